Background: an optimization exercise with open tools, aiming at small area and a short achievable clock period. Do not read the settings as production practice. RTL that was checked went through simulation tests only; none was proved equivalent to the original. Order is by start time. A run may have started before the one above it ended, and the first run may already hold edits. Some runs may be left out. An edit can pass the tests and still lose a function that they never use. Only the layout flow was run in runs 3 to 10, 12 to 22, 25, 26, 28, 31 and 34; the RTL was not checked for function there.

--- design/flow/run.sh ---
#!/bin/bash
# synth_recipe.tcl (not shown) runs the flow's synth.tcl, then flattens the netlist and writes it again
# the make line also repeats each setting of config.mk as NAME=value (left out here)
make -C /OpenROAD-flow-scripts/flow DESIGN_CONFIG=/design/flow/config.mk WORK_HOME=/design/flow/orfs CLKGATE_MAP_FILE= SYNTH_SCRIPT=/design/flow/synth_recipe.tcl finish
--- design/flow/config.mk ---
export PLATFORM = sky130hd
export DESIGN_NAME = maxpool_new
export DESIGN_NICKNAME = maxpool_new
export VERILOG_FILES = /design/flow/design.v
export SDC_FILE = /design/flow/constraint.sdc
export NUM_CORES = 4
export LEC_CHECK = 0
export CAP_MARGIN = 20
export CORE_MARGIN = 2
export CORE_UTILIZATION = 40
export SLEW_MARGIN = 20
--- design/flow/constraint.sdc ---
create_clock -name core_clock -period 25.0 [get_ports {clk}]
set_input_delay 5.0000 -clock core_clock [delete_from_list [all_inputs] [get_ports {clk}]]
set_output_delay 5.0000 -clock core_clock [all_outputs]
set_load 0.01 [all_outputs]
--- design/flow/design.v ---
`timescale 1ns / 1ps
module maxpool_new(
	input [4:0] stride,
	input  maxpool_enable, 
	output reg [18:0] address1 , write_address,
	output reg maxpool_done, patch_end,
	input clk ,
	input reset,
	input [9:0]  w1 ,h1,
	input [4:0] w2,h2,
	output reg [9:0] width, height
    );
reg [9:0] H1_index_outer , V1_index_outer ;
reg [5:0]	v1_index_inner , h1_index_inner ;
reg patch_begin ;
always @ (posedge clk) begin	 
		if (reset) begin
			H1_index_outer = 0;
			V1_index_outer = 0;
			v1_index_inner = 0;
			h1_index_inner = 0;
			address1 = 0;
			write_address = 0;
			patch_begin = 1;
			patch_end = 0;
			maxpool_done = 0;
			width = 0;
			height = 0;
		end
		else if (maxpool_enable) begin
				if (patch_begin) begin
						v1_index_inner = 0;
						h1_index_inner = 0;
						patch_end = 0;
						patch_begin = 0;
				end	
				if (!maxpool_done) begin
					address1 = address1 + 2'b01;
					h1_index_inner = h1_index_inner + 2'b01 ;
					if (h1_index_inner == w2) begin			 
						v1_index_inner = v1_index_inner + 1;
						h1_index_inner = 6'b0;								
						address1 = (v1_index_inner + V1_index_outer )* w1 + H1_index_outer;
					end	
					if (v1_index_inner == h2) begin			 
						H1_index_outer = H1_index_outer + stride;
						address1 = V1_index_outer * w1 + H1_index_outer ;
						patch_end = 1;
						patch_begin =1;
						v1_index_inner = 6'b0;
					end
					if ((H1_index_outer + w2) > w1	) begin		 
						width = H1_index_outer/w2;
						patch_begin = 1;
						V1_index_outer = V1_index_outer + stride;
						H1_index_outer = 10'b0000000000;
						address1 = V1_index_outer * w1;
					end
					if (address1 == h1*w1 ) 		maxpool_done = 1;		 
					if (maxpool_done)   height = V1_index_outer/h2 ;
					if (patch_begin)	write_address	= write_address + 1;
				end
		end
    end
endmodule 
==> results of run 1 <==
==> timing repair <==
item,in CTS,in global routing
setup buffers,0,5
gates resized for setup,3,38
endpoints found under the setup margin,1,3
pin swaps,0,8
endpoints found under the hold margin,0,0
==> per-layer routing <==
| metal | vias to the layer above | GRT usage | part of all wire |
|---|---|---|---|
| met5 | - | 0 | 0 |
| met4 | 0 | 0.0525 | 0.020 |
| met3 | 57 | 0.0260 | 0.054 |
| met2 | 561 | 0.352 | 0.44 |
| met1 | 10100 | 0.335 | 0.49 |
| li1 | 10100 | - | - |
==> stage by stage <==
stage	hold slack (ps)	area, um^2
after CTS	479	26700
final	473	26900
after detailed placement	464	26400
after global placement	456	26400
after global routing	519	26900
after floorplan	458	24300
==> cells in the final DEF (no fill, tap or decap), types with 39 or more instances in the layout <==
| cell | synthesis | routed |
|---|---|---|
| dfxtp_1 | 93 | 93 |
| mux2i_1 | 42 | 39 |
| xor2_1 | 62 | 62 |
| buf_4 | 0 | 90 |
| nor3_1 | 78 | 76 |
| nand2_1 | 345 | 345 |
| o21a_1 | 57 | 57 |
| a21oi_1 | 141 | 136 |
| ha_1 | 329 | 328 |
| clkdlybuf4s50_1 | 0 | 94 |
| nor2b_1 | 44 | 43 |
| fa_1 | 276 | 276 |
| inv_1 | 392 | 392 |
| and2_1 | 213 | 212 |
| xnor2_1 | 120 | 117 |
| o21ai_0 | 101 | 91 |
| nor2_1 | 217 | 216 |
| nand2b_1 | 46 | 46 |
==> registers in the layout (all words and copies together) (netlist names), 6 cells and up <==
signal          flops
h1_index_inner      6
height             10
H1_index_outer     10
width              10
V1_index_outer     10
v1_index_inner      6
write_address      19
address1           19
==> critical path, delay by kind of cell <==
kind	cells	cell delay (ps)
simple gates	20	4920
compound gates	45	7350
mux	6	1680
xor+xnor	3	430
fa+ha+maj	12	3420
buf+inv	7	1220
==> area by class of cell <==
class / count / area [um^2] / share of cell area
diodes: 1 / 2.50 / 0.0000930
flip-flops and latches: 93 / 1860 / 0.0692
multi-input cells: 2429 / 20600 / 0.766
clock inverters: 7 / 83.8 / 0.00312
clock buffers: 9 / 225 / 0.00837
inverters: 397 / 1500 / 0.0556
repair buffers: 187 / 1640 / 0.0609
well taps: 782 / 978 / 0.0364
==> path summary, 6_finish.rpt <==
kind              cells past startpoint  slack (ps)   startpoint        end
setup reg to reg                     96        5060  patch_begin  height[0]
hold reg to reg                       2         470     width[6]   width[6]
setup / recovery                     93        1230        w2[2]  height[0]
hold / removal                        2         470     width[6]   width[6]
==> cell families (layout without fill, tap and decap cells) <==
| group | count (synthesis) | in the layout |
|---|---|---|
| xor gates and xnor gates | 184 | 184 |
| DFF | 93 | 93 |
| adders and majority gates | 605 | 605 |
| muxes | 73 | 73 |
| AOI/OAI and AO/OA | 477 | 477 |
| and+or+nand+nor | 1090 | 1090 |
| other | 0 | 1 |
| buffers and inverters | 515 | 600 |
==> impl_metrics.yaml, run 1 <==
sta:
  slew_headroom: 0.272
  worst_slack_ps: 1230
  tightest_slew_ps: 1090
  rsz0062_at_grt: "true"
  hold_violations: 0
  setup_viol: 0
  drv_slew: 0
  layout_min_cycle_time_ps: 23770
  clock.fmax_mhz: 42.1
  skew_ps: 19.4
  timing.final.crit_share: 0.951
  fin_tns_setup_ps: 0
yosys:
  yosys-top-cells-count: "inv_1 (392), nand2_1 (345), ha_1 (329)"
  synth_compound_area_frac: 0.126
  synth.area.mux_share: 0.0319
  synth_area_mm2: 0.0243
  async_flop_share: 0
  synthCells: 3037
  synth.distinct_cells: 81
  yosysTopAreaCell: "fa_1"
  synthTopCellsByArea: "fa_1 (23%), ha_1 (17%), dfxtp_1 (7.7%)"
  yosysWarningCount: 1
  synth_fa_ha_area_frac: 0.397
  seq_area_frac_synth: 0.0767
  synth_area_per_cell_um2: 7.99
  synthXorXnorAreaFrac: 0.0677
  ys_seq_elements: 93
  synth_top_family_by_area: "adder cells"
  synth_edf_count: 0
  synthSimpleGateAreaFrac: 0.220
  synth_top_area_frac: 0.228
  ys.flop_type: "dfxtp_1"
  synth_most_common_cell: "inv_1"
drt:
  drt-initial-drc-count: 1647
  wl_um: 70100
  drt-vias-per-instance: 5.34
  final_antenna_net_count: 0
  drt_pass1_iterations: 5
  wl_per_cell_um: 18.0
  drcViolationCount: 0
  vias: 20800
floorplanning:
  die_y_um: 250
  core_mm2: 0.0601
  rows: 90
  io_pins: 98
  start_util: 0.404
  fp.dieW_um: 250
  dieArea_mm2: 0.0627
critical_path:
  end_kind: "register"
  cp_data_required_time_ps: 25290
  critical_path_class: "input port to register"
  max_stage_delay_ps: 570
  path_max_fanout: 14
  cp_slowest_cell: "or4_4"
  crit_path_frequent_cell: "o21a_1"
  crit_arrival_ps: 24060
  start_kind: "input port"
placed_design:
  port-buffer-count: 97
  pre_cts_ws_ps: -491
  dpl.cell_count: 3883
  gp_congestion: 0.904
  hpwl_um: 55100
cts:
  postCtsHoldBufs: 0
  clock_sinks: 93
  cts_max_level: 3
  clk_pin_slew_ps: 90
  clock_latency_ps: 400
  cts-root-buf: "clkbuf_16"
  clock_tree.buffer_depth: 2
  cts_buffers: 9
  cts_tree: "yes"
finish:
  nFillCells: 6085
  final_core_util: 0.447
  nets: 3760
  post_route_cells_drive_above_1_share: 0.0612
  fin_cells: 3905
  area_growth_pct: 10.8
flow_run:
  maxCapViolations: 0
global_route:
  grt_max_degree: 64
  gr-usage-all-layers: 0.226
  grt_pass1_vias: 20000
  antenna_found_initial: 1
  grt.overflow.total: 0
  grt_first_pass_wirelength_um: 113000
outcome:
  outcome: "timing/DRC/antenna clean"
worst_hold_path:
  hp-class: "register to register"
Power of run 1 is not shown: the default activity estimate is doubtful for this run.
==> run 2, diff against run 1 <==
==> design/flow/design.v (replaced) <==
module maxpool_new(
	input [4:0] stride,
	input  maxpool_enable,
	output reg [18:0] address1 , write_address,
	output reg maxpool_done, patch_end,
	input clk ,
	input reset,
	input [9:0]  w1 ,h1,
	input [4:0] w2,h2,
	output [9:0] width, height
    );
reg [9:0] w1r;
reg [4:0] w2r, h2r, sr;
reg [4:0]  hi, vi;       
reg [9:0]  H;            
reg [18:0] R;            
reg [14:0] M;            
reg [9:0]  Vrem;         
reg [9:0]  qw;           
reg [4:0]  rw;           
reg        wvalid;       
reg [9:0]  qh;           
reg [4:0]  rh;           
assign width  = wvalid ? qw : 10'd0;
assign height = maxpool_done ? qh : 10'd0;
wire [9:0]  C     = w1r - {5'd0, w2r};           
wire [9:0]  D1    = C + 10'd1;                   
wire        wrap  = (hi == w2r - 5'd1);
wire        vlast = (vi == h2r - 5'd1);
wire        pend  = wrap & vlast;
wire [9:0]  Hs    = H + {5'd0, sr};
wire        lastwin = (Hs > C);
wire        rowend  = pend & lastwin;
wire [4:0]  vi1   = vi + 5'd1;
wire [18:0] a_step = address1 + (wrap ? {9'd0, D1} : 19'd1);
wire [18:0] r_sum  = R + (lastwin ? {4'd0, M} : {9'd0, Hs});
wire [5:0]  rw_t  = {1'b0, rw} + {1'b0, sr};
wire        rw_ge = (rw_t >= {1'b0, w2r});
wire [5:0]  rh_t  = {1'b0, rh} + {1'b0, sr};
wire        rh_ge = (rh_t >= {1'b0, h2r});
wire        mcap  = wrap & (vi1 == sr) & (write_address == 19'd0);
wire [18:0] r_new = mcap ? a_step : r_sum;
wire done_n = rowend ? (Vrem == {5'd0, sr})
                     : (wrap & ~vlast & (H == 10'd0) & ({5'd0, vi1} == Vrem));
always @(posedge clk) begin
	w1r <= w1;
	w2r <= w2;
	h2r <= h2;
	sr  <= stride;
end
always @(posedge clk) begin
	if (reset) begin
		address1 <= 19'd0;
		write_address <= 19'd0;
		maxpool_done <= 1'b0;
		patch_end <= 1'b0;
		hi <= 5'd0;
		vi <= 5'd0;
		H <= 10'd0;
		R <= 19'd0;
		M <= 15'd0;
		Vrem <= h1;
		qw <= 10'd0;
		rw <= 5'd0;
		wvalid <= 1'b0;
		qh <= 10'd0;
		rh <= 5'd0;
	end else if (maxpool_enable) begin
		patch_end <= 1'b0;
		if (!maxpool_done) begin
			hi <= wrap ? 5'd0 : hi + 5'd1;
			if (wrap) vi <= vlast ? 5'd0 : vi1;
			if (mcap)
				M <= a_step[14:0];
			if (pend) begin
				patch_end <= 1'b1;
				write_address <= write_address + 19'd1;
				if (!wvalid) begin
					qw <= qw + {9'd0, rw_ge};
					rw <= rw_ge ? rw_t[4:0] - w2r : rw_t[4:0];
				end
			end
			if (rowend) begin
				address1 <= r_new;
				R <= r_new;
				H <= 10'd0;
				wvalid <= 1'b1;
				Vrem <= Vrem - {5'd0, sr};
				qh <= qh + {9'd0, rh_ge};
				rh <= rh_ge ? rh_t[4:0] - h2r : rh_t[4:0];
			end else if (pend) begin
				address1 <= r_sum;
				H <= Hs;
			end else begin
				address1 <= a_step;
			end
			maxpool_done <= done_n;
		end
	end
end
endmodule
==> run 2 against run 1 <==
Register-to-register slack improved by 13000 ps. Synthesized area fell by 58%. Routed wire length fell by 62%. Worst hold slack got worse by 21 ps. Via count fell by 58%. Utilization rose by 3.2 points. Sequential cell count rose by 67. Critical path type unchanged. Critical endpoint is now qh[9]. Largest cell class unchanged.
==> impl_metrics.yaml, run 2 <==
yosys:
  synth_area_per_cell_um2: 8.46
  yosysTopAreaCell: "dfxtp_1"
  synth_most_common_cell: "dfxtp_1"
  synthCells: 1219
  synth_edf_count: 10
  ys_seq_elements: 160
  yosysWarningCount: 1
  synthTopCellsByArea: "dfxtp_1 (29%), ha_1 (9.7%), xnor2_1 (5.9%)"
  synth_top_area_frac: 0.291
  ys.flop_type: "dfxtp_1"
  synth.distinct_cells: 79
  seq_area_frac_synth: 0.320
  yosys-top-cells-count: "dfxtp_1 (150), nor2_1 (134), nand2_1 (118)"
  synth_area_mm2: 0.0103
  async_flop_share: 0
global_route:
  grt.overflow.total: 0
  grt_max_degree: 79
  gr-usage-all-layers: 0.202
  grt_first_pass_wirelength_um: 43200
  grt_pass1_vias: 8319
  antenna_found_initial: 0
sta:
  drv_slew: 0
  hold_violations: 0
  clock.fmax_mhz: 136
  rsz0062_at_grt: "false"
  fin_tns_setup_ps: 0
  hold_ws_ps: 451
  setup_viol: 0
  tightest_slew_ps: 962
  slew_headroom: 0.356
  skew_ps: 9.16
  layout_min_cycle_time_ps: 7340
  timing.final.crit_share: 0.294
finish:
  design_area_mm2: 0.0121
  area_growth_pct: 17.4
  final_common_cell: "dfxtp_1"
  nets: 1422
  post_route_cells_drive_above_1_share: 0.0674
  final_cell_mix: "dfxtp_1 (150), nor2_1 (134), nand2_1 (118), clkdlybuf4s50_1 (96), a21oi_1 (83)"
  num_antenna_cells: 0
  nFillCells: 2495
drt:
  wl_met1_um: 12700
  wl_um: 26800
  drcViolationCount: 0
  dr_wl_met2_um: 12500
  vias: 8726
  wl_met3_um: 1160
  drt-initial-drc-count: 525
  drt-vias-per-instance: 5.33
  top_layer: "met4"
  wl_per_cell_um: 16.4
  drt_pass1_iterations: 5
  final_antenna_net_count: 0
critical_path:
  path_max_fanout: 27
  start_kind: "input port"
  r2r_setup_slack_ps: 18010
  cp_data_required_time_ps: 25290
  crit_arrival_ps: 7630
  end_kind: "register"
  critical_path_class: "input port to register"
cts:
  clock_sinks: 160
  postCtsHoldBufs: 0
  post_cts_resized: 0
  cts_tree: "yes"
  postCtsSetupBuffers: 0
  clk_pin_slew_ps: 60
  clock_tree.buffer_depth: 2
  clock_latency_ps: 430
  cts-root-buf: "clkbuf_16"
  cts_buffers: 17
  cts_max_level: 4
placed_design:
  place_area_mm2: 0.0115
  gp_congestion: 0.840
  hpwl_um: 19500
  port-buffer-count: 97
floorplanning:
  fp.dieW_um: 165
  start_util: 0.408
  dieArea_mm2: 0.0271
  rows: 58
  core_mm2: 0.0253
  die_y_um: 165
  io_pins: 98
outcome:
  outcome: "timing/DRC/antenna clean"
worst_hold_path:
  hp-class: "register to register"
flow_run:
  maxCapViolations: 0
[run 2: worst paths after layout]
check / from / to / cells after the start
worst max-delay path: maxpool_enable / qh[9] / 9
worst min-delay path: M[9] / M[9] / 2
worst max register to register: sr[1] / address1[8] / 26
worst min register to register: M[9] / M[9] / 2
[run 2: cells by family (layout without fill, tap and decap cells)]
| group | after synthesis | count (layout) | synth area share |
|---|---|---|---|
| DFF | 160 | 160 | 0.320 |
| buffers and inverters | 95 | 182 | 0.0380 |
| muxes | 28 | 28 | 0.0283 |
| and+or+nand+nor | 463 | 463 | 0.222 |
| xor gates and xnor gates | 134 | 134 | 0.117 |
| adders and majority gates | 90 | 90 | 0.116 |
| AOI/OAI and AO/OA | 249 | 249 | 0.159 |
[run 2: metal layers]
layer	up-vias	global-route usage
li1	4434	-
met1	4083	0.271
met2	177	0.333
met3	32	0.0319
met4	0	0.0632
met5	-	0
[run 2: stage by stage]
stage                      util  worst slack, ps  cells
final                     0.479            17660   1636
after global routing      0.479            17420   1636
after CTS                 0.479            17680   1636
after detailed placement  0.457            17210   1606
after global placement    0.457            17250   1606
after floorplan               -            18340   1219
[run 2: worst max-delay path, stage by stage]
cell and delay, ps:
clkdlybuf4s50_1 520, nor2b_2 150, buf_4 350, nand2_2 200, nor2_4 380, nand2b_4 260, or4_4 570, xor2_1 140
nor2_1 50
[run 2: cell type report]
class                           instances  area [um^2]  area share
Clock buffer                           21          460      0.0380
Clock inverter                          9          109     0.00899
Inverter                               48          180      0.0149
Multi-Input combinational cell        964         6620       0.547
Sequential cell                       160         3300       0.273
Tap cell                              330          413      0.0341
Timing Repair Buffer                  104         1020      0.0843
Power of run 2 is not shown: the default activity estimate is doubtful for this run.
==> run 3, diff against run 2 <==
==> design/flow/design.v (replaced) <==
module maxpool_new(
	input [4:0] stride,
	input  maxpool_enable,
	output reg [18:0] address1 , write_address,
	output reg maxpool_done, patch_end,
	input clk ,
	input reset,
	input [9:0]  w1 ,h1,
	input [4:0] w2,h2,
	output [9:0] width, height
    );
reg [9:0] w1r;
reg [4:0] w2m1, h2m1, sr;
reg [4:0]  hi, vi;       
reg [9:0]  Hn;           
reg [18:0] R;            
reg [18:0] N;            
reg [9:0]  Vrem;         
reg [9:0]  qw;           
reg [4:0]  rw;           
reg        wvalid;       
reg [9:0]  qh;           
reg [4:0]  rh;           
assign width  = wvalid ? qw : 10'd0;
assign height = maxpool_done ? qh : 10'd0;
wire [18:0] a_n, R_n, N_n, wa_n;
wire [4:0]  hi_n, vi_n, rw_n, rh_n;
wire [9:0]  Hn_n, Vrem_n, qw_n, qh_n;
wire        done_n, pe_n;
wire        u_run, u_vi, u_pend, u_rowend, u_ncap, u_w;
maxpool_next nx (
	.w1r(w1r), .w2m1(w2m1), .h2m1(h2m1), .sr(sr),
	.address1(address1), .write_address(write_address), .maxpool_done(maxpool_done),
	.hi(hi), .vi(vi), .Hn(Hn), .R(R), .N(N), .Vrem(Vrem),
	.qw(qw), .rw(rw), .wvalid(wvalid), .qh(qh), .rh(rh),
	.a_n(a_n), .R_n(R_n), .N_n(N_n), .wa_n(wa_n), .hi_n(hi_n), .vi_n(vi_n), .rw_n(rw_n), .rh_n(rh_n),
	.Hn_n(Hn_n), .Vrem_n(Vrem_n), .qw_n(qw_n), .qh_n(qh_n), .done_n(done_n), .pe_n(pe_n),
	.u_run(u_run), .u_vi(u_vi), .u_pend(u_pend), .u_rowend(u_rowend), .u_ncap(u_ncap), .u_w(u_w)
);
always @(posedge clk) begin
	w1r  <= w1;
	w2m1 <= w2 - 5'd1;
	h2m1 <= h2 - 5'd1;
	sr   <= stride;
end
always @(posedge clk) begin
	if (reset) begin
		address1 <= 19'd0;
		write_address <= 19'd0;
		maxpool_done <= 1'b0;
		patch_end <= 1'b0;
		hi <= 5'd0;
		vi <= 5'd0;
		Hn <= {5'd0, stride};
		R <= 19'd0;
		Vrem <= h1;
		qw <= 10'd0;
		rw <= 5'd0;
		wvalid <= 1'b0;
		qh <= 10'd0;
		rh <= 5'd0;
	end else if (maxpool_enable) begin
		patch_end <= pe_n;
		if (u_run) begin
			address1 <= a_n;
			hi <= hi_n;
			maxpool_done <= done_n;
		end
		if (u_vi) vi <= vi_n;
		if (u_pend) begin
			write_address <= wa_n;
			Hn <= Hn_n;
		end
		if (u_w) begin
			qw <= qw_n;
			rw <= rw_n;
		end
		if (u_rowend) begin
			R <= R_n;
			Vrem <= Vrem_n;
			qh <= qh_n;
			rh <= rh_n;
			wvalid <= 1'b1;
		end
	end
end
always @(posedge clk) begin
	if (maxpool_enable & u_ncap) N <= N_n;
end
endmodule
module maxpool_next(
	input [9:0]  w1r,
	input [4:0]  w2m1, h2m1, sr,
	input [18:0] address1, write_address,
	input        maxpool_done,
	input [4:0]  hi, vi,
	input [9:0]  Hn,
	input [18:0] R, N,
	input [9:0]  Vrem,
	input [9:0]  qw,
	input [4:0]  rw,
	input        wvalid,
	input [9:0]  qh,
	input [4:0]  rh,
	output [18:0] a_n, R_n, N_n, wa_n,
	output [4:0]  hi_n, vi_n, rw_n, rh_n,
	output [9:0]  Hn_n, Vrem_n, qw_n, qh_n,
	output        done_n, pe_n,
	output        u_run, u_vi, u_pend, u_rowend, u_ncap, u_w
);
wire [9:0]  D1      = w1r - {5'd0, w2m1};          
wire        wrap    = (hi == w2m1);
wire        vlast   = (vi == h2m1);
wire        pend    = wrap & vlast;
wire        lastwin = (Hn >= D1);                  
wire        rowend  = pend & lastwin;
wire [4:0]  vi1     = vi + 5'd1;
wire        firstw  = (Hn == {5'd0, sr});          
wire [18:0] a_step  = address1 + (wrap ? {9'd0, D1} : 19'd1);
wire [18:0] r_sum   = R + {9'd0, Hn};
wire        ncap    = wrap & (vi1 == sr) & firstw;
assign u_run    = ~maxpool_done;
assign u_vi     = u_run & wrap;
assign u_pend   = u_run & pend;
assign u_rowend = u_run & rowend;
assign u_ncap   = u_run & ncap;
assign u_w      = u_pend & ~wvalid;
assign N_n  = a_step;
assign R_n  = ncap ? a_step : N;
assign a_n  = rowend ? R_n : pend ? r_sum : a_step;
assign hi_n = wrap ? 5'd0 : hi + 5'd1;
assign vi_n = vlast ? 5'd0 : vi1;
assign wa_n = write_address + 19'd1;
assign Hn_n = lastwin ? {5'd0, sr} : Hn + {5'd0, sr};
assign Vrem_n = Vrem - {5'd0, sr};
wire [5:0]  rw_t  = {1'b0, rw} + {1'b0, sr};
wire        rw_ge = (rw_t > {1'b0, w2m1});
assign rw_n = rw_ge ? rw_t[4:0] - w2m1 - 5'd1 : rw_t[4:0];
assign qw_n = qw + {9'd0, rw_ge};
wire [5:0]  rh_t  = {1'b0, rh} + {1'b0, sr};
wire        rh_ge = (rh_t > {1'b0, h2m1});
assign rh_n = rh_ge ? rh_t[4:0] - h2m1 - 5'd1 : rh_t[4:0];
assign qh_n = qh + {9'd0, rh_ge};
assign done_n = rowend ? (Vrem == {5'd0, sr})
                       : (wrap & ~vlast & firstw & ({5'd0, vi1} == Vrem));
assign pe_n = u_pend;
endmodule
==> run 3 against run 2 <==
Still clean on timing, DRC and antenna. Critical endpoint is now address1[18]. Worst hold slack better by 14 ps. Global-route usage down 0.22 points. Final area down 0.99%. Sequential share of layout area up 2.9 points. Worst setup slack worse by 440 ps.
==> impl_metrics.yaml, run 3 <==
critical_path:
  cp_data_required_time_ps: 25350
  r2r-start: "w2m1[1]"
  crit_arrival_ps: 8140
  start_kind: "input port"
  critical_path_class: "input port to register"
  crit_path_frequent_cell: "buf_4"
  ff2ff_path_depth: 18
  max_stage_delay_ps: 660
  r2r_setup_slack_ps: 19480
  crit_path_cell_trace: "clkdlybuf4s50_1, nand2b_1, buf_4, or4_4, a211oi_4, buf_4, and2_1, a22o_1, a21oi_1, o2bb2ai_1"
  timing.rr.end: "address1[13]"
  path_max_fanout: 27
  end_kind: "register"
  cp_slowest_cell: "a211oi_4"
flow_run:
  maxCapViolations: 0
yosys:
  synth_area_mm2: 0.0101
  yosysTopAreaCell: "dfxtp_1"
  synth_fa_ha_area_frac: 0.112
  yosysWarningCount: 1
  synth_most_common_cell: "dfxtp_1"
  synth_area_per_cell_um2: 8.51
  synth_compound_area_frac: 0.167
  ys_seq_elements: 164
  ys.flop_type: "dfxtp_1"
  synth_edf_count: 34
  synthCells: 1188
  synthTopCellsByArea: "dfxtp_1 (26%), edfxtp_1 (10%), ha_1 (9.4%)"
  synthXorXnorAreaFrac: 0.103
  synth.area.mux_share: 0.0179
  synth.distinct_cells: 66
  synth_top_family_by_area: "simple AND/OR/NAND/NOR gates"
  yosys-top-cells-count: "dfxtp_1 (130), nand2_1 (122), nor2_1 (106)"
  synthSimpleGateAreaFrac: 0.196
  seq_area_frac_synth: 0.359
  synth_top_area_frac: 0.257
  async_flop_share: 0
finish:
  num_antenna_cells: 0
  final_core_util: 0.480
  nFillCells: 2462
  final_common_cell: "dfxtp_1"
  area_growth_pct: 18.6
  final_cell_mix: "dfxtp_1 (130), nand2_1 (122), nor2_1 (106), a21oi_1 (100), clkdlybuf4s50_1 (96)"
  post_route_cells_drive_above_1_share: 0.0485
  design_area_mm2: 0.0120
  nets: 1388
cts:
  cts_max_level: 4
  clk_pin_slew_ps: 70
  clock_sinks: 164
  postCtsSetupBuffers: 0
  post_cts_resized: 0
  cts_buffers: 17
  postCtsHoldBufs: 0
  cts-root-buf: "clkbuf_16"
  clock_latency_ps: 440
  clock_tree.buffer_depth: 2
  cts_tree: "yes"
sta:
  hold_violations: 0
  drv_slew: 0
  clock.fmax_mhz: 128
  timing.final.crit_share: 0.311
  skew_ps: 10.2
  setup_viol: 0
  layout_min_cycle_time_ps: 7780
  tightest_slew_ps: 1100
  fin_tns_setup_ps: 0
  slew_headroom: 0.264
  rsz0062_at_grt: "false"
drt:
  wl_per_cell_um: 16.4
  drcViolationCount: 0
  drt-initial-drc-count: 512
  drt_pass1_iterations: 5
  wl_met3_um: 1110
  dr_wl_met2_um: 12200
  top_layer: "met4"
  final_antenna_net_count: 0
  vias: 8517
  wl_met1_um: 12500
  drt-vias-per-instance: 5.30
  wl_um: 26300
outcome:
  outcome: "timing/DRC/antenna clean"
global_route:
  grt_pass1_vias: 7989
  antenna_found_initial: 0
  gr-usage-all-layers: 0.200
  grt.overflow.total: 0
  grt_max_degree: 88
  grt_first_pass_wirelength_um: 41800
floorplanning:
  rows: 58
  die_y_um: 163
  dieArea_mm2: 0.0266
  io_pins: 98
  fp.dieW_um: 163
  start_util: 0.405
  core_mm2: 0.0250
placed_design:
  gp_congestion: 0.837
  place_area_mm2: 0.0114
  port-buffer-count: 97
  hpwl_um: 19400
worst_hold_path:
  hold_end: "R[2]"
  hp-class: "register to register"
  hold_depth: 2
  min_from: "R[2]"
==> run 3: final cells by class <==
type	instances	area, um^2	share of cell area
inverters	75	282	0.0235
well taps	330	413	0.0345
multi-input cells	904	6040	0.504
clock buffers	20	468	0.0390
clock inverters	12	143	0.0119
repair buffers	103	1010	0.0846
flip-flops and latches	164	3620	0.302
==> run 3: worst max-delay path by stage <==
stage,start,cells past startpoint,slack [ps],to
2_1_floorplan,maxpool_enable,6,17930,Vrem[0]
3_3_place_gp,maxpool_enable,10,16880,address1[18]
3_5_place_dp,maxpool_enable,10,16790,address1[18]
4_1_cts,maxpool_enable,10,17250,address1[18]
5_1_grt,maxpool_enable,10,17060,address1[18]
6_report,maxpool_enable,10,17220,address1[18]
==> run 3: logic make-up (layout without fill, tap and decap cells) <==
logic type,after synthesis,in the layout
adders and majority gates,85,85
muxes,17,17
DFF,164,164
buffers and inverters,120,210
xor gates and xnor gates,118,118
AOI/OAI and AO/OA,279,279
and+or+nand+nor,405,405
==> run 3: layer usage <==
| metal | vias to the layer above | track usage |
|---|---|---|
| li1 | 4290 | - |
| met2 | 192 | 0.326 |
| met4 | 0 | 0.0644 |
| met5 | - | 0 |
| met1 | 4002 | 0.268 |
| met3 | 33 | 0.0346 |
==> run 3: per-stage QoR <==
| stage | hold WS (ps) | setup slack, ps | instances |
|---|---|---|---|
| finish | 466 | 17220 | 1608 |
| global route | 491 | 17060 | 1608 |
| CTS | 467 | 17250 | 1608 |
| detailed placement | 458 | 16790 | 1576 |
| global placement | 451 | 16880 | 1576 |
| floorplan | 441 | 17930 | 1188 |
==> run 3: critical path, delay by kind of cell <==
| family | cells | cell delay (ps) |
|---|---|---|
| AO/OA/AOI/OAI | 4 | 1030 |
| buffers and inverters | 3 | 1150 |
| AND/OR/NAND/NOR | 3 | 930 |
Power of run 3 is not shown: the default activity estimate is doubtful for this run.
==> run 4, diff against run 3 <==
--- a/design/flow/config.mk
+++ b/design/flow/config.mk
@@ -11 +11,2 @@
 export SLEW_MARGIN = 20
+export SYNTH_HIERARCHICAL = 1
==> run 4 against run 3 <==
Still clean. Synthesized cell count increased by 11%. Routed wire length rose by 6.3%. Worst setup slack improved by 900 ps.
==> impl_metrics.yaml, run 4 <==
yosys:
  yosys-top-cells-count: "nand3_1 (141), a21oi_1 (137), dfxtp_1 (130)"
  yosysTopAreaCell: "dfxtp_1"
  synth_area_mm2: 0.0115
  ys_seq_elements: 164
  synth_top_area_frac: 0.226
  synth_area_per_cell_um2: 8.77
  seq_area_frac_synth: 0.315
  synthTopCellsByArea: "dfxtp_1 (23%), edfxtp_1 (8.9%), a21bo_2 (8.6%)"
  yosysWarningCount: 7
  synthXorXnorAreaFrac: 0.0957
  ys.flop_type: "dfxtp_1"
  synthSimpleGateAreaFrac: 0.163
  synth_most_common_cell: "nand3_1"
  synth_compound_area_frac: 0.236
  synth_edf_count: 34
  synthCells: 1314
  synth.distinct_cells: 72
  synth_top_family_by_area: "compound AO/OA/AOI/OAI gates"
  synth_fa_ha_area_frac: 0.0982
  synth.area.mux_share: 0.0300
  async_flop_share: 0
sta:
  hold_ws_ps: 550
  timing.final.crit_share: 0.275
  rsz0062_at_grt: "false"
  fin_tns_setup_ps: 0
  slew_headroom: 0.292
  tightest_slew_ps: 1060
  layout_min_cycle_time_ps: 6890
  skew_ps: 12.1
  setup_viol: 0
  drv_slew: 0
  hold_violations: 0
  clock.fmax_mhz: 145
cts:
  cts_buffers: 17
  clk_pin_slew_ps: 70
  cts-root-buf: "clkbuf_16"
  cts_max_level: 4
  clock_latency_ps: 430
  postCtsHoldBufs: 0
  postCtsSetupBuffers: 0
  cts_tree: "yes"
  post_cts_resized: 0
  clock_tree.buffer_depth: 2
  clock_sinks: 164
global_route:
  grt_first_pass_wirelength_um: 46000
  grt_pass1_vias: 9023
  grt_max_degree: 120
  gr-usage-all-layers: 0.186
  grt.overflow.total: 0
  antenna_found_initial: 0
flow_run:
  maxCapViolations: 0
floorplanning:
  fp.dieW_um: 174
  rows: 62
  die_y_um: 174
  core_mm2: 0.0285
  start_util: 0.403
  io_pins: 98
  dieArea_mm2: 0.0302
finish:
  final_core_util: 0.461
  final_cell_mix: "nand3_1 (141), a21oi_1 (137), dfxtp_1 (130), a21bo_2 (99), clkdlybuf4s50_1 (95)"
  num_antenna_cells: 0
  nets: 1481
  post_route_cells_drive_above_1_share: 0.125
  final_common_cell: "nand3_1"
  area_growth_pct: 14.3
critical_path:
  cp_data_required_time_ps: 25080
  crit_arrival_ps: 6970
  end_kind: "register"
  critical_path_class: "input port to register"
  start_kind: "input port"
  path_max_fanout: 119
placed_design:
  hpwl_um: 20000
  gp_congestion: 0.856
  port-buffer-count: 97
drt:
  drt_pass1_iterations: 5
  final_antenna_net_count: 0
  drt-vias-per-instance: 5.37
  drt-initial-drc-count: 503
  drcViolationCount: 0
  vias: 9428
  wl_per_cell_um: 15.9
  wl_um: 28000
worst_hold_path:
  hp-class: "register to register"
outcome:
  outcome: "timing/DRC/antenna clean"
[run 4: worst max-delay path: stages]
cell and delay [ps]:
buf_6 600, buf_4 830, a21o_1 450
[run 4: modules after synthesis, one instance, submodules excluded]
| module | flops+latches | copies in the design |
|---|---|---|
| maxpool_new | 164 | 1 |
| maxpool_next | 0 | 1 |
[run 4: cell type report]
| cell class | count | area (um^2) |
|---|---|---|
| multi-input cells | 995 | 7190 |
| fillers | 2880 | 15400 |
| clock buffers | 21 | 460 |
| flip-flops and latches | 164 | 3620 |
| clock inverters | 11 | 101 |
| repair buffers | 105 | 1030 |
| well taps | 384 | 480 |
| inverters | 75 | 282 |
[run 4: cells by family after synthesis]
family          after synthesis
compound gates              382
fa+ha+maj                    85
xor+xnor                    125
simple gates                372
flops                       164
buf+inv                     155
mux                          31
[run 4: worst paths after layout]
kind             startpoint        end  slack [ps]  depth (start not counted)
max          maxpool_enable    Vrem[6]       18110                          3
min               patch_end  patch_end         550                          2
max reg2reg         w2m1[0]      R[18]       20140                         17
min reg2reg       patch_end  patch_end         550                          2
[run 4: metal layers]
metal,GRT usage,up-vias,part of all wire
met3,0.0316,31,0.029
li1,-,4755,-
met5,0,-,0
met1,0.237,4480,0.46
met4,0.0529,0,0.019
met2,0.325,162,0.49
[run 4: per-stage QoR]
stage	setup slack (ps)	area, um^2	std cells
2_1_floorplan	18760	11500	1314
3_3_place_gp	17720	12600	1723
3_5_place_dp	17640	12600	1723
4_1_cts	18110	13200	1755
5_1_grt	17910	13200	1755
6_report	18110	13200	1755
Power of run 4 is not shown: the default activity estimate is doubtful for this run.
==> run 5, diff against run 4 <==
==> design/flow/design.v (replaced) <==
module maxpool_new(
	input [4:0] stride,
	input  maxpool_enable,
	output reg [18:0] address1 , write_address,
	output reg maxpool_done, patch_end,
	input clk ,
	input reset,
	input [9:0]  w1 ,h1,
	input [4:0] w2,h2,
	output [9:0] width, height
    );
reg [9:0] w1r;
reg [4:0] w2m1, h2m1, sr;
reg [4:0]  hi, vi;       
reg [9:0]  Hn;           
reg [18:0] R;            
reg [18:0] N;            
reg [9:0]  Vrem;         
reg [9:0]  qw;           
reg [4:0]  rw;           
reg        wvalid;       
reg [9:0]  qh;           
reg [4:0]  rh;           
assign width  = wvalid ? qw : 10'd0;
assign height = maxpool_done ? qh : 10'd0;
wire [18:0] a_d, wa_d, R_d, N_d;
wire [4:0]  hi_d, vi_d, rw_d, rh_d;
wire [9:0]  Hn_d, Vrem_d, qw_d, qh_d;
wire        done_d, pe_d, wv_d;
wire        ce_run, ce_pe, ce_vi, ce_pend, ce_w, ce_row, ce_ncap;
maxpool_next nx (
	.reset(reset), .en(maxpool_enable), .stride(stride), .h1(h1),
	.w1r(w1r), .w2m1(w2m1), .h2m1(h2m1), .sr(sr),
	.address1(address1), .write_address(write_address), .maxpool_done(maxpool_done),
	.hi(hi), .vi(vi), .Hn(Hn), .R(R), .N(N), .Vrem(Vrem),
	.qw(qw), .rw(rw), .wvalid(wvalid), .qh(qh), .rh(rh),
	.a_d(a_d), .wa_d(wa_d), .R_d(R_d), .N_d(N_d),
	.hi_d(hi_d), .vi_d(vi_d), .rw_d(rw_d), .rh_d(rh_d),
	.Hn_d(Hn_d), .Vrem_d(Vrem_d), .qw_d(qw_d), .qh_d(qh_d),
	.done_d(done_d), .pe_d(pe_d), .wv_d(wv_d),
	.ce_run(ce_run), .ce_pe(ce_pe), .ce_vi(ce_vi), .ce_pend(ce_pend),
	.ce_w(ce_w), .ce_row(ce_row), .ce_ncap(ce_ncap)
);
always @(posedge clk) begin
	w1r  <= w1;
	w2m1 <= w2 - 5'd1;
	h2m1 <= h2 - 5'd1;
	sr   <= stride;
end
always @(posedge clk) begin
	if (ce_run) begin
		address1 <= a_d;
		hi <= hi_d;
		maxpool_done <= done_d;
	end
	if (ce_pe) patch_end <= pe_d;
	if (ce_vi) vi <= vi_d;
	if (ce_pend) begin
		write_address <= wa_d;
		Hn <= Hn_d;
	end
	if (ce_w) begin
		qw <= qw_d;
		rw <= rw_d;
	end
	if (ce_row) begin
		R <= R_d;
		Vrem <= Vrem_d;
		qh <= qh_d;
		rh <= rh_d;
		wvalid <= wv_d;
	end
	if (ce_ncap) N <= N_d;
end
endmodule
module maxpool_next(
	input        reset, en,
	input [4:0]  stride,
	input [9:0]  h1,
	input [9:0]  w1r,
	input [4:0]  w2m1, h2m1, sr,
	input [18:0] address1, write_address,
	input        maxpool_done,
	input [4:0]  hi, vi,
	input [9:0]  Hn,
	input [18:0] R, N,
	input [9:0]  Vrem,
	input [9:0]  qw,
	input [4:0]  rw,
	input        wvalid,
	input [9:0]  qh,
	input [4:0]  rh,
	output [18:0] a_d, wa_d, R_d, N_d,
	output [4:0]  hi_d, vi_d, rw_d, rh_d,
	output [9:0]  Hn_d, Vrem_d, qw_d, qh_d,
	output        done_d, pe_d, wv_d,
	output        ce_run, ce_pe, ce_vi, ce_pend, ce_w, ce_row, ce_ncap
);
wire [9:0]  D1      = w1r - {5'd0, w2m1};          
wire        wrap    = (hi == w2m1);
wire        vlast   = (vi == h2m1);
wire        pend    = wrap & vlast;
wire        lastwin = (Hn >= D1);                  
wire        rowend  = pend & lastwin;
wire [4:0]  vi1     = vi + 5'd1;
wire        firstw  = (Hn == {5'd0, sr});          
wire [18:0] a_step  = address1 + (wrap ? {9'd0, D1} : 19'd1);
wire [18:0] r_sum   = R + {9'd0, Hn};
wire        ncap    = wrap & (vi1 == sr) & firstw;
wire run = en & ~maxpool_done;
assign ce_run  = reset | run;
assign ce_pe   = reset | en;
assign ce_vi   = reset | run & wrap;
assign ce_pend = reset | run & pend;
assign ce_w    = reset | run & pend & ~wvalid;
assign ce_row  = reset | run & rowend;
assign ce_ncap = run & ncap;
wire [18:0] Rn  = ncap ? a_step : N;
wire [18:0] a_n = rowend ? Rn : pend ? r_sum : a_step;
wire [5:0]  rw_t  = {1'b0, rw} + {1'b0, sr};
wire        rw_ge = (rw_t > {1'b0, w2m1});
wire [5:0]  rh_t  = {1'b0, rh} + {1'b0, sr};
wire        rh_ge = (rh_t > {1'b0, h2m1});
wire done_n = rowend ? (Vrem == {5'd0, sr})
                     : (wrap & ~vlast & firstw & ({5'd0, vi1} == Vrem));
assign N_d    = a_step;
assign a_d    = reset ? 19'd0 : a_n;
assign R_d    = reset ? 19'd0 : Rn;
assign wa_d   = reset ? 19'd0 : write_address + 19'd1;
assign hi_d   = reset ? 5'd0 : wrap ? 5'd0 : hi + 5'd1;
assign vi_d   = reset ? 5'd0 : vlast ? 5'd0 : vi1;
assign Hn_d   = reset ? {5'd0, stride} : lastwin ? {5'd0, sr} : Hn + {5'd0, sr};
assign Vrem_d = reset ? h1 : Vrem - {5'd0, sr};
assign rw_d   = reset ? 5'd0 : rw_ge ? rw_t[4:0] - w2m1 - 5'd1 : rw_t[4:0];
assign qw_d   = reset ? 10'd0 : qw + {9'd0, rw_ge};
assign rh_d   = reset ? 5'd0 : rh_ge ? rh_t[4:0] - h2m1 - 5'd1 : rh_t[4:0];
assign qh_d   = reset ? 10'd0 : qh + {9'd0, rh_ge};
assign done_d = ~reset & done_n;
assign pe_d   = ~reset & ~maxpool_done & pend;
assign wv_d   = ~reset;
endmodule
==> run 5 against run 4 <==
Non-clock buffer count is 3 lower. Worst setup slack worse by 710 ps. Maximum frequency is 9.4% lower. Clock-buffer cell count is 4 lower. Worst hold slack better by 53 ps. Global-route usage is 0.19 points higher. Final area is 7.1% lower. Die area is 9.6% lower. Routed wire length is 12% lower. Cell count is 17% lower. Sequential share of layout area is 11 points higher. Critical path type unchanged.
==> impl_metrics.yaml, run 5 <==
critical_path:
  cp_slowest_cell: "buf_4"
  r2r-start: "w2m1[1]"
  r2r_setup_slack_ps: 20610
  crit_path_cell_trace: "buf_4, buf_4, a21oi_1, a21oi_1, nand2_1, nor2b_4, buf_4"
  critPathBufInv: 3
  critical_path_class: "input port to register"
  ff2ff_path_depth: 17
  max_stage_delay_ps: 720
  timing.rr.end: "address1[10]"
  crit_arrival_ps: 7670
  start_kind: "input port"
  crit_family: "buffers and inverters"
  cp_data_required_time_ps: 25070
  path_max_fanout: 73
  end_kind: "register"
  crit_path_frequent_cell: "buf_4"
drt:
  wl_per_cell_um: 17.0
  vias: 7719
  final_antenna_net_count: 0
  drt-initial-drc-count: 608
  drcViolationCount: 0
  drt_pass1_iterations: 5
  drt-vias-per-instance: 5.32
  wl_um: 24700
sta:
  timing.final.crit_share: 0.304
  tightest_slew_ps: 1140
  hold_violations: 0
  slew_headroom: 0.243
  skew_ps: 12.7
  clock.fmax_mhz: 132
  setup_viol: 0
  drv_slew: 0
  rsz0062_at_grt: "false"
  layout_min_cycle_time_ps: 7600
  fin_tns_setup_ps: 0
floorplanning:
  start_util: 0.410
  io_pins: 98
  rows: 58
  dieArea_mm2: 0.0273
  core_mm2: 0.0253
  fp.dieW_um: 165
  die_y_um: 165
cts:
  clock_tree.buffer_depth: 2
  cts_buffers: 17
  clk_pin_slew_ps: 70
  cts_max_level: 4
  post_cts_resized: 0
  postCtsSetupBuffers: 0
  cts-root-buf: "clkbuf_16"
  clock_sinks: 164
  cts_tree: "yes"
  postCtsHoldBufs: 0
  clock_latency_ps: 440
global_route:
  grt_pass1_vias: 7631
  met3_usage: 0.0265
  grt_first_pass_wirelength_um: 39800
  antenna_found_initial: 0
  grt_max_degree: 74
  met2_usage: 0.320
  gr-usage-all-layers: 0.188
  busiest_layer: "met2"
  use_met1: 0.251
  grt.overflow.total: 0
yosys:
  synth_edf_count: 139
  synth_area_per_cell_um2: 10.2
  synth_top_area_frac: 0.402
  seq_area_frac_synth: 0.450
  synth_area_mm2: 0.0104
  yosysTopAreaCell: "edfxtp_1"
  ys_seq_elements: 164
  synthCells: 1017
  yosysWarningCount: 7
  yosys-top-cells-count: "edfxtp_1 (139), nor2_1 (97), nand2_1 (86)"
  synth.distinct_cells: 74
  synthTopCellsByArea: "edfxtp_1 (40%), ha_1 (9.2%), xor2_1 (5.0%)"
  async_flop_share: 0
  synth_most_common_cell: "edfxtp_1"
  ys.flop_type: "edfxtp_1"
placed_design:
  gp_congestion: 0.824
  port-buffer-count: 97
  hpwl_um: 17800
flow_run:
  maxCapViolations: 0
finish:
  final_cell_mix: "edfxtp_1 (139), nor2_1 (97), clkdlybuf4s50_1 (96), nand2_1 (86), ha_1 (76)"
  post_route_cells_drive_above_1_share: 0.0579
  nets: 1232
  area_growth_pct: 17.8
  final_common_cell: "edfxtp_1"
  num_antenna_cells: 0
worst_hold_path:
  min_from: "N[1]"
  hold_end: "R[1]"
  hp-class: "register to register"
  hold_depth: 2
outcome:
  outcome: "timing/DRC/antenna clean"
-- run 5: cell count changes after synthesis, sizes merged, moves of 11 or more --
cell / delta
dfxtp: -105
edfxtp: +105
nand3: -104
a21bo: -103
a21oi: -69
buf: -40
nor2: +40
mux2: -26
nand2: +22
xnor2: -12
clkbuf: -11
-- run 5: worst max-delay path by stage --
stage / from / end / cells past startpoint
2_1_floorplan: reset / R[0] / 4
4_1_cts: reset / R[9] / 6
5_1_grt: reset / R[9] / 7
6_report: reset / Vrem[5] / 7
3_3_place_gp: reset / write_address[16] / 6
3_5_place_dp: reset / R[14] / 7
-- run 5: logic make-up after synthesis --
family / after synthesis / share of synthesized area
fa+ha+maj: 85 / 0.109
mux: 12 / 0.0118
flops: 164 / 0.450
compound gates: 195 / 0.123
xor+xnor: 121 / 0.105
simple gates: 344 / 0.163
buf+inv: 96 / 0.0372
-- run 5: worst reg2reg max path, cell delays in order, from the launching register on --
cell      delay, ps
dfxtp_1         320
inv_1           180
ha_1            260
nor2b_1         120
o21ai_0         200
a21boi_0        130
o21ai_0         290
nor2b_1         200
xnor2_1         190
ha_1            320
nand3_1          90
nand2_1          50
a41oi_1         220
a21oi_2          90
buf_4           250
nor2_1          840
o311a_1         310
nor3_1           50
-- run 5: per-layer routing --
metal,share of wire,wire length (um)
met1,0.47,11500
met5,0,0
met3,0.041,1010
met4,0.016,387
met2,0.48,11800
-- run 5: area by class of cell --
cell class | count | area (um^2)
inverters | 67 | 251
flip-flops and latches | 164 | 4670
clock inverters | 15 | 123
fillers | 2375 | 13100
repair buffers | 102 | 1010
well taps | 330 | 413
clock buffers | 17 | 425
multi-input cells | 757 | 5330
-- run 5: per-stage QoR --
step | utilization | instance area, um^2 | instances | hold WS, ps | setup slack, ps
2_1_floorplan | - | 10400 | 1017 | 554 | 16810
3_3_place_gp | 0.461 | 11700 | 1420 | 574 | 16710
3_5_place_dp | 0.461 | 11700 | 1420 | 584 | 16930
4_1_cts | 0.483 | 12200 | 1452 | 599 | 17390
5_1_grt | 0.483 | 12200 | 1452 | 660 | 17160
6_report | 0.483 | 12200 | 1452 | 603 | 17400
-- run 5: Yosys stat by module (local to each module, per instance) --
module        flip-flops and latches  cell area (um^2)  cells inside  times used
maxpool_new                      164              4940           202           1
maxpool_next                       0              5440           815           1
Power of run 5 is not shown: the default activity estimate is doubtful for this run.
==> run 6, diff against run 5 <==
--- a/design/flow/config.mk
+++ b/design/flow/config.mk
@@ -7,6 +7,6 @@
 export LEC_CHECK = 0
-export CAP_MARGIN = 20
+export CAP_MARGIN = 50
 export CORE_MARGIN = 2
 export CORE_UTILIZATION = 40
-export SLEW_MARGIN = 20
+export SLEW_MARGIN = 70
 export SYNTH_HIERARCHICAL = 1
==> run 6 against run 5 <==
Highest routed layer unchanged. Largest cell class unchanged. Global-route usage is 0.25 points higher. Cell count is 0.21% higher. Sequential cell count stayed put. Sequential share of layout area is 0.53 points lower. Routed wire length is 0.43% higher. Die area stayed put. Utilization is 0.69 points higher. First-iteration DRC count is 3.5% lower.
==> impl_metrics.yaml, run 6 <==
outcome:
  outcome: "timing/DRC/antenna clean"
critical_path:
  crit_arrival_ps: 6840
  cp_slowest_cell: "a21oi_2"
  critical_path_class: "input port to register"
  crit_path_cell_trace: "buf_6, clkinv_2, a21oi_2, nand2_1, nor2b_4, buf_8"
  path_max_fanout: 45
  start_kind: "input port"
  cp_data_required_time_ps: 25090
  end_kind: "register"
  critPathBufInv: 3
  max_stage_delay_ps: 410
  crit_family: "buffers and inverters"
floorplanning:
  dieArea_mm2: 0.0273
  die_y_um: 165
  io_pins: 98
  fp.dieW_um: 165
  start_util: 0.410
  core_mm2: 0.0253
  rows: 58
drt:
  vias: 7702
  drt_pass1_iterations: 5
  drcViolationCount: 0
  final_antenna_net_count: 0
  wl_um: 24800
  drt-initial-drc-count: 587
  drt-vias-per-instance: 5.29
  wl_per_cell_um: 17.1
yosys:
  async_flop_share: 0
  seq_area_frac_synth: 0.450
  yosysTopAreaCell: "edfxtp_1"
  yosys-top-cells-count: "edfxtp_1 (139), nor2_1 (97), nand2_1 (86)"
  synth.distinct_cells: 74
  ys_seq_elements: 164
  synth_area_mm2: 0.0104
  synthCells: 1017
  synth_top_area_frac: 0.402
  yosysWarningCount: 7
  synthTopCellsByArea: "edfxtp_1 (40%), ha_1 (9.2%), xor2_1 (5.0%)"
  synth_most_common_cell: "edfxtp_1"
  ys.flop_type: "edfxtp_1"
  synth_edf_count: 139
  synth_area_per_cell_um2: 10.2
sta:
  tightest_slew_ps: 421
  rsz0062_at_grt: "false"
  drv_slew: 0
  timing.final.crit_share: 0.270
  skew_ps: 15.3
  clock.fmax_mhz: 148
  layout_min_cycle_time_ps: 6750
  slew_headroom: 0.719
  fin_tns_setup_ps: 0
  hold_violations: 0
  setup_viol: 0
cts:
  cts_tree: "yes"
  clock_tree.buffer_depth: 2
  clock_latency_ps: 430
  cts_buffers: 17
  post_cts_resized: 0
  cts_max_level: 4
  postCtsSetupBuffers: 0
  clk_pin_slew_ps: 60
  postCtsHoldBufs: 0
  cts-root-buf: "clkbuf_16"
  clock_sinks: 164
global_route:
  antenna_found_initial: 0
  grt_max_degree: 46
  grt_first_pass_wirelength_um: 40200
  gr-usage-all-layers: 0.191
  grt.overflow.total: 0
  grt_pass1_vias: 7626
finish:
  area_growth_pct: 19.4
  final_common_cell: "edfxtp_1"
  nFillCells: 2360
  multi_input_area_mm2: 0.00542
  num_antenna_cells: 0
  final_cell_mix: "edfxtp_1 (139), clkdlybuf4s50_1 (96), nor2_1 (94), nand2_1 (85), ha_1 (76)"
  seq_area_mm2: 0.00468
  post_route_cells_drive_above_1_share: 0.0756
  nets: 1235
placed_design:
  hpwl_um: 18000
  port-buffer-count: 97
  gp_congestion: 0.824
flow_run:
  maxCapViolations: 0
worst_hold_path:
  hp-class: "register to register"
==> run 6: cell types whose count changed in the layout (fill, tap and decap cells not counted), sizes merged <==
cell / previous run / this run
clkdlybuf4s15: 0 / 1
inv: 73 / 72
clkinv: 9 / 8
bufinv: 0 / 1
buf: 6 / 7
clkbuf: 17 / 18
clkinvlp: 0 / 1
==> run 6: modules after synthesis, one instance, submodules excluded <==
module | cell area (um^2) | copies in the design | flip-flops and latches | cells inside
maxpool_new | 4940 | 1 | 164 | 202
maxpool_next | 5440 | 1 | 0 | 815
==> run 6: path summary, 6_finish.rpt <==
path / start / slack (ps) / depth (start not counted) / endpoint
hold / removal: N[1] / 610 / 2 / R[1]
setup reg to reg: w2m1[1] / 20590 / 18 / address1[15]
setup / recovery: reset / 18250 / 6 / R[18]
hold reg to reg: N[1] / 610 / 2 / R[1]
==> run 6: routing by layer <==
metal,routed length (um),vias to the layer above,GRT usage
met2,11900,191,0.327
met1,11600,3665,0.256
li1,-,3830,-
met3,1150,16,0.0307
met5,0,-,0
met4,194,0,0.0387
==> run 6: through the flow <==
step	hold slack [ps]	cell area, um^2	std cells	worst slack [ps]	util
after floorplan	554	10400	1017	16810	-
after global placement	574	11700	1420	16710	0.461
after detailed placement	590	11800	1422	17630	0.466
after CTS	604	12400	1454	18090	0.488
after global routing	639	12400	1455	18100	0.490
final	607	12400	1455	18250	0.490
==> run 6: tightest hold or removal path, stage by stage (launching register included) <==
cell and delay [ps]:
edfxtp_1 350, a21oi_1 60, nor2_1 80
==> run 6: final cells by class <==
| class | instances | area share |
|---|---|---|
| inverters | 67 | 0.0206 |
| flip-flops and latches | 164 | 0.377 |
| well taps | 330 | 0.0333 |
| repair buffers | 105 | 0.0861 |
| clock inverters | 15 | 0.0119 |
| multi-input cells | 757 | 0.437 |
| clock buffers | 17 | 0.0343 |
==> run 6: cell families (layout without fill, tap and decap cells) <==
group	after synthesis	in the layout	share of synthesized area
compound gates	195	195	0.123
xor+xnor	121	121	0.105
fa+ha+maj	85	85	0.109
buf+inv	96	204	0.0372
flops	164	164	0.450
mux	12	12	0.0118
simple gates	344	344	0.163
Power of run 6 is not shown: the default activity estimate is doubtful for this run.
==> run 7, diff against run 6 <==
==> design/flow/design.v (replaced) <==
module maxpool_new(
	input [4:0] stride,
	input  maxpool_enable,
	output reg [18:0] address1 , write_address,
	output reg maxpool_done, patch_end,
	input clk ,
	input reset,
	input [9:0]  w1 ,h1,
	input [4:0] w2,h2,
	output [9:0] width, height
    );
reg [9:0] w1r;
reg [4:0] w2m1, h2m1, sr;
reg [4:0]  hi, vi;       
reg [9:0]  Hn;           
reg        fw;           
reg [18:0] R;            
reg [18:0] N;            
reg [9:0]  Vrem;         
reg [9:0]  qw;           
reg [4:0]  rw;           
reg        wvalid;       
reg [9:0]  qh;           
reg [4:0]  rh;           
assign width  = wvalid ? qw : 10'd0;
assign height = maxpool_done ? qh : 10'd0;
wire [18:0] a_n, wa_n, R_n, N_n;
wire [4:0]  hi_n, vi_n, rw_n, rh_n;
wire [9:0]  Hn_n, Vrem_n, qw_n, qh_n;
wire        done_n, pe_n, fw_n;
wire        c_run, c_vi, c_pend, c_w, c_row, c_ncap;
maxpool_step st (
	.w1r(w1r), .w2m1(w2m1), .h2m1(h2m1), .sr(sr),
	.address1(address1), .write_address(write_address), .maxpool_done(maxpool_done),
	.hi(hi), .vi(vi), .Hn(Hn), .fw(fw), .R(R), .N(N), .Vrem(Vrem),
	.qw(qw), .rw(rw), .wvalid(wvalid), .qh(qh), .rh(rh),
	.a_n(a_n), .wa_n(wa_n), .R_n(R_n), .N_n(N_n),
	.hi_n(hi_n), .vi_n(vi_n), .rw_n(rw_n), .rh_n(rh_n),
	.Hn_n(Hn_n), .Vrem_n(Vrem_n), .qw_n(qw_n), .qh_n(qh_n),
	.done_n(done_n), .pe_n(pe_n), .fw_n(fw_n),
	.c_run(c_run), .c_vi(c_vi), .c_pend(c_pend), .c_w(c_w), .c_row(c_row), .c_ncap(c_ncap)
);
wire [18:0] a_d, wa_d, R_d, N_d;
wire [4:0]  hi_d, vi_d, rw_d, rh_d;
wire [9:0]  Hn_d, Vrem_d, qw_d, qh_d;
wire        done_d, pe_d, fw_d, wv_d;
wire        ce_run, ce_pe, ce_vi, ce_pend, ce_w, ce_row, ce_ncap;
maxpool_gate gt (
	.reset(reset), .en(maxpool_enable), .stride(stride), .h1(h1),
	.a_n(a_n), .wa_n(wa_n), .R_n(R_n), .N_n(N_n),
	.hi_n(hi_n), .vi_n(vi_n), .rw_n(rw_n), .rh_n(rh_n),
	.Hn_n(Hn_n), .Vrem_n(Vrem_n), .qw_n(qw_n), .qh_n(qh_n),
	.done_n(done_n), .pe_n(pe_n), .fw_n(fw_n),
	.c_run(c_run), .c_vi(c_vi), .c_pend(c_pend), .c_w(c_w), .c_row(c_row), .c_ncap(c_ncap),
	.a_d(a_d), .wa_d(wa_d), .R_d(R_d), .N_d(N_d),
	.hi_d(hi_d), .vi_d(vi_d), .rw_d(rw_d), .rh_d(rh_d),
	.Hn_d(Hn_d), .Vrem_d(Vrem_d), .qw_d(qw_d), .qh_d(qh_d),
	.done_d(done_d), .pe_d(pe_d), .fw_d(fw_d), .wv_d(wv_d),
	.ce_run(ce_run), .ce_pe(ce_pe), .ce_vi(ce_vi), .ce_pend(ce_pend),
	.ce_w(ce_w), .ce_row(ce_row), .ce_ncap(ce_ncap)
);
always @(posedge clk) begin
	w1r  <= w1;
	w2m1 <= w2 - 5'd1;
	h2m1 <= h2 - 5'd1;
	sr   <= stride;
end
always @(posedge clk) begin
	if (ce_run) begin
		address1 <= a_d;
		hi <= hi_d;
		maxpool_done <= done_d;
	end
	if (ce_pe) patch_end <= pe_d;
	if (ce_vi) vi <= vi_d;
	if (ce_pend) begin
		write_address <= wa_d;
		Hn <= Hn_d;
		fw <= fw_d;
	end
	if (ce_w) begin
		qw <= qw_d;
		rw <= rw_d;
	end
	if (ce_row) begin
		R <= R_d;
		Vrem <= Vrem_d;
		qh <= qh_d;
		rh <= rh_d;
		wvalid <= wv_d;
	end
	if (ce_ncap) N <= N_d;
end
endmodule
module maxpool_step(
	input [9:0]  w1r,
	input [4:0]  w2m1, h2m1, sr,
	input [18:0] address1, write_address,
	input        maxpool_done,
	input [4:0]  hi, vi,
	input [9:0]  Hn,
	input        fw,
	input [18:0] R, N,
	input [9:0]  Vrem,
	input [9:0]  qw,
	input [4:0]  rw,
	input        wvalid,
	input [9:0]  qh,
	input [4:0]  rh,
	output [18:0] a_n, wa_n, R_n, N_n,
	output [4:0]  hi_n, vi_n, rw_n, rh_n,
	output [9:0]  Hn_n, Vrem_n, qw_n, qh_n,
	output        done_n, pe_n, fw_n,
	output        c_run, c_vi, c_pend, c_w, c_row, c_ncap
);
wire [9:0]  D1      = w1r - {5'd0, w2m1};          
wire        wrap    = (hi == w2m1);
wire        vlast   = (vi == h2m1);
wire        pend    = wrap & vlast;
wire        lastwin = (Hn >= D1);                  
wire        rowend  = pend & lastwin;
wire [4:0]  vi1     = vi + 5'd1;
wire [18:0] a_step  = address1 + (wrap ? {9'd0, D1} : 19'd1);
wire [18:0] r_sum   = R + {9'd0, Hn};
wire        ncap    = wrap & (vi1 == sr) & fw;
assign c_run  = ~maxpool_done;
assign c_vi   = c_run & wrap;
assign c_pend = c_run & pend;
assign c_w    = c_pend & ~wvalid;
assign c_row  = c_run & rowend;
assign c_ncap = c_run & ncap;
wire [5:0]  rw_t  = {1'b0, rw} + {1'b0, sr};
wire        rw_ge = (rw_t > {1'b0, w2m1});
wire [5:0]  rh_t  = {1'b0, rh} + {1'b0, sr};
wire        rh_ge = (rh_t > {1'b0, h2m1});
assign N_n    = a_step;
assign R_n    = ncap ? a_step : N;
assign a_n    = rowend ? R_n : pend ? r_sum : a_step;
assign wa_n   = write_address + 19'd1;
assign hi_n   = wrap ? 5'd0 : hi + 5'd1;
assign vi_n   = vlast ? 5'd0 : vi1;
assign Hn_n   = lastwin ? {5'd0, sr} : Hn + {5'd0, sr};
assign fw_n   = lastwin;
assign Vrem_n = Vrem - {5'd0, sr};
assign rw_n   = rw_ge ? rw_t[4:0] - w2m1 - 5'd1 : rw_t[4:0];
assign qw_n   = qw + {9'd0, rw_ge};
assign rh_n   = rh_ge ? rh_t[4:0] - h2m1 - 5'd1 : rh_t[4:0];
assign qh_n   = qh + {9'd0, rh_ge};
assign done_n = rowend ? (Vrem == {5'd0, sr})
                       : (wrap & ~vlast & fw & ({5'd0, vi1} == Vrem));
assign pe_n   = c_pend;
endmodule
module maxpool_gate(
	input        reset, en,
	input [4:0]  stride,
	input [9:0]  h1,
	input [18:0] a_n, wa_n, R_n, N_n,
	input [4:0]  hi_n, vi_n, rw_n, rh_n,
	input [9:0]  Hn_n, Vrem_n, qw_n, qh_n,
	input        done_n, pe_n, fw_n,
	input        c_run, c_vi, c_pend, c_w, c_row, c_ncap,
	output [18:0] a_d, wa_d, R_d, N_d,
	output [4:0]  hi_d, vi_d, rw_d, rh_d,
	output [9:0]  Hn_d, Vrem_d, qw_d, qh_d,
	output        done_d, pe_d, fw_d, wv_d,
	output        ce_run, ce_pe, ce_vi, ce_pend, ce_w, ce_row, ce_ncap
);
assign ce_run  = reset | en & c_run;
assign ce_pe   = reset | en;
assign ce_vi   = reset | en & c_vi;
assign ce_pend = reset | en & c_pend;
assign ce_w    = reset | en & c_w;
assign ce_row  = reset | en & c_row;
assign ce_ncap = en & c_ncap;
assign a_d    = reset ? 19'd0 : a_n;
assign wa_d   = reset ? 19'd0 : wa_n;
assign R_d    = reset ? 19'd0 : R_n;
assign N_d    = N_n;
assign hi_d   = reset ? 5'd0 : hi_n;
assign vi_d   = reset ? 5'd0 : vi_n;
assign rw_d   = reset ? 5'd0 : rw_n;
assign rh_d   = reset ? 5'd0 : rh_n;
assign Hn_d   = reset ? {5'd0, stride} : Hn_n;
assign Vrem_d = reset ? h1 : Vrem_n;
assign qw_d   = reset ? 10'd0 : qw_n;
assign qh_d   = reset ? 10'd0 : qh_n;
assign done_d = ~reset & done_n;
assign pe_d   = ~reset & pe_n;
assign fw_d   = reset | fw_n;
assign wv_d   = ~reset;
endmodule
==> run 7 against run 6 <==
Synthesized area rose by 10%. Critical path depth fell by 4. Clock-buffer cell count did not move. Register-to-register slack got worse by 440 ps. Worst setup slack improved by 16 ps. Sequential share of layout area fell by 2.4 points. Still clean. Global-route usage fell by 0.78 points. Critical endpoint is now height[3]. Non-clock buffer count rose by 1. Utilization fell by 1.4 points. Maximum frequency rose by 0.24%. Sequential cell count rose by 1. Die area rose by 10%.
==> impl_metrics.yaml, run 7 <==
critical_path:
  r2r-start: "w2m1[1]"
  crit_family: "flip-flops"
  crit_arrival_ps: 1740
  cp_data_required_time_ps: 20000
  critical_path_class: "register to output pin"
  path_max_fanout: 13
  crit_path_cell_trace: "and2_1, clkdlybuf4s50_1"
  cp_slowest_cell: "edfxtp_1"
  end_kind: "output pin"
  critPathBufInv: 1
  ff2ff_path_depth: 18
  max_stage_delay_ps: 580
  r2r_setup_slack_ps: 20150
  timing.rr.end: "address1[16]"
  start_kind: "register"
finish:
  seq_area_mm2: 0.00471
  final_common_cell: "edfxtp_1"
  num_antenna_cells: 0
  area_growth_pct: 16.4
  final_cell_mix: "edfxtp_1 (140), clkdlybuf4s50_1 (96), inv_1 (92), xnor2_1 (79), ha_1 (76)"
  multi_input_area_mm2: 0.00615
  nets: 1317
  post_route_cells_drive_above_1_share: 0.0920
  nFillCells: 2648
drt:
  final_antenna_net_count: 0
  drt-initial-drc-count: 511
  drcViolationCount: 0
  wl_um: 27100
  drt_pass1_iterations: 5
  vias: 8171
  wl_per_cell_um: 17.1
  drt-vias-per-instance: 5.16
yosys:
  synth_area_mm2: 0.0114
  synthCells: 1121
  synth_compound_area_frac: 0.110
  ys.flop_type: "edfxtp_1"
  synth.area.mux_share: 0.0273
  synth_fa_ha_area_frac: 0.0988
  synth_edf_count: 140
  yosysTopAreaCell: "edfxtp_1"
  synthTopCellsByArea: "edfxtp_1 (37%), ha_1 (8.3%), xnor2_1 (6.0%)"
  yosysWarningCount: 7
  seq_area_frac_synth: 0.411
  yosys-top-cells-count: "edfxtp_1 (140), inv_1 (92), xnor2_1 (79)"
  synth_top_area_frac: 0.367
  synthSimpleGateAreaFrac: 0.197
  ys_seq_elements: 165
  synth_top_family_by_area: "simple AND/OR/NAND/NOR gates"
  synth_most_common_cell: "edfxtp_1"
  synth.distinct_cells: 86
  synth_area_per_cell_um2: 10.2
  synthXorXnorAreaFrac: 0.0956
  async_flop_share: 0
cts:
  cts-root-buf: "clkbuf_16"
  clock_latency_ps: 440
  postCtsSetupBuffers: 0
  clock_sinks: 165
  clk_pin_slew_ps: 70
  clock_tree.buffer_depth: 2
  cts_max_level: 4
  cts_buffers: 17
  post_cts_resized: 0
  cts_tree: "yes"
  postCtsHoldBufs: 0
sta:
  timing.final.crit_share: 0.270
  clock.fmax_mhz: 148
  layout_min_cycle_time_ps: 6740
  worst_slack_ps: 18260
  rsz0062_at_grt: "false"
  hold_ws_ps: 627
  tightest_slew_ps: 423
  hold_violations: 0
  drv_slew: 0
  skew_ps: 12.8
  fin_tns_setup_ps: 0
  slew_headroom: 0.718
  setup_viol: 0
placed_design:
  port-buffer-count: 97
  gp_congestion: 0.843
  hpwl_um: 19600
  pre_cts_ws_ps: 18170
floorplanning:
  core_mm2: 0.0280
  die_y_um: 173
  dieArea_mm2: 0.0300
  io_pins: 98
  start_util: 0.409
  rows: 61
  fp.dieW_um: 173
worst_hold_path:
  min_from: "address1[18]"
  hp-class: "register to register"
  hold_depth: 2
  hold_end: "N[18]"
global_route:
  grt.overflow.total: 0
  gr-usage-all-layers: 0.183
  antenna_found_initial: 0
  grt_pass1_vias: 8028
  grt_max_degree: 66
  grt_first_pass_wirelength_um: 43700
outcome:
  outcome: "timing/DRC/antenna clean"
flow_run:
  maxCapViolations: 0
[run 7: changes by cell type in the layout (fill, tap and decap cells not counted), moves of 8 or more]
| cell | delta |
|---|---|
| nand2_1 | -14 |
| a21oi_1 | -19 |
| and2b_1 | +40 |
| mux2_2 | +21 |
| nor2b_1 | +57 |
| inv_1 | +27 |
| xor2_1 | -20 |
| xnor2_1 | +22 |
| mux2i_1 | -8 |
| nor2_1 | -46 |
[run 7: how the worst max path moves through the flow]
stage                   startpoint        end  slack [ps]  cells past startpoint
floorplan                    reset       R[0]       18290                      4
global placement    maxpool_enable       N[6]       17980                      2
detailed placement  maxpool_enable      R[12]       18170                      3
CTS                   maxpool_done  height[0]       18240                      2
global route          maxpool_done  height[9]       18180                      2
finish                maxpool_done  height[3]       18260                      2
[run 7: layout make-up]
cell class                      count  share of cell area
Multi-Input combinational cell    811               0.462
Sequential cell                   165               0.353
Tap cell                          378              0.0355
Inverter                           93              0.0262
Timing Repair Buffer              106              0.0813
Clock inverter                     15              0.0104
Clock buffer                       17              0.0319
[run 7: worst register-to-register path, delay by kind of cell (launching register included)]
kind | cells | cell delay, ps
fa+ha+maj | 2 | 570
simple gates | 7 | 1510
compound gates | 6 | 1440
flops | 1 | 430
buf+inv | 3 | 770
[run 7: stage by stage]
stage | util | cells | cell area [um^2]
floorplan | - | 1121 | 11400
global placement | 0.449 | 1548 | 12600
detailed placement | 0.453 | 1549 | 12700
CTS | 0.473 | 1581 | 13300
global route | 0.476 | 1585 | 13300
finish | 0.476 | 1585 | 13300
[run 7: modules after synthesis (local to each module, per instance)]
| module | cells inside | flip-flops and latches | area (um^2) |
|---|---|---|---|
| maxpool_gate | 161 | 0 | 1160 |
| maxpool_new | 203 | 165 | 4970 |
| maxpool_step | 757 | 0 | 5320 |
[run 7: metal layers]
layer,up-vias,wire [um],track usage
met1,3846,13100,0.260
met2,209,12100,0.284
met3,32,1330,0.0341
li1,4084,-,-
met5,-,0,0
met4,0,479,0.0519
[run 7: cell families (layout without fill, tap and decap cells)]
| group | Yosys count | in the layout |
|---|---|---|
| XOR/XNOR | 121 | 121 |
| adder cells (fa/ha/maj) | 85 | 85 |
| multiplexers | 28 | 28 |
| flip-flops | 165 | 165 |
| buffers and inverters | 145 | 231 |
| AO/OA/AOI/OAI | 185 | 185 |
| AND/OR/NAND/NOR | 392 | 392 |
Power of run 7 is not shown: the default activity estimate is doubtful for this run.
==> run 8, diff against run 7 <==
--- a/design/flow/config.mk
+++ b/design/flow/config.mk
@@ -7,2 +7,3 @@
 export LEC_CHECK = 0
+export ABC_AREA = 1
 export CAP_MARGIN = 50
==> run 8 against run 7 <==
Maximum frequency is 0.63% lower. Sequential cell count did not move. Global-route usage is 0.27 points higher. Die area grew 4.8%. Register-to-register slack improved by 600 ps. Clock skew barely moved. Worst hold slack improved by 38 ps. Cell count grew 30%. Utilization is 0.84 points lower. Critical path type unchanged. Highest routed layer unchanged.
==> impl_metrics.yaml, run 8 <==
outcome:
  outcome: "timing/DRC/antenna clean"
floorplanning:
  core_mm2: 0.0296
  rows: 63
  start_util: 0.406
  dieArea_mm2: 0.0314
  die_y_um: 177
  io_pins: 98
  fp.dieW_um: 177
yosys:
  yosysTopAreaCell: "edfxtp_1"
  ys.flop_type: "edfxtp_1"
  synth_top_area_frac: 0.350
  synth_compound_area_frac: 0.0385
  synth_area_mm2: 0.0120
  async_flop_share: 0
  synth_area_per_cell_um2: 7.59
  synth.distinct_cells: 42
  synthTopCellsByArea: "edfxtp_1 (35%), nand2_1 (14%), inv_1 (9.2%)"
  yosysWarningCount: 7
  synth.area.mux_share: 0
  yosys-top-cells-count: "nand2_1 (432), inv_1 (295), nor2_1 (189)"
  seq_area_frac_synth: 0.392
  synth_most_common_cell: "nand2_1"
  synthCells: 1581
  synthSimpleGateAreaFrac: 0.280
  synth_edf_count: 140
  synthXorXnorAreaFrac: 0.0691
  synth_top_family_by_area: "simple AND/OR/NAND/NOR gates"
  synth_fa_ha_area_frac: 0.0942
  ys_seq_elements: 165
critical_path:
  r2r_setup_slack_ps: 20750
  start_kind: "register"
  ff2ff_path_depth: 22
  r2r-start: "sr[0]"
  crit_arrival_ps: 1780
  timing.rr.end: "qh[8]"
  end_kind: "output pin"
  path_max_fanout: 7
  cp_data_required_time_ps: 20000
  critical_path_class: "register to output pin"
drt:
  wl_per_cell_um: 13.5
  drcViolationCount: 0
  drt-vias-per-instance: 4.71
  final_antenna_net_count: 0
  drt_pass1_iterations: 5
  wl_um: 27900
  drt-initial-drc-count: 566
  vias: 9703
global_route:
  grt_first_pass_wirelength_um: 46200
  antenna_found_initial: 0
  grt_pass1_vias: 9251
  grt_max_degree: 46
  gr-usage-all-layers: 0.186
  grt.overflow.total: 0
finish:
  nets: 1779
  final_common_cell: "nand2_1"
  final_cell_mix: "nand2_1 (427), inv_1 (292), nor2_1 (188), edfxtp_1 (140), nand3_1 (97)"
  post_route_cells_drive_above_1_share: 0.0557
  design_area_mm2: 0.0138
  area_growth_pct: 15.1
  nFillCells: 2909
  num_antenna_cells: 0
sta:
  clock.fmax_mhz: 147
  layout_min_cycle_time_ps: 6780
  hold_violations: 0
  setup_viol: 0
  rsz0062_at_grt: "false"
  drv_slew: 0
  slew_headroom: 0.718
  fin_tns_setup_ps: 0
  skew_ps: 12.6
  timing.final.crit_share: 0.271
  tightest_slew_ps: 422
cts:
  cts_max_level: 4
  cts-root-buf: "clkbuf_16"
  cts_tree: "yes"
  clock_sinks: 165
  cts_buffers: 17
  postCtsSetupBuffers: 0
  clk_pin_slew_ps: 70
  clock_latency_ps: 440
  postCtsHoldBufs: 0
  post_cts_resized: 0
  clock_tree.buffer_depth: 2
worst_hold_path:
  hold_depth: 4
  hold_end: "R[2]"
  min_from: "N[2]"
  hp-class: "register to register"
placed_design:
  gp_congestion: 0.888
  port-buffer-count: 97
  place_area_mm2: 0.0132
  hpwl_um: 21100
flow_run:
  maxCapViolations: 0
[run 8: changes by cell type after synthesis, moves of 40 or more]
cell | previous run | this run
nor2b_1 | 74 | 0
nand2_1 | 72 | 432
nor2_1 | 49 | 189
inv_1 | 92 | 295
and2b_1 | 40 | 0
nand3_1 | 37 | 98
xnor2_1 | 79 | 33
[run 8: layer usage]
layer  GRT usage  up-vias  share of wire
li1            -     5067              -
met1       0.250     4404           0.48
met4      0.0534        0          0.016
met3      0.0232       29          0.039
met2       0.313      203           0.46
met5           0        -              0
[run 8: logic make-up after synthesis]
kind of cell | count (synthesis)
simple gates | 802
fa+ha+maj | 85
buf+inv | 349
xor+xnor | 93
compound gates | 87
flops | 165
[run 8: final cells by class]
| cell class | instances | area [um^2] | share of cell area |
|---|---|---|---|
| multi-input combinational | 1067 | 5860 | 0.424 |
| sequential | 165 | 4710 | 0.341 |
| inverter | 296 | 1120 | 0.0812 |
| timing repair buffer | 109 | 1070 | 0.0776 |
| tap | 390 | 488 | 0.0353 |
| clock buffer | 17 | 425 | 0.0308 |
| clock inverter | 15 | 138 | 0.00996 |
[run 8: worst max-delay path by stage]
stage,start,endpoint,slack (ps),depth (start not counted)
3_5_place_dp,maxpool_enable,address1[18],18260,4
2_1_floorplan,reset,R[0],18290,4
3_3_place_gp,reset,rh[3],17810,3
5_1_grt,maxpool_done,height[9],18100,4
4_1_cts,maxpool_done,height[5],18190,4
6_report,maxpool_done,height[1],18220,4
[run 8: metrics by stage]
| stage | hold slack (ps) | worst slack, ps | std cells | utilization |
|---|---|---|---|---|
| after detailed placement | 648 | 18260 | 2025 | 0.448 |
| after global routing | 698 | 18100 | 2059 | 0.467 |
| after CTS | 669 | 18190 | 2057 | 0.467 |
| final | 665 | 18220 | 2059 | 0.467 |
| after global placement | 635 | 17810 | 2019 | 0.443 |
| after floorplan | 611 | 18290 | 1581 | - |
[run 8: worst max-delay path, cell delays in order (launching register included)]
cell             delay (ps)
edfxtp_1                460
buf_2                   230
nand2_1                  70
inv_1                    60
clkdlybuf4s50_1         530
[run 8: per-module statistics from Yosys (local to each module, per instance)]
module        copies in the design  flops+latches  area [um^2]  cells inside
maxpool_step                     1              0         5650          1037
maxpool_new                      1            165         5020           241
maxpool_gate                     1              0         1330           303
Power of run 8 is not shown: the default activity estimate is doubtful for this run.
==> run 9, diff against run 8 <==
==> design/flow/flow/run.sh (new file) <==
#!/bin/bash
# Standard layout, with the port buffers made from buf_2 cells and timing
# repair asked to leave more setup slack than the clock period needs.
cp standard.sh standard_copy.txt
export BUFFER_PORTS_ARGS="-buffer_cell sky130_fd_sc_hd__buf_2"
export SETUP_SLACK_MARGIN=18
bash standard.sh > standard.log 2>&1
==> design/flow/standard.sh (new file) <==
#!/bin/bash
# synth_recipe.tcl (not shown) runs the flow's synth.tcl, then flattens the netlist and writes it again
# the make line also repeats each setting of config.mk as NAME=value (left out here)
make -C /OpenROAD-flow-scripts/flow DESIGN_CONFIG=/design/flow/config.mk WORK_HOME=/design/flow/orfs CLKGATE_MAP_FILE= SYNTH_SCRIPT=/design/flow/synth_recipe.tcl "${@:-finish}"
--- a/design/flow/config.mk
+++ b/design/flow/config.mk
@@ -7,3 +7,2 @@
 export LEC_CHECK = 0
-export ABC_AREA = 1
 export CAP_MARGIN = 50
removed: design/flow/run.sh
==> run 9 against run 8 <==
Worst hold slack got worse by 14 ps. Clock skew shrank 4.4 ps. Final area shrank 6.9%. Synthesized area down 4.6%. Worst setup slack improved by 410 ps. Still clean on timing, DRC and antenna.
==> impl_metrics.yaml, run 9 <==
critical_path:
  max_stage_delay_ps: 430
  crit_path_cell_trace: "clkbuf_4, and2_1, buf_2"
  cp_data_required_time_ps: 20000
  cp_slowest_cell: "edfxtp_1"
  crit_arrival_ps: 1370
  path_max_fanout: 11
  critical_path_class: "register to output pin"
  start_kind: "register"
  end_kind: "output pin"
sta:
  layout_min_cycle_time_ps: 6370
  slew_headroom: 0.709
  skew_ps: 8.23
  setup_viol: 0
  timing.final.crit_share: 0.255
  clock.fmax_mhz: 157
  drv_slew: 0
  hold_violations: 0
  worst_slack_ps: 18630
  fin_tns_setup_ps: 0
  rsz0062_at_grt: "false"
  tightest_slew_ps: 430
finish:
  area_growth_pct: 12.4
  post_route_cells_drive_above_1_share: 0.171
  final_cell_mix: "edfxtp_1 (140), buf_2 (96), inv_1 (92), xnor2_1 (79), ha_1 (76)"
  nets: 1317
  fin_cells: 1585
  final_common_cell: "edfxtp_1"
  num_antenna_cells: 0
drt:
  final_antenna_net_count: 0
  vias: 8114
  drt-initial-drc-count: 529
  wl_um: 26800
  wl_per_cell_um: 16.9
  drcViolationCount: 0
  drt-vias-per-instance: 5.12
  drt_pass1_iterations: 5
yosys:
  synth_area_per_cell_um2: 10.2
  ys.flop_type: "edfxtp_1"
  seq_area_frac_synth: 0.411
  ys_seq_elements: 165
  synthTopCellsByArea: "edfxtp_1 (37%), ha_1 (8.3%), xnor2_1 (6.0%)"
  synth_area_mm2: 0.0114
  synth_edf_count: 140
  yosys-top-cells-count: "edfxtp_1 (140), inv_1 (92), xnor2_1 (79)"
  synth_most_common_cell: "edfxtp_1"
  synthCells: 1121
  yosysWarningCount: 7
  synth.distinct_cells: 86
  synth_top_area_frac: 0.367
  yosysTopAreaCell: "edfxtp_1"
  async_flop_share: 0
cts:
  post_cts_resized: 0
  clk_pin_slew_ps: 70
  cts_max_level: 4
  clock_latency_ps: 440
  clock_tree.buffer_depth: 2
  clock_sinks: 165
  cts_tree: "yes"
  cts-root-buf: "clkbuf_16"
  postCtsHoldBufs: 0
  cts_buffers: 17
  postCtsSetupBuffers: 0
global_route:
  grt_first_pass_wirelength_um: 42500
  grt.overflow.total: 0
  antenna_found_initial: 2
  grt_max_degree: 76
  grt_pass1_vias: 7758
  gr-usage-all-layers: 0.180
placed_design:
  port-buffer-count: 97
  dpl.cell_count: 1549
  pre_cts_ws_ps: 18450
  hpwl_um: 19500
  gp_congestion: 0.884
floorplanning:
  core_mm2: 0.0280
  rows: 61
  io_pins: 98
  die_y_um: 173
  dieArea_mm2: 0.0300
  fp.dieW_um: 173
  start_util: 0.409
outcome:
  outcome: "timing/DRC/antenna clean"
flow_run:
  maxCapViolations: 0
worst_hold_path:
  hp-class: "register to register"
==> run 9: changes by cell type after synthesis, moves of 26 or more <==
cell     delta
inv_1     -203
nor2b_1    +74
nand2_1   -360
and2b_1    +40
xnor2_1    +46
and2_1     +26
nand3_1    -61
nor2_1    -140
==> run 9: kinds of logic after synthesis <==
family / after synthesis / share of synthesized area
AOI/OAI and AO/OA: 185 / 0.110
xor gates and xnor gates: 121 / 0.0956
adders and majority gates: 85 / 0.0988
buffers and inverters: 145 / 0.0598
DFF: 165 / 0.411
muxes: 28 / 0.0273
and+or+nand+nor: 392 / 0.197
==> run 9: area by class of cell <==
type | count | area (um^2)
inverters | 93 | 349
multi-input cells | 811 | 6150
fillers | 2708 | 15100
repair buffers | 106 | 592
clock buffers | 17 | 425
well taps | 378 | 473
flip-flops and latches | 165 | 4710
clock inverters | 15 | 168
==> run 9: through the flow <==
stage          hold WS [ps]  utilization  cell area (um^2)
2_1_floorplan           612            -             11400
3_3_place_gp            601        0.432             12100
3_5_place_dp            618        0.436             12200
4_1_cts                 640        0.457             12800
5_1_grt                 665        0.459             12900
6_report                651        0.459             12900
==> run 9: final timing paths <==
| check | from | endpoint | slack, ps | cells after the start |
|---|---|---|---|---|
| setup reg to reg | w2m1[1] | address1[16] | 20230 | 18 |
| hold reg to reg | address1[18] | N[18] | 650 | 2 |
| setup / recovery | maxpool_done | height[9] | 18630 | 3 |
| hold / removal | address1[18] | N[18] | 650 | 2 |
==> run 9: worst max-delay path, delay by kind of cell, from the launching register on <==
| kind | cells | cell delay, ps |
|---|---|---|
| flip-flops | 1 | 430 |
| buffers and inverters | 2 | 350 |
| AND/OR/NAND/NOR | 1 | 160 |
==> run 9: per-module statistics from Yosys (local to each module, per instance) <==
module | copies in the design | flip-flops and latches | area [um^2] | cells inside
maxpool_step | 1 | 0 | 5320 | 757
maxpool_new | 1 | 165 | 4970 | 203
maxpool_gate | 1 | 0 | 1160 | 161
==> run 9: layer usage <==
metal / vias up / GRT usage / routed length, um
met3: 18 / 0.0405 / 1460
met2: 197 / 0.284 / 12200
met5: - / 0 / 13
met4: 2 / 0.0311 / 206
li1: 4077 / - / -
met1: 3820 / 0.255 / 12900
Power of run 9 is not shown: the default activity estimate is doubtful for this run.
==> run 10, diff against run 9 <==
==> design/flow/design.v (replaced) <==
module maxpool_new(
	input [4:0] stride,
	input  maxpool_enable,
	output reg [18:0] address1 , write_address,
	output reg maxpool_done, patch_end,
	input clk ,
	input reset,
	input [9:0]  w1 ,h1,
	input [4:0] w2,h2,
	output reg [9:0] width,
	output [9:0] height
    );
reg [9:0] w1r;
reg [4:0] w2m1, h2m1, sr;
reg [4:0]  hi, vi;       
reg [9:0]  Hn;           
reg        fw;           
reg [18:0] R;            
reg [18:0] N;            
reg [9:0]  Vrem;         
reg [9:0]  q;            
reg [4:0]  r;            
reg        wvalid;       
assign height = maxpool_done ? q : 10'd0;
wire [18:0] a_n, wa_n, R_n, N_n;
wire [4:0]  hi_n, vi_n, r_n;
wire [9:0]  Hn_n, Vrem_n, q_n, width_n;
wire        done_n, pe_n, fw_n;
wire        c_run, c_vi, c_pend, c_qr, c_row, c_width, c_ncap;
maxpool_step st (
	.w1r(w1r), .w2m1(w2m1), .h2m1(h2m1), .sr(sr),
	.address1(address1), .write_address(write_address), .maxpool_done(maxpool_done),
	.hi(hi), .vi(vi), .Hn(Hn), .fw(fw), .R(R), .N(N), .Vrem(Vrem),
	.q(q), .r(r), .wvalid(wvalid),
	.a_n(a_n), .wa_n(wa_n), .R_n(R_n), .N_n(N_n),
	.hi_n(hi_n), .vi_n(vi_n), .r_n(r_n),
	.Hn_n(Hn_n), .Vrem_n(Vrem_n), .q_n(q_n), .width_n(width_n),
	.done_n(done_n), .pe_n(pe_n), .fw_n(fw_n),
	.c_run(c_run), .c_vi(c_vi), .c_pend(c_pend), .c_qr(c_qr), .c_row(c_row),
	.c_width(c_width), .c_ncap(c_ncap)
);
wire [18:0] a_d, wa_d, R_d, N_d;
wire [4:0]  hi_d, vi_d, r_d;
wire [9:0]  Hn_d, Vrem_d, q_d, width_d;
wire        done_d, pe_d, fw_d, wv_d;
maxpool_gate gt (
	.reset(reset), .en(maxpool_enable), .stride(stride), .h1(h1),
	.address1(address1), .write_address(write_address), .maxpool_done(maxpool_done),
	.patch_end(patch_end), .hi(hi), .vi(vi), .Hn(Hn), .fw(fw), .R(R), .N(N),
	.Vrem(Vrem), .q(q), .r(r), .wvalid(wvalid), .width(width),
	.a_n(a_n), .wa_n(wa_n), .R_n(R_n), .N_n(N_n),
	.hi_n(hi_n), .vi_n(vi_n), .r_n(r_n),
	.Hn_n(Hn_n), .Vrem_n(Vrem_n), .q_n(q_n), .width_n(width_n),
	.done_n(done_n), .pe_n(pe_n), .fw_n(fw_n),
	.c_run(c_run), .c_vi(c_vi), .c_pend(c_pend), .c_qr(c_qr), .c_row(c_row),
	.c_width(c_width), .c_ncap(c_ncap),
	.a_d(a_d), .wa_d(wa_d), .R_d(R_d), .N_d(N_d),
	.hi_d(hi_d), .vi_d(vi_d), .r_d(r_d),
	.Hn_d(Hn_d), .Vrem_d(Vrem_d), .q_d(q_d), .width_d(width_d),
	.done_d(done_d), .pe_d(pe_d), .fw_d(fw_d), .wv_d(wv_d)
);
always @(posedge clk) begin
	w1r  <= w1;
	w2m1 <= w2 - 5'd1;
	h2m1 <= h2 - 5'd1;
	sr   <= stride;
	address1      <= a_d;
	write_address <= wa_d;
	maxpool_done  <= done_d;
	patch_end     <= pe_d;
	hi     <= hi_d;
	vi     <= vi_d;
	Hn     <= Hn_d;
	fw     <= fw_d;
	R      <= R_d;
	N      <= N_d;
	Vrem   <= Vrem_d;
	q      <= q_d;
	r      <= r_d;
	wvalid <= wv_d;
	width  <= width_d;
end
endmodule
module maxpool_step(
	input [9:0]  w1r,
	input [4:0]  w2m1, h2m1, sr,
	input [18:0] address1, write_address,
	input        maxpool_done,
	input [4:0]  hi, vi,
	input [9:0]  Hn,
	input        fw,
	input [18:0] R, N,
	input [9:0]  Vrem,
	input [9:0]  q,
	input [4:0]  r,
	input        wvalid,
	output [18:0] a_n, wa_n, R_n, N_n,
	output [4:0]  hi_n, vi_n, r_n,
	output [9:0]  Hn_n, Vrem_n, q_n, width_n,
	output        done_n, pe_n, fw_n,
	output        c_run, c_vi, c_pend, c_qr, c_row, c_width, c_ncap
);
function [19:0] radd;
	input [18:0] x, y;
	input        ci;
	integer i;
	reg c;
	begin
		c = ci;
		for (i = 0; i < 19; i = i + 1) begin
			radd[i] = x[i] ^ y[i] ^ c;
			c = (x[i] & y[i]) | (c & (x[i] ^ y[i]));
		end
		radd[19] = c;
	end
endfunction
function [18:0] fadd;
	input [18:0] x;
	input [9:0]  y;
	reg [5:0] lo, m0, m1;
	reg [18:0] hi0, hi1;
	reg c10;
	begin
		lo  = radd({14'd0, x[4:0]}, {14'd0, y[4:0]}, 1'b0);
		m0  = radd({14'd0, x[9:5]}, {14'd0, y[9:5]}, 1'b0);
		m1  = radd({14'd0, x[9:5]}, {14'd0, y[9:5]}, 1'b1);
		hi0 = {10'd0, x[18:10]};
		hi1 = radd({10'd0, x[18:10]}, 19'd0, 1'b1);
		c10 = lo[5] ? m1[5] : m0[5];
		fadd = {c10 ? hi1[8:0] : hi0[8:0], lo[5] ? m1[4:0] : m0[4:0], lo[4:0]};
	end
endfunction
wire [9:0]  D1      = w1r - {5'd0, w2m1};          
wire        wrap    = (hi == w2m1);
wire        vlast   = (vi == h2m1);
wire        pend    = wrap & vlast;
wire [19:0] hd      = radd({9'd0, Hn}, {9'd0, ~D1}, 1'b1);
wire        lastwin = hd[10];                      
wire        rowend  = pend & lastwin;
wire [19:0] vi1w    = radd({14'd0, vi}, 19'd0, 1'b1);
wire [4:0]  vi1     = vi1w[4:0];
wire [18:0] a_step  = fadd(address1, wrap ? D1 : 10'd1);
wire [18:0] r_sum   = fadd(R, Hn);
wire        ncap    = wrap & (vi1 == sr) & fw;
assign c_run   = ~maxpool_done;
assign c_vi    = c_run & wrap;
assign c_pend  = c_run & pend;
assign c_qr    = c_pend & (~wvalid | lastwin);
assign c_row   = c_run & rowend;
assign c_width = c_row & ~wvalid;
assign c_ncap  = c_run & ncap;
wire [4:0]  dm1   = wvalid ? h2m1 : w2m1;
wire [19:0] rt    = radd({14'd0, r}, {14'd0, sr}, 1'b0);              
wire [19:0] rs    = radd({13'd0, rt[5:0]}, {13'd1, ~dm1}, 1'b0);      
wire        ge    = rs[6];
wire [19:0] qi    = radd({9'd0, q}, 19'd0, ge);
wire        s_h2  = (sr == h2m1 + 5'd1);                              
wire        first = rowend & ~wvalid;
wire [19:0] wa1   = radd(write_address, 19'd0, 1'b1);
wire [19:0] hi1   = radd({14'd0, hi}, 19'd0, 1'b1);
wire [19:0] hs    = radd({9'd0, Hn}, {14'd0, sr}, 1'b0);
wire [19:0] vs    = radd({9'd0, Vrem}, {9'd0, 5'h1f, ~sr}, 1'b1);
assign N_n    = a_step;
assign R_n    = ncap ? a_step : N;
assign a_n    = rowend ? R_n : pend ? r_sum : a_step;
assign wa_n   = wa1[18:0];
assign hi_n   = wrap ? 5'd0 : hi1[4:0];
assign vi_n   = vlast ? 5'd0 : vi1;
assign Hn_n   = lastwin ? {5'd0, sr} : hs[9:0];
assign fw_n   = lastwin;
assign Vrem_n = vs[9:0];
assign width_n = qi[9:0];
assign q_n    = first ? {9'd0, s_h2} : qi[9:0];
assign r_n    = first ? (s_h2 ? 5'd0 : sr) : ge ? rs[4:0] : rt[4:0];
assign done_n = rowend ? (Vrem == {5'd0, sr})
                       : (wrap & ~vlast & fw & ({5'd0, vi1} == Vrem));
assign pe_n   = c_pend;
endmodule
module maxpool_gate(
	input        reset, en,
	input [4:0]  stride,
	input [9:0]  h1,
	input [18:0] address1, write_address,
	input        maxpool_done, patch_end,
	input [4:0]  hi, vi,
	input [9:0]  Hn,
	input        fw,
	input [18:0] R, N,
	input [9:0]  Vrem, q,
	input [4:0]  r,
	input        wvalid,
	input [9:0]  width,
	input [18:0] a_n, wa_n, R_n, N_n,
	input [4:0]  hi_n, vi_n, r_n,
	input [9:0]  Hn_n, Vrem_n, q_n, width_n,
	input        done_n, pe_n, fw_n,
	input        c_run, c_vi, c_pend, c_qr, c_row, c_width, c_ncap,
	output [18:0] a_d, wa_d, R_d, N_d,
	output [4:0]  hi_d, vi_d, r_d,
	output [9:0]  Hn_d, Vrem_d, q_d, width_d,
	output        done_d, pe_d, fw_d, wv_d
);
wire e_run   = en & c_run;
wire e_vi    = en & c_vi;
wire e_pend  = en & c_pend;
wire e_qr    = en & c_qr;
wire e_row   = en & c_row;
wire e_width = en & c_width;
wire e_ncap  = en & c_ncap;
assign a_d     = reset ? 19'd0 : e_run ? a_n : address1;
assign done_d  = reset ? 1'b0 : e_run ? done_n : maxpool_done;
assign hi_d    = reset ? 5'd0 : e_run ? hi_n : hi;
assign pe_d    = reset ? 1'b0 : en ? pe_n : patch_end;
assign vi_d    = reset ? 5'd0 : e_vi ? vi_n : vi;
assign wa_d    = reset ? 19'd0 : e_pend ? wa_n : write_address;
assign Hn_d    = reset ? {5'd0, stride} : e_pend ? Hn_n : Hn;
assign fw_d    = reset ? 1'b1 : e_pend ? fw_n : fw;
assign q_d     = reset ? 10'd0 : e_qr ? q_n : q;
assign r_d     = reset ? 5'd0 : e_qr ? r_n : r;
assign R_d     = reset ? 19'd0 : e_row ? R_n : R;
assign Vrem_d  = reset ? h1 : e_row ? Vrem_n : Vrem;
assign wv_d    = reset ? 1'b0 : e_row ? 1'b1 : wvalid;
assign width_d = reset ? 10'd0 : e_width ? width_n : width;
assign N_d     = e_ncap ? N_n : N;
endmodule
--- a/design/flow/flow/run.sh
+++ b/design/flow/flow/run.sh
@@ -3,3 +3,2 @@
 # repair asked to leave more setup slack than the clock period needs.
-cp standard.sh standard_copy.txt
 export BUFFER_PORTS_ARGS="-buffer_cell sky130_fd_sc_hd__buf_2"
==> run 10 against run 9 <==
Non-clock buffer count grew 14. Still clean. Synthesized area shrank 8.8%. Register-to-register slack lost 1000 ps. Critical endpoint is now Vrem[3]. First-iteration DRC count down 13%. Routed wire length shrank 6.4%. Largest cell class unchanged.
==> impl_metrics.yaml, run 10 <==
outcome:
  outcome: "timing/DRC/antenna clean"
cts:
  cts_buffers: 17
  clock_latency_ps: 440
  clock_sinks: 160
  cts_max_level: 4
  postCtsSetupBuffers: 0
  clock_tree.buffer_depth: 2
  post_cts_resized: 0
  cts_tree: "yes"
  cts-root-buf: "clkbuf_16"
  clk_pin_slew_ps: 70
  postCtsHoldBufs: 0
sta:
  tightest_slew_ps: 420
  drv_slew: 0
  slew_headroom: 0.720
  layout_min_cycle_time_ps: 6350
  hold_violations: 0
  skew_ps: 12.6
  timing.final.crit_share: 0.254
  rsz0062_at_grt: "false"
  fin_tns_setup_ps: 0
  worst_slack_ps: 18650
  clock.fmax_mhz: 158
  setup_viol: 0
  hold_ws_ps: 488
worst_hold_path:
  hp-class: "register to register"
  min_from: "N[18]"
  hold_end: "N[18]"
  hold_depth: 1
drt:
  drcViolationCount: 0
  drt-initial-drc-count: 462
  vias: 8139
  wl_per_cell_um: 16.3
  drt-vias-per-instance: 5.29
  wl_um: 25100
  drt_pass1_iterations: 4
  final_antenna_net_count: 0
floorplanning:
  fp.dieW_um: 166
  dieArea_mm2: 0.0274
  die_y_um: 166
  core_mm2: 0.0258
  rows: 59
  io_pins: 98
  start_util: 0.404
finish:
  nets: 1348
  nFillCells: 2531
  multi_input_area_mm2: 0.00642
  num_antenna_cells: 0
  final_cell_mix: "dfxtp_1 (156), nand3_1 (118), a21oi_1 (110), inv_1 (102), buf_2 (96)"
  fin_cells: 1540
  post_route_cells_drive_above_1_share: 0.211
  area_growth_pct: 13.0
  seq_area_mm2: 0.00321
  final_common_cell: "dfxtp_1"
yosys:
  yosys-top-cells-count: "dfxtp_1 (160), nand3_1 (118), a21oi_1 (111)"
  ys.flop_type: "dfxtp_1"
  synth_area_mm2: 0.0104
  synth_area_per_cell_um2: 9.19
  synthTopCellsByArea: "dfxtp_1 (31%), ha_1 (10%), fa_1 (6.3%)"
  seq_area_frac_synth: 0.307
  synth.distinct_cells: 62
  yosysWarningCount: 8
  yosysTopAreaCell: "dfxtp_1"
  synthCells: 1136
  synth_edf_count: 0
  ys_seq_elements: 160
  synth_top_area_frac: 0.307
  synth_most_common_cell: "dfxtp_1"
  async_flop_share: 0
placed_design:
  dpl.cell_count: 1505
  pre_cts_ws_ps: 18290
  hpwl_um: 17400
  gp_congestion: 0.820
  port-buffer-count: 97
critical_path:
  ff2ff_path_depth: 23
  crit_path_cell_trace: "buf_8, buf_12, buf_12, buf_8, and2_1, clkbuf_2, o311ai_1"
  cp_data_required_time_ps: 25310
  max_stage_delay_ps: 390
  critical_path_class: "input port to register"
  r2r_setup_slack_ps: 19230
  end_kind: "register"
  timing.rr.end: "address1[18]"
  cp_slowest_cell: "buf_8"
  r2r-start: "w2m1[0]"
  crit_arrival_ps: 6650
  start_kind: "input port"
  path_max_fanout: 70
flow_run:
  maxCapViolations: 0
global_route:
  antenna_found_initial: 0
  grt_max_degree: 71
  grt.overflow.total: 0
  gr-usage-all-layers: 0.190
  grt_first_pass_wirelength_um: 41200
  grt_pass1_vias: 7868
==> run 10: cell types whose count changed after synthesis, sizes merged, moves of 49 or more <==
| cell | previous run | this run |
|---|---|---|
| edfxtp | 140 | 0 |
| dfxtp | 25 | 160 |
| a21bo | 0 | 98 |
| nand3 | 39 | 118 |
| a21oi | 46 | 111 |
| nor2b | 74 | 11 |
| xnor2 | 80 | 31 |
==> run 10: critical path: cells and delay by family <==
family                 cells  cell delay [ps]
AOI/OAI and AO/OA          1               90
and+or+nand+nor            1              340
buffers and inverters      5             1150
==> run 10: cell type report <==
| class | instances | area share |
|---|---|---|
| clock buffers | 17 | 0.0361 |
| clock inverters | 15 | 0.0125 |
| inverters | 103 | 0.0328 |
| multi-input cells | 790 | 0.544 |
| flip-flops and latches | 160 | 0.272 |
| well taps | 335 | 0.0355 |
| repair buffers | 120 | 0.0668 |
==> run 10: logic make-up after synthesis <==
family | Yosys count | share of synthesized area
and+or+nand+nor | 278 | 0.143
AOI/OAI and AO/OA | 302 | 0.212
xor gates and xnor gates | 48 | 0.0416
DFF | 160 | 0.307
buffers and inverters | 186 | 0.0823
adders and majority gates | 118 | 0.165
muxes | 44 | 0.0487
==> run 10: worst max path at each step <==
stage	depth (start not counted)	slack [ps]	from	end
finish	7	18650	maxpool_enable	Vrem[3]
global placement	4	17600	maxpool_enable	Vrem[7]
CTS	2	18590	maxpool_done	height[1]
global route	7	18540	maxpool_enable	Vrem[3]
floorplan	4	19170	maxpool_enable	N[10]
detailed placement	6	18290	maxpool_enable	Vrem[5]
==> run 10: metal layers <==
metal | vias up | part of all wire | GRT usage
met4 | 0 | 0.019 | 0.0584
li1 | 4080 | - | -
met1 | 3905 | 0.47 | 0.255
met3 | 30 | 0.033 | 0.0295
met5 | - | 0 | 0
met2 | 124 | 0.48 | 0.316
==> run 10: modules after synthesis (local to each module, per instance) <==
module / area [um^2] / cells / times used
maxpool_gate: 3020 / 447 / 1
maxpool_step: 4010 / 501 / 1
maxpool_new: 3410 / 188 / 1
==> run 10: metrics by stage <==
stage | utilization | area [um^2]
floorplan | - | 10400
global placement | 0.424 | 11000
detailed placement | 0.432 | 11200
CTS | 0.454 | 11700
global route | 0.457 | 11800
finish | 0.457 | 11800
Power of run 10 is not shown: the default activity estimate is doubtful for this run.
==> run 11, diff against run 10 <==
--- a/design/flow/design.v
+++ b/design/flow/design.v
@@ -202,24 +202,39 @@
 );
-wire e_run   = en & c_run;
-wire e_vi    = en & c_vi;
-wire e_pend  = en & c_pend;
-wire e_qr    = en & c_qr;
-wire e_row   = en & c_row;
-wire e_width = en & c_width;
-wire e_ncap  = en & c_ncap;
-assign a_d     = reset ? 19'd0 : e_run ? a_n : address1;
-assign done_d  = reset ? 1'b0 : e_run ? done_n : maxpool_done;
-assign hi_d    = reset ? 5'd0 : e_run ? hi_n : hi;
-assign pe_d    = reset ? 1'b0 : en ? pe_n : patch_end;
-assign vi_d    = reset ? 5'd0 : e_vi ? vi_n : vi;
-assign wa_d    = reset ? 19'd0 : e_pend ? wa_n : write_address;
-assign Hn_d    = reset ? {5'd0, stride} : e_pend ? Hn_n : Hn;
-assign fw_d    = reset ? 1'b1 : e_pend ? fw_n : fw;
-assign q_d     = reset ? 10'd0 : e_qr ? q_n : q;
-assign r_d     = reset ? 5'd0 : e_qr ? r_n : r;
-assign R_d     = reset ? 19'd0 : e_row ? R_n : R;
-assign Vrem_d  = reset ? h1 : e_row ? Vrem_n : Vrem;
-assign wv_d    = reset ? 1'b0 : e_row ? 1'b1 : wvalid;
-assign width_d = reset ? 10'd0 : e_width ? width_n : width;
-assign N_d     = e_ncap ? N_n : N;
-endmodule
+wire nr = ~reset;
+wire l_run   = nr & en & c_run,   k_run   = nr & ~(en & c_run);
+wire l_pe    = nr & en,           k_pe    = nr & ~en;
+wire l_vi    = nr & en & c_vi,    k_vi    = nr & ~(en & c_vi);
+wire l_pend  = nr & en & c_pend,  k_pend  = nr & ~(en & c_pend);
+wire l_qr    = nr & en & c_qr,    k_qr    = nr & ~(en & c_qr);
+wire l_row   = nr & en & c_row,   k_row   = nr & ~(en & c_row);
+wire l_width = nr & en & c_width, k_width = nr & ~(en & c_width);
+wire l_ncap  = en & c_ncap,       k_ncap  = ~(en & c_ncap);
+mp_sel #(19) s_a_d (.l(l_run), .k(k_run), .n(a_n), .q(address1), .d(a_d));
+mp_sel #(1) s_done_d (.l(l_run), .k(k_run), .n(done_n), .q(maxpool_done), .d(done_d));
+mp_sel #(5) s_hi_d (.l(l_run), .k(k_run), .n(hi_n), .q(hi), .d(hi_d));
+mp_sel #(1) s_pe_d (.l(l_pe), .k(k_pe), .n(pe_n), .q(patch_end), .d(pe_d));
+mp_sel #(5) s_vi_d (.l(l_vi), .k(k_vi), .n(vi_n), .q(vi), .d(vi_d));
+mp_sel #(19) s_wa_d (.l(l_pend), .k(k_pend), .n(wa_n), .q(write_address), .d(wa_d));
+wire [9:0] Hn_d_s;
+mp_sel #(10) s_Hn_d (.l(l_pend), .k(k_pend), .n(Hn_n), .q(Hn), .d(Hn_d_s));
+assign Hn_d = Hn_d_s | {10{reset}} & {5'd0, stride};
+wire fw_d_s;
+mp_sel #(1) s_fw_d (.l(l_pend), .k(k_pend), .n(fw_n), .q(fw), .d(fw_d_s));
+assign fw_d = fw_d_s | reset;
+mp_sel #(10) s_q_d (.l(l_qr), .k(k_qr), .n(q_n), .q(q), .d(q_d));
+mp_sel #(5) s_r_d (.l(l_qr), .k(k_qr), .n(r_n), .q(r), .d(r_d));
+mp_sel #(19) s_R_d (.l(l_row), .k(k_row), .n(R_n), .q(R), .d(R_d));
+wire [9:0] Vrem_d_s;
+mp_sel #(10) s_Vrem_d (.l(l_row), .k(k_row), .n(Vrem_n), .q(Vrem), .d(Vrem_d_s));
+assign Vrem_d = Vrem_d_s | {10{reset}} & h1;
+assign wv_d    = l_row | k_row & wvalid;
+mp_sel #(10) s_width_d (.l(l_width), .k(k_width), .n(width_n), .q(width), .d(width_d));
+mp_sel #(19) s_N_d (.l(l_ncap), .k(k_ncap), .n(N_n), .q(N), .d(N_d));
+endmodule
+module mp_sel #(parameter W = 1) (
+	input          l, k,
+	input  [W-1:0] n, q,
+	output [W-1:0] d
+);
+assign d = {W{l}} & n | {W{k}} & q;
+endmodule
==> run 11 against run 10 <==
Worst setup slack gained 140 ps. Still clean. Final area shrank 12%. Clock skew shrank 2.5 ps. Via count shrank 18%. Synthesized area shrank 13%. Critical endpoint is now height[8]. Worst hold slack lost 17 ps. Routed wire length shrank 13%. Synthesized cell count shrank 22%. Maximum frequency grew 2.2%. Critical path type is now register to output pin. Clock-buffer cell count grew 1.
==> impl_metrics.yaml, run 11 <==
yosys:
  yosys-top-cells-count: "dfxtp_1 (160), a22o_1 (134), ha_1 (85)"
  yosysWarningCount: 8
  synth_most_common_cell: "dfxtp_1"
  async_flop_share: 0
  synthCells: 890
  synth_area_per_cell_um2: 10.2
  synth_edf_count: 0
  synth.distinct_cells: 54
  ys.flop_type: "dfxtp_1"
  seq_area_frac_synth: 0.352
  synthTopCellsByArea: "dfxtp_1 (35%), a22o_1 (13%), ha_1 (12%)"
  yosysTopAreaCell: "dfxtp_1"
  ys_seq_elements: 160
  synth_area_mm2: 0.00911
  synth_top_area_frac: 0.352
global_route:
  grt_first_pass_wirelength_um: 35400
  grt_max_degree: 41
  met2_usage: 0.302
  busiest_layer: "met2"
  antenna_found_initial: 0
  use_met1: 0.258
  gr-usage-all-layers: 0.186
  grt_pass1_vias: 6607
  grt.overflow.total: 0
  met3_usage: 0.0304
sta:
  tightest_slew_ps: 436
  clock.fmax_mhz: 161
  rsz0062_at_grt: "false"
  skew_ps: 10.1
  fin_tns_setup_ps: 0
  drv_slew: 0
  hold_violations: 0
  worst_slack_ps: 18790
  setup_viol: 0
  slew_headroom: 0.708
  timing.final.crit_share: 0.248
  layout_min_cycle_time_ps: 6210
placed_design:
  dpl.cell_count: 1239
  place_area_mm2: 0.00972
  port-buffer-count: 97
  pre_cts_ws_ps: 18530
  gp_congestion: 0.844
  hpwl_um: 15900
critical_path:
  critical_path_class: "register to output pin"
  end_kind: "output pin"
  start_kind: "register"
  timing.rr.end: "R[18]"
  crit_end: "height[8]"
  cp_data_required_time_ps: 20000
  path_max_fanout: 15
  r2r_setup_slack_ps: 19330
  ff2ff_path_depth: 19
  r2r-start: "hi[0]"
  crit_start: "maxpool_done"
  crit_arrival_ps: 1210
finish:
  design_area_mm2: 0.0104
  nets: 1130
  seq_area_mm2: 0.00321
  multi_input_area_mm2: 0.00528
  nFillCells: 2153
  final_cell_mix: "dfxtp_1 (155), a22o_1 (134), buf_2 (98), ha_1 (85), inv_1 (82)"
  area_growth_pct: 14.0
  num_antenna_cells: 0
  fin_cells: 1271
  post_route_cells_drive_above_1_share: 0.192
  final_common_cell: "dfxtp_1"
cts:
  cts_buffers: 17
  postCtsSetupBuffers: 0
  clock_tree.buffer_depth: 2
  post_cts_resized: 0
  cts_max_level: 4
  postCtsHoldBufs: 0
  clk_pin_slew_ps: 60
  cts_tree: "yes"
  clock_sinks: 160
  clock_latency_ps: 430
  cts-root-buf: "clkbuf_16"
worst_hold_path:
  hp-class: "register to register"
  min_from: "patch_end"
floorplanning:
  dieArea_mm2: 0.0240
  core_mm2: 0.0225
  fp.dieW_um: 155
  rows: 55
  die_y_um: 155
  start_util: 0.405
  io_pins: 98
drt:
  drt_pass1_iterations: 5
  drt-initial-drc-count: 456
  wl_um: 21800
  drcViolationCount: 0
  final_antenna_net_count: 0
  vias: 6693
  drt-vias-per-instance: 5.27
  wl_per_cell_um: 17.2
flow_run:
  maxCapViolations: 0
outcome:
  outcome: "timing/DRC/antenna clean"
[run 11: changes by cell type after synthesis, moves of 22 or more]
cell      delta
a21oi_1     -94
nand3_1     -95
clkbuf_1    -22
a22o_1     +134
a21bo_2     -43
buf_2       -26
a21bo_1     -55
[run 11: per-module statistics from Yosys, one instance, submodules excluded, a selection]
module | cells | area, um^2 | times used | flops+latches
maxpool_gate | 38 | 262 | 1 | 0
maxpool_new | 188 | 3410 | 1 | 160
maxpool_step | 506 | 4000 | 1 | 0
[run 11: cells by family (layout without fill, tap and decap cells)]
logic type	count (synthesis)	count (layout)	share of synthesized area
AND/OR/NAND/NOR	168	168	0.0967
flip-flops	160	160	0.352
adder cells (fa/ha/maj)	118	118	0.189
multiplexers	24	24	0.0272
buffers and inverters	129	225	0.0789
XOR/XNOR	53	53	0.0525
AO/OA/AOI/OAI	238	238	0.204
[run 11: metrics by stage]
step,hold slack (ps),utilization
floorplan,439,-
global placement,451,0.427
detailed placement,453,0.432
CTS,469,0.460
global route,491,0.461
finish,471,0.461
[run 11: layout make-up]
| cell class | instances | share of cell area |
|---|---|---|
| well taps | 285 | 0.0343 |
| flip-flops and latches | 160 | 0.309 |
| multi-input cells | 601 | 0.508 |
| inverters | 84 | 0.0304 |
| repair buffers | 110 | 0.0582 |
| clock inverters | 13 | 0.0178 |
| clock buffers | 18 | 0.0423 |
[run 11: metal layers]
metal | wire length, um | part of all wire
met5 | 0 | 0
met4 | 313 | 0.014
met3 | 736 | 0.034
met2 | 10100 | 0.46
met1 | 10700 | 0.49
[run 11: critical path, stage by stage (launching register included)]
cell	delay, ps
dfxtp_2	470
and2_1	190
buf_2	130
[run 11: how the worst min path moves through the flow]
stage               cells past startpoint        end  slack, ps
floorplan                               1       N[5]        440
CTS                                     1   width[6]        470
detailed placement                      1   width[6]        450
finish                                  1  patch_end        470
global placement                        1   width[9]        450
global route                            1   width[3]        490
Power of run 11 is not shown: the default activity estimate is doubtful for this run.
==> run 12, diff against run 11 <==
==> design/flow/design.v (replaced) <==
module maxpool_new(
	input [4:0] stride,
	input  maxpool_enable,
	output reg [18:0] address1 , write_address,
	output reg maxpool_done, patch_end,
	input clk ,
	input reset,
	input [9:0]  w1 ,h1,
	input [4:0] w2,h2,
	output reg [9:0] width,
	output [9:0] height
    );
reg [9:0] w1r;
reg [4:0] w2m1, h2m1, sr;
reg [4:0]  hi, vi;       
reg [9:0]  Hn;           
reg        fw;           
reg [18:0] W;            
reg [18:0] N;            
reg [9:0]  Vrem;         
reg [9:0]  q;            
reg [4:0]  r;            
reg        wvalid;       
assign height = maxpool_done ? q : 10'd0;
wire [18:0] a_step, w_sum, wa_n;
wire [4:0]  hi_n, vi_n, r_n;
wire [9:0]  Hn_n, Vrem_n, q_n, width_n;
wire        done_n, pe_n, fw_n;
wire        c_run, c_a_step, c_a_w, c_a_N, c_vi, c_pend, c_w_step, c_w_N, c_w_w;
wire        c_qr, c_row, c_width, c_ncap;
maxpool_step st (
	.w1r(w1r), .w2m1(w2m1), .h2m1(h2m1), .sr(sr),
	.address1(address1), .write_address(write_address), .maxpool_done(maxpool_done),
	.hi(hi), .vi(vi), .Hn(Hn), .fw(fw), .W(W), .Vrem(Vrem),
	.q(q), .r(r), .wvalid(wvalid),
	.a_step(a_step), .w_sum(w_sum), .wa_n(wa_n),
	.hi_n(hi_n), .vi_n(vi_n), .r_n(r_n),
	.Hn_n(Hn_n), .Vrem_n(Vrem_n), .q_n(q_n), .width_n(width_n),
	.done_n(done_n), .pe_n(pe_n), .fw_n(fw_n),
	.c_run(c_run), .c_a_step(c_a_step), .c_a_w(c_a_w), .c_a_N(c_a_N),
	.c_vi(c_vi), .c_pend(c_pend), .c_w_step(c_w_step), .c_w_N(c_w_N), .c_w_w(c_w_w),
	.c_qr(c_qr), .c_row(c_row), .c_width(c_width), .c_ncap(c_ncap)
);
wire [18:0] a_d, wa_d, W_d, N_d;
wire [4:0]  hi_d, vi_d, r_d;
wire [9:0]  Hn_d, Vrem_d, q_d, width_d;
wire        done_d, pe_d, fw_d, wv_d;
maxpool_gate gt (
	.reset(reset), .en(maxpool_enable), .stride(stride), .h1(h1),
	.address1(address1), .write_address(write_address), .maxpool_done(maxpool_done),
	.patch_end(patch_end), .hi(hi), .vi(vi), .Hn(Hn), .fw(fw), .W(W), .N(N),
	.Vrem(Vrem), .q(q), .r(r), .wvalid(wvalid), .width(width),
	.a_step(a_step), .w_sum(w_sum), .wa_n(wa_n),
	.hi_n(hi_n), .vi_n(vi_n), .r_n(r_n),
	.Hn_n(Hn_n), .Vrem_n(Vrem_n), .q_n(q_n), .width_n(width_n),
	.done_n(done_n), .pe_n(pe_n), .fw_n(fw_n),
	.c_run(c_run), .c_a_step(c_a_step), .c_a_w(c_a_w), .c_a_N(c_a_N),
	.c_vi(c_vi), .c_pend(c_pend), .c_w_step(c_w_step), .c_w_N(c_w_N), .c_w_w(c_w_w),
	.c_qr(c_qr), .c_row(c_row), .c_width(c_width), .c_ncap(c_ncap),
	.a_d(a_d), .wa_d(wa_d), .W_d(W_d), .N_d(N_d),
	.hi_d(hi_d), .vi_d(vi_d), .r_d(r_d),
	.Hn_d(Hn_d), .Vrem_d(Vrem_d), .q_d(q_d), .width_d(width_d),
	.done_d(done_d), .pe_d(pe_d), .fw_d(fw_d), .wv_d(wv_d)
);
always @(posedge clk) begin
	w1r  <= w1;
	w2m1 <= w2 - 5'd1;
	h2m1 <= h2 - 5'd1;
	sr   <= stride;
	address1      <= a_d;
	write_address <= wa_d;
	maxpool_done  <= done_d;
	patch_end     <= pe_d;
	hi     <= hi_d;
	vi     <= vi_d;
	Hn     <= Hn_d;
	fw     <= fw_d;
	W      <= W_d;
	N      <= N_d;
	Vrem   <= Vrem_d;
	q      <= q_d;
	r      <= r_d;
	wvalid <= wv_d;
	width  <= width_d;
end
endmodule
module maxpool_step(
	input [9:0]  w1r,
	input [4:0]  w2m1, h2m1, sr,
	input [18:0] address1, write_address,
	input        maxpool_done,
	input [4:0]  hi, vi,
	input [9:0]  Hn,
	input        fw,
	input [18:0] W,
	input [9:0]  Vrem,
	input [9:0]  q,
	input [4:0]  r,
	input        wvalid,
	output [18:0] a_step, w_sum, wa_n,
	output [4:0]  hi_n, vi_n, r_n,
	output [9:0]  Hn_n, Vrem_n, q_n, width_n,
	output        done_n, pe_n, fw_n,
	output        c_run, c_a_step, c_a_w, c_a_N, c_vi, c_pend, c_w_step, c_w_N, c_w_w,
	output        c_qr, c_row, c_width, c_ncap
);
function [19:0] radd;
	input [18:0] x, y;
	input        ci;
	integer i;
	reg c;
	begin
		c = ci;
		for (i = 0; i < 19; i = i + 1) begin
			radd[i] = x[i] ^ y[i] ^ c;
			c = (x[i] & y[i]) | (c & (x[i] ^ y[i]));
		end
		radd[19] = c;
	end
endfunction
function [18:0] fadd;
	input [18:0] x;
	input [9:0]  y;
	reg [5:0] lo, m0, m1;
	reg [18:0] hi0, hi1;
	reg c10;
	begin
		lo  = radd({14'd0, x[4:0]}, {14'd0, y[4:0]}, 1'b0);
		m0  = radd({14'd0, x[9:5]}, {14'd0, y[9:5]}, 1'b0);
		m1  = radd({14'd0, x[9:5]}, {14'd0, y[9:5]}, 1'b1);
		hi0 = {10'd0, x[18:10]};
		hi1 = radd({10'd0, x[18:10]}, 19'd0, 1'b1);
		c10 = lo[5] ? m1[5] : m0[5];
		fadd = {c10 ? hi1[8:0] : hi0[8:0], lo[5] ? m1[4:0] : m0[4:0], lo[4:0]};
	end
endfunction
wire [9:0]  D1      = w1r - {5'd0, w2m1};          
wire        wrap    = (hi == w2m1);
wire        vlast   = (vi == h2m1);
wire        pend    = wrap & vlast;
wire [19:0] hd      = radd({9'd0, Hn}, {9'd0, ~D1}, 1'b1);
wire        lastwin = hd[10];                      
wire        rowend  = pend & lastwin;
wire [19:0] vi1w    = radd({14'd0, vi}, 19'd0, 1'b1);
wire [4:0]  vi1     = vi1w[4:0];
wire        ncap    = wrap & (vi1 == sr) & fw;
assign a_step = fadd(address1, wrap ? D1 : 10'd1);
wire [19:0] ws = radd(W, {14'd0, sr}, 1'b0);
assign w_sum  = ws[18:0];
assign c_run    = ~maxpool_done;
assign c_a_step = c_run & (~pend | rowend & ncap);
assign c_a_w    = c_run & pend & ~rowend;
assign c_a_N    = c_run & rowend & ~ncap;
assign c_vi     = c_run & wrap;
assign c_pend   = c_run & pend;
assign c_w_step = c_pend & rowend & ncap;
assign c_w_N    = c_pend & rowend & ~ncap;
assign c_w_w    = c_pend & ~rowend;
assign c_qr     = c_pend & (~wvalid | lastwin);
assign c_row    = c_run & rowend;
assign c_width  = c_row & ~wvalid;
assign c_ncap   = c_run & ncap;
wire [4:0]  dm1   = wvalid ? h2m1 : w2m1;
wire [19:0] rt    = radd({14'd0, r}, {14'd0, sr}, 1'b0);              
wire [19:0] rs    = radd({13'd0, rt[5:0]}, {13'd1, ~dm1}, 1'b0);      
wire        ge    = rs[6];
wire [19:0] qi    = radd({9'd0, q}, 19'd0, ge);
wire        s_h2  = (sr == h2m1 + 5'd1);                              
wire        first = rowend & ~wvalid;
wire [19:0] wa1   = radd(write_address, 19'd0, 1'b1);
wire [19:0] hi1   = radd({14'd0, hi}, 19'd0, 1'b1);
wire [19:0] hs    = radd({9'd0, Hn}, {14'd0, sr}, 1'b0);
wire [19:0] vs    = radd({9'd0, Vrem}, {9'd0, 5'h1f, ~sr}, 1'b1);
assign wa_n    = wa1[18:0];
assign hi_n    = wrap ? 5'd0 : hi1[4:0];
assign vi_n    = vlast ? 5'd0 : vi1;
assign Hn_n    = lastwin ? {5'd0, sr} : hs[9:0];
assign fw_n    = lastwin;
assign Vrem_n  = vs[9:0];
assign width_n = qi[9:0];
assign q_n     = first ? {9'd0, s_h2} : qi[9:0];
assign r_n     = first ? (s_h2 ? 5'd0 : sr) : ge ? rs[4:0] : rt[4:0];
assign done_n  = rowend ? (Vrem == {5'd0, sr})
                        : (wrap & ~vlast & fw & ({5'd0, vi1} == Vrem));
assign pe_n    = c_pend;
endmodule
module maxpool_gate(
	input        reset, en,
	input [4:0]  stride,
	input [9:0]  h1,
	input [18:0] address1, write_address,
	input        maxpool_done, patch_end,
	input [4:0]  hi, vi,
	input [9:0]  Hn,
	input        fw,
	input [18:0] W, N,
	input [9:0]  Vrem, q,
	input [4:0]  r,
	input        wvalid,
	input [9:0]  width,
	input [18:0] a_step, w_sum, wa_n,
	input [4:0]  hi_n, vi_n, r_n,
	input [9:0]  Hn_n, Vrem_n, q_n, width_n,
	input        done_n, pe_n, fw_n,
	input        c_run, c_a_step, c_a_w, c_a_N, c_vi, c_pend, c_w_step, c_w_N, c_w_w,
	input        c_qr, c_row, c_width, c_ncap,
	output [18:0] a_d, wa_d, W_d, N_d,
	output [4:0]  hi_d, vi_d, r_d,
	output [9:0]  Hn_d, Vrem_d, q_d, width_d,
	output        done_d, pe_d, fw_d, wv_d
);
wire ne = ~reset & en;
wire nr = ~reset;
wire l_run    = ne & c_run,    k_run   = nr & ~(en & c_run);
wire l_a_step = ne & c_a_step;
wire l_a_w    = ne & c_a_w;
wire l_a_N    = ne & c_a_N;
wire l_pe     = ne,            k_pe    = nr & ~en;
wire l_vi     = ne & c_vi,     k_vi    = nr & ~(en & c_vi);
wire l_pend   = ne & c_pend,   k_pend  = nr & ~(en & c_pend);
wire l_w_step = ne & c_w_step;
wire l_w_N    = ne & c_w_N;
wire l_w_w    = ne & c_w_w;
wire l_qr     = ne & c_qr,     k_qr    = nr & ~(en & c_qr);
wire l_row    = ne & c_row,    k_row   = nr & ~(en & c_row);
wire l_width  = ne & c_width,  k_width = nr & ~(en & c_width);
wire l_ncap   = en & c_ncap,   k_ncap  = ~(en & c_ncap);
mp_sel3 #(19) s_a (.l0(l_a_step), .l1(l_a_w), .l2(l_a_N), .k(k_run),
	.n0(a_step), .n1(w_sum), .n2(N), .q(address1), .d(a_d));
mp_sel3 #(19) s_W (.l0(l_w_step), .l1(l_w_w), .l2(l_w_N), .k(k_pend),
	.n0(a_step), .n1(w_sum), .n2(N), .q(W), .d(W_d));
mp_sel #(19) s_N  (.l(l_ncap), .k(k_ncap), .n(a_step), .q(N), .d(N_d));
mp_sel #(19) s_wa (.l(l_pend), .k(k_pend), .n(wa_n), .q(write_address), .d(wa_d));
mp_sel #(1)  s_dn (.l(l_run), .k(k_run), .n(done_n), .q(maxpool_done), .d(done_d));
mp_sel #(5)  s_hi (.l(l_run), .k(k_run), .n(hi_n), .q(hi), .d(hi_d));
mp_sel #(1)  s_pe (.l(l_pe), .k(k_pe), .n(pe_n), .q(patch_end), .d(pe_d));
mp_sel #(5)  s_vi (.l(l_vi), .k(k_vi), .n(vi_n), .q(vi), .d(vi_d));
mp_sel #(10) s_q  (.l(l_qr), .k(k_qr), .n(q_n), .q(q), .d(q_d));
mp_sel #(5)  s_r  (.l(l_qr), .k(k_qr), .n(r_n), .q(r), .d(r_d));
mp_sel #(10) s_wd (.l(l_width), .k(k_width), .n(width_n), .q(width), .d(width_d));
mp_sel #(1)  s_wv (.l(l_row), .k(k_row), .n(1'b1), .q(wvalid), .d(wv_d));
mp_sel2 #(10) s_Hn (.l0(l_pend), .l1(reset), .k(k_pend),
	.n0(Hn_n), .n1({5'd0, stride}), .q(Hn), .d(Hn_d));
mp_sel2 #(10) s_V  (.l0(l_row), .l1(reset), .k(k_row),
	.n0(Vrem_n), .n1(h1), .q(Vrem), .d(Vrem_d));
assign fw_d = reset | l_pend & fw_n | k_pend & fw;
endmodule
module mp_sel #(parameter W = 1) (
	input          l, k,
	input  [W-1:0] n, q,
	output [W-1:0] d
);
assign d = {W{l}} & n | {W{k}} & q;
endmodule
module mp_sel2 #(parameter W = 1) (
	input          l0, l1, k,
	input  [W-1:0] n0, n1, q,
	output [W-1:0] d
);
assign d = {W{l0}} & n0 | {W{l1}} & n1 | {W{k}} & q;
endmodule
module mp_sel3 #(parameter W = 1) (
	input          l0, l1, l2, k,
	input  [W-1:0] n0, n1, n2, q,
	output [W-1:0] d
);
assign d = {W{l0}} & n0 | {W{l1}} & n1 | {W{l2}} & n2 | {W{k}} & q;
endmodule
==> run 12 against run 11 <==
Cell count down 2.8%. Routed wire length is 4.4% lower. Worst setup slack worse by 48 ps. Final area fell by 2.4%. Synthesized cell count is 2.6% lower. Worst hold slack worse by 8.4 ps. Utilization about the same. Via count decreased by 1.7%. First-iteration DRC count fell by 8.8%. Die area is 0.93% lower. Sequential cell count is the same. Global-route usage down 0.20 points. Highest routed layer unchanged.
==> impl_metrics.yaml, run 12 <==
outcome:
  outcome: "timing/DRC/antenna clean"
critical_path:
  crit_end: "height[5]"
  cp.depth: 2
  start_kind: "register"
  r2r-start: "w2m1[0]"
  max_stage_delay_ps: 490
  ff2ff_path_depth: 21
  cp_data_required_time_ps: 20000
  crit_arrival_ps: 1260
  crit_start: "maxpool_done"
  critical_path_class: "register to output pin"
  end_kind: "output pin"
  crit_family: "flip-flops"
  timing.rr.end: "W[14]"
  r2r_setup_slack_ps: 19800
  critPathBufInv: 1
  crit_path_cell_trace: "and2_1, buf_2"
  cp_slowest_cell: "dfxtp_2"
  path_max_fanout: 17
cts:
  cts_max_level: 4
  clock_tree.buffer_depth: 2
  clk_pin_slew_ps: 70
  cts-root-buf: "clkbuf_16"
  clock_sinks: 160
  clock_latency_ps: 440
  cts_buffers: 17
  cts_tree: "yes"
  postCtsHoldBufs: 0
  post_cts_resized: 0
  postCtsSetupBuffers: 0
global_route:
  antenna_found_initial: 0
  grt_max_degree: 49
  grt_pass1_vias: 6650
  grt_first_pass_wirelength_um: 34800
  gr-usage-all-layers: 0.184
  grt.overflow.total: 0
yosys:
  synthTopCellsByArea: "dfxtp_1 (36%), ha_1 (12%), a22o_1 (7.4%)"
  synth_most_common_cell: "dfxtp_1"
  synth_top_area_frac: 0.355
  synth_edf_count: 0
  synth.distinct_cells: 53
  async_flop_share: 0
  ys_seq_elements: 160
  yosysTopAreaCell: "dfxtp_1"
  synth_area_mm2: 0.00902
  ys.flop_type: "dfxtp_1"
  synthCells: 867
  yosys-top-cells-count: "dfxtp_1 (160), ha_1 (89), inv_1 (89)"
  yosysWarningCount: 8
  synth_area_per_cell_um2: 10.4
  seq_area_frac_synth: 0.355
finish:
  final_cell_mix: "dfxtp_1 (154), buf_2 (96), ha_1 (89), inv_1 (88), a22o_1 (76)"
  post_route_cells_drive_above_1_share: 0.210
  num_antenna_cells: 0
  final_common_cell: "dfxtp_1"
  nets: 1099
  multi_input_area_mm2: 0.00512
  seq_area_mm2: 0.00321
  area_growth_pct: 12.4
  nFillCells: 2102
drt:
  drt_pass1_iterations: 10
  drt-initial-drc-count: 416
  wl_per_cell_um: 16.9
  final_antenna_net_count: 0
  vias: 6580
  wl_um: 20900
  drt-vias-per-instance: 5.32
  drcViolationCount: 0
sta:
  skew_ps: 7.33
  rsz0062_at_grt: "false"
  drv_slew: 0
  hold_violations: 0
  layout_min_cycle_time_ps: 6260
  clock.fmax_mhz: 160
  setup_viol: 0
  fin_tns_setup_ps: 0
  timing.final.crit_share: 0.250
  hold_ws_ps: 463
floorplanning:
  rows: 54
  dieArea_mm2: 0.0238
  die_y_um: 154
  start_util: 0.411
  core_mm2: 0.0220
  fp.dieW_um: 154
  io_pins: 98
flow_run:
  maxCapViolations: 0
worst_hold_path:
  hp-class: "register to register"
  hold_depth: 1
placed_design:
  gp_congestion: 0.823
  port-buffer-count: 97
  hpwl_um: 14700
run 12: cell types whose count changed in the layout (fill, tap and decap cells not counted), sizes merged, moves of 9 or more:
cell	change
buf	-9
xnor2	-12
inv	+9
a21o	-17
o221ai	-9
a222oi	+20
mux2i	-15
a22o	-58
o21ai	-22
nand3	-18
a22oi	+75
run 12: how the worst min path moves through the flow:
stage / start / to / slack, ps
3_5_place_dp: width[3] / width[3] / 450
3_3_place_gp: width[2] / width[2] / 450
4_1_cts: patch_end / patch_end / 470
2_1_floorplan: r[4] / r[4] / 440
5_1_grt: patch_end / patch_end / 480
6_report: patch_end / patch_end / 460
run 12: per-module statistics from Yosys, one instance, submodules excluded, excerpt:
module / cells inside / flip-flops and latches
maxpool_step: 386 / 0
maxpool_gate: 29 / 0
maxpool_new: 188 / 160
run 12: layout make-up:
cell class / instances / share of cell area
Multi-Input combinational cell: 573 / 0.505
Clock inverter: 14 / 0.0152
Clock buffer: 18 / 0.0423
Sequential cell: 160 / 0.317
Timing Repair Buffer: 102 / 0.0528
Inverter: 89 / 0.0330
Tap cell: 280 / 0.0346
run 12: cell families (layout without fill, tap and decap cells):
kind of cell,count (synthesis),in the layout,share of synthesized area
compound gates,233,233,0.214
flops,160,160,0.355
simple gates,157,157,0.0913
buf+inv,138,223,0.0885
fa+ha+maj,118,118,0.188
xor+xnor,47,47,0.0472
mux,12,12,0.0150
other cells,2,6,0.000832
run 12: routing by layer:
metal	up-vias	GRT usage	part of all wire
met2	183	0.286	0.46
met1	3119	0.250	0.47
met5	-	0	0
met3	26	0.0451	0.050
li1	3252	-	-
met4	0	0.0619	0.016
run 12: per-stage QoR:
stage | utilization | area [um^2] | cells | worst slack (ps)
after floorplan | - | 9040 | 871 | 18920
after global placement | 0.431 | 9470 | 1204 | 18070
after detailed placement | 0.435 | 9540 | 1204 | 18520
after CTS | 0.461 | 10100 | 1236 | 18740
after global routing | 0.462 | 10100 | 1236 | 18660
final | 0.462 | 10100 | 1236 | 18740
run 12: worst reg2reg max path, cell delays in order (launching register included):
cell and delay, ps:
dfxtp_1 400, ha_1 190, inv_1 50, fa_1 510, nand2_1 100, fa_1 420, fa_1 370, inv_1 80
fa_1 150, inv_1 50, fa_1 410, nand2_1 70, o21ai_0 100, fa_1 390, fa_1 400, inv_1 90
fa_1 170, inv_1 50, fa_2 450, mux2_2 350, a22oi_1 210, nand2_1 70
Power of run 12 is not shown: the default activity estimate is doubtful for this run.
==> run 13, diff against run 12 <==
==> design/flow/flow/run.sh (replaced) <==
#!/bin/bash
# Standard layout, with the port buffers made from buf_2 cells and timing
# repair asked to leave more setup slack than the clock period needs.
export BUFFER_PORTS_ARGS="-buffer_cell sky130_fd_sc_hd__buf_1"
export SETUP_SLACK_MARGIN=18
bash standard.sh > standard.log 2>&1
==> run 13 against run 12 <==
Global-route usage decreased by 0.39 points. Sequential share of layout area grew 0.36 points. Final area fell by 1.2%. Synthesized area did not move. Routed wire length fell by 2.0%. Clock skew grew 2.2 ps. Non-clock buffer count up 1. Critical endpoint is now height[0].
==> impl_metrics.yaml, run 13 <==
sta:
  skew_ps: 9.57
  timing.final.crit_share: 0.250
  clock.fmax_mhz: 160
  fin_tns_setup_ps: 0
  rsz0062_at_grt: "false"
  setup_viol: 0
  hold_violations: 0
  drv_slew: 0
  layout_min_cycle_time_ps: 6260
finish:
  nets: 1100
  area_growth_pct: 11.1
  seq_area_mm2: 0.00321
  num_antenna_cells: 0
  multi_input_area_mm2: 0.00512
  final_cell_mix: "dfxtp_1 (155), buf_1 (96), ha_1 (89), inv_1 (88), a22o_1 (76)"
  final_common_cell: "dfxtp_1"
  post_route_cells_drive_above_1_share: 0.109
  nFillCells: 2126
yosys:
  yosys-top-cells-count: "dfxtp_1 (160), ha_1 (89), inv_1 (89)"
  synth_edf_count: 0
  synth_top_area_frac: 0.355
  synth.distinct_cells: 53
  yosysWarningCount: 8
  async_flop_share: 0
  synth_area_per_cell_um2: 10.4
  yosysTopAreaCell: "dfxtp_1"
  seq_area_frac_synth: 0.355
  synthTopCellsByArea: "dfxtp_1 (36%), ha_1 (12%), a22o_1 (7.4%)"
  synthCells: 867
  synth_most_common_cell: "dfxtp_1"
  ys.flop_type: "dfxtp_1"
  ys_seq_elements: 160
  synth_area_mm2: 0.00902
global_route:
  grt.overflow.total: 0
  grt_max_degree: 49
  grt_pass1_vias: 6585
  gr-usage-all-layers: 0.180
  grt_first_pass_wirelength_um: 34100
  antenna_found_initial: 0
floorplanning:
  io_pins: 98
  dieArea_mm2: 0.0238
  fp.dieW_um: 154
  core_mm2: 0.0220
  die_y_um: 154
  start_util: 0.411
  rows: 54
cts:
  post_cts_resized: 0
  cts-root-buf: "clkbuf_16"
  cts_max_level: 4
  cts_tree: "yes"
  clock_latency_ps: 430
  cts_buffers: 17
  clock_tree.buffer_depth: 2
  postCtsSetupBuffers: 0
  clock_sinks: 160
  postCtsHoldBufs: 0
  clk_pin_slew_ps: 60
drt:
  drcViolationCount: 0
  drt-vias-per-instance: 5.27
  drt_pass1_iterations: 5
  wl_um: 20500
  drt-initial-drc-count: 416
  wl_per_cell_um: 16.5
  vias: 6516
  final_antenna_net_count: 0
critical_path:
  cp_data_required_time_ps: 20000
  critical_path_class: "register to output pin"
  path_max_fanout: 17
  r2r_setup_slack_ps: 19780
  timing.rr.end: "W[13]"
  end_kind: "output pin"
  crit_arrival_ps: 1260
  start_kind: "register"
  ff2ff_path_depth: 21
  r2r-start: "w2m1[3]"
worst_hold_path:
  hold_end: "width[2]"
  min_from: "width[2]"
  hp-class: "register to register"
  hold_depth: 1
outcome:
  outcome: "timing/DRC/antenna clean"
placed_design:
  gp_congestion: 0.831
  port-buffer-count: 97
  hpwl_um: 14600
flow_run:
  maxCapViolations: 0
## run 13: cell counts after synthesis
Identical to the previous run, type by type.
## run 13: how the worst max path moves through the flow
| stage | start | end | slack (ps) | depth (start not counted) |
|---|---|---|---|---|
| final | maxpool_done | height[0] | 18740 | 2 |
| after global routing | maxpool_done | height[4] | 18650 | 2 |
| after CTS | maxpool_done | height[0] | 18710 | 2 |
| after detailed placement | reset | Hn[6] | 18540 | 6 |
| after global placement | maxpool_enable | Hn[8] | 17870 | 5 |
| after floorplan | reset | Hn[8] | 18920 | 7 |
## run 13: stage by stage
step / hold slack (ps) / std cells / setup WS [ps] / utilization / area (um^2)
floorplan: 439 / 871 / 18920 / - / 9040
global placement: 456 / 1205 / 17870 / 0.426 / 9350
detailed placement: 455 / 1205 / 18540 / 0.429 / 9420
CTS: 474 / 1237 / 18710 / 0.455 / 10000
global route: 499 / 1237 / 18650 / 0.456 / 10000
finish: 471 / 1237 / 18740 / 0.456 / 10000
## run 13: worst max-delay path, stage by stage (launching register included)
cell and delay (ps):
dfxtp_2 500, and2_1 190, buf_1 150
## run 13: Yosys stat by module, one instance, submodules excluded, excerpt
module,flops+latches,area (um^2)
maxpool_gate,0,189
maxpool_step,0,3290
maxpool_new,160,3410
## run 13: cell families (layout without fill, tap and decap cells)
group / Yosys count / count (layout) / share of synthesized area
AOI/OAI and AO/OA: 233 / 233 / 0.214
xor gates and xnor gates: 47 / 47 / 0.0472
adders and majority gates: 118 / 118 / 0.188
buffers and inverters: 138 / 224 / 0.0885
DFF: 160 / 160 / 0.355
muxes: 12 / 12 / 0.0150
other: 2 / 6 / 0.000832
and+or+nand+nor: 157 / 157 / 0.0913
## run 13: metal layers
layer | global-route usage | up-vias | share of wire
met5 | 0 | - | 0
met4 | 0.0490 | 0 | 0.010
met3 | 0.0403 | 18 | 0.047
met2 | 0.293 | 148 | 0.46
met1 | 0.242 | 3096 | 0.48
li1 | - | 3254 | -
## run 13: area by class of cell
class | instances | area share
multi-input cells | 573 | 0.511
well taps | 280 | 0.0350
inverters | 89 | 0.0333
clock inverters | 12 | 0.0134
flip-flops and latches | 160 | 0.320
clock buffers | 20 | 0.0446
repair buffers | 103 | 0.0420
Power of run 13 is not shown: the default activity estimate is doubtful for this run.
==> run 14, diff against run 13 <==
==> design/flow/flow/run.sh (replaced) <==
#!/bin/bash
# Standard layout, with the port buffers made from buf_2 cells and timing
# repair asked to leave more setup slack than the clock period needs.
export BUFFER_PORTS_ARGS="-buffer_cell sky130_fd_sc_hd__buf_2"
export SETUP_SLACK_MARGIN=18
bash standard.sh > standard.log 2>&1
--- a/design/flow/config.mk
+++ b/design/flow/config.mk
@@ -10,2 +10,3 @@
 export CORE_UTILIZATION = 40
+export CTS_BUF_LIST = sky130_fd_sc_hd__clkbuf_8
 export SLEW_MARGIN = 70
==> run 14 against run 13 <==
Final area decreased by 0.74%. Critical path depth did not move. Register-to-register slack is essentially flat. Utilization down 0.34 points. First-iteration DRC count shrank 2.2%. Largest cell class unchanged. Sequential cell count unchanged. Highest routed layer unchanged. Die area stayed put.
==> impl_metrics.yaml, run 14 <==
yosys:
  synth_area_mm2: 0.00902
  synthTopCellsByArea: "dfxtp_1 (36%), ha_1 (12%), a22o_1 (7.4%)"
  synthCells: 867
  ys_seq_elements: 160
  synth.distinct_cells: 53
  ys.flop_type: "dfxtp_1"
  synth_edf_count: 0
  synth_top_area_frac: 0.355
  yosys-top-cells-count: "dfxtp_1 (160), ha_1 (89), inv_1 (89)"
  async_flop_share: 0
  yosysTopAreaCell: "dfxtp_1"
  seq_area_frac_synth: 0.355
  synth_most_common_cell: "dfxtp_1"
  yosysWarningCount: 8
  synth_area_per_cell_um2: 10.4
worst_hold_path:
  hp-class: "register to register"
  hold_end: "patch_end"
  hold_depth: 1
  min_from: "patch_end"
cts:
  clock_tree.buffer_depth: 2
  postCtsHoldBufs: 0
  cts_tree: "yes"
  post_cts_resized: 0
  clock_sinks: 160
  clk_pin_slew_ps: 90
  cts_max_level: 4
  cts_buffers: 17
  clock_latency_ps: 460
  cts-root-buf: "clkbuf_8"
  postCtsSetupBuffers: 0
sta:
  setup_viol: 0
  layout_min_cycle_time_ps: 6270
  hold_violations: 0
  drv_slew: 0
  fin_tns_setup_ps: 0
  rsz0062_at_grt: "false"
  timing.final.crit_share: 0.251
  hold_ws_ps: 468
  clock.fmax_mhz: 160
  skew_ps: 16.6
drt:
  final_antenna_net_count: 0
  drt_pass1_iterations: 6
  drt-vias-per-instance: 5.30
  vias: 6548
  wl_um: 20700
  drcViolationCount: 0
  wl_per_cell_um: 16.8
  drt-initial-drc-count: 407
floorplanning:
  io_pins: 98
  rows: 54
  start_util: 0.411
  die_y_um: 154
  dieArea_mm2: 0.0238
  core_mm2: 0.0220
  fp.dieW_um: 154
critical_path:
  critical_path_class: "register to output pin"
  end_kind: "output pin"
  cp_data_required_time_ps: 20000
  timing.rr.end: "W[18]"
  r2r_setup_slack_ps: 19790
  ff2ff_path_depth: 21
  r2r-start: "sr[0]"
  start_kind: "register"
  crit_arrival_ps: 1270
  path_max_fanout: 17
finish:
  nets: 1099
  final_cell_mix: "dfxtp_1 (155), buf_2 (96), inv_1 (89), ha_1 (89), a22o_1 (76)"
  final_common_cell: "dfxtp_1"
  num_antenna_cells: 0
  post_route_cells_drive_above_1_share: 0.209
  fin_cells: 1236
  area_growth_pct: 10.2
global_route:
  antenna_found_initial: 0
  grt_max_degree: 49
  grt.overflow.total: 0
  grt_first_pass_wirelength_um: 34700
  gr-usage-all-layers: 0.182
  grt_pass1_vias: 6685
placed_design:
  port-buffer-count: 97
  gp_congestion: 0.823
  dpl.cell_count: 1204
  hpwl_um: 14700
flow_run:
  maxCapViolations: 0
outcome:
  outcome: "timing/DRC/antenna clean"
[run 14: cell counts after synthesis]
No cell type changed its count.
[run 14: cell families (layout without fill, tap and decap cells)]
logic type | count (synthesis) | after routing | synth area share
AO/OA/AOI/OAI | 233 | 233 | 0.214
flip-flops | 160 | 160 | 0.355
AND/OR/NAND/NOR | 157 | 157 | 0.0913
buffers and inverters | 138 | 223 | 0.0885
adder cells (fa/ha/maj) | 118 | 118 | 0.188
XOR/XNOR | 47 | 47 | 0.0472
multiplexers | 12 | 12 | 0.0150
other | 2 | 6 | 0.000832
[run 14: worst max-delay path by stage]
| stage | endpoint | slack, ps | from | depth (start not counted) |
|---|---|---|---|---|
| 4_1_cts | height[5] | 18710 | maxpool_done | 2 |
| 5_1_grt | height[5] | 18630 | maxpool_done | 2 |
| 3_3_place_gp | Hn[8] | 18070 | reset | 5 |
| 2_1_floorplan | Hn[8] | 18920 | reset | 7 |
| 6_report | height[5] | 18730 | maxpool_done | 2 |
| 3_5_place_dp | W[15] | 18520 | maxpool_enable | 5 |
[run 14: per-stage QoR]
stage,area (um^2),worst slack (ps),util
finish,9950,18730,0.453
global route,9950,18630,0.453
CTS,9930,18710,0.452
detailed placement,9540,18520,0.435
global placement,9470,18070,0.431
floorplan,9040,18920,-
[run 14: critical path, stage by stage, from the launching register on]
cell and delay [ps]:
dfxtp_2 490, and2_1 190, buf_2 130
[run 14: layout make-up]
cell class / count / area [um^2]
fillers: 2133 / 12000
multi-input cells: 573 / 5120
flip-flops and latches: 160 / 3210
repair buffers: 102 / 536
well taps: 280 / 350
inverters: 89 / 334
clock buffers: 17 / 234
clock inverters: 15 / 158
[run 14: per-module statistics from Yosys (local to each module, per instance), excerpt]
| module | flops+latches | area (um^2) |
|---|---|---|
| maxpool_new | 160 | 3410 |
| maxpool_gate | 0 | 189 |
| maxpool_step | 0 | 3290 |
[run 14: per-layer routing]
layer	GRT usage	routed length (um)
met5	0	0
met4	0.0534	312
met3	0.0415	933
met2	0.290	9660
met1	0.247	9830
Power of run 14 is not shown: the default activity estimate is doubtful for this run.
==> run 15, diff against run 14 <==
--- a/design/flow/design.v
+++ b/design/flow/design.v
@@ -9,4 +9,3 @@
 	input [4:0] w2,h2,
-	output reg [9:0] width,
-	output [9:0] height
+	output reg [9:0] width, height
     );
@@ -14,2 +13,3 @@
 reg [4:0] w2m1, h2m1, sr;
+reg       s_h2;          
 reg [4:0]  hi, vi;       
@@ -23,6 +23,5 @@
 reg        wvalid;       
-assign height = maxpool_done ? q : 10'd0;
 wire [18:0] a_step, w_sum, wa_n;
 wire [4:0]  hi_n, vi_n, r_n;
-wire [9:0]  Hn_n, Vrem_n, q_n, width_n;
+wire [9:0]  Hn_n, Vrem_n, q_n, width_n, height_n;
 wire        done_n, pe_n, fw_n;
@@ -31,3 +30,3 @@
 maxpool_step st (
-	.w1r(w1r), .w2m1(w2m1), .h2m1(h2m1), .sr(sr),
+	.w1r(w1r), .w2m1(w2m1), .h2m1(h2m1), .sr(sr), .s_h2(s_h2),
 	.address1(address1), .write_address(write_address), .maxpool_done(maxpool_done),
@@ -37,3 +36,3 @@
 	.hi_n(hi_n), .vi_n(vi_n), .r_n(r_n),
-	.Hn_n(Hn_n), .Vrem_n(Vrem_n), .q_n(q_n), .width_n(width_n),
+	.Hn_n(Hn_n), .Vrem_n(Vrem_n), .q_n(q_n), .width_n(width_n), .height_n(height_n),
 	.done_n(done_n), .pe_n(pe_n), .fw_n(fw_n),
@@ -45,3 +44,3 @@
 wire [4:0]  hi_d, vi_d, r_d;
-wire [9:0]  Hn_d, Vrem_d, q_d, width_d;
+wire [9:0]  Hn_d, Vrem_d, q_d, width_d, height_d;
 wire        done_d, pe_d, fw_d, wv_d;
@@ -51,6 +50,6 @@
 	.patch_end(patch_end), .hi(hi), .vi(vi), .Hn(Hn), .fw(fw), .W(W), .N(N),
-	.Vrem(Vrem), .q(q), .r(r), .wvalid(wvalid), .width(width),
+	.Vrem(Vrem), .q(q), .r(r), .wvalid(wvalid), .width(width), .height(height),
 	.a_step(a_step), .w_sum(w_sum), .wa_n(wa_n),
 	.hi_n(hi_n), .vi_n(vi_n), .r_n(r_n),
-	.Hn_n(Hn_n), .Vrem_n(Vrem_n), .q_n(q_n), .width_n(width_n),
+	.Hn_n(Hn_n), .Vrem_n(Vrem_n), .q_n(q_n), .width_n(width_n), .height_n(height_n),
 	.done_n(done_n), .pe_n(pe_n), .fw_n(fw_n),
@@ -61,3 +60,3 @@
 	.hi_d(hi_d), .vi_d(vi_d), .r_d(r_d),
-	.Hn_d(Hn_d), .Vrem_d(Vrem_d), .q_d(q_d), .width_d(width_d),
+	.Hn_d(Hn_d), .Vrem_d(Vrem_d), .q_d(q_d), .width_d(width_d), .height_d(height_d),
 	.done_d(done_d), .pe_d(pe_d), .fw_d(fw_d), .wv_d(wv_d)
@@ -69,2 +68,3 @@
 	sr   <= stride;
+	s_h2 <= (stride == h2);
 	address1      <= a_d;
@@ -84,2 +84,3 @@
 	width  <= width_d;
+	height <= height_d;
 end
@@ -89,2 +90,3 @@
 	input [4:0]  w2m1, h2m1, sr,
+	input        s_h2,
 	input [18:0] address1, write_address,
@@ -101,3 +103,3 @@
 	output [4:0]  hi_n, vi_n, r_n,
-	output [9:0]  Hn_n, Vrem_n, q_n, width_n,
+	output [9:0]  Hn_n, Vrem_n, q_n, width_n, height_n,
 	output        done_n, pe_n, fw_n,
@@ -167,3 +169,2 @@
 wire [19:0] qi    = radd({9'd0, q}, 19'd0, ge);
-wire        s_h2  = (sr == h2m1 + 5'd1);                              
 wire        first = rowend & ~wvalid;
@@ -181,2 +182,3 @@
 assign q_n     = first ? {9'd0, s_h2} : qi[9:0];
+assign height_n = rowend ? q_n : q;
 assign r_n     = first ? (s_h2 ? 5'd0 : sr) : ge ? rs[4:0] : rt[4:0];
@@ -199,6 +201,6 @@
 	input        wvalid,
-	input [9:0]  width,
+	input [9:0]  width, height,
 	input [18:0] a_step, w_sum, wa_n,
 	input [4:0]  hi_n, vi_n, r_n,
-	input [9:0]  Hn_n, Vrem_n, q_n, width_n,
+	input [9:0]  Hn_n, Vrem_n, q_n, width_n, height_n,
 	input        done_n, pe_n, fw_n,
@@ -208,3 +210,3 @@
 	output [4:0]  hi_d, vi_d, r_d,
-	output [9:0]  Hn_d, Vrem_d, q_d, width_d,
+	output [9:0]  Hn_d, Vrem_d, q_d, width_d, height_d,
 	output        done_d, pe_d, fw_d, wv_d
@@ -239,2 +241,5 @@
 mp_sel #(5)  s_r  (.l(l_qr), .k(k_qr), .n(r_n), .q(r), .d(r_d));
+wire l_ht = l_run & done_n;
+wire k_ht = nr & ~l_ht;
+mp_sel #(10) s_ht (.l(l_ht), .k(k_ht), .n(height_n), .q(height), .d(height_d));
 mp_sel #(10) s_wd (.l(l_width), .k(k_width), .n(width_n), .q(width), .d(width_d));
==> design/flow/flow/run.sh (replaced) <==
#!/bin/bash
# Standard layout, with the port buffers made from buf_1 cells and timing
# repair asked to leave more setup slack than the clock period needs.
export BUFFER_PORTS_ARGS="-buffer_cell sky130_fd_sc_hd__buf_1"
export SETUP_SLACK_MARGIN=18
bash standard.sh > standard.log 2>&1
==> run 15 against run 14 <==
Register-to-register slack lost 120 ps. Synthesized area grew 4.3%. Sequential share of layout area grew 1.1 points. Global-route usage shrank 0.50 points. Routed wire length grew 2.6%. Largest cell class unchanged. Critical path depth shrank 1. Sequential cell count grew 11. Worst setup slack gained 110 ps. Die area grew 4.2%. Critical endpoint is now maxpool_done.
==> impl_metrics.yaml, run 15 <==
floorplanning:
  start_util: 0.404
  fp.dieW_um: 157
  io_pins: 98
  dieArea_mm2: 0.0248
  die_y_um: 157
  rows: 56
  core_mm2: 0.0233
global_route:
  grt_first_pass_wirelength_um: 34600
  antenna_found_initial: 0
  grt_max_degree: 30
  grt_pass1_vias: 6628
  grt.overflow.total: 0
  gr-usage-all-layers: 0.177
placed_design:
  port-buffer-count: 97
  hpwl_um: 15300
  gp_congestion: 0.832
worst_hold_path:
  min_from: "height[0]"
  hp-class: "register to register"
yosys:
  synth_edf_count: 0
  yosysWarningCount: 8
  yosysTopAreaCell: "dfxtp_1"
  synth_top_area_frac: 0.364
  ys.flop_type: "dfxtp_1"
  ys_seq_elements: 171
  yosys-top-cells-count: "dfxtp_1 (171), ha_1 (88), inv_1 (88)"
  synth_most_common_cell: "dfxtp_1"
  synth_area_mm2: 0.00941
  synthTopCellsByArea: "dfxtp_1 (36%), ha_1 (12%), a22o_1 (8.1%)"
  synth.distinct_cells: 56
  async_flop_share: 0
  synthCells: 909
  seq_area_frac_synth: 0.364
  synth_area_per_cell_um2: 10.3
drt:
  vias: 6808
  drt-initial-drc-count: 447
  final_antenna_net_count: 0
  drcViolationCount: 0
  wl_um: 21300
  wl_per_cell_um: 16.1
  drt_pass1_iterations: 7
  drt-vias-per-instance: 5.15
finish:
  seq_area_mm2: 0.00343
  multi_input_area_mm2: 0.00526
  post_route_cells_drive_above_1_share: 0.112
  nets: 1145
  final_cell_mix: "dfxtp_1 (167), buf_1 (96), inv_1 (91), ha_1 (88), a22o_1 (87)"
  final_common_cell: "dfxtp_1"
  nFillCells: 2334
  area_growth_pct: 9.22
  num_antenna_cells: 0
cts:
  postCtsSetupBuffers: 0
  clock_tree.buffer_depth: 2
  postCtsHoldBufs: 0
  cts_tree: "yes"
  clock_sinks: 171
  cts-root-buf: "clkbuf_8"
  post_cts_resized: 0
  cts_buffers: 17
  clock_latency_ps: 460
  cts_max_level: 4
  clk_pin_slew_ps: 90
flow_run:
  maxCapViolations: 0
sta:
  setup_viol: 0
  hold_violations: 0
  skew_ps: 10.3
  timing.final.crit_share: 0.246
  fin_tns_setup_ps: 0
  clock.fmax_mhz: 162
  layout_min_cycle_time_ps: 6160
  drv_slew: 0
  rsz0062_at_grt: "false"
critical_path:
  r2r-start: "sr[0]"
  end_kind: "output pin"
  cp_data_required_time_ps: 20000
  start_kind: "register"
  critPathBufInv: 1
  max_stage_delay_ps: 510
  crit_start: "maxpool_done"
  crit_arrival_ps: 1160
  path_max_fanout: 7
  cp_slowest_cell: "dfxtp_1"
  crit_family: "flip-flops"
  critical_path_class: "register to output pin"
  crit_path_cell_trace: "buf_1"
outcome:
  outcome: "timing/DRC/antenna clean"
## run 15: kinds of logic after synthesis
| family | synth area share |
|---|---|
| compound gates | 0.208 |
| simple gates | 0.0988 |
| flops | 0.364 |
| buf+inv | 0.0859 |
| fa+ha+maj | 0.179 |
| xor+xnor | 0.0438 |
| mux | 0.0197 |
| other cells | 0.000798 |
## run 15: cell type report
type	instances	area share
clock buffers	20	0.0268
clock inverters	12	0.00986
inverters	89	0.0325
multi-input cells	602	0.512
flip-flops and latches	171	0.334
well taps	319	0.0388
repair buffers	109	0.0458
## run 15: final timing paths
check                                    end  slack (ps)  cells after the start
worst min-delay path               height[0]         480                      1
worst max register to register     height[9]       19670                     21
worst min register to register     height[0]         480                      1
worst max-delay path            maxpool_done       18840                      1
## run 15: per-layer routing
layer / GRT usage / routed length (um)
met5: 0 / 0
met4: 0.0615 / 432
met3: 0.0328 / 785
met2: 0.283 / 9860
met1: 0.239 / 10200
## run 15: per-module statistics from Yosys, one instance, submodules excluded, excerpt
module / times used / cells / area, um^2 / flip-flops and latches
maxpool_step: 1 / 406 / 3340 / 0
maxpool_new: 1 / 196 / 3620 / 171
maxpool_gate: 1 / 31 / 213 / 0
## run 15: metrics by stage
step	area, um^2	worst slack, ps	cells	util	hold WS (ps)
after floorplan	9420	18920	913	-	439
after global placement	9760	17990	1283	0.420	455
after detailed placement	9890	18440	1289	0.425	458
after CTS	10300	18820	1321	0.441	483
after global routing	10300	18770	1322	0.442	492
final	10300	18840	1322	0.442	480
Power of run 15 is not shown: the default activity estimate is doubtful for this run.
==> run 16, diff against run 15 <==
--- a/design/flow/design.v
+++ b/design/flow/design.v
@@ -23,2 +23,3 @@
 reg        wvalid;       
+reg        done_i;       
 wire [18:0] a_step, w_sum, wa_n;
@@ -31,3 +32,3 @@
 	.w1r(w1r), .w2m1(w2m1), .h2m1(h2m1), .sr(sr), .s_h2(s_h2),
-	.address1(address1), .write_address(write_address), .maxpool_done(maxpool_done),
+	.address1(address1), .write_address(write_address), .maxpool_done(done_i),
 	.hi(hi), .vi(vi), .Hn(Hn), .fw(fw), .W(W), .Vrem(Vrem),
@@ -45,3 +46,3 @@
 wire [9:0]  Hn_d, Vrem_d, q_d, width_d, height_d;
-wire        done_d, pe_d, fw_d, wv_d;
+wire        done_d, done_i_d, pe_d, fw_d, wv_d;
 maxpool_gate gt (
@@ -49,3 +50,3 @@
 	.address1(address1), .write_address(write_address), .maxpool_done(maxpool_done),
-	.patch_end(patch_end), .hi(hi), .vi(vi), .Hn(Hn), .fw(fw), .W(W), .N(N),
+	.done_i(done_i), .patch_end(patch_end), .hi(hi), .vi(vi), .Hn(Hn), .fw(fw), .W(W), .N(N),
 	.Vrem(Vrem), .q(q), .r(r), .wvalid(wvalid), .width(width), .height(height),
@@ -61,3 +62,3 @@
 	.Hn_d(Hn_d), .Vrem_d(Vrem_d), .q_d(q_d), .width_d(width_d), .height_d(height_d),
-	.done_d(done_d), .pe_d(pe_d), .fw_d(fw_d), .wv_d(wv_d)
+	.done_d(done_d), .done_i_d(done_i_d), .pe_d(pe_d), .fw_d(fw_d), .wv_d(wv_d)
 );
@@ -72,2 +73,3 @@
 	maxpool_done  <= done_d;
+	done_i        <= done_i_d;
 	patch_end     <= pe_d;
@@ -193,3 +195,3 @@
 	input [18:0] address1, write_address,
-	input        maxpool_done, patch_end,
+	input        maxpool_done, done_i, patch_end,
 	input [4:0]  hi, vi,
@@ -211,3 +213,3 @@
 	output [9:0]  Hn_d, Vrem_d, q_d, width_d, height_d,
-	output        done_d, pe_d, fw_d, wv_d
+	output        done_d, done_i_d, pe_d, fw_d, wv_d
 );
@@ -236,2 +238,3 @@
 mp_sel #(1)  s_dn (.l(l_run), .k(k_run), .n(done_n), .q(maxpool_done), .d(done_d));
+mp_sel #(1)  s_di (.l(l_run), .k(k_run), .n(done_n), .q(done_i), .d(done_i_d));
 mp_sel #(5)  s_hi (.l(l_run), .k(k_run), .n(hi_n), .q(hi), .d(hi_d));
--- a/design/flow/config.mk
+++ b/design/flow/config.mk
@@ -10,3 +10,3 @@
 export CORE_UTILIZATION = 40
-export CTS_BUF_LIST = sky130_fd_sc_hd__clkbuf_8
+export CTS_BUF_LIST = sky130_fd_sc_hd__clkbuf_4 sky130_fd_sc_hd__clkbuf_8
 export SLEW_MARGIN = 70
==> run 16 against run 15 <==
Final area up 1.3%. Synthesized area up 0.56%. Clock-buffer cell count unchanged. Critical path type unchanged. Maximum frequency up 1.4%. Highest routed layer unchanged. Largest cell class unchanged. Non-clock buffer count unchanged.
==> impl_metrics.yaml, run 16 <==
cts:
  cts_buffers: 17
  post_cts_resized: 0
  clock_latency_ps: 460
  postCtsSetupBuffers: 0
  clk_pin_slew_ps: 90
  cts_max_level: 4
  cts-root-buf: "clkbuf_8"
  clock_sinks: 172
  clock_tree.buffer_depth: 2
  postCtsHoldBufs: 0
  cts_tree: "yes"
finish:
  multi_input_area_mm2: 0.00528
  post_route_cells_drive_above_1_share: 0.119
  seq_area_mm2: 0.00345
  final_common_cell: "dfxtp_1"
  nFillCells: 2310
  area_growth_pct: 9.97
  final_cell_mix: "dfxtp_1 (168), inv_1 (98), buf_1 (96), ha_1 (88), a22o_1 (87)"
  num_antenna_cells: 0
  nets: 1150
critical_path:
  crit_family: "flip-flops"
  crit_arrival_ps: 1070
  crit_path_cell_trace: "buf_1"
  max_stage_delay_ps: 440
  cp_slowest_cell: "dfxtp_1"
  critical_path_class: "register to output pin"
  start_kind: "register"
  end_kind: "output pin"
  path_max_fanout: 3
  cp_data_required_time_ps: 20000
  critPathBufInv: 1
placed_design:
  hpwl_um: 15200
  port-buffer-count: 97
  gp_congestion: 0.794
global_route:
  grt_pass1_vias: 6735
  grt.overflow.total: 0
  busiest_layer: "met2"
  grt_max_degree: 49
  grt_first_pass_wirelength_um: 34700
  met3_usage: 0.0287
  met2_usage: 0.294
  use_met1: 0.234
  gr-usage-all-layers: 0.176
  antenna_found_initial: 0
floorplanning:
  dieArea_mm2: 0.0249
  start_util: 0.405
  core_mm2: 0.0233
  fp.dieW_um: 158
  io_pins: 98
  rows: 56
  die_y_um: 158
yosys:
  synth_area_mm2: 0.00946
  async_flop_share: 0
  synth.distinct_cells: 55
  synth_top_area_frac: 0.364
  synthCells: 913
  synth_most_common_cell: "dfxtp_1"
  synth_edf_count: 0
  ys.flop_type: "dfxtp_1"
  yosysTopAreaCell: "dfxtp_1"
  synth_area_per_cell_um2: 10.4
  yosysWarningCount: 8
  ys_seq_elements: 172
  synthTopCellsByArea: "dfxtp_1 (36%), ha_1 (12%), a22o_1 (8.1%)"
  yosys-top-cells-count: "dfxtp_1 (172), inv_1 (99), ha_1 (88)"
  seq_area_frac_synth: 0.364
drt:
  drcViolationCount: 0
  drt-vias-per-instance: 5.17
  wl_um: 21300
  vias: 6859
  drt_pass1_iterations: 6
  drt-initial-drc-count: 445
  wl_per_cell_um: 16.0
  final_antenna_net_count: 0
sta:
  skew_ps: 10.3
  clock.fmax_mhz: 165
  fin_tns_setup_ps: 0
  setup_viol: 0
  rsz0062_at_grt: "false"
  layout_min_cycle_time_ps: 6070
  hold_violations: 0
  drv_slew: 0
  timing.final.crit_share: 0.243
worst_hold_path:
  hp-class: "register to register"
outcome:
  outcome: "timing/DRC/antenna clean"
flow_run:
  maxCapViolations: 0
## run 16: area by class of cell
type	instances	area share
clock inverters	12	0.0177
inverters	99	0.0357
well taps	319	0.0384
flip-flops and latches	172	0.331
repair buffers	109	0.0434
clock buffers	20	0.0259
multi-input cells	596	0.508
## run 16: Yosys stat by module, one instance, submodules excluded, a selection
module        cells inside  area (um^2)  copies in the design  flip-flops and latches
maxpool_gate            31          213                     1                       0
maxpool_new            197         3640                     1                     172
maxpool_step           408         3370                     1                       0
## run 16: worst paths after layout
| kind | end | depth (start not counted) | startpoint | slack, ps |
|---|---|---|---|---|
| hold / removal | height[5] | 1 | height[5] | 470 |
| hold reg to reg | height[5] | 1 | height[5] | 470 |
| setup / recovery | address1[3] | 1 | address1[3] | 18930 |
| setup reg to reg | W[16] | 20 | w2m1[0] | 19660 |
## run 16: metal layers
metal	wire length [um]	vias up	part of all wire
met2	9840	154	0.46
met4	295	0	0.014
li1	-	3414	-
met3	929	17	0.044
met5	0	-	0
met1	10200	3274	0.48
## run 16: stage by stage
step / cell area (um^2) / hold WS, ps / util / std cells / setup WS, ps
detailed placement: 9930 / 455 / 0.426 / 1295 / 18470
global placement: 9830 / 454 / 0.421 / 1289 / 18020
global route: 10400 / 501 / 0.446 / 1327 / 18850
CTS: 10400 / 480 / 0.445 / 1327 / 18890
floorplan: 9480 / 437 / - / 917 / 18920
finish: 10400 / 474 / 0.446 / 1327 / 18930
## run 16: cells by family (layout without fill, tap and decap cells)
| kind of cell | Yosys count | count (layout) | share of synthesized area |
|---|---|---|---|
| xor+xnor | 46 | 46 | 0.0426 |
| fa+ha+maj | 117 | 117 | 0.178 |
| flops | 172 | 172 | 0.364 |
| buf+inv | 149 | 240 | 0.0885 |
| other cells | 2 | 6 | 0.000794 |
| compound gates | 238 | 238 | 0.207 |
| simple gates | 172 | 172 | 0.0999 |
| mux | 17 | 17 | 0.0192 |
Power of run 16 is not shown: the default activity estimate is doubtful for this run.
==> run 17, diff against run 16 <==
--- a/design/flow/config.mk
+++ b/design/flow/config.mk
@@ -10,3 +10,3 @@
 export CORE_UTILIZATION = 40
-export CTS_BUF_LIST = sky130_fd_sc_hd__clkbuf_4 sky130_fd_sc_hd__clkbuf_8
+export CTS_BUF_LIST = sky130_fd_sc_hd__clkbuf_8
 export SLEW_MARGIN = 70
==> run 17 against run 16 <==
Clock-buffer cell count fell by 1. Sequential share of layout area barely moved. Synthesized area did not move. First-iteration DRC count did not move. Global-route usage did not move. Synthesized cell count did not move. Worst setup slack did not move. Maximum frequency did not move. Utilization barely moved. Highest routed layer unchanged.
==> impl_metrics.yaml, run 17 <==
outcome:
  outcome: "timing/DRC/antenna clean"
yosys:
  synthTopCellsByArea: "dfxtp_1 (36%), ha_1 (12%), a22o_1 (8.1%)"
  synth_area_per_cell_um2: 10.4
  async_flop_share: 0
  seq_area_frac_synth: 0.364
  synth_most_common_cell: "dfxtp_1"
  yosysTopAreaCell: "dfxtp_1"
  synth.distinct_cells: 55
  yosys-top-cells-count: "dfxtp_1 (172), inv_1 (99), ha_1 (88)"
  ys_seq_elements: 172
  yosysWarningCount: 8
  synth_edf_count: 0
  synth_top_area_frac: 0.364
  synthCells: 913
  ys.flop_type: "dfxtp_1"
  synth_area_mm2: 0.00946
drt:
  wl_um: 21300
  drt-initial-drc-count: 445
  drcViolationCount: 0
  drt_pass1_iterations: 6
  drt-vias-per-instance: 5.17
  vias: 6854
  wl_per_cell_um: 16.0
  final_antenna_net_count: 0
floorplanning:
  io_pins: 98
  fp.dieW_um: 158
  start_util: 0.405
  dieArea_mm2: 0.0249
  rows: 56
  core_mm2: 0.0233
  die_y_um: 158
cts:
  post_cts_resized: 0
  clock_latency_ps: 460
  clk_pin_slew_ps: 90
  cts_buffers: 17
  cts_tree: "yes"
  cts-root-buf: "clkbuf_8"
  clock_tree.buffer_depth: 2
  cts_max_level: 4
  clock_sinks: 172
  postCtsSetupBuffers: 0
  postCtsHoldBufs: 0
finish:
  post_route_cells_drive_above_1_share: 0.118
  num_antenna_cells: 0
  area_growth_pct: 9.93
  nets: 1150
  final_common_cell: "dfxtp_1"
  seq_area_mm2: 0.00345
  final_cell_mix: "dfxtp_1 (168), inv_1 (99), buf_1 (96), ha_1 (88), a22o_1 (87)"
  nFillCells: 2310
  multi_input_area_mm2: 0.00528
critical_path:
  crit_path_cell_trace: "buf_1"
  cp_data_required_time_ps: 20000
  end_kind: "output pin"
  crit_arrival_ps: 1070
  max_stage_delay_ps: 440
  critPathBufInv: 1
  cp_slowest_cell: "dfxtp_1"
  crit_family: "flip-flops"
  critical_path_class: "register to output pin"
  start_kind: "register"
  path_max_fanout: 3
global_route:
  antenna_found_initial: 0
  grt_max_degree: 49
  grt_first_pass_wirelength_um: 34700
  grt.overflow.total: 0
  grt_pass1_vias: 6735
  gr-usage-all-layers: 0.176
placed_design:
  port-buffer-count: 97
  gp_congestion: 0.794
  hpwl_um: 15200
sta:
  layout_min_cycle_time_ps: 6070
  skew_ps: 10.3
  fin_tns_setup_ps: 0
  rsz0062_at_grt: "false"
  timing.final.crit_share: 0.243
  setup_viol: 0
  clock.fmax_mhz: 165
  drv_slew: 0
  hold_violations: 0
worst_hold_path:
  hp-class: "register to register"
flow_run:
  maxCapViolations: 0
[run 17: cell counts after synthesis]
Identical to the previous run, type by type.
[run 17: kinds of logic (layout without fill, tap and decap cells)]
group,count (synthesis),in the layout,synth area share
XOR/XNOR,46,46,0.0426
AO/OA/AOI/OAI,238,238,0.207
AND/OR/NAND/NOR,172,172,0.0999
multiplexers,17,17,0.0192
buffers and inverters,149,240,0.0885
flip-flops,172,172,0.364
other,2,6,0.000794
adder cells (fa/ha/maj),117,117,0.178
[run 17: metrics by stage]
step | hold WS [ps] | util | cell area, um^2 | std cells | setup slack [ps]
floorplan | 437 | - | 9480 | 917 | 18920
detailed placement | 455 | 0.426 | 9930 | 1295 | 18470
finish | 474 | 0.446 | 10400 | 1327 | 18930
global route | 501 | 0.446 | 10400 | 1327 | 18850
CTS | 480 | 0.445 | 10400 | 1327 | 18890
global placement | 454 | 0.421 | 9830 | 1289 | 18020
[run 17: metal layers]
metal / global-route usage / vias up / wire, um
met5: 0 / - / 0
met2: 0.294 / 152 / 9840
met3: 0.0287 / 17 / 917
met4: 0.0541 / 0 / 295
met1: 0.234 / 3271 / 10200
li1: - / 3414 / -
[run 17: area by class of cell]
class,instances,share of cell area
Multi-Input combinational cell,596,0.508
Sequential cell,172,0.332
Timing Repair Buffer,109,0.0434
Tap cell,319,0.0384
Inverter,99,0.0357
Clock buffer,19,0.0251
Clock inverter,13,0.0180
[run 17: path summary, 6_finish.rpt]
check	slack (ps)	from	cells past startpoint	end
hold / removal	470	height[5]	1	height[5]
hold reg to reg	470	height[5]	1	height[5]
setup reg to reg	19660	w2m1[0]	20	W[16]
setup / recovery	18930	address1[3]	1	address1[3]
[run 17: Yosys stat by module (local to each module, per instance), a selection]
module / area, um^2 / flops+latches / cells
maxpool_gate: 213 / 0 / 31
maxpool_step: 3370 / 0 / 408
maxpool_new: 3640 / 172 / 197
Power of run 17 is not shown: the default activity estimate is doubtful for this run.
==> run 18, diff against run 17 <==
--- a/design/flow/config.mk
+++ b/design/flow/config.mk
@@ -11,2 +11,4 @@
 export CTS_BUF_LIST = sky130_fd_sc_hd__clkbuf_8
+export CTS_CLUSTER_DIAMETER = 150
+export CTS_CLUSTER_SIZE = 40
 export SLEW_MARGIN = 70
==> run 18 against run 17 <==
Via count is the same. Worst setup slack is the same. Critical path depth is the same. Critical path type unchanged. Highest routed layer unchanged.
==> impl_metrics.yaml, run 18 <==
global_route:
  grt_max_degree: 49
  grt_first_pass_wirelength_um: 34700
  gr-usage-all-layers: 0.176
  antenna_found_initial: 0
  grt.overflow.total: 0
  grt_pass1_vias: 6735
yosys:
  async_flop_share: 0
  synth_area_per_cell_um2: 10.4
  ys.flop_type: "dfxtp_1"
  synth_area_mm2: 0.00946
  ys_seq_elements: 172
  seq_area_frac_synth: 0.364
  yosys-top-cells-count: "dfxtp_1 (172), inv_1 (99), ha_1 (88)"
  synthTopCellsByArea: "dfxtp_1 (36%), ha_1 (12%), a22o_1 (8.1%)"
  synth_most_common_cell: "dfxtp_1"
  synth_edf_count: 0
  synthCells: 913
  synth.distinct_cells: 55
  synth_top_area_frac: 0.364
  yosysTopAreaCell: "dfxtp_1"
  yosysWarningCount: 8
floorplanning:
  fp.dieW_um: 158
  dieArea_mm2: 0.0249
  io_pins: 98
  core_mm2: 0.0233
  start_util: 0.405
  die_y_um: 158
  rows: 56
drt:
  final_antenna_net_count: 0
  wl_per_cell_um: 16.0
  wl_um: 21300
  drt-vias-per-instance: 5.17
  drt-initial-drc-count: 445
  vias: 6854
  drt_pass1_iterations: 6
  drcViolationCount: 0
sta:
  layout_min_cycle_time_ps: 6070
  drv_slew: 0
  setup_viol: 0
  skew_ps: 10.3
  hold_violations: 0
  rsz0062_at_grt: "false"
  clock.fmax_mhz: 165
  fin_tns_setup_ps: 0
  hold_ws_ps: 474
  timing.final.crit_share: 0.243
cts:
  cts_buffers: 17
  cts-root-buf: "clkbuf_8"
  postCtsSetupBuffers: 0
  clk_pin_slew_ps: 90
  cts_max_level: 4
  post_cts_resized: 0
  cts_tree: "yes"
  clock_sinks: 172
  clock_tree.buffer_depth: 2
  clock_latency_ps: 460
  postCtsHoldBufs: 0
critical_path:
  crit_arrival_ps: 1070
  critical_path_class: "register to output pin"
  end_kind: "output pin"
  crit_family: "flip-flops"
  path_max_fanout: 3
  cp_data_required_time_ps: 20000
  start_kind: "register"
  cp.depth: 1
  critPathBufInv: 1
  max_stage_delay_ps: 440
  cp_slowest_cell: "dfxtp_1"
  ff2ff_path_depth: 20
  crit_path_cell_trace: "buf_1"
finish:
  num_antenna_cells: 0
  nets: 1150
  final_common_cell: "dfxtp_1"
  area_growth_pct: 9.93
  nFillCells: 2310
  final_cell_mix: "dfxtp_1 (168), inv_1 (99), buf_1 (96), ha_1 (88), a22o_1 (87)"
  post_route_cells_drive_above_1_share: 0.118
  fin_cells: 1327
  design_area_mm2: 0.0104
placed_design:
  gp_congestion: 0.794
  port-buffer-count: 97
  place_area_mm2: 0.00993
  hpwl_um: 15200
  dpl.cell_count: 1295
worst_hold_path:
  hp-class: "register to register"
  hold_depth: 1
outcome:
  outcome: "timing/DRC/antenna clean"
flow_run:
  maxCapViolations: 0
## run 18: per-layer routing
metal  part of all wire  wire length (um)  track usage  vias up
met5                  0                 0            0        -
met4              0.014               295       0.0541        0
met3              0.043               917       0.0287       17
met2               0.46              9840        0.294      152
met1               0.48             10200        0.234     3271
li1                   -                 -            -     3414
## run 18: stage by stage
step                      utilization  setup WS, ps
after global placement          0.421         18020
after detailed placement        0.426         18470
after CTS                       0.445         18890
after global routing            0.446         18850
after floorplan                     -         18920
final                           0.446         18930
## run 18: final cells by class
class                           count  area (um^2)  area share
Multi-Input combinational cell    596         5280       0.508
Inverter                           99          372      0.0357
Sequential cell                   172         3450       0.332
Clock inverter                     13          188      0.0180
Timing Repair Buffer              109          452      0.0434
Clock buffer                       19          262      0.0251
Tap cell                          319          399      0.0384
## run 18: modules after synthesis, one instance, submodules excluded, a selection
module | copies in the design | cells inside
maxpool_new | 1 | 197
maxpool_step | 1 | 408
maxpool_gate | 1 | 31
## run 18: path summary, 6_finish.rpt
| path | startpoint | to | slack, ps |
|---|---|---|---|
| max | address1[3] | address1[3] | 18930 |
| min | height[5] | height[5] | 470 |
| max reg2reg | w2m1[0] | W[16] | 19660 |
| min reg2reg | height[5] | height[5] | 470 |
## run 18: kinds of logic after synthesis
group / count (synthesis) / share of synthesized area
AOI/OAI and AO/OA: 238 / 0.207
xor gates and xnor gates: 46 / 0.0426
adders and majority gates: 117 / 0.178
buffers and inverters: 149 / 0.0885
DFF: 172 / 0.364
muxes: 17 / 0.0192
other: 2 / 0.000794
and+or+nand+nor: 172 / 0.0999
Power of run 18 is not shown: the default activity estimate is doubtful for this run.
==> run 19, diff against run 18 <==
--- a/design/flow/config.mk
+++ b/design/flow/config.mk
@@ -7,3 +7,3 @@
 export LEC_CHECK = 0
-export CAP_MARGIN = 50
+export CAP_MARGIN = 20
 export CORE_MARGIN = 2
@@ -11,5 +11,3 @@
 export CTS_BUF_LIST = sky130_fd_sc_hd__clkbuf_8
-export CTS_CLUSTER_DIAMETER = 150
-export CTS_CLUSTER_SIZE = 40
-export SLEW_MARGIN = 70
+export SLEW_MARGIN = 20
 export SYNTH_HIERARCHICAL = 1
==> run 19 against run 18 <==
Register-to-register slack lost 170 ps. Cell count shrank 0.38%. Critical path type is now input port to register. Via count shrank 0.96%.
==> impl_metrics.yaml, run 19 <==
yosys:
  synth_compound_area_frac: 0.207
  synth_most_common_cell: "dfxtp_1"
  yosys-top-cells-count: "dfxtp_1 (172), inv_1 (99), ha_1 (88)"
  ys.flop_type: "dfxtp_1"
  synth_top_area_frac: 0.364
  synth_fa_ha_area_frac: 0.178
  async_flop_share: 0
  yosysWarningCount: 8
  synth_area_per_cell_um2: 10.4
  synthTopCellsByArea: "dfxtp_1 (36%), ha_1 (12%), a22o_1 (8.1%)"
  synth.distinct_cells: 55
  ys_seq_elements: 172
  synth.area.mux_share: 0.0192
  seq_area_frac_synth: 0.364
  yosysTopAreaCell: "dfxtp_1"
  synthCells: 913
  synth_area_mm2: 0.00946
  synthSimpleGateAreaFrac: 0.0999
  synthXorXnorAreaFrac: 0.0426
  synth_top_family_by_area: "compound AO/OA/AOI/OAI gates"
  synth_edf_count: 0
sta:
  fin_tns_setup_ps: 0
  hold_ws_ps: 473
  layout_min_cycle_time_ps: 6650
  drv_slew: 0
  clock.fmax_mhz: 150
  slew_headroom: 0.312
  rsz0062_at_grt: "false"
  timing.final.crit_share: 0.266
  hold_violations: 0
  setup_viol: 0
  tightest_slew_ps: 1020
  skew_ps: 17.3
finish:
  final_common_cell: "dfxtp_1"
  area_growth_pct: 8.74
  nets: 1145
  post_route_cells_drive_above_1_share: 0.101
  final_cell_mix: "dfxtp_1 (172), inv_1 (99), buf_1 (97), ha_1 (88), a22o_1 (87)"
  num_antenna_cells: 0
drt:
  drt_pass1_iterations: 5
  vias: 6788
  wl_um: 21300
  wl_per_cell_um: 16.1
  drt-initial-drc-count: 378
  drcViolationCount: 0
  drt-vias-per-instance: 5.13
  final_antenna_net_count: 0
worst_hold_path:
  hold_end: "height[5]"
  min_from: "height[5]"
  hp-class: "register to register"
  hold_depth: 1
global_route:
  gr-usage-all-layers: 0.177
  grt_pass1_vias: 6690
  grt_first_pass_wirelength_um: 34600
  antenna_found_initial: 0
  grt.overflow.total: 0
  grt_max_degree: 49
critical_path:
  max_stage_delay_ps: 710
  r2r_setup_slack_ps: 19490
  critPathBufInv: 2
  crit_arrival_ps: 7050
  path_max_fanout: 20
  cp_slowest_cell: "inv_1"
  r2r-start: "w2m1[2]"
  crit_family: "buffers and inverters"
  timing.rr.end: "W[16]"
  crit_path_cell_trace: "buf_1, nand2_1, inv_1, a22o_1"
  cp_data_required_time_ps: 25400
  critical_path_class: "input port to register"
  cp.depth: 4
  ff2ff_path_depth: 20
  start_kind: "input port"
  end_kind: "register"
cts:
  clock_latency_ps: 470
  post_cts_resized: 0
  postCtsHoldBufs: 0
  cts_tree: "yes"
  cts-root-buf: "clkbuf_8"
  clk_pin_slew_ps: 90
  postCtsSetupBuffers: 0
  cts_max_level: 4
  cts_buffers: 17
  clock_sinks: 172
  clock_tree.buffer_depth: 2
floorplanning:
  io_pins: 98
  die_y_um: 158
  fp.dieW_um: 158
  core_mm2: 0.0233
  rows: 56
  dieArea_mm2: 0.0249
  start_util: 0.405
flow_run:
  maxCapViolations: 0
placed_design:
  gp_congestion: 0.794
  hpwl_um: 15100
  port-buffer-count: 97
outcome:
  outcome: "timing/DRC/antenna clean"
==> run 19: cell counts after synthesis <==
Identical to the previous run, type by type.
==> run 19: kinds of logic (layout without fill, tap and decap cells) <==
logic type               Yosys count  in the layout
buffers and inverters            149            235
AO/OA/AOI/OAI                    238            238
adder cells (fa/ha/maj)          117            117
flip-flops                       172            172
XOR/XNOR                          46             46
other                              2              6
multiplexers                      17             17
AND/OR/NAND/NOR                  172            172
==> run 19: worst max path at each step <==
stage | end | from
detailed placement | N[6] | maxpool_enable
finish | N[15] | maxpool_enable
global placement | N[13] | maxpool_enable
floorplan | Hn[8] | reset
CTS | N[15] | maxpool_enable
global route | N[5] | maxpool_enable
==> run 19: cell type report <==
cell class	count	area [um^2]
clock buffers	21	289
clock inverters	11	158
fillers	2301	13000
inverters	99	372
multi-input cells	596	5210
flip-flops and latches	172	3440
well taps	319	399
repair buffers	104	417
==> run 19: through the flow <==
step	worst slack, ps	area, um^2	utilization	std cells
after global routing	18180	10300	0.441	1322
final	18350	10300	0.441	1322
after detailed placement	17840	9830	0.421	1289
after global placement	18020	9830	0.421	1289
after CTS	18350	10300	0.441	1321
after floorplan	18920	9480	-	917
==> run 19: worst register-to-register path, cell delays in order (launching register included) <==
cell and delay (ps):
dfxtp_1 370, xnor2_1 310, and4_1 480, nand2_1 190, fa_1 440, fa_1 360, inv_1 80, fa_1 160
inv_1 50, fa_1 410, nand2_1 90, o21ai_0 100, fa_1 420, fa_1 390, inv_1 80, fa_1 170
inv_1 50, fa_1 570, mux2_2 390, a22oi_1 220, nand2_1 70
==> run 19: metal layers <==
| metal | vias up | global-route usage | share of wire |
|---|---|---|---|
| li1 | 3401 | - | - |
| met3 | 17 | 0.0383 | 0.047 |
| met5 | - | 0 | 0 |
| met4 | 0 | 0.0519 | 0.015 |
| met1 | 3210 | 0.234 | 0.48 |
| met2 | 160 | 0.289 | 0.46 |
==> run 19: Yosys stat by module (local to each module, per instance), a selection <==
module        times used  cells  flops+latches
maxpool_new            1    197            172
maxpool_step           1    408              0
maxpool_gate           1     31              0
Power of run 19 is not shown: the default activity estimate is doubtful for this run.
==> run 20, diff against run 19 <==
--- a/design/flow/flow/run.sh
+++ b/design/flow/flow/run.sh
@@ -4,3 +4,3 @@
 export BUFFER_PORTS_ARGS="-buffer_cell sky130_fd_sc_hd__buf_1"
-export SETUP_SLACK_MARGIN=18
+export SETUP_SLACK_MARGIN=19.3
 bash standard.sh > standard.log 2>&1
--- a/design/flow/config.mk
+++ b/design/flow/config.mk
@@ -7,3 +7,3 @@
 export LEC_CHECK = 0
-export CAP_MARGIN = 20
+export CAP_MARGIN = 50
 export CORE_MARGIN = 2
@@ -11,3 +11,3 @@
 export CTS_BUF_LIST = sky130_fd_sc_hd__clkbuf_8
-export SLEW_MARGIN = 20
+export SLEW_MARGIN = 70
 export SYNTH_HIERARCHICAL = 1
==> run 20 against run 19 <==
Synthesized area unchanged. First-iteration DRC count is 29% higher. Largest cell class unchanged. Maximum frequency increased by 12%. Utilization up 6.6 points. Critical path depth down 3. Sequential cell count did not move. Routed wire length up 10%.
==> impl_metrics.yaml, run 20 <==
yosys:
  async_flop_share: 0
  synth_edf_count: 0
  synth_area_per_cell_um2: 10.4
  ys_seq_elements: 172
  yosysWarningCount: 8
  synth.distinct_cells: 55
  yosysTopAreaCell: "dfxtp_1"
  ys.flop_type: "dfxtp_1"
  synth_area_mm2: 0.00946
  synthCells: 913
  seq_area_frac_synth: 0.364
  synth_top_area_frac: 0.364
  synthTopCellsByArea: "dfxtp_1 (36%), ha_1 (12%), a22o_1 (8.1%)"
  yosys-top-cells-count: "dfxtp_1 (172), inv_1 (99), ha_1 (88)"
  synth_most_common_cell: "dfxtp_1"
global_route:
  antenna_found_initial: 0
  grt.overflow.total: 0
  grt_first_pass_wirelength_um: 37300
  grt_pass1_vias: 7297
  gr-usage-all-layers: 0.191
  grt_max_degree: 49
flow_run:
  maxCapViolations: 0
floorplanning:
  core_mm2: 0.0233
  start_util: 0.405
  io_pins: 98
  die_y_um: 158
  fp.dieW_um: 158
  rows: 56
  dieArea_mm2: 0.0249
critical_path:
  path_max_fanout: 2
  max_stage_delay_ps: 380
  cp_slowest_cell: "dfxtp_4"
  crit_family: "flip-flops"
  start_kind: "register"
  critPathBufInv: 1
  end_kind: "output pin"
  crit_arrival_ps: 960
  crit_path_cell_trace: "buf_6"
  cp_data_required_time_ps: 20000
  critical_path_class: "register to output pin"
placed_design:
  gp_congestion: 0.778
  port-buffer-count: 97
  dpl.cell_count: 1295
  hpwl_um: 15400
  place_area_mm2: 0.0101
sta:
  timing.final.crit_share: 0.238
  layout_min_cycle_time_ps: 5960
  setup_viol: 0
  skew_ps: 15.8
  clock.fmax_mhz: 168
  hold_violations: 0
  drv_slew: 0
  fin_tns_setup_ps: 0
  rsz0062_at_grt: "true"
cts:
  clock_latency_ps: 470
  cts_buffers: 17
  clk_pin_slew_ps: 90
  cts_tree: "yes"
  clock_tree.buffer_depth: 2
  cts-root-buf: "clkbuf_8"
  postCtsHoldBufs: 0
  clock_sinks: 172
  cts_max_level: 4
worst_hold_path:
  hp-class: "register to register"
drt:
  final_antenna_net_count: 0
  wl_um: 23400
  drt-vias-per-instance: 5.19
  drt_pass1_iterations: 7
  drt-initial-drc-count: 486
  vias: 7286
  wl_per_cell_um: 16.7
  drcViolationCount: 0
finish:
  num_antenna_cells: 0
  fin_cells: 1403
  nets: 1226
  area_growth_pct: 25.0
  design_area_mm2: 0.0118
  final_common_cell: "dfxtp_1"
  post_route_cells_drive_above_1_share: 0.311
  final_cell_mix: "dfxtp_1 (107), inv_1 (98), ha_1 (88), a22o_1 (87), nand2_1 (64)"
outcome:
  outcome: "timing/DRC/antenna clean"
==> run 20: cell counts after synthesis <==
Identical to the previous run, type by type.
==> run 20: metal layers <==
layer,track usage,share of wire,vias up
met2,0.323,0.47,206
met5,0,0,-
li1,-,-,3567
met3,0.0337,0.051,25
met1,0.249,0.46,3488
met4,0.0550,0.016,0
==> run 20: cell type report <==
type	count	area, um^2
Inverter	99	372
Multi-Input combinational cell	600	5440
Timing Repair Buffer	181	1630
Tap cell	319	399
Fill cell	2094	11500
Clock inverter	14	205
Sequential cell	172	3540
Clock buffer	18	248
==> run 20: logic make-up (layout without fill, tap and decap cells) <==
logic type,count (synthesis),after routing,share of synthesized area
AND/OR/NAND/NOR,172,176,0.0999
AO/OA/AOI/OAI,238,238,0.207
adder cells (fa/ha/maj),117,117,0.178
flip-flops,172,172,0.364
buffers and inverters,149,312,0.0885
other,2,6,0.000794
XOR/XNOR,46,46,0.0426
multiplexers,17,17,0.0192
==> run 20: modules after synthesis, one instance, submodules excluded, excerpt <==
module	flip-flops and latches	cells inside
maxpool_gate	0	31
maxpool_new	172	197
maxpool_step	0	408
==> run 20: path summary, 6_finish.rpt <==
path	start	endpoint	slack (ps)	depth (start not counted)
min	width[6]	width[6]	480	1
min reg2reg	width[6]	width[6]	480	1
max reg2reg	sr[0]	height[9]	19730	22
max	address1[0]	address1[0]	19040	1
==> run 20: what timing repair did <==
item | in CTS | in global routing
gates resized for setup | 194 | 2
gates cloned | 3 | 2
pin swaps | 2 | 8
endpoints found under the setup margin | 199 | 119
setup buffers | 55 | 16
==> run 20: metrics by stage <==
step	utilization	hold slack [ps]	setup slack (ps)
final	0.507	479	19040
after global routing	0.507	484	19000
after CTS	0.496	480	19020
after detailed placement	0.431	455	18540
after global placement	0.426	454	18260
after floorplan	-	437	18980
Power of run 20 is not shown: the default activity estimate is doubtful for this run.
==> run 21, diff against run 20 <==
--- a/design/flow/flow/run.sh
+++ b/design/flow/flow/run.sh
@@ -4,3 +4,3 @@
 export BUFFER_PORTS_ARGS="-buffer_cell sky130_fd_sc_hd__buf_1"
-export SETUP_SLACK_MARGIN=19.3
+export SETUP_SLACK_MARGIN=18
 bash standard.sh > standard.log 2>&1
--- a/design/flow/config.mk
+++ b/design/flow/config.mk
@@ -7,3 +7,3 @@
 export LEC_CHECK = 0
-export CAP_MARGIN = 50
+export CAP_MARGIN = 70
 export CORE_MARGIN = 2
@@ -11,3 +11,3 @@
 export CTS_BUF_LIST = sky130_fd_sc_hd__clkbuf_8
-export SLEW_MARGIN = 70
+export SLEW_MARGIN = 85
 export SYNTH_HIERARCHICAL = 1
==> run 21 against run 20 <==
Worst hold slack got worse by 6.3 ps. Utilization fell by 2.5 points. Global-route usage fell by 1.2 points. Synthesized area did not move. Critical path depth rose by 10. Register-to-register slack got worse by 330 ps. Final area fell by 5.0%. Synthesized cell count did not move. Highest routed layer unchanged.
==> impl_metrics.yaml, run 21 <==
flow_run:
  maxCapViolations: 0
sta:
  worst_slack_ps: 18660
  skew_ps: 15.3
  setup_viol: 0
  hold_violations: 0
  layout_min_cycle_time_ps: 6340
  timing.final.crit_share: 0.254
  fin_tns_setup_ps: 0
  clock.fmax_mhz: 158
  drv_slew: 0
  hold_ws_ps: 473
  rsz0062_at_grt: "false"
critical_path:
  cp_data_required_time_ps: 25410
  end_kind: "register"
  crit_arrival_ps: 6750
  max_stage_delay_ps: 250
  crit_family: "buffers and inverters"
  crit_start: "reset"
  critical_path_class: "input port to register"
  r2r-start: "sr[0]"
  crit_path_cell_trace: "buf_1, buf_8, buf_8, buf_16, nor2b_4, buf_2, buf_2, and2_4, buf_6, buf_6, a22o_1"
  critPathBufInv: 8
  path_max_fanout: 13
  start_kind: "input port"
  cp_slowest_cell: "and2_4"
finish:
  final_cell_mix: "dfxtp_1 (149), buf_1 (105), inv_1 (93), ha_1 (88), a22o_1 (87)"
  seq_area_mm2: 0.00348
  nets: 1196
  num_antenna_cells: 0
  post_route_cells_drive_above_1_share: 0.201
  nFillCells: 2180
  final_common_cell: "dfxtp_1"
  multi_input_area_mm2: 0.00563
  area_growth_pct: 18.8
cts:
  post_cts_resized: 0
  cts_tree: "yes"
  cts_max_level: 4
  cts_buffers: 17
  postCtsHoldBufs: 0
  cts-root-buf: "clkbuf_8"
  clock_sinks: 172
  clock_latency_ps: 470
  clock_tree.buffer_depth: 2
  postCtsSetupBuffers: 0
  clk_pin_slew_ps: 90
drt:
  drt-vias-per-instance: 5.16
  drt-initial-drc-count: 458
  final_antenna_net_count: 0
  drt_pass1_iterations: 5
  wl_um: 22000
  wl_per_cell_um: 16.1
  vias: 7079
  drcViolationCount: 0
yosys:
  synth.distinct_cells: 55
  ys_seq_elements: 172
  synth_area_per_cell_um2: 10.4
  synthCells: 913
  synth_top_area_frac: 0.364
  async_flop_share: 0
  yosysTopAreaCell: "dfxtp_1"
  synth_most_common_cell: "dfxtp_1"
  synth_edf_count: 0
  synthTopCellsByArea: "dfxtp_1 (36%), ha_1 (12%), a22o_1 (8.1%)"
  ys.flop_type: "dfxtp_1"
  synth_area_mm2: 0.00946
  yosysWarningCount: 8
  seq_area_frac_synth: 0.364
  yosys-top-cells-count: "dfxtp_1 (172), inv_1 (99), ha_1 (88)"
floorplanning:
  die_y_um: 158
  rows: 56
  core_mm2: 0.0233
  dieArea_mm2: 0.0249
  fp.dieW_um: 158
  io_pins: 98
  start_util: 0.405
outcome:
  outcome: "timing/DRC/antenna clean"
global_route:
  gr-usage-all-layers: 0.179
  grt_max_degree: 20
  grt.overflow.total: 0
  antenna_found_initial: 0
  grt_first_pass_wirelength_um: 35300
  grt_pass1_vias: 6964
placed_design:
  hpwl_um: 16700
  port-buffer-count: 97
  pre_cts_ws_ps: 18190
  gp_congestion: 0.794
worst_hold_path:
  hp-class: "register to register"
  min_from: "height[5]"
==> run 21: changes by cell type in the layout (fill, tap and decap cells not counted), sizes merged, moves of 3 or more <==
cell | before | now
inv | 104 | 101
clkdlybuf4s50 | 0 | 5
clkbuf | 18 | 27
buf | 179 | 139
clkinvlp | 1 | 4
clkdlybuf4s15 | 0 | 3
==> run 21: path summary, 6_finish.rpt <==
kind | endpoint | slack, ps | cells after the start
hold reg to reg | height[5] | 470 | 1
setup / recovery | write_address[5] | 18660 | 11
setup reg to reg | height[9] | 19400 | 23
hold / removal | height[5] | 470 | 1
==> run 21: layer usage <==
layer | routed length, um | GRT usage | part of all wire | up-vias
li1 | - | - | - | 3503
met1 | 10300 | 0.238 | 0.47 | 3369
met2 | 10300 | 0.292 | 0.47 | 180
met3 | 1040 | 0.0337 | 0.047 | 27
met4 | 393 | 0.0584 | 0.018 | 0
met5 | 0 | 0 | 0 | -
==> run 21: modules after synthesis, one instance, submodules excluded, a selection <==
module | flops+latches | cells inside
maxpool_gate | 0 | 31
maxpool_new | 172 | 197
maxpool_step | 0 | 408
==> run 21: layout make-up <==
type                            count  share of cell area
Multi-Input combinational cell    596               0.501
Sequential cell                   172               0.310
Timing Repair Buffer              155              0.0791
Tap cell                          319              0.0355
Inverter                           99              0.0337
Clock buffer                       19              0.0233
Clock inverter                     13              0.0168
==> run 21: cell families after synthesis <==
logic type      share of synthesized area
compound gates                      0.207
simple gates                       0.0999
other cells                      0.000794
flops                               0.364
xor+xnor                           0.0426
fa+ha+maj                           0.178
buf+inv                            0.0885
mux                                0.0192
==> run 21: through the flow <==
step           instances   util  area (um^2)
3_3_place_gp        1289  0.421         9830
6_report            1373  0.482        11200
5_1_grt             1373  0.482        11200
3_5_place_dp        1338  0.455        10600
4_1_cts             1370  0.474        11100
2_1_floorplan        917      -         9480
Power of run 21 is not shown: the default activity estimate is doubtful for this run.
==> run 22, diff against run 21 <==
--- a/design/flow/design.v
+++ b/design/flow/design.v
@@ -26,5 +26,5 @@
 wire [4:0]  hi_n, vi_n, r_n;
-wire [9:0]  Hn_n, Vrem_n, q_n, width_n, height_n;
+wire [9:0]  Hn_n, Vrem_n, q_n, width_n;
 wire        done_n, pe_n, fw_n;
-wire        c_run, c_a_step, c_a_w, c_a_N, c_vi, c_pend, c_w_step, c_w_N, c_w_w;
+wire        c_run, c_a_step, c_a_w, c_a_N, c_vi, c_pend;
 wire        c_qr, c_row, c_width, c_ncap;
@@ -37,6 +37,6 @@
 	.hi_n(hi_n), .vi_n(vi_n), .r_n(r_n),
-	.Hn_n(Hn_n), .Vrem_n(Vrem_n), .q_n(q_n), .width_n(width_n), .height_n(height_n),
+	.Hn_n(Hn_n), .Vrem_n(Vrem_n), .q_n(q_n), .width_n(width_n),
 	.done_n(done_n), .pe_n(pe_n), .fw_n(fw_n),
 	.c_run(c_run), .c_a_step(c_a_step), .c_a_w(c_a_w), .c_a_N(c_a_N),
-	.c_vi(c_vi), .c_pend(c_pend), .c_w_step(c_w_step), .c_w_N(c_w_N), .c_w_w(c_w_w),
+	.c_vi(c_vi), .c_pend(c_pend),
 	.c_qr(c_qr), .c_row(c_row), .c_width(c_width), .c_ncap(c_ncap)
@@ -54,6 +54,6 @@
 	.hi_n(hi_n), .vi_n(vi_n), .r_n(r_n),
-	.Hn_n(Hn_n), .Vrem_n(Vrem_n), .q_n(q_n), .width_n(width_n), .height_n(height_n),
+	.Hn_n(Hn_n), .Vrem_n(Vrem_n), .q_n(q_n), .width_n(width_n),
 	.done_n(done_n), .pe_n(pe_n), .fw_n(fw_n),
 	.c_run(c_run), .c_a_step(c_a_step), .c_a_w(c_a_w), .c_a_N(c_a_N),
-	.c_vi(c_vi), .c_pend(c_pend), .c_w_step(c_w_step), .c_w_N(c_w_N), .c_w_w(c_w_w),
+	.c_vi(c_vi), .c_pend(c_pend),
 	.c_qr(c_qr), .c_row(c_row), .c_width(c_width), .c_ncap(c_ncap),
@@ -105,5 +105,5 @@
 	output [4:0]  hi_n, vi_n, r_n,
-	output [9:0]  Hn_n, Vrem_n, q_n, width_n, height_n,
+	output [9:0]  Hn_n, Vrem_n, q_n, width_n,
 	output        done_n, pe_n, fw_n,
-	output        c_run, c_a_step, c_a_w, c_a_N, c_vi, c_pend, c_w_step, c_w_N, c_w_w,
+	output        c_run, c_a_step, c_a_w, c_a_N, c_vi, c_pend,
 	output        c_qr, c_row, c_width, c_ncap
@@ -159,5 +159,2 @@
 assign c_pend   = c_run & pend;
-assign c_w_step = c_pend & rowend & ncap;
-assign c_w_N    = c_pend & rowend & ~ncap;
-assign c_w_w    = c_pend & ~rowend;
 assign c_qr     = c_pend & (~wvalid | lastwin);
@@ -184,3 +181,2 @@
 assign q_n     = first ? {9'd0, s_h2} : qi[9:0];
-assign height_n = rowend ? q_n : q;
 assign r_n     = first ? (s_h2 ? 5'd0 : sr) : ge ? rs[4:0] : rt[4:0];
@@ -206,5 +202,5 @@
 	input [4:0]  hi_n, vi_n, r_n,
-	input [9:0]  Hn_n, Vrem_n, q_n, width_n, height_n,
+	input [9:0]  Hn_n, Vrem_n, q_n, width_n,
 	input        done_n, pe_n, fw_n,
-	input        c_run, c_a_step, c_a_w, c_a_N, c_vi, c_pend, c_w_step, c_w_N, c_w_w,
+	input        c_run, c_a_step, c_a_w, c_a_N, c_vi, c_pend,
 	input        c_qr, c_row, c_width, c_ncap,
@@ -224,5 +220,2 @@
 wire l_pend   = ne & c_pend,   k_pend  = nr & ~(en & c_pend);
-wire l_w_step = ne & c_w_step;
-wire l_w_N    = ne & c_w_N;
-wire l_w_w    = ne & c_w_w;
 wire l_qr     = ne & c_qr,     k_qr    = nr & ~(en & c_qr);
@@ -233,4 +226,4 @@
 	.n0(a_step), .n1(w_sum), .n2(N), .q(address1), .d(a_d));
-mp_sel3 #(19) s_W (.l0(l_w_step), .l1(l_w_w), .l2(l_w_N), .k(k_pend),
-	.n0(a_step), .n1(w_sum), .n2(N), .q(W), .d(W_d));
+wire l_W = reset | l_pend;
+mp_sel #(19) s_W (.l(l_W), .k(k_pend), .n(a_d), .q(W), .d(W_d));
 mp_sel #(19) s_N  (.l(l_ncap), .k(k_ncap), .n(a_step), .q(N), .d(N_d));
@@ -246,3 +239,3 @@
 wire k_ht = nr & ~l_ht;
-mp_sel #(10) s_ht (.l(l_ht), .k(k_ht), .n(height_n), .q(height), .d(height_d));
+mp_sel #(10) s_ht (.l(l_ht), .k(k_ht), .n(q_d), .q(height), .d(height_d));
 mp_sel #(10) s_wd (.l(l_width), .k(k_width), .n(width_n), .q(width), .d(width_d));
--- a/design/flow/config.mk
+++ b/design/flow/config.mk
@@ -7,3 +7,3 @@
 export LEC_CHECK = 0
-export CAP_MARGIN = 70
+export CAP_MARGIN = 50
 export CORE_MARGIN = 2
@@ -11,3 +11,3 @@
 export CTS_BUF_LIST = sky130_fd_sc_hd__clkbuf_8
-export SLEW_MARGIN = 85
+export SLEW_MARGIN = 70
 export SYNTH_HIERARCHICAL = 1
==> run 22 against run 21 <==
Cell count down 12%. Utilization down 3.4 points. Die area down 5.3%. Maximum frequency up 0.56%. Synthesized area down 5.4%. Critical endpoint is now W[14]. Clock skew up 2.4 ps. Sequential share of layout area up 4.2 points. Global-route usage down 0.78 points. Register-to-register slack better by 140 ps. Critical path depth down 5. Clock-buffer cell count unchanged. Worst setup slack better by 36 ps.
==> impl_metrics.yaml, run 22 <==
global_route:
  gr-usage-all-layers: 0.171
  grt_max_degree: 31
  grt.overflow.total: 0
  grt_first_pass_wirelength_um: 32600
  grt_pass1_vias: 6191
  antenna_found_initial: 0
cts:
  cts_buffers: 17
  clock_tree.buffer_depth: 2
  cts_max_level: 4
  clock_sinks: 172
  cts-root-buf: "clkbuf_8"
  post_cts_resized: 0
  clk_pin_slew_ps: 90
  postCtsSetupBuffers: 0
  cts_tree: "yes"
  postCtsHoldBufs: 0
  clock_latency_ps: 470
floorplanning:
  start_util: 0.409
  dieArea_mm2: 0.0236
  fp.dieW_um: 154
  die_y_um: 154
  io_pins: 98
  core_mm2: 0.0219
  rows: 54
worst_hold_path:
  hold_depth: 1
  hp-class: "register to register"
drt:
  wl_um: 19800
  wl_met1_um: 9620
  wl_per_cell_um: 16.4
  dr_wl_met2_um: 8940
  drcViolationCount: 0
  drt-vias-per-instance: 5.25
  drt_pass1_iterations: 7
  drt-initial-drc-count: 378
  vias: 6328
  wl_met3_um: 901
  final_antenna_net_count: 0
  top_layer: "met4"
finish:
  num_antenna_cells: 0
  area_growth_pct: 9.38
  post_route_cells_drive_above_1_share: 0.107
  nFillCells: 2146
  nets: 1068
  final_cell_mix: "dfxtp_1 (167), a22o_1 (106), buf_1 (97), inv_1 (90), ha_1 (88)"
  final_common_cell: "dfxtp_1"
sta:
  layout_min_cycle_time_ps: 6300
  hold_violations: 0
  skew_ps: 17.7
  clock.fmax_mhz: 159
  rsz0062_at_grt: "false"
  fin_tns_setup_ps: 0
  timing.final.crit_share: 0.252
  setup_viol: 0
  drv_slew: 0
critical_path:
  ff2ff_path_depth: 21
  cp_data_required_time_ps: 25360
  crit_arrival_ps: 6670
  end_kind: "register"
  path_max_fanout: 30
  critical_path_class: "input port to register"
  start_kind: "input port"
yosys:
  synth_top_area_frac: 0.385
  seq_area_frac_synth: 0.385
  ys.flop_type: "dfxtp_1"
  synth.distinct_cells: 55
  yosys-top-cells-count: "dfxtp_1 (172), a22o_1 (106), inv_1 (91)"
  ys_seq_elements: 172
  yosysWarningCount: 8
  async_flop_share: 0
  yosysTopAreaCell: "dfxtp_1"
  synth_most_common_cell: "dfxtp_1"
  synthTopCellsByArea: "dfxtp_1 (38%), ha_1 (12%), a22o_1 (10%)"
  synth_area_per_cell_um2: 10.8
  synth_edf_count: 0
  synthCells: 827
  synth_area_mm2: 0.00895
outcome:
  outcome: "timing/DRC/antenna clean"
placed_design:
  hpwl_um: 14300
  port-buffer-count: 97
  gp_congestion: 0.815
flow_run:
  maxCapViolations: 0
-- run 22: Yosys stat by module, one instance, submodules excluded, a selection --
module | area [um^2] | cells
maxpool_new | 3640 | 197
maxpool_step | 3160 | 366
maxpool_gate | 196 | 29
-- run 22: cell families (layout without fill, tap and decap cells) --
logic type	after synthesis	after routing	share of synthesized area
buf+inv	134	229	0.0843
other cells	2	6	0.000839
fa+ha+maj	117	117	0.188
compound gates	209	209	0.193
flops	172	172	0.385
mux	19	19	0.0226
simple gates	128	128	0.0798
xor+xnor	46	46	0.0465
-- run 22: per-layer routing --
metal,up-vias,track usage
li1,3117,-
met2,157,0.269
met3,19,0.0299
met4,0,0.0507
met5,-,0
met1,3035,0.241
-- run 22: final cells by class --
| cell class | count | area (um^2) | share of cell area |
|---|---|---|---|
| Clock buffer | 19 | 262 | 0.0267 |
| Clock inverter | 13 | 105 | 0.0107 |
| Inverter | 91 | 343 | 0.0350 |
| Multi-Input combinational cell | 525 | 4850 | 0.495 |
| Sequential cell | 172 | 3450 | 0.352 |
| Tap cell | 280 | 350 | 0.0358 |
| Timing Repair Buffer | 106 | 432 | 0.0441 |
-- run 22: worst paths after layout --
path,startpoint,to,slack (ps)
worst max register to register,w2m1[0],W[15],19540
worst min register to register,r[4],r[4],480
worst max-delay path,reset,W[14],18700
worst min-delay path,r[4],r[4],480
-- run 22: through the flow --
| step | std cells | instance area, um^2 | hold WS, ps | util | setup slack, ps |
|---|---|---|---|---|---|
| after detailed placement | 1174 | 9400 | 455 | 0.429 | 18100 |
| after floorplan | 831 | 8970 | 439 | - | 18740 |
| after global routing | 1206 | 9790 | 498 | 0.447 | 18630 |
| after global placement | 1170 | 9310 | 454 | 0.425 | 17940 |
| after CTS | 1206 | 9770 | 483 | 0.446 | 18600 |
| final | 1206 | 9790 | 477 | 0.447 | 18700 |
-- run 22: critical path, cell delays in order --
cell      delay, ps
buf_1            90
buf_6           290
a21o_4          300
clkinv_2        370
buf_4           370
a22o_1          230
Power of run 22 is not shown: the default activity estimate is doubtful for this run.
==> run 23, diff against run 22 <==
--- a/design/flow/design.v
+++ b/design/flow/design.v
@@ -25,6 +25,7 @@
 wire [18:0] a_step, w_sum, wa_n;
-wire [4:0]  hi_n, vi_n, r_n;
-wire [9:0]  Hn_n, Vrem_n, q_n, width_n;
+wire [4:0]  hi_n, vi_n, rs_n, rt_n;
+wire [9:0]  hs_n, Vrem_n, q_n;
 wire        done_n, pe_n, fw_n;
 wire        c_run, c_a_step, c_a_w, c_a_N, c_vi, c_pend;
+wire        c_hi, c_vi1, c_hs, c_qi, c_q0, c_rs, c_rt, c_rsr;
 wire        c_qr, c_row, c_width, c_ncap;
@@ -36,4 +37,4 @@
 	.a_step(a_step), .w_sum(w_sum), .wa_n(wa_n),
-	.hi_n(hi_n), .vi_n(vi_n), .r_n(r_n),
-	.Hn_n(Hn_n), .Vrem_n(Vrem_n), .q_n(q_n), .width_n(width_n),
+	.hi_n(hi_n), .vi_n(vi_n), .rs_n(rs_n), .rt_n(rt_n),
+	.hs_n(hs_n), .Vrem_n(Vrem_n), .q_n(q_n),
 	.done_n(done_n), .pe_n(pe_n), .fw_n(fw_n),
@@ -41,3 +42,5 @@
 	.c_vi(c_vi), .c_pend(c_pend),
-	.c_qr(c_qr), .c_row(c_row), .c_width(c_width), .c_ncap(c_ncap)
+	.c_qr(c_qr), .c_row(c_row), .c_width(c_width), .c_ncap(c_ncap),
+	.c_hi(c_hi), .c_vi1(c_vi1), .c_hs(c_hs), .c_qi(c_qi), .c_q0(c_q0),
+	.c_rs(c_rs), .c_rt(c_rt), .c_rsr(c_rsr)
 );
@@ -48,3 +51,3 @@
 maxpool_gate gt (
-	.reset(reset), .en(maxpool_enable), .stride(stride), .h1(h1),
+	.reset(reset), .en(maxpool_enable), .stride(stride), .sr(sr), .h1(h1),
 	.address1(address1), .write_address(write_address), .maxpool_done(maxpool_done),
@@ -53,4 +56,4 @@
 	.a_step(a_step), .w_sum(w_sum), .wa_n(wa_n),
-	.hi_n(hi_n), .vi_n(vi_n), .r_n(r_n),
-	.Hn_n(Hn_n), .Vrem_n(Vrem_n), .q_n(q_n), .width_n(width_n),
+	.hi_n(hi_n), .vi_n(vi_n), .rs_n(rs_n), .rt_n(rt_n),
+	.hs_n(hs_n), .Vrem_n(Vrem_n), .q_n(q_n),
 	.done_n(done_n), .pe_n(pe_n), .fw_n(fw_n),
@@ -59,2 +62,4 @@
 	.c_qr(c_qr), .c_row(c_row), .c_width(c_width), .c_ncap(c_ncap),
+	.c_hi(c_hi), .c_vi1(c_vi1), .c_hs(c_hs), .c_qi(c_qi), .c_q0(c_q0),
+	.c_rs(c_rs), .c_rt(c_rt), .c_rsr(c_rsr),
 	.a_d(a_d), .wa_d(wa_d), .W_d(W_d), .N_d(N_d),
@@ -104,7 +109,8 @@
 	output [18:0] a_step, w_sum, wa_n,
-	output [4:0]  hi_n, vi_n, r_n,
-	output [9:0]  Hn_n, Vrem_n, q_n, width_n,
+	output [4:0]  hi_n, vi_n, rs_n, rt_n,
+	output [9:0]  hs_n, Vrem_n, q_n,
 	output        done_n, pe_n, fw_n,
 	output        c_run, c_a_step, c_a_w, c_a_N, c_vi, c_pend,
-	output        c_qr, c_row, c_width, c_ncap
+	output        c_qr, c_row, c_width, c_ncap,
+	output        c_hi, c_vi1, c_hs, c_qi, c_q0, c_rs, c_rt, c_rsr
 );
@@ -173,11 +179,19 @@
 wire [19:0] vs    = radd({9'd0, Vrem}, {9'd0, 5'h1f, ~sr}, 1'b1);
+assign c_hi    = c_run & ~wrap;
+assign c_vi1   = c_vi & ~vlast;
+assign c_hs    = c_pend & ~lastwin;
+assign c_qi    = c_qr & ~first;
+assign c_q0    = c_qr & first & s_h2;
+assign c_rs    = c_qi & ge;
+assign c_rt    = c_qi & ~ge;
+assign c_rsr   = c_qr & first & ~s_h2;
 assign wa_n    = wa1[18:0];
-assign hi_n    = wrap ? 5'd0 : hi1[4:0];
-assign vi_n    = vlast ? 5'd0 : vi1;
-assign Hn_n    = lastwin ? {5'd0, sr} : hs[9:0];
+assign hi_n    = hi1[4:0];
+assign vi_n    = vi1;
+assign hs_n    = hs[9:0];
 assign fw_n    = lastwin;
 assign Vrem_n  = vs[9:0];
-assign width_n = qi[9:0];
-assign q_n     = first ? {9'd0, s_h2} : qi[9:0];
-assign r_n     = first ? (s_h2 ? 5'd0 : sr) : ge ? rs[4:0] : rt[4:0];
+assign q_n     = qi[9:0];
+assign rs_n    = rs[4:0];
+assign rt_n    = rt[4:0];
 assign done_n  = rowend ? (Vrem == {5'd0, sr})
@@ -188,3 +202,3 @@
 	input        reset, en,
-	input [4:0]  stride,
+	input [4:0]  stride, sr,
 	input [9:0]  h1,
@@ -201,4 +215,4 @@
 	input [18:0] a_step, w_sum, wa_n,
-	input [4:0]  hi_n, vi_n, r_n,
-	input [9:0]  Hn_n, Vrem_n, q_n, width_n,
+	input [4:0]  hi_n, vi_n, rs_n, rt_n,
+	input [9:0]  hs_n, Vrem_n, q_n,
 	input        done_n, pe_n, fw_n,
@@ -206,2 +220,3 @@
 	input        c_qr, c_row, c_width, c_ncap,
+	input        c_hi, c_vi1, c_hs, c_qi, c_q0, c_rs, c_rt, c_rsr,
 	output [18:0] a_d, wa_d, W_d, N_d,
@@ -232,7 +247,10 @@
 mp_sel #(1)  s_di (.l(l_run), .k(k_run), .n(done_n), .q(done_i), .d(done_i_d));
-mp_sel #(5)  s_hi (.l(l_run), .k(k_run), .n(hi_n), .q(hi), .d(hi_d));
+mp_sel #(5)  s_hi (.l(ne & c_hi), .k(k_run), .n(hi_n), .q(hi), .d(hi_d));
 mp_sel #(1)  s_pe (.l(l_pe), .k(k_pe), .n(pe_n), .q(patch_end), .d(pe_d));
-mp_sel #(5)  s_vi (.l(l_vi), .k(k_vi), .n(vi_n), .q(vi), .d(vi_d));
-mp_sel #(10) s_q  (.l(l_qr), .k(k_qr), .n(q_n), .q(q), .d(q_d));
-mp_sel #(5)  s_r  (.l(l_qr), .k(k_qr), .n(r_n), .q(r), .d(r_d));
+mp_sel #(5)  s_vi (.l(ne & c_vi1), .k(k_vi), .n(vi_n), .q(vi), .d(vi_d));
+wire l_qi = ne & c_qi;
+mp_sel #(9)  s_q  (.l(l_qi), .k(k_qr), .n(q_n[9:1]), .q(q[9:1]), .d(q_d[9:1]));
+mp_sel2 #(1) s_q0 (.l0(l_qi), .l1(ne & c_q0), .k(k_qr), .n0(q_n[0]), .n1(1'b1), .q(q[0]), .d(q_d[0]));
+mp_sel3 #(5) s_r  (.l0(ne & c_rs), .l1(ne & c_rt), .l2(ne & c_rsr), .k(k_qr),
+	.n0(rs_n), .n1(rt_n), .n2(sr), .q(r), .d(r_d));
 wire l_ht = l_run & done_n;
@@ -240,6 +258,6 @@
 mp_sel #(10) s_ht (.l(l_ht), .k(k_ht), .n(q_d), .q(height), .d(height_d));
-mp_sel #(10) s_wd (.l(l_width), .k(k_width), .n(width_n), .q(width), .d(width_d));
+mp_sel #(10) s_wd (.l(l_width), .k(k_width), .n(q_n), .q(width), .d(width_d));
 mp_sel #(1)  s_wv (.l(l_row), .k(k_row), .n(1'b1), .q(wvalid), .d(wv_d));
-mp_sel2 #(10) s_Hn (.l0(l_pend), .l1(reset), .k(k_pend),
-	.n0(Hn_n), .n1({5'd0, stride}), .q(Hn), .d(Hn_d));
+mp_sel2 #(10) s_Hn (.l0(ne & c_hs), .l1(reset | l_row), .k(k_pend),
+	.n0(hs_n), .n1({5'd0, stride}), .q(Hn), .d(Hn_d));
 mp_sel2 #(10) s_V  (.l0(l_row), .l1(reset), .k(k_row),
==> run 23 against run 22 <==
Still clean on timing, DRC and antenna. Non-clock buffer count down 2. Worst setup slack better by 150 ps. Utilization is 0.31 points lower. Sequential cell count unchanged. Clock-buffer cell count fell by 2. Cell count down 1.9%. Maximum frequency up 2.4%. Highest routed layer unchanged.
==> impl_metrics.yaml, run 23 <==
outcome:
  outcome: "timing/DRC/antenna clean"
floorplanning:
  rows: 54
  dieArea_mm2: 0.0231
  io_pins: 98
  fp.dieW_um: 152
  start_util: 0.404
  core_mm2: 0.0217
  die_y_um: 152
drt:
  drcViolationCount: 0
  vias: 5987
  wl_um: 18600
  drt_pass1_iterations: 5
  drt-initial-drc-count: 340
  drt-vias-per-instance: 5.06
  final_antenna_net_count: 0
  wl_per_cell_um: 15.7
yosys:
  synthTopCellsByArea: "dfxtp_1 (39%), ha_1 (13%), a22o_1 (10%)"
  synth_area_mm2: 0.00877
  synth_top_area_frac: 0.393
  yosysTopAreaCell: "dfxtp_1"
  async_flop_share: 0
  synth_area_per_cell_um2: 10.9
  seq_area_frac_synth: 0.393
  ys_seq_elements: 172
  synth_edf_count: 0
  ys.flop_type: "dfxtp_1"
  synth.distinct_cells: 55
  synthCells: 801
  synth_most_common_cell: "dfxtp_1"
  yosys-top-cells-count: "dfxtp_1 (172), a22o_1 (100), inv_1 (99)"
  yosysWarningCount: 8
finish:
  fin_cells: 1183
  nets: 1045
  final_common_cell: "dfxtp_1"
  num_antenna_cells: 0
  area_growth_pct: 9.89
  post_route_cells_drive_above_1_share: 0.111
  multi_input_area_mm2: 0.00468
  final_cell_mix: "dfxtp_1 (168), a22o_1 (100), inv_1 (98), buf_1 (97), ha_1 (88)"
  final_core_util: 0.444
  seq_area_mm2: 0.00345
  nFillCells: 2101
placed_design:
  gp_congestion: 0.834
  hpwl_um: 13700
  dpl.cell_count: 1151
  port-buffer-count: 97
sta:
  drv_slew: 0
  setup_viol: 0
  rsz0062_at_grt: "false"
  clock.fmax_mhz: 162
  layout_min_cycle_time_ps: 6160
  fin_tns_setup_ps: 0
  hold_violations: 0
  skew_ps: 20.0
  hold_ws_ps: 475
  timing.final.crit_share: 0.246
critical_path:
  end_kind: "register"
  critical_path_class: "input port to register"
  max_stage_delay_ps: 360
  cp_slowest_cell: "a222oi_1"
  crit_path_cell_trace: "buf_1, buf_4, nor2b_4, and2_2, a222oi_1, inv_1, a22o_1"
  start_kind: "input port"
  path_max_fanout: 20
  cp_data_required_time_ps: 25350
  crit_arrival_ps: 6500
flow_run:
  maxCapViolations: 0
cts:
  post_cts_resized: 0
  clock_sinks: 172
  cts-root-buf: "clkbuf_8"
  cts_buffers: 17
  postCtsHoldBufs: 0
  clk_pin_slew_ps: 90
  cts_tree: "yes"
  clock_tree.buffer_depth: 2
  cts_max_level: 4
  clock_latency_ps: 460
  postCtsSetupBuffers: 0
global_route:
  grt_max_degree: 42
  grt_pass1_vias: 6035
  antenna_found_initial: 0
  gr-usage-all-layers: 0.164
  grt_first_pass_wirelength_um: 31200
  grt.overflow.total: 0
worst_hold_path:
  hp-class: "register to register"
run 23: kinds of logic after synthesis:
group,Yosys count,share of synthesized area
AOI/OAI and AO/OA,207,0.201
DFF,172,0.393
buffers and inverters,138,0.0865
adders and majority gates,117,0.192
and+or+nand+nor,109,0.0678
xor gates and xnor gates,47,0.0478
muxes,9,0.0113
other,2,0.000857
run 23: worst max-delay path: cells and delay by family:
family	cells	cell delay, ps
AO/OA/AOI/OAI	2	600
buffers and inverters	3	460
AND/OR/NAND/NOR	2	440
run 23: routing by layer:
| metal | GRT usage | routed length [um] |
|---|---|---|
| met1 | 0.229 | 9200 |
| met2 | 0.262 | 8550 |
| met4 | 0.0441 | 219 |
| met3 | 0.0308 | 607 |
| met5 | 0 | 0 |
run 23: path summary, 6_finish.rpt:
path	startpoint	endpoint	slack, ps	cells after the start
setup / recovery	reset	height[0]	18840	7
hold / removal	width[0]	width[0]	470	1
setup reg to reg	w2m1[0]	W[13]	19650	21
hold reg to reg	width[0]	width[0]	470	1
run 23: stage by stage:
| step | worst slack [ps] | instance area, um^2 |
|---|---|---|
| CTS | 18660 | 9600 |
| detailed placement | 18160 | 9230 |
| global placement | 18030 | 9150 |
| global route | 18700 | 9630 |
| finish | 18840 | 9630 |
| floorplan | 18730 | 8780 |
run 23: area by class of cell:
type | instances | share of cell area
Inverter | 99 | 0.0386
Multi-Input combinational cell | 496 | 0.486
Timing Repair Buffer | 104 | 0.0429
Clock buffer | 17 | 0.0243
Sequential cell | 172 | 0.358
Tap cell | 280 | 0.0364
Clock inverter | 15 | 0.0143
run 23: per-module statistics from Yosys (local to each module, per instance), a selection:
module	cells	area [um^2]
maxpool_step	322	2880
maxpool_new	197	3630
maxpool_gate	36	250
Power of run 23 is not shown: the default activity estimate is doubtful for this run.
==> run 24, diff against run 23 <==
==> design/flow/flow/run.sh (replaced) <==
#!/bin/bash
# Standard layout, with the port buffers made from buf_1 cells and timing
# repair (gate upsizing and pin swaps only) asked to leave more setup slack
# than the clock period needs.
export BUFFER_PORTS_ARGS="-buffer_cell sky130_fd_sc_hd__buf_1"
export SETUP_SLACK_MARGIN=19.0
export SETUP_MOVE_SEQUENCE="sizeup,swap"
export SKIP_GATE_CLONING=1
bash standard.sh > standard.log 2>&1
==> run 24 against run 23 <==
Register-to-register slack got worse by 30 ps. Worst hold slack worse by 9.2 ps. Still clean on timing, DRC and antenna. Synthesized cell count is the same. Final area increased by 5.7%. Cell count did not move. Routed wire length grew 1.1%. Via count increased by 0.92%. Maximum frequency grew 2.3%. Global-route usage is 0.22 points higher.
==> impl_metrics.yaml, run 24 <==
outcome:
  outcome: "timing/DRC/antenna clean"
sta:
  clock.fmax_mhz: 166
  fin_tns_setup_ps: 0
  setup_viol: 0
  timing.final.crit_share: 0.241
  drv_slew: 0
  rsz0062_at_grt: "true"
  hold_violations: 0
  skew_ps: 16.5
  layout_min_cycle_time_ps: 6020
yosys:
  synth_top_area_frac: 0.393
  yosys-top-cells-count: "dfxtp_1 (172), a22o_1 (100), inv_1 (99)"
  synth_edf_count: 0
  synthTopCellsByArea: "dfxtp_1 (39%), ha_1 (13%), a22o_1 (10%)"
  ys_seq_elements: 172
  synth.distinct_cells: 55
  synth_area_per_cell_um2: 10.9
  yosysTopAreaCell: "dfxtp_1"
  synthCells: 801
  ys.flop_type: "dfxtp_1"
  synth_most_common_cell: "dfxtp_1"
  synth_area_mm2: 0.00877
  async_flop_share: 0
  seq_area_frac_synth: 0.393
  yosysWarningCount: 8
cts:
  clock_tree.buffer_depth: 2
  clock_latency_ps: 470
  cts_max_level: 4
  clk_pin_slew_ps: 110
  postCtsHoldBufs: 0
  cts_tree: "yes"
  postCtsSetupBuffers: 0
  cts-root-buf: "clkbuf_8"
  cts_buffers: 17
  clock_sinks: 172
finish:
  area_growth_pct: 16.1
  multi_input_area_mm2: 0.00475
  nFillCells: 1996
  final_cell_mix: "dfxtp_1 (111), a22o_1 (100), inv_1 (97), ha_1 (88), dfxtp_2 (45)"
  final_common_cell: "dfxtp_1"
  post_route_cells_drive_above_1_share: 0.259
  nets: 1045
  num_antenna_cells: 0
  design_area_mm2: 0.0102
  seq_area_mm2: 0.00356
floorplanning:
  rows: 54
  core_mm2: 0.0217
  fp.dieW_um: 152
  die_y_um: 152
  io_pins: 98
  dieArea_mm2: 0.0231
  start_util: 0.404
critical_path:
  start_kind: "input port"
  critical_path_class: "input port to register"
  cp_data_required_time_ps: 25420
  end_kind: "register"
  path_max_fanout: 20
  crit_arrival_ps: 6440
drt:
  drt-initial-drc-count: 301
  drt-vias-per-instance: 5.11
  drcViolationCount: 0
  vias: 6042
  wl_per_cell_um: 15.9
  drt_pass1_iterations: 6
  final_antenna_net_count: 0
  wl_um: 18800
flow_run:
  maxCapViolations: 0
global_route:
  grt_first_pass_wirelength_um: 31400
  gr-usage-all-layers: 0.167
  antenna_found_initial: 0
  grt_max_degree: 32
  grt.overflow.total: 0
  grt_pass1_vias: 6015
placed_design:
  hpwl_um: 13700
  gp_congestion: 0.821
  port-buffer-count: 97
  place_area_mm2: 0.00929
worst_hold_path:
  hp-class: "register to register"
run 24: path summary, 6_finish.rpt:
path / cells after the start / slack (ps) / end / start
max: 7 / 18980 / W[3] / reset
min: 1 / 470 / patch_end / patch_end
max reg2reg: 21 / 19620 / W[14] / w2m1[0]
min reg2reg: 1 / 470 / patch_end / patch_end
run 24: repair_timing:
item / CTS / global route
gates resized for setup: 123 / 63
endpoints found under the setup margin: 105 / 77
pin swaps: 1 / 12
cloned: 0 / 0
run 24: critical path, cell delays in order:
cell	delay, ps
buf_6	100
buf_12	150
nor2b_4	330
and2_4	450
a22oi_1	150
nand2_1	110
a22o_1	140
run 24: layout make-up:
cell class	count	share of cell area
timing repair buffer	104	0.0713
sequential	172	0.350
clock inverter	15	0.0178
tap	280	0.0344
inverter	99	0.0368
clock buffer	17	0.0230
multi-input combinational	496	0.467
run 24: per-module statistics from Yosys (local to each module, per instance), a selection:
module / area, um^2 / times used / flip-flops and latches
maxpool_new: 3630 / 1 / 172
maxpool_step: 2880 / 1 / 0
maxpool_gate: 250 / 1 / 0
run 24: per-layer routing:
| metal | track usage | wire length (um) | vias to the layer above |
|---|---|---|---|
| met5 | 0 | 0 | - |
| met1 | 0.232 | 9220 | 2871 |
| met2 | 0.267 | 8650 | 122 |
| met3 | 0.0331 | 712 | 14 |
| li1 | - | - | 3035 |
| met4 | 0.0396 | 201 | 0 |
run 24: stage by stage:
step / instances / worst slack [ps] / util / hold WS [ps]
after global placement: 1147 / 17990 / 0.424 / 456
final: 1183 / 18980 / 0.469 / 466
after CTS: 1183 / 18990 / 0.459 / 483
after global routing: 1183 / 18890 / 0.469 / 480
after detailed placement: 1151 / 18140 / 0.428 / 453
after floorplan: 806 / 18790 / - / 440
run 24: logic make-up (layout without fill, tap and decap cells):
logic type / count (synthesis) / after routing / share of synthesized area
mux: 9 / 9 / 0.0113
buf+inv: 138 / 235 / 0.0865
xor+xnor: 47 / 47 / 0.0478
compound gates: 207 / 207 / 0.201
flops: 172 / 172 / 0.393
simple gates: 109 / 109 / 0.0678
other cells: 2 / 7 / 0.000857
fa+ha+maj: 117 / 117 / 0.192
Power of run 24 is not shown: the default activity estimate is doubtful for this run.
==> run 25, diff against run 24 <==
--- a/design/flow/design.v
+++ b/design/flow/design.v
@@ -9,3 +9,4 @@
 	input [4:0] w2,h2,
-	output reg [9:0] width, height
+	output reg [9:0] width,
+	output [9:0] height
     );
@@ -23,3 +24,3 @@
 reg        wvalid;       
-reg        done_i;       
+assign height = maxpool_done ? q : 10'd0;
 wire [18:0] a_step, w_sum, wa_n;
@@ -33,3 +34,3 @@
 	.w1r(w1r), .w2m1(w2m1), .h2m1(h2m1), .sr(sr), .s_h2(s_h2),
-	.address1(address1), .write_address(write_address), .maxpool_done(done_i),
+	.address1(address1), .write_address(write_address), .maxpool_done(maxpool_done),
 	.hi(hi), .vi(vi), .Hn(Hn), .fw(fw), .W(W), .Vrem(Vrem),
@@ -48,4 +49,4 @@
 wire [4:0]  hi_d, vi_d, r_d;
-wire [9:0]  Hn_d, Vrem_d, q_d, width_d, height_d;
-wire        done_d, done_i_d, pe_d, fw_d, wv_d;
+wire [9:0]  Hn_d, Vrem_d, q_d, width_d;
+wire        done_d, pe_d, fw_d, wv_d;
 maxpool_gate gt (
@@ -53,4 +54,4 @@
 	.address1(address1), .write_address(write_address), .maxpool_done(maxpool_done),
-	.done_i(done_i), .patch_end(patch_end), .hi(hi), .vi(vi), .Hn(Hn), .fw(fw), .W(W), .N(N),
-	.Vrem(Vrem), .q(q), .r(r), .wvalid(wvalid), .width(width), .height(height),
+	.patch_end(patch_end), .hi(hi), .vi(vi), .Hn(Hn), .fw(fw), .W(W), .N(N),
+	.Vrem(Vrem), .q(q), .r(r), .wvalid(wvalid), .width(width),
 	.a_step(a_step), .w_sum(w_sum), .wa_n(wa_n),
@@ -66,4 +67,4 @@
 	.hi_d(hi_d), .vi_d(vi_d), .r_d(r_d),
-	.Hn_d(Hn_d), .Vrem_d(Vrem_d), .q_d(q_d), .width_d(width_d), .height_d(height_d),
-	.done_d(done_d), .done_i_d(done_i_d), .pe_d(pe_d), .fw_d(fw_d), .wv_d(wv_d)
+	.Hn_d(Hn_d), .Vrem_d(Vrem_d), .q_d(q_d), .width_d(width_d),
+	.done_d(done_d), .pe_d(pe_d), .fw_d(fw_d), .wv_d(wv_d)
 );
@@ -78,3 +79,2 @@
 	maxpool_done  <= done_d;
-	done_i        <= done_i_d;
 	patch_end     <= pe_d;
@@ -91,3 +91,2 @@
 	width  <= width_d;
-	height <= height_d;
 end
@@ -205,3 +204,3 @@
 	input [18:0] address1, write_address,
-	input        maxpool_done, done_i, patch_end,
+	input        maxpool_done, patch_end,
 	input [4:0]  hi, vi,
@@ -213,3 +212,3 @@
 	input        wvalid,
-	input [9:0]  width, height,
+	input [9:0]  width,
 	input [18:0] a_step, w_sum, wa_n,
@@ -223,4 +222,4 @@
 	output [4:0]  hi_d, vi_d, r_d,
-	output [9:0]  Hn_d, Vrem_d, q_d, width_d, height_d,
-	output        done_d, done_i_d, pe_d, fw_d, wv_d
+	output [9:0]  Hn_d, Vrem_d, q_d, width_d,
+	output        done_d, pe_d, fw_d, wv_d
 );
@@ -246,3 +245,2 @@
 mp_sel #(1)  s_dn (.l(l_run), .k(k_run), .n(done_n), .q(maxpool_done), .d(done_d));
-mp_sel #(1)  s_di (.l(l_run), .k(k_run), .n(done_n), .q(done_i), .d(done_i_d));
 mp_sel #(5)  s_hi (.l(ne & c_hi), .k(k_run), .n(hi_n), .q(hi), .d(hi_d));
@@ -255,5 +253,2 @@
 	.n0(rs_n), .n1(rt_n), .n2(sr), .q(r), .d(r_d));
-wire l_ht = l_run & done_n;
-wire k_ht = nr & ~l_ht;
-mp_sel #(10) s_ht (.l(l_ht), .k(k_ht), .n(q_d), .q(height), .d(height_d));
 mp_sel #(10) s_wd (.l(l_width), .k(k_width), .n(q_n), .q(width), .d(width_d));
==> design/flow/flow/run.sh (replaced) <==
#!/bin/bash
# Standard layout, with the port buffers made from buf_1 cells and timing
# repair asked to leave more setup slack than the clock period needs.
export BUFFER_PORTS_ARGS="-buffer_cell sky130_fd_sc_hd__buf_1"
export SETUP_SLACK_MARGIN=18
bash standard.sh > standard.log 2>&1
==> run 25 against run 24 <==
Cell count shrank 1.9%. Routed wire length shrank 2.9%. First-iteration DRC count grew 46%. Sequential cell count shrank 11. Worst hold slack gained 13 ps. Synthesized area shrank 3.5%. Largest cell class unchanged.
==> impl_metrics.yaml, run 25 <==
outcome:
  outcome: "timing/DRC/antenna clean"
placed_design:
  hpwl_um: 13300
  port-buffer-count: 97
  place_area_mm2: 0.00891
  gp_congestion: 0.763
yosys:
  synthCells: 785
  synth_top_area_frac: 0.381
  seq_area_frac_synth: 0.381
  async_flop_share: 0
  synth_edf_count: 0
  synth_area_mm2: 0.00846
  ys_seq_elements: 161
  yosysTopAreaCell: "dfxtp_1"
  synthTopCellsByArea: "dfxtp_1 (38%), ha_1 (13%), a22o_1 (9.2%)"
  synth.distinct_cells: 53
  yosys-top-cells-count: "dfxtp_1 (161), inv_1 (98), a22o_1 (89)"
  synth_area_per_cell_um2: 10.8
  yosysWarningCount: 8
  synth_most_common_cell: "dfxtp_1"
  ys.flop_type: "dfxtp_1"
global_route:
  grt_pass1_vias: 5620
  gr-usage-all-layers: 0.169
  antenna_found_initial: 0
  grt.overflow.total: 0
  grt_max_degree: 42
  grt_first_pass_wirelength_um: 29600
floorplanning:
  core_mm2: 0.0209
  rows: 53
  dieArea_mm2: 0.0223
  start_util: 0.405
  die_y_um: 149
  io_pins: 98
  fp.dieW_um: 149
sta:
  skew_ps: 17.2
  rsz0062_at_grt: "false"
  fin_tns_setup_ps: 0
  drv_slew: 0
  clock.fmax_mhz: 157
  setup_viol: 0
  timing.final.crit_share: 0.255
  layout_min_cycle_time_ps: 6370
  hold_violations: 0
cts:
  postCtsHoldBufs: 0
  clock_tree.buffer_depth: 2
  clk_pin_slew_ps: 90
  clock_latency_ps: 460
  cts-root-buf: "clkbuf_8"
  post_cts_resized: 0
  clock_sinks: 161
  cts_buffers: 17
  cts_max_level: 4
  cts_tree: "yes"
  postCtsSetupBuffers: 0
worst_hold_path:
  min_from: "N[5]"
  hp-class: "register to register"
critical_path:
  crit_arrival_ps: 1370
  critical_path_class: "register to output pin"
  start_kind: "register"
  r2r-start: "w2m1[0]"
  path_max_fanout: 19
  cp_data_required_time_ps: 20000
  end_kind: "output pin"
  crit_start: "maxpool_done"
finish:
  post_route_cells_drive_above_1_share: 0.0993
  final_cell_mix: "dfxtp_1 (156), inv_1 (98), buf_1 (95), a22o_1 (89), ha_1 (88)"
  area_growth_pct: 10.7
  design_area_mm2: 0.00937
  nFillCells: 2012
  nets: 1029
  final_common_cell: "dfxtp_1"
  num_antenna_cells: 0
drt:
  drt-vias-per-instance: 5.06
  drt-initial-drc-count: 439
  drcViolationCount: 0
  final_antenna_net_count: 0
  wl_um: 18200
  vias: 5874
  drt_pass1_iterations: 6
  wl_per_cell_um: 15.7
flow_run:
  maxCapViolations: 0
## run 25: changes by cell type after synthesis, moves of 2 or more
cell	previous run	this run
and2_1	3	28
and2_2	15	0
a22o_1	100	89
dfxtp_1	172	161
buf_2	6	4
## run 25: stage by stage
stage	worst slack (ps)	std cells	hold slack, ps	utilization
finish	18630	1161	479	0.448
global route	18540	1161	499	0.448
global placement	17790	1128	456	0.423
detailed placement	18130	1130	455	0.427
floorplan	18760	790	440	-
CTS	18590	1161	480	0.447
## run 25: final timing paths
path | endpoint | slack [ps] | cells after the start
setup / recovery | height[0] | 18630 | 2
hold reg to reg | N[5] | 480 | 1
setup reg to reg | W[11] | 19560 | 22
hold / removal | N[5] | 480 | 1
## run 25: layer usage
layer	routed length, um	part of all wire	track usage
met4	335	0.018	0.0619
met3	680	0.037	0.0287
met1	9150	0.50	0.241
met5	0	0	0
met2	8070	0.44	0.256
## run 25: Yosys stat by module (local to each module, per instance), a selection
module	flops+latches	copies in the design	cell area [um^2]
maxpool_new	161	1	3470
maxpool_step	0	1	2870
maxpool_gate	0	1	226
## run 25: final cells by class
class	count	area [um^2]	share of cell area
clock inverter	11	151	0.0162
tap	275	344	0.0367
clock buffer	20	275	0.0294
timing repair buffer	102	405	0.0433
inverter	98	370	0.0395
multi-input combinational	494	4590	0.490
sequential	161	3230	0.345
## run 25: logic make-up (layout without fill, tap and decap cells)
kind of cell / after synthesis / in the layout / synth area share
compound gates: 196 / 196 / 0.196
xor+xnor: 47 / 47 / 0.0495
fa+ha+maj: 117 / 117 / 0.199
buf+inv: 135 / 231 / 0.0880
flops: 161 / 161 / 0.381
mux: 8 / 8 / 0.0105
other cells: 2 / 7 / 0.000888
simple gates: 119 / 119 / 0.0750
## run 25: worst max-delay path, cell delays in order, from the launching register on
cell and delay (ps):
dfxtp_2 540, and2_1 180, buf_1 200
Power of run 25 is not shown: the default activity estimate is doubtful for this run.
==> run 26, diff against run 25 <==
--- a/design/flow/design.v
+++ b/design/flow/design.v
@@ -24,2 +24,3 @@
 reg        wvalid;       
+reg        done_i;       
 assign height = maxpool_done ? q : 10'd0;
@@ -34,3 +35,3 @@
 	.w1r(w1r), .w2m1(w2m1), .h2m1(h2m1), .sr(sr), .s_h2(s_h2),
-	.address1(address1), .write_address(write_address), .maxpool_done(maxpool_done),
+	.address1(address1), .write_address(write_address), .maxpool_done(done_i),
 	.hi(hi), .vi(vi), .Hn(Hn), .fw(fw), .W(W), .Vrem(Vrem),
@@ -50,3 +51,3 @@
 wire [9:0]  Hn_d, Vrem_d, q_d, width_d;
-wire        done_d, pe_d, fw_d, wv_d;
+wire        done_d, done_i_d, pe_d, fw_d, wv_d;
 maxpool_gate gt (
@@ -54,3 +55,3 @@
 	.address1(address1), .write_address(write_address), .maxpool_done(maxpool_done),
-	.patch_end(patch_end), .hi(hi), .vi(vi), .Hn(Hn), .fw(fw), .W(W), .N(N),
+	.done_i(done_i), .patch_end(patch_end), .hi(hi), .vi(vi), .Hn(Hn), .fw(fw), .W(W), .N(N),
 	.Vrem(Vrem), .q(q), .r(r), .wvalid(wvalid), .width(width),
@@ -68,3 +69,3 @@
 	.Hn_d(Hn_d), .Vrem_d(Vrem_d), .q_d(q_d), .width_d(width_d),
-	.done_d(done_d), .pe_d(pe_d), .fw_d(fw_d), .wv_d(wv_d)
+	.done_d(done_d), .done_i_d(done_i_d), .pe_d(pe_d), .fw_d(fw_d), .wv_d(wv_d)
 );
@@ -79,2 +80,3 @@
 	maxpool_done  <= done_d;
+	done_i        <= done_i_d;
 	patch_end     <= pe_d;
@@ -204,3 +206,3 @@
 	input [18:0] address1, write_address,
-	input        maxpool_done, patch_end,
+	input        maxpool_done, done_i, patch_end,
 	input [4:0]  hi, vi,
@@ -223,39 +225,94 @@
 	output [9:0]  Hn_d, Vrem_d, q_d, width_d,
-	output        done_d, pe_d, fw_d, wv_d
+	output        done_d, done_i_d, pe_d, fw_d, wv_d
 );
-wire ne = ~reset & en;
-wire nr = ~reset;
-wire l_run    = ne & c_run,    k_run   = nr & ~(en & c_run);
-wire l_a_step = ne & c_a_step;
-wire l_a_w    = ne & c_a_w;
-wire l_a_N    = ne & c_a_N;
-wire l_pe     = ne,            k_pe    = nr & ~en;
-wire l_vi     = ne & c_vi,     k_vi    = nr & ~(en & c_vi);
-wire l_pend   = ne & c_pend,   k_pend  = nr & ~(en & c_pend);
-wire l_qr     = ne & c_qr,     k_qr    = nr & ~(en & c_qr);
-wire l_row    = ne & c_row,    k_row   = nr & ~(en & c_row);
-wire l_width  = ne & c_width,  k_width = nr & ~(en & c_width);
-wire l_ncap   = en & c_ncap,   k_ncap  = ~(en & c_ncap);
-mp_sel3 #(19) s_a (.l0(l_a_step), .l1(l_a_w), .l2(l_a_N), .k(k_run),
+wire la0;
+mp_l u_la0 (.reset(reset), .en(en), .c(c_a_step), .l(la0));
+wire la1;
+mp_l u_la1 (.reset(reset), .en(en), .c(c_a_w), .l(la1));
+wire la2;
+mp_l u_la2 (.reset(reset), .en(en), .c(c_a_N), .l(la2));
+wire ka;
+mp_k u_ka (.reset(reset), .en(en), .c(c_run), .k(ka));
+mp_sel3 #(19) s_a (.l0(la0), .l1(la1), .l2(la2), .k(ka),
 	.n0(a_step), .n1(w_sum), .n2(N), .q(address1), .d(a_d));
-wire l_W = reset | l_pend;
-mp_sel #(19) s_W (.l(l_W), .k(k_pend), .n(a_d), .q(W), .d(W_d));
-mp_sel #(19) s_N  (.l(l_ncap), .k(k_ncap), .n(a_step), .q(N), .d(N_d));
-mp_sel #(19) s_wa (.l(l_pend), .k(k_pend), .n(wa_n), .q(write_address), .d(wa_d));
-mp_sel #(1)  s_dn (.l(l_run), .k(k_run), .n(done_n), .q(maxpool_done), .d(done_d));
-mp_sel #(5)  s_hi (.l(ne & c_hi), .k(k_run), .n(hi_n), .q(hi), .d(hi_d));
-mp_sel #(1)  s_pe (.l(l_pe), .k(k_pe), .n(pe_n), .q(patch_end), .d(pe_d));
-mp_sel #(5)  s_vi (.l(ne & c_vi1), .k(k_vi), .n(vi_n), .q(vi), .d(vi_d));
-wire l_qi = ne & c_qi;
-mp_sel #(9)  s_q  (.l(l_qi), .k(k_qr), .n(q_n[9:1]), .q(q[9:1]), .d(q_d[9:1]));
-mp_sel2 #(1) s_q0 (.l0(l_qi), .l1(ne & c_q0), .k(k_qr), .n0(q_n[0]), .n1(1'b1), .q(q[0]), .d(q_d[0]));
-mp_sel3 #(5) s_r  (.l0(ne & c_rs), .l1(ne & c_rt), .l2(ne & c_rsr), .k(k_qr),
+wire lW;
+mp_lr u_lW (.reset(reset), .en(en), .c(c_pend), .l(lW));
+wire kW;
+mp_k u_kW (.reset(reset), .en(en), .c(c_pend), .k(kW));
+mp_sel #(19) s_W (.l(lW), .k(kW), .n(a_d), .q(W), .d(W_d));
+wire lN = en & c_ncap, kN = ~(en & c_ncap);
+mp_sel #(19) s_N  (.l(lN), .k(kN), .n(a_step), .q(N), .d(N_d));
+wire lwa;
+mp_l u_lwa (.reset(reset), .en(en), .c(c_pend), .l(lwa));
+wire kwa;
+mp_k u_kwa (.reset(reset), .en(en), .c(c_pend), .k(kwa));
+mp_sel #(19) s_wa (.l(lwa), .k(kwa), .n(wa_n), .q(write_address), .d(wa_d));
+wire ldn;
+mp_l u_ldn (.reset(reset), .en(en), .c(c_run), .l(ldn));
+wire kdn;
+mp_k u_kdn (.reset(reset), .en(en), .c(c_run), .k(kdn));
+mp_sel #(1)  s_dn (.l(ldn), .k(kdn), .n(done_n), .q(maxpool_done), .d(done_d));
+mp_sel #(1)  s_di (.l(ldn), .k(kdn), .n(done_n), .q(done_i), .d(done_i_d));
+wire lhi;
+mp_l u_lhi (.reset(reset), .en(en), .c(c_hi), .l(lhi));
+wire khi;
+mp_k u_khi (.reset(reset), .en(en), .c(c_run), .k(khi));
+mp_sel #(5)  s_hi (.l(lhi), .k(khi), .n(hi_n), .q(hi), .d(hi_d));
+wire lpe;
+mp_l u_lpe (.reset(reset), .en(en), .c(1'b1), .l(lpe));
+wire kpe;
+mp_k u_kpe (.reset(reset), .en(en), .c(1'b1), .k(kpe));
+mp_sel #(1)  s_pe (.l(lpe), .k(kpe), .n(pe_n), .q(patch_end), .d(pe_d));
+wire lvi;
+mp_l u_lvi (.reset(reset), .en(en), .c(c_vi1), .l(lvi));
+wire kvi;
+mp_k u_kvi (.reset(reset), .en(en), .c(c_vi), .k(kvi));
+mp_sel #(5)  s_vi (.l(lvi), .k(kvi), .n(vi_n), .q(vi), .d(vi_d));
+wire lqi;
+mp_l u_lqi (.reset(reset), .en(en), .c(c_qi), .l(lqi));
+wire lq0;
+mp_l u_lq0 (.reset(reset), .en(en), .c(c_q0), .l(lq0));
+wire kq;
+mp_k u_kq (.reset(reset), .en(en), .c(c_qr), .k(kq));
+mp_sel #(9)  s_q  (.l(lqi), .k(kq), .n(q_n[9:1]), .q(q[9:1]), .d(q_d[9:1]));
+mp_sel2 #(1) s_q0 (.l0(lqi), .l1(lq0), .k(kq), .n0(q_n[0]), .n1(1'b1), .q(q[0]), .d(q_d[0]));
+wire lr0;
+mp_l u_lr0 (.reset(reset), .en(en), .c(c_rs), .l(lr0));
+wire lr1;
+mp_l u_lr1 (.reset(reset), .en(en), .c(c_rt), .l(lr1));
+wire lr2;
+mp_l u_lr2 (.reset(reset), .en(en), .c(c_rsr), .l(lr2));
+wire kr;
+mp_k u_kr (.reset(reset), .en(en), .c(c_qr), .k(kr));
+mp_sel3 #(5) s_r  (.l0(lr0), .l1(lr1), .l2(lr2), .k(kr),
 	.n0(rs_n), .n1(rt_n), .n2(sr), .q(r), .d(r_d));
-mp_sel #(10) s_wd (.l(l_width), .k(k_width), .n(q_n), .q(width), .d(width_d));
-mp_sel #(1)  s_wv (.l(l_row), .k(k_row), .n(1'b1), .q(wvalid), .d(wv_d));
-mp_sel2 #(10) s_Hn (.l0(ne & c_hs), .l1(reset | l_row), .k(k_pend),
+wire lwd;
+mp_l u_lwd (.reset(reset), .en(en), .c(c_width), .l(lwd));
+wire kwd;
+mp_k u_kwd (.reset(reset), .en(en), .c(c_width), .k(kwd));
+mp_sel #(10) s_wd (.l(lwd), .k(kwd), .n(q_n), .q(width), .d(width_d));
+wire lwv;
+mp_l u_lwv (.reset(reset), .en(en), .c(c_row), .l(lwv));
+wire kwv;
+mp_k u_kwv (.reset(reset), .en(en), .c(c_row), .k(kwv));
+mp_sel #(1)  s_wv (.l(lwv), .k(kwv), .n(1'b1), .q(wvalid), .d(wv_d));
+wire lHn0;
+mp_l u_lHn0 (.reset(reset), .en(en), .c(c_hs), .l(lHn0));
+wire lHn1;
+mp_lr u_lHn1 (.reset(reset), .en(en), .c(c_row), .l(lHn1));
+wire kHn;
+mp_k u_kHn (.reset(reset), .en(en), .c(c_pend), .k(kHn));
+mp_sel2 #(10) s_Hn (.l0(lHn0), .l1(lHn1), .k(kHn),
 	.n0(hs_n), .n1({5'd0, stride}), .q(Hn), .d(Hn_d));
-mp_sel2 #(10) s_V  (.l0(l_row), .l1(reset), .k(k_row),
+wire lV;
+mp_l u_lV (.reset(reset), .en(en), .c(c_row), .l(lV));
+wire kV;
+mp_k u_kV (.reset(reset), .en(en), .c(c_row), .k(kV));
+mp_sel2 #(10) s_V  (.l0(lV), .l1(reset), .k(kV),
 	.n0(Vrem_n), .n1(h1), .q(Vrem), .d(Vrem_d));
-assign fw_d = reset | l_pend & fw_n | k_pend & fw;
+wire lfw;
+mp_l u_lfw (.reset(reset), .en(en), .c(c_pend), .l(lfw));
+wire kfw;
+mp_k u_kfw (.reset(reset), .en(en), .c(c_pend), .k(kfw));
+assign fw_d = reset | lfw & fw_n | kfw & fw;
 endmodule
@@ -282 +339,10 @@
 endmodule
+module mp_l (input reset, en, c, output l);
+assign l = ~reset & en & c;
+endmodule
+module mp_k (input reset, en, c, output k);
+assign k = ~reset & ~(en & c);
+endmodule
+module mp_lr (input reset, en, c, output l);
+assign l = reset | en & c;
+endmodule
==> run 26 against run 25 <==
Final area is 1.6% higher. Critical path depth stayed put. Maximum frequency is 0.29% higher. Synthesized cell count is 0.64% higher. Worst setup slack better by 18 ps. Sequential cell count is 1 higher. Non-clock buffer count is 2 higher. Clock skew is 1.3 ps higher. Critical endpoint unchanged.
==> impl_metrics.yaml, run 26 <==
cts:
  clk_pin_slew_ps: 80
  cts_max_level: 4
  clock_tree.buffer_depth: 2
  clock_latency_ps: 470
  postCtsHoldBufs: 0
  cts_tree: "yes"
  postCtsSetupBuffers: 0
  clock_sinks: 162
  cts_buffers: 17
  cts-root-buf: "clkbuf_8"
  post_cts_resized: 0
critical_path:
  critical_path_class: "register to output pin"
  ff2ff_path_depth: 21
  crit_arrival_ps: 1350
  cp_slowest_cell: "dfxtp_1"
  timing.rr.end: "W[13]"
  cp_data_required_time_ps: 20000
  end_kind: "output pin"
  r2r-start: "w2m1[0]"
  crit_path_cell_trace: "and2_1, buf_1"
  crit_start: "maxpool_done"
  max_stage_delay_ps: 540
  start_kind: "register"
  r2r_setup_slack_ps: 19590
  path_max_fanout: 12
global_route:
  gr-usage-all-layers: 0.171
  grt_first_pass_wirelength_um: 30300
  grt_pass1_vias: 5844
  grt_max_degree: 46
  grt.overflow.total: 0
  antenna_found_initial: 0
worst_hold_path:
  hp-class: "register to register"
  hold_depth: 1
  min_from: "width[6]"
  hold_end: "width[6]"
sta:
  drv_slew: 0
  skew_ps: 18.6
  clock.fmax_mhz: 157
  setup_viol: 0
  rsz0062_at_grt: "false"
  fin_tns_setup_ps: 0
  layout_min_cycle_time_ps: 6350
  timing.final.crit_share: 0.254
  hold_violations: 0
yosys:
  yosys-top-cells-count: "dfxtp_1 (162), inv_1 (95), a22o_1 (91)"
  synthTopCellsByArea: "dfxtp_1 (38%), ha_1 (13%), a22o_1 (9.3%)"
  async_flop_share: 0
  seq_area_frac_synth: 0.378
  ys.flop_type: "dfxtp_1"
  synth.distinct_cells: 52
  synth_most_common_cell: "dfxtp_1"
  synth_area_per_cell_um2: 10.9
  synth_edf_count: 0
  yosysWarningCount: 8
  yosysTopAreaCell: "dfxtp_1"
  synthCells: 790
  synth_area_mm2: 0.00859
  synth_top_area_frac: 0.378
  ys_seq_elements: 162
drt:
  drt-vias-per-instance: 5.17
  wl_per_cell_um: 15.9
  vias: 6063
  drt_pass1_iterations: 6
  wl_um: 18600
  final_antenna_net_count: 0
  drt-initial-drc-count: 480
  drcViolationCount: 0
placed_design:
  gp_congestion: 0.794
  port-buffer-count: 97
  hpwl_um: 13600
finish:
  post_route_cells_drive_above_1_share: 0.110
  num_antenna_cells: 0
  nFillCells: 2029
  area_growth_pct: 10.8
  final_common_cell: "dfxtp_1"
  final_cell_mix: "dfxtp_1 (158), buf_1 (95), inv_1 (94), a22o_1 (91), ha_1 (88)"
  nets: 1040
floorplanning:
  die_y_um: 151
  dieArea_mm2: 0.0227
  io_pins: 98
  start_util: 0.408
  rows: 53
  core_mm2: 0.0210
  fp.dieW_um: 151
outcome:
  outcome: "timing/DRC/antenna clean"
flow_run:
  maxCapViolations: 0
## run 26: changes by cell type after synthesis, moves of 4 or more
cell and change:
a21o_1 +4, a21oi_1 -4, a21oi_2 +14, and2_1 -14, and3b_1 +17
## run 26: layer usage
metal  share of wire  track usage  vias up  wire [um]
met5               0            0        -          0
met4           0.012       0.0509        0        227
met3           0.055       0.0339       16       1030
met2            0.46        0.273      171       8540
met1            0.47        0.234     2855       8830
li1                -            -     3021          -
## run 26: through the flow
stage,worst slack (ps),util,hold WS [ps],area [um^2],std cells
6_report,18650,0.453,475,9520,1173
5_1_grt,18540,0.453,488,9520,1173
4_1_cts,18580,0.452,481,9510,1173
3_5_place_dp,18460,0.434,453,9130,1141
3_3_place_gp,17900,0.428,457,8990,1136
2_1_floorplan,19020,-,437,8610,797
## run 26: worst max-delay path: cells and delay by family (launching register included)
| family | cells | cell delay [ps] |
|---|---|---|
| DFF | 1 | 540 |
| buffers and inverters | 1 | 160 |
| and+or+nand+nor | 1 | 200 |
## run 26: kinds of logic (layout without fill, tap and decap cells)
logic type	Yosys count	after routing	synth area share
mux	9	9	0.0115
buf+inv	131	232	0.0825
fa+ha+maj	117	117	0.196
simple gates	115	115	0.0771
xor+xnor	47	47	0.0488
compound gates	207	207	0.206
flops	162	162	0.378
other cells	2	9	0.000875
## run 26: layout make-up
type / count / area [um^2] / share of cell area
multi-input cells: 504 / 4760 / 0.500
repair buffers: 104 / 429 / 0.0451
well taps: 275 / 344 / 0.0362
flip-flops and latches: 162 / 3250 / 0.341
clock buffers: 17 / 234 / 0.0246
inverters: 96 / 360 / 0.0379
clock inverters: 15 / 144 / 0.0151
## run 26: worst max-delay path by stage
stage | to | slack [ps] | depth (start not counted)
after global placement | W[18] | 17900 | 5
after floorplan | W[10] | 19020 | 6
after CTS | height[0] | 18580 | 2
final | height[0] | 18650 | 2
after detailed placement | W[6] | 18460 | 6
after global routing | height[1] | 18540 | 2
## run 26: per-module statistics from Yosys, one instance, submodules excluded, a selection
module,cells,copies in the design,area (um^2),flip-flops and latches
mp_k,1,14,8.76,0
mp_l,1,18,8.76,0
maxpool_gate,5,1,27.5,0
maxpool_step,320,1,2870,0
mp_lr,1,2,7.51,0
maxpool_new,197,1,3490,162
Power of run 26 is not shown: the default activity estimate is doubtful for this run.
==> run 27, diff against run 26 <==
--- a/design/flow/design.v
+++ b/design/flow/design.v
@@ -227,92 +227,38 @@
 );
-wire la0;
-mp_l u_la0 (.reset(reset), .en(en), .c(c_a_step), .l(la0));
-wire la1;
-mp_l u_la1 (.reset(reset), .en(en), .c(c_a_w), .l(la1));
-wire la2;
-mp_l u_la2 (.reset(reset), .en(en), .c(c_a_N), .l(la2));
-wire ka;
-mp_k u_ka (.reset(reset), .en(en), .c(c_run), .k(ka));
-mp_sel3 #(19) s_a (.l0(la0), .l1(la1), .l2(la2), .k(ka),
+wire ne = ~reset & en;
+wire nr = ~reset;
+wire l_run    = ne & c_run,    k_run   = nr & ~(en & c_run);
+wire l_a_step = ne & c_a_step;
+wire l_a_w    = ne & c_a_w;
+wire l_a_N    = ne & c_a_N;
+wire l_pe     = ne,            k_pe    = nr & ~en;
+wire l_vi     = ne & c_vi,     k_vi    = nr & ~(en & c_vi);
+wire l_pend   = ne & c_pend,   k_pend  = nr & ~(en & c_pend);
+wire l_qr     = ne & c_qr,     k_qr    = nr & ~(en & c_qr);
+wire l_row    = ne & c_row,    k_row   = nr & ~(en & c_row);
+wire l_width  = ne & c_width,  k_width = nr & ~(en & c_width);
+wire l_ncap   = en & c_ncap,   k_ncap  = ~(en & c_ncap);
+mp_sel3 #(19) s_a (.l0(l_a_step), .l1(l_a_w), .l2(l_a_N), .k(k_run),
 	.n0(a_step), .n1(w_sum), .n2(N), .q(address1), .d(a_d));
-wire lW;
-mp_lr u_lW (.reset(reset), .en(en), .c(c_pend), .l(lW));
-wire kW;
-mp_k u_kW (.reset(reset), .en(en), .c(c_pend), .k(kW));
-mp_sel #(19) s_W (.l(lW), .k(kW), .n(a_d), .q(W), .d(W_d));
-wire lN = en & c_ncap, kN = ~(en & c_ncap);
-mp_sel #(19) s_N  (.l(lN), .k(kN), .n(a_step), .q(N), .d(N_d));
-wire lwa;
-mp_l u_lwa (.reset(reset), .en(en), .c(c_pend), .l(lwa));
-wire kwa;
-mp_k u_kwa (.reset(reset), .en(en), .c(c_pend), .k(kwa));
-mp_sel #(19) s_wa (.l(lwa), .k(kwa), .n(wa_n), .q(write_address), .d(wa_d));
-wire ldn;
-mp_l u_ldn (.reset(reset), .en(en), .c(c_run), .l(ldn));
-wire kdn;
-mp_k u_kdn (.reset(reset), .en(en), .c(c_run), .k(kdn));
-mp_sel #(1)  s_dn (.l(ldn), .k(kdn), .n(done_n), .q(maxpool_done), .d(done_d));
-mp_sel #(1)  s_di (.l(ldn), .k(kdn), .n(done_n), .q(done_i), .d(done_i_d));
-wire lhi;
-mp_l u_lhi (.reset(reset), .en(en), .c(c_hi), .l(lhi));
-wire khi;
-mp_k u_khi (.reset(reset), .en(en), .c(c_run), .k(khi));
-mp_sel #(5)  s_hi (.l(lhi), .k(khi), .n(hi_n), .q(hi), .d(hi_d));
-wire lpe;
-mp_l u_lpe (.reset(reset), .en(en), .c(1'b1), .l(lpe));
-wire kpe;
-mp_k u_kpe (.reset(reset), .en(en), .c(1'b1), .k(kpe));
-mp_sel #(1)  s_pe (.l(lpe), .k(kpe), .n(pe_n), .q(patch_end), .d(pe_d));
-wire lvi;
-mp_l u_lvi (.reset(reset), .en(en), .c(c_vi1), .l(lvi));
-wire kvi;
-mp_k u_kvi (.reset(reset), .en(en), .c(c_vi), .k(kvi));
-mp_sel #(5)  s_vi (.l(lvi), .k(kvi), .n(vi_n), .q(vi), .d(vi_d));
-wire lqi;
-mp_l u_lqi (.reset(reset), .en(en), .c(c_qi), .l(lqi));
-wire lq0;
-mp_l u_lq0 (.reset(reset), .en(en), .c(c_q0), .l(lq0));
-wire kq;
-mp_k u_kq (.reset(reset), .en(en), .c(c_qr), .k(kq));
-mp_sel #(9)  s_q  (.l(lqi), .k(kq), .n(q_n[9:1]), .q(q[9:1]), .d(q_d[9:1]));
-mp_sel2 #(1) s_q0 (.l0(lqi), .l1(lq0), .k(kq), .n0(q_n[0]), .n1(1'b1), .q(q[0]), .d(q_d[0]));
-wire lr0;
-mp_l u_lr0 (.reset(reset), .en(en), .c(c_rs), .l(lr0));
-wire lr1;
-mp_l u_lr1 (.reset(reset), .en(en), .c(c_rt), .l(lr1));
-wire lr2;
-mp_l u_lr2 (.reset(reset), .en(en), .c(c_rsr), .l(lr2));
-wire kr;
-mp_k u_kr (.reset(reset), .en(en), .c(c_qr), .k(kr));
-mp_sel3 #(5) s_r  (.l0(lr0), .l1(lr1), .l2(lr2), .k(kr),
+wire l_W = reset | l_pend;
+mp_sel #(19) s_W (.l(l_W), .k(k_pend), .n(a_d), .q(W), .d(W_d));
+mp_sel #(19) s_N  (.l(l_ncap), .k(k_ncap), .n(a_step), .q(N), .d(N_d));
+mp_sel #(19) s_wa (.l(l_pend), .k(k_pend), .n(wa_n), .q(write_address), .d(wa_d));
+mp_sel #(1)  s_dn (.l(l_run), .k(k_run), .n(done_n), .q(maxpool_done), .d(done_d));
+mp_sel #(1)  s_di (.l(l_run), .k(k_run), .n(done_n), .q(done_i), .d(done_i_d));
+mp_sel #(5)  s_hi (.l(ne & c_hi), .k(k_run), .n(hi_n), .q(hi), .d(hi_d));
+mp_sel #(1)  s_pe (.l(l_pe), .k(k_pe), .n(pe_n), .q(patch_end), .d(pe_d));
+mp_sel #(5)  s_vi (.l(ne & c_vi1), .k(k_vi), .n(vi_n), .q(vi), .d(vi_d));
+wire l_qi = ne & c_qi;
+mp_sel #(9)  s_q  (.l(l_qi), .k(k_qr), .n(q_n[9:1]), .q(q[9:1]), .d(q_d[9:1]));
+mp_sel2 #(1) s_q0 (.l0(l_qi), .l1(ne & c_q0), .k(k_qr), .n0(q_n[0]), .n1(1'b1), .q(q[0]), .d(q_d[0]));
+mp_sel3 #(5) s_r  (.l0(ne & c_rs), .l1(ne & c_rt), .l2(ne & c_rsr), .k(k_qr),
 	.n0(rs_n), .n1(rt_n), .n2(sr), .q(r), .d(r_d));
-wire lwd;
-mp_l u_lwd (.reset(reset), .en(en), .c(c_width), .l(lwd));
-wire kwd;
-mp_k u_kwd (.reset(reset), .en(en), .c(c_width), .k(kwd));
-mp_sel #(10) s_wd (.l(lwd), .k(kwd), .n(q_n), .q(width), .d(width_d));
-wire lwv;
-mp_l u_lwv (.reset(reset), .en(en), .c(c_row), .l(lwv));
-wire kwv;
-mp_k u_kwv (.reset(reset), .en(en), .c(c_row), .k(kwv));
-mp_sel #(1)  s_wv (.l(lwv), .k(kwv), .n(1'b1), .q(wvalid), .d(wv_d));
-wire lHn0;
-mp_l u_lHn0 (.reset(reset), .en(en), .c(c_hs), .l(lHn0));
-wire lHn1;
-mp_lr u_lHn1 (.reset(reset), .en(en), .c(c_row), .l(lHn1));
-wire kHn;
-mp_k u_kHn (.reset(reset), .en(en), .c(c_pend), .k(kHn));
-mp_sel2 #(10) s_Hn (.l0(lHn0), .l1(lHn1), .k(kHn),
+mp_sel #(10) s_wd (.l(l_width), .k(k_width), .n(q_n), .q(width), .d(width_d));
+mp_sel #(1)  s_wv (.l(l_row), .k(k_row), .n(1'b1), .q(wvalid), .d(wv_d));
+mp_sel2 #(10) s_Hn (.l0(ne & c_hs), .l1(reset | l_row), .k(k_pend),
 	.n0(hs_n), .n1({5'd0, stride}), .q(Hn), .d(Hn_d));
-wire lV;
-mp_l u_lV (.reset(reset), .en(en), .c(c_row), .l(lV));
-wire kV;
-mp_k u_kV (.reset(reset), .en(en), .c(c_row), .k(kV));
-mp_sel2 #(10) s_V  (.l0(lV), .l1(reset), .k(kV),
+mp_sel2 #(10) s_V  (.l0(l_row), .l1(reset), .k(k_row),
 	.n0(Vrem_n), .n1(h1), .q(Vrem), .d(Vrem_d));
-wire lfw;
-mp_l u_lfw (.reset(reset), .en(en), .c(c_pend), .l(lfw));
-wire kfw;
-mp_k u_kfw (.reset(reset), .en(en), .c(c_pend), .k(kfw));
-assign fw_d = reset | lfw & fw_n | kfw & fw;
+assign fw_d = reset | l_pend & fw_n | k_pend & fw;
 endmodule
@@ -339,10 +285 @@
 endmodule
-module mp_l (input reset, en, c, output l);
-assign l = ~reset & en & c;
-endmodule
-module mp_k (input reset, en, c, output k);
-assign k = ~reset & ~(en & c);
-endmodule
-module mp_lr (input reset, en, c, output l);
-assign l = reset | en & c;
-endmodule
==> run 27 against run 26 <==
Cell count is 0.68% lower. Critical path depth unchanged. Clock-buffer cell count unchanged. Sequential cell count unchanged. Utilization shrank 0.67 points. Routed wire length decreased by 2.1%. Final area fell by 1.8%. Maximum frequency rose by 1.7%.
==> impl_metrics.yaml, run 27 <==
outcome:
  outcome: "timing/DRC/antenna clean"
critical_path:
  crit_path_cell_trace: "and2_1, buf_1"
  path_max_fanout: 12
  max_stage_delay_ps: 450
  critical_path_class: "register to output pin"
  crit_start: "maxpool_done"
  crit_family: "flip-flops"
  end_kind: "output pin"
  cp_slowest_cell: "dfxtp_2"
  cp_data_required_time_ps: 20000
  r2r-start: "w2m1[0]"
  start_kind: "register"
  crit_arrival_ps: 1250
  critPathBufInv: 1
sta:
  clock.fmax_mhz: 160
  skew_ps: 18.0
  setup_viol: 0
  drv_slew: 0
  timing.final.crit_share: 0.250
  hold_ws_ps: 478
  rsz0062_at_grt: "false"
  fin_tns_setup_ps: 0
  layout_min_cycle_time_ps: 6250
  hold_violations: 0
cts:
  cts_tree: "yes"
  post_cts_resized: 0
  clk_pin_slew_ps: 90
  postCtsSetupBuffers: 0
  postCtsHoldBufs: 0
  cts_max_level: 4
  clock_sinks: 162
  clock_tree.buffer_depth: 2
  cts-root-buf: "clkbuf_8"
  cts_buffers: 17
  clock_latency_ps: 450
yosys:
  ys_seq_elements: 162
  yosysTopAreaCell: "dfxtp_1"
  synth_area_per_cell_um2: 10.8
  synth.distinct_cells: 53
  yosysWarningCount: 8
  synthTopCellsByArea: "dfxtp_1 (38%), ha_1 (13%), a22o_1 (9.3%)"
  async_flop_share: 0
  seq_area_frac_synth: 0.382
  synth_most_common_cell: "dfxtp_1"
  ys.flop_type: "dfxtp_1"
  synth_area_mm2: 0.00850
  synth_edf_count: 0
  synth_top_area_frac: 0.382
  yosys-top-cells-count: "dfxtp_1 (162), inv_1 (98), a22o_1 (90)"
  synthCells: 787
global_route:
  gr-usage-all-layers: 0.170
  antenna_found_initial: 0
  grt.overflow.total: 0
  grt_max_degree: 27
  grt_pass1_vias: 5742
  grt_first_pass_wirelength_um: 29900
worst_hold_path:
  hp-class: "register to register"
  min_from: "width[0]"
finish:
  nets: 1032
  num_antenna_cells: 0
  area_growth_pct: 10.0
  final_core_util: 0.446
  nFillCells: 2102
  final_cell_mix: "dfxtp_1 (157), inv_1 (97), buf_1 (96), a22o_1 (90), ha_1 (88)"
  final_common_cell: "dfxtp_1"
  post_route_cells_drive_above_1_share: 0.101
floorplanning:
  io_pins: 98
  fp.dieW_um: 150
  start_util: 0.405
  core_mm2: 0.0210
  rows: 53
  die_y_um: 150
  dieArea_mm2: 0.0224
drt:
  wl_per_cell_um: 15.7
  drcViolationCount: 0
  wl_um: 18200
  drt_pass1_iterations: 6
  vias: 5926
  drt-vias-per-instance: 5.09
  drt-initial-drc-count: 353
  final_antenna_net_count: 0
placed_design:
  gp_congestion: 0.777
  hpwl_um: 13500
  port-buffer-count: 97
flow_run:
  maxCapViolations: 0
run 27: cell count changes after synthesis, moves of 4 or more:
cell / change
and3b_1: -17
a21oi_2: -14
and2_1: +14
a21o_1: -4
a21oi_1: +4
run 27: worst register-to-register path, delay by kind of cell, from the launching register on:
| kind | cells | cell delay (ps) |
|---|---|---|
| compound gates | 3 | 520 |
| simple gates | 3 | 270 |
| flops | 1 | 400 |
| buf+inv | 5 | 310 |
| fa+ha+maj | 10 | 3450 |
| mux | 1 | 320 |
run 27: worst paths after layout:
| kind | end | slack, ps | cells past startpoint |
|---|---|---|---|
| setup / recovery | height[0] | 18750 | 2 |
| hold / removal | width[0] | 480 | 1 |
| setup reg to reg | W[12] | 19650 | 22 |
| hold reg to reg | width[0] | 480 | 1 |
run 27: Yosys stat by module (local to each module, per instance), excerpt:
module / cell area [um^2] / copies in the design / flops+latches
maxpool_gate: 226 / 1 / 0
maxpool_new: 3490 / 1 / 162
maxpool_step: 2870 / 1 / 0
run 27: layout make-up:
type | count | area, um^2 | share of cell area
Inverter | 98 | 370 | 0.0396
Sequential cell | 162 | 3250 | 0.348
Clock inverter | 15 | 133 | 0.0142
Timing Repair Buffer | 103 | 405 | 0.0434
Tap cell | 275 | 344 | 0.0368
Clock buffer | 17 | 234 | 0.0250
Multi-Input combinational cell | 495 | 4610 | 0.493
run 27: cells by family (layout without fill, tap and decap cells):
group / Yosys count / in the layout / synth area share
other: 2 / 7 / 0.000884
flip-flops: 162 / 162 / 0.382
XOR/XNOR: 47 / 47 / 0.0493
multiplexers: 8 / 8 / 0.0105
buffers and inverters: 135 / 233 / 0.0876
AO/OA/AOI/OAI: 197 / 197 / 0.197
adder cells (fa/ha/maj): 117 / 117 / 0.198
AND/OR/NAND/NOR: 119 / 119 / 0.0747
run 27: routing by layer:
metal | vias up | track usage | share of wire
met5 | - | 0 | 0
met4 | 0 | 0.0594 | 0.020
met3 | 25 | 0.0311 | 0.041
met2 | 120 | 0.261 | 0.46
met1 | 2805 | 0.239 | 0.48
li1 | 2976 | - | -
run 27: through the flow:
| stage | worst slack [ps] | cells | cell area, um^2 |
|---|---|---|---|
| global placement | 17730 | 1131 | 8880 |
| finish | 18750 | 1165 | 9350 |
| CTS | 18560 | 1165 | 9320 |
| detailed placement | 18390 | 1133 | 8960 |
| global route | 18630 | 1165 | 9350 |
| floorplan | 18760 | 792 | 8510 |
Power of run 27 is not shown: the default activity estimate is doubtful for this run.
==> run 28, diff against run 27 <==
--- a/design/flow/design.v
+++ b/design/flow/design.v
@@ -25,3 +25,4 @@
 reg        done_i;       
-assign height = maxpool_done ? q : 10'd0;
+reg        done_h;       
+assign height = done_h ? q : 10'd0;
 wire [18:0] a_step, w_sum, wa_n;
@@ -51,3 +52,3 @@
 wire [9:0]  Hn_d, Vrem_d, q_d, width_d;
-wire        done_d, done_i_d, pe_d, fw_d, wv_d;
+wire        done_d, done_i_d, done_h_d, pe_d, fw_d, wv_d;
 maxpool_gate gt (
@@ -55,3 +56,3 @@
 	.address1(address1), .write_address(write_address), .maxpool_done(maxpool_done),
-	.done_i(done_i), .patch_end(patch_end), .hi(hi), .vi(vi), .Hn(Hn), .fw(fw), .W(W), .N(N),
+	.done_i(done_i), .done_h(done_h), .patch_end(patch_end), .hi(hi), .vi(vi), .Hn(Hn), .fw(fw), .W(W), .N(N),
 	.Vrem(Vrem), .q(q), .r(r), .wvalid(wvalid), .width(width),
@@ -69,3 +70,3 @@
 	.Hn_d(Hn_d), .Vrem_d(Vrem_d), .q_d(q_d), .width_d(width_d),
-	.done_d(done_d), .done_i_d(done_i_d), .pe_d(pe_d), .fw_d(fw_d), .wv_d(wv_d)
+	.done_d(done_d), .done_i_d(done_i_d), .done_h_d(done_h_d), .pe_d(pe_d), .fw_d(fw_d), .wv_d(wv_d)
 );
@@ -81,2 +82,3 @@
 	done_i        <= done_i_d;
+	done_h        <= done_h_d;
 	patch_end     <= pe_d;
@@ -206,3 +208,3 @@
 	input [18:0] address1, write_address,
-	input        maxpool_done, done_i, patch_end,
+	input        maxpool_done, done_i, done_h, patch_end,
 	input [4:0]  hi, vi,
@@ -225,40 +227,95 @@
 	output [9:0]  Hn_d, Vrem_d, q_d, width_d,
-	output        done_d, done_i_d, pe_d, fw_d, wv_d
+	output        done_d, done_i_d, done_h_d, pe_d, fw_d, wv_d
 );
-wire ne = ~reset & en;
-wire nr = ~reset;
-wire l_run    = ne & c_run,    k_run   = nr & ~(en & c_run);
-wire l_a_step = ne & c_a_step;
-wire l_a_w    = ne & c_a_w;
-wire l_a_N    = ne & c_a_N;
-wire l_pe     = ne,            k_pe    = nr & ~en;
-wire l_vi     = ne & c_vi,     k_vi    = nr & ~(en & c_vi);
-wire l_pend   = ne & c_pend,   k_pend  = nr & ~(en & c_pend);
-wire l_qr     = ne & c_qr,     k_qr    = nr & ~(en & c_qr);
-wire l_row    = ne & c_row,    k_row   = nr & ~(en & c_row);
-wire l_width  = ne & c_width,  k_width = nr & ~(en & c_width);
-wire l_ncap   = en & c_ncap,   k_ncap  = ~(en & c_ncap);
-mp_sel3 #(19) s_a (.l0(l_a_step), .l1(l_a_w), .l2(l_a_N), .k(k_run),
+wire la0;
+mp_l u_la0 (.reset(reset), .en(en), .c(c_a_step), .l(la0));
+wire la1;
+mp_l u_la1 (.reset(reset), .en(en), .c(c_a_w), .l(la1));
+wire la2;
+mp_l u_la2 (.reset(reset), .en(en), .c(c_a_N), .l(la2));
+wire ka;
+mp_k u_ka (.reset(reset), .en(en), .c(c_run), .k(ka));
+mp_sel3 #(19) s_a (.l0(la0), .l1(la1), .l2(la2), .k(ka),
 	.n0(a_step), .n1(w_sum), .n2(N), .q(address1), .d(a_d));
-wire l_W = reset | l_pend;
-mp_sel #(19) s_W (.l(l_W), .k(k_pend), .n(a_d), .q(W), .d(W_d));
-mp_sel #(19) s_N  (.l(l_ncap), .k(k_ncap), .n(a_step), .q(N), .d(N_d));
-mp_sel #(19) s_wa (.l(l_pend), .k(k_pend), .n(wa_n), .q(write_address), .d(wa_d));
-mp_sel #(1)  s_dn (.l(l_run), .k(k_run), .n(done_n), .q(maxpool_done), .d(done_d));
-mp_sel #(1)  s_di (.l(l_run), .k(k_run), .n(done_n), .q(done_i), .d(done_i_d));
-mp_sel #(5)  s_hi (.l(ne & c_hi), .k(k_run), .n(hi_n), .q(hi), .d(hi_d));
-mp_sel #(1)  s_pe (.l(l_pe), .k(k_pe), .n(pe_n), .q(patch_end), .d(pe_d));
-mp_sel #(5)  s_vi (.l(ne & c_vi1), .k(k_vi), .n(vi_n), .q(vi), .d(vi_d));
-wire l_qi = ne & c_qi;
-mp_sel #(9)  s_q  (.l(l_qi), .k(k_qr), .n(q_n[9:1]), .q(q[9:1]), .d(q_d[9:1]));
-mp_sel2 #(1) s_q0 (.l0(l_qi), .l1(ne & c_q0), .k(k_qr), .n0(q_n[0]), .n1(1'b1), .q(q[0]), .d(q_d[0]));
-mp_sel3 #(5) s_r  (.l0(ne & c_rs), .l1(ne & c_rt), .l2(ne & c_rsr), .k(k_qr),
+wire lW;
+mp_lr u_lW (.reset(reset), .en(en), .c(c_pend), .l(lW));
+wire kW;
+mp_k u_kW (.reset(reset), .en(en), .c(c_pend), .k(kW));
+mp_sel #(19) s_W (.l(lW), .k(kW), .n(a_d), .q(W), .d(W_d));
+wire lN = en & c_ncap, kN = ~(en & c_ncap);
+mp_sel #(19) s_N  (.l(lN), .k(kN), .n(a_step), .q(N), .d(N_d));
+wire lwa;
+mp_l u_lwa (.reset(reset), .en(en), .c(c_pend), .l(lwa));
+wire kwa;
+mp_k u_kwa (.reset(reset), .en(en), .c(c_pend), .k(kwa));
+mp_sel #(19) s_wa (.l(lwa), .k(kwa), .n(wa_n), .q(write_address), .d(wa_d));
+wire ldn;
+mp_l u_ldn (.reset(reset), .en(en), .c(c_run), .l(ldn));
+wire kdn;
+mp_k u_kdn (.reset(reset), .en(en), .c(c_run), .k(kdn));
+mp_sel #(1)  s_dn (.l(ldn), .k(kdn), .n(done_n), .q(maxpool_done), .d(done_d));
+mp_sel #(1)  s_di (.l(ldn), .k(kdn), .n(done_n), .q(done_i), .d(done_i_d));
+mp_sel #(1)  s_dh (.l(ldn), .k(kdn), .n(done_n), .q(done_h), .d(done_h_d));
+wire lhi;
+mp_l u_lhi (.reset(reset), .en(en), .c(c_hi), .l(lhi));
+wire khi;
+mp_k u_khi (.reset(reset), .en(en), .c(c_run), .k(khi));
+mp_sel #(5)  s_hi (.l(lhi), .k(khi), .n(hi_n), .q(hi), .d(hi_d));
+wire lpe;
+mp_l u_lpe (.reset(reset), .en(en), .c(1'b1), .l(lpe));
+wire kpe;
+mp_k u_kpe (.reset(reset), .en(en), .c(1'b1), .k(kpe));
+mp_sel #(1)  s_pe (.l(lpe), .k(kpe), .n(pe_n), .q(patch_end), .d(pe_d));
+wire lvi;
+mp_l u_lvi (.reset(reset), .en(en), .c(c_vi1), .l(lvi));
+wire kvi;
+mp_k u_kvi (.reset(reset), .en(en), .c(c_vi), .k(kvi));
+mp_sel #(5)  s_vi (.l(lvi), .k(kvi), .n(vi_n), .q(vi), .d(vi_d));
+wire lqi;
+mp_l u_lqi (.reset(reset), .en(en), .c(c_qi), .l(lqi));
+wire lq0;
+mp_l u_lq0 (.reset(reset), .en(en), .c(c_q0), .l(lq0));
+wire kq;
+mp_k u_kq (.reset(reset), .en(en), .c(c_qr), .k(kq));
+mp_sel #(9)  s_q  (.l(lqi), .k(kq), .n(q_n[9:1]), .q(q[9:1]), .d(q_d[9:1]));
+mp_sel2 #(1) s_q0 (.l0(lqi), .l1(lq0), .k(kq), .n0(q_n[0]), .n1(1'b1), .q(q[0]), .d(q_d[0]));
+wire lr0;
+mp_l u_lr0 (.reset(reset), .en(en), .c(c_rs), .l(lr0));
+wire lr1;
+mp_l u_lr1 (.reset(reset), .en(en), .c(c_rt), .l(lr1));
+wire lr2;
+mp_l u_lr2 (.reset(reset), .en(en), .c(c_rsr), .l(lr2));
+wire kr;
+mp_k u_kr (.reset(reset), .en(en), .c(c_qr), .k(kr));
+mp_sel3 #(5) s_r  (.l0(lr0), .l1(lr1), .l2(lr2), .k(kr),
 	.n0(rs_n), .n1(rt_n), .n2(sr), .q(r), .d(r_d));
-mp_sel #(10) s_wd (.l(l_width), .k(k_width), .n(q_n), .q(width), .d(width_d));
-mp_sel #(1)  s_wv (.l(l_row), .k(k_row), .n(1'b1), .q(wvalid), .d(wv_d));
-mp_sel2 #(10) s_Hn (.l0(ne & c_hs), .l1(reset | l_row), .k(k_pend),
+wire lwd;
+mp_l u_lwd (.reset(reset), .en(en), .c(c_width), .l(lwd));
+wire kwd;
+mp_k u_kwd (.reset(reset), .en(en), .c(c_width), .k(kwd));
+mp_sel #(10) s_wd (.l(lwd), .k(kwd), .n(q_n), .q(width), .d(width_d));
+wire lwv;
+mp_l u_lwv (.reset(reset), .en(en), .c(c_row), .l(lwv));
+wire kwv;
+mp_k u_kwv (.reset(reset), .en(en), .c(c_row), .k(kwv));
+mp_sel #(1)  s_wv (.l(lwv), .k(kwv), .n(1'b1), .q(wvalid), .d(wv_d));
+wire lHn0;
+mp_l u_lHn0 (.reset(reset), .en(en), .c(c_hs), .l(lHn0));
+wire lHn1;
+mp_lr u_lHn1 (.reset(reset), .en(en), .c(c_row), .l(lHn1));
+wire kHn;
+mp_k u_kHn (.reset(reset), .en(en), .c(c_pend), .k(kHn));
+mp_sel2 #(10) s_Hn (.l0(lHn0), .l1(lHn1), .k(kHn),
 	.n0(hs_n), .n1({5'd0, stride}), .q(Hn), .d(Hn_d));
-mp_sel2 #(10) s_V  (.l0(l_row), .l1(reset), .k(k_row),
+wire lV;
+mp_l u_lV (.reset(reset), .en(en), .c(c_row), .l(lV));
+wire kV;
+mp_k u_kV (.reset(reset), .en(en), .c(c_row), .k(kV));
+mp_sel2 #(10) s_V  (.l0(lV), .l1(reset), .k(kV),
 	.n0(Vrem_n), .n1(h1), .q(Vrem), .d(Vrem_d));
-assign fw_d = reset | l_pend & fw_n | k_pend & fw;
+wire lfw;
+mp_l u_lfw (.reset(reset), .en(en), .c(c_pend), .l(lfw));
+wire kfw;
+mp_k u_kfw (.reset(reset), .en(en), .c(c_pend), .k(kfw));
+assign fw_d = reset | lfw & fw_n | kfw & fw;
 endmodule
@@ -285 +342,10 @@
 endmodule
+module mp_l (input reset, en, c, output l);
+assign l = ~reset & en & c;
+endmodule
+module mp_k (input reset, en, c, output k);
+assign k = ~reset & ~(en & c);
+endmodule
+module mp_lr (input reset, en, c, output l);
+assign l = reset | en & c;
+endmodule
==> run 28 against run 27 <==
Still clean on timing, DRC and antenna. Global-route usage grew 0.19 points. Sequential share of layout area shrank 0.73 points. Worst setup slack lost 95 ps. Critical endpoint unchanged. Synthesized area grew 1.3%. Utilization grew 0.93 points. Sequential cell count grew 1. Maximum frequency shrank 1.5%. Register-to-register slack lost 50 ps. Via count grew 1.6%.
==> impl_metrics.yaml, run 28 <==
yosys:
  seq_area_frac_synth: 0.379
  synth_edf_count: 0
  synth_most_common_cell: "dfxtp_1"
  synth_compound_area_frac: 0.205
  ys_seq_elements: 163
  yosysTopAreaCell: "dfxtp_1"
  yosysWarningCount: 8
  yosys-top-cells-count: "dfxtp_1 (163), inv_1 (95), a22o_1 (91)"
  synth.distinct_cells: 54
  synth_top_area_frac: 0.379
  synthCells: 792
  synthXorXnorAreaFrac: 0.0487
  synth_fa_ha_area_frac: 0.195
  async_flop_share: 0
  synthTopCellsByArea: "dfxtp_1 (38%), ha_1 (13%), a22o_1 (9.3%)"
  ys.flop_type: "dfxtp_1"
  synth_top_family_by_area: "compound AO/OA/AOI/OAI gates"
  synth.area.mux_share: 0.0115
  synth_area_per_cell_um2: 10.9
  synth_area_mm2: 0.00861
  synthSimpleGateAreaFrac: 0.0769
floorplanning:
  start_util: 0.408
  rows: 53
  die_y_um: 151
  core_mm2: 0.0211
  io_pins: 98
  dieArea_mm2: 0.0227
  fp.dieW_um: 151
cts:
  cts_max_level: 4
  cts_tree: "yes"
  postCtsSetupBuffers: 0
  cts_buffers: 17
  postCtsHoldBufs: 0
  clock_sinks: 163
  clock_tree.buffer_depth: 2
  clk_pin_slew_ps: 90
  clock_latency_ps: 470
  post_cts_resized: 0
  cts-root-buf: "clkbuf_8"
finish:
  fin_cells: 1176
  final_cell_mix: "dfxtp_1 (159), buf_1 (95), inv_1 (94), a22o_1 (91), ha_1 (88)"
  final_core_util: 0.455
  post_route_cells_drive_above_1_share: 0.111
  area_growth_pct: 11.5
  nets: 1043
  num_antenna_cells: 0
  final_common_cell: "dfxtp_1"
drt:
  drt-initial-drc-count: 364
  drcViolationCount: 0
  wl_um: 18800
  vias: 6018
  drt_pass1_iterations: 5
  wl_per_cell_um: 15.9
  drt-vias-per-instance: 5.12
  final_antenna_net_count: 0
global_route:
  grt.overflow.total: 0
  grt_first_pass_wirelength_um: 30600
  gr-usage-all-layers: 0.171
  antenna_found_initial: 0
  grt_max_degree: 46
  grt_pass1_vias: 6000
critical_path:
  critPathBufInv: 1
  cp_data_required_time_ps: 20000
  r2r-start: "w2m1[0]"
  critical_path_class: "register to output pin"
  crit_arrival_ps: 1340
  timing.rr.end: "W[13]"
  cp_slowest_cell: "dfxtp_1"
  ff2ff_path_depth: 21
  r2r_setup_slack_ps: 19600
  max_stage_delay_ps: 500
  crit_path_cell_trace: "and2_1, buf_1"
  start_kind: "register"
  crit_family: "flip-flops"
  path_max_fanout: 11
  end_kind: "output pin"
sta:
  rsz0062_at_grt: "false"
  setup_viol: 0
  timing.final.crit_share: 0.254
  clock.fmax_mhz: 158
  layout_min_cycle_time_ps: 6340
  hold_violations: 0
  fin_tns_setup_ps: 0
  skew_ps: 14.1
  drv_slew: 0
placed_design:
  port-buffer-count: 97
  dpl.cell_count: 1144
  hpwl_um: 13600
  gp_congestion: 0.789
outcome:
  outcome: "timing/DRC/antenna clean"
worst_hold_path:
  hold_end: "N[0]"
  hp-class: "register to register"
  hold_depth: 1
  min_from: "N[0]"
flow_run:
  maxCapViolations: 0
-- run 28: cell types whose count changed in the layout (fill, tap and decap cells not counted), moves of 4 or more --
cell / before / now
a21oi_4: 1 / 6
and3b_1: 1 / 13
nor2_1: 16 / 11
and2_1: 21 / 12
a21oi_2: 5 / 9
and2_2: 4 / 0
-- run 28: area by class of cell --
cell class	instances	area, um^2
fillers	2067	11500
multi-input cells	505	4790
flip-flops and latches	163	3270
repair buffers	105	437
inverters	96	360
well taps	275	344
clock buffers	17	234
clock inverters	15	171
-- run 28: worst max-delay path by stage --
stage | startpoint | end | cells after the start
2_1_floorplan | reset | W[10] | 6
3_3_place_gp | maxpool_enable | W[5] | 5
3_5_place_dp | reset | W[9] | 6
4_1_cts | done_h | height[0] | 2
5_1_grt | done_h | height[0] | 2
6_report | done_h | height[0] | 2
-- run 28: through the flow --
stage	setup WS (ps)	instance area [um^2]	hold slack (ps)
after floorplan	19020	8640	440
after global placement	17910	9010	457
after detailed placement	18440	9170	456
after CTS	18550	9580	483
after global routing	18500	9600	493
final	18660	9600	482
-- run 28: kinds of logic (layout without fill, tap and decap cells) --
kind of cell | Yosys count | count (layout)
simple gates | 116 | 116
flops | 163 | 163
mux | 9 | 9
buf+inv | 131 | 233
fa+ha+maj | 117 | 117
xor+xnor | 47 | 47
other cells | 2 | 9
compound gates | 207 | 207
-- run 28: per-layer routing --
metal,vias up,track usage,wire (um)
met5,-,0,0
met4,0,0.0607,346
met3,24,0.0321,713
met2,117,0.274,8340
met1,2840,0.232,9360
li1,3037,-,-
-- run 28: Yosys stat by module, one instance, submodules excluded, excerpt --
module        cell area (um^2)  cells inside  flip-flops and latches  copies in the design
maxpool_new               3510           198                     163                     1
mp_k                      8.76             1                       0                    14
mp_lr                     7.51             1                       0                     2
mp_l                      8.76             1                       0                    18
maxpool_step              2860           320                       0                     1
maxpool_gate              27.5             5                       0                     1
-- run 28: worst reg2reg max path, cell delays in order, from the launching register on --
cell	delay, ps
dfxtp_1	420
ha_1	190
inv_1	60
fa_1	520
nand2_1	90
fa_1	420
fa_1	360
inv_1	70
fa_1	150
inv_1	50
fa_1	420
mux2i_1	160
fa_1	400
fa_1	370
inv_1	100
fa_1	170
inv_1	50
fa_2	460
mux2_2	340
a22oi_1	200
nand2_1	90
a22o_1	230
Power of run 28 is not shown: the default activity estimate is doubtful for this run.
==> run 29, diff against run 28 <==
==> design/flow/design.v: back to that of run 27 <==
--- a/design/flow/config.mk
+++ b/design/flow/config.mk
@@ -9,4 +9,5 @@
 export CORE_MARGIN = 2
-export CORE_UTILIZATION = 40
+export CORE_UTILIZATION = 60
 export CTS_BUF_LIST = sky130_fd_sc_hd__clkbuf_8
+export PLACE_DENSITY = 0.8
 export SLEW_MARGIN = 70
==> run 29 against run 28 <==
Worst setup slack gained 21 ps. Synthesized cell count shrank 0.63%. Via count grew 1.0%. Die area shrank 33%. Global-route usage grew 6.6 points. Utilization grew 21 points. Sequential cell count shrank 1. Largest cell class unchanged.
==> impl_metrics.yaml, run 29 <==
cts:
  post_cts_resized: 0
  clock_tree.buffer_depth: 2
  cts-root-buf: "clkbuf_8"
  clock_latency_ps: 450
  cts_max_level: 4
  postCtsSetupBuffers: 0
  clk_pin_slew_ps: 80
  postCtsHoldBufs: 0
  cts_buffers: 17
  clock_sinks: 162
  cts_tree: "yes"
floorplanning:
  dieArea_mm2: 0.0151
  die_y_um: 123
  io_pins: 98
  rows: 43
  start_util: 0.612
  core_mm2: 0.0139
  fp.dieW_um: 123
finish:
  final_common_cell: "dfxtp_1"
  fin_cells: 1069
  nFillCells: 1072
  post_route_cells_drive_above_1_share: 0.0945
  final_cell_mix: "dfxtp_1 (158), inv_1 (97), buf_1 (96), a22o_1 (90), ha_1 (88)"
  num_antenna_cells: 0
  seq_area_mm2: 0.00325
  multi_input_area_mm2: 0.00459
  final_core_util: 0.668
  area_growth_pct: 9.09
  nets: 1031
yosys:
  async_flop_share: 0
  synth_top_area_frac: 0.382
  ys_seq_elements: 162
  ys.flop_type: "dfxtp_1"
  yosys-top-cells-count: "dfxtp_1 (162), inv_1 (98), a22o_1 (90)"
  yosysWarningCount: 8
  seq_area_frac_synth: 0.382
  synth.distinct_cells: 53
  synth_most_common_cell: "dfxtp_1"
  synth_edf_count: 0
  synth_area_mm2: 0.00850
  synthTopCellsByArea: "dfxtp_1 (38%), ha_1 (13%), a22o_1 (9.3%)"
  synth_area_per_cell_um2: 10.8
  synthCells: 787
  yosysTopAreaCell: "dfxtp_1"
drt:
  wl_um: 17300
  wl_per_cell_um: 16.2
  drt_pass1_iterations: 5
  drt-initial-drc-count: 492
  final_antenna_net_count: 0
  vias: 6078
  drcViolationCount: 0
  drt-vias-per-instance: 5.69
placed_design:
  port-buffer-count: 97
  pre_cts_ws_ps: 18000
  gp_congestion: 0.845
  hpwl_um: 12400
  dpl.cell_count: 1037
worst_hold_path:
  min_from: "N[2]"
  hold_depth: 1
  hold_end: "N[2]"
  hp-class: "register to register"
sta:
  clock.fmax_mhz: 158
  timing.final.crit_share: 0.253
  worst_slack_ps: 18680
  hold_violations: 0
  setup_viol: 0
  fin_tns_setup_ps: 0
  drv_slew: 0
  layout_min_cycle_time_ps: 6320
  skew_ps: 12.6
  rsz0062_at_grt: "false"
critical_path:
  critical_path_class: "register to output pin"
  cp_data_required_time_ps: 20000
  cp_slowest_cell: "dfxtp_1"
  ff2ff_path_depth: 22
  timing.rr.end: "W[16]"
  path_max_fanout: 12
  critPathBufInv: 1
  crit_family: "flip-flops"
  crit_path_cell_trace: "and2_1, buf_1"
  end_kind: "output pin"
  r2r_setup_slack_ps: 19550
  crit_arrival_ps: 1320
  r2r-start: "w2m1[0]"
  start_kind: "register"
  max_stage_delay_ps: 520
global_route:
  antenna_found_initial: 0
  grt_first_pass_wirelength_um: 28100
  gr-usage-all-layers: 0.238
  grt_max_degree: 39
  grt.overflow.total: 0
  grt_pass1_vias: 5825
flow_run:
  maxCapViolations: 0
outcome:
  outcome: "timing/DRC/antenna clean"
[run 29: modules after synthesis, one instance, submodules excluded, a selection]
module,cells inside,flip-flops and latches,copies in the design
maxpool_new,197,162,1
maxpool_step,322,0,1
maxpool_gate,34,0,1
[run 29: cell type report]
cell class / instances / area share
tap: 180 / 0.0243
clock buffer: 22 / 0.0327
clock inverter: 10 / 0.0132
inverter: 98 / 0.0397
multi-input combinational: 495 / 0.496
sequential: 162 / 0.350
timing repair buffer: 102 / 0.0439
[run 29: cells by family (layout without fill, tap and decap cells)]
group           count (synthesis)  in the layout  share of synthesized area
compound gates                197            197                      0.197
flops                         162            162                      0.382
buf+inv                       135            232                     0.0876
simple gates                  119            119                     0.0747
fa+ha+maj                     117            117                      0.198
xor+xnor                       47             47                     0.0493
mux                             8              8                     0.0105
other cells                     2              7                   0.000884
[run 29: metrics by stage]
| step | cell area (um^2) | hold slack [ps] |
|---|---|---|
| global route | 9270 | 494 |
| global placement | 8750 | 454 |
| floorplan | 8510 | 440 |
| finish | 9270 | 476 |
| detailed placement | 8810 | 454 |
| CTS | 9240 | 480 |
[run 29: layer usage]
layer | up-vias | share of wire | GRT usage
met1 | 2927 | 0.47 | 0.324
met5 | - | 0 | 0
met4 | 0 | 0.015 | 0.0902
met2 | 160 | 0.47 | 0.376
li1 | 2974 | - | -
met3 | 17 | 0.050 | 0.0466
[run 29: worst max path at each step]
stage / startpoint / endpoint / slack, ps / cells past startpoint
final: maxpool_done / height[0] / 18680 / 2
after global routing: maxpool_done / height[9] / 18580 / 2
after CTS: reset / Hn[8] / 18500 / 6
after detailed placement: reset / Hn[8] / 18000 / 6
after global placement: reset / Hn[8] / 17760 / 6
after floorplan: reset / W[10] / 18760 / 9
Power of run 29 is not shown: the default activity estimate is doubtful for this run.
==> run 30, diff against run 29 <==
--- a/design/flow/config.mk
+++ b/design/flow/config.mk
@@ -11,3 +11,2 @@
 export CTS_BUF_LIST = sky130_fd_sc_hd__clkbuf_8
-export PLACE_DENSITY = 0.8
 export SLEW_MARGIN = 70
==> run 30 against run 29 <==
First-iteration DRC count down 7.5%. Sequential share of layout area is essentially flat. Die area unchanged. Critical path type unchanged.
==> impl_metrics.yaml, run 30 <==
outcome:
  outcome: "timing/DRC/antenna clean"
finish:
  final_common_cell: "dfxtp_1"
  nets: 1030
  design_area_mm2: 0.00925
  nFillCells: 1147
  area_growth_pct: 8.90
  post_route_cells_drive_above_1_share: 0.0957
  num_antenna_cells: 0
  final_cell_mix: "dfxtp_1 (159), inv_1 (96), buf_1 (95), a22o_1 (90), ha_1 (88)"
critical_path:
  r2r_setup_slack_ps: 19490
  r2r-start: "w2m1[0]"
  end_kind: "output pin"
  ff2ff_path_depth: 22
  critical_path_class: "register to output pin"
  crit_arrival_ps: 1340
  timing.rr.end: "W[14]"
  path_max_fanout: 12
  start_kind: "register"
  cp_data_required_time_ps: 20000
worst_hold_path:
  hp-class: "register to register"
  hold_end: "N[18]"
  hold_depth: 1
  min_from: "N[18]"
yosys:
  synth_compound_area_frac: 0.197
  synth.distinct_cells: 53
  synthTopCellsByArea: "dfxtp_1 (38%), ha_1 (13%), a22o_1 (9.3%)"
  synth_top_family_by_area: "adder cells"
  ys_seq_elements: 162
  synthXorXnorAreaFrac: 0.0493
  synth_most_common_cell: "dfxtp_1"
  synthCells: 787
  seq_area_frac_synth: 0.382
  synth.area.mux_share: 0.0105
  synth_area_mm2: 0.00850
  synth_area_per_cell_um2: 10.8
  yosysWarningCount: 8
  async_flop_share: 0
  ys.flop_type: "dfxtp_1"
  yosys-top-cells-count: "dfxtp_1 (162), inv_1 (98), a22o_1 (90)"
  synth_edf_count: 0
  synthSimpleGateAreaFrac: 0.0747
  yosysTopAreaCell: "dfxtp_1"
  synth_top_area_frac: 0.382
  synth_fa_ha_area_frac: 0.198
cts:
  clock_sinks: 162
  clock_latency_ps: 450
  postCtsSetupBuffers: 0
  post_cts_resized: 0
  cts_max_level: 4
  clock_tree.buffer_depth: 2
  cts_buffers: 17
  postCtsHoldBufs: 0
  clk_pin_slew_ps: 80
  cts-root-buf: "clkbuf_8"
  cts_tree: "yes"
drt:
  wl_um: 18100
  drt_pass1_iterations: 7
  drt-initial-drc-count: 455
  drt-vias-per-instance: 5.73
  final_antenna_net_count: 0
  drcViolationCount: 0
  vias: 6116
  wl_per_cell_um: 16.9
floorplanning:
  io_pins: 98
  rows: 43
  die_y_um: 123
  fp.dieW_um: 123
  core_mm2: 0.0139
  dieArea_mm2: 0.0151
  start_util: 0.612
global_route:
  gr-usage-all-layers: 0.247
  grt_max_degree: 37
  grt_first_pass_wirelength_um: 29200
  grt_pass1_vias: 5947
  antenna_found_initial: 0
  grt.overflow.total: 0
sta:
  hold_ws_ps: 480
  fin_tns_setup_ps: 0
  rsz0062_at_grt: "false"
  hold_violations: 0
  drv_slew: 0
  skew_ps: 7.30
  clock.fmax_mhz: 158
  timing.final.crit_share: 0.254
  setup_viol: 0
  layout_min_cycle_time_ps: 6340
placed_design:
  gp_congestion: 0.846
  place_area_mm2: 0.00882
  port-buffer-count: 97
  hpwl_um: 13100
flow_run:
  maxCapViolations: 0
## run 30: worst max-delay path by stage
stage / start / endpoint / slack [ps] / depth (start not counted)
after floorplan: reset / W[10] / 18760 / 9
after global placement: reset / W[2] / 17820 / 6
after detailed placement: reset / write_address[16] / 18110 / 5
after CTS: reset / write_address[16] / 18590 / 5
after global routing: maxpool_done / height[8] / 18570 / 2
final: maxpool_done / height[9] / 18660 / 2
## run 30: per-layer routing
metal	vias up	GRT usage	wire, um
li1	2964	-	-
met1	2967	0.318	8230
met2	165	0.411	8650
met3	20	0.0586	885
met4	0	0.0803	303
met5	-	0	0
## run 30: critical path: stages (launching register included)
cell	delay (ps)
dfxtp_1	540
and2_1	200
buf_1	150
## run 30: kinds of logic (layout without fill, tap and decap cells)
family	after synthesis	in the layout
flip-flops	162	162
AND/OR/NAND/NOR	119	119
adder cells (fa/ha/maj)	117	117
AO/OA/AOI/OAI	197	197
multiplexers	8	8
XOR/XNOR	47	47
other	2	7
buffers and inverters	135	231
## run 30: layout make-up
cell class	instances	area, um^2	share of cell area
flip-flops and latches	162	3250	0.351
well taps	180	225	0.0243
multi-input cells	495	4600	0.497
inverters	98	368	0.0398
clock buffers	21	289	0.0312
clock inverters	11	125	0.0135
repair buffers	101	400	0.0433
## run 30: through the flow
step                      worst slack [ps]  std cells  utilization
after floorplan                      18760        792            -
after global placement               17820       1034        0.630
after detailed placement             18110       1036        0.635
after CTS                            18590       1068        0.665
after global routing                 18570       1068        0.666
final                                18660       1068        0.666
## run 30: modules after synthesis, one instance, submodules excluded, a selection
module / area [um^2] / cells inside / flops+latches
maxpool_new: 3490 / 197 / 162
maxpool_gate: 226 / 34 / 0
maxpool_step: 2870 / 322 / 0
Power of run 30 is not shown: the default activity estimate is doubtful for this run.
==> run 31, diff against run 30 <==
--- a/design/flow/design.v
+++ b/design/flow/design.v
@@ -25,3 +25,4 @@
 reg        done_i;       
-assign height = maxpool_done ? q : 10'd0;
+reg        done_h;       
+assign height = done_h ? q : 10'd0;
 wire [18:0] a_step, w_sum, wa_n;
@@ -51,3 +52,3 @@
 wire [9:0]  Hn_d, Vrem_d, q_d, width_d;
-wire        done_d, done_i_d, pe_d, fw_d, wv_d;
+wire        done_d, done_i_d, done_h_d, pe_d, fw_d, wv_d;
 maxpool_gate gt (
@@ -55,3 +56,3 @@
 	.address1(address1), .write_address(write_address), .maxpool_done(maxpool_done),
-	.done_i(done_i), .patch_end(patch_end), .hi(hi), .vi(vi), .Hn(Hn), .fw(fw), .W(W), .N(N),
+	.done_i(done_i), .done_h(done_h), .patch_end(patch_end), .hi(hi), .vi(vi), .Hn(Hn), .fw(fw), .W(W), .N(N),
 	.Vrem(Vrem), .q(q), .r(r), .wvalid(wvalid), .width(width),
@@ -69,3 +70,3 @@
 	.Hn_d(Hn_d), .Vrem_d(Vrem_d), .q_d(q_d), .width_d(width_d),
-	.done_d(done_d), .done_i_d(done_i_d), .pe_d(pe_d), .fw_d(fw_d), .wv_d(wv_d)
+	.done_d(done_d), .done_i_d(done_i_d), .done_h_d(done_h_d), .pe_d(pe_d), .fw_d(fw_d), .wv_d(wv_d)
 );
@@ -81,2 +82,3 @@
 	done_i        <= done_i_d;
+	done_h        <= done_h_d;
 	patch_end     <= pe_d;
@@ -206,3 +208,3 @@
 	input [18:0] address1, write_address,
-	input        maxpool_done, done_i, patch_end,
+	input        maxpool_done, done_i, done_h, patch_end,
 	input [4:0]  hi, vi,
@@ -225,3 +227,3 @@
 	output [9:0]  Hn_d, Vrem_d, q_d, width_d,
-	output        done_d, done_i_d, pe_d, fw_d, wv_d
+	output        done_d, done_i_d, done_h_d, pe_d, fw_d, wv_d
 );
@@ -243,7 +245,12 @@
 wire l_W = reset | l_pend;
-mp_sel #(19) s_W (.l(l_W), .k(k_pend), .n(a_d), .q(W), .d(W_d));
+wire k_W, k_wa, k_Hn;    
+mp_k u_kW  (.reset(reset), .en(en), .c(c_pend), .k(k_W));
+mp_k u_kwa (.reset(reset), .en(en), .c(c_pend), .k(k_wa));
+mp_k u_kHn (.reset(reset), .en(en), .c(c_pend), .k(k_Hn));
+mp_sel #(19) s_W (.l(l_W), .k(k_W), .n(a_d), .q(W), .d(W_d));
 mp_sel #(19) s_N  (.l(l_ncap), .k(k_ncap), .n(a_step), .q(N), .d(N_d));
-mp_sel #(19) s_wa (.l(l_pend), .k(k_pend), .n(wa_n), .q(write_address), .d(wa_d));
+mp_sel #(19) s_wa (.l(l_pend), .k(k_wa), .n(wa_n), .q(write_address), .d(wa_d));
 mp_sel #(1)  s_dn (.l(l_run), .k(k_run), .n(done_n), .q(maxpool_done), .d(done_d));
 mp_sel #(1)  s_di (.l(l_run), .k(k_run), .n(done_n), .q(done_i), .d(done_i_d));
+mp_sel #(1)  s_dh (.l(l_run), .k(k_run), .n(done_n), .q(done_h), .d(done_h_d));
 mp_sel #(5)  s_hi (.l(ne & c_hi), .k(k_run), .n(hi_n), .q(hi), .d(hi_d));
@@ -258,3 +265,3 @@
 mp_sel #(1)  s_wv (.l(l_row), .k(k_row), .n(1'b1), .q(wvalid), .d(wv_d));
-mp_sel2 #(10) s_Hn (.l0(ne & c_hs), .l1(reset | l_row), .k(k_pend),
+mp_sel2 #(10) s_Hn (.l0(ne & c_hs), .l1(reset | l_row), .k(k_Hn),
 	.n0(hs_n), .n1({5'd0, stride}), .q(Hn), .d(Hn_d));
@@ -262,3 +269,3 @@
 	.n0(Vrem_n), .n1(h1), .q(Vrem), .d(Vrem_d));
-assign fw_d = reset | l_pend & fw_n | k_pend & fw;
+assign fw_d = reset | l_pend & fw_n | k_Hn & fw;
 endmodule
@@ -285 +292,4 @@
 endmodule
+module mp_k (input reset, en, c, output k);
+assign k = ~reset & ~(en & c);
+endmodule
--- a/design/flow/config.mk
+++ b/design/flow/config.mk
@@ -9,3 +9,3 @@
 export CORE_MARGIN = 2
-export CORE_UTILIZATION = 60
+export CORE_UTILIZATION = 40
 export CTS_BUF_LIST = sky130_fd_sc_hd__clkbuf_8
==> run 31 against run 30 <==
Via count down 2.3%. First-iteration DRC count down 25%. Final area up 2.1%. Non-clock buffer count up 4. Maximum frequency about the same. Global-route usage down 8.0 points. Register-to-register slack better by 140 ps. Critical path depth unchanged. Worst hold slack worse by 2.0 ps. Clock-buffer cell count down 4. Clock skew up 6.1 ps. Largest cell class unchanged.
==> impl_metrics.yaml, run 31 <==
sta:
  timing.final.crit_share: 0.254
  clock.fmax_mhz: 158
  layout_min_cycle_time_ps: 6340
  setup_viol: 0
  fin_tns_setup_ps: 0
  skew_ps: 13.4
  hold_violations: 0
  rsz0062_at_grt: "false"
  drv_slew: 0
placed_design:
  place_area_mm2: 0.00904
  port-buffer-count: 97
  hpwl_um: 13400
  dpl.cell_count: 1141
  gp_congestion: 0.828
drt:
  wl_um: 18200
  drt_pass1_iterations: 5
  wl_per_cell_um: 15.5
  drt-initial-drc-count: 341
  drt-vias-per-instance: 5.09
  vias: 5973
  final_antenna_net_count: 0
  drcViolationCount: 0
yosys:
  synthTopCellsByArea: "dfxtp_1 (38%), ha_1 (13%), a22o_1 (9.3%)"
  synth_area_mm2: 0.00855
  async_flop_share: 0
  yosys-top-cells-count: "dfxtp_1 (163), inv_1 (98), a22o_1 (91)"
  ys_seq_elements: 163
  yosysTopAreaCell: "dfxtp_1"
  synth_area_per_cell_um2: 10.8
  synth_edf_count: 0
  synth.distinct_cells: 52
  seq_area_frac_synth: 0.381
  synth_most_common_cell: "dfxtp_1"
  synthCells: 793
  synth_top_area_frac: 0.381
  ys.flop_type: "dfxtp_1"
  yosysWarningCount: 8
outcome:
  outcome: "timing/DRC/antenna clean"
critical_path:
  path_max_fanout: 11
  start_kind: "register"
  critical_path_class: "register to output pin"
  r2r_setup_slack_ps: 19630
  ff2ff_path_depth: 21
  crit_arrival_ps: 1340
  cp_data_required_time_ps: 20000
  end_kind: "output pin"
  timing.rr.end: "W[13]"
  r2r-start: "w2m1[0]"
cts:
  clock_latency_ps: 470
  cts_buffers: 17
  cts-root-buf: "clkbuf_8"
  postCtsSetupBuffers: 0
  clock_sinks: 163
  clock_tree.buffer_depth: 2
  post_cts_resized: 0
  postCtsHoldBufs: 0
  clk_pin_slew_ps: 90
  cts_max_level: 4
  cts_tree: "yes"
finish:
  area_growth_pct: 10.4
  nFillCells: 2014
  fin_cells: 1173
  final_common_cell: "dfxtp_1"
  final_cell_mix: "dfxtp_1 (159), inv_1 (97), buf_1 (96), a22o_1 (91), ha_1 (88)"
  post_route_cells_drive_above_1_share: 0.110
  seq_area_mm2: 0.00327
  nets: 1040
  num_antenna_cells: 0
  multi_input_area_mm2: 0.00467
  design_area_mm2: 0.00945
worst_hold_path:
  min_from: "width[2]"
  hold_depth: 1
  hold_end: "width[2]"
  hp-class: "register to register"
floorplanning:
  die_y_um: 150
  io_pins: 98
  fp.dieW_um: 150
  start_util: 0.407
  core_mm2: 0.0210
  dieArea_mm2: 0.0226
  rows: 53
flow_run:
  maxCapViolations: 0
global_route:
  grt_pass1_vias: 5757
  grt_first_pass_wirelength_um: 29800
  grt_max_degree: 25
  gr-usage-all-layers: 0.167
  antenna_found_initial: 0
  grt.overflow.total: 0
[run 31: changes by cell type after synthesis, sizes merged, moves of 2 or more]
cell   before  now
xor2       26   24
xnor2      21   23
a21oi      12   16
nand3       6    8
[run 31: area by class of cell]
| cell class | instances | share of cell area |
|---|---|---|
| clock inverter | 15 | 0.0150 |
| tap | 275 | 0.0364 |
| timing repair buffer | 105 | 0.0448 |
| multi-input combinational | 500 | 0.494 |
| clock buffer | 17 | 0.0248 |
| sequential | 163 | 0.346 |
| inverter | 98 | 0.0389 |
[run 31: worst max path at each step]
stage | cells past startpoint | end | slack, ps | from
2_1_floorplan | 9 | W[10] | 18640 | maxpool_enable
3_3_place_gp | 4 | N[6] | 18050 | maxpool_enable
3_5_place_dp | 6 | W[10] | 18320 | maxpool_enable
4_1_cts | 2 | height[0] | 18590 | done_h
5_1_grt | 2 | height[0] | 18540 | done_h
6_report | 2 | height[0] | 18660 | done_h
[run 31: stage by stage]
step	setup slack, ps	utilization	hold slack, ps
final	18660	0.449	478
after global routing	18540	0.449	496
after CTS	18590	0.448	479
after detailed placement	18320	0.430	453
after global placement	18050	0.425	456
after floorplan	18640	-	440
[run 31: cell families after synthesis]
| logic type | share of synthesized area |
|---|---|
| buf+inv | 0.0867 |
| simple gates | 0.0769 |
| fa+ha+maj | 0.197 |
| compound gates | 0.197 |
| other cells | 0.000878 |
| mux | 0.0116 |
| flops | 0.381 |
| xor+xnor | 0.0490 |
[run 31: critical path, stage by stage, from the launching register on]
cell and delay (ps):
dfxtp_1 510, and2_1 200, buf_1 160
[run 31: per-layer routing]
metal,wire [um],global-route usage,up-vias
li1,-,-,3000
met1,8870,0.232,2814
met2,8210,0.260,140
met3,867,0.0348,19
met4,265,0.0561,0
met5,0,0,-
[run 31: modules after synthesis (local to each module, per instance), a selection]
module | cells | flops+latches | copies in the design
maxpool_gate | 34 | 0 | 1
maxpool_new | 198 | 163 | 1
mp_k | 1 | 0 | 3
maxpool_step | 323 | 0 | 1
Power of run 31 is not shown: the default activity estimate is doubtful for this run.
==> run 32, diff against run 31 <==
--- a/design/flow/design.v
+++ b/design/flow/design.v
@@ -25,4 +25,3 @@
 reg        done_i;       
-reg        done_h;       
-assign height = done_h ? q : 10'd0;
+assign height = maxpool_done ? q : 10'd0;
 wire [18:0] a_step, w_sum, wa_n;
@@ -52,3 +51,3 @@
 wire [9:0]  Hn_d, Vrem_d, q_d, width_d;
-wire        done_d, done_i_d, done_h_d, pe_d, fw_d, wv_d;
+wire        done_d, done_i_d, pe_d, fw_d, wv_d;
 maxpool_gate gt (
@@ -56,3 +55,3 @@
 	.address1(address1), .write_address(write_address), .maxpool_done(maxpool_done),
-	.done_i(done_i), .done_h(done_h), .patch_end(patch_end), .hi(hi), .vi(vi), .Hn(Hn), .fw(fw), .W(W), .N(N),
+	.done_i(done_i), .patch_end(patch_end), .hi(hi), .vi(vi), .Hn(Hn), .fw(fw), .W(W), .N(N),
 	.Vrem(Vrem), .q(q), .r(r), .wvalid(wvalid), .width(width),
@@ -70,3 +69,3 @@
 	.Hn_d(Hn_d), .Vrem_d(Vrem_d), .q_d(q_d), .width_d(width_d),
-	.done_d(done_d), .done_i_d(done_i_d), .done_h_d(done_h_d), .pe_d(pe_d), .fw_d(fw_d), .wv_d(wv_d)
+	.done_d(done_d), .done_i_d(done_i_d), .pe_d(pe_d), .fw_d(fw_d), .wv_d(wv_d)
 );
@@ -82,3 +81,2 @@
 	done_i        <= done_i_d;
-	done_h        <= done_h_d;
 	patch_end     <= pe_d;
@@ -199,3 +197,3 @@
 assign rt_n    = rt[4:0];
-assign done_n  = rowend ? (Vrem == {5'd0, sr})
+assign done_n  = rowend ? (vs[9:0] == 10'd0)                     
                         : (wrap & ~vlast & fw & ({5'd0, vi1} == Vrem));
@@ -208,3 +206,3 @@
 	input [18:0] address1, write_address,
-	input        maxpool_done, done_i, done_h, patch_end,
+	input        maxpool_done, done_i, patch_end,
 	input [4:0]  hi, vi,
@@ -227,3 +225,3 @@
 	output [9:0]  Hn_d, Vrem_d, q_d, width_d,
-	output        done_d, done_i_d, done_h_d, pe_d, fw_d, wv_d
+	output        done_d, done_i_d, pe_d, fw_d, wv_d
 );
@@ -245,12 +243,7 @@
 wire l_W = reset | l_pend;
-wire k_W, k_wa, k_Hn;    
-mp_k u_kW  (.reset(reset), .en(en), .c(c_pend), .k(k_W));
-mp_k u_kwa (.reset(reset), .en(en), .c(c_pend), .k(k_wa));
-mp_k u_kHn (.reset(reset), .en(en), .c(c_pend), .k(k_Hn));
-mp_sel #(19) s_W (.l(l_W), .k(k_W), .n(a_d), .q(W), .d(W_d));
+mp_sel #(19) s_W (.l(l_W), .k(k_pend), .n(a_d), .q(W), .d(W_d));
 mp_sel #(19) s_N  (.l(l_ncap), .k(k_ncap), .n(a_step), .q(N), .d(N_d));
-mp_sel #(19) s_wa (.l(l_pend), .k(k_wa), .n(wa_n), .q(write_address), .d(wa_d));
+mp_sel #(19) s_wa (.l(l_pend), .k(k_pend), .n(wa_n), .q(write_address), .d(wa_d));
 mp_sel #(1)  s_dn (.l(l_run), .k(k_run), .n(done_n), .q(maxpool_done), .d(done_d));
 mp_sel #(1)  s_di (.l(l_run), .k(k_run), .n(done_n), .q(done_i), .d(done_i_d));
-mp_sel #(1)  s_dh (.l(l_run), .k(k_run), .n(done_n), .q(done_h), .d(done_h_d));
 mp_sel #(5)  s_hi (.l(ne & c_hi), .k(k_run), .n(hi_n), .q(hi), .d(hi_d));
@@ -260,3 +253,3 @@
 mp_sel #(9)  s_q  (.l(l_qi), .k(k_qr), .n(q_n[9:1]), .q(q[9:1]), .d(q_d[9:1]));
-mp_sel2 #(1) s_q0 (.l0(l_qi), .l1(ne & c_q0), .k(k_qr), .n0(q_n[0]), .n1(1'b1), .q(q[0]), .d(q_d[0]));
+assign q_d[0] = l_qi & q_n[0] | ne & c_q0 | k_qr & q[0];
 mp_sel3 #(5) s_r  (.l0(ne & c_rs), .l1(ne & c_rt), .l2(ne & c_rsr), .k(k_qr),
@@ -264,8 +257,9 @@
 mp_sel #(10) s_wd (.l(l_width), .k(k_width), .n(q_n), .q(width), .d(width_d));
-mp_sel #(1)  s_wv (.l(l_row), .k(k_row), .n(1'b1), .q(wvalid), .d(wv_d));
-mp_sel2 #(10) s_Hn (.l0(ne & c_hs), .l1(reset | l_row), .k(k_Hn),
-	.n0(hs_n), .n1({5'd0, stride}), .q(Hn), .d(Hn_d));
+assign wv_d = l_row | k_row & wvalid;
+mp_sel2 #(5) s_Hn (.l0(ne & c_hs), .l1(reset | l_row), .k(k_pend),
+	.n0(hs_n[4:0]), .n1(stride), .q(Hn[4:0]), .d(Hn_d[4:0]));
+mp_sel #(5)  s_Hh (.l(ne & c_hs), .k(k_pend), .n(hs_n[9:5]), .q(Hn[9:5]), .d(Hn_d[9:5]));
 mp_sel2 #(10) s_V  (.l0(l_row), .l1(reset), .k(k_row),
 	.n0(Vrem_n), .n1(h1), .q(Vrem), .d(Vrem_d));
-assign fw_d = reset | l_pend & fw_n | k_Hn & fw;
+assign fw_d = reset | l_pend & fw_n | k_pend & fw;
 endmodule
@@ -292,4 +286 @@
 endmodule
-module mp_k (input reset, en, c, output k);
-assign k = ~reset & ~(en & c);
-endmodule
==> run 32 against run 31 <==
Worst setup slack better by 100 ps. Synthesized cell count is 2.1% lower. Die area down 2.0%. Global-route usage is 0.24 points higher. Via count down 1.9%. Critical path type unchanged. Highest routed layer unchanged.
==> impl_metrics.yaml, run 32 <==
sta:
  timing.final.crit_share: 0.250
  tightest_slew_ps: 403
  slew_headroom: 0.731
  clock.fmax_mhz: 160
  drv_slew: 0
  worst_slack_ps: 18760
  rsz0062_at_grt: "false"
  fin_tns_setup_ps: 0
  setup_viol: 0
  hold_violations: 0
  layout_min_cycle_time_ps: 6240
  skew_ps: 15.7
yosys:
  synth_area_mm2: 0.00838
  async_flop_share: 0
  ys_seq_elements: 162
  synth_edf_count: 0
  yosys-top-cells-count: "dfxtp_1 (162), a22o_1 (95), inv_1 (91)"
  synth_top_area_frac: 0.387
  yosysWarningCount: 8
  synth.distinct_cells: 51
  synth_area_per_cell_um2: 10.8
  synthCells: 776
  synthTopCellsByArea: "dfxtp_1 (39%), ha_1 (13%), a22o_1 (9.9%)"
  synth_most_common_cell: "dfxtp_1"
  yosysTopAreaCell: "dfxtp_1"
  ys.flop_type: "dfxtp_1"
  seq_area_frac_synth: 0.387
critical_path:
  end_kind: "output pin"
  timing.rr.end: "W[15]"
  cp_data_required_time_ps: 20000
  ff2ff_path_depth: 21
  r2r-start: "w2m1[0]"
  path_max_fanout: 12
  critical_path_class: "register to output pin"
  r2r_setup_slack_ps: 19600
  start_kind: "register"
  crit_arrival_ps: 1240
drt:
  wl_um: 18100
  drt-vias-per-instance: 5.11
  drcViolationCount: 0
  wl_per_cell_um: 15.8
  vias: 5860
  drt_pass1_iterations: 6
  drt-initial-drc-count: 387
  final_antenna_net_count: 0
worst_hold_path:
  hold_end: "Vrem[6]"
  hold_depth: 2
  hp-class: "register to register"
  min_from: "Vrem[6]"
placed_design:
  gp_congestion: 0.786
  pre_cts_ws_ps: 18260
  port-buffer-count: 97
  hpwl_um: 13200
cts:
  cts-root-buf: "clkbuf_8"
  clk_pin_slew_ps: 90
  cts_tree: "yes"
  cts_buffers: 17
  clock_tree.buffer_depth: 2
  clock_sinks: 162
  clock_latency_ps: 470
  postCtsSetupBuffers: 0
  postCtsHoldBufs: 0
  post_cts_resized: 0
  cts_max_level: 4
finish:
  nets: 1015
  area_growth_pct: 10.9
  num_antenna_cells: 0
  nFillCells: 2006
  final_common_cell: "dfxtp_1"
  final_cell_mix: "dfxtp_1 (157), buf_1 (96), a22o_1 (95), inv_1 (89), ha_1 (84)"
  post_route_cells_drive_above_1_share: 0.0982
global_route:
  grt_pass1_vias: 5867
  grt.overflow.total: 0
  gr-usage-all-layers: 0.170
  grt_first_pass_wirelength_um: 29800
  antenna_found_initial: 0
  grt_max_degree: 27
floorplanning:
  rows: 52
  dieArea_mm2: 0.0221
  io_pins: 98
  core_mm2: 0.0204
  die_y_um: 149
  fp.dieW_um: 149
  start_util: 0.410
outcome:
  outcome: "timing/DRC/antenna clean"
flow_run:
  maxCapViolations: 0
## run 32: changes by cell type after synthesis, moves of 6 or more
cell and change:
a21o_1 +6, and2_2 -15, and2_1 +13, inv_1 -7, a222oi_1 -6
## run 32: layout make-up
class	count	area [um^2]	share of cell area
multi-input combinational	489	4540	0.488
sequential	162	3250	0.350
timing repair buffer	103	405	0.0436
inverter	91	345	0.0372
tap	270	338	0.0363
clock buffer	18	248	0.0267
clock inverter	13	174	0.0187
## run 32: how the worst max path moves through the flow
stage | startpoint | cells past startpoint | to | slack, ps
2_1_floorplan | reset | 9 | W[10] | 18750
3_3_place_gp | maxpool_enable | 5 | W[7] | 17660
3_5_place_dp | reset | 6 | W[11] | 18260
4_1_cts | maxpool_done | 2 | height[0] | 18560
5_1_grt | maxpool_done | 2 | height[7] | 18640
6_report | maxpool_done | 2 | height[7] | 18760
## run 32: critical path: stages, from the launching register on
cell and delay, ps:
dfxtp_2 460, and2_1 170, buf_1 150
## run 32: metal layers
layer | part of all wire | track usage | routed length, um | vias up
met4 | 0.016 | 0.0552 | 297 | 0
met2 | 0.44 | 0.262 | 7970 | 117
met1 | 0.50 | 0.239 | 8980 | 2773
met5 | 0 | 0 | 0 | -
li1 | - | - | - | 2950
met3 | 0.045 | 0.0349 | 804 | 20
## run 32: kinds of logic after synthesis
family,synth area share
buffers and inverters,0.0819
and+or+nand+nor,0.0749
muxes,0.0118
adders and majority gates,0.195
DFF,0.387
AOI/OAI and AO/OA,0.201
xor gates and xnor gates,0.0491
## run 32: per-stage QoR
stage          instance area, um^2  instances  utilization  hold WS [ps]
3_3_place_gp                  8770       1112        0.429           455
2_1_floorplan                 8380        776            -           433
5_1_grt                       9300       1146        0.455           499
3_5_place_dp                  8840       1115        0.433           452
6_report                      9300       1146        0.455           475
4_1_cts                       9270       1146        0.454           478
## run 32: per-module statistics from Yosys (local to each module, per instance), excerpt
| module | flops+latches | cells |
|---|---|---|
| maxpool_step | 0 | 321 |
| maxpool_gate | 0 | 35 |
| maxpool_new | 162 | 197 |
Power of run 32 is not shown: the default activity estimate is doubtful for this run.
==> run 33, diff against run 32 <==
==> design/flow/flow/run.sh (replaced) <==
#!/bin/bash
# Standard layout, with the port buffers made from buf_1 cells and timing
# repair (gate upsizing and pin swaps only) asked to leave more setup slack
# than the clock period needs.
export BUFFER_PORTS_ARGS="-buffer_cell sky130_fd_sc_hd__buf_1"
export SETUP_SLACK_MARGIN=18.9
export SETUP_MOVE_SEQUENCE="sizeup,swap"
export SKIP_GATE_CLONING=1
bash standard.sh > standard.log 2>&1
==> run 33 against run 32 <==
Critical path depth unchanged. Highest routed layer unchanged. Still clean. Maximum frequency is 1.6% higher. Routed wire length hardly changed. Utilization rose by 0.70 points. Register-to-register slack worse by 70 ps. Die area stayed put. Non-clock buffer count shrank 1. Synthesized cell count stayed put. Critical path type unchanged.
==> impl_metrics.yaml, run 33 <==
outcome:
  outcome: "timing/DRC/antenna clean"
worst_hold_path:
  hold_end: "Vrem[6]"
  min_from: "Vrem[6]"
  hp-class: "register to register"
  hold_depth: 2
critical_path:
  cp_data_required_time_ps: 20000
  timing.rr.end: "W[11]"
  cp_slowest_cell: "dfxtp_4"
  path_max_fanout: 12
  r2r_setup_slack_ps: 19530
  crit_arrival_ps: 1140
  start_kind: "register"
  critPathBufInv: 1
  critical_path_class: "register to output pin"
  r2r-start: "w2m1[0]"
  ff2ff_path_depth: 21
  crit_family: "flip-flops"
  crit_path_cell_trace: "and2_4, buf_6"
  max_stage_delay_ps: 430
  end_kind: "output pin"
drt:
  final_antenna_net_count: 0
  drt-vias-per-instance: 5.15
  drt-initial-drc-count: 345
  wl_um: 18100
  drcViolationCount: 0
  vias: 5894
  wl_per_cell_um: 15.8
  drt_pass1_iterations: 7
cts:
  postCtsHoldBufs: 0
  cts_tree: "yes"
  clock_tree.buffer_depth: 2
  postCtsSetupBuffers: 0
  cts_max_level: 4
  clk_pin_slew_ps: 80
  cts_buffers: 17
  clock_latency_ps: 450
  cts-root-buf: "clkbuf_8"
  clock_sinks: 162
yosys:
  ys.flop_type: "dfxtp_1"
  ys_seq_elements: 162
  seq_area_frac_synth: 0.387
  synthCells: 776
  synthTopCellsByArea: "dfxtp_1 (39%), ha_1 (13%), a22o_1 (9.9%)"
  synth_area_per_cell_um2: 10.8
  yosysTopAreaCell: "dfxtp_1"
  synth.distinct_cells: 51
  synth_area_mm2: 0.00838
  yosysWarningCount: 8
  synth_most_common_cell: "dfxtp_1"
  synth_top_area_frac: 0.387
  async_flop_share: 0
  synth_edf_count: 0
  yosys-top-cells-count: "dfxtp_1 (162), a22o_1 (95), inv_1 (91)"
global_route:
  antenna_found_initial: 0
  met2_usage: 0.269
  grt_pass1_vias: 5781
  grt_first_pass_wirelength_um: 29800
  grt_max_degree: 30
  use_met1: 0.234
  grt.overflow.total: 0
  busiest_layer: "met2"
  gr-usage-all-layers: 0.169
  met3_usage: 0.0303
finish:
  area_growth_pct: 12.6
  final_cell_mix: "dfxtp_1 (149), a22o_1 (95), inv_1 (89), ha_1 (84), buf_1 (84)"
  num_antenna_cells: 0
  post_route_cells_drive_above_1_share: 0.141
  final_common_cell: "dfxtp_1"
  seq_area_mm2: 0.00326
  nets: 1014
  multi_input_area_mm2: 0.00460
  nFillCells: 1932
placed_design:
  port-buffer-count: 97
  pre_cts_ws_ps: 18330
  gp_congestion: 0.766
  hpwl_um: 13400
floorplanning:
  die_y_um: 149
  fp.dieW_um: 149
  io_pins: 98
  rows: 52
  dieArea_mm2: 0.0221
  core_mm2: 0.0204
  start_util: 0.410
sta:
  skew_ps: 14.4
  rsz0062_at_grt: "true"
  layout_min_cycle_time_ps: 6140
  setup_viol: 0
  clock.fmax_mhz: 163
  worst_slack_ps: 18860
  slew_headroom: 0.716
  timing.final.crit_share: 0.246
  tightest_slew_ps: 426
  hold_violations: 0
  fin_tns_setup_ps: 0
  drv_slew: 0
flow_run:
  maxCapViolations: 0
==> run 33: cell counts after synthesis <==
Identical to the previous run, type by type.
==> run 33: timing repair <==
action,CTS,global route
gates resized for setup,23,23
setup endpoints to repair,41,57
pin swaps,4,8
==> run 33: Yosys stat by module (local to each module, per instance), a selection <==
module / copies in the design / flops+latches / cells inside / area (um^2)
maxpool_new: 1 / 162 / 197 / 3490
maxpool_step: 1 / 0 / 321 / 2830
maxpool_gate: 1 / 0 / 35 / 231
==> run 33: area by class of cell <==
type / instances / share of cell area
Timing Repair Buffer: 102 / 0.0500
Multi-Input combinational cell: 489 / 0.487
Clock buffer: 18 / 0.0262
Tap cell: 270 / 0.0358
Clock inverter: 13 / 0.0186
Sequential cell: 162 / 0.346
Inverter: 91 / 0.0365
==> run 33: stage by stage <==
| step | instance area, um^2 | util | hold slack [ps] | cells |
|---|---|---|---|---|
| global placement | 8820 | 0.432 | 452 | 1112 |
| detailed placement | 8890 | 0.435 | 457 | 1114 |
| global route | 9440 | 0.462 | 492 | 1145 |
| CTS | 9380 | 0.459 | 480 | 1145 |
| finish | 9440 | 0.462 | 480 | 1145 |
| floorplan | 8460 | - | 433 | 776 |
==> run 33: how the worst max path moves through the flow <==
stage,start,end,slack [ps],cells after the start
after global routing,maxpool_done,height[5],18790,2
after global placement,maxpool_enable,write_address[11],17760,5
after floorplan,reset,W[10],18790,9
after CTS,maxpool_done,height[9],18820,2
after detailed placement,reset,write_address[12],18330,6
final,maxpool_done,height[0],18860,2
==> run 33: logic make-up after synthesis <==
group | Yosys count | share of synthesized area
AOI/OAI and AO/OA | 202 | 0.201
adders and majority gates | 113 | 0.195
buffers and inverters | 125 | 0.0819
and+or+nand+nor | 118 | 0.0749
DFF | 162 | 0.387
xor gates and xnor gates | 47 | 0.0491
muxes | 9 | 0.0118
==> run 33: worst min-delay path, cell delays in order (launching register included) <==
cell and delay (ps):
dfxtp_1 340, a222oi_1 60, inv_1 50
==> run 33: per-layer routing <==
layer | wire, um | up-vias | part of all wire
met5 | 0 | - | 0
met4 | 245 | 0 | 0.014
met3 | 716 | 19 | 0.040
met2 | 8360 | 120 | 0.46
met1 | 8750 | 2799 | 0.48
li1 | - | 2956 | -
Power of run 33 is not shown: the default activity estimate is doubtful for this run.
==> run 34, diff against run 33 <==
--- a/design/flow/design.v
+++ b/design/flow/design.v
@@ -25,3 +25,4 @@
 reg        done_i;       
-assign height = maxpool_done ? q : 10'd0;
+reg        done_h;       
+assign height = {done_h ? q[9:5] : 5'd0, maxpool_done ? q[4:0] : 5'd0};
 wire [18:0] a_step, w_sum, wa_n;
@@ -51,3 +52,3 @@
 wire [9:0]  Hn_d, Vrem_d, q_d, width_d;
-wire        done_d, done_i_d, pe_d, fw_d, wv_d;
+wire        done_d, done_i_d, done_h_d, pe_d, fw_d, wv_d;
 maxpool_gate gt (
@@ -55,3 +56,3 @@
 	.address1(address1), .write_address(write_address), .maxpool_done(maxpool_done),
-	.done_i(done_i), .patch_end(patch_end), .hi(hi), .vi(vi), .Hn(Hn), .fw(fw), .W(W), .N(N),
+	.done_i(done_i), .done_h(done_h), .patch_end(patch_end), .hi(hi), .vi(vi), .Hn(Hn), .fw(fw), .W(W), .N(N),
 	.Vrem(Vrem), .q(q), .r(r), .wvalid(wvalid), .width(width),
@@ -69,3 +70,3 @@
 	.Hn_d(Hn_d), .Vrem_d(Vrem_d), .q_d(q_d), .width_d(width_d),
-	.done_d(done_d), .done_i_d(done_i_d), .pe_d(pe_d), .fw_d(fw_d), .wv_d(wv_d)
+	.done_d(done_d), .done_i_d(done_i_d), .done_h_d(done_h_d), .pe_d(pe_d), .fw_d(fw_d), .wv_d(wv_d)
 );
@@ -81,2 +82,3 @@
 	done_i        <= done_i_d;
+	done_h        <= done_h_d;
 	patch_end     <= pe_d;
@@ -206,3 +208,3 @@
 	input [18:0] address1, write_address,
-	input        maxpool_done, done_i, patch_end,
+	input        maxpool_done, done_i, done_h, patch_end,
 	input [4:0]  hi, vi,
@@ -225,3 +227,3 @@
 	output [9:0]  Hn_d, Vrem_d, q_d, width_d,
-	output        done_d, done_i_d, pe_d, fw_d, wv_d
+	output        done_d, done_i_d, done_h_d, pe_d, fw_d, wv_d
 );
@@ -248,2 +250,3 @@
 mp_sel #(1)  s_di (.l(l_run), .k(k_run), .n(done_n), .q(done_i), .d(done_i_d));
+mp_sel #(1)  s_dh (.l(l_run), .k(k_run), .n(done_n), .q(done_h), .d(done_h_d));
 mp_sel #(5)  s_hi (.l(ne & c_hi), .k(k_run), .n(hi_n), .q(hi), .d(hi_d));
==> run 34 against run 33 <==
Synthesized area up 0.57%. Critical path depth grew 5. Global-route usage up 0.41 points. Cell count increased by 0.35%. Sequential share of layout area decreased by 0.19 points. First-iteration DRC count up 27%. Utilization decreased by 0.28 points. Maximum frequency increased by 0.53%. Routed wire length up 1.9%. Clock-buffer cell count is 1 higher. Clock skew decreased by 3.6 ps.
==> impl_metrics.yaml, run 34 <==
outcome:
  outcome: "timing/DRC/antenna clean"
global_route:
  grt_first_pass_wirelength_um: 30300
  grt_max_degree: 38
  grt.overflow.total: 0
  gr-usage-all-layers: 0.173
  grt_pass1_vias: 5869
  antenna_found_initial: 0
yosys:
  synth_area_mm2: 0.00843
  ys.flop_type: "dfxtp_1"
  seq_area_frac_synth: 0.387
  yosys-top-cells-count: "dfxtp_1 (163), a22o_1 (96), inv_1 (89)"
  synthTopCellsByArea: "dfxtp_1 (39%), ha_1 (12%), a22o_1 (10%)"
  synth_area_per_cell_um2: 10.9
  ys_seq_elements: 163
  async_flop_share: 0
  synthCells: 775
  synth_edf_count: 0
  synth_top_area_frac: 0.387
  yosysWarningCount: 8
  synth.distinct_cells: 56
  yosysTopAreaCell: "dfxtp_1"
  synth_most_common_cell: "dfxtp_1"
cts:
  clk_pin_slew_ps: 90
  clock_latency_ps: 460
  postCtsHoldBufs: 0
  cts_tree: "yes"
  clock_sinks: 163
  cts_max_level: 4
  clock_tree.buffer_depth: 2
  cts-root-buf: "clkbuf_8"
  cts_buffers: 17
placed_design:
  pre_cts_ws_ps: 18050
  gp_congestion: 0.781
  dpl.cell_count: 1117
  hpwl_um: 13700
  port-buffer-count: 97
sta:
  drv_slew: 0
  slew_headroom: 0.727
  timing.final.crit_share: 0.244
  fin_tns_setup_ps: 0
  worst_slack_ps: 18890
  hold_violations: 0
  skew_ps: 10.8
  tightest_slew_ps: 409
  hold_ws_ps: 480
  clock.fmax_mhz: 164
  setup_viol: 0
  rsz0062_at_grt: "true"
  layout_min_cycle_time_ps: 6110
finish:
  num_antenna_cells: 0
  final_cell_mix: "dfxtp_1 (149), a22o_1 (96), inv_1 (88), ha_1 (84), buf_1 (83)"
  seq_area_mm2: 0.00329
  nFillCells: 2021
  multi_input_area_mm2: 0.00463
  area_growth_pct: 13.4
  fin_cells: 1149
  nets: 1012
  final_common_cell: "dfxtp_1"
  post_route_cells_drive_above_1_share: 0.149
drt:
  wl_per_cell_um: 16.0
  drt_pass1_iterations: 5
  wl_um: 18400
  drt-initial-drc-count: 438
  drcViolationCount: 0
  final_antenna_net_count: 0
  drt-vias-per-instance: 5.15
  vias: 5923
floorplanning:
  die_y_um: 149
  start_util: 0.405
  dieArea_mm2: 0.0223
  io_pins: 98
  core_mm2: 0.0208
  rows: 53
  fp.dieW_um: 149
worst_hold_path:
  hp-class: "register to register"
critical_path:
  end_kind: "register"
  cp_data_required_time_ps: 25350
  path_max_fanout: 37
  r2r_setup_slack_ps: 19500
  start_kind: "input port"
  critical_path_class: "input port to register"
  crit_arrival_ps: 6460
flow_run:
  maxCapViolations: 0
## run 34: changes by cell type in the layout (fill, tap and decap cells not counted), moves of 2 or more
| cell | change |
|---|---|
| buf_4 | -3 |
| buf_6 | +3 |
| clkinv_2 | +2 |
| and2_4 | +3 |
| and2_1 | -2 |
| buf_12 | +2 |
| buf_2 | -4 |
| o21ai_1 | +2 |
| inv_8 | -2 |
| nand2_1 | -2 |
## run 34: worst paths after layout
| check | from | to | cells after the start |
|---|---|---|---|
| max | reset | Hn[3] | 7 |
| min | N[4] | N[4] | 1 |
| max reg2reg | w2m1[0] | W[16] | 21 |
| min reg2reg | N[4] | N[4] | 1 |
## run 34: timing repair
action | CTS | global route
pin swaps | 3 | 3
cloned | 0 | 0
resized for setup | 35 | 23
setup endpoints to repair | 49 | 46
setup buffers | 0 | 0
## run 34: logic make-up (layout without fill, tap and decap cells)
group           count (synthesis)  after routing  synth area share
xor+xnor                       47             47            0.0505
simple gates                  120            120            0.0787
fa+ha+maj                     113            113             0.194
mux                             9              9            0.0117
buf+inv                       124            223            0.0810
flops                         163            163             0.387
compound gates                199            199             0.198
## run 34: per-stage QoR
step | area, um^2 | util
after floorplan | 8510 | -
after global placement | 8880 | 0.426
after detailed placement | 8940 | 0.429
after CTS | 9490 | 0.456
after global routing | 9560 | 0.459
final | 9560 | 0.459
## run 34: area by class of cell
cell class,count,share of cell area
multi-input combinational,488,0.484
clock buffer,19,0.0273
clock inverter,13,0.0190
tap,275,0.0360
timing repair buffer,101,0.0543
inverter,90,0.0357
sequential,163,0.344
## run 34: routing by layer
| layer | track usage | vias to the layer above | wire length, um |
|---|---|---|---|
| met5 | 0 | - | 0 |
| met4 | 0.0476 | 0 | 216 |
| met3 | 0.0367 | 16 | 653 |
| met2 | 0.276 | 114 | 8710 |
| met1 | 0.237 | 2838 | 8840 |
| li1 | - | 2955 | - |
## run 34: critical path, cell delays in order
cell and delay (ps):
buf_8 70, buf_12 150, a21o_4 270, clkinvlp_4 300, buf_12 260, a222oi_1 310, inv_1 70
## run 34: Yosys stat by module (local to each module, per instance), excerpt
module / cells inside / flip-flops and latches / area, um^2 / times used
maxpool_new: 198 / 163 / 3510 / 1
maxpool_step: 318 / 0 / 2840 / 1
maxpool_gate: 35 / 0 / 231 / 1
Power of run 34 is not shown: the default activity estimate is doubtful for this run.
==> run 35, diff against run 34 <==
--- a/design/flow/design.v
+++ b/design/flow/design.v
@@ -25,4 +25,3 @@
 reg        done_i;       
-reg        done_h;       
-assign height = {done_h ? q[9:5] : 5'd0, maxpool_done ? q[4:0] : 5'd0};
+assign height = maxpool_done ? q : 10'd0;
 wire [18:0] a_step, w_sum, wa_n;
@@ -52,3 +51,3 @@
 wire [9:0]  Hn_d, Vrem_d, q_d, width_d;
-wire        done_d, done_i_d, done_h_d, pe_d, fw_d, wv_d;
+wire        done_d, done_i_d, pe_d, fw_d, wv_d;
 maxpool_gate gt (
@@ -56,3 +55,3 @@
 	.address1(address1), .write_address(write_address), .maxpool_done(maxpool_done),
-	.done_i(done_i), .done_h(done_h), .patch_end(patch_end), .hi(hi), .vi(vi), .Hn(Hn), .fw(fw), .W(W), .N(N),
+	.done_i(done_i), .patch_end(patch_end), .hi(hi), .vi(vi), .Hn(Hn), .fw(fw), .W(W), .N(N),
 	.Vrem(Vrem), .q(q), .r(r), .wvalid(wvalid), .width(width),
@@ -70,3 +69,3 @@
 	.Hn_d(Hn_d), .Vrem_d(Vrem_d), .q_d(q_d), .width_d(width_d),
-	.done_d(done_d), .done_i_d(done_i_d), .done_h_d(done_h_d), .pe_d(pe_d), .fw_d(fw_d), .wv_d(wv_d)
+	.done_d(done_d), .done_i_d(done_i_d), .pe_d(pe_d), .fw_d(fw_d), .wv_d(wv_d)
 );
@@ -82,3 +81,2 @@
 	done_i        <= done_i_d;
-	done_h        <= done_h_d;
 	patch_end     <= pe_d;
@@ -208,3 +206,3 @@
 	input [18:0] address1, write_address,
-	input        maxpool_done, done_i, done_h, patch_end,
+	input        maxpool_done, done_i, patch_end,
 	input [4:0]  hi, vi,
@@ -227,3 +225,3 @@
 	output [9:0]  Hn_d, Vrem_d, q_d, width_d,
-	output        done_d, done_i_d, done_h_d, pe_d, fw_d, wv_d
+	output        done_d, done_i_d, pe_d, fw_d, wv_d
 );
@@ -250,3 +248,2 @@
 mp_sel #(1)  s_di (.l(l_run), .k(k_run), .n(done_n), .q(done_i), .d(done_i_d));
-mp_sel #(1)  s_dh (.l(l_run), .k(k_run), .n(done_n), .q(done_h), .d(done_h_d));
 mp_sel #(5)  s_hi (.l(ne & c_hi), .k(k_run), .n(hi_n), .q(hi), .d(hi_d));
--- a/design/flow/flow/run.sh
+++ b/design/flow/flow/run.sh
@@ -5,3 +5,3 @@
 export BUFFER_PORTS_ARGS="-buffer_cell sky130_fd_sc_hd__buf_1"
-export SETUP_SLACK_MARGIN=18.9
+export SETUP_SLACK_MARGIN=18.95
 export SETUP_MOVE_SEQUENCE="sizeup,swap"
==> run 35 against run 34 <==
Sequential cell count decreased by 1. Cell count decreased by 0.17%. Register-to-register slack improved by 60 ps.
==> impl_metrics.yaml, run 35 <==
critical_path:
  cp_slowest_cell: "dfxtp_4"
  cp_data_required_time_ps: 20000
  end_kind: "output pin"
  timing.rr.end: "W[12]"
  ff2ff_path_depth: 21
  crit_arrival_ps: 1150
  max_stage_delay_ps: 430
  r2r-start: "w2m1[0]"
  r2r_setup_slack_ps: 19560
  critical_path_class: "register to output pin"
  crit_path_cell_trace: "and2_4, buf_6"
  critPathBufInv: 1
  crit_family: "flip-flops"
  path_max_fanout: 12
  start_kind: "register"
cts:
  postCtsSetupBuffers: 0
  postCtsHoldBufs: 0
  clk_pin_slew_ps: 90
  cts_max_level: 4
  clock_tree.buffer_depth: 2
  clock_latency_ps: 470
  cts_tree: "yes"
  cts_buffers: 17
  cts-root-buf: "clkbuf_8"
  clock_sinks: 162
yosys:
  synthCells: 776
  synth_top_area_frac: 0.387
  yosys-top-cells-count: "dfxtp_1 (162), a22o_1 (95), inv_1 (91)"
  synth_area_per_cell_um2: 10.8
  seq_area_frac_synth: 0.387
  yosysWarningCount: 8
  synthTopCellsByArea: "dfxtp_1 (39%), ha_1 (13%), a22o_1 (9.9%)"
  synth_area_mm2: 0.00838
  synth.distinct_cells: 51
  ys.flop_type: "dfxtp_1"
  async_flop_share: 0
  ys_seq_elements: 162
  synth_most_common_cell: "dfxtp_1"
  yosysTopAreaCell: "dfxtp_1"
  synth_edf_count: 0
floorplanning:
  die_y_um: 149
  fp.dieW_um: 149
  dieArea_mm2: 0.0221
  io_pins: 98
  core_mm2: 0.0204
  rows: 52
  start_util: 0.410
sta:
  skew_ps: 18.0
  tightest_slew_ps: 395
  slew_headroom: 0.736
  setup_viol: 0
  clock.fmax_mhz: 163
  fin_tns_setup_ps: 0
  rsz0062_at_grt: "true"
  timing.final.crit_share: 0.246
  hold_violations: 0
  drv_slew: 0
  layout_min_cycle_time_ps: 6150
finish:
  area_growth_pct: 12.9
  post_route_cells_drive_above_1_share: 0.204
  final_common_cell: "dfxtp_1"
  num_antenna_cells: 0
  nets: 1015
  final_core_util: 0.463
  nFillCells: 2026
  final_cell_mix: "dfxtp_1 (130), a22o_1 (95), inv_1 (91), ha_1 (84), buf_1 (45)"
drt:
  wl_um: 18000
  drcViolationCount: 0
  drt_pass1_iterations: 6
  drt-vias-per-instance: 5.13
  vias: 5887
  wl_per_cell_um: 15.7
  final_antenna_net_count: 0
  drt-initial-drc-count: 400
worst_hold_path:
  min_from: "N[1]"
  hp-class: "register to register"
  hold_depth: 1
  hold_end: "N[1]"
placed_design:
  hpwl_um: 13300
  port-buffer-count: 97
  gp_congestion: 0.763
global_route:
  antenna_found_initial: 0
  gr-usage-all-layers: 0.170
  grt_first_pass_wirelength_um: 29900
  grt_pass1_vias: 5802
  grt.overflow.total: 0
  busiest_layer: "met2"
  use_met1: 0.233
  grt_max_degree: 49
  met3_usage: 0.0382
  met2_usage: 0.272
flow_run:
  maxCapViolations: 0
outcome:
  outcome: "timing/DRC/antenna clean"
## run 35: changes by cell type after synthesis, moves of 2 or more
cell     before  now
inv_1        89   91
nand2_1      34   36
nor3_1        6    8
o21ai_0      10    8
## run 35: worst max-delay path by stage
stage | from | to | cells after the start
2_1_floorplan | reset | W[10] | 9
3_3_place_gp | maxpool_enable | N[13] | 4
3_5_place_dp | reset | Hn[3] | 7
4_1_cts | maxpool_done | height[0] | 2
5_1_grt | maxpool_done | height[8] | 2
6_report | maxpool_done | height[0] | 2
## run 35: repair_timing
| action | 4_1_cts | 5_1_grt |
|---|---|---|
| pin swaps | 4 | 5 |
| resized for setup | 53 | 45 |
| endpoints found under the setup margin | 39 | 64 |
## run 35: area by class of cell
type	instances	area (um^2)	share of cell area
Inverter	91	342	0.0361
Timing Repair Buffer	103	520	0.0550
Tap cell	270	338	0.0357
Clock buffer	18	248	0.0262
Multi-Input combinational cell	489	4600	0.486
Clock inverter	14	126	0.0134
Sequential cell	162	3290	0.348
## run 35: stage by stage
| stage | instances | area, um^2 | setup WS [ps] | hold slack [ps] |
|---|---|---|---|---|
| 2_1_floorplan | 776 | 8460 | 18790 | 433 |
| 3_3_place_gp | 1112 | 8820 | 18020 | 451 |
| 3_5_place_dp | 1115 | 8900 | 18360 | 451 |
| 4_1_cts | 1147 | 9370 | 18800 | 480 |
| 5_1_grt | 1147 | 9460 | 18780 | 501 |
| 6_report | 1147 | 9460 | 18850 | 475 |
## run 35: per-module statistics from Yosys (local to each module, per instance), excerpt
module        area [um^2]  cells
maxpool_step         2830    321
maxpool_new          3490    197
maxpool_gate          231     35
## run 35: routing by layer
layer  vias up  wire, um
met5         -         0
met4         0       199
met3        14       809
met2       130      8250
met1      2784      8760
li1       2959         -
## run 35: cells by family after synthesis
kind of cell,synth area share
mux,0.0118
buf+inv,0.0819
fa+ha+maj,0.195
xor+xnor,0.0491
flops,0.387
simple gates,0.0749
compound gates,0.201
Power of run 35 is not shown: the default activity estimate is doubtful for this run.

[separate check: timing with driven ports]
In the flow no input, the clock included, has a driving cell. The finished layouts below were timed again as built, in two steps. Step 1: set_driving_cell puts a clkbuf_16 on clk and a buf_2 on each other input, an assumption about the parent block. Step 2 also shifts input and output timing later by t, the mid clock arrival at the registers, as if the neighbouring blocks saw the same clock. Slacks: ideal / step 1 / step 2; pairs: ideal / step 1.
run | t, ns | setup slack, ns | clock arrival spread, ns | worst register clock-pin slew, ns | pins driven straight from the clock port
run 1 | 0.445 | 1.233 / 1.253 / 0.808 | 0.019 / 0.020 | 0.09 / 0.09 | 1
run 2 | 0.475 | 17.657 / 17.667 / 17.192 | 0.009 / 0.009 | 0.07 / 0.07 | 1
run 3 | 0.482 | 17.216 / 17.232 / 16.750 | 0.010 / 0.010 | 0.07 / 0.07 | 1
run 4 | 0.473 | 18.114 / 18.122 / 17.649 | 0.012 / 0.012 | 0.07 / 0.07 | 1
run 5 | 0.475 | 17.401 / 17.420 / 16.945 | 0.013 / 0.013 | 0.07 / 0.07 | 1
run 6 | 0.474 | 18.246 / 18.237 / 17.783 | 0.015 / 0.015 | 0.07 / 0.07 | 1
run 7 | 0.482 | 18.262 / 18.214 / 18.185 | 0.013 / 0.012 | 0.08 / 0.08 | 1
run 8 | 0.479 | 18.219 / 18.172 / 18.299 | 0.012 / 0.013 | 0.07 / 0.07 | 1
run 9 | 0.480 | 18.632 / 18.582 / 18.407 | 0.009 / 0.009 | 0.07 / 0.07 | 1
run 10 | 0.477 | 18.652 / 18.620 / 18.169 | 0.012 / 0.013 | 0.08 / 0.08 | 1
run 11 | 0.467 | 18.789 / 18.743 / 18.481 | 0.010 / 0.010 | 0.07 / 0.07 | 1
run 12 | 0.479 | 18.741 / 18.695 / 18.536 | 0.007 / 0.007 | 0.07 / 0.07 | 1
run 13 | 0.470 | 18.741 / 18.693 / 18.500 | 0.010 / 0.010 | 0.07 / 0.07 | 1
run 14 | 0.495 | 18.731 / 18.687 / 18.561 | 0.016 / 0.017 | 0.10 / 0.10 | 1
run 15 | 0.502 | 18.842 / 18.797 / 18.524 | 0.011 / 0.011 | 0.09 / 0.09 | 1
run 16 | 0.502 | 18.928 / 18.882 / 18.499 | 0.011 / 0.011 | 0.10 / 0.10 | 1
run 17 | 0.502 | 18.928 / 18.882 / 18.499 | 0.011 / 0.011 | 0.10 / 0.10 | 1
run 18 | 0.502 | 18.928 / 18.882 / 18.499 | 0.011 / 0.011 | 0.10 / 0.10 | 1
run 19 | 0.498 | 18.347 / 18.358 / 17.859 | 0.018 / 0.017 | 0.10 / 0.10 | 1
run 20 | 0.508 | 19.039 / 18.997 / 18.816 | 0.016 / 0.016 | 0.10 / 0.10 | 1
run 21 | 0.502 | 18.660 / 18.682 / 18.180 | 0.016 / 0.016 | 0.10 / 0.10 | 1
run 22 | 0.502 | 18.695 / 18.715 / 18.213 | 0.018 / 0.018 | 0.10 / 0.10 | 1
run 23 | 0.492 | 18.843 / 18.861 / 18.369 | 0.020 / 0.020 | 0.10 / 0.10 | 1
run 24 | 0.498 | 18.982 / 18.985 / 18.487 | 0.017 / 0.016 | 0.11 / 0.11 | 1
run 25 | 0.494 | 18.630 / 18.585 / 18.377 | 0.017 / 0.018 | 0.10 / 0.10 | 1
run 26 | 0.496 | 18.648 / 18.608 / 18.520 | 0.019 / 0.018 | 0.10 / 0.10 | 1
run 27 | 0.487 | 18.755 / 18.712 / 18.381 | 0.018 / 0.018 | 0.10 / 0.10 | 1
run 28 | 0.503 | 18.660 / 18.618 / 18.427 | 0.014 / 0.014 | 0.10 / 0.10 | 1
run 29 | 0.485 | 18.681 / 18.643 / 18.316 | 0.013 / 0.013 | 0.09 / 0.09 | 1
run 30 | 0.486 | 18.661 / 18.623 / 18.432 | 0.007 / 0.008 | 0.09 / 0.09 | 1
run 31 | 0.506 | 18.660 / 18.618 / 18.347 | 0.014 / 0.013 | 0.10 / 0.10 | 1
run 32 | 0.498 | 18.761 / 18.721 / 18.295 | 0.016 / 0.016 | 0.10 / 0.10 | 1
run 33 | 0.488 | 18.861 / 18.819 / 18.519 | 0.014 / 0.015 | 0.10 / 0.10 | 1
run 34 | 0.495 | 18.893 / 18.863 / 18.388 | 0.011 / 0.011 | 0.09 / 0.09 | 1
run 35 | 0.498 | 18.848 / 18.810 / 18.540 | 0.019 / 0.018 | 0.10 / 0.10 | 1
After both steps every run listed still meets setup and hold. For run 34, which loses most, drivers alone change the setup slack by -0.030 ns; drivers and shift together by -0.505 ns.
